Source: an optimization exercise on an open RTL-to-GDS flow (aim: small area, a short achievable clock period and few clock cycles). Production flows keep margins and buffers that such runs may drop.
At most, simulation tests tie the RTL to the original design; equivalence was not proved.
Runs are listed by start time; runs that overlapped did not see each other's results, and the first one shown may already differ from the original design.
Some runs may be left out. An edit can pass the tests and still lose a function that they never use.
For runs 3, 4, 8, 9, 11, 12, 18 and 19, only the layout was checked, not whether the RTL still works.
Power is estimated from default activity; no workload was simulated.

==> design.v <==
`timescale 1ns/1ps
module betterNeighborsInMyCluster(clock, nrst, start, address, wr_en, data_in, MY_CLUSTER_ID, mybest, besthop, bestvalue, bestneighborID, nextsinks, data_out, done);
	input clock, nrst, start;
	input [16-1:0] data_in, MY_CLUSTER_ID;
	input [16-1:0] mybest;  
	output done, wr_en;
	output [16-1:0] address, data_out;
	output [16-1:0] besthop, bestneighborID, nextsinks;
	output [16-1:0] bestvalue;  
	reg done_buf, wr_en_buf;
	reg [16-1:0] address_count, data_out_buf, i, j, k;
	reg [16-1:0] knownSinkCount, neighborCount, clusterID, neighborID, knownSinks, betterneighbors, betterneighborCount, besthop_buf, bestneighborID_buf, nextsinks_buf;
	reg [16-1:0] BATTERY_THRESHOLD, batteryStat, qValue, bestvalue_buf, HCM;  
	reg [31:0] fpTemp;
	reg [31:0] kTemp;  
	reg [3:0] state;
	always @ (posedge clock) begin
		if (!nrst) begin
			done_buf <= 0;
			wr_en_buf <= 0;
			address_count <= 16'h688;  
			betterneighbors <= 0;
			betterneighborCount <= 0;
			besthop_buf <= 16'd65;
			bestvalue_buf  <= 16'hFFFE;  
			BATTERY_THRESHOLD <= 0;  
			nextsinks_buf <= 16'd65;
			state <= 0;
			i <= 0;
			j <= 0;
			k <= 0;
		end
		else begin
			case (state)
				0: begin
					if (start) begin
						state = 1;
						address_count <= 16'h688;  
					end
					else state = 0;
				end
				1: begin
					knownSinkCount = data_in;
					state = 2;
					address_count = 16'h68A;  
				end
				2: begin
					neighborCount = data_in;
					state = 3;
					address_count = 16'hC8;  
				end
				3: begin
					clusterID = data_in;
					if (MY_CLUSTER_ID != clusterID) begin
						i = i + 1;
						address_count = 16'hC8 + 2*i;  
						if (i == neighborCount) begin
							state = 10;
							address_count = 16'h48 + 2*besthop_buf;  
						end
					end
					else begin
						state = 4;
						address_count = 16'h148 + 2*i;  
					end
				end
				4: begin
					batteryStat = data_in; 
					if (BATTERY_THRESHOLD > batteryStat) begin
						i = i + 1;
						state = 3;
						address_count = 16'hC8 + 2*i;  
						if (i == neighborCount) begin
							state = 10;
							address_count = 16'h48 + 2*besthop_buf;  
						end
					end
					else begin
						state = 5;
						address_count = 16'h1C8 + 2*i;  
					end
				end
				5: begin
					qValue = data_in;
					if (qValue <= mybest) begin  
						betterneighborCount = betterneighborCount + 1;
						state = 6;
						data_out_buf = i;  
						address_count = 16'h668 + 2*(betterneighborCount-1);
						wr_en_buf = 1;
					end
					else begin
						state = 8;
						address_count = 16'h48 + 2*i;  
					end
				end
				6: begin
					wr_en_buf = 0;
					state = 7;
					kTemp = (11-1) * batteryStat;  
					if (kTemp[14:0] != 15'd0)  
						k = kTemp[30:15] + 1;
					else
						k = kTemp[30:15];
					if (k >= 11)
						k = 11 - 1;
					address_count = 16'h648 + 2*k;  
				end
				7: begin
					HCM = data_in;
					fpTemp = qValue * HCM;  
					qValue = fpTemp[28:13];  
					if (qValue < bestvalue_buf) begin  
						besthop_buf = i;
						bestvalue_buf = qValue;
					end
					state = 8;
					address_count = 16'h48 + 2*i;  
				end
				8: begin
					neighborID = data_in;
					state = 9;
					address_count = 16'h8 + 2*j;  
				end
				9: begin
					knownSinks = data_in;
					if (neighborID == knownSinks) begin
						nextsinks_buf = i;
					end
					j = j + 1;
					address_count = 16'h8 + 2*j;  
					if (j == knownSinkCount) begin
						j = 0;
						i = i + 1;
						state = 3;
						address_count = 16'hC8 + 2*i;  
					end
					if (i == neighborCount) begin
						state = 10;
						address_count = 16'h48 + 2*besthop_buf;  
					end
				end
				10: begin
					bestneighborID_buf = data_in;
					state = 11;
					data_out_buf = betterneighborCount;
					address_count = 16'h68C;
					wr_en_buf = 1;
				end
				11: begin
					wr_en_buf = 0;
					state = 12;
				end
				12: begin
					done_buf = 1;
				end
				default: state = 12;
			endcase
		end
	end
	assign done = done_buf;
	assign address = address_count;
	assign wr_en = wr_en_buf;
	assign besthop = besthop_buf;
	assign bestvalue = bestvalue_buf;
	assign bestneighborID = bestneighborID_buf;
	assign nextsinks = nextsinks_buf;
	assign data_out = data_out_buf;
endmodule
==> run.sh <==
#!/bin/bash
# synth_recipe.tcl (not shown) runs the flow's synth.tcl, then flattens the netlist and writes it again
# the make line also repeats each setting of config.mk as NAME=value (left out here)
make -C /OpenROAD-flow-scripts/flow DESIGN_CONFIG=/design/flow/config.mk WORK_HOME=/design/flow/orfs CLKGATE_MAP_FILE= SYNTH_SCRIPT=/design/flow/synth_recipe.tcl finish
==> config.mk <==
export PLATFORM = sky130hd
export DESIGN_NAME = betterNeighborsInMyCluster
export DESIGN_NICKNAME = betterNeighborsInMyCluster
export VERILOG_FILES = /design/flow/design.v
export SDC_FILE = /design/flow/constraint.sdc
export NUM_CORES = 4
export LEC_CHECK = 0
export CAP_MARGIN = 20
export CORE_MARGIN = 2
export CORE_UTILIZATION = 40
export SLEW_MARGIN = 20
==> constraint.sdc <==
create_clock -name core_clock -period 11.0 [get_ports {clock}]
set_input_delay 2.2000 -clock core_clock [delete_from_list [all_inputs] [get_ports {clock}]]
set_output_delay 2.2000 -clock core_clock [all_outputs]
set_load 0.01 [all_outputs]
==> metrics.yaml, run 1 <==
worst_hold_path:
  hold_start: "nextsinks_buf[6]"
  hold_path_class: "flip-flop to flip-flop"
  holdPathEnd: "nextsinks_buf[6]"
  hold_depth: 2
placement:
  place_hpwl_mm: 56.4
  gp_congestion: 0.931
  numPortBuffers: 147
layout:
  fillerInstances: 5482
  multi_input_area_um2: 15600
  area_delta_synth_final_pct: 14.5
  layout.nets: 3119
  drive_gt1_share_pct: 6.19
  final-seq-area_um2: 5710
worst_setup_path:
  max_stage_delay_ps: 720
  r2r_start: "qValue[6]"
  path_class: "input pin to flip-flop"
  cp.required_ps: 11450
  start_kind: "input pin"
  critical_path_peak_fanout: 21
  cp.arrival_ps: 10880
  r2r-end: "bestvalue_buf[3]"
  critPathSlowestCell: "clkdlybuf4s50_1"
  reg2reg_depth: 34
  endpoint_kind: "flip-flop"
  crit_top_cell: "fa_1"
  rrSetupSlack_ps: 2150
sta:
  hold_slack_ps: 489
  finClkSkew_ps: 37.4
  hold_viol: 0
  relSlewSlack_pct: 22.7
  worst_pin_slew_ps: 1160
  final-max-slew-violation-count: 0
  min_period_over_period_pct: 94.8
  rsz0062_at_grt: "false"
  max_freq_ghz: 0.0959
  fin_setup_tns_ps: 0
  min_period_ps: 10430
  setup_viol: 0
global_route:
  grt_pass1_wl_mm: 116
  grt_pass1_vias: 20004
  grt-ovfl-total: 0
  antenna_found_initial: 6
  grt_max_degree: 38
  grt_usage_pct: 25.0
pwr:
  p_per_area_nw_per_um2: 160
  peakVddDrop_uv: 224
  pwr-share-clk_pct: 22.2
  switching_power_mw: 1.82
  pwr-share-comb_pct: 55.2
  leakagePower_nw: 11.2
  power.sequential.fraction_pct: 22.6
  p_int_mw: 2.39
  power.total_mw: 4.21
  netSwitchingFraction_pct: 43.3
cts:
  h-tree-depth: 1
  tritoncts: "built"
  cts.path.max_buffers: 3
  clock_latency_ps: 590
  post_cts_buffers: 0
  clk_pin_slew_worst_paths_ps: 70
  cts.sinks: 229
  ctsHoldBuffers: 0
  numCtsBuffers: 29
  postCtsResizedCells: 0
  cts-root-buf: "clkbuf_16"
routing:
  vias: 19523
  route.detailed.wl_per_inst_um: 21.1
  routed_wl_mm: 73.9
  first_iter_violations: 1546
  avgViaCountPerCell: 5.57
  final_antenna_net_count: 0
  drc: 0
  first_pass_iters: 6
synthesis:
  synth_edf_count: 112
  async_flop_share_pct: 0
  netlist_area_um2: 23000
  synth_cell_types: 87
  synthCells: 2622
  avgSynthCellArea_um2: 8.77
  ys.flop_type: "dfxtp_1"
  seq_area_frac_synth_pct: 24.8
  yosysWarnings: 1
  ys_ff_latch: 229
floorplanning:
  row_count: 87
  start_util_pct: 40.6
  dieArea_um2: 59400
  die_w_um: 244
  core_um2: 56600
  die_h_um: 244
  io_pins: 149
job:
  drv_cap: 0
outcome:
  status: "complete, no violations"
==> registers in the layout, summed over array words and instances, names as in the netlist, 15 cells and up <==
| register | count |
|---|---|
| data_out_buf | 16 |
| batteryStat | 16 |
| bestneighborID_buf | 16 |
| nextsinks_buf | 16 |
| bestvalue_buf | 16 |
| neighborCount | 16 |
| betterneighborCount | 16 |
| j | 16 |
| neighborID | 16 |
| knownSinkCount | 16 |
| address_count | 15 |
| besthop_buf | 16 |
| qValue | 16 |
| i | 16 |
==> kinds of logic after synthesis <==
group | share of synthesized area [%]
buffers and inverters | 7.64
AND/OR/NAND/NOR | 18.8
adder cells (fa/ha/maj) | 25.1
AO/OA/AOI/OAI | 10.8
other | 0.0163
XOR/XNOR | 9.17
flip-flops | 24.8
multiplexers | 3.69
==> cell type report <==
| type | count | area share [%] |
|---|---|---|
| Multi-Input combinational cell | 1938 | 59.1 |
| Sequential cell | 229 | 21.7 |
| Timing Repair Buffer | 222 | 7.82 |
| Inverter | 302 | 4.31 |
| Tap cell | 756 | 3.59 |
| Clock buffer | 40 | 2.95 |
| Clock inverter | 14 | 0.513 |
| Antenna cell | 3 | 0.0285 |
==> per-layer routing <==
layer / vias up / part of all wire, % / global-route usage [%]
met5: - / 0.043 / 0
met4: 6 / 4.2 / 10.2
met3: 192 / 6.6 / 3.33
met2: 788 / 47 / 41.4
met1: 9569 / 42 / 32.8
li1: 8968 / - / -
==> worst max path at each step <==
stage | startpoint | cells past startpoint | slack [ps] | end
floorplan | data_in[3] | 35 | 630 | bestvalue_buf[11]
global placement | data_in[5] | 37 | 140 | bestvalue_buf[12]
detailed placement | data_in[5] | 35 | 20 | bestvalue_buf[3]
CTS | data_in[5] | 35 | 610 | bestvalue_buf[3]
global route | data_in[5] | 35 | 130 | bestvalue_buf[3]
finish | data_in[5] | 35 | 570 | bestvalue_buf[3]
==> critical path: cells and delay by family <==
kind	cells	cell delay (ps)
adders and majority gates	8	3640
AOI/OAI and AO/OA	11	2430
buffers and inverters	10	1750
and+or+nand+nor	5	650
xor gates and xnor gates	1	180
==> metrics by stage <==
step | instance area (um^2) | util, % | setup slack (ps) | std cells
2_1_floorplan | 23000 | - | 628 | 2622
3_3_place_gp | 25400 | 44.9 | 139 | 3447
3_5_place_dp | 25400 | 44.9 | 23.8 | 3447
4_1_cts | 26300 | 46.5 | 608 | 3501
5_1_grt | 26300 | 46.5 | 133 | 3501
6_report | 26300 | 46.5 | 568 | 3504
==> power groups by stage <==
stage          Sequential, mW  Clock [mW]  Combinational (mW)
2_1_floorplan           0.958           0                1.47
3_3_place_gp            0.967           0                2.28
3_5_place_dp            0.967           0                2.33
4_1_cts                 0.949       0.954                2.35
5_1_grt                 0.952       0.987                2.61
6_report                0.950       0.935                2.32
==> cells in the mapped netlist, types with 17 or more instances <==
master	n	area share [%]
and2_1	110	3.0
nor3_1	38	0.83
xnor2_1	156	5.9
ha_1	154	8.4
or3_1	25	0.68
a21o_1	17	0.55
edfxtp_1	112	15
mux2i_1	59	2.6
nor4_1	20	0.54
o21ai_0	104	2.3
a31oi_1	20	0.54
nor2_1	181	3.0
inv_1	298	4.9
nor2b_1	19	0.52
nand3_1	43	0.94
nand2_1	320	5.2
clkbuf_1	127	2.1
dfxtp_1	117	10
mux2_2	21	1.0
nand4_1	32	0.87
xor2_1	77	2.9
a21oi_1	111	2.4
o22ai_1	19	0.52
nand2b_1	22	0.60
fa_1	192	17
==> cell usage in the layout, fill, tap and decap left out, types with 13 or more instances in the layout <==
cell,instances
nand2_1,320
inv_1,298
fa_1,192
nor2_1,179
xnor2_1,156
ha_1,154
clkdlybuf4s50_1,147
dfxtp_1,117
edfxtp_1,112
a21oi_1,111
and2_1,110
o21ai_0,104
xor2_1,77
buf_4,73
mux2i_1,59
nand3_1,43
nor3_1,36
nand4_1,32
clkbuf_16,29
or3_1,25
nand2b_1,22
mux2_2,21
a31oi_1,19
nor2b_1,19
o22ai_1,19
nor4_1,19
a21o_1,17
and3_1,14
nand3b_1,13
Testbench counts, summed over its fixed seeds: cycles 108,365.
==> run 2, diff against run 1 <==
==> design.v (replaced) <==
`timescale 1ns/1ps
module betterNeighborsInMyCluster(clock, nrst, start, address, wr_en, data_in, MY_CLUSTER_ID, mybest, besthop, bestvalue, bestneighborID, nextsinks, data_out, done);
	input clock, nrst, start;
	input [15:0] data_in, MY_CLUSTER_ID;
	input [15:0] mybest;
	output done, wr_en;
	output [15:0] address, data_out;
	output [15:0] besthop, bestneighborID, nextsinks;
	output [15:0] bestvalue;
	localparam HB = 6;            
	localparam NB = 1 << HB;
	localparam R  = 2;            
	localparam NSTEP = 16 / R;
	localparam [10:0] A_KS = 11'h004, A_NID = 11'h024, A_CID = 11'h064, A_BAT = 11'h0A4,
	                  A_QV = 11'h0E4, A_HCM = 11'h324, A_LIST = 11'h334, A_KSC = 11'h344,
	                  A_NC = 11'h345, A_CNT = 11'h346;
	localparam [4:0] S_IDLE = 0, S_NC = 1, S_SNK = 2, S_CID = 3, S_QV = 4, S_NID = 5,
	                 S_BAT = 6, S_CIDF = 7, S_WR = 8, S_HCMA = 9, S_HCMB = 10, S_WR2 = 11,
	                 S_E0 = 12, S_E1 = 13, S_VN = 14, S_VS = 15, S_VW = 16, S_BW = 17,
	                 S_BN = 18, S_DONE = 19;
	reg [4:0] st, pst;
	reg [10:0] waddr;
	reg wr_en_r, done_r;
	reg [6:0] dout;
	reg [15:0] dq;
	reg [5:0] ksc;
	reg [6:0] nc;
	reg [6:0] c, m, cnt;
	reg [4:0] j;
	reg [5:0] ci, vci;
	reg nxt, flag;
	reg [NB-1:0] bitmap;
	reg [63:0] cand;
	reg [15:0] qreg;
	reg [6:0] hop, sinks;
	reg [15:0] bval;
	reg [15:0] acc, sr, hm;
	reg [2:0] mcnt;
	reg mbusy, mcmp;
	reg [5:0] mh;
	wire eq = (dq == MY_CLUSTER_ID);
	wire better = (dq <= mybest);
	wire bmhit = bitmap[dq[HB-1:0]];
	wire vmatch = (dq == qreg);
	wire [19:0] kt = {1'b0, dq, 3'b000} + {3'b000, dq, 1'b0};
	wire [4:0] kc = kt[19:15] + {4'd0, (kt[14:0] != 15'd0)};
	wire [3:0] k = (kc >= 5'd11) ? 4'd10 : kc[3:0];
	reg [5:0] top;
	integer ii;
	always @* begin
		top = 6'd0;
		for (ii = 0; ii < 64; ii = ii + 1)
			if (cand[ii]) top = ii[5:0];
	end
	wire cand_any = |cand;
	wire [6:0] m1 = m + 7'd1;
	wire [6:0] m2 = m + 7'd2;
	wire hcm_pst = (pst == S_HCMA) || (pst == S_HCMB);
	wire mstart = hcm_pst && !mbusy;
	wire mfree = !mbusy && !mcmp && !hcm_pst;
	wire mbusy_n = mstart || (mbusy && mcnt != NSTEP - 1);
	wire [15:0] mb = mstart ? dq : hm;
	wire [15:0] ms = mstart ? qreg : sr;
	wire [15:0] ma = mstart ? 16'd0 : acc;
	reg [16+R-1:0] pp;
	integer b;
	always @* begin
		pp = {(16+R){1'b0}};
		for (b = 0; b < R; b = b + 1)
			if (ms[b]) pp = pp + ({{R{1'b0}}, mb} << b);
	end
	wire [16+R-1:0] msum = {{R{1'b0}}, ma} + pp;
	wire [15:0] mval = {acc[12:0], sr[15:13]};
	reg [4:0] ns;
	reg [10:0] na;
	reg [6:0] nc_c, nc_m;
	reg [4:0] nj;
	reg n_nxt, clr_top, found, n_wr, n_done;
	reg [4:0] nn_st;
	reg [10:0] nn_a;
	reg [6:0] nn_c, nn_m;
	reg nn_nxt;
	always @* begin
		nn_st = S_E0; nn_a = A_CNT; nn_c = c; nn_m = m; nn_nxt = nxt;
		if (!nxt) begin
			if (m1 < nc) begin
				nn_st = S_CID; nn_c = m1; nn_a = A_CID + {4'd0, m1};
			end
		end else if (m1 < nc) begin
			if (flag) begin
				nn_st = S_QV; nn_m = m1; nn_nxt = 1'b0; nn_a = A_QV + {4'd0, m1};
			end else if (m2 < nc) begin
				nn_st = S_CID; nn_c = m2; nn_a = A_CID + {4'd0, m2};
			end
		end
	end
	wire [4:0] bn_st = mfree ? S_BN : S_BW;
	wire [10:0] bn_a = mfree ? (A_NID + {4'd0, hop}) : waddr;
	wire [4:0] vn_st = cand_any ? S_VN : bn_st;
	wire [10:0] vn_a = cand_any ? (A_NID + {5'd0, top}) : bn_a;
	always @* begin
		ns = st; na = waddr; nc_c = c; nc_m = m; nj = j; n_nxt = nxt;
		clr_top = 1'b0; found = 1'b0;
		case (st)
			S_IDLE: if (start) begin
				ns = S_NC; na = A_NC;
			end
			S_NC: begin
				ns = S_SNK; na = A_KS; nj = 5'd0;
			end
			S_SNK: begin
				if ({1'b0, j} + 6'd1 == ksc) begin
					ns = S_CID; nc_c = 7'd0; na = A_CID;
				end else begin
					nj = j + 5'd1; na = A_KS + {6'd0, j} + 11'd1;
				end
			end
			S_CID: begin
				if (pst == S_CID && eq && (c - 7'd1) < nc) begin
					ns = S_QV; nc_m = c - 7'd1; n_nxt = 1'b1; na = A_QV + {4'd0, c} - 11'd1;
				end else if (pst == S_CID && c >= nc) begin
					ns = S_E0; na = A_CNT;
				end else begin
					nc_c = c + 7'd1; na = A_CID + {4'd0, c} + 11'd1;
				end
			end
			S_QV: begin
				ns = S_NID; na = A_NID + {4'd0, m};
			end
			S_NID: begin
				if (better) begin
					ns = S_BAT; na = A_BAT + {4'd0, m};
				end else begin
					ns = nn_st; na = nn_a; nc_c = nn_c; nc_m = nn_m; n_nxt = nn_nxt;
				end
			end
			S_BAT: begin
				if (!nxt && m1 < nc) begin
					ns = S_CIDF; na = A_CID + {4'd0, m1};
				end else begin
					ns = S_WR; na = A_LIST + {4'd0, cnt};
				end
			end
			S_CIDF: begin
				n_nxt = 1'b1;
				ns = S_HCMB; na = A_HCM + {7'd0, k};
			end
			S_WR: begin
				ns = S_HCMA; na = A_HCM + {7'd0, k};
			end
			S_HCMA: if (!mbusy_n) begin
				ns = nn_st; na = nn_a; nc_c = nn_c; nc_m = nn_m; n_nxt = nn_nxt;
			end
			S_HCMB: if (!mbusy_n) begin
				ns = S_WR2; na = A_LIST + {4'd0, cnt};
			end
			S_WR2: begin
				ns = nn_st; na = nn_a; nc_c = nn_c; nc_m = nn_m; n_nxt = nn_nxt;
			end
			S_E0: begin
				if (pst == S_NID) ns = S_E1;
				else begin
					ns = vn_st; na = vn_a; clr_top = cand_any;
				end
			end
			S_E1: begin
				ns = vn_st; na = vn_a; clr_top = cand_any;
			end
			S_VN: begin
				ns = S_VS; na = A_KS; nj = 5'd0;
			end
			S_VS: begin
				if (pst == S_VS && vmatch) begin
					found = 1'b1; ns = bn_st; na = bn_a;
				end else if ({1'b0, j} + 6'd1 == ksc) begin
					ns = S_VW;
				end else begin
					nj = j + 5'd1; na = A_KS + {6'd0, j} + 11'd1;
				end
			end
			S_VW: begin
				if (vmatch) begin
					found = 1'b1; ns = bn_st; na = bn_a;
				end else begin
					ns = vn_st; na = vn_a; clr_top = cand_any;
				end
			end
			S_BW: begin
				ns = bn_st; na = bn_a;
			end
			S_BN: ns = S_DONE;
			default: ns = S_DONE;
		endcase
		n_wr = (ns == S_WR) || (ns == S_WR2) || (ns == S_E0 && st != S_E0);
	end
	always @(posedge clock) begin
		dq <= data_in;
		pst <= st;
		if (!nrst) begin
			st <= S_IDLE;
			pst <= S_IDLE;
			waddr <= A_KSC;
			wr_en_r <= 1'b0;
			done_r <= 1'b0;
			mbusy <= 1'b0;
			mcmp <= 1'b0;
		end else begin
			st <= ns;
			waddr <= na;
			c <= nc_c;
			m <= nc_m;
			j <= nj;
			nxt <= n_nxt;
			wr_en_r <= n_wr;
			if (ns == S_WR || ns == S_WR2) begin
				dout <= m;
				cnt <= cnt + 7'd1;
			end else if (n_wr)
				dout <= cnt;
			if (st == S_NC) ksc <= dq[5:0];
			if (pst == S_NC) nc <= dq[6:0];
			if (pst == S_SNK) bitmap[dq[HB-1:0]] <= 1'b1;
			if (pst == S_CID || pst == S_CIDF) flag <= eq;
			if (pst == S_QV || pst == S_VN) qreg <= dq;
			if (st == S_NID) ci <= m[5:0];
			if (pst == S_NID && bmhit) cand[ci] <= 1'b1;
			if (clr_top) begin
				cand[top] <= 1'b0;
				vci <= top;
			end
			if (found) sinks <= {1'b0, vci};
			if (mstart || mbusy) begin
				acc <= msum[16+R-1:R];
				sr <= {msum[R-1:0], ms[15:R]};
			end
			if (mstart) begin
				hm <= dq;
				mh <= ci;
				mcnt <= 3'd1;
				mbusy <= 1'b1;
			end else if (mbusy) begin
				mcnt <= mcnt + 3'd1;
				if (mcnt == NSTEP - 1) mbusy <= 1'b0;
			end
			mcmp <= mbusy && (mcnt == NSTEP - 1);
			if (mcmp && (mval < bval)) begin
				bval <= mval;
				hop <= {1'b0, mh};
			end
			if (st == S_BN) begin
				qreg <= data_in;
				done_r <= 1'b1;
			end
			if (st == S_IDLE && start) begin
				bval <= 16'hFFFE; hop <= 7'd65; sinks <= 7'd65; cnt <= 7'd0;
				bitmap <= {NB{1'b0}}; cand <= 64'd0;
			end
		end
	end
	assign address = {4'd0, waddr, 1'b0};
	assign wr_en = wr_en_r;
	assign data_out = {9'd0, dout};
	assign done = done_r;
	assign besthop = {9'd0, hop};
	assign nextsinks = {9'd0, sinks};
	assign bestvalue = bval;
	assign bestneighborID = qreg;
endmodule
==> run 2 against run 1 <==
Net effect:
- first-iteration DRC count rose by 34%
- setup slack improved by 4500 ps
- via count down 1.5%
- non-clock buffer count shrank 73
- critical path depth down 12
- worst hold slack lost 52 ps
- clock power grew 58%
- clock skew is 13 ps lower
- total power down 15%
- cell count is 7.6% lower
- largest power group is now sequential cells
==> metrics.yaml, run 2 <==
global_route:
  grt_pass1_vias: 18669  # -6.7%
  antenna_found_initial: 0  # -6
  grt-ovfl-total: 0  # unchanged
  grt_usage_pct: 23.5  # -1.5 points
  grt_max_degree: 66  # +74%
  grt_pass1_wl_mm: 109  # -5.6%
routing:
  final_antenna_net_count: 0  # unchanged
  avgViaCountPerCell: 5.94  # +6.7%
  vias: 19236  # -1.5%
  first_pass_iters: 7  # +1
  routed_wl_mm: 70.7  # -4.4%
  first_iter_violations: 2073  # +34%
  route.detailed.wl_per_inst_um: 21.8  # +3.5%
  drc: 0  # unchanged
synthesis:
  yosysTopAreaCellShare_pct: 38.3  # +22 points
  ys.flop_type: "edfxtp_1"
  synth_compound_area_share_pct: 18.0  # +7.2 points
  synth_xor_area_share_pct: 5.03  # -4.1 points
  synthSimpleGateAreaFrac_pct: 17.3  # -1.5 points
  netlist_area_um2: 22800  # -0.82%
  ys_top_cells_by_count: "291 x edfxtp_1, 247 x nor2_1, 172 x a21oi_1"
  avgSynthCellArea_um2: 9.66  # +10%
  ys_ff_latch: 332  # +45%
  synth_fa_ha_area_share_pct: 7.60  # -17 points
  yosysMostFrequentCell: "edfxtp_1"
  synthCells: 2361  # -10%
  synth.area.top_cells: "edfxtp_1 38%, ha_1 7.3%, nor2_1 4.1%"
  synth.area.mux_share_pct: 5.52  # +1.8 points
  async_flop_share_pct: 0  # unchanged
  yosysWarnings: 1  # unchanged
  synth_cell_types: 90  # +3.4%
  seq_area_frac_synth_pct: 41.9  # +17 points
  yosys.area.top_type: "edfxtp_1"
  synth_edf_count: 291  # +160%
  synth_top_family_by_area: "compound AO/OA/AOI/OAI gates"
layout:
  layout.nets: 2634  # -16%
  antenna-diode-count: 0  # -3
  finalNonFillerCells: 3236  # -7.6%
  top_regs: "bitmap: 64 flops, cand: 64 flops"
  area_delta_synth_final_pct: 14.6  # about the same
  final_cell_mix: "291 x edfxtp_1, 246 x nor2_1, 171 x a21oi_1"
  utilization_pct: 46.4  # -0.19 points
  layout_commonest_cell: "edfxtp_1"
  finalInstanceArea_um2: 26100  # -0.78%
  drive_gt1_share_pct: 8.35  # +2.2 points
floorplanning:
  start_util_pct: 40.5  # -0.18 points
  io_pins: 149  # unchanged
  row_count: 87  # unchanged
  core_um2: 56400  # -0.38%
  die_h_um: 243  # -0.40%
  die_w_um: 243  # -0.40%
  dieArea_um2: 59000  # -0.80%
cts:
  numCtsBuffers: 41  # +41%
  tritoncts: "built"
  ctsHoldBuffers: 0  # unchanged
  cts-root-buf: "clkbuf_16"
  post_cts_buffers: 0  # unchanged
  postCtsResizedCells: 0  # unchanged
  clock_latency_ps: 590  # about the same
  cts.path.max_buffers: 3  # unchanged
  clk_pin_slew_worst_paths_ps: 60  # about the same
  h-tree-depth: 2  # +1
  cts.sinks: 332  # +45%
worst_hold_path:
  hold_start: "waddr[10]"
  hold_path_class: "flip-flop to flip-flop"
placement:
  gp_congestion: 0.936  # +0.57%
  postPlaceCellArea_um2: 24700  # -3.0%
  place_hpwl_mm: 51.2  # -9.3%
  place_inst: 3160  # -8.3%
  numPortBuffers: 116  # -21%
  place_ws_ps: 5050  # +5030 ps
pwr:
  pwr-share-comb_pct: 15.6  # -40 points
  leakagePower_nw: 9.47  # -16%
  power.sequential.fraction_pct: 43.0  # +20 points
  switching_power_mw: 0.987  # -46%
  power.total_mw: 3.58  # -15%
  netSwitchingFraction_pct: 27.6  # -16 points
  p_per_area_nw_per_um2: 137  # -14%
  peakVddDrop_uv: 113  # -49%
  pwr-share-clk_pct: 41.4  # +19 points
  p_int_mw: 2.59  # +8.4%
worst_setup_path:
  rrSetupSlack_ps: 5080  # +2930 ps
  critical_path_peak_fanout: 55  # +160%
  start_kind: "flip-flop"
  cp.required_ps: 11320  # -130 ps
  startpoint: "pst[1]"
  path_class: "flip-flop to flip-flop"
  endpoint_kind: "flip-flop"
  r2r_start: "pst[1]"
  cp.arrival_ps: 6240  # -4640 ps
sta:
  finClkSkew_ps: 24.5  # -13.0 ps
  worst_pin_slew_ps: 1220  # +60.3 ps
  hold_viol: 0  # unchanged
  fin_setup_tns_ps: 0  # unchanged
  hold_slack_ps: 437  # -52.3 ps
  min_period_ps: 5920  # -4510 ps
  rsz0062_at_grt: "false"
  min_period_over_period_pct: 53.8  # -41 points
  final-max-slew-violation-count: 0  # unchanged
  fin_ws_ps: 5080  # +4510 ps
  max_freq_ghz: 0.169  # +76%
  relSlewSlack_pct: 18.7  # -4.0 points
  setup_viol: 0  # unchanged
outcome:
  status: "complete, no violations"
job:
  drv_cap: 0  # unchanged
-- run 2: changes by cell type after synthesis, sizes merged, moves of 56 or more --
| cell | delta |
|---|---|
| dfxtp | -76 |
| and2 | -56 |
| nand2 | -184 |
| nor2 | +66 |
| fa | -189 |
| xnor2 | -80 |
| inv | -200 |
| edfxtp | +179 |
| a21oi | +61 |
-- run 2: kinds of logic (layout without fill, tap and decap cells) --
group / Yosys count / after routing
buffers and inverters: 239 / 327
DFF: 332 / 332
adders and majority gates: 137 / 137
xor gates and xnor gates: 131 / 131
and+or+nand+nor: 791 / 791
AOI/OAI and AO/OA: 637 / 637
other: 1 / 32
muxes: 93 / 93
-- run 2: critical path, stage by stage, from the launching register on --
cell and delay (ps):
dfxtp_1 420, xor2_1 280, nand4b_1 210, buf_4 370, nand2_1 150, o21ai_0 210, nor2b_1 230, ha_1 220
fa_1 430, a21o_1 200, a21oi_1 210, o21ai_0 150, o41ai_1 580, o21ai_0 230, o41a_1 370, a21oi_1 180
xor2_1 140, o21ai_0 100, ha_1 350, o21a_1 130, o31a_1 150, o211ai_1 100, xnor2_1 170, nor2_1 50
-- run 2: worst paths after layout --
kind	cells past startpoint	to
max	23	acc[15]
min	2	waddr[10]
max reg2reg	23	acc[15]
min reg2reg	2	waddr[10]
-- run 2: power groups by stage --
stage	clock (mW)	combinational [mW]	sequential [mW]
after floorplan	0	0.391	1.53
after global placement	0	0.542	1.56
after detailed placement	0	0.550	1.56
after CTS	1.51	0.554	1.53
after global routing	1.56	0.616	1.55
final	1.48	0.557	1.54
-- run 2: routing by layer --
metal	share of wire [%]	wire, um	GRT usage, %	vias up
met4	2.4	1710	6.68	0
met3	6.9	4900	3.44	113
met5	0	0	0	-
met1	45	31700	33.0	9418
li1	-	-	-	8978
met2	46	32400	37.5	727
-- run 2: area by class of cell --
class	instances	area (um^2)
Sequential cell	332	9560
Timing Repair Buffer	149	1410
Fill cell	5425	30200
Inverter	102	384
Multi-Input combinational cell	1821	12400
Tap cell	756	946
Clock buffer	54	1120
Clock inverter	22	348
Testbench counts for the RTL of run 2, summed over its fixed seeds: cycles 53,979.
==> run 3, diff against run 2 <==
==> design.v (replaced) <==
`timescale 1ns/1ps
module betterNeighborsInMyCluster(clock, nrst, start, address, wr_en, data_in, MY_CLUSTER_ID, mybest, besthop, bestvalue, bestneighborID, nextsinks, data_out, done);
	input clock, nrst, start;
	input [15:0] data_in, MY_CLUSTER_ID;
	input [15:0] mybest;
	output done, wr_en;
	output [15:0] address, data_out;
	output [15:0] besthop, bestneighborID, nextsinks;
	output [15:0] bestvalue;
	localparam HB = 5;            
	localparam NB = 1 << HB;
	localparam R  = 4;            
	localparam NSTEP = 16 / R;
	localparam [10:0] A_KS = 11'h004, A_NID = 11'h024, A_CID = 11'h064, A_BAT = 11'h0A4,
	                  A_QV = 11'h0E4, A_HCM = 11'h324, A_LIST = 11'h334, A_KSC = 11'h344,
	                  A_NC = 11'h345, A_CNT = 11'h346;
	localparam [3:0] S_IDLE = 0, S_NC = 1, S_SNK = 2, S_CID = 3, S_QV = 4, S_BAT = 5,
	                 S_WR = 6, S_HCM = 7, S_CNT = 8, S_RCID = 9, S_RNID = 10, S_RSPEC = 11,
	                 S_VS = 12, S_BW = 13, S_BN = 14, S_DONE = 15;
	reg [3:0] st;
	reg [10:0] waddr;
	reg wr_en_r, done_r;
	reg [6:0] dout;
	reg [5:0] ksc;
	reg [6:0] nc;
	reg [6:0] m, cnt;
	reg [4:0] j;
	reg [3:0] kreg;
	reg hit;
	reg [NB-1:0] bitmap;
	reg [15:0] qreg;
	reg [6:0] hop, sinks;
	reg [15:0] bval;
	reg [15:0] acc, sr, hm;
	reg [1:0] mcnt;
	reg mbusy, mcmp, mpend;
	reg [5:0] mh;
	wire eq = (data_in == MY_CLUSTER_ID);
	wire better = (data_in <= mybest);
	wire match = (data_in == qreg);
	wire bhit = bitmap[data_in[HB-1:0]];
	wire [9:0] th;
	assign th[0] = data_in >= 16'd1;
	assign th[1] = data_in >= 16'd3277;
	assign th[2] = data_in >= 16'd6554;
	assign th[3] = data_in >= 16'd9831;
	assign th[4] = data_in >= 16'd13108;
	assign th[5] = data_in >= 16'd16385;
	assign th[6] = data_in >= 16'd19661;
	assign th[7] = data_in >= 16'd22938;
	assign th[8] = data_in >= 16'd26215;
	assign th[9] = data_in >= 16'd29492;
	wire [3:0] k = th[0] + th[1] + th[2] + th[3] + th[4] + th[5] + th[6] + th[7] + th[8] + th[9];
	wire mstart = mpend;
	wire [15:0] ms = mstart ? qreg : sr;
	wire [15:0] ma = mstart ? 16'd0 : acc;
	reg [16+R-1:0] pp;
	integer b;
	always @* begin
		pp = {{R{1'b0}}, ma};
		for (b = 0; b < R; b = b + 1)
			if (ms[b]) pp = pp + ({{R{1'b0}}, hm} << b);
	end
	wire [15:0] mval = {acc[12:0], sr[15:13]};
	wire mfree = !mpend && !mbusy && !mcmp;
	wire [6:0] m1 = m + 7'd1;
	wire [6:0] mm1 = m - 7'd1;
	wire [6:0] mm2 = m - 7'd2;
	wire lastf = (m1 == nc);           
	wire first = (m == 7'd0);
	wire jlast = ({1'b0, j} + 6'd1 == ksc);
	wire [10:0] a_bn = A_NID + {4'd0, hop};
	reg [3:0] ts, fs;
	reg [10:0] ta, fa;
	reg [6:0] tm, fm;
	always @* begin
		ts = st; fs = st; ta = waddr; fa = waddr; tm = m; fm = m;
		case (st)
			S_IDLE: begin
				ts = S_NC; ta = A_NC;
			end
			S_NC: begin
				ts = S_SNK; ta = A_KS; fs = ts; fa = ta;
			end
			S_SNK: begin
				if (jlast) begin
					ts = S_CID; ta = A_CID; tm = 7'd0;
				end else begin
					ts = S_SNK; ta = A_KS + {6'd0, j} + 11'd1;
				end
				fs = ts; fa = ta; fm = tm;
			end
			S_CID: begin  
				ts = S_QV; ta = A_QV + {4'd0, m};
				if (lastf) begin
					fs = S_CNT; fa = A_CNT;
				end else begin
					fs = S_CID; fa = A_CID + {4'd0, m1}; fm = m1;
				end
			end
			S_QV: begin  
				ts = S_BAT; ta = A_BAT + {4'd0, m};
				if (lastf) begin
					fs = S_CNT; fa = A_CNT;
				end else begin
					fs = S_CID; fa = A_CID + {4'd0, m1}; fm = m1;
				end
			end
			S_BAT: begin
				ts = S_WR; ta = A_LIST + {4'd0, cnt}; fs = ts; fa = ta;
			end
			S_WR: begin
				ts = S_HCM; ta = A_HCM + {7'd0, kreg}; fs = ts; fa = ta;
			end
			S_HCM: begin
				if (lastf) begin
					ts = S_CNT; ta = A_CNT;
				end else begin
					ts = S_CID; ta = A_CID + {4'd0, m1}; tm = m1;
				end
				fs = ts; fa = ta; fm = tm;
			end
			S_CNT: begin
				ts = S_RCID; ta = A_CID + {4'd0, m}; fs = ts; fa = ta;
			end
			S_RCID: begin  
				ts = S_RNID; ta = A_NID + {4'd0, m};
				if (first) begin
					fs = S_BW; fa = a_bn;
				end else begin
					fs = S_RCID; fa = A_CID + {4'd0, mm1}; fm = mm1;
				end
			end
			S_RNID: begin
				ts = S_RSPEC; ta = A_CID + {4'd0, mm1}; fs = ts; fa = ta;
			end
			S_RSPEC: begin  
				if (hit) begin
					ts = S_VS; ta = A_KS; fs = ts; fa = ta;
				end else if (first) begin
					ts = S_BW; ta = a_bn; fs = ts; fa = ta;
				end else begin
					ts = S_RNID; ta = A_NID + {4'd0, mm1}; tm = mm1;
					if (mm1 == 7'd0) begin
						fs = S_BW; fa = a_bn;
					end else begin
						fs = S_RCID; fa = A_CID + {4'd0, mm2}; fm = mm2;
					end
				end
			end
			S_VS: begin  
				ts = S_BW; ta = a_bn;
				if (!jlast) begin
					fs = S_VS; fa = A_KS + {6'd0, j} + 11'd1;
				end else if (first) begin
					fs = S_BW; fa = a_bn;
				end else begin
					fs = S_RCID; fa = A_CID + {4'd0, mm1}; fm = mm1;
				end
			end
			S_BW: begin
				ts = S_BW; ta = a_bn; fs = ts; fa = ta;
			end
			default: ;
		endcase
	end
	wire cond = (st == S_IDLE) ? start :
	            (st == S_CID || st == S_RCID || st == S_RSPEC) ? eq :
	            (st == S_QV) ? better :
	            (st == S_VS) ? match : 1'b1;
	wire [3:0] ns0 = cond ? ts : fs;
	wire [3:0] ns = (ns0 == S_BW && mfree) ? S_BN : ns0;
	always @(posedge clock) begin
		if (!nrst) begin
			st <= S_IDLE;
			waddr <= A_KSC;
			wr_en_r <= 1'b0;
			done_r <= 1'b0;
			mbusy <= 1'b0;
			mpend <= 1'b0;
			mcmp <= 1'b0;
		end else begin
			if (st != S_DONE && st != S_BN) begin
				st <= ns;
				waddr <= cond ? ta : fa;
				m <= cond ? tm : fm;
			end else
				st <= S_DONE;
			wr_en_r <= (ns == S_WR) || (ns == S_CNT);
			if (st == S_BN) done_r <= 1'b1;
			mpend <= (st == S_HCM);
			if (mstart || mbusy) begin
				acc <= pp[16+R-1:R];
				sr <= {pp[R-1:0], ms[15:R]};
			end
			if (mstart) begin
				mcnt <= 2'd1;
				mbusy <= 1'b1;
			end else if (mbusy) begin
				mcnt <= mcnt + 2'd1;
				if (mcnt == NSTEP - 1) mbusy <= 1'b0;
			end
			mcmp <= mbusy && (mcnt == NSTEP - 1);
		end
		if (st == S_IDLE) begin
			ksc <= data_in[5:0];
			bval <= 16'hFFFE; hop <= 7'd65; sinks <= 7'd65; cnt <= 7'd0;
			bitmap <= {NB{1'b0}};
		end
		if (st == S_NC) nc <= data_in[6:0];
		if (st == S_NC || st == S_SNK) j <= (st == S_NC) ? 5'd0 : j + 5'd1;
		if (st == S_RNID) j <= 5'd0;
		if (st == S_VS) j <= j + 5'd1;
		if (st == S_SNK) bitmap[data_in[HB-1:0]] <= 1'b1;
		if (st == S_QV || st == S_RNID || st == S_BN) qreg <= data_in;
		if (st == S_RNID) hit <= bhit;
		if (st == S_BAT) kreg <= k;
		if (st == S_HCM) begin
			hm <= data_in;
			mh <= m[5:0];
		end
		if (ns == S_WR) begin
			dout <= m;
			cnt <= cnt + 7'd1;
		end
		if (ns == S_CNT) dout <= cnt;
		if (st == S_VS && match) sinks <= m;
		if (mcmp && (mval < bval)) begin
			bval <= mval;
			hop <= {1'b0, mh};
		end
	end
	assign address = {4'd0, waddr, 1'b0};
	assign wr_en = wr_en_r;
	assign data_out = {9'd0, dout};
	assign done = done_r;
	assign besthop = {9'd0, hop};
	assign nextsinks = {9'd0, sinks};
	assign bestvalue = bval;
	assign bestneighborID = qreg;
endmodule
--- a/config.mk
+++ b/config.mk
@@ -10,2 +10,3 @@
 export CORE_UTILIZATION = 40
+export SETUP_SLACK_MARGIN = 5
 export SLEW_MARGIN = 20
==> run 3 against run 2 <==
Net effect:
- still clean
- fmax fell by 14%
- first-iteration DRC count shrank 42%
- global-route usage is 1.4 points higher
- register-to-register slack got worse by 940 ps
- via count shrank 27%
- critical path type unchanged
- largest power group is now combinational logic
==> metrics.yaml, run 3 <==
placement:
  numPortBuffers: 115  # -0.86%
  gp_congestion: 0.958  # +2.3%
  place_hpwl_mm: 37.3  # -27%
  place_inst: 2298  # -27%
  place_ws_ps: 3490  # -1560 ps
layout:
  final_cell_mix: "158 x nand2_1, 145 x edfxtp_1, 127 x nor2_1"
  regMostFlops: "bitmap"
  finalNonFillerCells: 2396  # -26%
  drive_gt1_share_pct: 16.3  # +8.0 points
  area_delta_synth_final_pct: 22.6
  largest_reg_flops: 32
  layout_commonest_cell: "nand2_1"
  antenna-diode-count: 0  # unchanged
  layout.nets: 2048  # -22%
cts:
  tritoncts: "built"
  ctsHoldBuffers: 0  # unchanged
  cts-root-buf: "clkbuf_16"
  clk_pin_slew_worst_paths_ps: 90  # +30 ps
  numCtsBuffers: 17  # -59%
  cts.path.max_buffers: 2  # -1
  h-tree-depth: 4  # +2
  clock_latency_ps: 460  # -130 ps
  cts.sinks: 197  # -41%
synthesis:
  seq_area_frac_synth_pct: 34.3  # -7.6 points
  synth.area.top_cells: "edfxtp_1 28%, ha_1 9.7%, dfxtp_1 6.6%"
  async_flop_share_pct: 0  # unchanged
  yosysMostFrequentCell: "nand2_1"
  ys_ff_latch: 197  # -41%
  yosys.area.top_type: "edfxtp_1"
  yosysTopAreaCellShare_pct: 27.7  # -11 points
  yosysWarnings: 1  # unchanged
  avgSynthCellArea_um2: 9.12  # -5.6%
  synth_cell_types: 79  # -12%
  ys_top_cells_by_count: "159 x nand2_1, 145 x edfxtp_1, 131 x nor2_1"
  netlist_area_um2: 15700  # -31%
  synth_edf_count: 145  # -50%
  ys.flop_type: "edfxtp_1"
  synthCells: 1723  # -27%
worst_setup_path:
  endpoint_kind: "flip-flop"
  crit_top_cell: "ha_4"
  path_class: "flip-flop to flip-flop"
  cp.arrival_ps: 7060  # +820 ps
  critical_path_peak_fanout: 4  # -93%
  max_stage_delay_ps: 460  # -120 ps
  critPathSlowestCell: "edfxtp_1"
  critPathTopFamily: "compound AO/OA/AOI/OAI gates"
  cp.required_ps: 11210  # -110 ps
  critPathBufInv: 3  # +2
  start_kind: "flip-flop"
sta:
  finClkSkew_ps: 18.3  # -6.24 ps
  fin_setup_tns_ps: 0  # unchanged
  hold_viol: 0  # unchanged
  relSlewSlack_pct: 28.5  # +9.9 points
  rsz0062_at_grt: "true"
  fin_ws_ps: 4140  # -937 ps
  min_period_ps: 6860  # +937 ps
  setup_viol: 0  # unchanged
  max_freq_ghz: 0.146  # -14%
  final-max-slew-violation-count: 0  # unchanged
  worst_pin_slew_ps: 1070  # -151 ps
  min_period_over_period_pct: 62.3  # +8.5 points
floorplanning:
  die_h_um: 202  # -17%
  start_util_pct: 40.6  # +0.11 points
  io_pins: 149  # unchanged
  die_w_um: 202  # -17%
  dieArea_um2: 40900  # -31%
  core_um2: 38700  # -31%
  row_count: 72  # -17%
global_route:
  grt_max_degree: 37  # -44%
  grt_pass1_vias: 13386  # -28%
  antenna_found_initial: 0  # unchanged
  grt_pass1_wl_mm: 78.5  # -28%
  grt_usage_pct: 24.8  # +1.4 points
  grt-ovfl-total: 0  # unchanged
routing:
  final_antenna_net_count: 0  # unchanged
  first_iter_violations: 1206  # -42%
  first_pass_iters: 6  # -1
  avgViaCountPerCell: 5.83  # -2.0%
  vias: 13961  # -27%
  drc: 0  # unchanged
  route.detailed.wl_per_inst_um: 21.8  # -0.38%
  routed_wl_mm: 52.1  # -26%
job:
  drv_cap: 0  # unchanged
outcome:
  status: "complete, no violations"
pwr:
  peakVddDrop_uv: 141  # +24%
  leakagePower_nw: 7.66  # -19%
  p_per_area_nw_per_um2: 164  # +20%
worst_hold_path:
  hold_path_class: "flip-flop to flip-flop"
## run 3: routing by layer
metal	part of all wire, %	routed length, um	global-route usage (%)
met1	43	22400	32.9
met2	47	24700	40.8
met3	6.2	3210	3.89
met4	3.4	1800	9.65
met5	0	0	0
## run 3: worst paths after layout
path / endpoint / depth (start not counted) / from / slack [ps]
setup reg to reg: acc[14] / 33 / acc[1] / 4140
setup / recovery: acc[14] / 33 / acc[1] / 4140
hold / removal: bitmap[12] / 2 / bitmap[12] / 470
hold reg to reg: bitmap[12] / 2 / bitmap[12] / 470
## run 3: report_power, final
part | switching [mW] | internal, mW | total, mW
Sequential | 0.137 | 0.963 | 1.10
Combinational | 0.866 | 0.525 | 1.39
Clock | 0.348 | 0.328 | 0.676
## run 3: timing repair
item,CTS,global route
endpoints found under the hold margin,0,0
pin swaps,31,57
cloned,4,0
setup endpoints to repair,22,22
resized for setup,65,86
buffers inserted,31,31
## run 3: through the flow
step	hold WS (ps)	utilization, %	power (mW)	instance area, um^2
after CTS	473	48.1	3.13	18600
after global placement	439	44.9	2.42	17400
after detailed placement	448	44.9	2.42	17400
after global routing	501	49.7	3.33	19300
final	474	49.7	3.17	19300
after floorplan	420	-	1.96	16100
## run 3: worst register-to-register path, delay by kind of cell (launching register included)
family | cells | cell delay (ps)
XOR/XNOR | 4 | 600
flip-flops | 1 | 460
multiplexers | 1 | 250
AND/OR/NAND/NOR | 6 | 890
buffers and inverters | 3 | 400
adder cells (fa/ha/maj) | 5 | 1410
AO/OA/AOI/OAI | 14 | 2600
## run 3: cell type report
| cell class | count | area [um^2] |
|---|---|---|
| Fill cell | 3608 | 19500 |
| Multi-Input combinational cell | 1355 | 10300 |
| Sequential cell | 197 | 5400 |
| Timing Repair Buffer | 206 | 2000 |
| Tap cell | 518 | 648 |
| Clock buffer | 18 | 450 |
| Inverter | 88 | 338 |
| Clock inverter | 14 | 183 |
## run 3: logic make-up after synthesis
logic type | count (synthesis) | synth area share, %
adder cells (fa/ha/maj) | 135 | 11.2
multiplexers | 71 | 5.65
AND/OR/NAND/NOR | 502 | 14.9
buffers and inverters | 203 | 5.84
XOR/XNOR | 138 | 7.79
other | 1 | 0.0239
AO/OA/AOI/OAI | 476 | 20.3
flip-flops | 197 | 34.3
==> run 4, diff against run 3 <==
--- a/config.mk
+++ b/config.mk
@@ -10,3 +10,2 @@
 export CORE_UTILIZATION = 40
-export SETUP_SLACK_MARGIN = 5
 export SLEW_MARGIN = 20
==> run 4 against run 3 <==
Net effect:
- still clean on timing, DRC and antenna
- cell count fell by 2.6%
- total power fell by 2.2%
- sequential power barely moved
- largest cell class unchanged
==> metrics.yaml, run 4 <==
sta:
  min_period_over_period_pct: 73.1  # +11 points
  relSlewSlack_pct: 26.7  # -1.9 points
  worst_pin_slew_ps: 1090  # +23.4 ps
  hold_viol: 0  # unchanged
  fin_setup_tns_ps: 0  # unchanged
  max_freq_ghz: 0.124  # -15%
  min_period_ps: 8040  # +1190 ps
  final-max-slew-violation-count: 0  # unchanged
  hold_slack_ps: 475  # +1.19 ps
  finClkSkew_ps: 16.1  # -2.15 ps
  setup_viol: 0  # unchanged
  rsz0062_at_grt: "false"
routing:
  first_pass_iters: 6  # unchanged
  routed_wl_mm: 50.2  # -3.7%
  route.detailed.wl_per_inst_um: 21.5  # -1.1%
  vias: 13557  # -2.9%
  final_antenna_net_count: 0  # unchanged
  first_iter_violations: 1290  # +7.0%
  avgViaCountPerCell: 5.81  # -0.27%
  drc: 0  # unchanged
synthesis:
  synth_cell_types: 79  # unchanged
  seq_area_frac_synth_pct: 34.3  # unchanged
  synth.area.top_cells: "edfxtp_1 28%, ha_1 9.7%, dfxtp_1 6.6%"
  ys_top_cells_by_count: "159 x nand2_1, 145 x edfxtp_1, 131 x nor2_1"
  synthCells: 1723  # unchanged
  yosysMostFrequentCell: "nand2_1"
  ys_ff_latch: 197  # unchanged
  netlist_area_um2: 15700  # unchanged
  yosysWarnings: 1  # unchanged
  ys.flop_type: "edfxtp_1"
  synth_edf_count: 145  # unchanged
  avgSynthCellArea_um2: 9.12  # unchanged
  yosys.area.top_type: "edfxtp_1"
  yosysTopAreaCellShare_pct: 27.7  # unchanged
  async_flop_share_pct: 0  # unchanged
global_route:
  grt_usage_pct: 24.6  # -0.27 points
  grt_max_degree: 37  # unchanged
  grt-ovfl-total: 0  # unchanged
  antenna_found_initial: 1  # +1
  grt_pass1_vias: 13295  # -0.68%
  grt_pass1_wl_mm: 77.4  # -1.4%
layout:
  utilization_pct: 46.2  # -3.6 points
  area_delta_synth_final_pct: 13.8
  final_cell_mix: "159 x nand2_1, 145 x edfxtp_1, 130 x nor2_1"
  largest_reg_flops: 32  # unchanged
  finalInstanceArea_um2: 17900  # -7.2%
  drive_gt1_share_pct: 7.38  # -9.0 points
  antenna-diode-count: 0  # unchanged
  layout_commonest_cell: "nand2_1"
  regMostFlops: "bitmap"
  layout.nets: 1985  # -3.1%
worst_setup_path:
  r2r_start: "mpend"
  path_class: "flip-flop to flip-flop"
  rrSetupSlack_ps: 2960  # -1190 ps
  critical_path_peak_fanout: 18  # +14
  cp.required_ps: 11230  # +20 ps
  critPathSlowestCell: "dfxtp_1"
  start_kind: "flip-flop"
  crit_top_cell: "a21oi_1"
  cp.arrival_ps: 8270  # +1210 ps
  reg2reg_depth: 32  # -3.0%
  max_stage_delay_ps: 760  # +300 ps
  r2r-end: "acc[14]"
  endpoint_kind: "flip-flop"
cts:
  ctsHoldBuffers: 0  # unchanged
  clock_latency_ps: 470  # about the same
  tritoncts: "built"
  h-tree-depth: 4  # unchanged
  cts-root-buf: "clkbuf_16"
  clk_pin_slew_worst_paths_ps: 80  # about the same
  postCtsResizedCells: 0  # -100%
  cts.path.max_buffers: 2  # unchanged
  post_cts_buffers: 0  # -100%
  cts.sinks: 197  # unchanged
  numCtsBuffers: 17  # unchanged
pwr:
  power.total_mw: 3.10  # -2.2%
  peakVddDrop_uv: 146  # +3.5%
  p_per_area_nw_per_um2: 173  # +5.4%
  leakagePower_nw: 7.16  # -6.6%
placement:
  numPortBuffers: 115  # unchanged
  place_hpwl_mm: 37.7  # +1.2%
  gp_congestion: 0.964  # +0.67%
  postPlaceCellArea_um2: 17300  # -0.76%
worst_hold_path:
  hold_path_class: "flip-flop to flip-flop"
  holdPathEnd: "bitmap[12]"
  hold_start: "bitmap[12]"
  hold_depth: 2  # unchanged
floorplanning:
  dieArea_um2: 40900  # unchanged
  die_w_um: 202  # unchanged
  core_um2: 38700  # unchanged
  start_util_pct: 40.6  # unchanged
  row_count: 72  # unchanged
  die_h_um: 202  # unchanged
  io_pins: 149  # unchanged
outcome:
  status: "complete, no violations"
job:
  drv_cap: 0  # unchanged
-- run 4: logic make-up (layout without fill, tap and decap cells) --
family	after synthesis	in the layout	share of synthesized area, %
AND/OR/NAND/NOR	502	502	14.9
AO/OA/AOI/OAI	476	476	20.3
buffers and inverters	203	263	5.84
flip-flops	197	197	34.3
XOR/XNOR	138	138	7.79
adder cells (fa/ha/maj)	135	135	11.2
multiplexers	71	71	5.65
other	1	33	0.0239
-- run 4: metrics by stage --
stage,std cells,setup WS (ps)
after floorplan,1755,3120
after global placement,2301,3310
after detailed placement,2301,3030
after global routing,2333,2390
after CTS,2333,2990
final,2333,2960
-- run 4: where the power goes --
part / total, mW / internal (mW) / switching (mW)
clock network: 0.659 / 0.327 / 0.332
registers: 1.08 / 0.963 / 0.117
logic: 1.36 / 0.491 / 0.867
total: 3.10 / 1.78 / 1.32
-- run 4: worst max path at each step --
stage | startpoint | end | slack [ps] | cells past startpoint
global placement | mpend | acc[14] | 3310 | 33
finish | mpend | acc[14] | 2960 | 32
CTS | mpend | acc[14] | 2990 | 32
global route | mpend | acc[14] | 2390 | 33
floorplan | mpend | acc[14] | 3120 | 36
detailed placement | mpend | acc[14] | 3030 | 32
-- run 4: worst max-delay path: cells and delay by family, from the launching register on --
kind	cells	cell delay (ps)
AO/OA/AOI/OAI	13	2700
XOR/XNOR	3	400
adder cells (fa/ha/maj)	6	2050
buffers and inverters	1	70
flip-flops	1	760
multiplexers	1	250
AND/OR/NAND/NOR	8	1570
-- run 4: final cells by class --
type / count / area [um^2]
Timing Repair Buffer: 143 / 1360
Fill cell: 3716 / 20900
Tap cell: 518 / 648
Clock inverter: 15 / 183
Inverter: 88 / 330
Clock buffer: 17 / 425
Sequential cell: 197 / 5400
Multi-Input combinational cell: 1355 / 9540
-- run 4: routing by layer --
layer	track usage, %	share of wire (%)	up-vias
met2	39.2	46	497
met3	3.69	5.8	108
met1	33.0	44	6518
met5	0	0	-
li1	-	-	6434
met4	11.0	3.7	0
==> run 5, diff against run 4 <==
==> design.v (replaced) <==
`timescale 1ns/1ps
module betterNeighborsInMyCluster(clock, nrst, start, address, wr_en, data_in, MY_CLUSTER_ID, mybest, besthop, bestvalue, bestneighborID, nextsinks, data_out, done);
	input clock, nrst, start;
	input [15:0] data_in, MY_CLUSTER_ID;
	input [15:0] mybest;
	output done, wr_en;
	output [15:0] address, data_out;
	output [15:0] besthop, bestneighborID, nextsinks;
	output [15:0] bestvalue;
	localparam HB = 5;            
	localparam NB = 1 << HB;
	localparam [10:0] A_KS = 11'h004, A_NID = 11'h024, A_CID = 11'h064, A_BAT = 11'h0A4,
	                  A_QV = 11'h0E4, A_HCM = 11'h324, A_LIST = 11'h334, A_KSC = 11'h344,
	                  A_NC = 11'h345, A_CNT = 11'h346;
	localparam [3:0] S_IDLE = 0, S_NC = 1, S_SNK = 2, S_CID = 3, S_QV = 4, S_BAT = 5,
	                 S_WR = 6, S_HCM = 7, S_RCID = 8, S_RNID = 9, S_RSPEC = 10, S_VS = 11,
	                 S_CNT = 12, S_BW = 13, S_BN = 14, S_DONE = 15;
	reg [3:0] st;
	reg [10:0] waddr;
	reg wr_en_r, done_r;
	reg [4:0] kscm;               
	reg [5:0] ncm;                
	reg [6:0] m;                  
	reg [6:0] cnt;
	reg [4:0] j;
	reg [3:0] kreg;
	reg hit;
	reg [NB-1:0] bitmap;
	reg [15:0] qreg;
	reg [6:0] hop, sinks;
	reg [15:0] bval;
	reg [15:0] acc, sr, hm;
	reg [2:0] mph;                
	reg [5:0] mh;
	wire eq = (data_in == MY_CLUSTER_ID);
	wire better = (data_in <= mybest);
	wire match = (data_in == qreg);
	wire bhit = bitmap[data_in[HB-1:0]];
	wire [9:0] th;
	assign th[0] = data_in >= 16'd1;
	assign th[1] = data_in >= 16'd3277;
	assign th[2] = data_in >= 16'd6554;
	assign th[3] = data_in >= 16'd9831;
	assign th[4] = data_in >= 16'd13108;
	assign th[5] = data_in >= 16'd16385;
	assign th[6] = data_in >= 16'd19661;
	assign th[7] = data_in >= 16'd22938;
	assign th[8] = data_in >= 16'd26215;
	assign th[9] = data_in >= 16'd29492;
	wire [3:0] k;
	assign k[3] = th[7];
	assign k[2] = th[3] & ~th[7];
	assign k[1] = (th[1] & ~th[3]) | (th[5] & ~th[7]) | th[9];
	assign k[0] = (th[0] & ~th[1]) | (th[2] & ~th[3]) | (th[4] & ~th[5]) | (th[6] & ~th[7]) | (th[8] & ~th[9]);
	wire [15:0] r0 = sr[0] ? hm : 16'd0;
	wire [15:0] r1 = sr[1] ? hm : 16'd0;
	wire [15:0] r2 = sr[2] ? hm : 16'd0;
	wire [15:0] r3 = sr[3] ? hm : 16'd0;
	wire [19:0] msum = {4'd0, acc} + {4'd0, r0} + {3'd0, r1, 1'b0} + {2'd0, r2, 2'b0} + {1'd0, r3, 3'b0};
	wire [15:0] mval = {acc[12:0], sr[15:13]};
	wire mfree = (mph == 3'd0);
	wire lastf = (m[5:0] == ncm);      
	wire first = (m[5:0] == 6'd0);
	wire second = (m[5:0] == 6'd1);
	wire jlast = (j == kscm);
	wire is_idle = (st == S_IDLE);
	reg [3:0] ts, fs;
	reg [10:0] tb, fb;
	reg [2:0] tis, fis;                
	reg [2:0] tms, fms;                
	always @* begin
		ts = st; fs = st; tb = 11'd0; fb = 11'd0; tis = 3'd0; fis = 3'd0; tms = 3'd0; fms = 3'd0;
		case (st)
			S_IDLE: begin
				ts = S_NC; tb = A_NC; fb = A_KSC;
			end
			S_NC: begin
				ts = S_SNK; tb = A_KS;
				fs = ts; fb = tb;
			end
			S_SNK: begin
				if (jlast) begin
					ts = S_CID; tb = A_CID; tms = 3'd4;
				end else begin
					ts = S_SNK; tb = A_KS + 11'd1; tis = 3'd2;
				end
				fs = ts; fb = tb; fis = tis; fms = tms;
			end
			S_CID, S_QV: begin  
				ts = (st == S_CID) ? S_QV : S_BAT; tb = (st == S_CID) ? A_QV : A_BAT; tis = 3'd1;
				if (lastf) begin
					fs = S_RNID; fb = A_NID; fis = 3'd1;
					if (st == S_CID) begin
						if (first) begin
							fs = S_CNT; fb = A_CNT; fms = 3'd5;
						end else begin
							fs = S_RCID; fb = A_CID - 11'd1; fms = 3'd2;
						end
					end
				end else begin
					fs = S_CID; fb = A_CID + 11'd1; fis = 3'd1; fms = 3'd1;
				end
			end
			S_BAT: begin
				ts = S_WR; tb = A_LIST; tis = 3'd3;
				fs = ts; fb = tb; fis = tis;
			end
			S_WR: begin
				ts = S_HCM; tb = A_HCM; tis = 3'd4;
				fs = ts; fb = tb; fis = tis;
			end
			S_HCM: begin
				if (lastf) begin
					ts = S_RNID; tb = A_NID; tis = 3'd1;
				end else begin
					ts = S_CID; tb = A_CID + 11'd1; tis = 3'd1; tms = 3'd1;
				end
				fs = ts; fb = tb; fis = tis; fms = tms;
			end
			S_RCID: begin  
				ts = S_RNID; tb = A_NID; tis = 3'd1;
				if (first) begin
					fs = S_CNT; fb = A_CNT; fms = 3'd5;
				end else begin
					fs = S_RCID; fb = A_CID - 11'd1; fis = 3'd1; fms = 3'd2;
				end
			end
			S_RNID: begin
				ts = S_RSPEC; tb = A_CID - 11'd1; tis = 3'd1;
				fs = ts; fb = tb; fis = tis;
			end
			S_RSPEC: begin  
				if (hit) begin
					ts = S_VS; tb = A_KS; fs = ts; fb = tb;
				end else if (first) begin
					ts = S_CNT; tb = A_CNT; tms = 3'd5;
					fs = ts; fb = tb; fms = tms;
				end else begin
					ts = S_RNID; tb = A_NID - 11'd1; tis = 3'd1; tms = 3'd2;
					if (second) begin
						fs = S_CNT; fb = A_CNT; fms = 3'd5;
					end else begin
						fs = S_RCID; fb = A_CID - 11'd2; fis = 3'd1; fms = 3'd3;
					end
				end
			end
			S_VS: begin  
				ts = S_CNT; tb = A_CNT; tms = 3'd5;
				if (!jlast) begin
					fs = S_VS; fb = A_KS + 11'd1; fis = 3'd2;
				end else if (first) begin
					fs = S_CNT; fb = A_CNT; fms = 3'd5;
				end else begin
					fs = S_RCID; fb = A_CID - 11'd1; fis = 3'd1; fms = 3'd2;
				end
			end
			S_CNT, S_BW: begin
				ts = S_BW; tb = A_NID; tis = 3'd5;
				fs = ts; fb = tb; fis = tis;
			end
			default: begin
				ts = S_DONE; fs = S_DONE; tb = waddr; fb = waddr;
			end
		endcase
	end
	reg [10:0] ti, fi;
	reg [6:0] tm, fm;
	always @* begin
		case (tis)
			3'd1: ti = {4'd0, m};
			3'd2: ti = {6'd0, j};
			3'd3: ti = {4'd0, cnt};
			3'd4: ti = {7'd0, kreg};
			3'd5: ti = {4'd0, hop};
			default: ti = 11'd0;
		endcase
		case (fis)
			3'd1: fi = {4'd0, m};
			3'd2: fi = {6'd0, j};
			3'd3: fi = {4'd0, cnt};
			3'd4: fi = {7'd0, kreg};
			3'd5: fi = {4'd0, hop};
			default: fi = 11'd0;
		endcase
		case (tms)
			3'd1: tm = m + 7'd1;
			3'd2: tm = m - 7'd1;
			3'd3: tm = m - 7'd2;
			3'd4: tm = 7'd0;
			3'd5: tm = cnt;
			default: tm = m;
		endcase
		case (fms)
			3'd1: fm = m + 7'd1;
			3'd2: fm = m - 7'd1;
			3'd3: fm = m - 7'd2;
			3'd4: fm = 7'd0;
			3'd5: fm = cnt;
			default: fm = m;
		endcase
	end
	wire [10:0] ta = tb + ti;
	wire [10:0] fa = fb + fi;
	wire cond = (is_idle & start) |
	            ((st == S_CID || st == S_RCID || st == S_RSPEC) & eq) |
	            ((st == S_QV) & better) |
	            ((st == S_VS) & match);
	wire [3:0] ns0 = cond ? ts : fs;
	wire [3:0] ns = (ns0 == S_BW && mfree) ? S_BN : ns0;
	always @(posedge clock) begin
		if (!nrst) begin
			st <= S_IDLE;
			waddr <= A_KSC;
			wr_en_r <= 1'b0;
			done_r <= 1'b0;
			mph <= 3'd0;
		end else begin
			st <= ns;
			waddr <= cond ? ta : fa;
			wr_en_r <= (ns == S_WR) || (ns == S_CNT);
			if (st == S_BN) done_r <= 1'b1;
			if (st == S_HCM) mph <= 3'd1;
			else if (mph == 3'd5) mph <= 3'd0;
			else if (mph != 3'd0) mph <= mph + 3'd1;
		end
		m <= cond ? tm : fm;
		if (is_idle) begin
			bval <= 16'hFFFE; hop <= 7'd65; sinks <= 7'd65; cnt <= 7'd0;
			kscm <= data_in[4:0] - 5'd1;
		end
		bitmap <= is_idle ? {NB{1'b0}} : (bitmap | ((st == S_SNK) ? ({{(NB-1){1'b0}}, 1'b1} << data_in[HB-1:0]) : {NB{1'b0}}));
		if (st == S_NC) ncm <= data_in[5:0] - 6'd1;
		if (st == S_NC || st == S_RNID) j <= 5'd0;
		if (st == S_SNK || st == S_VS) j <= j + 5'd1;
		if (st == S_QV || st == S_RNID || st == S_BN) qreg <= data_in;
		if (st == S_RNID) hit <= bhit;
		if (st == S_BAT) kreg <= k;
		if (st == S_WR) cnt <= cnt + 7'd1;
		if (st == S_VS && match) sinks <= m;
		if (st == S_HCM) begin
			hm <= data_in;
			mh <= m[5:0];
			acc <= 16'd0;
			sr <= qreg;
		end else begin
			acc <= msum[19:4];
			sr <= {msum[3:0], sr[15:4]};
		end
		if (mph == 3'd5 && (mval < bval)) begin
			bval <= mval;
			hop <= {1'b0, mh};
		end
	end
	assign address = {4'd0, waddr, 1'b0};
	assign wr_en = wr_en_r;
	assign data_out = {9'd0, m};
	assign done = done_r;
	assign besthop = {9'd0, hop};
	assign nextsinks = {9'd0, sinks};
	assign bestvalue = bval;
	assign bestneighborID = qreg;
endmodule
==> run 5 against run 4 <==
Net effect:
- first-iteration DRC count is 31% lower
- largest cell class unchanged
- synthesized area decreased by 17%
- final area is 16% lower
- still clean on timing, DRC and antenna
- non-clock buffer count is 10 lower
- sequential power is 5% lower
==> metrics.yaml, run 5 <==
outcome:
  status: "complete, no violations"
routing:
  avgViaCountPerCell: 5.52  # -5.0%
  routed_wl_mm: 37.2  # -26%
  final_antenna_net_count: 0  # unchanged
  first_pass_iters: 5  # -1
  first_iter_violations: 894  # -31%
  vias: 10476  # -23%
  drc: 0  # unchanged
  route.detailed.wl_per_inst_um: 19.6  # -8.9%
worst_hold_path:
  holdPathEnd: "sr[1]"
  hold_start: "sr[5]"
  hold_path_class: "flip-flop to flip-flop"
  hold_depth: 2  # unchanged
global_route:
  antenna_found_initial: 0  # -1
  grt_usage_pct: 22.3  # -2.2 points
  grt_max_degree: 56  # +51%
  grt_pass1_wl_mm: 58.1  # -25%
  grt_pass1_vias: 10116  # -24%
  grt-ovfl-total: 0  # unchanged
synthesis:
  ys.flop_type: "edfxtp_1"
  async_flop_share_pct: 0  # unchanged
  synthCells: 1367  # -21%
  ys_top_cells_by_count: "129 x nor2_1, 124 x nand2_1, 102 x edfxtp_1"
  avgSynthCellArea_um2: 9.56  # +4.8%
  synth.area.top_cells: "edfxtp_1 23%, dfxtp_1 13%, ha_1 8.1%"
  yosys.area.top_type: "edfxtp_1"
  netlist_area_um2: 13100  # -17%
  yosysWarnings: 1  # unchanged
  ys_ff_latch: 187  # -5.1%
  yosysMostFrequentCell: "nor2_1"
  seq_area_frac_synth_pct: 36.5  # +2.1 points
  synth_edf_count: 102  # -30%
  yosysTopAreaCellShare_pct: 23.4  # -4.3 points
  synth_cell_types: 80  # +1.3%
pwr:
  peakVddDrop_uv: 188  # +29%
  pwr-share-clk_pct: 16.9  # -4.4 points
  p_int_mw: 2.23  # +25%
  netSwitchingFraction_pct: 41.3  # -1.2 points
  pwr-share-comb_pct: 56.0  # +12 points
  power.total_mw: 3.80  # +23%
  power.sequential.fraction_pct: 27.1  # -7.8 points
  leakagePower_nw: 6.15  # -14%
  p_per_area_nw_per_um2: 252  # +45%
  switching_power_mw: 1.57  # +19%
layout:
  area_delta_synth_final_pct: 15.5
  layout_commonest_cell: "nor2_1"
  fillerInstances: 3123  # -16%
  final_cell_mix: "129 x nor2_1, 124 x nand2_1, 116 x clkdlybuf4s50_1"
  antenna-diode-count: 0  # unchanged
  largest_reg_flops: 32  # unchanged
  drive_gt1_share_pct: 6.11  # -1.3 points
  layout.nets: 1626  # -18%
  regMostFlops: "bitmap"
sta:
  worst_pin_slew_ps: 1080  # -14.4 ps
  fin_setup_tns_ps: 0  # unchanged
  hold_viol: 0  # unchanged
  min_period_ps: 5760  # -2280 ps
  setup_viol: 0  # unchanged
  max_freq_ghz: 0.174  # +40%
  min_period_over_period_pct: 52.3  # -21 points
  relSlewSlack_pct: 27.8  # +1.2 points
  finClkSkew_ps: 8.30  # -7.80 ps
  final-max-slew-violation-count: 0  # unchanged
  rsz0062_at_grt: "false"
floorplanning:
  die_h_um: 185  # -8.6%
  dieArea_um2: 34100  # -17%
  io_pins: 149  # unchanged
  die_w_um: 185  # -8.6%
  row_count: 66  # -8.3%
  start_util_pct: 40.4  # -0.20 points
  core_um2: 32400  # -16%
cts:
  h-tree-depth: 4  # unchanged
  post_cts_buffers: 0  # unchanged
  clk_pin_slew_worst_paths_ps: 80  # about the same
  ctsHoldBuffers: 0  # unchanged
  cts.path.max_buffers: 2  # unchanged
  numCtsBuffers: 17  # unchanged
  clock_latency_ps: 450  # -20 ps
  cts.sinks: 187  # -5.1%
  cts-root-buf: "clkbuf_16"
  postCtsResizedCells: 0  # unchanged
  tritoncts: "built"
job:
  drv_cap: 0  # unchanged
worst_setup_path:
  max_stage_delay_ps: 790  # +30 ps
  rrSetupSlack_ps: 5870  # +2910 ps
  critical_path_peak_fanout: 27  # +9
  path_class: "input pin to flip-flop"
  reg2reg_depth: 17  # -47%
  start_kind: "input pin"
  critPathSlowestCell: "clkdlybuf4s50_1"
  crit_chain: "clkdlybuf4s50_1 -> ha_1 -> nand4_1 -> nor3_1 -> a21oi_1 -> nor4_1 -> nor4_4 -> buf_4 -> nand2_1 -> a2bb2oi_1 -> a21boi_0"
  startpoint: "data_in[4]"
  cp.required_ps: 11150  # -80 ps
  r2r_start: "m[1]"
  endpoint_kind: "flip-flop"
  r2r-end: "waddr[8]"
  cp.arrival_ps: 5910  # -2360 ps
placement:
  numPortBuffers: 116  # +0.87%
  gp_congestion: 0.935  # -3.0%
  place_hpwl_mm: 28.0  # -26%
[run 5: how the worst max path moves through the flow]
stage / slack [ps] / cells past startpoint / to
2_1_floorplan: 5770 / 11 / m[0]
3_3_place_gp: 4910 / 11 / m[0]
3_5_place_dp: 4780 / 11 / m[0]
4_1_cts: 5260 / 11 / m[0]
5_1_grt: 4950 / 11 / m[0]
6_report: 5240 / 11 / m[0]
[run 5: layout make-up]
cell class | count | area [um^2] | area share, %
Multi-Input combinational cell | 1042 | 7640 | 50.6
Timing Repair Buffer | 133 | 1290 | 8.54
Tap cell | 442 | 553 | 3.66
Clock inverter | 10 | 86.3 | 0.572
Clock buffer | 22 | 528 | 3.50
Sequential cell | 187 | 4760 | 31.6
Inverter | 62 | 233 | 1.54
[run 5: metal layers]
metal / vias up / share of wire (%) / track usage [%]
met5: - / 0 / 0
met4: 0 / 1.7 / 6.10
met2: 344 / 46 / 34.8
li1: 4930 / - / -
met1: 5157 / 47 / 32.2
met3: 45 / 5.4 / 3.46
[run 5: kinds of logic (layout without fill, tap and decap cells)]
| family | count (synthesis) | count (layout) | synth area share (%) |
|---|---|---|---|
| xor gates and xnor gates | 92 | 92 | 6.17 |
| muxes | 17 | 17 | 2.27 |
| other | 1 | 32 | 0.0287 |
| and+or+nand+nor | 490 | 490 | 18.8 |
| adders and majority gates | 132 | 132 | 15.3 |
| buffers and inverters | 169 | 227 | 6.18 |
| DFF | 187 | 187 | 36.5 |
| AOI/OAI and AO/OA | 279 | 279 | 14.8 |
[run 5: power by group through the flow]
stage	Clock (mW)	Combinational [mW]	Sequential (mW)
final	0.640	2.13	1.03
after floorplan	0	1.70	0.974
after detailed placement	0	2.11	1.04
after global placement	0	2.08	1.04
after global routing	0.680	2.44	1.04
after CTS	0.649	2.13	1.03
[run 5: critical path, delay by kind of cell]
kind / cells / cell delay (ps)
simple gates: 5 / 1120
buf+inv: 2 / 1050
compound gates: 3 / 1020
fa+ha+maj: 1 / 500
[run 5: stage by stage]
step                instances  instance area (um^2)  hold slack (ps)  setup slack [ps]  utilization (%)
floorplan                1398                 13200              399              5770                -
global placement         1865                 14500              402              4910             44.7
detailed placement       1865                 14500              409              4780             44.7
CTS                      1897                 15100              426              5260             46.6
global route             1898                 15100              440              4950             46.6
finish                   1898                 15100              424              5240             46.6
Testbench counts for the RTL of run 5, summed over its fixed seeds: cycles 50,154.
==> run 6, diff against run 5 <==
--- a/config.mk
+++ b/config.mk
@@ -10,2 +10,3 @@
 export CORE_UTILIZATION = 40
+export SETUP_SLACK_MARGIN = 5
 export SLEW_MARGIN = 20
==> run 6 against run 5 <==
Net effect:
- final area hardly changed
- first-iteration DRC count is 2.2% lower
- critical endpoint unchanged
- sequential share of layout area is essentially flat
- critical path type unchanged
- utilization hardly changed
- largest cell class unchanged
- synthesized cell count stayed put
- global-route usage unchanged
==> metrics.yaml, run 6 <==
global_route:
  grt_pass1_wl_mm: 58.1  # unchanged
  grt_usage_pct: 22.3  # unchanged
  grt_max_degree: 56  # unchanged
  antenna_found_initial: 0  # unchanged
  grt_pass1_vias: 10116  # unchanged
  grt-ovfl-total: 0  # unchanged
cts:
  cts-root-buf: "clkbuf_16"
  tritoncts: "built"
  h-tree-depth: 4  # unchanged
  clock_latency_ps: 450  # about the same
  post_cts_buffers: 0  # unchanged
  cts.sinks: 187  # unchanged
  numCtsBuffers: 17  # unchanged
  postCtsResizedCells: 0  # unchanged
  cts.path.max_buffers: 2  # unchanged
  clk_pin_slew_worst_paths_ps: 80  # about the same
  ctsHoldBuffers: 0  # unchanged
sta:
  rsz0062_at_grt: "false"
  final-max-slew-violation-count: 0  # unchanged
  min_period_ps: 5550  # -204 ps
  fin_ws_ps: 5450  # +204 ps
  relSlewSlack_pct: 28.3  # +0.50 points
  fin_setup_tns_ps: 0  # unchanged
  min_period_over_period_pct: 50.5  # -1.9 points
  worst_pin_slew_ps: 1070  # -7.46 ps
  hold_viol: 0  # unchanged
  max_freq_ghz: 0.180  # +3.7%
  finClkSkew_ps: 7.78  # -0.520 ps
  setup_viol: 0  # unchanged
worst_setup_path:
  startpoint: "data_in[4]"
  endpoint_kind: "flip-flop"
  r2r_start: "m[1]"
  critPathSlowestCell: "clkdlybuf4s50_1"
  critical_path_peak_fanout: 27  # unchanged
  crit_chain: "clkdlybuf4s50_1 -> ha_1 -> nand4_1 -> nor3_1 -> a21oi_1 -> nor4_1 -> nor4_4 -> buf_4 -> nand2_1 -> a2bb2oi_2 -> a21boi_0"
  cp.required_ps: 11150  # about the same
  cp.arrival_ps: 5700  # -210 ps
  r2r-end: "waddr[8]"
  critPathTopFamily: "simple AND/OR/NAND/NOR gates"
  rrSetupSlack_ps: 5880  # about the same
  max_stage_delay_ps: 800  # about the same
  reg2reg_depth: 17  # unchanged
  critPathBufInv: 2  # unchanged
  start_kind: "input pin"
  path_class: "input pin to flip-flop"
pwr:
  switching_power_mw: 1.57  # about the same
  peakVddDrop_uv: 187  # -0.35%
  p_per_area_nw_per_um2: 251  # about the same
  power.sequential.fraction_pct: 27.1  # about the same
  leakagePower_nw: 6.15  # about the same
  p_int_mw: 2.23  # about the same
  netSwitchingFraction_pct: 41.3  # about the same
  pwr-share-comb_pct: 56.0  # about the same
  pwr-share-clk_pct: 16.9  # about the same
placement:
  place_ws_ps: 4780  # unchanged
  numPortBuffers: 116  # unchanged
  gp_congestion: 0.935  # unchanged
  place_hpwl_mm: 28.0  # unchanged
routing:
  first_iter_violations: 874  # -2.2%
  route.detailed.wl_per_inst_um: 19.6  # -0.23%
  routed_wl_mm: 37.2  # -0.23%
  first_pass_iters: 5  # unchanged
  final_antenna_net_count: 0  # unchanged
  avgViaCountPerCell: 5.52  # about the same
  drc: 0  # unchanged
  vias: 10479  # +0.029%
layout:
  antenna-diode-count: 0  # unchanged
  regMostFlops: "bitmap"
  largest_reg_flops: 32  # unchanged
  layout_commonest_cell: "nor2_1"
  drive_gt1_share_pct: 6.18  # +0.069 points
  area_delta_synth_final_pct: 15.5  # about the same
  final_cell_mix: "129 x nor2_1, 124 x nand2_1, 116 x clkdlybuf4s50_1"
  layout.nets: 1626  # unchanged
synthesis:
  synth_xor_area_share_pct: 6.17  # unchanged
  synth.area.mux_share_pct: 2.27  # unchanged
  avgSynthCellArea_um2: 9.56  # unchanged
  ys_top_cells_by_count: "129 x nor2_1, 124 x nand2_1, 102 x edfxtp_1"
  yosysMostFrequentCell: "nor2_1"
  yosysTopAreaCellShare_pct: 23.4  # unchanged
  synth_fa_ha_area_share_pct: 15.3  # unchanged
  synthSimpleGateAreaFrac_pct: 18.8  # unchanged
  yosysWarnings: 1  # unchanged
  ys.flop_type: "edfxtp_1"
  synth.area.top_cells: "edfxtp_1 23%, dfxtp_1 13%, ha_1 8.1%"
  ys_ff_latch: 187  # unchanged
  seq_area_frac_synth_pct: 36.5  # unchanged
  netlist_area_um2: 13100  # unchanged
  async_flop_share_pct: 0  # unchanged
  synth_top_family_by_area: "simple AND/OR/NAND/NOR gates"
  yosys.area.top_type: "edfxtp_1"
  synth_compound_area_share_pct: 14.8  # unchanged
  synthCells: 1367  # unchanged
  synth_edf_count: 102  # unchanged
  synth_cell_types: 80  # unchanged
worst_hold_path:
  hold_depth: 2  # unchanged
  holdPathEnd: "sr[1]"
  hold_path_class: "flip-flop to flip-flop"
  hold_start: "sr[5]"
floorplanning:
  die_h_um: 185  # unchanged
  dieArea_um2: 34100  # unchanged
  io_pins: 149  # unchanged
  die_w_um: 185  # unchanged
  row_count: 66  # unchanged
  start_util_pct: 40.4  # unchanged
  core_um2: 32400  # unchanged
job:
  drv_cap: 0  # unchanged
outcome:
  status: "complete, no violations"
[run 6: cell counts after synthesis]
No cell type changed its count.
[run 6: layout make-up]
type,instances,area [um^2]
Clock buffer,22,528
Multi-Input combinational cell,1042,7640
Tap cell,442,553
Inverter,62,233
Clock inverter,10,86.3
Sequential cell,187,4760
Timing Repair Buffer,133,1290
Fill cell,3123,17300
[run 6: per-layer routing]
metal	routed length (um)	global-route usage [%]
met1	17300	32.2
met2	16800	34.8
met3	2300	3.46
met4	697	6.10
met5	0	0
[run 6: how the worst max path moves through the flow]
stage	endpoint	cells after the start
global route	m[0]	11
CTS	m[0]	11
floorplan	m[0]	11
finish	m[0]	11
global placement	m[0]	11
detailed placement	m[0]	11
[run 6: power groups by stage]
stage | Combinational, mW | Sequential, mW | Clock, mW
after CTS | 2.13 | 1.03 | 0.649
final | 2.13 | 1.03 | 0.640
after global routing | 2.44 | 1.04 | 0.680
after global placement | 2.08 | 1.04 | 0
after detailed placement | 2.11 | 1.04 | 0
after floorplan | 1.70 | 0.974 | 0
[run 6: tightest hold or removal path: cells and delay by family (launching register included)]
family	cells	cell delay, ps
flops	1	310
simple gates	2	90
[run 6: through the flow]
stage                     power (mW)  cells  instance area, um^2  util [%]  hold WS [ps]
after global routing            4.17   1898                15100      46.6           440
after global placement          3.12   1865                14500      44.7           402
after CTS                       3.81   1897                15100      46.6           426
final                           3.80   1898                15100      46.6           425
after floorplan                 2.68   1398                13200         -           399
after detailed placement        3.15   1865                14500      44.7           409
[run 6: logic make-up after synthesis]
family / Yosys count
buf+inv: 169
simple gates: 490
mux: 17
xor+xnor: 92
fa+ha+maj: 132
flops: 187
other cells: 1
compound gates: 279
==> run 7, diff against run 6 <==
==> flow/run.sh (new file) <==
#!/bin/bash
set -o pipefail
bash standard.sh SETUP_SLACK_MARGIN=8 finish 2>&1 | tee flow_make.log
==> standard.sh (new file) <==
#!/bin/bash
# synth_recipe.tcl (not shown) runs the flow's synth.tcl, then flattens the netlist and writes it again
# the make line also repeats each setting of config.mk as NAME=value (left out here)
make -C /OpenROAD-flow-scripts/flow DESIGN_CONFIG=/design/flow/config.mk WORK_HOME=/design/flow/orfs CLKGATE_MAP_FILE= SYNTH_SCRIPT=/design/flow/synth_recipe.tcl "${@:-finish}"
--- a/config.mk
+++ b/config.mk
@@ -10,3 +10,2 @@
 export CORE_UTILIZATION = 40
-export SETUP_SLACK_MARGIN = 5
 export SLEW_MARGIN = 20
removed: run.sh
==> run 7 against run 6 <==
Net effect:
- global-route usage increased by 2.0 points
- utilization up 8.4 points
- clock power is 2% lower
- total power up 23%
- routed wire length increased by 12%
- fmax rose by 32%
- largest cell class unchanged
- highest routed layer unchanged
==> metrics.yaml, run 7 <==
sta:
  fin_ws_ps: 6780  # +1330 ps
  finClkSkew_ps: 10.6  # +2.77 ps
  setup_viol: 0  # unchanged
  min_period_ps: 4220  # -1330 ps
  hold_viol: 0  # unchanged
  worst_pin_slew_ps: 987  # -83.6 ps
  fin_setup_tns_ps: 0  # unchanged
  final-max-slew-violation-count: 0  # unchanged
  rsz0062_at_grt: "true"
  max_freq_ghz: 0.237  # +32%
  min_period_over_period_pct: 38.4  # -12 points
  relSlewSlack_pct: 33.9  # +5.6 points
global_route:
  grt_max_degree: 55  # -1.8%
  antenna_found_initial: 1  # +1
  grt_usage_pct: 24.3  # +2.0 points
  grt_pass1_wl_mm: 62.9  # +8.3%
  grt_pass1_vias: 10988  # +8.6%
  grt-ovfl-total: 0  # unchanged
pwr:
  switching_power_mw: 1.90  # +21%
  pwr-share-comb_pct: 64.6  # +8.6 points
  power.sequential.fraction_pct: 21.9  # -5.2 points
  peakVddDrop_uv: 311  # +66%
  netSwitchingFraction_pct: 40.8  # -0.44 points
  pwr-share-clk_pct: 13.4  # -3.5 points
  p_int_mw: 2.76  # +24%
  leakagePower_nw: 7.36  # +20%
  p_per_area_nw_per_um2: 262  # +4.1%
worst_setup_path:
  crit_top_cell: "buf_6"
  path_class: "input pin to flip-flop"
  cp.arrival_ps: 4390  # -1310 ps
  r2r-end: "acc[13]"
  endpoint_kind: "flip-flop"
  critPathTopFamily: "buffers and inverters"
  crit_path_end: "m[0]"
  critical_path_peak_fanout: 6  # -78%
  r2r_start: "hm[2]"
  cp.required_ps: 11170  # +20 ps
  crit_chain: "buf_12 -> ha_4 -> nand4_1 -> buf_6 -> nor3_4 -> buf_4 -> buf_6 -> a21oi_4 -> nor4_4 -> nor4_4 -> buf_6 -> buf_12 -> nand2_2 -> a2bb2oi_4 -> a21boi_2"
  startpoint: "data_in[13]"
  path_depth: 15  # +4
  rrSetupSlack_ps: 6910  # +1030 ps
  start_kind: "input pin"
  reg2reg_depth: 16  # -1
  critPathSlowestCell: "ha_4"
  max_stage_delay_ps: 260  # -540 ps
  critPathBufInv: 6  # +4
synthesis:
  ys_ff_latch: 187  # unchanged
  yosys.area.top_type: "edfxtp_1"
  async_flop_share_pct: 0  # unchanged
  ys_top_cells_by_count: "129 x nor2_1, 124 x nand2_1, 102 x edfxtp_1"
  synth_cell_types: 80  # unchanged
  yosysTopAreaCellShare_pct: 23.4  # unchanged
  avgSynthCellArea_um2: 9.56  # unchanged
  seq_area_frac_synth_pct: 36.5  # unchanged
  netlist_area_um2: 13100  # unchanged
  yosysMostFrequentCell: "nor2_1"
  synth_edf_count: 102  # unchanged
  yosysWarnings: 1  # unchanged
  synthCells: 1367  # unchanged
  ys.flop_type: "edfxtp_1"
  synth.area.top_cells: "edfxtp_1 23%, dfxtp_1 13%, ha_1 8.1%"
routing:
  drc: 0  # unchanged
  route.detailed.wl_per_inst_um: 20.0  # +2.3%
  first_iter_violations: 1020  # +17%
  final_antenna_net_count: 0  # unchanged
  avgViaCountPerCell: 5.44  # -1.5%
  first_pass_iters: 5  # unchanged
  routed_wl_mm: 41.5  # +12%
  vias: 11272  # +7.6%
cts:
  ctsHoldBuffers: 0  # unchanged
  cts.sinks: 187  # unchanged
  numCtsBuffers: 17  # unchanged
  clock_latency_ps: 460  # about the same
  cts.path.max_buffers: 2  # unchanged
  clk_pin_slew_worst_paths_ps: 80  # about the same
  tritoncts: "built"
  cts-root-buf: "clkbuf_16"
  h-tree-depth: 4  # unchanged
layout:
  final_cell_mix: "135 x buf_4, 113 x nand2_1, 112 x nor2_1"
  regMostFlops: "bitmap"
  layout_commonest_cell: "buf_4"
  drive_gt1_share_pct: 33.6  # +27 points
  layout.nets: 1799  # +11%
  area_delta_synth_final_pct: 36.2
  largest_reg_flops: 32  # unchanged
placement:
  gp_congestion: 0.935  # about the same
  numPortBuffers: 116  # unchanged
  place_ws_ps: 5200  # +424 ps
  place_hpwl_mm: 27.9  # -0.27%
floorplanning:
  start_util_pct: 40.4  # unchanged
  die_h_um: 185  # unchanged
  io_pins: 149  # unchanged
  row_count: 66  # unchanged
  core_um2: 32400  # unchanged
  die_w_um: 185  # unchanged
  dieArea_um2: 34100  # unchanged
job:
  drv_cap: 0  # unchanged
worst_hold_path:
  hold_path_class: "flip-flop to flip-flop"
outcome:
  status: "complete, no violations"
-- run 7: cell counts after synthesis --
No cell type changed its count.
-- run 7: cells by family after synthesis --
family / share of synthesized area (%)
AND/OR/NAND/NOR: 18.8
AO/OA/AOI/OAI: 14.8
flip-flops: 36.5
buffers and inverters: 6.18
adder cells (fa/ha/maj): 15.3
XOR/XNOR: 6.17
multiplexers: 2.27
other: 0.0287
-- run 7: worst min-delay path by stage --
| stage | startpoint | endpoint | slack (ps) | cells past startpoint |
|---|---|---|---|---|
| after floorplan | sr[4] | sr[0] | 400 | 2 |
| after global placement | sr[4] | sr[0] | 400 | 2 |
| after detailed placement | sr[6] | sr[2] | 410 | 2 |
| after CTS | sr[4] | sr[0] | 420 | 2 |
| after global routing | sr[4] | sr[0] | 430 | 2 |
| final | sr[5] | sr[1] | 420 | 2 |
-- run 7: timing repair --
action	in CTS	in global routing
endpoints found under the setup margin	198	174
pin swaps	67	49
gates cloned	4	2
buffers inserted	118	50
gates resized for setup	594	124
-- run 7: tightest hold or removal path: cells and delay by family, from the launching register on --
family        cells  cell delay [ps]
flops             1              300
simple gates      2               90
-- run 7: final cells by class --
type	instances	area (um^2)
antenna	1	2.50
tap	442	553
sequential	187	4800
clock buffer	19	464
clock inverter	13	123
inverter	62	258
multi-input combinational	1043	8750
fill	2904	14600
timing repair buffer	305	2860
-- run 7: through the flow --
step | area, um^2 | power [mW] | hold WS, ps | util (%) | std cells
after floorplan | 13700 | 2.86 | 399 | - | 1398
after global routing | 17800 | 5.01 | 434 | 55.0 | 2071
after CTS | 16900 | 4.37 | 420 | 52.2 | 2019
after detailed placement | 14800 | 3.34 | 409 | 45.6 | 1865
final | 17800 | 4.66 | 417 | 55.0 | 2072
after global placement | 14800 | 3.32 | 402 | 45.6 | 1865
-- run 7: per-layer routing --
layer / track usage, % / part of all wire (%) / vias up
met2: 38.0 / 46 / 378
met4: 8.10 / 2.1 / 0
li1: - / - / 5286
met3: 5.24 / 6.2 / 64
met1: 33.4 / 46 / 5544
met5: 0 / 0 / -
-- run 7: power by group through the flow --
stage	logic (mW)	registers (mW)	clock network [mW]
final	3.01	1.02	0.626
after global routing	3.31	1.04	0.662
after CTS	2.71	1.02	0.633
after detailed placement	2.29	1.06	0
after global placement	2.27	1.05	0
after floorplan	1.89	0.975	0
==> run 8, diff against run 7 <==
==> design.v (replaced) <==
`timescale 1ns/1ps
module betterNeighborsInMyCluster(clock, nrst, start, address, wr_en, data_in, MY_CLUSTER_ID, mybest, besthop, bestvalue, bestneighborID, nextsinks, data_out, done);
	input clock, nrst, start;
	input [15:0] data_in, MY_CLUSTER_ID;
	input [15:0] mybest;
	output done, wr_en;
	output [15:0] address, data_out;
	output [15:0] besthop, bestneighborID, nextsinks;
	output [15:0] bestvalue;
	localparam HB = 5;            
	localparam NB = 1 << HB;
	localparam [10:0] A_KS = 11'h004, A_NID = 11'h024, A_HCM = 11'h324, A_LIST = 11'h334,
	                  A_KSC = 11'h344, A_NC = 11'h345, A_CNT = 11'h346;
	localparam [6:0] P0 = 7'h24;  
	localparam [5:0] J0 = 6'h04;  
	localparam [6:0] C0 = 7'h34;  
	localparam [3:0] S_IDLE = 0, S_NC = 1, S_SNK = 2, S_CID = 3, S_QV = 4, S_BAT = 5,
	                 S_WR = 6, S_HCM = 7, S_RCID = 8, S_RNID = 9, S_RSPEC = 10, S_VS = 11,
	                 S_CNT = 12, S_BW = 13, S_BN = 14, S_DONE = 15;
	localparam [1:0] T_NID = 2'd0, T_CID = 2'd1, T_BAT = 2'd2, T_QV = 2'd3;
	reg [3:0] st;
	reg [10:0] waddr;
	reg wr_en_r, done_r;
	reg [6:0] dout;
	reg [5:0] jlast;              
	reg [6:0] plast;              
	reg [6:0] p;                  
	reg [5:0] jp;                 
	reg [6:0] cp;                 
	reg [3:0] kp;                 
	reg hit;
	reg [NB-1:0] bitmap;
	reg [15:0] qreg;
	reg [6:0] hop, sinks;
	reg [15:0] bval;
	reg [15:0] acc, sr, hm;
	reg [2:0] mph;                
	reg [5:0] mh;
	function lt16;
		input [15:0] a, b;
		reg [15:0] g, e;
		reg [7:0] g1, e1;
		reg [3:0] g2, e2;
		reg [1:0] g3, e3;
		integer i;
		begin
			g = ~a & b;
			e = ~(a ^ b);
			for (i = 0; i < 8; i = i + 1) begin
				g1[i] = g[2*i+1] | (e[2*i+1] & g[2*i]);
				e1[i] = e[2*i+1] & e[2*i];
			end
			for (i = 0; i < 4; i = i + 1) begin
				g2[i] = g1[2*i+1] | (e1[2*i+1] & g1[2*i]);
				e2[i] = e1[2*i+1] & e1[2*i];
			end
			for (i = 0; i < 2; i = i + 1) begin
				g3[i] = g2[2*i+1] | (e2[2*i+1] & g2[2*i]);
				e3[i] = e2[2*i+1] & e2[2*i];
			end
			lt16 = g3[1] | (e3[1] & g3[0]);
		end
	endfunction
	function [19:0] add20;
		input [19:0] a, b;
		reg [19:0] p, g, G, P, G2, P2;
		integer i, l, q;
		begin
			p = a ^ b;
			g = a & b;
			G = g; P = p;
			for (l = 0; l < 5; l = l + 1) begin
				G2 = G; P2 = P;
				for (i = 0; i < 20; i = i + 1)
					if ((i >> l) & 1) begin
						q = ((i >> l) << l) - 1;
						G2[i] = G[i] | (P[i] & G[q]);
						P2[i] = P[i] & P[q];
					end
				G = G2; P = P2;
			end
			add20 = p ^ {G[18:0], 1'b0};
		end
	endfunction
	wire eq = (data_in == MY_CLUSTER_ID);
	wire better = ~lt16(mybest, data_in);
	wire match = (data_in == qreg);
	wire bhit = bitmap[data_in[HB-1:0]];
	wire [9:0] th;
	assign th[0] = data_in >= 16'd1;
	assign th[1] = data_in >= 16'd3277;
	assign th[2] = data_in >= 16'd6554;
	assign th[3] = data_in >= 16'd9831;
	assign th[4] = data_in >= 16'd13108;
	assign th[5] = data_in >= 16'd16385;
	assign th[6] = data_in >= 16'd19661;
	assign th[7] = data_in >= 16'd22938;
	assign th[8] = data_in >= 16'd26215;
	assign th[9] = data_in >= 16'd29492;
	wire [3:0] k4;
	assign k4[3] = th[3];
	assign k4[2] = ~th[3] | th[7];
	assign k4[1] = (th[1] & ~th[3]) | (th[5] & ~th[7]) | th[9];
	assign k4[0] = (th[0] & ~th[1]) | (th[2] & ~th[3]) | (th[4] & ~th[5]) | (th[6] & ~th[7]) | (th[8] & ~th[9]);
	wire [15:0] r0 = sr[0] ? hm : 16'd0;
	wire [15:0] r1 = sr[1] ? hm : 16'd0;
	wire [15:0] r2 = sr[2] ? hm : 16'd0;
	wire [15:0] r3 = sr[3] ? hm : 16'd0;
	wire [19:0] o0 = {4'd0, acc}, o1 = {4'd0, r0}, o2 = {3'd0, r1, 1'b0}, o3 = {2'd0, r2, 2'b0}, o4 = {1'd0, r3, 3'b0};
	wire [19:0] s1 = o0 ^ o1 ^ o2;
	wire [19:0] c1 = {((o0 & o1) | (o0 & o2) | (o1 & o2)), 1'b0};
	wire [19:0] s2 = s1 ^ c1 ^ o3;
	wire [19:0] c2 = {((s1 & c1) | (s1 & o3) | (c1 & o3)), 1'b0};
	wire [19:0] s3 = s2 ^ c2 ^ o4;
	wire [19:0] c3 = {((s2 & c2) | (s2 & o4) | (c2 & o4)), 1'b0};
	wire [19:0] msum = add20(s3, c3);
	wire [15:0] mval = {acc[12:0], sr[15:13]};
	wire mfree = (mph == 3'd0);
	wire plastf = (p == plast);
	wire first = (p == P0);
	wire second = (p == P0 + 7'd1);
	wire jend = (jp == jlast);
	wire [6:0] pinc = p + 7'd1;
	wire [6:0] pdec = p - 7'd1;
	wire [6:0] pdec2 = p - 7'd2;
	wire [6:0] mcur = p - P0;
	function [10:0] tab;
		input [1:0] t;
		input [6:0] q;
		tab = {2'b00, {2'b00, q[6]} + {1'b0, t}, q[5:0]};
	endfunction
	reg [3:0] ts, fs;
	reg [10:0] ta, fa;
	reg [6:0] tp, fp;
	always @* begin
		ts = st; fs = st; ta = waddr; fa = waddr; tp = p; fp = p;
		case (st)
			S_IDLE: begin
				ts = S_NC; ta = A_NC; fa = A_KSC;
			end
			S_NC: begin
				ts = S_SNK; ta = {5'd0, J0};
				fs = ts; fa = ta;
			end
			S_SNK: begin
				if (jend) begin
					ts = S_CID; ta = tab(T_CID, P0); tp = P0;
				end else begin
					ta = {5'd0, jp + 6'd1};
				end
				fs = ts; fa = ta; fp = tp;
			end
			S_CID, S_QV: begin  
				ts = (st == S_CID) ? S_QV : S_BAT; ta = tab((st == S_CID) ? T_QV : T_BAT, p);
				if (plastf) begin
					fs = S_RNID; fa = tab(T_NID, p);
					if (st == S_CID) begin
						if (first) begin
							fs = S_CNT; fa = A_CNT;
						end else begin
							fs = S_RCID; fa = tab(T_CID, pdec); fp = pdec;
						end
					end
				end else begin
					fs = S_CID; fa = tab(T_CID, pinc); fp = pinc;
				end
			end
			S_BAT: begin
				ts = S_WR; ta = {4'h6, cp};
				fs = ts; fa = ta;
			end
			S_WR: begin
				ts = S_HCM; ta = {7'h32, kp};
				fs = ts; fa = ta;
			end
			S_HCM: begin
				if (plastf) begin
					ts = S_RNID; ta = tab(T_NID, p);
				end else begin
					ts = S_CID; ta = tab(T_CID, pinc); tp = pinc;
				end
				fs = ts; fa = ta; fp = tp;
			end
			S_RCID: begin  
				ts = S_RNID; ta = tab(T_NID, p);
				if (first) begin
					fs = S_CNT; fa = A_CNT;
				end else begin
					fs = S_RCID; fa = tab(T_CID, pdec); fp = pdec;
				end
			end
			S_RNID: begin
				ts = S_RSPEC; ta = tab(T_CID, pdec);
				fs = ts; fa = ta;
			end
			S_RSPEC: begin  
				if (hit) begin
					ts = S_VS; ta = {5'd0, J0}; fs = ts; fa = ta;
				end else if (first) begin
					ts = S_CNT; ta = A_CNT; fs = ts; fa = ta;
				end else begin
					ts = S_RNID; ta = tab(T_NID, pdec); tp = pdec;
					if (second) begin
						fs = S_CNT; fa = A_CNT;
					end else begin
						fs = S_RCID; fa = tab(T_CID, pdec2); fp = pdec2;
					end
				end
			end
			S_VS: begin  
				ts = S_CNT; ta = A_CNT;
				if (!jend) begin
					fa = {5'd0, jp + 6'd1};
				end else if (first) begin
					fs = S_CNT; fa = A_CNT;
				end else begin
					fs = S_RCID; fa = tab(T_CID, pdec); fp = pdec;
				end
			end
			S_CNT, S_BW: begin
				ts = S_BW; ta = A_NID + {4'd0, hop};
				fs = ts; fa = ta;
			end
			default: begin
				ts = S_DONE; fs = S_DONE;
			end
		endcase
	end
	wire cond = (st == S_IDLE) ? start :
	            (st == S_CID || st == S_RCID || st == S_RSPEC) ? eq :
	            (st == S_QV) ? better :
	            (st == S_VS) ? match : 1'b1;
	wire [3:0] ns0 = cond ? ts : fs;
	wire [3:0] ns = (ns0 == S_BW && mfree) ? S_BN : ns0;
	always @(posedge clock) begin
		if (!nrst) begin
			st <= S_IDLE;
			waddr <= A_KSC;
			wr_en_r <= 1'b0;
			done_r <= 1'b0;
			mph <= 3'd0;
		end else begin
			st <= ns;
			waddr <= cond ? ta : fa;
			wr_en_r <= (ns == S_WR) || (ns == S_CNT);
			if (st == S_BN) done_r <= 1'b1;
			if (st == S_HCM) mph <= 3'd1;
			else if (mph == 3'd5) mph <= 3'd0;
			else if (mph != 3'd0) mph <= mph + 3'd1;
		end
		p <= cond ? tp : fp;
		if (st == S_IDLE) begin
			bval <= 16'hFFFE; hop <= 7'd65; sinks <= 7'd65; cp <= C0;
			jlast <= data_in[5:0] + (J0 - 6'd1);
		end
		bitmap <= (st == S_IDLE) ? {NB{1'b0}} : (bitmap | ((st == S_SNK) ? ({{(NB-1){1'b0}}, 1'b1} << data_in[HB-1:0]) : {NB{1'b0}}));
		if (st == S_NC) plast <= data_in[6:0] + (P0 - 7'd1);
		if (st == S_NC || st == S_RNID) jp <= J0;
		if (st == S_SNK || st == S_VS) jp <= jp + 6'd1;
		if (st == S_QV || st == S_RNID || st == S_BN) qreg <= data_in;
		if (st == S_RNID) hit <= bhit;
		if (st == S_BAT) begin
			kp <= k4;
			dout <= mcur;
		end
		if (st == S_WR) cp <= cp + 7'd1;
		if (ns == S_CNT) dout <= cp - C0;
		if (st == S_VS && match) sinks <= mcur;
		if (st == S_HCM) begin
			hm <= data_in;
			mh <= mcur[5:0];
			acc <= 16'd0;
			sr <= qreg;
		end else begin
			acc <= msum[19:4];
			sr <= {msum[3:0], sr[15:4]};
		end
		if (mph == 3'd5 && lt16(mval, bval)) begin
			bval <= mval;
			hop <= {1'b0, mh};
		end
	end
	assign address = {4'd0, waddr, 1'b0};
	assign wr_en = wr_en_r;
	assign data_out = {9'd0, dout};
	assign done = done_r;
	assign besthop = {9'd0, hop};
	assign nextsinks = {9'd0, sinks};
	assign bestvalue = bval;
	assign bestneighborID = qreg;
endmodule
==> run.sh (new file) <==
#!/bin/bash
# synth_recipe.tcl (not shown) runs the flow's synth.tcl, then flattens the netlist and writes it again
# the make line also repeats each setting of config.mk as NAME=value (left out here)
make -C /OpenROAD-flow-scripts/flow DESIGN_CONFIG=/design/flow/config.mk WORK_HOME=/design/flow/orfs CLKGATE_MAP_FILE= SYNTH_SCRIPT=/design/flow/synth_recipe.tcl finish
--- a/config.mk
+++ b/config.mk
@@ -10,2 +10,3 @@
 export CORE_UTILIZATION = 40
+export SETUP_SLACK_MARGIN = 5
 export SLEW_MARGIN = 20
removed: flow/run.sh
removed: standard.sh
==> run 8 against run 7 <==
Net effect:
- largest power group unchanged
- non-clock buffer count is 166 lower
- sequential share of layout area is 5.8 points higher
- synthesized cell count rose by 4.0%
- still clean
- fmax decreased by 25%
- critical endpoint is now dout[0]
- critical path depth unchanged
==> metrics.yaml, run 8 <==
outcome:
  status: "complete, no violations"
worst_setup_path:
  crit_chain: "clkdlybuf4s50_1 -> buf_4 -> ha_1 -> a21oi_1 -> o31ai_1 -> a21oi_1 -> nor2_1 -> o41ai_1 -> a31oi_4 -> buf_4 -> a311oi_1 -> nor4_4 -> buf_4 -> buf_12 -> mux2_4"
  cp.required_ps: 11200  # +30 ps
  critPathSlowestCell: "o41ai_1"
  start_kind: "input pin"
  crit_top_cell: "buf_4"
  cp.arrival_ps: 5820  # +1430 ps
  max_stage_delay_ps: 540  # +280 ps
  path_class: "input pin to flip-flop"
  endpoint_kind: "flip-flop"
  critical_path_peak_fanout: 43  # +37
job:
  drv_cap: 0  # unchanged
sta:
  fin_setup_tns_ps: 0  # unchanged
  finClkSkew_ps: 12.8  # +2.25 ps
  max_freq_ghz: 0.178  # -25%
  hold_viol: 0  # unchanged
  min_period_ps: 5620  # +1400 ps
  fin_ws_ps: 5380  # -1400 ps
  hold_slack_ps: 428  # +10.9 ps
  final-max-slew-violation-count: 0  # unchanged
  relSlewSlack_pct: 31.2  # -2.7 points
  rsz0062_at_grt: "false"
  setup_viol: 0  # unchanged
  min_period_over_period_pct: 51.1  # +13 points
  worst_pin_slew_ps: 1030  # +40.8 ps
synthesis:
  synth_edf_count: 112  # +9.8%
  async_flop_share_pct: 0  # unchanged
  seq_area_frac_synth_pct: 37.6  # +1.1 points
  yosysMostFrequentCell: "nand2_1"
  avgSynthCellArea_um2: 9.44  # -1.3%
  synthCells: 1422  # +4.0%
  synth_cell_types: 80  # unchanged
  yosysWarnings: 1  # unchanged
  yosysTopAreaCellShare_pct: 25.1  # +1.6 points
  ys_ff_latch: 196  # +4.8%
  ys_top_cells_by_count: "154 x nand2_1, 125 x nor2_1, 112 x edfxtp_1"
  synth.area.top_cells: "edfxtp_1 25%, dfxtp_1 13%, fa_1 7.2%"
  netlist_area_um2: 13400  # +2.7%
  yosys.area.top_type: "edfxtp_1"
  ys.flop_type: "edfxtp_1"
global_route:
  use_met3_pct: 4.99  # -0.25 points
  antenna_found_initial: 1  # unchanged
  grt_pass1_vias: 10525  # -4.2%
  grt-ovfl-total: 0  # unchanged
  use_met2_pct: 34.5  # -3.5 points
  grt_pass1_wl_mm: 61.5  # -2.2%
  busiest_layer: "met2"
  grt_max_degree: 62  # +13%
  grt_usage_pct: 22.6  # -1.7 points
  globalRouteMet1Util_pct: 32.0  # -1.4 points
routing:
  first_iter_violations: 1134  # +11%
  final_antenna_net_count: 0  # unchanged
  first_pass_iters: 5  # unchanged
  drc: 0  # unchanged
  route.detailed.wl_per_inst_um: 20.1  # +0.37%
  vias: 10928  # -3.1%
  avgViaCountPerCell: 5.60  # +2.9%
  routed_wl_mm: 39.3  # -5.4%
cts:
  cts.sinks: 196  # +4.8%
  clk_pin_slew_worst_paths_ps: 80  # about the same
  clock_latency_ps: 450  # about the same
  tritoncts: "built"
  cts.path.max_buffers: 2  # unchanged
  numCtsBuffers: 17  # unchanged
  h-tree-depth: 4  # unchanged
  cts-root-buf: "clkbuf_16"
placement:
  place_hpwl_mm: 29.6  # +6.0%
  gp_congestion: 0.943  # +0.85%
  postPlaceCellArea_um2: 14800  # +0.31%
  place_ws_ps: 4620  # -582 ps
  place_inst: 1917  # +2.8%
  numPortBuffers: 115  # -0.86%
pwr:
  leakagePower_nw: 5.99  # -19%
  p_per_area_nw_per_um2: 271  # +3.6%
  pwr-share-clk_pct: 14.4  # +1.0 points
  p_int_mw: 2.34  # -15%
  switching_power_mw: 1.85  # -3.0%
  peakVddDrop_uv: 165  # -47%
  power.sequential.fraction_pct: 28.2  # +6.3 points
  netSwitchingFraction_pct: 44.1  # +3.3 points
  power.total_mw: 4.18  # -10%
  pwr-share-comb_pct: 57.4  # -7.2 points
floorplanning:
  die_w_um: 187  # +1.3%
  io_pins: 149  # unchanged
  row_count: 67  # +1.5%
  die_h_um: 187  # +1.3%
  core_um2: 33300  # +2.8%
  start_util_pct: 40.3  # -0.055 points
  dieArea_um2: 35000  # +2.6%
layout:
  largest_reg_flops: 32  # unchanged
  layout.nets: 1665  # -7.4%
  utilization_pct: 46.4  # -8.6 points
  layout_commonest_cell: "nand2_1"
  finalNonFillerCells: 1953  # -5.7%
  area_delta_synth_final_pct: 15.0
  final_cell_mix: "154 x nand2_1, 125 x nor2_1, 114 x clkdlybuf4s50_1"
  finalInstanceArea_um2: 15400  # -13%
  drive_gt1_share_pct: 5.91  # -28 points
  antenna-diode-count: 0  # -1
  regMostFlops: "bitmap"
worst_hold_path:
  hold_path_class: "flip-flop to flip-flop"
-- run 8: changes by cell type in the layout (fill, tap and decap cells not counted), sizes merged, moves of 10 or more --
cell           before  now
ha                 85   74
clkdlybuf4s50      14  114
a21oi              53   68
and2               78   67
buf               276   24
nand2             124  157
edfxtp            102  112
-- run 8: what timing repair did --
| action | in CTS | in global routing |
|---|---|---|
| endpoints found under the setup margin | 0 | 9 |
| resized for setup | 0 | 1 |
| buffers inserted | 0 | 3 |
| hold buffers | 0 | 0 |
-- run 8: power groups by stage --
stage / Clock, mW / Sequential [mW] / Combinational, mW
floorplan: 0 / 1.11 / 1.87
global placement: 0 / 1.19 / 2.35
detailed placement: 0 / 1.20 / 2.39
CTS: 0.614 / 1.18 / 2.41
global route: 0.645 / 1.20 / 2.74
finish: 0.603 / 1.18 / 2.40
-- run 8: final timing paths --
path	slack (ps)	depth (start not counted)	startpoint	to
setup / recovery	5380	15	data_in[2]	dout[0]
hold / removal	430	2	sr[7]	sr[3]
setup reg to reg	5640	14	sr[1]	acc[12]
hold reg to reg	430	2	sr[7]	sr[3]
-- run 8: logic make-up (layout without fill, tap and decap cells) --
group                      Yosys count  count (layout)  synth area share, %
and+or+nand+nor                    494             494                 17.9
AOI/OAI and AO/OA                  301             301                 14.9
DFF                                196             196                 37.6
buffers and inverters              189             240                 6.41
adders and majority gates          122             122                 14.1
xor gates and xnor gates            93              93                 6.07
muxes                               26              26                 2.97
other                                1              33               0.0279
-- run 8: critical path: cells and delay by family --
family | cells | cell delay (ps)
compound gates | 6 | 1540
buf+inv | 5 | 1320
fa+ha+maj | 1 | 290
mux | 1 | 280
simple gates | 2 | 150
-- run 8: layer usage --
layer,routed length (um),up-vias
met3,3120,60
met4,838,2
met5,19,-
met1,17900,5265
met2,17300,506
li1,-,5095
-- run 8: final cells by class --
| type | count | area, um^2 |
|---|---|---|
| repair buffers | 139 | 1350 |
| well taps | 448 | 561 |
| fillers | 3184 | 17900 |
| flip-flops and latches | 196 | 5040 |
| clock inverters | 15 | 145 |
| inverters | 69 | 259 |
| multi-input cells | 1069 | 7640 |
| clock buffers | 17 | 425 |
==> run 9, diff against run 8 <==
==> flow/run.sh (new file) <==
#!/bin/bash
# The standard layout; timing repair aims at a tighter setup margin and the port buffers
# are plain buffers. The make output goes to flow_make.log, each ORFS step to its own log under orfs/logs.
set -o pipefail
bash standard.sh SETUP_SLACK_MARGIN=7.5 "BUFFER_PORTS_ARGS=-buffer_cell sky130_fd_sc_hd__buf_4" finish 2>&1 | tee flow_make.log
==> standard.sh (new file) <==
#!/bin/bash
# synth_recipe.tcl (not shown) runs the flow's synth.tcl, then flattens the netlist and writes it again
# the make line also repeats each setting of config.mk as NAME=value (left out here)
make -C /OpenROAD-flow-scripts/flow DESIGN_CONFIG=/design/flow/config.mk WORK_HOME=/design/flow/orfs CLKGATE_MAP_FILE= SYNTH_SCRIPT=/design/flow/synth_recipe.tcl "${@:-finish}"
--- a/config.mk
+++ b/config.mk
@@ -10,3 +10,2 @@
 export CORE_UTILIZATION = 40
-export SETUP_SLACK_MARGIN = 5
 export SLEW_MARGIN = 20
removed: run.sh
==> run 9 against run 8 <==
Net effect:
- largest cell class unchanged
- count of clock-buffer cells in the layout did not move
- non-clock buffer count rose by 71
- global-route usage rose by 0.82 points
- die area did not move
- critical path type unchanged
- sequential share of layout area fell by 2.6 points
- clock skew rose by 2.5 ps
- critical path depth fell by 4
- total power rose by 18%
- final area rose by 8.9%
- via count rose by 4.8%
==> metrics.yaml, run 9 <==
pwr:
  pwr-share-comb_pct: 63.4  # +6.0 points
  p_int_mw: 2.82  # +21%
  leakagePower_nw: 6.71  # +12%
  netSwitchingFraction_pct: 43.1  # -1.1 points
  pwr-share-clk_pct: 12.8  # -1.6 points
  peakVddDrop_uv: 249  # +51%
  p_per_area_nw_per_um2: 295  # +8.6%
  power.sequential.fraction_pct: 23.8  # -4.4 points
  switching_power_mw: 2.13  # +15%
floorplanning:
  die_h_um: 187  # unchanged
  start_util_pct: 40.3  # unchanged
  row_count: 67  # unchanged
  dieArea_um2: 35000  # unchanged
  core_um2: 33300  # unchanged
  die_w_um: 187  # unchanged
  io_pins: 149  # unchanged
global_route:
  grt-ovfl-total: 0  # unchanged
  grt_pass1_wl_mm: 63.5  # +3.3%
  grt_usage_pct: 23.4  # +0.82 points
  grt_max_degree: 54  # -13%
  grt_pass1_vias: 10853  # +3.1%
  antenna_found_initial: 1  # unchanged
synthesis:
  synth_compound_area_share_pct: 14.9  # unchanged
  synthCells: 1422  # unchanged
  synth.area.top_cells: "edfxtp_1 25%, dfxtp_1 13%, fa_1 7.2%"
  yosysMostFrequentCell: "nand2_1"
  yosysWarnings: 1  # unchanged
  netlist_area_um2: 13400  # unchanged
  synth_xor_area_share_pct: 6.07  # unchanged
  avgSynthCellArea_um2: 9.44  # unchanged
  async_flop_share_pct: 0  # unchanged
  synthSimpleGateAreaFrac_pct: 17.9  # unchanged
  ys_ff_latch: 196  # unchanged
  yosysTopAreaCellShare_pct: 25.1  # unchanged
  synth_top_family_by_area: "simple AND/OR/NAND/NOR gates"
  synth.area.mux_share_pct: 2.97  # unchanged
  synth_cell_types: 80  # unchanged
  ys_top_cells_by_count: "154 x nand2_1, 125 x nor2_1, 112 x edfxtp_1"
  ys.flop_type: "edfxtp_1"
  synth_fa_ha_area_share_pct: 14.1  # unchanged
  yosys.area.top_type: "edfxtp_1"
  seq_area_frac_synth_pct: 37.6  # unchanged
  synth_edf_count: 112  # unchanged
worst_setup_path:
  cp.arrival_ps: 4640  # -1180 ps
  critical_path_peak_fanout: 10  # -77%
  start_kind: "input pin"
  crit_chain: "buf_6 -> xor2_1 -> nor4_2 -> nand4_1 -> a21oi_2 -> a31oi_4 -> buf_12 -> mux2i_4 -> nor4_4 -> buf_6 -> mux2_4"
  crit_top_cell: "buf_6"
  cp.required_ps: 11190  # about the same
  critPathTopFamily: "simple AND/OR/NAND/NOR gates"
  path_class: "input pin to flip-flop"
  max_stage_delay_ps: 380  # -160 ps
  endpoint_kind: "flip-flop"
  critPathBufInv: 3  # -2
  critPathSlowestCell: "nor4_2"
sta:
  hold_viol: 0  # unchanged
  setup_viol: 0  # unchanged
  max_freq_ghz: 0.225  # +26%
  fin_setup_tns_ps: 0  # unchanged
  finClkSkew_ps: 15.3  # +2.46 ps
  final-max-slew-violation-count: 0  # unchanged
  relSlewSlack_pct: 36.4  # +5.2 points
  min_period_over_period_pct: 40.4  # -11 points
  min_period_ps: 4450  # -1170 ps
  worst_pin_slew_ps: 947  # -80.9 ps
  rsz0062_at_grt: "true"
routing:
  routed_wl_mm: 41.8  # +6.4%
  vias: 11455  # +4.8%
  final_antenna_net_count: 0  # unchanged
  avgViaCountPerCell: 5.66  # +1.1%
  first_iter_violations: 1087  # -4.1%
  first_pass_iters: 6  # +1
  route.detailed.wl_per_inst_um: 20.6  # +2.7%
  drc: 0  # unchanged
layout:
  layout_commonest_cell: "buf_4"
  area_delta_synth_final_pct: 25.2
  final_cell_mix: "155 x buf_4, 148 x nand2_1, 113 x nor2_1"
  drive_gt1_share_pct: 23.7  # +18 points
  largest_reg_flops: 32  # unchanged
  fillerInstances: 3026  # -5.0%
  layout.nets: 1736  # +4.3%
  antenna-diode-count: 0  # unchanged
  regMostFlops: "bitmap"
  finalNonFillerCells: 2024  # +3.6%
  utilization_pct: 50.5  # +4.1 points
cts:
  clock_latency_ps: 450  # about the same
  clk_pin_slew_worst_paths_ps: 70  # about the same
  cts.sinks: 196  # unchanged
  numCtsBuffers: 17  # unchanged
  cts-root-buf: "clkbuf_16"
  cts.path.max_buffers: 2  # unchanged
  ctsHoldBuffers: 0  # unchanged
  h-tree-depth: 4  # unchanged
  tritoncts: "built"
placement:
  gp_congestion: 0.949  # +0.73%
  place_hpwl_mm: 29.3  # -0.82%
  numPortBuffers: 115  # unchanged
  place_inst: 1912  # -0.26%
worst_hold_path:
  hold_path_class: "flip-flop to flip-flop"
outcome:
  status: "complete, no violations"
job:
  drv_cap: 0  # unchanged
[run 9: cell types whose count changed in the layout (fill, tap and decap cells not counted), sizes merged]
cell | previous run | this run
clkinvlp | 3 | 2
clkinv | 6 | 5
clkbuf | 17 | 20
buf | 24 | 207
clkdlybuf4s50 | 114 | 0
bufinv | 0 | 1
dlymetal6s2s | 1 | 0
inv | 75 | 76
[run 9: timing repair]
item	in CTS	in global routing
pin swaps	32	53
cloned	3	3
buffers inserted	37	37
setup endpoints to repair	90	75
resized for setup	94	86
hold endpoints to repair	0	0
[run 9: power by group through the flow]
stage,sequential [mW],combinational (mW),clock [mW]
floorplan,1.11,1.99,0
global placement,1.19,2.46,0
detailed placement,1.19,2.49,0
CTS,1.18,2.87,0.640
global route,1.20,3.48,0.667
finish,1.18,3.14,0.633
[run 9: logic make-up (layout without fill, tap and decap cells)]
logic type | after synthesis | in the layout
simple gates | 494 | 494
compound gates | 301 | 301
flops | 196 | 196
buf+inv | 189 | 311
fa+ha+maj | 122 | 122
xor+xnor | 93 | 93
mux | 26 | 26
other cells | 1 | 33
[run 9: layout make-up]
| cell class | instances | area (um^2) | area share [%] |
|---|---|---|---|
| timing repair buffer | 210 | 2020 | 12.0 |
| clock buffer | 17 | 425 | 2.53 |
| tap | 448 | 561 | 3.34 |
| clock inverter | 15 | 166 | 0.990 |
| sequential | 196 | 5050 | 30.1 |
| inverter | 69 | 298 | 1.77 |
| multi-input combinational | 1069 | 8280 | 49.3 |
[run 9: tightest hold or removal path: cells and delay by family (launching register included)]
| kind | cells | cell delay (ps) |
|---|---|---|
| DFF | 1 | 300 |
| and+or+nand+nor | 2 | 90 |
[run 9: layer usage]
metal  GRT usage, %  vias up  share of wire, %
met5              0        -                 0
met4           7.84        0               2.9
met3           4.11       95               8.2
met2           35.9      591                45
met1           33.4     5533                44
li1               -     5236                 -
[run 9: path summary, 6_finish.rpt]
| check | cells past startpoint | endpoint | slack [ps] | startpoint |
|---|---|---|---|---|
| worst max-delay path | 11 | dout[0] | 6550 | data_in[10] |
| worst min-delay path | 2 | sr[0] | 420 | sr[4] |
| worst max register to register | 14 | acc[12] | 6680 | hm[3] |
| worst min register to register | 2 | sr[0] | 420 | sr[4] |
[run 9: through the flow]
step | instance area [um^2] | setup slack, ps | power (mW) | hold slack (ps)
after floorplan | 13900 | 6360 | 3.10 | 399
after global placement | 14700 | 5540 | 3.65 | 405
after detailed placement | 14700 | 5490 | 3.68 | 413
after CTS | 16100 | 6590 | 4.69 | 415
after global routing | 16800 | 6510 | 5.35 | 437
final | 16800 | 6550 | 4.95 | 415
==> run 10, diff against run 9 <==
==> design.v: back to that of run 5 <==
==> flow/run.sh (replaced) <==
#!/bin/bash
set -o pipefail
bash standard.sh SETUP_SLACK_MARGIN=7 finish 2>&1 | tee flow_make.log
==> run 10 against run 9 <==
Net effect:
- total power shrank 17%
- count of clock-buffer cells in the layout grew 6
- clock skew shrank 5.2 ps
- routed wire length shrank 4.6%
- fmax grew 5.9%
- non-clock buffer count shrank 9
- global-route usage grew 0.49 points
- combinational power shrank 21%
- first-iteration DRC count shrank 12%
==> metrics.yaml, run 10 <==
routing:
  vias: 10931  # -4.6%
  avgViaCountPerCell: 5.56  # -1.8%
  route.met2.wl_mm: 18.5  # -1.8%
  first_pass_iters: 7  # +1
  routed_wl_mm: 39.9  # -4.6%
  first_iter_violations: 960  # -12%
  routed.top_layer: "met4"
  wl_met1_mm: 17.7  # -3.3%
  final_antenna_net_count: 0  # unchanged
  wl_met3_mm: 2.77  # -19%
  route.detailed.wl_per_inst_um: 20.3  # -1.8%
  drc: 0  # unchanged
synthesis:
  yosysWarnings: 1  # unchanged
  async_flop_share_pct: 0  # unchanged
  yosysTopAreaCellShare_pct: 23.4  # -1.6 points
  synthSimpleGateAreaFrac_pct: 18.8  # +0.84 points
  synth_cell_types: 80  # unchanged
  synth_fa_ha_area_share_pct: 15.3  # +1.3 points
  synth.area.top_cells: "edfxtp_1 23%, dfxtp_1 13%, ha_1 8.1%"
  avgSynthCellArea_um2: 9.56  # +1.3%
  seq_area_frac_synth_pct: 36.5  # -1.1 points
  ys_top_cells_by_count: "129 x nor2_1, 124 x nand2_1, 102 x edfxtp_1"
  synth.area.mux_share_pct: 2.27  # -0.71 points
  ys.flop_type: "edfxtp_1"
  yosysMostFrequentCell: "nor2_1"
  synth_edf_count: 102  # -8.9%
  netlist_area_um2: 13100  # -2.6%
  yosys.area.top_type: "edfxtp_1"
  synth_top_family_by_area: "simple AND/OR/NAND/NOR gates"
  synth_compound_area_share_pct: 14.8  # -0.15 points
  ys_ff_latch: 187  # -4.6%
  synth_xor_area_share_pct: 6.17  # +0.095 points
  synthCells: 1367  # -3.9%
floorplanning:
  io_pins: 149  # unchanged
  die_h_um: 185  # -1.3%
  die_w_um: 185  # -1.3%
  core_um2: 32400  # -2.7%
  start_util_pct: 40.4  # +0.055 points
  row_count: 66  # -1.5%
  dieArea_um2: 34100  # -2.5%
worst_setup_path:
  reg2reg_depth: 15  # +1
  crit_path_end: "m[0]"
  r2r_start: "hm[2]"
  path_class: "input pin to flip-flop"
  max_stage_delay_ps: 540  # +160 ps
  cp.required_ps: 11150  # -40 ps
  critPathSlowestCell: "or4_4"
  start_kind: "input pin"
  endpoint_kind: "flip-flop"
  path_depth: 11  # unchanged
  rrSetupSlack_ps: 6990  # +310 ps
  r2r-end: "acc[15]"
  critical_path_peak_fanout: 6  # -4
  critPathTopFamily: "simple AND/OR/NAND/NOR gates"
  crit_chain: "buf_12 -> ha_4 -> nand4_1 -> buf_6 -> nor3_4 -> buf_6 -> a2111oi_4 -> buf_4 -> or4_4 -> a2bb2oi_4 -> a21boi_2"
  critPathBufInv: 4  # +1
  startpoint: "data_in[14]"
  cp.arrival_ps: 4350  # -290 ps
  crit_top_cell: "buf_6"
global_route:
  grt_usage_pct: 23.9  # +0.49 points
  grt_pass1_vias: 10767  # -0.79%
  grt_max_degree: 56  # +3.7%
  antenna_found_initial: 0  # -1
  grt-ovfl-total: 0  # unchanged
  grt_pass1_wl_mm: 62.0  # -2.5%
worst_hold_path:
  hold_path_class: "flip-flop to flip-flop"
layout:
  layout.nets: 1694  # -2.4%
  area_delta_synth_final_pct: 26.6
  drive_gt1_share_pct: 19.7  # -4.0 points
  layout_commonest_cell: "nand2_1"
  final_cell_mix: "121 x nand2_1, 118 x nor2_1, 102 x edfxtp_1"
  regMostFlops: "bitmap"
  antenna-diode-count: 0  # unchanged
  largest_reg_flops: 32  # unchanged
cts:
  numCtsBuffers: 17  # unchanged
  tritoncts: "built"
  ctsHoldBuffers: 0  # unchanged
  cts.path.max_buffers: 2  # unchanged
  clk_pin_slew_worst_paths_ps: 70  # about the same
  clock_latency_ps: 450  # about the same
  cts-root-buf: "clkbuf_16"
  cts.sinks: 187  # -4.6%
  h-tree-depth: 4  # unchanged
sta:
  rsz0062_at_grt: "true"
  worst_pin_slew_ps: 962  # +15.2 ps
  final-max-slew-violation-count: 0  # unchanged
  finClkSkew_ps: 10.1  # -5.17 ps
  min_period_ps: 4200  # -249 ps
  fin_setup_tns_ps: 0  # unchanged
  hold_viol: 0  # unchanged
  max_freq_ghz: 0.238  # +5.9%
  setup_viol: 0  # unchanged
  min_period_over_period_pct: 38.2  # -2.3 points
  relSlewSlack_pct: 35.6  # -0.76 points
pwr:
  peakVddDrop_uv: 192  # -23%
  power.sequential.fraction_pct: 24.9  # +1.1 points
  switching_power_mw: 1.70  # -20%
  p_per_area_nw_per_um2: 249  # -15%
  netSwitchingFraction_pct: 41.2  # -1.9 points
  p_int_mw: 2.43  # -14%
  pwr-share-comb_pct: 60.2  # -3.2 points
  leakagePower_nw: 6.67  # -0.53%
  pwr-share-clk_pct: 14.9  # +2.1 points
  power.total_mw: 4.12  # -17%
placement:
  numPortBuffers: 116  # +0.87%
  gp_congestion: 0.938  # -1.2%
  place_hpwl_mm: 27.9  # -4.8%
job:
  drv_cap: 0  # unchanged
outcome:
  status: "complete, no violations"
-- run 10: cell types whose count changed in the layout (fill, tap and decap cells not counted), sizes merged, moves of 11 or more --
cell / previous run / this run
and2: 67 / 78
buf: 207 / 108
inv: 76 / 65
dlygate4sd2: 0 / 13
a21oi: 68 / 53
ha: 74 / 85
nand2: 157 / 124
clkdlybuf4s50: 0 / 74
-- run 10: kinds of logic (layout without fill, tap and decap cells) --
| group | after synthesis | count (layout) |
|---|---|---|
| flops | 187 | 187 |
| simple gates | 490 | 490 |
| mux | 17 | 17 |
| buf+inv | 169 | 295 |
| xor+xnor | 92 | 92 |
| compound gates | 279 | 279 |
| fa+ha+maj | 132 | 132 |
| other cells | 1 | 32 |
-- run 10: worst register-to-register path: stages, from the launching register on --
cell and delay (ps):
edfxtp_1 450, and2_4 180, fa_1 510, fa_1 440
fa_1 540, ha_4 170, inv_2 40, fa_2 360
nor2b_2 140, o31a_1 200, o211ai_1 150, a31oi_2 240
a21oi_2 110, a21oi_2 160, xnor2_1 130, nor2_1 60
-- run 10: cell type report --
cell class / instances / area, um^2
clock buffer: 23 / 490
clock inverter: 9 / 80.1
fill: 3015 / 15800
inverter: 62 / 250
multi-input combinational: 1042 / 8390
sequential: 187 / 4780
tap: 442 / 553
timing repair buffer: 201 / 2010
-- run 10: how the worst min path moves through the flow --
stage	start	endpoint	slack, ps	cells after the start
detailed placement	sr[6]	sr[2]	410	2
global route	sr[9]	sr[5]	440	2
finish	sr[11]	sr[7]	420	2
floorplan	sr[4]	sr[0]	400	2
global placement	sr[6]	sr[2]	400	2
CTS	sr[11]	sr[7]	410	2
-- run 10: per-stage QoR --
step	worst slack (ps)	std cells	hold slack, ps	instance area (um^2)	utilization, %
floorplan	6620	1398	399	13300	-
global placement	5240	1864	402	14500	44.9
detailed placement	5170	1864	409	14500	44.9
CTS	6890	1950	415	16200	50.0
global route	6780	1966	439	16500	51.1
finish	6800	1966	416	16500	51.1
-- run 10: layer usage --
metal / track usage, % / vias to the layer above
li1: - / 5081
met1: 33.2 / 5360
met2: 37.6 / 431
met3: 4.43 / 59
met4: 7.43 / 0
met5: 0 / -
-- run 10: power groups by stage --
stage          registers [mW]  clock network [mW]  logic (mW)
2_1_floorplan           0.974                   0        1.71
3_3_place_gp             1.05                   0        2.07
3_5_place_dp             1.05                   0        2.11
4_1_cts                  1.02               0.626        2.31
5_1_grt                  1.04               0.653        2.81
6_report                 1.03               0.614        2.48
-- run 10: repair_timing --
item,in CTS,in global routing
gates resized for setup,294,63
setup buffers,52,16
gates cloned,2,0
pin swaps,65,32
endpoints found under the setup margin,65,36
Testbench counts for the RTL of run 10, summed over its fixed seeds: cycles 50,154.
==> run 11, diff against run 10 <==
==> design.v (replaced) <==
`timescale 1ns/1ps
module betterNeighborsInMyCluster(clock, nrst, start, address, wr_en, data_in, MY_CLUSTER_ID, mybest, besthop, bestvalue, bestneighborID, nextsinks, data_out, done);
	input clock, nrst, start;
	input [15:0] data_in, MY_CLUSTER_ID;
	input [15:0] mybest;
	output done, wr_en;
	output [15:0] address, data_out;
	output [15:0] besthop, bestneighborID, nextsinks;
	output [15:0] bestvalue;
	localparam HB = 5;            
	localparam NB = 1 << HB;
	localparam [10:0] A_KS = 11'h004, A_NID = 11'h024, A_HCM = 11'h324, A_LIST = 11'h334,
	                  A_KSC = 11'h344, A_NC = 11'h345, A_CNT = 11'h346;
	localparam [6:0] P0 = 7'h24;  
	localparam [5:0] J0 = 6'h04;  
	localparam [6:0] C0 = 7'h34;  
	localparam [3:0] S_IDLE = 0, S_NC = 1, S_SNK = 2, S_CID = 3, S_QV = 4, S_BAT = 5,
	                 S_WR = 6, S_HCM = 7, S_RCID = 8, S_RNID = 9, S_RSPEC = 10, S_VS = 11,
	                 S_CNT = 12, S_BW = 13, S_BN = 14, S_DONE = 15;
	localparam [1:0] T_NID = 2'd0, T_CID = 2'd1, T_BAT = 2'd2, T_QV = 2'd3;
	reg [3:0] st;
	reg [10:0] waddr;
	reg wr_en_r, done_r;
	reg [6:0] dout;
	reg [5:0] jlast;              
	reg [6:0] plast;              
	reg [6:0] p;                  
	reg [5:0] jp;                 
	reg [6:0] cp;                 
	reg [3:0] kp;                 
	reg hit;
	reg [NB-1:0] bitmap;
	reg [15:0] qreg;
	reg [6:0] hop, sinks;
	reg [15:0] bval;
	reg [15:0] acc, accc, sr, hm;
	reg mci;
	reg [2:0] mph;                
	reg [5:0] mh;
	function lt16;
		input [15:0] a, b;
		reg [15:0] g, e;
		reg [7:0] g1, e1;
		reg [3:0] g2, e2;
		reg [1:0] g3, e3;
		integer i;
		begin
			g = ~a & b;
			e = ~(a ^ b);
			for (i = 0; i < 8; i = i + 1) begin
				g1[i] = g[2*i+1] | (e[2*i+1] & g[2*i]);
				e1[i] = e[2*i+1] & e[2*i];
			end
			for (i = 0; i < 4; i = i + 1) begin
				g2[i] = g1[2*i+1] | (e1[2*i+1] & g1[2*i]);
				e2[i] = e1[2*i+1] & e1[2*i];
			end
			for (i = 0; i < 2; i = i + 1) begin
				g3[i] = g2[2*i+1] | (e2[2*i+1] & g2[2*i]);
				e3[i] = e2[2*i+1] & e2[2*i];
			end
			lt16 = g3[1] | (e3[1] & g3[0]);
		end
	endfunction
	wire eq = (data_in == MY_CLUSTER_ID);
	wire better = ~lt16(mybest, data_in);
	wire match = (data_in == qreg);
	wire bhit = bitmap[data_in[HB-1:0]];
	wire [9:0] th;
	assign th[0] = data_in >= 16'd1;
	assign th[1] = data_in >= 16'd3277;
	assign th[2] = data_in >= 16'd6554;
	assign th[3] = data_in >= 16'd9831;
	assign th[4] = data_in >= 16'd13108;
	assign th[5] = data_in >= 16'd16385;
	assign th[6] = data_in >= 16'd19661;
	assign th[7] = data_in >= 16'd22938;
	assign th[8] = data_in >= 16'd26215;
	assign th[9] = data_in >= 16'd29492;
	wire [3:0] k4;
	assign k4[3] = th[3];
	assign k4[2] = ~th[3] | th[7];
	assign k4[1] = (th[1] & ~th[3]) | (th[5] & ~th[7]) | th[9];
	assign k4[0] = (th[0] & ~th[1]) | (th[2] & ~th[3]) | (th[4] & ~th[5]) | (th[6] & ~th[7]) | (th[8] & ~th[9]);
	wire [19:0] r0 = sr[0] ? {4'd0, hm} : 20'd0;
	wire [19:0] r1 = sr[1] ? {3'd0, hm, 1'd0} : 20'd0;
	wire [19:0] r2 = sr[2] ? {2'd0, hm, 2'd0} : 20'd0;
	wire [19:0] r3 = sr[3] ? {1'd0, hm, 3'd0} : 20'd0;
	wire [19:0] oa = {4'd0, acc}, oc = {4'd0, accc};
	wire [19:0] s1 = oa ^ oc ^ r0;
	wire [19:0] c1 = {((oa & oc) | (oa & r0) | (oc & r0)), mci};
	wire [19:0] t1 = r1 ^ r2 ^ r3;
	wire [19:0] d1 = {((r1 & r2) | (r1 & r3) | (r2 & r3)), 1'b0};
	wire [19:0] s2 = s1 ^ c1 ^ t1;
	wire [19:0] c2 = {((s1 & c1) | (s1 & t1) | (c1 & t1)), 1'b0};
	wire [19:0] s3 = s2 ^ c2 ^ d1;
	wire [19:0] c3 = {((s2 & c2) | (s2 & d1) | (c2 & d1)), 1'b0};
	wire [4:0] mlow = {1'b0, s3[3:0]} + {1'b0, c3[3:0]};
	wire [15:0] afin = acc + accc + {15'd0, mci};
	wire [15:0] mval = {afin[12:0], sr[15:13]};
	wire mfree = (mph == 3'd0);
	wire plastf = (p == plast);
	wire first = (p == P0);
	wire second = (p == P0 + 7'd1);
	wire jend = (jp == jlast);
	wire [6:0] pinc = p + 7'd1;
	wire [6:0] pdec = p - 7'd1;
	wire [6:0] pdec2 = p - 7'd2;
	wire [6:0] mcur = p - P0;
	function [10:0] tab;
		input [1:0] t;
		input [6:0] q;
		tab = {2'b00, {2'b00, q[6]} + {1'b0, t}, q[5:0]};
	endfunction
	reg [3:0] ts, fs;
	reg [10:0] ta, fa;
	reg [6:0] tp, fp;
	always @* begin
		ts = st; fs = st; ta = waddr; fa = waddr; tp = p; fp = p;
		case (st)
			S_IDLE: begin
				ts = S_NC; ta = A_NC; fa = A_KSC;
			end
			S_NC: begin
				ts = S_SNK; ta = {5'd0, J0};
				fs = ts; fa = ta;
			end
			S_SNK: begin
				if (jend) begin
					ts = S_CID; ta = tab(T_CID, P0); tp = P0;
				end else begin
					ta = {5'd0, jp + 6'd1};
				end
				fs = ts; fa = ta; fp = tp;
			end
			S_CID, S_QV: begin  
				ts = (st == S_CID) ? S_QV : S_BAT; ta = tab((st == S_CID) ? T_QV : T_BAT, p);
				if (plastf) begin
					fs = S_RNID; fa = tab(T_NID, p);
					if (st == S_CID) begin
						if (first) begin
							fs = S_CNT; fa = A_CNT;
						end else begin
							fs = S_RCID; fa = tab(T_CID, pdec); fp = pdec;
						end
					end
				end else begin
					fs = S_CID; fa = tab(T_CID, pinc); fp = pinc;
				end
			end
			S_BAT: begin
				ts = S_WR; ta = {4'h6, cp};
				fs = ts; fa = ta;
			end
			S_WR: begin
				ts = S_HCM; ta = {7'h32, kp};
				fs = ts; fa = ta;
			end
			S_HCM: begin
				if (plastf) begin
					ts = S_RNID; ta = tab(T_NID, p);
				end else begin
					ts = S_CID; ta = tab(T_CID, pinc); tp = pinc;
				end
				fs = ts; fa = ta; fp = tp;
			end
			S_RCID: begin  
				ts = S_RNID; ta = tab(T_NID, p);
				if (first) begin
					fs = S_CNT; fa = A_CNT;
				end else begin
					fs = S_RCID; fa = tab(T_CID, pdec); fp = pdec;
				end
			end
			S_RNID: begin
				ts = S_RSPEC; ta = tab(T_CID, pdec);
				fs = ts; fa = ta;
			end
			S_RSPEC: begin  
				if (hit) begin
					ts = S_VS; ta = {5'd0, J0}; fs = ts; fa = ta;
				end else if (first) begin
					ts = S_CNT; ta = A_CNT; fs = ts; fa = ta;
				end else begin
					ts = S_RNID; ta = tab(T_NID, pdec); tp = pdec;
					if (second) begin
						fs = S_CNT; fa = A_CNT;
					end else begin
						fs = S_RCID; fa = tab(T_CID, pdec2); fp = pdec2;
					end
				end
			end
			S_VS: begin  
				ts = S_CNT; ta = A_CNT;
				if (!jend) begin
					fa = {5'd0, jp + 6'd1};
				end else if (first) begin
					fs = S_CNT; fa = A_CNT;
				end else begin
					fs = S_RCID; fa = tab(T_CID, pdec); fp = pdec;
				end
			end
			S_CNT, S_BW: begin
				ts = S_BW; ta = A_NID + {4'd0, hop};
				fs = ts; fa = ta;
			end
			default: begin
				ts = S_DONE; fs = S_DONE;
			end
		endcase
	end
	wire cond = (st == S_IDLE) ? start :
	            (st == S_CID || st == S_RCID || st == S_RSPEC) ? eq :
	            (st == S_QV) ? better :
	            (st == S_VS) ? match : 1'b1;
	wire [3:0] ns0 = cond ? ts : fs;
	wire [3:0] ns = (ns0 == S_BW && mfree) ? S_BN : ns0;
	always @(posedge clock) begin
		if (!nrst) begin
			st <= S_IDLE;
			waddr <= A_KSC;
			wr_en_r <= 1'b0;
			done_r <= 1'b0;
			mph <= 3'd0;
		end else begin
			st <= ns;
			waddr <= cond ? ta : fa;
			wr_en_r <= (ns == S_WR) || (ns == S_CNT);
			if (st == S_BN) done_r <= 1'b1;
			if (st == S_HCM) mph <= 3'd1;
			else if (mph == 3'd5) mph <= 3'd0;
			else if (mph != 3'd0) mph <= mph + 3'd1;
		end
		p <= cond ? tp : fp;
		if (st == S_IDLE) begin
			bval <= 16'hFFFE; hop <= 7'd65; sinks <= 7'd65; cp <= C0;
			jlast <= data_in[5:0] + (J0 - 6'd1);
		end
		bitmap <= (st == S_IDLE) ? {NB{1'b0}} : (bitmap | ((st == S_SNK) ? ({{(NB-1){1'b0}}, 1'b1} << data_in[HB-1:0]) : {NB{1'b0}}));
		if (st == S_NC) plast <= data_in[6:0] + (P0 - 7'd1);
		if (st == S_NC || st == S_RNID) jp <= J0;
		if (st == S_SNK || st == S_VS) jp <= jp + 6'd1;
		if (st == S_QV || st == S_RNID || st == S_BN) qreg <= data_in;
		if (st == S_RNID) hit <= bhit;
		if (st == S_BAT) kp <= k4;
		dout <= (st == S_BAT) ? mcur : cp - C0;
		if (st == S_WR) cp <= cp + 7'd1;
		if (st == S_VS && match) sinks <= mcur;
		if (st == S_HCM) begin
			hm <= data_in;
			mh <= mcur[5:0];
			acc <= 16'd0;
			accc <= 16'd0;
			mci <= 1'b0;
			sr <= qreg;
		end else begin
			acc <= s3[19:4];
			accc <= c3[19:4];
			mci <= mlow[4];
			sr <= {mlow[3:0], sr[15:4]};
		end
		if (mph == 3'd5 && lt16(mval, bval)) begin
			bval <= mval;
			hop <= {1'b0, mh};
		end
	end
	assign address = {4'd0, waddr, 1'b0};
	assign wr_en = wr_en_r;
	assign data_out = {9'd0, dout};
	assign done = done_r;
	assign besthop = {9'd0, hop};
	assign nextsinks = {9'd0, sinks};
	assign bestvalue = bval;
	assign bestneighborID = qreg;
endmodule
==> flow/run.sh (replaced) <==
#!/bin/bash
# The standard layout; timing repair aims at a tighter setup margin and the port buffers
# are plain buffers. The make output goes to flow_make.log, each ORFS step to its own log under orfs/logs.
set -o pipefail
bash standard.sh SETUP_SLACK_MARGIN=7.5 "BUFFER_PORTS_ARGS=-buffer_cell sky130_fd_sc_hd__buf_4" finish 2>&1 | tee flow_make.log
==> run 11 against run 10 <==
Net effect:
- still clean on timing, DRC and antenna
- non-clock buffer count is 2 higher
- final area rose by 8.0%
- first-iteration DRC count increased by 24%
- global-route usage down 0.33 points
- largest power group unchanged
- utilization decreased by 0.76 points
- worst hold slack better by 8.8 ps
- fmax is 1.5% higher
- critical path type unchanged
- total power rose by 14%
==> metrics.yaml, run 11 <==
outcome:
  status: "complete, no violations"
routing:
  drc: 0  # unchanged
  avgViaCountPerCell: 5.59  # +0.50%
  first_iter_violations: 1193  # +24%
  routed_wl_mm: 44.8  # +12%
  vias: 12019  # +10%
  route.detailed.wl_per_inst_um: 20.8  # +2.8%
  first_pass_iters: 7  # unchanged
  final_antenna_net_count: 0  # unchanged
placement:
  numPortBuffers: 115  # -0.86%
  gp_congestion: 0.955  # +1.8%
  place_hpwl_mm: 31.4  # +12%
  postPlaceCellArea_um2: 15600  # +7.3%
global_route:
  grt_usage_pct: 23.6  # -0.33 points
  antenna_found_initial: 0  # unchanged
  grt_max_degree: 78  # +39%
  grt-ovfl-total: 0  # unchanged
  grt_pass1_vias: 12041  # +12%
  grt_pass1_wl_mm: 69.5  # +12%
worst_setup_path:
  critical_path_peak_fanout: 6  # unchanged
  start_kind: "input pin"
  path_class: "input pin to flip-flop"
  r2r-end: "waddr[5]"
  endpoint_kind: "flip-flop"
  reg2reg_depth: 9  # -6
  r2r_start: "st[1]"
  cp.arrival_ps: 4400  # +50 ps
  rrSetupSlack_ps: 7000  # about the same
  cp.required_ps: 11270  # +120 ps
layout:
  layout_commonest_cell: "buf_4"
  drive_gt1_share_pct: 22.8  # +3.2 points
  finalInstanceArea_um2: 17900  # +8.0%
  layout.nets: 1859  # +9.7%
  regMostFlops: "bitmap"
  final_cell_mix: "165 x buf_4, 124 x nand2_1, 117 x nor2_1"
  antenna-diode-count: 0  # unchanged
  largest_reg_flops: 32  # unchanged
  area_delta_synth_final_pct: 24.3
floorplanning:
  die_w_um: 194  # +4.8%
  die_h_um: 194  # +4.8%
  core_um2: 35500  # +9.6%
  row_count: 69  # +4.5%
  start_util_pct: 40.5  # +0.14 points
  dieArea_um2: 37500  # +9.8%
  io_pins: 149  # unchanged
sta:
  max_freq_ghz: 0.242  # +1.5%
  finClkSkew_ps: 26.1  # +16.1 ps
  worst_pin_slew_ps: 1060  # +99.4 ps
  rsz0062_at_grt: "true"
  min_period_ps: 4140  # -62.8 ps
  fin_setup_tns_ps: 0  # unchanged
  final-max-slew-violation-count: 0  # unchanged
  setup_viol: 0  # unchanged
  hold_slack_ps: 425  # +8.81 ps
  min_period_over_period_pct: 37.6  # -0.57 points
  relSlewSlack_pct: 28.5  # -7.1 points
  hold_viol: 0  # unchanged
cts:
  cts.sinks: 212  # +13%
  clk_pin_slew_worst_paths_ps: 60  # about the same
  clock_latency_ps: 550  # +100 ps
  cts-root-buf: "clkbuf_16"
  tritoncts: "built"
  ctsHoldBuffers: 0  # unchanged
  h-tree-depth: 1  # -3
  numCtsBuffers: 26  # +9
  cts.path.max_buffers: 3  # +1
pwr:
  peakVddDrop_uv: 255  # +33%
  netSwitchingFraction_pct: 40.9  # -0.28 points
  p_per_area_nw_per_um2: 264  # +5.7%
  p_int_mw: 2.78  # +15%
  power.sequential.fraction_pct: 26.4  # +1.5 points
  switching_power_mw: 1.93  # +13%
  leakagePower_nw: 7.25  # +8.6%
  pwr-share-comb_pct: 54.2  # -6.0 points
  pwr-share-clk_pct: 19.4  # +4.5 points
synthesis:
  synth_edf_count: 105  # +2.9%
  yosysTopAreaCellShare_pct: 21.9  # -1.5 points
  netlist_area_um2: 14400  # +10%
  ys_top_cells_by_count: "141 x nand2_1, 123 x nor2_1, 121 x inv_1"
  async_flop_share_pct: 0  # unchanged
  yosysMostFrequentCell: "nand2_1"
  synthCells: 1524  # +11%
  synth_cell_types: 88  # +10%
  seq_area_frac_synth_pct: 36.8  # +0.37 points
  ys.flop_type: "dfxtp_1"
  ys_ff_latch: 212  # +13%
  yosysWarnings: 1  # unchanged
  avgSynthCellArea_um2: 9.43  # -1.3%
  yosys.area.top_type: "edfxtp_1"
  synth.area.top_cells: "edfxtp_1 22%, dfxtp_1 15%, fa_1 8.6%"
worst_hold_path:
  hold_path_class: "flip-flop to flip-flop"
  holdPathEnd: "sr[2]"
  hold_depth: 2  # unchanged
  hold_start: "sr[6]"
job:
  drv_cap: 0  # unchanged
-- run 11: cell types whose count changed in the layout (fill, tap and decap cells not counted), sizes merged, moves of 12 or more --
cell / previous run / this run
buf: 108 / 203
a21o: 23 / 8
dlygate4sd2: 13 / 0
fa: 47 / 62
nor2b: 15 / 43
o22ai: 2 / 14
xor2: 52 / 23
dfxtp: 85 / 107
a21oi: 53 / 76
inv: 65 / 122
clkdlybuf4s50: 74 / 0
or3: 19 / 6
xnor2: 40 / 71
nand2: 124 / 146
-- run 11: how the worst max path moves through the flow --
stage,startpoint,end,slack (ps),cells after the start
final,mybest[1],p[3],6860,13
after global routing,mybest[2],st[1],6810,13
after CTS,mybest[1],wr_en_r,6880,13
after detailed placement,data_in[0],p[2],5770,9
after global placement,data_in[1],p[3],5830,10
after floorplan,mybest[1],p[1],6440,12
-- run 11: power by group through the flow --
stage                     logic, mW  clock network [mW]  registers, mW
after floorplan                1.67                   0           1.18
after global placement         2.13                   0           1.26
after detailed placement       2.16                   0           1.26
after CTS                      2.47               0.927           1.24
after global routing           2.90               0.960           1.27
final                          2.55               0.913           1.25
-- run 11: kinds of logic after synthesis --
| family | share of synthesized area (%) |
|---|---|
| xor gates and xnor gates | 5.83 |
| AOI/OAI and AO/OA | 14.4 |
| buffers and inverters | 7.90 |
| DFF | 36.8 |
| adders and majority gates | 15.2 |
| and+or+nand+nor | 16.9 |
| other | 0.0261 |
| muxes | 2.86 |
-- run 11: area by class of cell --
| type | count | area, um^2 |
|---|---|---|
| well taps | 461 | 577 |
| fillers | 3304 | 17600 |
| clock inverters | 14 | 180 |
| clock buffers | 34 | 732 |
| inverters | 124 | 493 |
| flip-flops and latches | 212 | 5300 |
| multi-input cells | 1103 | 8810 |
| repair buffers | 203 | 1770 |
-- run 11: routing by layer --
metal	share of wire, %	wire, um	vias up	GRT usage, %
met4	3.7	1660	0	9.16
met1	44	19700	5791	33.8
li1	-	-	5545	-
met5	0	0	-	0
met2	44	19600	569	35.6
met3	8.7	3920	114	3.73
-- run 11: metrics by stage --
step                setup slack (ps)  power (mW)  cells  utilization [%]
global route                    6810        5.13   2151             50.3
global placement                5830        3.39   2023             44.0
detailed placement              5770        3.43   2023             44.0
CTS                             6880        4.64   2140             49.7
finish                          6860        4.71   2151             50.3
floorplan                       6440        2.85   1556                -
-- run 11: repair_timing --
action / in CTS / in global routing
pin swaps: 43 / 21
cloned: 6 / 0
setup buffers: 63 / 10
gates resized for setup: 119 / 36
endpoints found under the setup margin: 93 / 79
-- run 11: critical path, stage by stage --
cell and delay (ps):
buf_8 90, inv_12 30, ha_4 210, and4b_1 190, o311a_4 330, o311ai_4 220
a21oi_2 80, buf_6 140, o21bai_4 200, and2_4 240, nor3_4 60, nor3_4 250
buf_12 140
==> run 12, diff against run 11 <==
==> run.sh (new file) <==
#!/bin/bash
# synth_recipe.tcl (not shown) runs the flow's synth.tcl, then flattens the netlist and writes it again
# the make line also repeats each setting of config.mk as NAME=value (left out here)
make -C /OpenROAD-flow-scripts/flow DESIGN_CONFIG=/design/flow/config.mk WORK_HOME=/design/flow/orfs CLKGATE_MAP_FILE= SYNTH_SCRIPT=/design/flow/synth_recipe.tcl finish
--- a/config.mk
+++ b/config.mk
@@ -10,2 +10,3 @@
 export CORE_UTILIZATION = 40
+export SETUP_SLACK_MARGIN = 5
 export SLEW_MARGIN = 20
removed: flow/run.sh
removed: standard.sh
==> run 12 against run 11 <==
Net effect:
- via count shrank 5.1%
- fmax shrank 26%
- synthesized area is the same
- final area shrank 7.5%
- setup slack lost 1400 ps
- first-iteration DRC count shrank 11%
- clock skew shrank 6.5 ps
- utilization shrank 3.8 points
- combinational power shrank 16%
- critical path type unchanged
- highest routed layer unchanged
==> metrics.yaml, run 12 <==
sta:
  fin_setup_tns_ps: 0  # unchanged
  relSlewSlack_pct: 31.2  # +2.8 points
  fin_ws_ps: 5440  # -1430 ps
  worst_pin_slew_ps: 1030  # -34.3 ps
  finClkSkew_ps: 19.7  # -6.49 ps
  final-max-slew-violation-count: 0  # unchanged
  hold_viol: 0  # unchanged
  min_period_over_period_pct: 50.6  # +13 points
  max_freq_ghz: 0.180  # -26%
  rsz0062_at_grt: "false"
  setup_viol: 0  # unchanged
  min_period_ps: 5560  # +1430 ps
pwr:
  power.sequential.fraction_pct: 29.4  # +3.0 points
  p_int_mw: 2.47  # -11%
  switching_power_mw: 1.75  # -9.3%
  power.total_mw: 4.22  # -10%
  pwr-share-clk_pct: 19.6  # +0.2 points
  p_per_area_nw_per_um2: 255  # -3.2%
  peakVddDrop_uv: 136  # -47%
  leakagePower_nw: 6.47  # -11%
  netSwitchingFraction_pct: 41.4  # +0.56 points
  pwr-share-comb_pct: 51.0  # -3.2 points
placement:
  numPortBuffers: 115  # unchanged
  place_inst: 2026  # +0.15%
  place_ws_ps: 4670  # -1100 ps
  place_hpwl_mm: 30.9  # -1.5%
  gp_congestion: 0.957  # +0.18%
routing:
  routed_wl_mm: 41.9  # -6.5%
  first_iter_violations: 1058  # -11%
  drc: 0  # unchanged
  first_pass_iters: 6  # -1
  route.detailed.wl_per_inst_um: 20.2  # -2.9%
  final_antenna_net_count: 0  # unchanged
  avgViaCountPerCell: 5.51  # -1.4%
  vias: 11410  # -5.1%
layout:
  finalNonFillerCells: 2072  # -3.7%
  antenna-diode-count: 0  # unchanged
  area_delta_synth_final_pct: 14.9
  drive_gt1_share_pct: 6.27  # -17 points
  fillerInstances: 3381  # +2.3%
  largest_reg_flops: 32  # unchanged
  layout_commonest_cell: "nand2_1"
  regMostFlops: "bitmap"
  final_cell_mix: "141 x nand2_1, 122 x nor2_1, 120 x inv_1"
  layout.nets: 1781  # -4.2%
cts:
  clk_pin_slew_worst_paths_ps: 70  # about the same
  ctsHoldBuffers: 0  # unchanged
  cts.sinks: 212  # unchanged
  post_cts_buffers: 0  # -100%
  tritoncts: "built"
  cts.path.max_buffers: 3  # unchanged
  numCtsBuffers: 25  # -3.8%
  h-tree-depth: 1  # unchanged
  clock_latency_ps: 550  # about the same
  cts-root-buf: "clkbuf_16"
  postCtsResizedCells: 0  # -100%
synthesis:
  synth.area.top_cells: "edfxtp_1 22%, dfxtp_1 15%, fa_1 8.6%"
  yosysWarnings: 1  # unchanged
  synth_cell_types: 88  # unchanged
  seq_area_frac_synth_pct: 36.8  # unchanged
  yosysMostFrequentCell: "nand2_1"
  netlist_area_um2: 14400  # unchanged
  avgSynthCellArea_um2: 9.43  # unchanged
  async_flop_share_pct: 0  # unchanged
  synth_edf_count: 105  # unchanged
  synthCells: 1524  # unchanged
  ys_top_cells_by_count: "141 x nand2_1, 123 x nor2_1, 121 x inv_1"
  yosys.area.top_type: "edfxtp_1"
  yosysTopAreaCellShare_pct: 21.9  # unchanged
  ys.flop_type: "dfxtp_1"
  ys_ff_latch: 212  # unchanged
global_route:
  grt_usage_pct: 22.1  # -1.4 points
  grt-ovfl-total: 0  # unchanged
  grt_max_degree: 78  # unchanged
  grt_pass1_wl_mm: 66.1  # -4.8%
  grt_pass1_vias: 11155  # -7.4%
  antenna_found_initial: 0  # unchanged
worst_setup_path:
  start_kind: "input pin"
  critPathSlowestCell: "clkdlybuf4s50_1"
  cp.arrival_ps: 5760  # +1360 ps
  max_stage_delay_ps: 910  # +580 ps
  path_class: "input pin to flip-flop"
  critical_path_peak_fanout: 15  # +9
  crit_chain: "clkdlybuf4s50_1 -> xnor2_1 -> nand4_1 -> nor4_2 -> a31oi_1 -> o21bai_4 -> and2_4 -> nor3_1 -> nor3_2"
  cp.required_ps: 11200  # -70 ps
  endpoint_kind: "flip-flop"
floorplanning:
  start_util_pct: 40.5  # unchanged
  row_count: 69  # unchanged
  dieArea_um2: 37500  # unchanged
  die_w_um: 194  # unchanged
  core_um2: 35500  # unchanged
  die_h_um: 194  # unchanged
  io_pins: 149  # unchanged
worst_hold_path:
  hold_path_class: "flip-flop to flip-flop"
outcome:
  status: "complete, no violations"
job:
  drv_cap: 0  # unchanged
==> run 12: cell families after synthesis <==
family | share of synthesized area, %
compound gates | 14.4
xor+xnor | 5.83
fa+ha+maj | 15.2
buf+inv | 7.90
flops | 36.8
mux | 2.86
other cells | 0.0261
simple gates | 16.9
==> run 12: layout make-up <==
type / instances / area [um^2] / share of cell area (%)
Clock buffer: 37 / 752 / 4.55
Clock inverter: 9 / 68.8 / 0.416
Inverter: 124 / 465 / 2.82
Multi-Input combinational cell: 1097 / 8090 / 48.9
Sequential cell: 212 / 5300 / 32.0
Tap cell: 461 / 577 / 3.49
Timing Repair Buffer: 132 / 1280 / 7.74
==> run 12: final timing paths <==
check	depth (start not counted)	slack (ps)	start	endpoint
max	9	5440	data_in[2]	p[4]
min reg2reg	2	420	sr[4]	sr[0]
max reg2reg	17	6200	acc[0]	hop[1]
min	2	420	sr[4]	sr[0]
==> run 12: through the flow <==
step | instance area [um^2] | utilization (%) | hold slack [ps]
after CTS | 16500 | 46.5 | 424
after floorplan | 14500 | - | 399
after global placement | 15700 | 44.2 | 406
after detailed placement | 15700 | 44.2 | 408
after global routing | 16500 | 46.6 | 435
final | 16500 | 46.6 | 424
==> run 12: power by group through the flow <==
stage	logic [mW]	registers, mW	clock network (mW)
2_1_floorplan	1.62	1.18	0
3_3_place_gp	2.10	1.25	0
3_5_place_dp	2.15	1.26	0
4_1_cts	2.16	1.24	0.845
5_1_grt	2.49	1.26	0.875
6_report	2.15	1.24	0.825
==> run 12: layer usage <==
layer	GRT usage [%]	share of wire, %	vias to the layer above
met1	32.2	46	5486
met5	0	0	-
li1	-	-	5357
met4	6.79	2.9	0
met3	4.08	8.1	91
met2	33.4	43	476
==> run 12: critical path, delay by kind of cell <==
family / cells / cell delay, ps
and+or+nand+nor: 5 / 1780
xor gates and xnor gates: 1 / 190
buffers and inverters: 1 / 910
AOI/OAI and AO/OA: 2 / 660
==> run 13, diff against run 12 <==
==> design.v (replaced) <==
`timescale 1ns/1ps
module betterNeighborsInMyCluster(clock, nrst, start, address, wr_en, data_in, MY_CLUSTER_ID, mybest, besthop, bestvalue, bestneighborID, nextsinks, data_out, done);
	input clock, nrst, start;
	input [15:0] data_in, MY_CLUSTER_ID;
	input [15:0] mybest;
	output done, wr_en;
	output [15:0] address, data_out;
	output [15:0] besthop, bestneighborID, nextsinks;
	output [15:0] bestvalue;
	localparam HB = 5;            
	localparam NB = 1 << HB;
	localparam [10:0] A_NID = 11'h024, A_KSC = 11'h344, A_NC = 11'h345, A_CNT = 11'h346;
	localparam [6:0] P0 = 7'h24;  
	localparam [5:0] J0 = 6'h04;  
	localparam [6:0] C0 = 7'h34;  
	localparam [1:0] T_NID = 2'd0, T_CID = 2'd1, T_BAT = 2'd2, T_QV = 2'd3;
	localparam IDLE = 0, NC = 1, SNK = 2, CID = 3, QV = 4, BAT = 5, WR = 6, HCM = 7,
	           RNID = 8, RCID = 9, VS = 10, CNT = 11, BW = 12, BN = 13, DONE = 14, NS = 15;
	reg [NS-1:0] st;
	reg [10:0] waddr;
	reg wr_en_r, done_r;
	reg [6:0] dout;
	reg [5:0] jlast;              
	reg [6:0] plast;              
	reg [6:0] p;                  
	reg [5:0] jp;                 
	reg [6:0] cp;                 
	reg [3:0] kp;                 
	reg [NB-1:0] bitmap;
	reg [15:0] qreg;
	reg [6:0] hop, sinks;
	reg [15:0] bval;
	reg [15:0] acc, accc, sr, hm;
	reg mci;
	reg [2:0] mph;                
	reg [5:0] mh;
	function lt16;
		input [15:0] a, b;
		reg [15:0] g, e;
		reg [7:0] g1, e1;
		reg [3:0] g2, e2;
		reg [1:0] g3, e3;
		integer i;
		begin
			g = ~a & b;
			e = ~(a ^ b);
			for (i = 0; i < 8; i = i + 1) begin
				g1[i] = g[2*i+1] | (e[2*i+1] & g[2*i]);
				e1[i] = e[2*i+1] & e[2*i];
			end
			for (i = 0; i < 4; i = i + 1) begin
				g2[i] = g1[2*i+1] | (e1[2*i+1] & g1[2*i]);
				e2[i] = e1[2*i+1] & e1[2*i];
			end
			for (i = 0; i < 2; i = i + 1) begin
				g3[i] = g2[2*i+1] | (e2[2*i+1] & g2[2*i]);
				e3[i] = e2[2*i+1] & e2[2*i];
			end
			lt16 = g3[1] | (e3[1] & g3[0]);
		end
	endfunction
	function [10:0] tab;
		input [1:0] t;
		input [6:0] q;
		tab = {2'b00, {2'b00, q[6]} + {1'b0, t}, q[5:0]};
	endfunction
	wire eq = (data_in == MY_CLUSTER_ID);
	wire better = ~lt16(mybest, data_in);
	wire match = (data_in == qreg);
	wire bhit = bitmap[data_in[HB-1:0]];
	wire [9:0] th;
	assign th[0] = data_in >= 16'd1;
	assign th[1] = data_in >= 16'd3277;
	assign th[2] = data_in >= 16'd6554;
	assign th[3] = data_in >= 16'd9831;
	assign th[4] = data_in >= 16'd13108;
	assign th[5] = data_in >= 16'd16385;
	assign th[6] = data_in >= 16'd19661;
	assign th[7] = data_in >= 16'd22938;
	assign th[8] = data_in >= 16'd26215;
	assign th[9] = data_in >= 16'd29492;
	wire [3:0] k4;
	assign k4[3] = th[3];
	assign k4[2] = ~th[3] | th[7];
	assign k4[1] = (th[1] & ~th[3]) | (th[5] & ~th[7]) | th[9];
	assign k4[0] = (th[0] & ~th[1]) | (th[2] & ~th[3]) | (th[4] & ~th[5]) | (th[6] & ~th[7]) | (th[8] & ~th[9]);
	wire [19:0] r0 = sr[0] ? {4'd0, hm} : 20'd0;
	wire [19:0] r1 = sr[1] ? {3'd0, hm, 1'd0} : 20'd0;
	wire [19:0] r2 = sr[2] ? {2'd0, hm, 2'd0} : 20'd0;
	wire [19:0] r3 = sr[3] ? {1'd0, hm, 3'd0} : 20'd0;
	wire [19:0] oa = {4'd0, acc}, oc = {4'd0, accc};
	wire [19:0] s1 = oa ^ oc ^ r0;
	wire [19:0] c1 = {((oa & oc) | (oa & r0) | (oc & r0)), mci};
	wire [19:0] t1 = r1 ^ r2 ^ r3;
	wire [19:0] d1 = {((r1 & r2) | (r1 & r3) | (r2 & r3)), 1'b0};
	wire [19:0] s2 = s1 ^ c1 ^ t1;
	wire [19:0] c2 = {((s1 & c1) | (s1 & t1) | (c1 & t1)), 1'b0};
	wire [19:0] s3 = s2 ^ c2 ^ d1;
	wire [19:0] c3 = {((s2 & c2) | (s2 & d1) | (c2 & d1)), 1'b0};
	wire [4:0] mlow = {1'b0, s3[3:0]} + {1'b0, c3[3:0]};
	wire [15:0] afin = acc + accc + {15'd0, mci};
	wire [15:0] mval = {afin[12:0], sr[15:13]};
	wire mfree = (mph == 3'd0);
	wire plastf = (p == plast);
	wire first = (p == P0);
	wire jend = (jp == jlast);
	wire [6:0] pinc = p + 7'd1;
	wire [6:0] pdec = p - 7'd1;
	wire [6:0] mcur = p - P0;
	reg [NS-1:0] tn, fn;
	reg [10:0] ta, fa;
	reg [6:0] tp, fp;
	always @* begin
		tn = {NS{1'b0}}; fn = {NS{1'b0}};
		ta = waddr; fa = waddr; tp = p; fp = p;
		if (st[CID] | st[QV] | st[HCM]) begin
			if (plastf) begin
				fn[RNID] = 1'b1; fa = tab(T_NID, p);
			end else begin
				fn[CID] = 1'b1; fa = tab(T_CID, pinc); fp = pinc;
			end
		end
		if (st[RNID] | st[RCID] | (st[VS] & jend)) begin
			if (first) begin
				fn[CNT] = 1'b1; fa = A_CNT;
			end else begin
				fn[RNID] = 1'b1; fa = tab(T_NID, pdec); fp = pdec;
			end
		end
		if (st[IDLE]) begin
			tn[NC] = 1'b1; ta = A_NC;
			fn[IDLE] = 1'b1; fa = A_KSC;
		end
		if (st[NC]) begin
			fn[SNK] = 1'b1; fa = {5'd0, J0};
		end
		if (st[SNK]) begin
			if (jend) begin
				fn[CID] = 1'b1; fa = tab(T_CID, P0); fp = P0;
			end else begin
				fn[SNK] = 1'b1; fa = {5'd0, jp + 6'd1};
			end
		end
		if (st[CID]) begin
			tn[QV] = 1'b1; ta = tab(T_QV, p);
		end
		if (st[QV]) begin
			tn[BAT] = 1'b1; ta = tab(T_BAT, p);
		end
		if (st[BAT]) begin
			fn[WR] = 1'b1; fa = {4'h6, cp};
		end
		if (st[WR]) begin
			fn[HCM] = 1'b1; fa = {7'h32, kp};
		end
		if (st[RNID]) begin
			tn[RCID] = 1'b1; ta = tab(T_CID, p);
		end
		if (st[RCID]) begin
			tn[VS] = 1'b1; ta = {5'd0, J0};
		end
		if (st[VS]) begin
			tn[CNT] = 1'b1; ta = A_CNT;
			if (!jend) begin
				fn[VS] = 1'b1; fa = {5'd0, jp + 6'd1};
			end
		end
		if (st[CNT] | st[BW]) begin
			fn[mfree ? BN : BW] = 1'b1; fa = A_NID + {4'd0, hop};
		end
		if (st[BN] | st[DONE]) begin
			fn[DONE] = 1'b1;
		end
	end
	wire cond = (st[IDLE] & start) | ((st[CID] | st[RCID]) & eq) | (st[QV] & better) |
	            (st[RNID] & bhit) | (st[VS] & match);
	always @(posedge clock) begin
		if (!nrst) begin
			st <= {{(NS-1){1'b0}}, 1'b1};
			waddr <= A_KSC;
			wr_en_r <= 1'b0;
			done_r <= 1'b0;
			mph <= 3'd0;
		end else begin
			st <= cond ? tn : fn;
			waddr <= cond ? ta : fa;
			wr_en_r <= cond ? (tn[WR] | tn[CNT]) : (fn[WR] | fn[CNT]);
			if (st[BN]) done_r <= 1'b1;
			if (st[HCM]) mph <= 3'd1;
			else if (mph == 3'd5) mph <= 3'd0;
			else if (mph != 3'd0) mph <= mph + 3'd1;
		end
		p <= cond ? tp : fp;
		if (st[IDLE]) begin
			bval <= 16'hFFFE; hop <= 7'd65; sinks <= 7'd65; cp <= C0;
			jlast <= data_in[5:0] + (J0 - 6'd1);
		end
		bitmap <= st[IDLE] ? {NB{1'b0}} : (bitmap | (st[SNK] ? ({{(NB-1){1'b0}}, 1'b1} << data_in[HB-1:0]) : {NB{1'b0}}));
		if (st[NC]) plast <= data_in[6:0] + (P0 - 7'd1);
		if (st[NC] | st[RCID]) jp <= J0;
		if (st[SNK] | st[VS]) jp <= jp + 6'd1;
		if (st[RNID] | st[BN]) qreg <= data_in;
		if (st[QV]) qreg <= data_in;
		if (st[BAT]) kp <= k4;
		if (st[WR]) cp <= cp + 7'd1;
		dout <= st[BAT] ? mcur : cp - C0;
		if (st[VS] & match) sinks <= mcur;
		if (st[HCM]) begin
			hm <= data_in;
			mh <= mcur[5:0];
			acc <= 16'd0;
			accc <= 16'd0;
			mci <= 1'b0;
			sr <= qreg;
		end else begin
			acc <= s3[19:4];
			accc <= c3[19:4];
			mci <= mlow[4];
			sr <= {mlow[3:0], sr[15:4]};
		end
		if (mph == 3'd5 && lt16(mval, bval)) begin
			bval <= mval;
			hop <= {1'b0, mh};
		end
	end
	assign address = {4'd0, waddr, 1'b0};
	assign wr_en = wr_en_r;
	assign data_out = {9'd0, dout};
	assign done = done_r;
	assign besthop = {9'd0, hop};
	assign nextsinks = {9'd0, sinks};
	assign bestvalue = bval;
	assign bestneighborID = qreg;
endmodule
==> run 13 against run 12 <==
Net effect:
- still clean on timing, DRC and antenna
- clock skew rose by 1.4 ps
- worst hold slack gained 34 ps
- sequential share of layout area is 3.0 points higher
- sequential cell count rose by 10
- utilization increased by 0.47 points
- count of clock-buffer cells in the layout shrank 4
- critical path type unchanged
==> metrics.yaml, run 13 <==
worst_setup_path:
  critPathSlowestCell: "clkdlybuf4s50_1"
  crit_top_cell: "mux4_2"
  path_class: "input pin to flip-flop"
  crit_chain: "clkdlybuf4s50_1 -> mux4_2 -> mux4_2 -> or2_1 -> a2111oi_4 -> buf_4 -> a211oi_1 -> a31o_2"
  rrSetupSlack_ps: 6690  # +490 ps
  path_depth: 8  # -1
  r2r-end: "bval[3]"
  max_stage_delay_ps: 1020  # +110 ps
  critical_path_peak_fanout: 39  # +24
  r2r_start: "acc[0]"
  cp.required_ps: 11440  # +240 ps
  endpoint_kind: "flip-flop"
  reg2reg_depth: 16  # -1
  cp.arrival_ps: 5470  # -290 ps
  critPathBufInv: 2  # +1
  start_kind: "input pin"
  critPathTopFamily: "buffers and inverters"
pwr:
  pwr-share-clk_pct: 24.5  # +4.9 points
  p_int_mw: 2.22  # -10%
  leakagePower_nw: 6.23  # -3.8%
  netSwitchingFraction_pct: 36.2  # -5.2 points
  pwr-share-comb_pct: 43.9  # -7.1 points
  power.sequential.fraction_pct: 31.7  # +2.3 points
  switching_power_mw: 1.26  # -28%
  power.total_mw: 3.48  # -17%
  p_per_area_nw_per_um2: 222  # -13%
  peakVddDrop_uv: 113  # -17%
layout:
  area_delta_synth_final_pct: 16.8
  final_cell_mix: "123 x inv_1, 117 x dfxtp_1, 116 x clkdlybuf4s50_1"
  drive_gt1_share_pct: 5.91  # -0.35 points
  finalInstanceArea_um2: 15700  # -5.3%
  layout_commonest_cell: "inv_1"
  regMostFlops: "bitmap"
  largest_reg_flops: 32  # unchanged
  layout.nets: 1617  # -9.2%
  finalNonFillerCells: 1902  # -8.2%
  fillerInstances: 3107  # -8.1%
  antenna-diode-count: 0  # unchanged
outcome:
  status: "complete, no violations"
sta:
  relSlewSlack_pct: 34.0  # +2.7 points
  fin_setup_tns_ps: 0  # unchanged
  worst_pin_slew_ps: 984  # -43.9 ps
  rsz0062_at_grt: "false"
  max_freq_ghz: 0.199  # +10%
  hold_viol: 0  # unchanged
  min_period_over_period_pct: 45.8  # -4.8 points
  min_period_ps: 5030  # -528 ps
  hold_slack_ps: 458  # +34.2 ps
  finClkSkew_ps: 21.1  # +1.44 ps
  final-max-slew-violation-count: 0  # unchanged
  setup_viol: 0  # unchanged
worst_hold_path:
  holdPathEnd: "sr[0]"
  hold_path_class: "flip-flop to flip-flop"
  hold_depth: 1  # -1
  hold_start: "sr[4]"
floorplanning:
  dieArea_um2: 35000  # -6.6%
  io_pins: 149  # unchanged
  die_w_um: 187  # -3.4%
  start_util_pct: 40.3  # -0.24 points
  die_h_um: 187  # -3.4%
  row_count: 67  # -2.9%
  core_um2: 33300  # -6.2%
synthesis:
  yosysTopAreaCellShare_pct: 23.3  # +1.4 points
  synth_edf_count: 104  # -0.95%
  ys_top_cells_by_count: "123 x inv_1, 118 x dfxtp_1, 107 x nor2_1"
  async_flop_share_pct: 0  # unchanged
  synth_cell_types: 70  # -20%
  netlist_area_um2: 13400  # -6.8%
  synthCells: 1351  # -11%
  ys.flop_type: "dfxtp_1"
  seq_area_frac_synth_pct: 40.9  # +4.1 points
  avgSynthCellArea_um2: 9.92  # +5.2%
  yosysMostFrequentCell: "inv_1"
  yosys.area.top_type: "edfxtp_1"
  synth.area.top_cells: "edfxtp_1 23%, dfxtp_1 18%, fa_1 9.3%"
  yosysWarnings: 1  # unchanged
  ys_ff_latch: 222  # +4.7%
routing:
  routed_wl_mm: 35.4  # -16%
  drc: 0  # unchanged
  final_antenna_net_count: 0  # unchanged
  first_iter_violations: 735  # -31%
  route.detailed.wl_per_inst_um: 18.6  # -8.0%
  avgViaCountPerCell: 5.16  # -6.3%
  vias: 9809  # -14%
  first_pass_iters: 5  # -1
job:
  drv_cap: 0  # unchanged
cts:
  cts.sinks: 222  # +4.7%
  h-tree-depth: 1  # unchanged
  numCtsBuffers: 26  # +4.0%
  postCtsResizedCells: 0  # unchanged
  ctsHoldBuffers: 0  # unchanged
  post_cts_buffers: 0  # unchanged
  clk_pin_slew_worst_paths_ps: 70  # about the same
  cts.path.max_buffers: 3  # unchanged
  cts-root-buf: "clkbuf_16"
  clock_latency_ps: 540  # about the same
  tritoncts: "built"
placement:
  place_hpwl_mm: 26.0  # -16%
  postPlaceCellArea_um2: 14800  # -5.7%
  place_inst: 1854  # -8.5%
  numPortBuffers: 116  # +0.87%
  gp_congestion: 0.955  # -0.20%
global_route:
  grt_pass1_vias: 9908  # -11%
  grt-ovfl-total: 0  # unchanged
  grt_max_degree: 77  # -1.3%
  grt_usage_pct: 20.3  # -1.8 points
  grt_pass1_wl_mm: 56.2  # -15%
  antenna_found_initial: 0  # unchanged
-- run 13: cell count changes after synthesis, moves of 10 or more --
| cell | previous run | this run |
|---|---|---|
| a21oi_1 | 75 | 91 |
| a31oi_1 | 44 | 14 |
| buf_2 | 15 | 4 |
| dfxtp_1 | 107 | 118 |
| mux2_2 | 5 | 15 |
| nand2_1 | 141 | 78 |
| nor2_1 | 123 | 107 |
| nor3_1 | 30 | 20 |
| o21ai_0 | 56 | 38 |
| o22ai_1 | 14 | 3 |
| xnor2_1 | 69 | 56 |
| xor2_1 | 23 | 34 |
-- run 13: power groups by stage --
stage                     clock [mW]  sequential (mW)  combinational [mW]
after floorplan                    0             1.06                1.21
after global placement             0             1.12                1.51
after detailed placement           0             1.12                1.55
after CTS                      0.871             1.10                1.56
after global routing           0.903             1.12                1.83
final                          0.851             1.10                1.53
-- run 13: worst max-delay path by stage --
stage	startpoint	endpoint	slack, ps
5_1_grt	data_in[3]	waddr[0]	5860
2_1_floorplan	data_in[1]	p[0]	6420
3_5_place_dp	data_in[3]	waddr[0]	5430
4_1_cts	data_in[3]	waddr[0]	5990
3_3_place_gp	data_in[3]	waddr[0]	5440
6_report	data_in[3]	waddr[0]	5970
-- run 13: final cells by class --
class,instances,area [um^2],share of cell area [%]
multi-input combinational,935,7060,45.1
sequential,222,5490,35.0
timing repair buffer,125,1230,7.85
clock buffer,33,739,4.72
tap,448,561,3.58
inverter,124,465,2.97
clock inverter,15,109,0.695
-- run 13: cell families after synthesis --
group / share of synthesized area [%]
buf+inv: 7.26
flops: 40.9
compound gates: 10.9
xor+xnor: 5.88
other cells: 0.0280
mux: 3.29
simple gates: 15.9
fa+ha+maj: 15.8
-- run 13: per-layer routing --
| layer | vias to the layer above | share of wire (%) | track usage, % | wire length [um] |
|---|---|---|---|---|
| li1 | 4704 | - | - | - |
| met5 | - | 0 | 0 | 0 |
| met1 | 4736 | 47 | 28.8 | 16700 |
| met2 | 308 | 45 | 31.9 | 15800 |
| met4 | 0 | 2.2 | 5.92 | 796 |
| met3 | 61 | 5.9 | 3.66 | 2080 |
-- run 13: worst register-to-register path: stages (launching register included) --
cell and delay [ps]:
dfxtp_1 350, fa_1 470, inv_1 90, fa_1 200, nor2b_1 70, o31a_1 270
o211ai_1 230, a21oi_1 130, nor3_1 250, nor3_1 90, or2_2 300, ha_1 300
nand4_1 140, o21ai_0 310, nand3_1 120, o21ai_1 110, or2_2 490
-- run 13: stage by stage --
stage	setup slack [ps]	utilization [%]
after floorplan	6420	-
after global placement	5440	44.5
after detailed placement	5430	44.5
after CTS	5990	47.0
after global routing	5860	47.0
final	5970	47.0
Testbench counts for the RTL of run 13, summed over its fixed seeds: cycles 49,005.
==> run 14, diff against run 13 <==
==> flow/run.sh (new file) <==
#!/bin/bash
# The standard layout; timing repair aims at a tighter setup margin and the port buffers
# are plain buffers. The make output goes to flow_make.log, each ORFS step to its own log under orfs/logs.
set -o pipefail
bash standard.sh SETUP_SLACK_MARGIN=7.5 "BUFFER_PORTS_ARGS=-buffer_cell sky130_fd_sc_hd__buf_4" finish 2>&1 | tee flow_make.log
==> standard.sh (new file) <==
#!/bin/bash
# synth_recipe.tcl (not shown) runs the flow's synth.tcl, then flattens the netlist and writes it again
# the make line also repeats each setting of config.mk as NAME=value (left out here)
make -C /OpenROAD-flow-scripts/flow DESIGN_CONFIG=/design/flow/config.mk WORK_HOME=/design/flow/orfs CLKGATE_MAP_FILE= SYNTH_SCRIPT=/design/flow/synth_recipe.tcl "${@:-finish}"
--- a/config.mk
+++ b/config.mk
@@ -10,3 +10,2 @@
 export CORE_UTILIZATION = 40
-export SETUP_SLACK_MARGIN = 5
 export SLEW_MARGIN = 20
removed: run.sh
==> run 14 against run 13 <==
Net effect:
- largest cell class unchanged
- sequential share of layout area decreased by 1.8 points
- clock power increased by 2%
- largest power group unchanged
- via count up 4.5%
==> metrics.yaml, run 14 <==
floorplanning:
  io_pins: 149  # unchanged
  start_util_pct: 40.3  # unchanged
  die_w_um: 187  # unchanged
  core_um2: 33300  # unchanged
  row_count: 67  # unchanged
  die_h_um: 187  # unchanged
  dieArea_um2: 35000  # unchanged
cts:
  cts-root-buf: "clkbuf_16"
  ctsHoldBuffers: 0  # unchanged
  cts.path.max_buffers: 3  # unchanged
  numCtsBuffers: 25  # -3.8%
  clock_latency_ps: 530  # about the same
  tritoncts: "built"
  clk_pin_slew_worst_paths_ps: 60  # about the same
  h-tree-depth: 1  # unchanged
  cts.sinks: 222  # unchanged
global_route:
  grt-ovfl-total: 0  # unchanged
  grt_pass1_wl_mm: 57.1  # +1.6%
  antenna_found_initial: 0  # unchanged
  grt_max_degree: 78  # +1.3%
  grt_usage_pct: 20.8  # +0.47 points
  grt_pass1_vias: 10010  # +1.0%
sta:
  min_period_over_period_pct: 37.1  # -8.6 points
  finClkSkew_ps: 15.8  # -5.32 ps
  final-max-slew-violation-count: 0  # unchanged
  worst_pin_slew_ps: 939  # -44.7 ps
  setup_viol: 0  # unchanged
  fin_setup_tns_ps: 0  # unchanged
  relSlewSlack_pct: 37.0  # +3.0 points
  rsz0062_at_grt: "true"
  hold_viol: 0  # unchanged
  min_period_ps: 4080  # -950 ps
  max_freq_ghz: 0.245  # +23%
worst_setup_path:
  cp.required_ps: 11230  # -210 ps
  r2r_start: "accc[0]"
  crit_chain: "buf_16 -> mux4_2 -> mux4_2 -> or2_4 -> a2111oi_4 -> buf_6 -> buf_6 -> buf_12 -> buf_16"
  max_stage_delay_ps: 490  # -530 ps
  startpoint: "data_in[1]"
  critPathSlowestCell: "mux4_2"
  critical_path_peak_fanout: 6  # -85%
  start_kind: "input pin"
  path_class: "input pin to flip-flop"
  endpoint_kind: "flip-flop"
  cp.arrival_ps: 4320  # -1150 ps
layout:
  final_cell_mix: "143 x buf_4, 120 x inv_1, 112 x dfxtp_1"
  area_delta_synth_final_pct: 23.5
  layout_commonest_cell: "buf_4"
  drive_gt1_share_pct: 22.3  # +16 points
  layout.nets: 1675  # +3.6%
  fillerInstances: 3083  # -0.77%
  finalInstanceArea_um2: 16600  # +5.8%
  largest_reg_flops: 32  # unchanged
  antenna-diode-count: 0  # unchanged
  regMostFlops: "bitmap"
routing:
  routed.top_layer: "met4"
  vias: 10255  # +4.5%
  final_antenna_net_count: 0  # unchanged
  drc: 0  # unchanged
  route.detailed.wl_per_inst_um: 18.9  # +1.8%
  avgViaCountPerCell: 5.24  # +1.6%
  first_iter_violations: 867  # +18%
  first_pass_iters: 6  # +1
  routed_wl_mm: 37.1  # +4.8%
  route.met2.wl_mm: 16.6  # +4.8%
  wl_met1_mm: 16.8  # +0.52%
  wl_met3_mm: 2.70  # +30%
pwr:
  peakVddDrop_uv: 123  # +9.4%
  p_per_area_nw_per_um2: 223  # +0.17%
  leakagePower_nw: 6.83  # +9.7%
synthesis:
  netlist_area_um2: 13400  # unchanged
  ys_ff_latch: 222  # unchanged
  ys.flop_type: "dfxtp_1"
  yosysTopAreaCellShare_pct: 23.3  # unchanged
  synth.area.top_cells: "edfxtp_1 23%, dfxtp_1 18%, fa_1 9.3%"
  synthCells: 1351  # unchanged
  ys_top_cells_by_count: "123 x inv_1, 118 x dfxtp_1, 107 x nor2_1"
  yosysWarnings: 1  # unchanged
  yosys.area.top_type: "edfxtp_1"
  avgSynthCellArea_um2: 9.92  # unchanged
  async_flop_share_pct: 0  # unchanged
  seq_area_frac_synth_pct: 40.9  # unchanged
  yosysMostFrequentCell: "inv_1"
  synth_edf_count: 104  # unchanged
  synth_cell_types: 70  # unchanged
worst_hold_path:
  hold_start: "sr[4]"
  hold_path_class: "flip-flop to flip-flop"
placement:
  place_hpwl_mm: 25.4  # -2.1%
  gp_congestion: 0.928  # -2.8%
  numPortBuffers: 116  # unchanged
  postPlaceCellArea_um2: 14600  # -1.5%
outcome:
  status: "complete, no violations"
job:
  drv_cap: 0  # unchanged
[run 14: cell counts after synthesis]
No cell type changed its count.
[run 14: per-stage QoR]
| stage | std cells | hold slack (ps) | utilization, % | setup slack (ps) | total power, mW |
|---|---|---|---|---|---|
| detailed placement | 1854 | 442 | 43.8 | 5910 | 2.67 |
| CTS | 1948 | 458 | 48.8 | 6960 | 3.66 |
| floorplan | 1382 | 428 | - | 6510 | 2.29 |
| global placement | 1854 | 439 | 43.8 | 5950 | 2.64 |
| global route | 1958 | 465 | 49.8 | 6900 | 4.03 |
| finish | 1958 | 457 | 49.8 | 6920 | 3.69 |
[run 14: per-layer routing]
metal	global-route usage, %	up-vias
met5	0	-
met4	6.14	0
met3	3.73	81
met2	32.7	414
met1	29.4	4931
li1	-	4829
[run 14: critical path, delay by kind of cell]
kind	cells	cell delay, ps
buffers and inverters	5	590
AOI/OAI and AO/OA	1	300
muxes	2	970
and+or+nand+nor	1	250
[run 14: area by class of cell]
| type | instances | area (um^2) | share of cell area (%) |
|---|---|---|---|
| Multi-Input combinational cell | 938 | 7450 | 45.0 |
| Sequential cell | 222 | 5500 | 33.2 |
| Timing Repair Buffer | 181 | 1720 | 10.4 |
| Clock buffer | 39 | 742 | 4.48 |
| Tap cell | 448 | 561 | 3.39 |
| Inverter | 124 | 472 | 2.85 |
| Clock inverter | 6 | 110 | 0.665 |
[run 14: power by group]
part | internal (mW) | leakage [nW] | switching, mW
Sequential | 0.999 | 1.92 | 0.102
Clock | 0.532 | 0.419 | 0.333
Combinational | 0.828 | 4.50 | 0.897
Total | 2.36 | 6.83 | 1.33
[run 14: cells by family after synthesis]
family | synth area share, %
simple gates | 15.9
compound gates | 10.9
buf+inv | 7.26
flops | 40.9
fa+ha+maj | 15.8
xor+xnor | 5.88
mux | 3.29
other cells | 0.0280
[run 14: worst paths after layout]
check	to	slack, ps	depth (start not counted)
setup / recovery	p[1]	6920	9
setup reg to reg	bval[12]	7120	18
hold reg to reg	sr[0]	460	1
hold / removal	sr[0]	460	1
[run 14: repair_timing]
item / 4_1_cts / 5_1_grt
gates cloned: 11 / 2
buffers inserted: 38 / 8
resized for setup: 75 / 50
pin swaps: 30 / 22
endpoints found under the setup margin: 87 / 91
==> run 15, diff against run 14 <==
--- a/design.v
+++ b/design.v
@@ -21,3 +21,2 @@
 	reg wr_en_r, done_r;
-	reg [6:0] dout;
 	reg [5:0] jlast;              
@@ -27,3 +26,2 @@
 	reg [6:0] cp;                 
-	reg [3:0] kp;                 
 	reg [NB-1:0] bitmap;
@@ -35,3 +33,3 @@
 	reg [2:0] mph;                
-	reg [5:0] mh;
+	reg [6:0] mh;                 
 	function lt16;
@@ -61,2 +59,25 @@
 	endfunction
+	function [15:0] add16;
+		input [15:0] a, b;
+		input ci;
+		reg [15:0] p, g, G, P, G2, P2;
+		integer i, l, q;
+		begin
+			p = a ^ b;
+			g = a & b;
+			g[0] = g[0] | (p[0] & ci);
+			G = g; P = p;
+			for (l = 0; l < 4; l = l + 1) begin
+				G2 = G; P2 = P;
+				for (i = 0; i < 16; i = i + 1)
+					if ((i >> l) & 1) begin
+						q = ((i >> l) << l) - 1;
+						G2[i] = G[i] | (P[i] & G[q]);
+						P2[i] = P[i] & P[q];
+					end
+				G = G2; P = P2;
+			end
+			add16 = p ^ {G[14:0], ci};
+		end
+	endfunction
 	function [10:0] tab;
@@ -69,3 +90,9 @@
 	wire match = (data_in == qreg);
-	wire bhit = bitmap[data_in[HB-1:0]];
+	reg bhit;
+	integer bi;
+	always @* begin
+		bhit = 1'b0;
+		for (bi = 0; bi < NB; bi = bi + 1)
+			bhit = bhit | (bitmap[bi] & (data_in[HB-1:0] == bi));
+	end
 	wire [9:0] th;
@@ -100,3 +127,3 @@
 	wire [4:0] mlow = {1'b0, s3[3:0]} + {1'b0, c3[3:0]};
-	wire [15:0] afin = acc + accc + {15'd0, mci};
+	wire [15:0] afin = add16(acc, accc, mci);
 	wire [15:0] mval = {afin[12:0], sr[15:13]};
@@ -115,3 +142,3 @@
 		ta = waddr; fa = waddr; tp = p; fp = p;
-		if (st[CID] | st[QV] | st[HCM]) begin
+		if (st[CID] | st[QV] | st[WR]) begin
 			if (plastf) begin
@@ -124,3 +151,3 @@
 			if (first) begin
-				fn[CNT] = 1'b1; fa = A_CNT;
+				fn[BW] = 1'b1; fa = A_CNT;
 			end else begin
@@ -150,6 +177,7 @@
 		if (st[BAT]) begin
-			fn[WR] = 1'b1; fa = {4'h6, cp};
-		end
-		if (st[WR]) begin
-			fn[HCM] = 1'b1; fa = {7'h32, kp};
+			fn[HCM] = 1'b1; fa = {7'h32, k4};
+		end
+		if (st[HCM]) begin
+			fn = {NS{1'b0}};
+			fn[WR] = 1'b1; fa = {4'h6, cp}; fp = p;
 		end
@@ -162,3 +190,3 @@
 		if (st[VS]) begin
-			tn[CNT] = 1'b1; ta = A_CNT;
+			tn[BW] = 1'b1; ta = A_CNT;
 			if (!jend) begin
@@ -167,4 +195,7 @@
 		end
-		if (st[CNT] | st[BW]) begin
-			fn[mfree ? BN : BW] = 1'b1; fa = A_NID + {4'd0, hop};
+		if (st[BW]) begin
+			fn[mfree ? CNT : BW] = 1'b1; fa = A_CNT;
+		end
+		if (st[CNT]) begin
+			fn[BN] = 1'b1; fa = A_NID + {4'd0, hop};
 		end
@@ -186,3 +217,3 @@
 			waddr <= cond ? ta : fa;
-			wr_en_r <= cond ? (tn[WR] | tn[CNT]) : (fn[WR] | fn[CNT]);
+			wr_en_r <= fn[WR] | fn[CNT];
 			if (st[BN]) done_r <= 1'b1;
@@ -203,5 +234,3 @@
 		if (st[QV]) qreg <= data_in;
-		if (st[BAT]) kp <= k4;
 		if (st[WR]) cp <= cp + 7'd1;
-		dout <= st[BAT] ? mcur : cp - C0;
 		if (st[VS] & match) sinks <= mcur;
@@ -209,3 +238,3 @@
 			hm <= data_in;
-			mh <= mcur[5:0];
+			mh <= mcur;
 			acc <= 16'd0;
@@ -222,4 +251,5 @@
 			bval <= mval;
-			hop <= {1'b0, mh};
-		end
+			hop <= mh;
+		end
+		if (st[BW] & mfree) mh <= cp - C0;
 	end
@@ -227,3 +257,3 @@
 	assign wr_en = wr_en_r;
-	assign data_out = {9'd0, dout};
+	assign data_out = {9'd0, mh};
 	assign done = done_r;
==> run 15 against run 14 <==
Net effect:
- still clean
- first-iteration DRC count shrank 8.9%
- sequential share of layout area is 0.21 points lower
- critical path depth rose by 3
- clock power down 5.2%
- synthesized cell count is 1.8% lower
- routed wire length shrank 1.2%
- cell count shrank 2.6%
- clock skew shrank 3.7 ps
- count of clock-buffer cells in the layout is 5 lower
- critical path type unchanged
- highest routed layer unchanged
==> metrics.yaml, run 15 <==
worst_setup_path:
  critPathTopFamily: "compound AO/OA/AOI/OAI gates"
  crit_top_cell: "a221oi_2"
  critical_path_peak_fanout: 7  # +1
  start_kind: "input pin"
  startpoint: "data_in[1]"
  critPathSlowestCell: "o41ai_4"
  r2r_start: "mci"
  r2r-end: "bval[6]"
  path_class: "input pin to flip-flop"
  path_depth: 12  # +3
  crit_path_end: "waddr[3]"
  critPathBufInv: 3  # -2
  cp.arrival_ps: 4350  # +30 ps
  crit_chain: "buf_16 -> ha_4 -> a221oi_2 -> a2111oi_1 -> a31oi_1 -> nand2_1 -> o41ai_4 -> o211ai_4 -> buf_12 -> buf_4 -> a21oi_4 -> a221oi_2"
  endpoint_kind: "flip-flop"
  reg2reg_depth: 18  # unchanged
  rrSetupSlack_ps: 7280  # +160 ps
  cp.required_ps: 11390  # +160 ps
  max_stage_delay_ps: 470  # -20 ps
global_route:
  busiest_layer: "met2"
  globalRouteMet1Util_pct: 29.3  # -0.10 points
  grt_usage_pct: 21.6  # +0.81 points
  grt_max_degree: 87  # +12%
  use_met2_pct: 35.9  # +3.1 points
  grt_pass1_wl_mm: 56.9  # -0.35%
  grt-ovfl-total: 0  # unchanged
  grt_pass1_vias: 9946  # -0.64%
  antenna_found_initial: 0  # unchanged
  use_met3_pct: 3.15  # -0.59 points
cts:
  numCtsBuffers: 25  # unchanged
  clk_pin_slew_worst_paths_ps: 60  # about the same
  ctsHoldBuffers: 0  # unchanged
  cts-root-buf: "clkbuf_16"
  cts.path.max_buffers: 3  # unchanged
  cts.sinks: 212  # -4.5%
  clock_latency_ps: 530  # about the same
  h-tree-depth: 1  # unchanged
  tritoncts: "built"
floorplanning:
  core_um2: 32400  # -2.7%
  dieArea_um2: 34200  # -2.2%
  row_count: 66  # -1.5%
  io_pins: 149  # unchanged
  die_h_um: 185  # -1.1%
  start_util_pct: 40.5  # +0.18 points
  die_w_um: 185  # -1.1%
sta:
  min_period_over_period_pct: 36.0  # -1.1 points
  worst_pin_slew_ps: 1100  # +162 ps
  max_freq_ghz: 0.253  # +3.2%
  min_period_ps: 3960  # -125 ps
  relSlewSlack_pct: 26.6  # -10 points
  hold_viol: 0  # unchanged
  fin_ws_ps: 7040  # +125 ps
  rsz0062_at_grt: "true"
  setup_viol: 0  # unchanged
  fin_setup_tns_ps: 0  # unchanged
  finClkSkew_ps: 12.0  # -3.73 ps
  final-max-slew-violation-count: 0  # unchanged
layout:
  layout.nets: 1632  # -2.6%
  antenna-diode-count: 0  # unchanged
  drive_gt1_share_pct: 20.7  # -1.6 points
  regMostFlops: "bitmap"
  area_delta_synth_final_pct: 22.0
  largest_reg_flops: 32  # unchanged
  layout_commonest_cell: "buf_4"
  final_cell_mix: "135 x buf_4, 121 x inv_1, 106 x dfxtp_1"
  finalInstanceArea_um2: 16000  # -3.5%
placement:
  place_ws_ps: 6030  # +116 ps
  gp_congestion: 0.927  # about the same
  postPlaceCellArea_um2: 14300  # -2.1%
  numPortBuffers: 116  # unchanged
  place_hpwl_mm: 26.3  # +3.3%
routing:
  route.detailed.wl_per_inst_um: 19.2  # +1.4%
  first_pass_iters: 6  # unchanged
  drc: 0  # unchanged
  avgViaCountPerCell: 5.23  # about the same
  routed_wl_mm: 36.7  # -1.2%
  first_iter_violations: 790  # -8.9%
  vias: 9988  # -2.6%
  final_antenna_net_count: 0  # unchanged
synthesis:
  yosysMostFrequentCell: "inv_1"
  ys.flop_type: "dfxtp_1"
  ys_ff_latch: 212  # -4.5%
  yosysWarnings: 1  # unchanged
  async_flop_share_pct: 0  # unchanged
  synth_cell_types: 74  # +5.7%
  synth.area.top_cells: "edfxtp_1 23%, dfxtp_1 17%, fa_1 9.9%"
  netlist_area_um2: 13100  # -2.3%
  ys_top_cells_by_count: "124 x inv_1, 110 x dfxtp_1, 104 x nor2_1"
  seq_area_frac_synth_pct: 40.2  # -0.72 points
  yosysTopAreaCellShare_pct: 23.4  # +0.089 points
  avgSynthCellArea_um2: 9.87  # -0.53%
  yosys.area.top_type: "edfxtp_1"
  synthCells: 1327  # -1.8%
  synth_edf_count: 102  # -1.9%
job:
  drv_cap: 0  # unchanged
pwr:
  p_per_area_nw_per_um2: 220  # -1.4%
  peakVddDrop_uv: 153  # +24%
  leakagePower_nw: 6.46  # -5.4%
worst_hold_path:
  hold_path_class: "flip-flop to flip-flop"
outcome:
  status: "complete, no violations"
==> run 15: worst min-delay path by stage <==
| stage | cells past startpoint | to | slack, ps | start |
|---|---|---|---|---|
| 6_report | 1 | sr[8] | 450 | sr[12] |
| 5_1_grt | 1 | sr[8] | 460 | sr[12] |
| 4_1_cts | 1 | sr[3] | 450 | sr[7] |
| 3_5_place_dp | 1 | sr[1] | 440 | sr[5] |
| 3_3_place_gp | 1 | sr[2] | 440 | sr[6] |
| 2_1_floorplan | 2 | done_r | 430 | st[13] |
==> run 15: metrics by stage <==
step           cells  util, %  hold WS (ps)  power, mW
2_1_floorplan   1358        -           428       2.18
6_report        1908     49.4           449       3.51
3_3_place_gp    1822     44.1           436       2.51
5_1_grt         1908     49.4           459       3.84
3_5_place_dp    1822     44.1           440       2.54
4_1_cts         1897     48.5           452       3.45
==> run 15: where the power goes <==
part	total (mW)	switching [mW]	internal (mW)
Clock	0.819	0.335	0.485
Sequential	1.06	0.0998	0.959
Combinational	1.63	0.848	0.786
==> run 15: area by class of cell <==
class	instances	area, um^2
clock inverters	11	110
repair buffers	155	1370
clock buffers	34	689
well taps	442	553
flip-flops and latches	212	5270
multi-input cells	930	7500
fillers	2987	16400
inverters	124	480
==> run 15: timing repair <==
item                                   in CTS  in global routing
gates resized for setup                    74                 30
gates cloned                                9                  0
buffers inserted                           21                 11
endpoints found under the hold margin       0                  0
setup endpoints to repair                  86                 88
pin swaps                                  53                 29
==> run 15: logic make-up (layout without fill, tap and decap cells) <==
logic type / after synthesis / count (layout) / share of synthesized area (%)
simple gates: 417 / 423 / 16.2
xor+xnor: 89 / 89 / 6.01
flops: 212 / 212 / 40.2
mux: 29 / 29 / 2.40
other cells: 1 / 32 / 0.0286
buf+inv: 222 / 324 / 7.65
compound gates: 224 / 224 / 11.1
fa+ha+maj: 133 / 133 / 16.4
==> run 15: worst reg2reg max path, delay by kind of cell, from the launching register on <==
| family | cells | cell delay (ps) |
|---|---|---|
| buf+inv | 3 | 400 |
| compound gates | 5 | 990 |
| simple gates | 6 | 720 |
| xor+xnor | 1 | 110 |
| fa+ha+maj | 3 | 880 |
| flops | 1 | 330 |
==> run 15: routing by layer <==
| metal | part of all wire (%) | wire, um |
|---|---|---|
| met1 | 44 | 16300 |
| met2 | 47 | 17400 |
| met3 | 5.4 | 2000 |
| met4 | 2.8 | 1030 |
| met5 | 0 | 0 |
Testbench counts for the RTL of run 15, summed over its fixed seeds: cycles 49,321.
==> run 16, diff against run 15 <==
--- a/flow/run.sh
+++ b/flow/run.sh
@@ -4,2 +4,2 @@
 set -o pipefail
-bash standard.sh SETUP_SLACK_MARGIN=7.5 "BUFFER_PORTS_ARGS=-buffer_cell sky130_fd_sc_hd__buf_4" finish 2>&1 | tee flow_make.log
+bash standard.sh SETUP_SLACK_MARGIN=7.5 "BUFFER_PORTS_ARGS=-buffer_cell sky130_fd_sc_hd__buf_2"  finish 2>&1 | tee flow_make.log
==> run 16 against run 15 <==
Net effect:
- total power down 1.2%
- non-clock buffer count down 5
- clock skew up 4.5 ps
- die area unchanged
- cell count down 0.42%
- sequential power about the same
- combinational power down 5%
- fmax down 0.83%
- utilization down 1.1 points
- clock power up 5.4%
- count of clock-buffer cells in the layout down 5
- critical endpoint is now p[1]
- largest cell class unchanged
- largest power group unchanged
- highest routed layer unchanged
==> metrics.yaml, run 16 <==
routing:
  first_iter_violations: 802  # +1.5%
  first_pass_iters: 5  # -1
  drc: 0  # unchanged
  final_antenna_net_count: 0  # unchanged
  wl_met1_mm: 15.2  # -6.8%
  wl_met3_mm: 2.47  # +24%
  routed.top_layer: "met4"
  route.met2.wl_mm: 16.9  # -2.6%
  routed_wl_mm: 35.6  # -3.0%
  route.detailed.wl_per_inst_um: 18.7  # -2.6%
  vias: 9922  # -0.66%
  avgViaCountPerCell: 5.22  # -0.24%
synthesis:
  seq_area_frac_synth_pct: 40.2  # unchanged
  synth.area.top_cells: "edfxtp_1 23%, dfxtp_1 17%, fa_1 9.9%"
  yosysMostFrequentCell: "inv_1"
  yosys.area.top_type: "edfxtp_1"
  ys_ff_latch: 212  # unchanged
  netlist_area_um2: 13100  # unchanged
  yosysTopAreaCellShare_pct: 23.4  # unchanged
  ys.flop_type: "dfxtp_1"
  synth_cell_types: 74  # unchanged
  async_flop_share_pct: 0  # unchanged
  synthCells: 1327  # unchanged
  ys_top_cells_by_count: "124 x inv_1, 110 x dfxtp_1, 104 x nor2_1"
  avgSynthCellArea_um2: 9.87  # unchanged
  synth_edf_count: 102  # unchanged
  yosysWarnings: 1  # unchanged
worst_setup_path:
  reg2reg_depth: 19  # +1
  cp.required_ps: 11210  # -180 ps
  r2r-end: "hop[6]"
  max_stage_delay_ps: 440  # -30 ps
  r2r_start: "accc[0]"
  cp.arrival_ps: 4200  # -150 ps
  path_class: "input pin to flip-flop"
  rrSetupSlack_ps: 7300  # +20 ps
  critPathSlowestCell: "o41ai_4"
  critical_path_peak_fanout: 8  # +1
  start_kind: "input pin"
  endpoint_kind: "flip-flop"
  crit_chain: "buf_16 -> ha_4 -> a221oi_2 -> a2111oi_1 -> a31oi_1 -> nand2_1 -> o41ai_4 -> o211ai_4 -> buf_12 -> nor2_4"
worst_hold_path:
  holdPathEnd: "sr[7]"
  hold_path_class: "flip-flop to flip-flop"
  hold_depth: 1  # unchanged
  hold_start: "sr[11]"
global_route:
  grt_usage_pct: 21.0  # -0.63 points
  grt_max_degree: 87  # unchanged
  grt_pass1_wl_mm: 55.3  # -2.8%
  antenna_found_initial: 0  # unchanged
  grt_pass1_vias: 9802  # -1.4%
  grt-ovfl-total: 0  # unchanged
layout:
  largest_reg_flops: 32  # unchanged
  fillerInstances: 3036  # +1.6%
  antenna-diode-count: 0  # unchanged
  finalInstanceArea_um2: 15600  # -2.3%
  utilization_pct: 48.2  # -1.1 points
  regMostFlops: "bitmap"
  layout_commonest_cell: "inv_1"
  final_cell_mix: "121 x inv_1, 106 x dfxtp_1, 106 x buf_2"
  area_delta_synth_final_pct: 19.2
  layout.nets: 1625  # -0.43%
  drive_gt1_share_pct: 19.9  # -0.85 points
sta:
  fin_setup_tns_ps: 0  # unchanged
  hold_slack_ps: 450  # +0.932 ps
  hold_viol: 0  # unchanged
  max_freq_ghz: 0.251  # -0.83%
  setup_viol: 0  # unchanged
  finClkSkew_ps: 16.5  # +4.46 ps
  final-max-slew-violation-count: 0  # unchanged
  rsz0062_at_grt: "true"
  relSlewSlack_pct: 29.9  # +3.3 points
  min_period_over_period_pct: 36.3  # +0.30 points
  worst_pin_slew_ps: 1050  # -49.0 ps
  min_period_ps: 3990  # +32.9 ps
pwr:
  p_int_mw: 2.23  # -0.12%
  peakVddDrop_uv: 130  # -15%
  switching_power_mw: 1.24  # -3.0%
  leakagePower_nw: 6.31  # -2.4%
  pwr-share-clk_pct: 24.9  # +1.6 points
  netSwitchingFraction_pct: 35.9  # -0.67 points
  power.total_mw: 3.47  # -1.2%
  p_per_area_nw_per_um2: 222  # +1.1%
  power.sequential.fraction_pct: 30.4  # +0.3 points
  pwr-share-comb_pct: 44.7  # -1.8 points
cts:
  cts.path.max_buffers: 3  # unchanged
  clock_latency_ps: 530  # about the same
  h-tree-depth: 1  # unchanged
  clk_pin_slew_worst_paths_ps: 60  # about the same
  cts-root-buf: "clkbuf_16"
  numCtsBuffers: 24  # -4.0%
  tritoncts: "built"
  cts.sinks: 212  # unchanged
  ctsHoldBuffers: 0  # unchanged
floorplanning:
  start_util_pct: 40.5  # unchanged
  die_w_um: 185  # unchanged
  row_count: 66  # unchanged
  io_pins: 149  # unchanged
  core_um2: 32400  # unchanged
  dieArea_um2: 34200  # unchanged
  die_h_um: 185  # unchanged
placement:
  postPlaceCellArea_um2: 14000  # -2.0%
  place_hpwl_mm: 26.1  # -0.40%
  gp_congestion: 0.994  # +7.2%
  numPortBuffers: 116  # unchanged
outcome:
  status: "complete, no violations"
job:
  drv_cap: 0  # unchanged
[run 16: critical path: cells and delay by family]
kind,cells,cell delay [ps]
AOI/OAI and AO/OA,5,1150
and+or+nand+nor,2,310
adders and majority gates,1,200
buffers and inverters,2,310
[run 16: final cells by class]
type / instances / area, um^2 / share of cell area (%)
clock buffers: 29 / 641 / 4.10
clock inverters: 14 / 208 / 1.33
inverters: 124 / 480 / 3.08
multi-input cells: 929 / 7430 / 47.6
flip-flops and latches: 212 / 5270 / 33.8
well taps: 442 / 553 / 3.54
repair buffers: 150 / 1030 / 6.63
[run 16: logic make-up (layout without fill, tap and decap cells)]
logic type               after synthesis  in the layout  share of synthesized area, %
adder cells (fa/ha/maj)              133            133                          16.4
buffers and inverters                222            317                          7.65
XOR/XNOR                              89             89                          6.01
AND/OR/NAND/NOR                      417            422                          16.2
multiplexers                          29             29                          2.40
flip-flops                           212            212                          40.2
AO/OA/AOI/OAI                        224            224                          11.1
other                                  1             32                        0.0286
[run 16: layer usage]
metal | GRT usage [%] | vias up
met1 | 27.8 | 4796
met2 | 35.3 | 353
met4 | 6.29 | 0
met5 | 0 | -
li1 | - | 4704
met3 | 3.46 | 69
[run 16: worst max path at each step]
stage	startpoint	to	slack (ps)
6_report	data_in[1]	p[1]	7010
5_1_grt	data_in[1]	p[0]	6970
4_1_cts	data_in[1]	p[5]	7060
3_5_place_dp	data_in[0]	p[0]	5880
3_3_place_gp	data_in[0]	p[0]	5940
2_1_floorplan	data_in[1]	p[0]	6800
[run 16: what timing repair did]
item	4_1_cts	5_1_grt
pin swaps	50	17
cloned	7	0
setup buffers	19	9
resized for setup	65	32
endpoints found under the hold margin	0	0
setup endpoints to repair	91	88
[run 16: through the flow]
step	cells	setup slack (ps)
4_1_cts	1891	7060
2_1_floorplan	1358	6800
5_1_grt	1900	6970
3_3_place_gp	1822	5940
3_5_place_dp	1822	5880
6_report	1900	7010
[run 16: power by group through the flow]
| stage | clock [mW] | sequential (mW) | combinational [mW] |
|---|---|---|---|
| 2_1_floorplan | 0 | 1.02 | 1.16 |
| 3_3_place_gp | 0 | 1.07 | 1.43 |
| 3_5_place_dp | 0 | 1.07 | 1.46 |
| 4_1_cts | 0.882 | 1.06 | 1.55 |
| 5_1_grt | 0.912 | 1.07 | 1.84 |
| 6_report | 0.863 | 1.05 | 1.55 |
==> run 17, diff against run 16 <==
--- a/flow/run.sh
+++ b/flow/run.sh
@@ -4,2 +4,2 @@
 set -o pipefail
-bash standard.sh SETUP_SLACK_MARGIN=7.5 "BUFFER_PORTS_ARGS=-buffer_cell sky130_fd_sc_hd__buf_2"  finish 2>&1 | tee flow_make.log
+bash standard.sh SETUP_SLACK_MARGIN=7.5 "BUFFER_PORTS_ARGS=-buffer_cell sky130_fd_sc_hd__buf_2" "CTS_BUF_LIST=sky130_fd_sc_hd__clkbuf_4 sky130_fd_sc_hd__clkbuf_8" finish 2>&1 | tee flow_make.log
==> run 17 against run 16 <==
Net effect:
- utilization down 0.30 points
- cell count up 1.5%
- synthesized area unchanged
- final area down 0.62%
- register-to-register slack worse by 30 ps
- critical path type unchanged
- highest routed layer unchanged
==> metrics.yaml, run 17 <==
sta:
  worst_pin_slew_ps: 1040  # -16.4 ps
  max_freq_ghz: 0.254  # +1.3%
  finClkSkew_ps: 25.1  # +8.57 ps
  hold_viol: 0  # unchanged
  min_period_ps: 3940  # -49.3 ps
  relSlewSlack_pct: 31.0  # +1.1 points
  setup_viol: 0  # unchanged
  fin_setup_tns_ps: 0  # unchanged
  min_period_over_period_pct: 35.8  # -0.45 points
  final-max-slew-violation-count: 0  # unchanged
  rsz0062_at_grt: "true"
worst_hold_path:
  hold_path_class: "flip-flop to flip-flop"
  holdPathEnd: "sr[7]"
  hold_depth: 1  # unchanged
  hold_start: "sr[11]"
layout:
  final_cell_mix: "121 x inv_1, 108 x buf_2, 106 x dfxtp_1"
  largest_reg_flops: 32  # unchanged
  antenna-diode-count: 0  # unchanged
  area_delta_synth_final_pct: 18.5
  regMostFlops: "bitmap"
  layout.nets: 1642  # +1.0%
  finalNonFillerCells: 1929  # +1.5%
  fillerInstances: 3057  # +0.69%
  layout_commonest_cell: "inv_1"
  drive_gt1_share_pct: 21.5  # +1.6 points
floorplanning:
  die_w_um: 185  # unchanged
  io_pins: 149  # unchanged
  dieArea_um2: 34200  # unchanged
  row_count: 66  # unchanged
  start_util_pct: 40.5  # unchanged
  core_um2: 32400  # unchanged
  die_h_um: 185  # unchanged
synthesis:
  ys_top_cells_by_count: "124 x inv_1, 110 x dfxtp_1, 104 x nor2_1"
  yosys.area.top_type: "edfxtp_1"
  async_flop_share_pct: 0  # unchanged
  synth.area.top_cells: "edfxtp_1 23%, dfxtp_1 17%, fa_1 9.9%"
  synthCells: 1327  # unchanged
  yosysMostFrequentCell: "inv_1"
  synth_edf_count: 102  # unchanged
  netlist_area_um2: 13100  # unchanged
  ys.flop_type: "dfxtp_1"
  ys_ff_latch: 212  # unchanged
  avgSynthCellArea_um2: 9.87  # unchanged
  yosysTopAreaCellShare_pct: 23.4  # unchanged
  seq_area_frac_synth_pct: 40.2  # unchanged
  yosysWarnings: 1  # unchanged
  synth_cell_types: 74  # unchanged
job:
  drv_cap: 0  # unchanged
worst_setup_path:
  endpoint_kind: "flip-flop"
  cp.arrival_ps: 4180  # -20 ps
  start_kind: "input pin"
  critPathSlowestCell: "o41ai_4"
  max_stage_delay_ps: 440  # about the same
  path_depth: 10  # unchanged
  rrSetupSlack_ps: 7270  # -30 ps
  critPathTopFamily: "compound AO/OA/AOI/OAI gates"
  crit_chain: "buf_16 -> ha_4 -> a221oi_2 -> a2111oi_1 -> a31oi_1 -> nand2_1 -> o41ai_4 -> o211ai_4 -> buf_12 -> nor2_4"
  path_class: "input pin to flip-flop"
  r2r_start: "acc[0]"
  critical_path_peak_fanout: 8  # unchanged
  cp.required_ps: 11240  # +30 ps
  r2r-end: "bval[8]"
  reg2reg_depth: 18  # -1
  critPathBufInv: 2  # unchanged
global_route:
  grt_pass1_wl_mm: 56.1  # +1.3%
  grt_pass1_vias: 9984  # +1.9%
  antenna_found_initial: 0  # unchanged
  grt_max_degree: 87  # unchanged
  grt_usage_pct: 21.3  # +0.34 points
  grt-ovfl-total: 0  # unchanged
routing:
  vias: 10059  # +1.4%
  first_iter_violations: 695  # -13%
  avgViaCountPerCell: 5.21  # -0.14%
  final_antenna_net_count: 0  # unchanged
  route.detailed.wl_per_inst_um: 18.7  # -0.13%
  first_pass_iters: 8  # +3
  drc: 0  # unchanged
  routed_wl_mm: 36.1  # +1.4%
placement:
  numPortBuffers: 116  # unchanged
  place_inst: 1822  # unchanged
  place_hpwl_mm: 26.1  # unchanged
  gp_congestion: 0.994  # unchanged
pwr:
  leakagePower_nw: 6.31  # about the same
  p_per_area_nw_per_um2: 217  # -2.4%
  peakVddDrop_uv: 137  # +5.2%
cts:
  tritoncts: "built"
  ctsHoldBuffers: 0  # unchanged
  cts-root-buf: "clkbuf_8"
  cts.sinks: 212  # unchanged
  h-tree-depth: 2  # +1
  clock_latency_ps: 560  # +30 ps
  numCtsBuffers: 37  # +54%
  clk_pin_slew_worst_paths_ps: 60  # about the same
  cts.path.max_buffers: 3  # unchanged
outcome:
  status: "complete, no violations"
-- run 17: worst max-delay path by stage --
stage / to / slack (ps) / startpoint
finish: p[2] / 7060 / data_in[1]
detailed placement: p[0] / 5880 / data_in[0]
CTS: p[5] / 7080 / data_in[1]
global route: st[12] / 6980 / data_in[0]
global placement: p[0] / 5940 / data_in[0]
floorplan: p[0] / 6800 / data_in[1]
-- run 17: stage by stage --
| step | setup WS [ps] | total power [mW] | hold WS (ps) | area (um^2) | util [%] |
|---|---|---|---|---|---|
| 2_1_floorplan | 6800 | 2.18 | 428 | 13500 | - |
| 3_3_place_gp | 5940 | 2.50 | 436 | 14000 | 43.2 |
| 3_5_place_dp | 5880 | 2.53 | 444 | 14000 | 43.2 |
| 4_1_cts | 7080 | 3.37 | 450 | 15400 | 47.4 |
| 5_1_grt | 6980 | 3.71 | 483 | 15500 | 47.9 |
| 6_report | 7060 | 3.37 | 449 | 15500 | 47.9 |
-- run 17: cell families (layout without fill, tap and decap cells) --
group / after synthesis / count (layout) / share of synthesized area [%]
and+or+nand+nor: 417 / 423 / 16.2
AOI/OAI and AO/OA: 224 / 224 / 11.1
buffers and inverters: 222 / 345 / 7.65
DFF: 212 / 212 / 40.2
adders and majority gates: 133 / 133 / 16.4
xor gates and xnor gates: 89 / 89 / 6.01
muxes: 29 / 29 / 2.40
other: 1 / 32 / 0.0286
-- run 17: worst reg2reg max path: stages, from the launching register on --
cell      delay, ps
dfxtp_4         350
fa_2            380
inv_2            70
fa_2            190
nor2b_1          50
o21a_1          190
o21a_1          210
o211ai_1        230
nand3b_1        190
a21oi_2         220
xor2_2           90
ha_1            290
nand4_1         150
nor3_2          250
o211ai_1        150
buf_6           200
buf_12          140
nand2_8          80
nand2_2          50
-- run 17: where the power goes --
part           total [mW]  switching [mW]  internal, mW  leakage, nW
combinational        1.56           0.822         0.740         4.07
clock               0.746           0.341         0.406        0.401
sequential           1.06          0.0975         0.959         1.83
-- run 17: repair_timing --
| action | CTS | global route |
|---|---|---|
| buffers inserted | 24 | 7 |
| setup endpoints to repair | 93 | 80 |
| gates cloned | 8 | 0 |
| pin swaps | 46 | 38 |
| resized for setup | 68 | 25 |
-- run 17: metal layers --
| layer | global-route usage, % | share of wire, % | wire, um |
|---|---|---|---|
| met1 | 28.1 | 43 | 15600 |
| met2 | 35.2 | 47 | 17100 |
| met3 | 4.01 | 6.5 | 2340 |
| met5 | 0 | 0 | 0 |
| met4 | 7.40 | 3.0 | 1080 |
-- run 17: cell type report --
cell class                      count  area [um^2]  share of cell area [%]
Tap cell                          442          553                    3.56
Clock inverter                     18          121                   0.782
Timing Repair Buffer              153         1030                    6.62
Clock buffer                       50          638                    4.11
Sequential cell                   212         5280                    34.0
Multi-Input combinational cell    930         7430                    47.8
Inverter                          124          480                    3.10
==> run 18, diff against run 17 <==
--- a/design.v
+++ b/design.v
@@ -22,3 +22,3 @@
 	reg [5:0] jlast;              
-	reg [6:0] plast;              
+	reg [6:0] pend;               
 	reg [6:0] p;                  
@@ -80,2 +80,22 @@
 			add16 = p ^ {G[14:0], ci};
+		end
+	endfunction
+	function cout13;
+		input [12:0] a, b;
+		input ci;
+		reg [13:0] g, p, G, P;
+		integer i, l;
+		begin
+			g = {a & b, ci};
+			p = {a ^ b, 1'b0};
+			for (l = 1; l < 16; l = l * 2) begin
+				G = g; P = p;
+				for (i = 0; i < 14; i = i + 1)
+					if (i >= l) begin
+						G[i] = g[i] | (p[i] & g[i-l]);
+						P[i] = p[i] & p[i-l];
+					end
+				g = G; p = P;
+			end
+			cout13 = g[13];
 		end
@@ -129,29 +149,22 @@
 	wire [15:0] mval = {afin[12:0], sr[15:13]};
+	wire [12:0] bhn = ~bval[15:3];
+	wire ltlo = (sr[15:13] < bval[2:0]);
+	wire [12:0] zs = acc[12:0] ^ accc[12:0] ^ bhn;
+	wire [13:0] zc = {((acc[12:0] & accc[12:0]) | (acc[12:0] & bhn) | (accc[12:0] & bhn)), mci};
+	wire mlt = ~(zc[13] ^ cout13(zs, zc[12:0], ~ltlo) ^ cout13(acc[12:0], accc[12:0], mci));
 	wire mfree = (mph == 3'd0);
-	wire plastf = (p == plast);
-	wire first = (p == P0);
-	wire jend = (jp == jlast);
 	wire [6:0] pinc = p + 7'd1;
 	wire [6:0] pdec = p - 7'd1;
-	wire [6:0] mcur = p - P0;
+	wire [6:0] pdec2 = p - 7'd2;
+	wire lastc = (pinc == pend);       
+	wire lastq = (p == pend);          
+	wire firstr = (p == P0 + 7'd1);    
+	wire first = (p == P0);            
+	wire jend = (jp == jlast);
+	wire [6:0] mcur = p - (P0 + 7'd1);
 	reg [NS-1:0] tn, fn;
 	reg [10:0] ta, fa;
-	reg [6:0] tp, fp;
 	always @* begin
 		tn = {NS{1'b0}}; fn = {NS{1'b0}};
-		ta = waddr; fa = waddr; tp = p; fp = p;
-		if (st[CID] | st[QV] | st[WR]) begin
-			if (plastf) begin
-				fn[RNID] = 1'b1; fa = tab(T_NID, p);
-			end else begin
-				fn[CID] = 1'b1; fa = tab(T_CID, pinc); fp = pinc;
-			end
-		end
-		if (st[RNID] | st[RCID] | (st[VS] & jend)) begin
-			if (first) begin
-				fn[BW] = 1'b1; fa = A_CNT;
-			end else begin
-				fn[RNID] = 1'b1; fa = tab(T_NID, pdec); fp = pdec;
-			end
-		end
+		ta = waddr; fa = waddr;
 		if (st[IDLE]) begin
@@ -165,3 +178,3 @@
 			if (jend) begin
-				fn[CID] = 1'b1; fa = tab(T_CID, P0); fp = P0;
+				fn[CID] = 1'b1; fa = tab(T_CID, P0);
 			end else begin
@@ -172,5 +185,15 @@
 			tn[QV] = 1'b1; ta = tab(T_QV, p);
-		end
-		if (st[QV]) begin
-			tn[BAT] = 1'b1; ta = tab(T_BAT, p);
+			if (lastc) begin
+				fn[RNID] = 1'b1; fa = tab(T_NID, p);
+			end else begin
+				fn[CID] = 1'b1; fa = tab(T_CID, pinc);
+			end
+		end
+		if (st[QV] | st[WR]) begin
+			tn[BAT] = 1'b1; ta = tab(T_BAT, pdec);
+			if (lastq) begin
+				fn[RNID] = 1'b1; fa = tab(T_NID, pdec);
+			end else begin
+				fn[CID] = 1'b1; fa = tab(T_CID, p);
+			end
 		end
@@ -180,15 +203,24 @@
 		if (st[HCM]) begin
-			fn = {NS{1'b0}};
-			fn[WR] = 1'b1; fa = {4'h6, cp}; fp = p;
+			fn[WR] = 1'b1; fa = {4'h6, cp};
 		end
 		if (st[RNID]) begin
-			tn[RCID] = 1'b1; ta = tab(T_CID, p);
-		end
-		if (st[RCID]) begin
-			tn[VS] = 1'b1; ta = {5'd0, J0};
-		end
-		if (st[VS]) begin
-			tn[BW] = 1'b1; ta = A_CNT;
-			if (!jend) begin
+			tn[RCID] = 1'b1; ta = tab(T_CID, pdec);
+			if (firstr) begin
+				fn[BW] = 1'b1; fa = A_CNT;
+			end else begin
+				fn[RNID] = 1'b1; fa = tab(T_NID, pdec2);
+			end
+		end
+		if (st[RCID] | st[VS]) begin
+			if (st[RCID]) begin
+				tn[VS] = 1'b1; ta = {5'd0, J0};
+			end else begin
+				tn[BW] = 1'b1; ta = A_CNT;
+			end
+			if (st[VS] & !jend) begin
 				fn[VS] = 1'b1; fa = {5'd0, jp + 6'd1};
+			end else if (first) begin
+				fn[BW] = 1'b1; fa = A_CNT;
+			end else begin
+				fn[RNID] = 1'b1; fa = tab(T_NID, pdec);
 			end
@@ -223,3 +255,5 @@
 		end
-		p <= cond ? tp : fp;
+		if (st[SNK]) p <= P0;
+		if (st[CID]) p <= pinc;
+		if (st[RNID]) p <= pdec;
 		if (st[IDLE]) begin
@@ -229,3 +263,3 @@
 		bitmap <= st[IDLE] ? {NB{1'b0}} : (bitmap | (st[SNK] ? ({{(NB-1){1'b0}}, 1'b1} << data_in[HB-1:0]) : {NB{1'b0}}));
-		if (st[NC]) plast <= data_in[6:0] + (P0 - 7'd1);
+		if (st[NC]) pend <= data_in[6:0] + P0;
 		if (st[NC] | st[RCID]) jp <= J0;
@@ -235,3 +269,3 @@
 		if (st[WR]) cp <= cp + 7'd1;
-		if (st[VS] & match) sinks <= mcur;
+		if (st[VS] & match) sinks <= p - P0;
 		if (st[HCM]) begin
@@ -249,3 +283,3 @@
 		end
-		if (mph == 3'd5 && lt16(mval, bval)) begin
+		if (mph == 3'd5 && mlt) begin
 			bval <= mval;
==> run 18 against run 17 <==
Net effect:
- still clean
- via count increased by 16%
- sequential share of layout area decreased by 3.2 points
- synthesized area increased by 10%
- combinational power increased by about 10%
- count of clock-buffer cells in the layout increased by 5
- worst hold slack got worse by 4.9 ps
- non-clock buffer count increased by 14
- critical path depth increased by 1
- die area increased by 10%
- sequential cell count decreased by 1
- routed wire length increased by 22%
- utilization increased by 0.086 points
- critical endpoint is now waddr[1]
- largest cell class unchanged
- highest routed layer unchanged
==> metrics.yaml, run 18 <==
outcome:
  status: "complete, no violations"
worst_setup_path:
  max_stage_delay_ps: 390  # -50 ps
  reg2reg_depth: 9  # -9
  crit_chain: "buf_12 -> inv_8 -> ha_4 -> a222oi_1 -> o211ai_1 -> o41ai_2 -> a31oi_2 -> a2111oi_4 -> and2_4 -> a211oi_4 -> a221o_1"
  critical_path_peak_fanout: 8  # unchanged
  start_kind: "input pin"
  critPathSlowestCell: "o41ai_2"
  path_class: "input pin to flip-flop"
  rrSetupSlack_ps: 6850  # -420 ps
  r2r_start: "p[0]"
  cp.required_ps: 11440  # +200 ps
  cp.arrival_ps: 4610  # +430 ps
  r2r-end: "waddr[3]"
  endpoint_kind: "flip-flop"
layout:
  regMostFlops: "bitmap"
  utilization_pct: 48.0  # +0.086 points
  layout_commonest_cell: "inv_1"
  final-seq-area_um2: 5250  # -0.43%
  drive_gt1_share_pct: 20.9  # -0.62 points
  final_cell_mix: "137 x inv_1, 106 x buf_2, 103 x dfxtp_1"
  layout.nets: 1847  # +12%
  area_delta_synth_final_pct: 18.4
  fillerInstances: 3363  # +10%
  largest_reg_flops: 32  # unchanged
  multi_input_area_um2: 8620  # +16%
cts:
  numCtsBuffers: 40  # +8.1%
  h-tree-depth: 2  # unchanged
  cts.path.max_buffers: 3  # unchanged
  clk_pin_slew_worst_paths_ps: 60  # about the same
  clock_latency_ps: 570  # about the same
  tritoncts: "built"
  cts.sinks: 211  # -0.47%
  cts-root-buf: "clkbuf_8"
  ctsHoldBuffers: 0  # unchanged
placement:
  gp_congestion: 0.952  # -4.2%
  numPortBuffers: 115  # -0.86%
  place_hpwl_mm: 32.0  # +22%
worst_hold_path:
  hold_start: "sr[8]"
  hold_path_class: "flip-flop to flip-flop"
  holdPathEnd: "sr[4]"
  hold_depth: 1  # unchanged
global_route:
  grt-ovfl-total: 0  # unchanged
  grt_pass1_wl_mm: 68.6  # +22%
  antenna_found_initial: 1  # +1
  grt_pass1_vias: 11597  # +16%
  grt_usage_pct: 23.3  # +1.9 points
  grt_max_degree: 75  # -14%
routing:
  avgViaCountPerCell: 5.48  # +5.1%
  first_iter_violations: 907  # +31%
  final_antenna_net_count: 0  # unchanged
  first_pass_iters: 7  # -1
  drc: 0  # unchanged
  vias: 11681  # +16%
  routed_wl_mm: 44.1  # +22%
  route.detailed.wl_per_inst_um: 20.7  # +11%
synthesis:
  yosysTopAreaCellShare_pct: 21.2  # -2.2 points
  avgSynthCellArea_um2: 9.59  # -2.8%
  netlist_area_um2: 14400  # +10%
  ys_top_cells_by_count: "151 x inv_1, 109 x dfxtp_1, 102 x edfxtp_1"
  ys_ff_latch: 211  # -0.47%
  yosysMostFrequentCell: "inv_1"
  yosysWarnings: 1  # unchanged
  seq_area_frac_synth_pct: 36.3  # -3.9 points
  synth.area.mux_share_pct: 1.85  # -0.55 points
  synthSimpleGateAreaFrac_pct: 16.5  # +0.39 points
  async_flop_share_pct: 0  # unchanged
  synth_edf_count: 102  # unchanged
  synth_cell_types: 83  # +12%
  synth_xor_area_share_pct: 6.55  # +0.55 points
  synth_compound_area_share_pct: 13.0  # +1.8 points
  yosys.area.top_type: "edfxtp_1"
  synth.area.top_cells: "edfxtp_1 21%, dfxtp_1 15%, fa_1 11%"
  synthCells: 1505  # +13%
  synth_fa_ha_area_share_pct: 17.7  # +1.2 points
  synth_top_family_by_area: "adder cells"
  ys.flop_type: "dfxtp_1"
sta:
  relSlewSlack_pct: 29.3  # -1.6 points
  fin_setup_tns_ps: 0  # unchanged
  setup_viol: 0  # unchanged
  max_freq_ghz: 0.240  # -5.4%
  min_period_over_period_pct: 37.9  # +2.1 points
  worst_pin_slew_ps: 1060  # +24.6 ps
  finClkSkew_ps: 26.9  # +1.85 ps
  rsz0062_at_grt: "true"
  min_period_ps: 4170  # +227 ps
  hold_viol: 0  # unchanged
  final-max-slew-violation-count: 0  # unchanged
floorplanning:
  io_pins: 149  # unchanged
  dieArea_um2: 37600  # +10%
  core_um2: 35600  # +9.9%
  row_count: 69  # +4.5%
  start_util_pct: 40.6  # +0.12 points
  die_w_um: 194  # +4.9%
  die_h_um: 194  # +4.9%
pwr:
  peakVddDrop_uv: 165  # +20%
  power.total_mw: 3.64  # +8.2%
  leakagePower_nw: 7.11  # +13%
  p_per_area_nw_per_um2: 213  # -1.7%
job:
  drv_cap: 0  # unchanged
run 18: cell type report:
class	instances	share of cell area, %
Inverter	153	3.45
Sequential cell	211	30.7
Clock inverter	18	1.31
Antenna cell	1	0.0146
Timing Repair Buffer	167	6.70
Multi-Input combinational cell	1066	50.5
Clock buffer	55	3.95
Tap cell	461	3.38
run 18: critical path: cells and delay by family:
family | cells | cell delay [ps]
and+or+nand+nor | 1 | 330
AOI/OAI and AO/OA | 7 | 1740
adders and majority gates | 1 | 170
buffers and inverters | 2 | 150
run 18: repair_timing:
| item | CTS | global route |
|---|---|---|
| setup buffers | 37 | 6 |
| pin swaps | 29 | 16 |
| cloned | 6 | 1 |
| setup endpoints to repair | 84 | 63 |
| gates resized for setup | 78 | 34 |
run 18: how the worst max path moves through the flow:
stage,start,end,slack (ps)
floorplan,data_in[0],waddr[3],6530
global placement,data_in[2],waddr[3],5290
detailed placement,data_in[2],waddr[1],5160
CTS,data_in[2],waddr[1],6910
global route,data_in[2],waddr[1],6700
finish,data_in[2],waddr[1],6830
run 18: per-layer routing:
layer,vias to the layer above,part of all wire (%),GRT usage [%]
met2,526,44,36.0
li1,5405,-,-
met5,-,0,0
met1,5641,45,32.9
met3,109,7.6,3.81
met4,0,3.5,8.16
run 18: stage by stage:
| step | hold slack, ps | cells | instance area (um^2) | setup slack (ps) |
|---|---|---|---|---|
| 2_1_floorplan | 428 | 1537 | 14800 | 6530 |
| 3_3_place_gp | 437 | 2008 | 15300 | 5290 |
| 3_5_place_dp | 442 | 2008 | 15300 | 5160 |
| 4_1_cts | 437 | 2124 | 16800 | 6910 |
| 5_1_grt | 466 | 2131 | 17100 | 6700 |
| 6_report | 444 | 2132 | 17100 | 6830 |
run 18: report_power, final:
| part | internal, mW | leakage (nW) | switching, mW |
|---|---|---|---|
| Combinational | 0.821 | 4.84 | 0.895 |
| Sequential | 0.951 | 1.81 | 0.106 |
| Clock | 0.518 | 0.461 | 0.350 |
| Total | 2.29 | 7.11 | 1.35 |
run 18: cells by family (layout without fill, tap and decap cells):
kind of cell               Yosys count  after routing
adders and majority gates          157            157
buffers and inverters              265            393
DFF                                211            211
muxes                               24             24
AOI/OAI and AO/OA                  281            283
xor gates and xnor gates           108            108
other                                1             34
and+or+nand+nor                    458            461
==> run 19, diff against run 18 <==
--- a/design.v
+++ b/design.v
@@ -22,3 +22,3 @@
 	reg [5:0] jlast;              
-	reg [6:0] pend;               
+	reg [6:0] plast;              
 	reg [6:0] p;                  
@@ -155,16 +155,28 @@
 	wire mfree = (mph == 3'd0);
+	wire plastf = (p == plast);
+	wire first = (p == P0);
+	wire jend = (jp == jlast);
 	wire [6:0] pinc = p + 7'd1;
 	wire [6:0] pdec = p - 7'd1;
-	wire [6:0] pdec2 = p - 7'd2;
-	wire lastc = (pinc == pend);       
-	wire lastq = (p == pend);          
-	wire firstr = (p == P0 + 7'd1);    
-	wire first = (p == P0);            
-	wire jend = (jp == jlast);
-	wire [6:0] mcur = p - (P0 + 7'd1);
+	wire [6:0] mcur = p - P0;
 	reg [NS-1:0] tn, fn;
 	reg [10:0] ta, fa;
+	reg [6:0] tp, fp;
 	always @* begin
 		tn = {NS{1'b0}}; fn = {NS{1'b0}};
-		ta = waddr; fa = waddr;
+		ta = waddr; fa = waddr; tp = p; fp = p;
+		if (st[CID] | st[QV] | st[WR]) begin
+			if (plastf) begin
+				fn[RNID] = 1'b1; fa = tab(T_NID, p);
+			end else begin
+				fn[CID] = 1'b1; fa = tab(T_CID, pinc); fp = pinc;
+			end
+		end
+		if (st[RNID] | st[RCID] | (st[VS] & jend)) begin
+			if (first) begin
+				fn[BW] = 1'b1; fa = A_CNT;
+			end else begin
+				fn[RNID] = 1'b1; fa = tab(T_NID, pdec); fp = pdec;
+			end
+		end
 		if (st[IDLE]) begin
@@ -178,3 +190,3 @@
 			if (jend) begin
-				fn[CID] = 1'b1; fa = tab(T_CID, P0);
+				fn[CID] = 1'b1; fa = tab(T_CID, P0); fp = P0;
 			end else begin
@@ -185,15 +197,5 @@
 			tn[QV] = 1'b1; ta = tab(T_QV, p);
-			if (lastc) begin
-				fn[RNID] = 1'b1; fa = tab(T_NID, p);
-			end else begin
-				fn[CID] = 1'b1; fa = tab(T_CID, pinc);
-			end
-		end
-		if (st[QV] | st[WR]) begin
-			tn[BAT] = 1'b1; ta = tab(T_BAT, pdec);
-			if (lastq) begin
-				fn[RNID] = 1'b1; fa = tab(T_NID, pdec);
-			end else begin
-				fn[CID] = 1'b1; fa = tab(T_CID, p);
-			end
+		end
+		if (st[QV]) begin
+			tn[BAT] = 1'b1; ta = tab(T_BAT, p);
 		end
@@ -203,24 +205,15 @@
 		if (st[HCM]) begin
-			fn[WR] = 1'b1; fa = {4'h6, cp};
+			fn = {NS{1'b0}};
+			fn[WR] = 1'b1; fa = {4'h6, cp}; fp = p;
 		end
 		if (st[RNID]) begin
-			tn[RCID] = 1'b1; ta = tab(T_CID, pdec);
-			if (firstr) begin
-				fn[BW] = 1'b1; fa = A_CNT;
-			end else begin
-				fn[RNID] = 1'b1; fa = tab(T_NID, pdec2);
-			end
-		end
-		if (st[RCID] | st[VS]) begin
-			if (st[RCID]) begin
-				tn[VS] = 1'b1; ta = {5'd0, J0};
-			end else begin
-				tn[BW] = 1'b1; ta = A_CNT;
-			end
-			if (st[VS] & !jend) begin
+			tn[RCID] = 1'b1; ta = tab(T_CID, p);
+		end
+		if (st[RCID]) begin
+			tn[VS] = 1'b1; ta = {5'd0, J0};
+		end
+		if (st[VS]) begin
+			tn[BW] = 1'b1; ta = A_CNT;
+			if (!jend) begin
 				fn[VS] = 1'b1; fa = {5'd0, jp + 6'd1};
-			end else if (first) begin
-				fn[BW] = 1'b1; fa = A_CNT;
-			end else begin
-				fn[RNID] = 1'b1; fa = tab(T_NID, pdec);
 			end
@@ -255,5 +248,3 @@
 		end
-		if (st[SNK]) p <= P0;
-		if (st[CID]) p <= pinc;
-		if (st[RNID]) p <= pdec;
+		p <= cond ? tp : fp;
 		if (st[IDLE]) begin
@@ -263,3 +254,3 @@
 		bitmap <= st[IDLE] ? {NB{1'b0}} : (bitmap | (st[SNK] ? ({{(NB-1){1'b0}}, 1'b1} << data_in[HB-1:0]) : {NB{1'b0}}));
-		if (st[NC]) pend <= data_in[6:0] + P0;
+		if (st[NC]) plast <= data_in[6:0] + (P0 - 7'd1);
 		if (st[NC] | st[RCID]) jp <= J0;
@@ -269,3 +260,3 @@
 		if (st[WR]) cp <= cp + 7'd1;
-		if (st[VS] & match) sinks <= p - P0;
+		if (st[VS] & match) sinks <= mcur;
 		if (st[HCM]) begin
==> run 19 against run 18 <==
Net effect:
- combinational power down 9%
- total power decreased by 5.2%
- synthesized cell count shrank 8.2%
- register-to-register slack gained 920 ps
- critical path type unchanged
- largest cell class unchanged
==> metrics.yaml, run 19 <==
outcome:
  status: "complete, no violations"
global_route:
  grt_pass1_wl_mm: 59.3  # -14%
  grt_pass1_vias: 10310  # -11%
  grt-ovfl-total: 0  # unchanged
  antenna_found_initial: 0  # -1
  grt_max_degree: 63  # -16%
  grt_usage_pct: 21.5  # -1.8 points
worst_setup_path:
  r2r_start: "acc[0]"
  rrSetupSlack_ps: 7770  # +920 ps
  start_kind: "input pin"
  path_class: "input pin to flip-flop"
  reg2reg_depth: 12  # +3
  r2r-end: "bval[15]"
  cp.arrival_ps: 4560  # -50 ps
  endpoint_kind: "flip-flop"
  cp.required_ps: 11440  # about the same
  critical_path_peak_fanout: 6  # -2
placement:
  postPlaceCellArea_um2: 14500  # -5.1%
  gp_congestion: 0.927  # -2.6%
  place_hpwl_mm: 28.2  # -12%
  place_inst: 1883  # -6.2%
  numPortBuffers: 116  # +0.87%
synthesis:
  async_flop_share_pct: 0  # unchanged
  yosysTopAreaCellShare_pct: 22.4  # +1.2 points
  seq_area_frac_synth_pct: 38.5  # +2.2 points
  yosys.area.top_type: "edfxtp_1"
  synth_edf_count: 102  # unchanged
  synthCells: 1381  # -8.2%
  yosysMostFrequentCell: "inv_1"
  synth.area.top_cells: "edfxtp_1 22%, dfxtp_1 16%, fa_1 11%"
  ys.flop_type: "dfxtp_1"
  ys_top_cells_by_count: "148 x inv_1, 110 x dfxtp_1, 102 x edfxtp_1"
  ys_ff_latch: 212  # +0.47%
  netlist_area_um2: 13700  # -5.3%
  avgSynthCellArea_um2: 9.90  # +3.2%
  synth_cell_types: 76  # -8.4%
  yosysWarnings: 1  # unchanged
routing:
  vias: 10339  # -11%
  final_antenna_net_count: 0  # unchanged
  first_pass_iters: 5  # -2
  first_iter_violations: 861  # -5.1%
  wl_met1_mm: 16.8  # -14%
  drc: 0  # unchanged
  route.detailed.wl_per_inst_um: 19.1  # -7.5%
  route.met2.wl_mm: 17.2  # -12%
  routed.top_layer: "met4"
  routed_wl_mm: 37.8  # -14%
  wl_met3_mm: 2.61  # -22%
  avgViaCountPerCell: 5.23  # -4.5%
sta:
  setup_viol: 0  # unchanged
  final-max-slew-violation-count: 0  # unchanged
  fin_setup_tns_ps: 0  # unchanged
  finClkSkew_ps: 39.5  # +12.6 ps
  relSlewSlack_pct: 45.5  # +16 points
  min_period_ps: 4120  # -51.6 ps
  min_period_over_period_pct: 37.4  # -0.47 points
  hold_viol: 0  # unchanged
  rsz0062_at_grt: "true"
  max_freq_ghz: 0.243  # +1.3%
  worst_pin_slew_ps: 818  # -242 ps
worst_hold_path:
  hold_depth: 1  # unchanged
  hold_start: "sr[11]"
  hold_path_class: "flip-flop to flip-flop"
  holdPathEnd: "sr[7]"
layout:
  regMostFlops: "bitmap"
  antenna-diode-count: 0  # -1
  final_cell_mix: "145 x inv_1, 108 x dfxtp_1, 104 x buf_2"
  finalInstanceArea_um2: 15900  # -7.2%
  layout_commonest_cell: "inv_1"
  finalNonFillerCells: 1976  # -7.3%
  layout.nets: 1698  # -8.1%
  largest_reg_flops: 32  # unchanged
  area_delta_synth_final_pct: 16.0
  drive_gt1_share_pct: 18.3  # -2.6 points
floorplanning:
  row_count: 67  # -2.9%
  core_um2: 33600  # -5.5%
  dieArea_um2: 35700  # -5.2%
  die_w_um: 189  # -2.6%
  io_pins: 149  # unchanged
  die_h_um: 189  # -2.6%
  start_util_pct: 40.7  # +0.095 points
cts:
  numCtsBuffers: 38  # -5.0%
  cts-root-buf: "clkbuf_8"
  cts.sinks: 212  # +0.47%
  clk_pin_slew_worst_paths_ps: 70  # about the same
  cts.path.max_buffers: 3  # unchanged
  tritoncts: "built"
  ctsHoldBuffers: 0  # unchanged
  clock_latency_ps: 550  # -20 ps
  h-tree-depth: 2  # unchanged
job:
  drv_cap: 0  # unchanged
pwr:
  peakVddDrop_uv: 98.7  # -40%
  p_per_area_nw_per_um2: 218  # +2.1%
  leakagePower_nw: 6.67  # -6.2%
[run 19: changes by cell type after synthesis, sizes merged, moves of 10 or more]
cell | previous run | this run
nor3 | 34 | 23
nand3 | 38 | 23
nand2b | 5 | 15
a21oi | 88 | 67
xor2 | 56 | 41
a31oi | 18 | 8
ha | 79 | 69
nand2 | 89 | 78
[run 19: area by class of cell]
cell class / instances / area [um^2]
Timing Repair Buffer: 144 / 971
Clock inverter: 16 / 168
Inverter: 149 / 578
Clock buffer: 52 / 653
Tap cell: 448 / 561
Fill cell: 3187 / 17800
Sequential cell: 212 / 5270
Multi-Input combinational cell: 955 / 7660
[run 19: kinds of logic (layout without fill, tap and decap cells)]
family	Yosys count	in the layout	share of synthesized area, %
buffers and inverters	247	361	8.08
XOR/XNOR	91	91	5.83
multiplexers	33	33	2.64
flip-flops	212	212	38.5
adder cells (fa/ha/maj)	147	147	17.7
other	1	32	0.0274
AND/OR/NAND/NOR	425	426	16.2
AO/OA/AOI/OAI	225	226	11.0
[run 19: repair_timing]
action / in CTS / in global routing
cloned: 2 / 1
setup buffers: 19 / 3
setup endpoints to repair: 68 / 68
pin swaps: 19 / 3
resized for setup: 47 / 24
[run 19: worst max-delay path: stages]
cell       delay [ps]
buf_12            110
inv_8              40
ha_4              150
a22o_1            200
a32oi_1           160
o22ai_1           100
a211o_1           280
o41ai_4           380
buf_6             160
o2111ai_4         130
buf_12            210
buf_16            130
and3_4            150
o21a_1            150
[run 19: worst max path at each step]
stage	from	to	slack (ps)	depth (start not counted)
CTS	data_in[1]	p[4]	6930	12
floorplan	data_in[2]	waddr[6]	6770	10
finish	data_in[1]	waddr[5]	6880	14
detailed placement	data_in[0]	p[4]	5560	10
global route	data_in[0]	st[12]	6840	14
global placement	data_in[0]	p[4]	5610	10
[run 19: where the power goes]
part	total, mW	switching (mW)	internal [mW]
Clock	0.798	0.338	0.460
Combinational	1.57	0.835	0.732
Sequential	1.09	0.122	0.966
[run 19: stage by stage]
| stage | power [mW] | setup slack [ps] | util, % | hold slack, ps |
|---|---|---|---|---|
| final | 3.45 | 6880 | 47.2 | 447 |
| after global routing | 3.81 | 6840 | 47.2 | 458 |
| after CTS | 3.48 | 6930 | 46.8 | 437 |
| after detailed placement | 2.65 | 5560 | 43.1 | 439 |
| after global placement | 2.59 | 5610 | 43.1 | 427 |
| after floorplan | 2.25 | 6770 | - | 428 |
[run 19: layer usage]
layer | GRT usage [%] | up-vias
li1 | - | 4879
met1 | 29.8 | 4987
met2 | 34.2 | 404
met3 | 3.86 | 69
met4 | 6.91 | 0
met5 | 0 | -
==> run 20, diff against run 19 <==
--- a/design.v
+++ b/design.v
@@ -80,22 +80,2 @@
 			add16 = p ^ {G[14:0], ci};
-		end
-	endfunction
-	function cout13;
-		input [12:0] a, b;
-		input ci;
-		reg [13:0] g, p, G, P;
-		integer i, l;
-		begin
-			g = {a & b, ci};
-			p = {a ^ b, 1'b0};
-			for (l = 1; l < 16; l = l * 2) begin
-				G = g; P = p;
-				for (i = 0; i < 14; i = i + 1)
-					if (i >= l) begin
-						G[i] = g[i] | (p[i] & g[i-l]);
-						P[i] = p[i] & p[i-l];
-					end
-				g = G; p = P;
-			end
-			cout13 = g[13];
 		end
@@ -149,7 +129,2 @@
 	wire [15:0] mval = {afin[12:0], sr[15:13]};
-	wire [12:0] bhn = ~bval[15:3];
-	wire ltlo = (sr[15:13] < bval[2:0]);
-	wire [12:0] zs = acc[12:0] ^ accc[12:0] ^ bhn;
-	wire [13:0] zc = {((acc[12:0] & accc[12:0]) | (acc[12:0] & bhn) | (accc[12:0] & bhn)), mci};
-	wire mlt = ~(zc[13] ^ cout13(zs, zc[12:0], ~ltlo) ^ cout13(acc[12:0], accc[12:0], mci));
 	wire mfree = (mph == 3'd0);
@@ -274,3 +249,3 @@
 		end
-		if (mph == 3'd5 && mlt) begin
+		if (mph == 3'd5 && lt16(mval, bval)) begin
 			bval <= mval;
==> flow/run.sh (replaced) <==
#!/bin/bash
# The standard layout; timing repair aims at a tighter setup margin and the port buffers
# are plain buffers. The make output goes to flow_make.log, each ORFS step to its own log under orfs/logs.
set -o pipefail
bash standard.sh SETUP_SLACK_MARGIN=7.5 "BUFFER_PORTS_ARGS=-buffer_cell sky130_fd_sc_hd__buf_2" "CTS_BUF_LIST=sky130_fd_sc_hd__clkbuf_4 sky130_fd_sc_hd__clkbuf_8" ABC_AREA=1 finish 2>&1 | tee flow_make.log
==> run 20 against run 19 <==
Net effect:
- global-route usage rose by 0.62 points
- die area shrank 0.71%
- worst hold slack got worse by 37 ps
- first-iteration DRC count rose by 1.5%
- combinational power increased by 22%
- sequential cell count is the same
- clock skew down 17 ps
- count of clock-buffer cells in the layout increased by 7
- register-to-register slack worse by 440 ps
- largest power group unchanged
- final area grew 1.8%
- fmax increased by 8.8%
- still clean
- critical path type unchanged
- via count up 11%
==> metrics.yaml, run 20 <==
synthesis:
  ys_ff_latch: 212  # unchanged
  seq_area_frac_synth_pct: 38.8  # +0.28 points
  synthCells: 1688  # +22%
  synth_edf_count: 102  # unchanged
  yosysWarnings: 1  # unchanged
  synth_cell_types: 51  # -33%
  ys_top_cells_by_count: "338 x nand2_1, 322 x inv_1, 155 x nor2_1"
  avgSynthCellArea_um2: 8.04  # -19%
  yosysMostFrequentCell: "nand2_1"
  yosys.area.top_type: "edfxtp_1"
  netlist_area_um2: 13600  # -0.72%
  synth.area.top_cells: "edfxtp_1 23%, dfxtp_1 16%, fa_1 9.6%"
  yosysTopAreaCellShare_pct: 22.6  # +0.16 points
  async_flop_share_pct: 0  # unchanged
  ys.flop_type: "dfxtp_1"
pwr:
  power.total_mw: 3.76  # +8.8%
  p_per_area_nw_per_um2: 232  # +6.8%
  leakagePower_nw: 7.63  # +14%
  peakVddDrop_uv: 276  # +180%
cts:
  h-tree-depth: 2  # unchanged
  clock_latency_ps: 560  # about the same
  cts-root-buf: "clkbuf_8"
  clk_pin_slew_worst_paths_ps: 60  # about the same
  cts.sinks: 212  # unchanged
  numCtsBuffers: 41  # +7.9%
  tritoncts: "built"
  cts.path.max_buffers: 3  # unchanged
layout:
  drive_gt1_share_pct: 19.3  # +1.0 points
  layout_commonest_cell: "nand2_1"
  finalNonFillerCells: 2330  # +18%
  fillerInstances: 3283  # +3.0%
  multi_input_area_um2: 7160  # -6.5%
  layout.nets: 2034  # +20%
  final-seq-area_um2: 5270  # +0.12%
  area_delta_synth_final_pct: 19.0
  regMostFlops: "bitmap"
  final_cell_mix: "318 x nand2_1, 313 x inv_1, 143 x nor2_1"
  largest_reg_flops: 32  # unchanged
  antenna-diode-count: 0  # unchanged
sta:
  rsz0062_at_grt: "true"
  hold_viol: 0  # unchanged
  max_freq_ghz: 0.264  # +8.8%
  worst_pin_slew_ps: 911  # +93.6 ps
  min_period_over_period_pct: 34.4  # -3.0 points
  finClkSkew_ps: 22.8  # -16.7 ps
  setup_viol: 0  # unchanged
  fin_setup_tns_ps: 0  # unchanged
  final-max-slew-violation-count: 0  # unchanged
  relSlewSlack_pct: 39.2  # -6.2 points
  min_period_ps: 3780  # -333 ps
routing:
  drc: 0  # unchanged
  route.detailed.wl_per_inst_um: 16.7  # -13%
  first_pass_iters: 7  # +2
  first_iter_violations: 874  # +1.5%
  routed_wl_mm: 38.8  # +2.7%
  avgViaCountPerCell: 4.94  # -5.6%
  final_antenna_net_count: 0  # unchanged
  vias: 11512  # +11%
floorplanning:
  row_count: 67  # unchanged
  die_h_um: 188  # -0.35%
  die_w_um: 188  # -0.35%
  dieArea_um2: 35400  # -0.71%
  io_pins: 149  # unchanged
  start_util_pct: 40.6  # -0.092 points
  core_um2: 33400  # -0.50%
worst_setup_path:
  reg2reg_depth: 18  # +6
  critical_path_peak_fanout: 7  # +1
  r2r_start: "mci"
  cp.arrival_ps: 4040  # -520 ps
  endpoint_kind: "flip-flop"
  path_class: "input pin to flip-flop"
  rrSetupSlack_ps: 7330  # -440 ps
  r2r-end: "bval[10]"
  cp.required_ps: 11250  # -190 ps
  start_kind: "input pin"
worst_hold_path:
  holdPathEnd: "sr[1]"
  hold_start: "sr[5]"
  hold_path_class: "flip-flop to flip-flop"
  hold_depth: 2  # +1
placement:
  gp_congestion: 0.934  # +0.71%
  place_inst: 2208  # +17%
  numPortBuffers: 116  # unchanged
  place_hpwl_mm: 29.1  # +3.4%
global_route:
  grt-ovfl-total: 0  # unchanged
  antenna_found_initial: 0  # unchanged
  grt_max_degree: 75  # +19%
  grt_pass1_vias: 11131  # +8.0%
  grt_pass1_wl_mm: 61.0  # +2.9%
  grt_usage_pct: 22.1  # +0.62 points
outcome:
  status: "complete, no violations"
job:
  drv_cap: 0  # unchanged
## run 20: logic make-up (layout without fill, tap and decap cells)
family                     count (synthesis)  in the layout  synth area share (%)
xor gates and xnor gates                  39             39                  2.52
muxes                                      1              1                0.0737
AOI/OAI and AO/OA                        214            214                  9.02
buffers and inverters                    420            580                  12.9
adders and majority gates                133            133                  15.9
DFF                                      212            212                  38.8
and+or+nand+nor                          668            671                  20.8
other                                      1             32                0.0276
## run 20: cell type report
| type | instances | area share (%) |
|---|---|---|
| multi-input cells | 1090 | 44.3 |
| flip-flops and latches | 212 | 32.7 |
| inverters | 341 | 7.99 |
| repair buffers | 164 | 6.48 |
| clock buffers | 59 | 4.60 |
| well taps | 448 | 3.47 |
| clock inverters | 16 | 0.473 |
## run 20: where the power goes
part	internal, mW	switching, mW	total [mW]
Clock	0.435	0.345	0.780
Combinational	0.827	1.09	1.91
Sequential	0.963	0.0970	1.06
Total	2.23	1.53	3.76
## run 20: repair_timing
| action | 4_1_cts | 5_1_grt |
|---|---|---|
| setup buffers | 35 | 8 |
| setup endpoints to repair | 85 | 86 |
| hold buffers | 0 | 0 |
| pin swaps | 32 | 27 |
| gates cloned | 3 | 0 |
| resized for setup | 54 | 58 |
| endpoints found under the hold margin | 0 | 0 |
## run 20: worst max-delay path by stage
| stage | slack, ps | endpoint | from |
|---|---|---|---|
| finish | 7220 | p[1] | data_in[0] |
| global placement | 6090 | st[2] | data_in[0] |
| detailed placement | 5980 | st[2] | data_in[0] |
| floorplan | 7100 | p[0] | data_in[0] |
| global route | 7160 | hop[0] | mci |
| CTS | 7240 | hop[2] | mci |
## run 20: per-stage QoR
stage | hold WS (ps) | setup slack [ps] | util [%] | instance area, um^2
2_1_floorplan | 396 | 7100 | - | 13800
3_3_place_gp | 402 | 6090 | 43.4 | 14500
5_1_grt | 438 | 7160 | 48.3 | 16200
3_5_place_dp | 407 | 5980 | 43.4 | 14500
6_report | 410 | 7220 | 48.3 | 16200
4_1_cts | 411 | 7240 | 47.4 | 15800
## run 20: per-layer routing
layer	vias to the layer above	wire, um	global-route usage (%)
li1	5631	-	-
met1	5415	17300	29.9
met2	387	18000	35.8
met3	79	2420	4.02
met4	0	1120	7.42
met5	-	0	0
## run 20: critical path: stages
cell and delay, ps:
buf_12 90, clkinvlp_4 130, ha_4 210, nand2_4 80
inv_4 40, nand3_2 60, nand2_2 50, nor3_2 120
nand4_1 130, nor2_2 120, nand4_1 170, nand2_2 140
nand3_4 160, nor2_4 180, buf_6 150
Testbench counts for the RTL of run 20, summed over its fixed seeds: cycles 49,321.
==> run 21, diff against run 20 <==
==> flow/run.sh (replaced) <==
#!/bin/bash
# The standard layout; timing repair aims at a tighter setup margin and the port buffers
# are plain buffers. The make output goes to flow_make.log, each ORFS step to its own log under orfs/logs.
set -o pipefail
bash standard.sh SETUP_SLACK_MARGIN=7.5 "BUFFER_PORTS_ARGS=-buffer_cell sky130_fd_sc_hd__buf_2" "CTS_BUF_LIST=sky130_fd_sc_hd__clkbuf_4 sky130_fd_sc_hd__clkbuf_8" CTS_CLUSTER_SIZE=16 CTS_CLUSTER_DIAMETER=60 finish 2>&1 | tee flow_make.log
==> run 21 against run 20 <==
Net effect:
- total power down 14%
- die area decreased by 3.4%
- sequential power about the same
- largest cell class unchanged
==> metrics.yaml, run 21 <==
outcome:
  status: "complete, no violations"
layout:
  utilization_pct: 47.5  # -0.83 points
  finalInstanceArea_um2: 15400  # -4.9%
  final_cell_mix: "121 x inv_1, 107 x dfxtp_1, 107 x buf_2"
  regMostFlops: "bitmap"
  layout_commonest_cell: "inv_1"
  largest_reg_flops: 32  # unchanged
  drive_gt1_share_pct: 20.3  # +0.97 points
  area_delta_synth_final_pct: 17.3
  antenna-diode-count: 0  # unchanged
  layout.nets: 1625  # -20%
cts:
  cts.path.max_buffers: 3  # unchanged
  tritoncts: "built"
  cts.sinks: 212  # unchanged
  ctsHoldBuffers: 0  # unchanged
  numCtsBuffers: 22  # -46%
  h-tree-depth: 1  # -1
  clock_latency_ps: 560  # about the same
  clk_pin_slew_worst_paths_ps: 100  # +40 ps
  cts-root-buf: "clkbuf_8"
global_route:
  antenna_found_initial: 0  # unchanged
  grt_pass1_wl_mm: 55.5  # -9.0%
  grt_max_degree: 87  # +16%
  grt_usage_pct: 21.0  # -1.1 points
  grt-ovfl-total: 0  # unchanged
  grt_pass1_vias: 9817  # -12%
worst_setup_path:
  reg2reg_depth: 18  # unchanged
  start_kind: "input pin"
  rrSetupSlack_ps: 7220  # -110 ps
  cp.arrival_ps: 4450  # +410 ps
  endpoint_kind: "flip-flop"
  path_class: "input pin to flip-flop"
  critical_path_peak_fanout: 8  # +1
  cp.required_ps: 11490  # +240 ps
pwr:
  leakagePower_nw: 6.19  # -19%
  pwr-share-clk_pct: 19.6  # -1.2 points
  pwr-share-comb_pct: 47.8  # -3.2 points
  switching_power_mw: 1.22  # -20%
  netSwitchingFraction_pct: 37.8  # -2.9 points
  p_int_mw: 2.01  # -9.6%
  peakVddDrop_uv: 139  # -50%
  power.sequential.fraction_pct: 32.6  # +4.4 points
  p_per_area_nw_per_um2: 211  # -9.4%
synthesis:
  ys_top_cells_by_count: "124 x inv_1, 110 x dfxtp_1, 104 x nor2_1"
  ys.flop_type: "dfxtp_1"
  yosysWarnings: 1  # unchanged
  synth_cell_types: 74  # +45%
  synth_edf_count: 102  # unchanged
  synthCells: 1327  # -21%
  yosys.area.top_type: "edfxtp_1"
  netlist_area_um2: 13100  # -3.5%
  yosysMostFrequentCell: "inv_1"
  yosysTopAreaCellShare_pct: 23.4  # +0.82 points
  async_flop_share_pct: 0  # unchanged
  seq_area_frac_synth_pct: 40.2  # +1.4 points
  ys_ff_latch: 212  # unchanged
  avgSynthCellArea_um2: 9.87  # +23%
  synth.area.top_cells: "edfxtp_1 23%, dfxtp_1 17%, fa_1 9.9%"
routing:
  routed.top_layer: "met4"
  wl_met3_mm: 2.28  # -5.9%
  first_iter_violations: 809  # -7.4%
  drc: 0  # unchanged
  wl_met1_mm: 15.4  # -11%
  route.detailed.wl_per_inst_um: 18.8  # +13%
  first_pass_iters: 6  # -1
  routed_wl_mm: 35.6  # -8.2%
  route.met2.wl_mm: 17.0  # -5.5%
  vias: 9903  # -14%
  final_antenna_net_count: 0  # unchanged
  avgViaCountPerCell: 5.21  # +5.5%
floorplanning:
  core_um2: 32400  # -3.2%
  dieArea_um2: 34200  # -3.4%
  start_util_pct: 40.5  # -0.12 points
  die_h_um: 185  # -1.7%
  die_w_um: 185  # -1.7%
  row_count: 66  # -1.5%
  io_pins: 149  # unchanged
worst_hold_path:
  hold_depth: 1  # -1
  hold_path_class: "flip-flop to flip-flop"
sta:
  hold_slack_ps: 461  # +50.6 ps
  worst_pin_slew_ps: 1050  # +138 ps
  min_period_ps: 3960  # +174 ps
  fin_ws_ps: 7040  # -174 ps
  relSlewSlack_pct: 30.0  # -9.2 points
  finClkSkew_ps: 21.2  # -1.60 ps
  final-max-slew-violation-count: 0  # unchanged
  setup_viol: 0  # unchanged
  rsz0062_at_grt: "true"
  min_period_over_period_pct: 36.0  # +1.6 points
  max_freq_ghz: 0.253  # -4.4%
  fin_setup_tns_ps: 0  # unchanged
  hold_viol: 0  # unchanged
placement:
  place_hpwl_mm: 26.1  # -10%
  postPlaceCellArea_um2: 14000  # -3.6%
  numPortBuffers: 116  # unchanged
  place_ws_ps: 5880  # -96.9 ps
  gp_congestion: 0.994  # +6.5%
job:
  drv_cap: 0  # unchanged
## run 21: cell count changes after synthesis, moves of 51 or more
| cell | previous run | this run |
|---|---|---|
| and2_1 | 0 | 68 |
| inv_1 | 322 | 124 |
| nand2_1 | 338 | 84 |
| nor2_1 | 155 | 104 |
| nand3_1 | 98 | 23 |
| xnor2_1 | 12 | 68 |
## run 21: power groups by stage
stage / Clock [mW] / Combinational (mW) / Sequential [mW]
2_1_floorplan: 0 / 1.16 / 1.02
3_3_place_gp: 0 / 1.43 / 1.07
3_5_place_dp: 0 / 1.46 / 1.07
4_1_cts: 0.649 / 1.56 / 1.06
5_1_grt: 0.679 / 1.83 / 1.07
6_report: 0.634 / 1.55 / 1.05
## run 21: per-stage QoR
step | std cells | total power, mW
floorplan | 1358 | 2.18
global placement | 1822 | 2.50
detailed placement | 1822 | 2.53
CTS | 1892 | 3.26
global route | 1899 | 3.58
finish | 1899 | 3.24
## run 21: final cells by class
type                            instances  area [um^2]
Clock buffer                           26          345
Clock inverter                         14          209
Fill cell                            3081        17000
Inverter                              124          480
Multi-Input combinational cell        930         7460
Sequential cell                       212         5270
Tap cell                              442          553
Timing Repair Buffer                  151         1040
## run 21: repair_timing
| item | 4_1_cts | 5_1_grt |
|---|---|---|
| endpoints found under the setup margin | 93 | 80 |
| cloned | 8 | 0 |
| pin swaps | 46 | 20 |
| setup buffers | 22 | 7 |
| gates resized for setup | 70 | 35 |
## run 21: kinds of logic (layout without fill, tap and decap cells)
family | Yosys count | after routing | synth area share, %
xor gates and xnor gates | 89 | 89 | 6.01
adders and majority gates | 133 | 133 | 16.4
muxes | 29 | 29 | 2.40
DFF | 212 | 212 | 40.2
buffers and inverters | 222 | 315 | 7.65
other | 1 | 32 | 0.0286
AOI/OAI and AO/OA | 224 | 224 | 11.1
and+or+nand+nor | 417 | 423 | 16.2
## run 21: worst max-delay path: stages
cell and delay (ps):
buf_16 130, ha_4 210, a221oi_2 250, a2111oi_1 80
a31oi_1 210, nand2_1 120, o41ai_4 440, o211ai_4 190
buf_6 160, buf_16 130, nor2_2 140, a22o_1 190
## run 21: metal layers
| layer | global-route usage [%] | up-vias |
|---|---|---|
| met4 | 6.29 | 0 |
| met3 | 3.17 | 65 |
| met2 | 35.2 | 348 |
| met5 | 0 | - |
| met1 | 28.2 | 4796 |
| li1 | - | 4694 |
## run 21: final timing paths
path	startpoint	to
setup / recovery	data_in[1]	waddr[4]
hold / removal	sr[8]	sr[4]
setup reg to reg	acc[0]	hop[3]
hold reg to reg	sr[8]	sr[4]
==> run 22, diff against run 21 <==
==> flow/run.sh (replaced) <==
#!/bin/bash
# The standard layout; timing repair aims at a tighter setup margin and the port buffers
# are plain buffers. The make output goes to flow_make.log, each ORFS step to its own log under orfs/logs.
set -o pipefail
bash standard.sh SETUP_SLACK_MARGIN=7.0 "BUFFER_PORTS_ARGS=-buffer_cell sky130_fd_sc_hd__buf_2" "CTS_BUF_LIST=sky130_fd_sc_hd__clkbuf_4 sky130_fd_sc_hd__clkbuf_8" finish 2>&1 | tee flow_make.log
==> run 22 against run 21 <==
Net effect:
- cell count increased by 0.47%
- fmax down 3.5%
- synthesized cell count did not move
- critical endpoint is now waddr[9]
- first-iteration DRC count decreased by 5.9%
- clock skew fell by 3.8 ps
- worst hold slack worse by 19 ps
- highest routed layer unchanged
- synthesized area is the same
- routed wire length up 1.7%
- die area is the same
- critical path depth shrank 1
- utilization down 0.67 points
==> metrics.yaml, run 22 <==
outcome:
  status: "complete, no violations"
pwr:
  power.sequential.fraction_pct: 31.9  # -0.7 points
  peakVddDrop_uv: 104  # -25%
  netSwitchingFraction_pct: 36.6  # -1.2 points
  pwr-share-comb_pct: 44.5  # -3.3 points
  p_per_area_nw_per_um2: 218  # +3.7%
  power.total_mw: 3.31  # +2.2%
  pwr-share-clk_pct: 23.6  # +4.0 points
  leakagePower_nw: 6.14  # -0.85%
  p_int_mw: 2.10  # +4.2%
  switching_power_mw: 1.21  # -1.1%
floorplanning:
  row_count: 66  # unchanged
  die_h_um: 185  # unchanged
  core_um2: 32400  # unchanged
  io_pins: 149  # unchanged
  start_util_pct: 40.5  # unchanged
  die_w_um: 185  # unchanged
  dieArea_um2: 34200  # unchanged
layout:
  final_cell_mix: "122 x inv_1, 110 x buf_2, 106 x dfxtp_1"
  antenna-diode-count: 0  # unchanged
  drive_gt1_share_pct: 18.1  # -2.2 points
  layout_commonest_cell: "inv_1"
  regMostFlops: "bitmap"
  layout.nets: 1621  # -0.25%
  finalNonFillerCells: 1908  # +0.47%
  utilization_pct: 46.8  # -0.67 points
  area_delta_synth_final_pct: 15.6
  largest_reg_flops: 32  # unchanged
routing:
  drc: 0  # unchanged
  avgViaCountPerCell: 5.14  # -1.4%
  route.detailed.wl_per_inst_um: 19.0  # +1.3%
  routed_wl_mm: 36.2  # +1.7%
  final_antenna_net_count: 0  # unchanged
  first_iter_violations: 761  # -5.9%
  first_pass_iters: 5  # -1
  vias: 9808  # -0.96%
placement:
  numPortBuffers: 116  # unchanged
  gp_congestion: 0.926  # -6.8%
  place_inst: 1822  # unchanged
  place_hpwl_mm: 26.7  # +1.9%
synthesis:
  yosys.area.top_type: "edfxtp_1"
  yosysMostFrequentCell: "inv_1"
  netlist_area_um2: 13100  # unchanged
  yosysWarnings: 1  # unchanged
  seq_area_frac_synth_pct: 40.2  # unchanged
  synth.area.top_cells: "edfxtp_1 23%, dfxtp_1 17%, fa_1 9.9%"
  async_flop_share_pct: 0  # unchanged
  yosysTopAreaCellShare_pct: 23.4  # unchanged
  ys_ff_latch: 212  # unchanged
  synth_edf_count: 102  # unchanged
  ys.flop_type: "dfxtp_1"
  synthCells: 1327  # unchanged
  avgSynthCellArea_um2: 9.87  # unchanged
  ys_top_cells_by_count: "124 x inv_1, 110 x dfxtp_1, 104 x nor2_1"
  synth_cell_types: 74  # unchanged
worst_setup_path:
  path_class: "input pin to flip-flop"
  crit_chain: "clkbuf_4 -> xnor2_1 -> nand3_1 -> nor4_4 -> nand3_4 -> and3_1 -> o211ai_4 -> buf_12 -> buf_4 -> mux2_2 -> nand2_1"
  rrSetupSlack_ps: 7190  # -30 ps
  cp.arrival_ps: 4580  # +130 ps
  endpoint_kind: "flip-flop"
  start_kind: "input pin"
  critical_path_peak_fanout: 11  # +3
  cp.required_ps: 11480  # about the same
  critPathSlowestCell: "nor4_4"
  max_stage_delay_ps: 430  # about the same
cts:
  cts.sinks: 212  # unchanged
  cts.path.max_buffers: 3  # unchanged
  cts-root-buf: "clkbuf_8"
  numCtsBuffers: 38  # +73%
  clock_latency_ps: 540  # -20 ps
  clk_pin_slew_worst_paths_ps: 60  # -40 ps
  h-tree-depth: 2  # +1
  tritoncts: "built"
global_route:
  grt_pass1_wl_mm: 55.5  # unchanged
  grt_usage_pct: 21.3  # +0.25 points
  grt-ovfl-total: 0  # unchanged
  grt_pass1_vias: 9638  # -1.8%
  grt_max_degree: 72  # -17%
  antenna_found_initial: 0  # unchanged
sta:
  setup_viol: 0  # unchanged
  fin_setup_tns_ps: 0  # unchanged
  hold_viol: 0  # unchanged
  finClkSkew_ps: 17.3  # -3.83 ps
  rsz0062_at_grt: "true"
  worst_pin_slew_ps: 995  # -54.8 ps
  final-max-slew-violation-count: 0  # unchanged
  hold_slack_ps: 442  # -18.7 ps
  min_period_over_period_pct: 37.3  # +1.3 points
  relSlewSlack_pct: 33.2  # +3.1 points
  max_freq_ghz: 0.244  # -3.5%
  min_period_ps: 4100  # +142 ps
job:
  drv_cap: 0  # unchanged
worst_hold_path:
  hold_path_class: "flip-flop to flip-flop"
==> run 22: changes by cell type in the layout (fill, tap and decap cells not counted), moves of 4 or more <==
| cell | previous run | this run |
|---|---|---|
| nand2_1 | 68 | 83 |
| and2_4 | 5 | 0 |
| and2_1 | 63 | 68 |
| a21oi_1 | 59 | 63 |
| nand2_2 | 14 | 0 |
| bufinv_16 | 4 | 0 |
| buf_4 | 24 | 14 |
| inv_8 | 4 | 0 |
| clkbuf_4 | 4 | 20 |
| clkbuf_8 | 25 | 47 |
| buf_6 | 7 | 2 |
| xnor2_2 | 4 | 0 |
| xnor2_1 | 64 | 68 |
==> run 22: repair_timing <==
action / 4_1_cts / 5_1_grt
gates resized for setup: 24 / 32
gates cloned: 2 / 2
setup buffers: 5 / 8
setup endpoints to repair: 86 / 70
hold buffers: 0 / 0
pin swaps: 7 / 10
==> run 22: cells by family (layout without fill, tap and decap cells) <==
| family | count (synthesis) | in the layout | synth area share, % |
|---|---|---|---|
| multiplexers | 29 | 29 | 2.40 |
| other | 1 | 32 | 0.0286 |
| XOR/XNOR | 89 | 89 | 6.01 |
| AO/OA/AOI/OAI | 224 | 224 | 11.1 |
| AND/OR/NAND/NOR | 417 | 419 | 16.2 |
| adder cells (fa/ha/maj) | 133 | 133 | 16.4 |
| buffers and inverters | 222 | 328 | 7.65 |
| flip-flops | 212 | 212 | 40.2 |
==> run 22: worst paths after layout <==
check | start | endpoint | cells past startpoint
max reg2reg | acc[0] | hop[3] | 18
min reg2reg | sr[5] | sr[1] | 1
max | data_in[10] | waddr[9] | 11
min | sr[5] | sr[1] | 1
==> run 22: metrics by stage <==
step	cell area (um^2)	setup WS (ps)
2_1_floorplan	13300	6800
3_3_place_gp	13900	5930
3_5_place_dp	13900	5860
4_1_cts	14900	7000
5_1_grt	15100	6850
6_report	15100	6900
==> run 22: layout make-up <==
| class | count | area (um^2) |
|---|---|---|
| tap | 442 | 553 |
| inverter | 124 | 480 |
| timing repair buffer | 135 | 841 |
| fill | 3076 | 17200 |
| clock inverter | 4 | 22.5 |
| clock buffer | 65 | 782 |
| multi-input combinational | 926 | 7190 |
| sequential | 212 | 5270 |
==> run 22: worst max-delay path, delay by kind of cell <==
| kind | cells | cell delay (ps) |
|---|---|---|
| AOI/OAI and AO/OA | 1 | 130 |
| and+or+nand+nor | 5 | 1110 |
| buffers and inverters | 3 | 570 |
| xor gates and xnor gates | 1 | 210 |
| muxes | 1 | 350 |
==> run 22: power groups by stage <==
stage | clock network, mW | registers [mW] | logic (mW)
floorplan | 0 | 1.02 | 1.15
global placement | 0 | 1.07 | 1.43
detailed placement | 0 | 1.07 | 1.47
global route | 0.828 | 1.07 | 1.74
finish | 0.780 | 1.06 | 1.47
CTS | 0.794 | 1.05 | 1.49
==> run 22: layer usage <==
metal  global-route usage, %  share of wire [%]
met1                    28.8                 44
met2                    34.8                 47
met3                    3.38                5.9
met4                    6.95                3.2
met5                       0                  0
==> run 23, diff against run 22 <==
==> flow/run.sh (replaced) <==
#!/bin/bash
# The standard layout; timing repair aims at a tighter setup margin and the port buffers
# are plain buffers. The make output goes to flow_make.log, each ORFS step to its own log under orfs/logs.
set -o pipefail
bash standard.sh SETUP_SLACK_MARGIN=8.0 "BUFFER_PORTS_ARGS=-buffer_cell sky130_fd_sc_hd__buf_2" "CTS_BUF_LIST=sky130_fd_sc_hd__clkbuf_4 sky130_fd_sc_hd__clkbuf_8" CTS_CLUSTER_SIZE=16 CTS_CLUSTER_DIAMETER=60 finish 2>&1 | tee flow_make.log
==> run 23 against run 22 <==
Net effect:
- largest power group unchanged
- utilization rose by 4.3 points
- clock power fell by 27%
- via count rose by 6.1%
- sequential cell count did not move
- total power barely moved
==> metrics.yaml, run 23 <==
placement:
  gp_congestion: 0.933  # +0.69%
  place_inst: 1822  # unchanged
  place_ws_ps: 5940  # +80.9 ps
  place_hpwl_mm: 26.1  # -2.1%
  numPortBuffers: 116  # unchanged
  postPlaceCellArea_um2: 14100  # +1.0%
global_route:
  grt_max_degree: 85  # +18%
  grt_usage_pct: 22.1  # +0.84 points
  grt_pass1_vias: 10365  # +7.5%
  antenna_found_initial: 0  # unchanged
  grt-ovfl-total: 0  # unchanged
  grt_pass1_wl_mm: 58.5  # +5.3%
sta:
  final-max-slew-violation-count: 0  # unchanged
  rsz0062_at_grt: "true"
  min_period_ps: 4060  # -43.3 ps
  hold_slack_ps: 469  # +27.3 ps
  worst_pin_slew_ps: 1030  # +38.3 ps
  finClkSkew_ps: 35.6  # +18.2 ps
  max_freq_ghz: 0.247  # +1.1%
  relSlewSlack_pct: 31.1  # -2.0 points
  fin_ws_ps: 6940  # +43.3 ps
  min_period_over_period_pct: 36.9  # -0.39 points
  setup_viol: 0  # unchanged
  hold_viol: 0  # unchanged
  fin_setup_tns_ps: 0  # unchanged
worst_setup_path:
  critPathTopFamily: "compound AO/OA/AOI/OAI gates"
  crit_chain: "buf_16 -> ha_4 -> a221oi_4 -> a2111oi_2 -> a31oi_1 -> nand2_1 -> o41ai_4 -> o211ai_4 -> buf_12 -> nor2_4"
  max_stage_delay_ps: 510  # +80 ps
  path_class: "input pin to flip-flop"
  cp.arrival_ps: 4300  # -280 ps
  critical_path_peak_fanout: 7  # -4
  start_kind: "input pin"
  critPathSlowestCell: "o41ai_4"
  critPathBufInv: 2  # -1
  cp.required_ps: 11240  # -240 ps
  endpoint_kind: "flip-flop"
synthesis:
  ys_top_cells_by_count: "124 x inv_1, 110 x dfxtp_1, 104 x nor2_1"
  synth_cell_types: 74  # unchanged
  netlist_area_um2: 13100  # unchanged
  synthCells: 1327  # unchanged
  avgSynthCellArea_um2: 9.87  # unchanged
  yosysTopAreaCellShare_pct: 23.4  # unchanged
  yosysWarnings: 1  # unchanged
  async_flop_share_pct: 0  # unchanged
  seq_area_frac_synth_pct: 40.2  # unchanged
  ys.flop_type: "dfxtp_1"
  yosysMostFrequentCell: "inv_1"
  ys_ff_latch: 212  # unchanged
  synth.area.top_cells: "edfxtp_1 23%, dfxtp_1 17%, fa_1 9.9%"
  synth_edf_count: 102  # unchanged
  yosys.area.top_type: "edfxtp_1"
layout:
  utilization_pct: 51.1  # +4.3 points
  layout.nets: 1715  # +5.8%
  largest_reg_flops: 32  # unchanged
  fillerInstances: 2923  # -5.0%
  drive_gt1_share_pct: 28.2  # +10 points
  final_cell_mix: "121 x inv_1, 102 x edfxtp_1, 101 x buf_4"
  multi_input_area_um2: 7720  # +7.3%
  antenna-diode-count: 0  # unchanged
  finalInstanceArea_um2: 16500  # +9.2%
  regMostFlops: "bitmap"
  area_delta_synth_final_pct: 26.3
  layout_commonest_cell: "inv_1"
  final-seq-area_um2: 5310  # +0.66%
  finalNonFillerCells: 1987  # +4.1%
floorplanning:
  start_util_pct: 40.5  # unchanged
  row_count: 66  # unchanged
  die_h_um: 185  # unchanged
  io_pins: 149  # unchanged
  die_w_um: 185  # unchanged
  dieArea_um2: 34200  # unchanged
  core_um2: 32400  # unchanged
cts:
  tritoncts: "built"
  clk_pin_slew_worst_paths_ps: 100  # +40 ps
  clock_latency_ps: 560  # +20 ps
  ctsHoldBuffers: 0  # unchanged
  h-tree-depth: 1  # -1
  cts-root-buf: "clkbuf_8"
  cts.sinks: 212  # unchanged
  cts.path.max_buffers: 3  # unchanged
  numCtsBuffers: 21  # -45%
pwr:
  leakagePower_nw: 6.74  # +9.8%
  switching_power_mw: 1.28  # +5.5%
  pwr-share-clk_pct: 17.2  # -6.4 points
  p_int_mw: 2.03  # -3.1%
  pwr-share-comb_pct: 51.3  # +6.8 points
  power.sequential.fraction_pct: 31.5  # -0.4 points
  netSwitchingFraction_pct: 38.6  # +2.0 points
  power.total_mw: 3.31  # about the same
  peakVddDrop_uv: 144  # +39%
  p_per_area_nw_per_um2: 200  # -8.4%
routing:
  first_pass_iters: 5  # unchanged
  first_iter_violations: 878  # +15%
  route.detailed.wl_per_inst_um: 19.2  # +1.0%
  avgViaCountPerCell: 5.24  # +1.9%
  drc: 0  # unchanged
  final_antenna_net_count: 0  # unchanged
  routed_wl_mm: 38.1  # +5.2%
  vias: 10408  # +6.1%
worst_hold_path:
  hold_path_class: "flip-flop to flip-flop"
job:
  drv_cap: 0  # unchanged
outcome:
  status: "complete, no violations"
[run 23: final timing paths]
check                                start     end  slack [ps]  cells past startpoint
worst max-delay path            data_in[1]    p[6]        6940                     10
worst min-delay path                sr[12]   sr[8]         470                      1
worst max register to register         mci  hop[3]        7120                     19
worst min register to register      sr[12]   sr[8]         470                      1
[run 23: repair_timing]
| action | 4_1_cts | 5_1_grt |
|---|---|---|
| gates resized for setup | 167 | 43 |
| cloned | 11 | 0 |
| buffers inserted | 78 | 39 |
| pin swaps | 35 | 37 |
| setup endpoints to repair | 171 | 162 |
[run 23: final cells by class]
class / count / area share [%]
multi-input combinational: 930 / 46.7
inverter: 124 / 2.90
tap: 442 / 3.34
sequential: 212 / 32.1
clock inverter: 13 / 0.938
timing repair buffer: 242 / 12.2
clock buffer: 24 / 1.88
[run 23: metal layers]
layer	vias up	track usage, %	share of wire (%)
met5	-	0	0
met4	0	6.25	2.7
met3	65	2.93	6.0
met2	364	37.7	48
met1	5107	29.5	43
li1	4872	-	-
[run 23: logic make-up (layout without fill, tap and decap cells)]
group | Yosys count | in the layout | synth area share, %
AOI/OAI and AO/OA | 224 | 224 | 11.1
other | 1 | 32 | 0.0286
and+or+nand+nor | 417 | 423 | 16.2
muxes | 29 | 29 | 2.40
xor gates and xnor gates | 89 | 89 | 6.01
buffers and inverters | 222 | 403 | 7.65
DFF | 212 | 212 | 40.2
adders and majority gates | 133 | 133 | 16.4
[run 23: power by group through the flow]
stage / combinational, mW / sequential (mW) / clock [mW]
after floorplan: 1.18 / 1.02 / 0
after global placement: 1.45 / 1.07 / 0
after detailed placement: 1.49 / 1.08 / 0
after CTS: 1.60 / 1.06 / 0.581
after global routing: 1.97 / 1.06 / 0.616
final: 1.70 / 1.04 / 0.570
==> run 24, diff against run 23 <==
==> flow/run.sh (replaced) <==
#!/bin/bash
# The standard layout; timing repair aims at a tighter setup margin and the port buffers
# are plain buffers. The make output goes to flow_make.log, each ORFS step to its own log under orfs/logs.
set -o pipefail
bash standard.sh SETUP_SLACK_MARGIN=7.5 "BUFFER_PORTS_ARGS=-buffer_cell sky130_fd_sc_hd__buf_2" "CTS_BUF_LIST=sky130_fd_sc_hd__clkbuf_4 sky130_fd_sc_hd__clkbuf_8" CTS_CLUSTER_SIZE=16 CTS_CLUSTER_DIAMETER=60 CORE_UTILIZATION=70 PLACE_DENSITY=0.85 finish 2>&1 | tee flow_make.log
==> run 24 against run 23 <==
Net effect:
- highest routed layer unchanged
- count of clock-buffer cells in the layout up 3
- sequential cell count unchanged
- combinational power up 7%
- utilization up 31 points
- sequential power about the same
- total power up 3.0%
- still clean
- setup slack worse by 420 ps
- worst hold slack worse by 4.9 ps
- final area down 8.4%
==> metrics.yaml, run 24 <==
routing:
  first_iter_violations: 1156  # +32%
  route.detailed.wl_per_inst_um: 23.0  # +20%
  first_pass_iters: 5  # unchanged
  vias: 10739  # +3.2%
  final_antenna_net_count: 0  # unchanged
  drc: 0  # unchanged
  routed_wl_mm: 39.1  # +2.5%
  avgViaCountPerCell: 6.33  # +21%
worst_setup_path:
  critPathBufInv: 4  # +2
  start_kind: "flip-flop"
  critPathTopFamily: "compound AO/OA/AOI/OAI gates"
  crit_chain: "fa_2 -> inv_2 -> fa_2 -> nor2b_1 -> o21a_1 -> o21a_1 -> o211ai_1 -> nand3b_1 -> buf_4 -> xnor2_2 -> ha_1 -> nand4_1 -> nor3_4 -> o211ai_1 -> buf_6 -> buf_8 -> nand2_8 -> nand2_1"
  path_class: "flip-flop to flip-flop"
  cp.required_ps: 11290  # +50 ps
  max_stage_delay_ps: 390  # -120 ps
  endpoint_kind: "flip-flop"
  critPathSlowestCell: "fa_2"
  critical_path_peak_fanout: 6  # -1
  cp.arrival_ps: 4770  # +470 ps
synthesis:
  synth_top_family_by_area: "adder cells"
  synth_edf_count: 102  # unchanged
  ys_ff_latch: 212  # unchanged
  synth.area.top_cells: "edfxtp_1 23%, dfxtp_1 17%, fa_1 9.9%"
  avgSynthCellArea_um2: 9.87  # unchanged
  seq_area_frac_synth_pct: 40.2  # unchanged
  synth.area.mux_share_pct: 2.40  # unchanged
  ys.flop_type: "dfxtp_1"
  yosys.area.top_type: "edfxtp_1"
  yosysWarnings: 1  # unchanged
  synth_xor_area_share_pct: 6.01  # unchanged
  synth_compound_area_share_pct: 11.1  # unchanged
  netlist_area_um2: 13100  # unchanged
  yosysTopAreaCellShare_pct: 23.4  # unchanged
  async_flop_share_pct: 0  # unchanged
  yosysMostFrequentCell: "inv_1"
  synthSimpleGateAreaFrac_pct: 16.2  # unchanged
  synth_fa_ha_area_share_pct: 16.4  # unchanged
  synthCells: 1327  # unchanged
  ys_top_cells_by_count: "124 x inv_1, 110 x dfxtp_1, 104 x nor2_1"
  synth_cell_types: 74  # unchanged
pwr:
  switching_power_mw: 1.39  # +8.8%
  leakagePower_nw: 6.22  # -7.6%
  power.sequential.fraction_pct: 31.3  # -0.2 points
  netSwitchingFraction_pct: 40.8  # +2.2 points
  power.total_mw: 3.41  # +3.0%
  peakVddDrop_uv: 130  # -9.8%
  p_int_mw: 2.02  # -0.71%
  pwr-share-clk_pct: 15.3  # -1.9 points
  p_per_area_nw_per_um2: 225  # +12%
  pwr-share-comb_pct: 53.4  # +2.1 points
cts:
  cts.sinks: 212  # unchanged
  tritoncts: "built"
  clock_latency_ps: 540  # -20 ps
  cts.path.max_buffers: 3  # unchanged
  cts-root-buf: "clkbuf_8"
  clk_pin_slew_worst_paths_ps: 110  # about the same
  numCtsBuffers: 18  # -14%
  h-tree-depth: 1  # unchanged
layout:
  final-seq-area_um2: 5280  # -0.61%
  largest_reg_flops: 32  # unchanged
  final_cell_mix: "121 x inv_1, 110 x buf_2, 106 x dfxtp_1"
  area_delta_synth_final_pct: 15.7
  drive_gt1_share_pct: 21.2  # -7.0 points
  regMostFlops: "bitmap"
  layout.nets: 1634  # -4.7%
  layout_commonest_cell: "inv_1"
  multi_input_area_um2: 7530  # -2.4%
  fillerInstances: 1085  # -63%
  antenna-diode-count: 0  # unchanged
sta:
  final-max-slew-violation-count: 0  # unchanged
  fin_setup_tns_ps: 0  # unchanged
  hold_viol: 0  # unchanged
  max_freq_ghz: 0.224  # -9.3%
  min_period_over_period_pct: 40.7  # +3.8 points
  worst_pin_slew_ps: 1050  # +13.8 ps
  finClkSkew_ps: 19.0  # -16.6 ps
  relSlewSlack_pct: 30.2  # -0.92 points
  rsz0062_at_grt: "true"
  setup_viol: 0  # unchanged
  min_period_ps: 4470  # +417 ps
floorplanning:
  die_h_um: 141  # -24%
  row_count: 50  # -24%
  io_pins: 149  # unchanged
  core_um2: 18500  # -43%
  die_w_um: 141  # -24%
  start_util_pct: 70.7  # +30 points
  dieArea_um2: 19800  # -42%
global_route:
  antenna_found_initial: 0  # unchanged
  grt_usage_pct: 37.3  # +15 points
  grt_max_degree: 87  # +2.4%
  grt_pass1_vias: 10508  # +1.4%
  grt_pass1_wl_mm: 57.2  # -2.1%
  grt-ovfl-total: 0  # unchanged
worst_hold_path:
  hold_path_class: "flip-flop to flip-flop"
job:
  drv_cap: 0  # unchanged
outcome:
  status: "complete, no violations"
placement:
  place_hpwl_mm: 24.9  # -4.6%
  numPortBuffers: 116  # unchanged
  gp_congestion: 0.988  # +6.0%
-- run 24: kinds of logic (layout without fill, tap and decap cells) --
family | Yosys count | after routing
other | 1 | 32
AND/OR/NAND/NOR | 417 | 423
adder cells (fa/ha/maj) | 133 | 133
flip-flops | 212 | 212
XOR/XNOR | 89 | 89
multiplexers | 29 | 29
buffers and inverters | 222 | 320
AO/OA/AOI/OAI | 224 | 224
-- run 24: worst paths after layout --
path	from	endpoint	slack (ps)	depth (start not counted)
worst max-delay path	acc[0]	bval[4]	6530	18
worst min-delay path	sr[5]	sr[1]	460	1
worst max register to register	acc[0]	bval[4]	6530	18
worst min register to register	sr[5]	sr[1]	460	1
-- run 24: repair_timing --
item | 4_1_cts | 5_1_grt
endpoints found under the setup margin | 92 | 79
hold buffers | 0 | 0
buffers inserted | 27 | 12
resized for setup | 76 | 38
pin swaps | 46 | 26
gates cloned | 8 | 2
-- run 24: routing by layer --
layer / part of all wire (%) / global-route usage, % / vias to the layer above
met4: 4.8 / 15.3 / 0
li1: - / - / 4713
met2: 48 / 63.0 / 656
met5: 0 / 0 / -
met1: 37 / 48.2 / 5219
met3: 9.7 / 6.45 / 151
-- run 24: worst reg2reg max path, cell delays in order, from the launching register on --
cell      delay (ps)
dfxtp_4          370
fa_2             390
inv_2             70
fa_2             200
nor2b_1           50
o21a_1           190
o21a_1           210
o211ai_1         320
nand3b_1         170
buf_4            170
xnor2_2          140
ha_1             340
nand4_1          240
nor3_4           400
o211ai_1         340
buf_6            270
buf_8            150
nand2_8          100
nand2_1           90
-- run 24: per-stage QoR --
step	setup slack, ps	utilization [%]	instances	instance area, um^2	hold slack, ps
after detailed placement	5940	74.1	1615	13700	443
after global placement	5990	74.1	1615	13700	436
after CTS	7100	80.1	1682	14800	469
after floorplan	6800	-	1358	13500	428
final	6530	81.9	1696	15200	465
after global routing	6400	81.9	1696	15200	486
-- run 24: final cells by class --
cell class	instances	area share, %
Multi-Input combinational cell	930	49.7
Inverter	124	3.17
Timing Repair Buffer	164	7.68
Clock buffer	27	2.20
Tap cell	234	1.93
Clock inverter	5	0.520
Sequential cell	212	34.8
-- run 24: power by group through the flow --
stage | Sequential [mW] | Clock, mW | Combinational [mW]
floorplan | 1.02 | 0 | 1.16
global placement | 1.07 | 0 | 1.39
detailed placement | 1.07 | 0 | 1.51
CTS | 1.06 | 0.517 | 1.61
global route | 1.07 | 0.549 | 2.01
finish | 1.06 | 0.522 | 1.82
==> run 25, diff against run 24 <==
==> flow/run.sh (replaced) <==
#!/bin/bash
# The standard layout; timing repair aims at a tighter setup margin and the port buffers
# are plain buffers. The make output goes to flow_make.log, each ORFS step to its own log under orfs/logs.
set -o pipefail
bash standard.sh SETUP_SLACK_MARGIN=7.5 "BUFFER_PORTS_ARGS=-buffer_cell sky130_fd_sc_hd__buf_2" "CTS_BUF_LIST=sky130_fd_sc_hd__clkbuf_4 sky130_fd_sc_hd__clkbuf_8" CTS_CLUSTER_SIZE=16 CTS_CLUSTER_DIAMETER=60 CORE_UTILIZATION=60 PLACE_DENSITY=0.75 ABC_AREA=1 finish 2>&1 | tee flow_make.log
==> run 25 against run 24 <==
Net effect:
- total power increased by 7.9%
- synthesized cell count is 27% higher
- still clean
- largest power group unchanged
- fmax grew 17%
- setup slack better by 660 ps
==> metrics.yaml, run 25 <==
cts:
  ctsHoldBuffers: 0  # unchanged
  numCtsBuffers: 21  # +3
  tritoncts: "built"
  clk_pin_slew_worst_paths_ps: 100  # about the same
  cts-root-buf: "clkbuf_8"
  cts.sinks: 212  # unchanged
  cts.path.max_buffers: 3  # unchanged
  clock_latency_ps: 550  # about the same
  h-tree-depth: 1  # unchanged
worst_setup_path:
  reg2reg_depth: 18  # unchanged
  critPathSlowestCell: "fa_2"
  r2r-end: "bval[14]"
  r2r_start: "acc[0]"
  cp.arrival_ps: 4060  # -710 ps
  critical_path_peak_fanout: 6  # unchanged
  crit_chain: "fa_2 -> inv_2 -> fa_2 -> nor2_2 -> a211oi_2 -> o21ai_2 -> nand2_1 -> nand2_2 -> a21oi_4 -> fa_2 -> ha_4 -> nand2_4 -> o21ai_2 -> a21oi_2 -> o221ai_2 -> buf_6 -> nand2_8 -> nand2_8"
  start_kind: "flip-flop"
  endpoint_kind: "flip-flop"
  path_class: "flip-flop to flip-flop"
  rrSetupSlack_ps: 7190  # +660 ps
  crit_top_cell: "fa_2"
  cp.required_ps: 11260  # -30 ps
  max_stage_delay_ps: 490  # +100 ps
synthesis:
  async_flop_share_pct: 0  # unchanged
  netlist_area_um2: 13600  # +3.6%
  synthCells: 1688  # +27%
  yosysWarnings: 1  # unchanged
  ys.flop_type: "dfxtp_1"
  avgSynthCellArea_um2: 8.04  # -19%
  ys_ff_latch: 212  # unchanged
  seq_area_frac_synth_pct: 38.8  # -1.4 points
  yosysTopAreaCellShare_pct: 22.6  # -0.82 points
  yosysMostFrequentCell: "nand2_1"
  synth.area.top_cells: "edfxtp_1 23%, dfxtp_1 16%, fa_1 9.6%"
  synth_edf_count: 102  # unchanged
  ys_top_cells_by_count: "338 x nand2_1, 322 x inv_1, 155 x nor2_1"
  synth_cell_types: 51  # -31%
  yosys.area.top_type: "edfxtp_1"
routing:
  final_antenna_net_count: 0  # unchanged
  routed_wl_mm: 37.6  # -3.7%
  first_pass_iters: 7  # +2
  vias: 11647  # +8.5%
  drc: 0  # unchanged
  first_iter_violations: 945  # -18%
  avgViaCountPerCell: 5.47  # -14%
  route.detailed.wl_per_inst_um: 17.7  # -23%
floorplanning:
  die_h_um: 154  # +9.7%
  die_w_um: 154  # +9.7%
  row_count: 55  # +10%
  start_util_pct: 60.5  # -10 points
  io_pins: 149  # unchanged
  dieArea_um2: 23800  # +20%
  core_um2: 22400  # +21%
layout:
  area_delta_synth_final_pct: 16.1
  regMostFlops: "bitmap"
  finalInstanceArea_um2: 15800  # +4.0%
  drive_gt1_share_pct: 19.0  # -2.2 points
  layout.nets: 2013  # +23%
  final_cell_mix: "319 x nand2_1, 312 x inv_1, 140 x nor2_1"
  largest_reg_flops: 32  # unchanged
  antenna-diode-count: 0  # unchanged
  fillerInstances: 1824  # +68%
  layout_commonest_cell: "nand2_1"
worst_hold_path:
  hold_start: "sr[7]"
  hold_path_class: "flip-flop to flip-flop"
  hold_depth: 2  # +1
  holdPathEnd: "sr[3]"
pwr:
  leakagePower_nw: 7.43  # +19%
  power.total_mw: 3.67  # +7.9%
  p_per_area_nw_per_um2: 233  # +3.7%
  peakVddDrop_uv: 268  # +110%
placement:
  postPlaceCellArea_um2: 14300  # +4.2%
  numPortBuffers: 116  # unchanged
  place_ws_ps: 6170  # +237 ps
  place_hpwl_mm: 27.4  # +10%
  gp_congestion: 0.957  # -3.2%
sta:
  setup_viol: 0  # unchanged
  fin_ws_ps: 7190  # +664 ps
  rsz0062_at_grt: "true"
  fin_setup_tns_ps: 0  # unchanged
  min_period_over_period_pct: 34.6  # -6.0 points
  max_freq_ghz: 0.263  # +17%
  min_period_ps: 3810  # -664 ps
  final-max-slew-violation-count: 0  # unchanged
  relSlewSlack_pct: 25.0  # -5.2 points
  worst_pin_slew_ps: 1120  # +76.2 ps
  hold_viol: 0  # unchanged
  finClkSkew_ps: 31.8  # +12.8 ps
global_route:
  antenna_found_initial: 0  # unchanged
  grt_max_degree: 73  # -16%
  grt_pass1_vias: 11154  # +6.1%
  grt-ovfl-total: 0  # unchanged
  grt_usage_pct: 31.1  # -6.3 points
  grt_pass1_wl_mm: 58.5  # +2.2%
job:
  drv_cap: 0  # unchanged
outcome:
  status: "complete, no violations"
==> run 25: cell count changes after synthesis, moves of 25 or more <==
cell     delta
and2_1     -68
inv_1     +198
nand2_1   +254
nand3_1    +75
nor2_1     +51
nor2b_1    -46
o21ai_0    +25
xnor2_1    -56
==> run 25: cell type report <==
class / count / area (um^2) / share of cell area, %
clock buffer: 30 / 369 / 2.34
timing repair inverter: 1 / 8.76 / 0.0556
timing repair buffer: 160 / 1020 / 6.48
sequential: 212 / 5280 / 33.5
tap: 285 / 357 / 2.26
inverter: 341 / 1310 / 8.33
multi-input combinational: 1092 / 7360 / 46.7
clock inverter: 7 / 60.1 / 0.381
==> run 25: power by group <==
part           total (mW)  internal (mW)  leakage [nW]  switching (mW)
Clock               0.526          0.226         0.231           0.300
Combinational        2.09          0.871          5.37            1.22
Sequential           1.06          0.960          1.83          0.0986
==> run 25: worst max-delay path: cells and delay by family, from the launching register on <==
kind	cells	cell delay, ps
AOI/OAI and AO/OA	6	890
adders and majority gates	4	1400
buffers and inverters	2	250
DFF	1	370
and+or+nand+nor	6	570
==> run 25: worst max-delay path by stage <==
stage	start	endpoint	slack, ps	cells past startpoint
global route	acc[0]	hop[0]	7080	18
floorplan	data_in[0]	p[0]	7100	13
global placement	data_in[0]	st[3]	6250	14
finish	acc[0]	bval[14]	7190	18
detailed placement	data_in[0]	st[2]	6170	14
CTS	mci	hop[2]	7200	18
==> run 25: kinds of logic after synthesis <==
kind of cell               synth area share [%]
adders and majority gates                  15.9
buffers and inverters                      12.9
DFF                                        38.8
and+or+nand+nor                            20.8
muxes                                    0.0737
other                                    0.0276
AOI/OAI and AO/OA                          9.02
xor gates and xnor gates                   2.52
==> run 25: through the flow <==
step / hold WS [ps] / utilization, % / cells
floorplan: 396 / - / 1719
global placement: 398 / 63.7 / 2045
detailed placement: 408 / 63.7 / 2045
CTS: 434 / 68.0 / 2118
global route: 454 / 70.3 / 2128
finish: 432 / 70.3 / 2128
==> run 25: metal layers <==
metal  vias to the layer above  share of wire (%)  global-route usage (%)  routed length (um)
li1                       5581                  -                       -                   -
met1                      5459                 43                    44.5               16200
met2                       517                 46                    49.2               17300
met3                        90                7.6                    4.31                2850
met4                         0                3.5                    10.1                1300
met5                         -                  0                       0                   0
==> run 25: what timing repair did <==
| action | CTS | global route |
|---|---|---|
| cloned | 6 | 1 |
| pin swaps | 38 | 44 |
| setup endpoints to repair | 85 | 85 |
| setup buffers | 30 | 9 |
| gates resized for setup | 58 | 99 |
==> run 26, diff against run 25 <==
==> flow/run.sh (replaced) <==
#!/bin/bash
# The standard layout; timing repair aims at a tighter setup margin and the port buffers
# are plain buffers. The make output goes to flow_make.log, each ORFS step to its own log under orfs/logs.
set -o pipefail
bash standard.sh SETUP_SLACK_MARGIN=7.5 "BUFFER_PORTS_ARGS=-buffer_cell sky130_fd_sc_hd__buf_2" "CTS_BUF_LIST=sky130_fd_sc_hd__clkbuf_4 sky130_fd_sc_hd__clkbuf_8" CTS_CLUSTER_SIZE=16 CTS_CLUSTER_DIAMETER=60 CORE_UTILIZATION=60 PLACE_DENSITY=0.75 finish 2>&1 | tee flow_make.log
==> run 26 against run 25 <==
Net effect:
- still clean
- sequential share of layout area is 1.7 points higher
- worst hold slack better by 31 ps
- combinational power is 23% lower
- utilization is 0.92 points lower
- global-route usage is 1.7 points lower
- clock power is 3% higher
- largest power group unchanged
- highest routed layer unchanged
==> metrics.yaml, run 26 <==
job:
  drv_cap: 0  # unchanged
synthesis:
  async_flop_share_pct: 0  # unchanged
  yosys.area.top_type: "edfxtp_1"
  ys.flop_type: "dfxtp_1"
  synth_edf_count: 102  # unchanged
  ys_top_cells_by_count: "124 x inv_1, 110 x dfxtp_1, 104 x nor2_1"
  yosysTopAreaCellShare_pct: 23.4  # +0.82 points
  ys_ff_latch: 212  # unchanged
  yosysMostFrequentCell: "inv_1"
  seq_area_frac_synth_pct: 40.2  # +1.4 points
  netlist_area_um2: 13100  # -3.5%
  yosysWarnings: 1  # unchanged
  synth_cell_types: 74  # +45%
  synth.area.top_cells: "edfxtp_1 23%, dfxtp_1 17%, fa_1 9.9%"
  synthCells: 1327  # -21%
  avgSynthCellArea_um2: 9.87  # +23%
cts:
  numCtsBuffers: 20  # -4.8%
  clk_pin_slew_worst_paths_ps: 90  # about the same
  clock_latency_ps: 550  # about the same
  cts-root-buf: "clkbuf_8"
  cts.path.max_buffers: 3  # unchanged
  h-tree-depth: 1  # unchanged
  tritoncts: "built"
  cts.sinks: 212  # unchanged
floorplanning:
  die_h_um: 152  # -1.7%
  dieArea_um2: 23000  # -3.4%
  row_count: 54  # -1.8%
  die_w_um: 152  # -1.7%
  core_um2: 21600  # -3.6%
  io_pins: 149  # unchanged
  start_util_pct: 60.6  # +0.077 points
routing:
  final_antenna_net_count: 0  # unchanged
  drc: 0  # unchanged
  routed_wl_mm: 33.6  # -11%
  first_pass_iters: 5  # -2
  avgViaCountPerCell: 5.81  # +6.1%
  route.detailed.wl_per_inst_um: 19.4  # +9.9%
  vias: 10043  # -14%
  first_iter_violations: 879  # -7.0%
sta:
  min_period_ps: 3920  # +117 ps
  hold_viol: 0  # unchanged
  finClkSkew_ps: 33.8  # +2.00 ps
  final-max-slew-violation-count: 0  # unchanged
  max_freq_ghz: 0.255  # -3.0%
  rsz0062_at_grt: "true"
  min_period_over_period_pct: 35.7  # +1.1 points
  fin_setup_tns_ps: 0  # unchanged
  worst_pin_slew_ps: 1020  # -105 ps
  relSlewSlack_pct: 32.1  # +7.1 points
  setup_viol: 0  # unchanged
  fin_ws_ps: 7080  # -117 ps
placement:
  place_inst: 1659  # -19%
  place_ws_ps: 5900  # -279 ps
  gp_congestion: 0.972  # +1.6%
  numPortBuffers: 116  # unchanged
  postPlaceCellArea_um2: 13800  # -3.7%
  place_hpwl_mm: 24.2  # -12%
global_route:
  antenna_found_initial: 0  # unchanged
  grt_max_degree: 87  # +19%
  busiest_layer: "met2"
  grt_usage_pct: 29.4  # -1.7 points
  use_met2_pct: 49.0  # -0.18 points
  grt-ovfl-total: 0  # unchanged
  grt_pass1_vias: 9813  # -12%
  globalRouteMet1Util_pct: 38.9  # -5.5 points
  use_met3_pct: 4.73  # +0.42 points
  grt_pass1_wl_mm: 51.9  # -11%
worst_setup_path:
  r2r_start: "acc[0]"
  start_kind: "input pin"
  cp.required_ps: 11240  # -20 ps
  reg2reg_depth: 17  # -1
  critical_path_peak_fanout: 8  # +2
  path_class: "input pin to flip-flop"
  cp.arrival_ps: 4170  # +110 ps
  endpoint_kind: "flip-flop"
  r2r-end: "bval[14]"
  rrSetupSlack_ps: 7200  # about the same
layout:
  final_cell_mix: "121 x inv_1, 110 x buf_2, 106 x dfxtp_1"
  final-seq-area_um2: 5280  # unchanged
  finalNonFillerCells: 1730  # -19%
  drive_gt1_share_pct: 19.9  # +0.90 points
  fillerInstances: 1693  # -7.2%
  regMostFlops: "bitmap"
  multi_input_area_um2: 7460  # +1.4%
  largest_reg_flops: 32  # unchanged
  area_delta_synth_final_pct: 14.5
  finalInstanceArea_um2: 15000  # -4.9%
  layout_commonest_cell: "inv_1"
  layout.nets: 1619  # -20%
pwr:
  peakVddDrop_uv: 118  # -56%
  power.total_mw: 3.20  # -13%
  p_per_area_nw_per_um2: 213  # -8.5%
  leakagePower_nw: 6.11  # -18%
worst_hold_path:
  hold_path_class: "flip-flop to flip-flop"
  hold_start: "sr[7]"
  holdPathEnd: "sr[3]"
  hold_depth: 1  # -1
outcome:
  status: "complete, no violations"
==> run 26: per-layer routing <==
metal,routed length (um),vias to the layer above
met2,16300,448
met5,0,-
met1,13700,4820
li1,-,4689
met4,1190,0
met3,2440,86
==> run 26: critical path, stage by stage <==
cell	delay (ps)
buf_16	130
ha_4	190
a221oi_2	240
a2111oi_1	80
a31oi_1	210
nand2_1	120
o41ai_4	430
o211ai_4	190
buf_12	190
nor2_4	190
==> run 26: how the worst max path moves through the flow <==
stage                     from  slack [ps]  endpoint
CTS                 data_in[1]        7110      p[1]
global route        data_in[1]        6990      p[1]
floorplan           data_in[1]        6800      p[0]
finish              data_in[1]        7080      p[1]
global placement    data_in[0]        5940      p[3]
detailed placement  data_in[0]        5900      p[6]
==> run 26: where the power goes <==
part	leakage, nW	internal (mW)	switching [mW]	total, mW
clock	0.232	0.252	0.291	0.543
sequential	1.83	0.957	0.0981	1.06
combinational	4.05	0.754	0.846	1.60
total	6.11	1.96	1.24	3.20
==> run 26: kinds of logic after synthesis <==
group / synth area share [%]
DFF: 40.2
muxes: 2.40
other: 0.0286
and+or+nand+nor: 16.2
AOI/OAI and AO/OA: 11.1
buffers and inverters: 7.65
xor gates and xnor gates: 6.01
adders and majority gates: 16.4
==> run 26: layout make-up <==
type	count	area share, %
diodes	1	0.0167
clock buffers	26	2.18
inverters	124	3.20
clock inverters	10	0.834
repair buffers	147	6.49
flip-flops and latches	212	35.2
well taps	280	2.34
multi-input cells	930	49.8
==> run 26: repair_timing <==
action                     4_1_cts  5_1_grt
pin swaps                       40       29
cloned                           7        1
hold endpoints to repair         0        0
setup buffers                   21        5
gates resized for setup         66       31
setup endpoints to repair       91       78
hold buffers                     0        0
==> run 26: per-stage QoR <==
stage	utilization [%]	hold WS, ps
floorplan	-	428
global placement	63.7	436
detailed placement	63.7	444
CTS	68.4	468
global route	69.3	459
finish	69.4	464
==> run 27, diff against run 26 <==
==> flow/run.sh (replaced) <==
#!/bin/bash
# The standard layout; timing repair aims at a tighter setup margin and the port buffers
# are plain buffers. The make output goes to flow_make.log, each ORFS step to its own log under orfs/logs.
set -o pipefail
bash standard.sh SETUP_SLACK_MARGIN=7.5 "BUFFER_PORTS_ARGS=-buffer_cell sky130_fd_sc_hd__buf_2" "CTS_BUF_LIST=sky130_fd_sc_hd__clkbuf_4 sky130_fd_sc_hd__clkbuf_8" CTS_CLUSTER_SIZE=16 CTS_CLUSTER_DIAMETER=60 CORE_UTILIZATION=50 PLACE_DENSITY=0.70 finish 2>&1 | tee flow_make.log
==> run 27 against run 26 <==
Net effect:
- still clean on timing, DRC and antenna
- synthesized cell count did not move
- global-route usage fell by 4.3 points
- clock skew fell by 17 ps
- register-to-register slack barely moved
- combinational power fell by 4%
- first-iteration DRC count fell by 6.3%
- non-clock buffer count rose by 4
- die area rose by 19%
- fmax fell by 0.78%
- final area rose by 0.53%
- routed wire length rose by 4.1%
- critical path type unchanged
- largest power group unchanged
==> metrics.yaml, run 27 <==
job:
  drv_cap: 0  # unchanged
synthesis:
  yosysTopAreaCellShare_pct: 23.4  # unchanged
  yosysWarnings: 1  # unchanged
  synth_cell_types: 74  # unchanged
  synth_edf_count: 102  # unchanged
  ys_top_cells_by_count: "124 x inv_1, 110 x dfxtp_1, 104 x nor2_1"
  synth.area.top_cells: "edfxtp_1 23%, dfxtp_1 17%, fa_1 9.9%"
  yosys.area.top_type: "edfxtp_1"
  async_flop_share_pct: 0  # unchanged
  seq_area_frac_synth_pct: 40.2  # unchanged
  avgSynthCellArea_um2: 9.87  # unchanged
  netlist_area_um2: 13100  # unchanged
  ys.flop_type: "dfxtp_1"
  synthCells: 1327  # unchanged
  ys_ff_latch: 212  # unchanged
  yosysMostFrequentCell: "inv_1"
routing:
  drc: 0  # unchanged
  route.detailed.wl_per_inst_um: 19.6  # +0.85%
  routed_wl_mm: 35.0  # +4.1%
  avgViaCountPerCell: 5.64  # -2.9%
  final_antenna_net_count: 0  # unchanged
  first_pass_iters: 5  # unchanged
  vias: 10068  # +0.25%
  first_iter_violations: 824  # -6.3%
sta:
  min_period_ps: 3960  # +30.9 ps
  max_freq_ghz: 0.253  # -0.78%
  fin_setup_tns_ps: 0  # unchanged
  final-max-slew-violation-count: 0  # unchanged
  fin_ws_ps: 7040  # -30.9 ps
  hold_slack_ps: 471  # +7.00 ps
  hold_viol: 0  # unchanged
  worst_pin_slew_ps: 1070  # +50.0 ps
  finClkSkew_ps: 17.2  # -16.6 ps
  setup_viol: 0  # unchanged
  relSlewSlack_pct: 28.8  # -3.3 points
  rsz0062_at_grt: "true"
  min_period_over_period_pct: 36.0  # +0.28 points
worst_setup_path:
  path_depth: 10  # unchanged
  cp.arrival_ps: 4180  # about the same
  path_class: "input pin to flip-flop"
  r2r-end: "hop[5]"
  start_kind: "input pin"
  critical_path_peak_fanout: 7  # -1
  crit_chain: "buf_16 -> ha_4 -> a221oi_2 -> a2111oi_1 -> a31oi_1 -> nand2_1 -> o41ai_4 -> o211ai_4 -> buf_12 -> nor2_4"
  cp.required_ps: 11220  # -20 ps
  critPathTopFamily: "compound AO/OA/AOI/OAI gates"
  rrSetupSlack_ps: 7200  # about the same
  endpoint_kind: "flip-flop"
  critPathSlowestCell: "o41ai_4"
  max_stage_delay_ps: 420  # about the same
  reg2reg_depth: 18  # +1
  critPathBufInv: 2  # unchanged
  r2r_start: "accc[0]"
worst_hold_path:
  hold_path_class: "flip-flop to flip-flop"
  hold_depth: 1  # unchanged
  holdPathEnd: "sr[8]"
  hold_start: "sr[12]"
layout:
  antenna-diode-count: 0  # -1
  utilization_pct: 58.2  # -11 points
  finalNonFillerCells: 1786  # +3.2%
  area_delta_synth_final_pct: 15.1
  layout.nets: 1622  # +0.19%
  layout_commonest_cell: "inv_1"
  finalInstanceArea_um2: 15100  # +0.53%
  final_cell_mix: "121 x inv_1, 108 x buf_2, 107 x dfxtp_1"
  drive_gt1_share_pct: 20.6  # +0.66 points
  regMostFlops: "bitmap"
  largest_reg_flops: 32  # unchanged
floorplanning:
  die_h_um: 166  # +9.3%
  core_um2: 25900  # +20%
  start_util_pct: 50.6  # -10 points
  die_w_um: 166  # +9.3%
  io_pins: 149  # unchanged
  dieArea_um2: 27500  # +19%
  row_count: 59  # +9.3%
global_route:
  antenna_found_initial: 0  # unchanged
  grt_pass1_wl_mm: 54.9  # +5.8%
  grt-ovfl-total: 0  # unchanged
  grt_pass1_vias: 9916  # +1.0%
  grt_usage_pct: 25.1  # -4.3 points
  grt_max_degree: 87  # unchanged
pwr:
  peakVddDrop_uv: 179  # +52%
  power.sequential.fraction_pct: 34.2  # +1.2 points
  p_per_area_nw_per_um2: 205  # -3.7%
  power.total_mw: 3.10  # -3.2%
  pwr-share-comb_pct: 49.9  # about the same
  leakagePower_nw: 6.13  # +0.20%
  p_int_mw: 1.89  # -3.6%
  pwr-share-clk_pct: 15.9  # -1.1 points
  netSwitchingFraction_pct: 38.9  # +0.27 points
  switching_power_mw: 1.20  # -2.5%
cts:
  cts-root-buf: "clkbuf_8"
  ctsHoldBuffers: 0  # unchanged
  numCtsBuffers: 19  # -5.0%
  h-tree-depth: 1  # unchanged
  cts.path.max_buffers: 3  # unchanged
  cts.sinks: 212  # unchanged
  tritoncts: "built"
  clock_latency_ps: 540  # about the same
  clk_pin_slew_worst_paths_ps: 100  # about the same
placement:
  gp_congestion: 0.982  # +0.95%
  place_inst: 1715  # +3.4%
  place_ws_ps: 5900  # -0.600 ps
  place_hpwl_mm: 25.4  # +4.9%
  numPortBuffers: 116  # unchanged
  postPlaceCellArea_um2: 13800  # +0.55%
outcome:
  status: "complete, no violations"
==> run 27: cell counts after synthesis <==
Identical to the previous run, type by type.
==> run 27: kinds of logic (layout without fill, tap and decap cells) <==
logic type | after synthesis | count (layout) | synth area share [%]
AND/OR/NAND/NOR | 417 | 423 | 16.2
AO/OA/AOI/OAI | 224 | 224 | 11.1
buffers and inverters | 222 | 309 | 7.65
flip-flops | 212 | 212 | 40.2
adder cells (fa/ha/maj) | 133 | 133 | 16.4
XOR/XNOR | 89 | 89 | 6.01
multiplexers | 29 | 29 | 2.40
other | 1 | 32 | 0.0286
==> run 27: worst register-to-register path, stage by stage, from the launching register on <==
cell and delay [ps]:
dfxtp_4 360, fa_2 380, inv_2 60, fa_2 190, nor2b_1 50, o21a_1 180
o21a_1 200, o211ai_1 280, nand3b_1 200, a21oi_2 190, xor2_1 220, ha_1 290
a21o_1 200, a21oi_2 170, nor2_2 70, nor2_4 110, buf_12 150, buf_12 120
nand3_4 100
==> run 27: area by class of cell <==
class | count | area [um^2]
clock inverters | 6 | 57.6
multi-input cells | 930 | 7480
inverters | 124 | 480
fillers | 2231 | 10800
flip-flops and latches | 212 | 5280
repair buffers | 151 | 1030
clock buffers | 28 | 335
well taps | 335 | 419
==> run 27: worst max-delay path by stage <==
stage / startpoint / end / slack, ps
6_report: data_in[1] / p[6] / 7040
5_1_grt: data_in[1] / p[2] / 6980
4_1_cts: data_in[1] / p[0] / 7090
3_5_place_dp: data_in[0] / p[0] / 5900
3_3_place_gp: data_in[0] / p[0] / 5980
2_1_floorplan: data_in[1] / p[0] / 6800
==> run 27: repair_timing <==
action / in CTS / in global routing
endpoints found under the setup margin: 93 / 87
cloned: 9 / 0
resized for setup: 90 / 22
buffers inserted: 25 / 3
pin swaps: 50 / 16
==> run 27: metal layers <==
layer | global-route usage, % | routed length (um) | up-vias
met2 | 41.5 | 16400 | 368
met1 | 35.2 | 15500 | 4943
li1 | - | - | 4686
met4 | 7.18 | 984 | 0
met3 | 2.81 | 2140 | 71
met5 | 0 | 0 | -
==> run 27: power by group through the flow <==
stage	Clock, mW	Sequential, mW	Combinational (mW)
after global placement	0	1.07	1.40
after CTS	0.503	1.06	1.54
after detailed placement	0	1.07	1.46
after global routing	0.531	1.07	1.83
after floorplan	0	1.02	1.16
final	0.492	1.06	1.54

[static timing again, ports no longer ideal]
How much do the figures lean on ideal ports? The routed layouts below were timed once more, with nothing changed but the port constraints. Step 1 assumes that a clkbuf_16 drives the clock port and a buf_2 every other input. Step 2 moves the port delays by t, midway between the first and last clock arrival at a register: inputs arrive t later, outputs are due t later. That takes back most of the time a late clock gives input paths. Three values: no drivers, after step 1, after step 2; two values: the first two.
run	t, ns	slack for setup (ns)	hold WS [ns]	worst setup path at the end
run 1	0.628	0.568 / 0.605 / -0.023	0.489 / 0.489 / 0.489	input to register
run 2	0.637	5.081 / 5.081 / 4.965	0.437 / 0.437 / 0.437	input to register
run 3	0.506	4.145 / 4.145 / 4.145	0.474 / 0.474 / 0.474	register to register
run 4	0.516	2.957 / 2.957 / 2.957	0.475 / 0.475 / 0.475	register to register
run 5	0.491	5.242 / 5.266 / 4.775	0.424 / 0.424 / 0.424	input to register
run 6	0.492	5.447 / 5.471 / 4.979	0.425 / 0.425 / 0.425	input to register
run 7	0.504	6.779 / 6.775 / 6.271	0.417 / 0.417 / 0.417	input to register
run 8	0.494	5.379 / 5.412 / 4.918	0.428 / 0.428 / 0.428	input to register
run 9	0.490	6.553 / 6.548 / 6.058	0.415 / 0.415 / 0.415	input to register
run 10	0.491	6.802 / 6.801 / 6.309	0.416 / 0.416 / 0.416	input to register
run 11	0.584	6.865 / 6.854 / 6.270	0.425 / 0.425 / 0.425	input to register
run 12	0.593	5.439 / 5.458 / 4.865	0.424 / 0.424 / 0.424	input to register
run 13	0.582	5.967 / 5.998 / 5.416	0.458 / 0.458 / 0.458	input to register
run 14	0.571	6.917 / 6.834 / 6.263	0.457 / 0.457 / 0.457	input to register
run 15	0.575	7.042 / 7.008 / 6.433	0.449 / 0.449 / 0.449	input to register
run 16	0.575	7.009 / 7.002 / 6.427	0.450 / 0.450 / 0.450	input to register
run 17	0.593	7.058 / 7.037 / 6.444	0.449 / 0.449 / 0.449	input to register
run 18	0.607	6.832 / 6.821 / 6.213	0.444 / 0.444 / 0.444	input to register
run 19	0.580	6.883 / 6.858 / 6.279	0.447 / 0.447 / 0.447	input to register
run 20	0.597	7.216 / 7.201 / 6.604	0.410 / 0.410 / 0.410	input to register
run 21	0.595	7.043 / 7.032 / 6.437	0.461 / 0.461 / 0.461	input to register
run 22	0.584	6.901 / 6.912 / 6.328	0.442 / 0.442 / 0.442	input to register
run 23	0.590	6.945 / 6.929 / 6.339	0.469 / 0.469 / 0.469	input to register
run 24	0.570	6.528 / 6.528 / 6.358	0.465 / 0.465 / 0.465	input to register
run 25	0.577	7.192 / 7.172 / 6.595	0.432 / 0.432 / 0.432	input to register
run 26	0.577	7.075 / 7.054 / 6.477	0.464 / 0.464 / 0.464	input to register
run 27	0.576	7.044 / 7.029 / 6.453	0.471 / 0.471 / 0.471	input to register
Met with ideal ports but missed after step 2: setup timing in run 1. For run 14, which loses most, drivers alone change the setup slack by -0.083 ns; drivers and shift together by -0.654 ns.
